What follows belongs to an exercise in optimizing a design on an open flow for small area and a short achievable clock period; a production flow would make more cautious choices.
The RTL was checked by simulation tests, not by an equivalence proof against the original design.
Order is by start time. A run may have started before the one above it ended, and the first run may already hold edits.
Not every run is shown, and edits may drop behaviour that the tests do not exercise.

===== design/flow/run.sh =====
#!/bin/bash
# synth_recipe.tcl (not shown) runs the flow's synth.tcl, then flattens the netlist and writes it again
# the make line also repeats each setting of config.mk as NAME=value (left out here)
make -C /OpenROAD-flow-scripts/flow DESIGN_CONFIG=/design/flow/config.mk WORK_HOME=/design/flow/orfs CLKGATE_MAP_FILE= SYNTH_SCRIPT=/design/flow/synth_recipe.tcl finish

===== design/flow/config.mk =====
export PLATFORM = sky130hd
export DESIGN_NAME = demapper
export DESIGN_NICKNAME = demapper
export VERILOG_FILES = /design/flow/design.v
export SDC_FILE = /design/flow/constraint.sdc
export NUM_CORES = 4
export LEC_CHECK = 0
export CAP_MARGIN = 20
export CORE_MARGIN = 2
export CORE_UTILIZATION = 40
export SLEW_MARGIN = 20

===== design/flow/constraint.sdc =====
create_clock -name core_clock -period 85.0 [get_ports {clk}]
set_input_delay 17.0000 -clock core_clock [delete_from_list [all_inputs] [get_ports {clk}]]
set_output_delay 17.0000 -clock core_clock [all_outputs]
set_load 0.01 [all_outputs]

===== design/flow/design.v =====
module cordic (
  input [15:0] x_real, x_imag,
  input enable,
  output reg [15:0] angle,
  output reg ready
);
  reg [23:0] x_temp, y_temp, x_temp1, adjust_x, adjust_y;
  reg [19:0] angle1;
  reg xr_sign, xi_sign;
  integer i, d;
  function [19:0] look_up;
    input integer k;
    begin
      case (k)
        0: look_up = 20'b00001100100100010000;
        1: look_up = 20'b00000111011010110010;
        2: look_up = 20'b00000011111010110111;
        3: look_up = 20'b00000001111111010110;
        4: look_up = 20'b00000000111111111011;
        5: look_up = 20'b00000000011111111111;
        6: look_up = 20'b00000000010000000000;
        7: look_up = 20'b00000000001000000000;
        8: look_up = 20'b00000000000100000000;
        9: look_up = 20'b00000000000010000000;
        10: look_up = 20'b00000000000001000000;
        11: look_up = 20'b00000000000000100000;
        12: look_up = 20'b00000000000000010000;
        13: look_up = 20'b00000000000000001000;
        14: look_up = 20'b00000000000000000100;
        15: look_up = 20'b00000000000000000010;
        default: look_up = 20'b00000000000000000010;
      endcase
    end
  endfunction
  localparam [19:0] pi = 20'b00110010010000111111;
  always @(*) begin
    begin
      ready = 0;   
      angle = 16'd0;
      xr_sign = x_real[15];
      xi_sign = x_imag[15];
      x_temp = xr_sign ? {-x_real, 8'h00} : {x_real, 8'h00};
      y_temp = {x_imag, 8'h00};
      angle1 = 0;
      for (i = 0; i < 16; i = i + 1) begin
        case ({y_temp[23], x_temp[23]})
          2'b00: begin adjust_x = 0; adjust_y = 0; d = 1; end
          2'b01: begin adjust_x = ~(24'hFFFFFF >> i); adjust_y = 0; d = 1; end
          2'b10: begin adjust_x = 0; adjust_y = ~(24'hFFFFFF >> i); d = -1; end
          2'b11: begin adjust_x = ~(24'hFFFFFF >> i); adjust_y = ~(24'hFFFFFF >> i); d = -1; end
        endcase
        if (d > 0) begin
          x_temp1 = x_temp + ((y_temp >> i) | adjust_y);
          y_temp  = y_temp - ((x_temp >> i) | adjust_x);
          angle1  = angle1 + look_up(i);
        end else begin
          x_temp1 = x_temp - ((y_temp >> i) | adjust_y);
          y_temp  = y_temp + ((x_temp >> i) | adjust_x);
          angle1  = angle1 - look_up(i);
        end
        x_temp  = x_temp1;
      end
      case ({xr_sign, xi_sign})
        2'b00: angle1 = angle1;                   
        2'b01: angle1 = pi + pi + angle1;         
        2'b10,
        2'b11: angle1 = pi - angle1;              
      endcase
      angle1 = angle1 >> 4;                       
      angle = angle1[19:4];                       
      ready = 1;   
    end
  end
endmodule
module psk (
  input [5:0] n_points,
  input [15:0] x_real, x_imag,
  output reg [5:0] index
);
  localparam PI = 16'd804;   
  reg [15:0] reset_angle, dividend;
  wire [15:0] angle;
  wire cor_ready;
  cordic c1 (
    .angle(angle),
    .ready(cor_ready),
    .x_real(x_real),
    .x_imag(x_imag),
    .enable(1'b1)   
  );
  always @(*) begin
    reset_angle = (PI >> 2) - (
      (n_points == 6'd4)  ? 16'd201 :
      (n_points == 6'd8)  ? 16'd100 :
      (n_points == 6'd12) ? 16'd67  :
      (n_points == 6'd16) ? 16'd50  : 16'd0
    );
    begin   
      if (angle < reset_angle)
        dividend = angle - reset_angle + (PI << 1);   
      else
        dividend = angle - reset_angle;
      case (n_points)
        6'd4: begin
          if      (dividend < 16'd402)   index = 6'd0;
          else if (dividend < 16'd804)   index = 6'd1;
          else if (dividend < 16'd1206)  index = 6'd2;
          else                           index = 6'd3;
        end
        6'd8: begin
          if      (dividend < 16'd201)   index = 6'd0;
          else if (dividend < 16'd402)   index = 6'd1;
          else if (dividend < 16'd603)   index = 6'd2;
          else if (dividend < 16'd804)   index = 6'd3;
          else if (dividend < 16'd1005)  index = 6'd4;
          else if (dividend < 16'd1206)  index = 6'd5;
          else if (dividend < 16'd1407)  index = 6'd6;
          else                           index = 6'd7;
        end
        6'd12: begin
          if      (dividend < 16'd134)   index = 6'd0;
          else if (dividend < 16'd268)   index = 6'd1;
          else if (dividend < 16'd402)   index = 6'd2;
          else if (dividend < 16'd536)   index = 6'd3;
          else if (dividend < 16'd670)   index = 6'd4;
          else if (dividend < 16'd804)   index = 6'd5;
          else if (dividend < 16'd938)   index = 6'd6;
          else if (dividend < 16'd1072)  index = 6'd7;
          else if (dividend < 16'd1206)  index = 6'd8;
          else if (dividend < 16'd1340)  index = 6'd9;
          else if (dividend < 16'd1474)  index = 6'd10;
          else                           index = 6'd11;
        end
        6'd16: begin
          if      (dividend < 16'd100)   index = 6'd0;
          else if (dividend < 16'd201)   index = 6'd1;
          else if (dividend < 16'd301)   index = 6'd2;
          else if (dividend < 16'd402)   index = 6'd3;
          else if (dividend < 16'd502)   index = 6'd4;
          else if (dividend < 16'd603)   index = 6'd5;
          else if (dividend < 16'd703)   index = 6'd6;
          else if (dividend < 16'd804)   index = 6'd7;
          else if (dividend < 16'd904)   index = 6'd8;
          else if (dividend < 16'd1005)  index = 6'd9;
          else if (dividend < 16'd1105)  index = 6'd10;
          else if (dividend < 16'd1206)  index = 6'd11;
          else if (dividend < 16'd1306)  index = 6'd12;
          else if (dividend < 16'd1407)  index = 6'd13;
          else if (dividend < 16'd1507)  index = 6'd14;
          else                           index = 6'd15;
        end
        default: index = 6'd0;
      endcase
    end
  end
endmodule
`timescale 1ns / 1ps
module demapper #(
  parameter MAX_BITS = 5  
)(
  input clk,
  input rst,                    
  input enable,                 
  input [15:0] x_real,
  input [15:0] x_imag,
  input [3:0]  coding_rate,   
  output reg [MAX_BITS-1:0] bits,
  output reg valid_out          
);
  reg [15:0] abs_x, abs_y, max, min, magnitude;
  reg [5:0]  points;
  reg [1:0]  region;
  reg [5:0]  i;
  reg [MAX_BITS-1:0] bits_next;
  wire [5:0] psk_index;
  psk psk_inst (
    .n_points(points),
    .x_real(x_real),
    .x_imag(x_imag),
    .index(psk_index)
  );
  always @(*) begin
    abs_x = x_real[15] ? (~x_real + 1) : x_real;
    abs_y = x_imag[15] ? (~x_imag + 1) : x_imag;
    if (abs_x > abs_y) begin
      max = abs_x;
      min = abs_y;
    end else begin
      max = abs_y;
      min = abs_x;
    end
    magnitude = max + (min >> 2) + (min >> 3) + (min >> 4)
                    - (min >> 6) - (min >> 7);
    region = apsk_32_region(magnitude, coding_rate);
    case (MAX_BITS)
      3'd2: points = 6'd4;    
      3'd3: points = 6'd8;    
      3'd4: points = (magnitude < apsk_16_threshold(coding_rate)) ? 6'd4 : 6'd12;
      3'd5: begin             
        case (region)
          2'd0: points = 6'd4;
          2'd1: points = 6'd12;
          2'd2: points = 6'd16;
          default: points = 6'd0;
        endcase
      end
      default: points = 6'd0;
    endcase
  end
  always @(*) begin
    bits_next = 0;
    i = psk_index;
    case (MAX_BITS)
      3'd2: begin  
        if (i >= 4) i = 0;
        bits_next = gray_qpsk(i);
      end
      3'd3: begin  
        if (i >= 8) i = 0;
        bits_next = gray_8psk(i);
      end
      3'd4: begin  
        if (magnitude < apsk_16_threshold(coding_rate)) begin
          if (i >= 4) i = 0;
          bits_next = gray_16apsk(i);
        end else begin
          if (i >= 12) i = 0;
          bits_next = gray_16apsk(i + 4);
        end
      end
      3'd5: begin  
        case (region)
          2'd0: begin if (i >= 4)  i = 0; bits_next = gray_32apsk(i); end
          2'd1: begin if (i >= 12) i = 0; bits_next = gray_32apsk(i + 4); end
          2'd2: begin if (i >= 16) i = 0; bits_next = gray_32apsk(i + 16); end
          default: bits_next = 0;
        endcase
      end
      default: bits_next = 0;
    endcase
  end
  always @(posedge clk) begin
    if (rst)
      valid_out <= 1'b0;
    else
      valid_out <= enable;
    if (enable)
      bits <= bits_next;
  end
  function [15:0] apsk_16_threshold;
    input [3:0] rate;
    begin
      case (rate)
        4'd1: apsk_16_threshold = 16'd169;
        4'd2: apsk_16_threshold = 16'd173;
        4'd3: apsk_16_threshold = 16'd174;
        4'd4: apsk_16_threshold = 16'd175;
        4'd5: apsk_16_threshold = 16'd177;
        4'd6: apsk_16_threshold = 16'd178;
        default: apsk_16_threshold = 16'd173;
      endcase
    end
  endfunction
  function [1:0] apsk_32_region;
    input [15:0] mag;
    input [3:0]  rate;
    reg [15:0] t1, t2;
    begin
      case (rate)
        4'd2: begin t1 = 16'd54; t2 = 16'd173; end
        4'd3: begin t1 = 16'd57; t2 = 16'd175; end
        4'd4: begin t1 = 16'd59; t2 = 16'd176; end
        4'd5: begin t1 = 16'd62; t2 = 16'd178; end
        4'd6: begin t1 = 16'd63; t2 = 16'd179; end
        default: begin t1 = 16'd54; t2 = 16'd173; end
      endcase
      if (mag < t1)
        apsk_32_region = 2'd0;
      else if (mag < t2)
        apsk_32_region = 2'd1;
      else
        apsk_32_region = 2'd2;
    end
  endfunction
  function [1:0] gray_qpsk;
    input [5:0] k;
    begin
      case (k)
        6'd0: gray_qpsk = 2'b00;
        6'd1: gray_qpsk = 2'b01;
        6'd2: gray_qpsk = 2'b11;
        6'd3: gray_qpsk = 2'b10;
        default: gray_qpsk = 2'd0;
      endcase
    end
  endfunction
  function [2:0] gray_8psk;
    input [5:0] k;
    begin
      case (k)
        6'd0: gray_8psk = 3'b000;
        6'd1: gray_8psk = 3'b100;
        6'd2: gray_8psk = 3'b110;
        6'd3: gray_8psk = 3'b010;
        6'd4: gray_8psk = 3'b011;
        6'd5: gray_8psk = 3'b111;
        6'd6: gray_8psk = 3'b101;
        6'd7: gray_8psk = 3'b001;
        default: gray_8psk = 3'd0;
      endcase
    end
  endfunction
  function [3:0] gray_16apsk;
    input [5:0] k;
    begin
      case (k)
        6'd0: gray_16apsk = 4'b1100;
        6'd1: gray_16apsk = 4'b1110;
        6'd2: gray_16apsk = 4'b1111;
        6'd3: gray_16apsk = 4'b1101;
        6'd4: gray_16apsk = 4'b0000;
        6'd5: gray_16apsk = 4'b1000;
        6'd6: gray_16apsk = 4'b1010;
        6'd7: gray_16apsk = 4'b0010;
        6'd8: gray_16apsk = 4'b0110;
        6'd9: gray_16apsk = 4'b0111;
        6'd10: gray_16apsk = 4'b0011;
        6'd11: gray_16apsk = 4'b1011;
        6'd12: gray_16apsk = 4'b1001;
        6'd13: gray_16apsk = 4'b0001;
        6'd14: gray_16apsk = 4'b0101;
        6'd15: gray_16apsk = 4'b0100;
        default: gray_16apsk = 4'd0;
      endcase
    end
  endfunction
  function [4:0] gray_32apsk;
    input [5:0] k;
    begin
      case (k)
        6'd0: gray_32apsk = 5'b10001;
        6'd1: gray_32apsk = 5'b10101;
        6'd2: gray_32apsk = 5'b10111;
        6'd3: gray_32apsk = 5'b10011;
        6'd4: gray_32apsk = 5'b00000;
        6'd5: gray_32apsk = 5'b00001;
        6'd6: gray_32apsk = 5'b00101;
        6'd7: gray_32apsk = 5'b00100;
        6'd8: gray_32apsk = 5'b10100;
        6'd9: gray_32apsk = 5'b10110;
        6'd10: gray_32apsk = 5'b00110;
        6'd11: gray_32apsk = 5'b00111;
        6'd12: gray_32apsk = 5'b00011;
        6'd13: gray_32apsk = 5'b00010;
        6'd14: gray_32apsk = 5'b10010;
        6'd15: gray_32apsk = 5'b10000;
        6'd16: gray_32apsk = 5'b11001;
        6'd17: gray_32apsk = 5'b01001;
        6'd18: gray_32apsk = 5'b01101;
        6'd19: gray_32apsk = 5'b11101;
        6'd20: gray_32apsk = 5'b01100;
        6'd21: gray_32apsk = 5'b11100;
        6'd22: gray_32apsk = 5'b11110;
        6'd23: gray_32apsk = 5'b01110;
        6'd24: gray_32apsk = 5'b11111;
        6'd25: gray_32apsk = 5'b01111;
        6'd26: gray_32apsk = 5'b01011;
        6'd27: gray_32apsk = 5'b11011;
        6'd28: gray_32apsk = 5'b01010;
        6'd29: gray_32apsk = 5'b11010;
        6'd30: gray_32apsk = 5'b11000;
        6'd31: gray_32apsk = 5'b01000;
        default: gray_32apsk = 5'd0;
      endcase
    end
  endfunction
endmodule

==> results of run 1 <==
-- critical path, delay by kind of cell --
kind | cells | cell delay, ns
AO/OA/AOI/OAI | 204 | 32.59
XOR/XNOR | 31 | 5.56
adder cells (fa/ha/maj) | 20 | 5.44
buffers and inverters | 23 | 3.15
multiplexers | 4 | 0.96
AND/OR/NAND/NOR | 88 | 15.51
-- through the flow --
step	setup TNS (ns)	std cells	area [um2]	hold WS, ns	worst slack [ns]
after floorplan	0	6819	49300	17.07	0.00933
after global placement	-2.31	8629	53200	17.53	-0.589
after detailed placement	-6.34	8629	53200	17.54	-1.66
after CTS	0	8638	53500	17.31	0.0382
after global routing	-1.56	8689	54800	17.32	-0.428
final	0	8689	54800	17.31	4.79
-- synthesized netlist by cell type, types with 76 or more instances --
master	number
inv_1	587
nor2b_1	132
nand2_1	428
o21bai_1	217
ha_1	935
o21ai_0	438
a21oi_1	617
o21a_1	81
a21boi_0	76
nand2b_1	129
nor2_1	550
or3_1	95
xor2_1	360
fa_1	82
xnor2_1	733
clkbuf_1	97
a21o_1	311
nor3_1	152
-- routing by layer --
metal  wire length [um]  up-vias  part of all wire
met1              67100    22100              0.48
met5                  0        -                 0
met4               2020        0             0.014
met2              68300      700              0.48
li1                   -    24500                 -
met3               3460      111             0.025
-- state kept, by name, summed over array words and instances, names as in the netlist --
| register | cells |
|---|---|
| bits | 5 |
| valid_out | 1 |
-- cells by family (layout without fill, tap and decap cells) --
logic type / Yosys count / after routing / share of synthesized area
AOI/OAI and AO/OA: 2040 / 2040 / 0.264
and+or+nand+nor: 1828 / 1828 / 0.184
DFF: 6 / 6 / 0.00346
muxes: 99 / 99 / 0.0215
buffers and inverters: 718 / 961 / 0.0552
adders and majority gates: 1017 / 1017 / 0.272
xor gates and xnor gates: 1105 / 1107 / 0.200
other: 1 / 6 / 0.0000763
-- what timing repair did --
| action | CTS | global route |
|---|---|---|
| buffers inserted | 5 | 49 |
| hold buffers | 0 | 0 |
| pin swaps | 2 | 65 |
| gates cloned | 0 | 2 |
| endpoints found under the setup margin | 4 | 4 |
| resized for setup | 28 | 229 |
-- worst max path at each step --
stage / from / end / depth (start not counted)
after detailed placement: x_real[4] / bits[0] / 396
after floorplan: x_real[0] / bits[2] / 423
after global placement: x_real[4] / bits[4] / 393
after global routing: x_real[4] / bits[0] / 403
after CTS: x_real[4] / bits[1] / 396
final: x_real[4] / bits[1] / 370
-- final cells by class --
type / count / area (um2)
Clock buffer: 4 / 78.8
Fill cell: 12500 / 67100
Inverter: 600 / 2270
Multi-Input combinational cell: 6097 / 47400
Sequential cell: 6 / 170
Tap cell: 1625 / 2030
Timing Repair Buffer: 357 / 2830
==> impl_summary.log, run 1 <==
[metrics] Worst Max-Slew Pin Slew: 0.953 ns
[metrics] result of the run: complete, no violations
[metrics] final weighted congestion in routability-driven placement: 0.931
[metrics] final WL: 141000 um
[metrics] average instance area after synthesis: 7.21 um2
[metrics] starting utilization of the core area: 0.403
[metrics] f_max: 12.5 MHz
[metrics] crit start category: input pin
[metrics] deepest level of the CTS H-tree: 1
[metrics] signed area change from the synthesized netlist to the final layout: 11.5%
[metrics] Longest Clk Path Bufs: 2
[metrics] number of DRC violations after detailed routing: 0
[metrics] global-route wire length before repair: 232000 um
[metrics] worst endpoint required time: 85.09 ns
[metrics] total count of max-transition violations in the final report: 0
[metrics] # setup viols final: 0
[metrics] critical path's most frequent cell: a21o_1
[metrics] Tcrit/Tclk final: 0.944
[metrics] total congestion overflow: 0
[metrics] count of input and output buffers: 44
[metrics] Mapped Area: 49100 um2
[metrics] number of synthesized flops with an enable pin: 5
[metrics] leading cell types by total area after synthesis: ha_1, xnor2_1, xor2_1
[metrics] dominant cell type by area after synthesis: ha_1
[metrics] most frequent cells in the layout: ha_1, xnor2_1, inv_1
[metrics] global routing met3 resource utilization: 0.00452
[metrics] maximum number of pins on one net before global-route repair: 35
[metrics] number of clock buffers inserted by TritonCTS: 3
[metrics] count of final hold-check violations: 0
[metrics] global routing usage on met2: 0.394
[metrics] Post-synth ARST share: 0
[metrics] post-DR vias/cell: 5.46
[metrics] CTS Root Buffer Type: clkbuf_16
[metrics] post-DP HPWL: 122000 um
[metrics] total via count in the routed design: 47500
[metrics] crit path kind: in2reg
[metrics] worst relative slew slack: 0.360
[metrics] crit path max fanout: 26
[metrics] Clock Sinks: 6
[metrics] CTS clk-pin slew, worst paths: 0.04 ns
[metrics] critical path capture point type: flip-flop
[metrics] overall routing resource usage: 0.216
[metrics] share of layout cells above drive strength 1: 0.0899
[metrics] Post-Syn Instances: 6814
[metrics] number of search-and-repair iterations in the first detailed-routing pass: 5
[metrics] global-route met1 utilization: 0.290
[metrics] Worst Hold End: valid_out
[metrics] layout net count: 8121
[metrics] width of the die: 354 um
[metrics] number of antenna violations at the first check in global routing: 0
[metrics] startpoint of the worst hold path: rst
[metrics] DR WL/cell: 16.2 um
[metrics] antenna cell count: 0
[metrics] number of maximum-capacitance constraint violations: 0
[metrics] TritonCTS clock tree: yes
[metrics] height of the chip: 354 um
[metrics] fraction of post-synthesis cell area in the top cell type by area: 0.238
[metrics] number of global-route vias before repair: 46100
[metrics] Iteration-0 DRC Markers: 2433
[metrics] minimum clock period after layout: 80.21 ns
[metrics] post-synthesis register bit count: 6
[metrics] commonest non-fill, non-tap cell in the layout: ha_1
[metrics] Die ar.: 126000 um2
[metrics] number of different library cells in the post-synthesis netlist: 116
[metrics] dominant register cell in the synthesized netlist: edfxtp_1
[metrics] cell row count: 128
[metrics] maximum cell stage delay along the critical path: 0.59 ns
[metrics] standard cell core area: 122000 um2
[metrics] ANT nets after route: 0
[metrics] peak-usage layer in the global routing report: met2
[metrics] count of yosys warnings during synthesis: 3
[metrics] path class of the lowest-slack min-delay path: in2reg
[metrics] I/O pin total: 45
[metrics] cell count of the worst hold path: 2
[metrics] core utilization of the finished layout: 0.449
[metrics] critical path's slowest cell: or4_1
[metrics] critical path data arrival time: 80.30 ns
[metrics] sequential share of the synthesized area: 0.00346
Power of run 1 is left out: the tool's default activity adds up to more than one toggle a clock period on the data nets, which glitch-free logic cannot reach.
==> run 2, diff against run 1 <==
==> design/flow/design.v (replaced) <==
`timescale 1ns / 1ps
module cadd #(parameter W = 24) (
  input [W-1:0] a,
  input [W-1:0] b,
  input m,
  input ci,
  output [W-1:0] s,
  output co
);
  wire [W:0] c;
  wire [W-1:0] bb = b ^ {W{m}};
  assign c[0] = ci;
  genvar k;
  generate for (k = 0; k < W; k = k + 1) begin : g
    assign s[k] = a[k] ^ bb[k] ^ c[k];
    assign c[k+1] = (a[k] & bb[k]) | (c[k] & (a[k] ^ bb[k]));
  end endgenerate
  assign co = c[W];
endmodule
`timescale 1ns / 1ps
module demapper #(
  parameter MAX_BITS = 5
)(
  input clk,
  input rst,                    
  input enable,                 
  input [15:0] x_real,
  input [15:0] x_imag,
  input [3:0]  coding_rate,
  output reg [MAX_BITS-1:0] bits,
  output reg valid_out
);
  reg [15:0] xr_q, xi_q;
  reg [3:0] cr_q;
  always @(posedge clk) begin
    xr_q <= x_real;
    xi_q <= x_imag;
    cr_q <= coding_rate;
  end
  reg [9:0] vp;
  always @(posedge clk) begin
    if (rst) begin
      vp <= 10'd0;
      valid_out <= 1'b0;
    end else begin
      vp <= {vp[8:0], enable};
      valid_out <= vp[9];
    end
  end
  wire [15:0] ax, ay;
  cadd #(.W(16)) u_ax (.a(16'd0), .b(xr_q), .m(xr_q[15]), .ci(xr_q[15]), .s(ax), .co());
  cadd #(.W(16)) u_ay (.a(16'd0), .b(xi_q), .m(xi_q[15]), .ci(xi_q[15]), .s(ay), .co());
  wire big = (|ax[15:8]) | (|ay[15:8]);
  wire xgt = ax[7:0] > ay[7:0];
  wire [7:0] mx = xgt ? ax[7:0] : ay[7:0];
  wire [7:0] mn = xgt ? ay[7:0] : ax[7:0];
  wire [9:0] mag = mx + (mn >> 2) + (mn >> 3) + (mn >> 4) - (mn >> 6) - (mn >> 7);
  reg [9:0] t1, t2;
  always @(*) begin
    case (cr_q)
      4'd3: begin t1 = 10'd57; t2 = 10'd175; end
      4'd4: begin t1 = 10'd59; t2 = 10'd176; end
      4'd5: begin t1 = 10'd62; t2 = 10'd178; end
      4'd6: begin t1 = 10'd63; t2 = 10'd179; end
      default: begin t1 = 10'd54; t2 = 10'd173; end
    endcase
  end
  wire ri_0 = ~big & (mag < t1);           
  wire rm_0 = ~big & ~ri_0 & (mag < t2);   
  wire qx_0 = xr_q[15], qy_0 = xi_q[15];
  wire [23:0] x_0 = {ax, 8'd0};
  wire [23:0] y_0 = {xi_q, 8'd0};
  wire s_0 = y_0[23];
  wire [15:0] y1_0; wire y1_0_co;
  wire m0 = ~(s_0 ^ qx_0);
  cadd #(.W(16)) u_y1_0 (.a(y_0[23:8]), .b(xr_q[15:0]), .m(m0), .ci(m0), .s(y1_0), .co(y1_0_co));
  wire [15:0] x1_0; wire x1_0_co;
  cadd #(.W(16)) u_x1_0 (.a(x_0[23:8]), .b({y_0[23:8]}), .m(s_0), .ci(s_0), .s(x1_0), .co(x1_0_co));
  wire [23:0] y_1 = {y1_0, 8'd0};
  wire [23:0] x_1 = {x1_0, 8'd0};
  wire s_1 = y_1[23];
  wire [16:0] y2_0; wire y2_0_co;
  cadd #(.W(17)) u_y2_0 (.a(y_1[23:7]), .b({x_1[23], x_1[23:8]}), .m(~s_1), .ci(~s_1), .s(y2_0), .co(y2_0_co));
  wire [16:0] x2_0; wire x2_0_co;
  cadd #(.W(17)) u_x2_0 (.a(x_1[23:7]), .b({y_1[23], y_1[23:8]}), .m(s_1), .ci(s_1), .s(x2_0), .co(x2_0_co));
  reg [16:0] yl_c1;
  always @(posedge clk) yl_c1 <= y2_0[16:0];
  reg [16:0] xl_c1;
  always @(posedge clk) xl_c1 <= x2_0[16:0];
  reg [0:0] s_c1;
  always @(posedge clk) s_c1 <= s_1;
  reg qx_c1;
  always @(posedge clk) qx_c1 <= qx_0;
  reg qy_c1;
  always @(posedge clk) qy_c1 <= qy_0;
  reg ri_c1;
  always @(posedge clk) ri_c1 <= ri_0;
  reg rm_c1;
  always @(posedge clk) rm_c1 <= rm_0;
  reg [1:0] d_c1;
  always @(posedge clk) d_c1 <= {~s_1, ~s_0};
  wire [23:0] y_2 = {yl_c1, 7'd0};
  wire [23:0] x_2 = {xl_c1, 7'd0};
  wire s_2 = y_2[23];
  wire [18:0] y3_0; wire y3_0_co;
  cadd #(.W(19)) u_y3_0 (.a(y_2[23:5]), .b({{2{x_2[23]}}, x_2[23:7]}), .m(~s_2), .ci(~s_2), .s(y3_0), .co(y3_0_co));
  wire [18:0] x3_0; wire x3_0_co;
  cadd #(.W(19)) u_x3_0 (.a(x_2[23:5]), .b({{2{y_2[23]}}, y_2[23:7]}), .m(s_2), .ci(s_2), .s(x3_0), .co(x3_0_co));
  wire [23:0] y_3 = {y3_0, 5'd0};
  wire [23:0] x_3 = {x3_0, 5'd0};
  wire s_3 = y_3[23];
  wire [15:0] y4_0; wire y4_0_co;
  cadd #(.W(16)) u_y4_0 (.a(y_3[17:2]), .b({x_3[20:5]}), .m(~s_3), .ci(~s_3), .s(y4_0), .co(y4_0_co));
  wire [15:0] x4_0; wire x4_0_co;
  cadd #(.W(16)) u_x4_0 (.a(x_3[17:2]), .b({y_3[20:5]}), .m(s_3), .ci(s_3), .s(x4_0), .co(x4_0_co));
  reg [15:0] yl_c3;
  always @(posedge clk) yl_c3 <= y4_0[15:0];
  reg [15:0] xl_c3;
  always @(posedge clk) xl_c3 <= x4_0[15:0];
  reg [0:0] cy_c3;
  always @(posedge clk) cy_c3 <= y4_0_co;
  reg [0:0] cx_c3;
  always @(posedge clk) cx_c3 <= x4_0_co;
  reg [5:0] yh_c3;
  always @(posedge clk) yh_c3 <= y_3[23:18];
  reg [5:0] xh_c3;
  always @(posedge clk) xh_c3 <= x_3[23:18];
  wire [23:0] xi_c3 = {xh_c3, 18'd0};
  wire [23:0] yi_c3 = {yh_c3, 18'd0};
  reg [0:0] s_c3;
  always @(posedge clk) s_c3 <= s_3;
  reg qx_c3;
  always @(posedge clk) qx_c3 <= qx_c1;
  reg qy_c3;
  always @(posedge clk) qy_c3 <= qy_c1;
  reg ri_c3;
  always @(posedge clk) ri_c3 <= ri_c1;
  reg rm_c3;
  always @(posedge clk) rm_c3 <= rm_c1;
  reg [3:0] d_c3;
  always @(posedge clk) d_c3 <= {~s_3, ~s_2, ~s_c1[0], d_c1[0]};
  wire [5:0] y4_1; wire y4_1_co;
  cadd #(.W(6)) u_y4_1 (.a(yi_c3[23:18]), .b({{3{xi_c3[23]}}, xi_c3[23:21]}), .m(~s_c3[0]), .ci(cy_c3[0]), .s(y4_1), .co(y4_1_co));
  wire [5:0] x4_1; wire x4_1_co;
  cadd #(.W(6)) u_x4_1 (.a(xi_c3[23:18]), .b({{3{yi_c3[23]}}, yi_c3[23:21]}), .m(s_c3[0]), .ci(cx_c3[0]), .s(x4_1), .co(x4_1_co));
  wire [23:0] y_4 = {y4_1, yl_c3, 2'd0};
  wire [23:0] x_4 = {x4_1, xl_c3, 2'd0};
  wire s_4 = y_4[23];
  wire [23:0] y5_0; wire y5_0_co;
  cadd #(.W(24)) u_y5_0 (.a(y_4[23:0]), .b({{4{x_4[23]}}, x_4[23:4]}), .m(~s_4), .ci(~s_4), .s(y5_0), .co(y5_0_co));
  wire [23:0] x5_0; wire x5_0_co;
  cadd #(.W(24)) u_x5_0 (.a(x_4[23:0]), .b({{4{y_4[23]}}, y_4[23:4]}), .m(s_4), .ci(s_4), .s(x5_0), .co(x5_0_co));
  wire [23:0] y_5 = {y5_0};
  wire [23:0] x_5 = {x5_0};
  wire s_5 = y_5[23];
  wire [3:0] y6_0; wire y6_0_co;
  cadd #(.W(4)) u_y6_0 (.a(y_5[3:0]), .b({x_5[8:5]}), .m(~s_5), .ci(~s_5), .s(y6_0), .co(y6_0_co));
  wire [3:0] x6_0; wire x6_0_co;
  cadd #(.W(4)) u_x6_0 (.a(x_5[3:0]), .b({y_5[8:5]}), .m(s_5), .ci(s_5), .s(x6_0), .co(x6_0_co));
  reg [3:0] yl_c5;
  always @(posedge clk) yl_c5 <= y6_0[3:0];
  reg [3:0] xl_c5;
  always @(posedge clk) xl_c5 <= x6_0[3:0];
  reg [0:0] cy_c5;
  always @(posedge clk) cy_c5 <= y6_0_co;
  reg [0:0] cx_c5;
  always @(posedge clk) cx_c5 <= x6_0_co;
  reg [19:0] yh_c5;
  always @(posedge clk) yh_c5 <= y_5[23:4];
  reg [19:0] xh_c5;
  always @(posedge clk) xh_c5 <= x_5[23:4];
  wire [23:0] xi_c5 = {xh_c5, 4'd0};
  wire [23:0] yi_c5 = {yh_c5, 4'd0};
  reg [0:0] s_c5;
  always @(posedge clk) s_c5 <= s_5;
  reg qx_c5;
  always @(posedge clk) qx_c5 <= qx_c3;
  reg qy_c5;
  always @(posedge clk) qy_c5 <= qy_c3;
  reg ri_c5;
  always @(posedge clk) ri_c5 <= ri_c3;
  reg rm_c5;
  always @(posedge clk) rm_c5 <= rm_c3;
  reg [5:0] d_c5;
  always @(posedge clk) d_c5 <= {~s_5, ~s_4, ~s_c3[0], d_c3[2], d_c3[1], d_c3[0]};
  wire [19:0] y6_1; wire y6_1_co;
  cadd #(.W(20)) u_y6_1 (.a(yi_c5[23:4]), .b({{5{xi_c5[23]}}, xi_c5[23:9]}), .m(~s_c5[0]), .ci(cy_c5[0]), .s(y6_1), .co(y6_1_co));
  wire [19:0] x6_1; wire x6_1_co;
  cadd #(.W(20)) u_x6_1 (.a(xi_c5[23:4]), .b({{5{yi_c5[23]}}, yi_c5[23:9]}), .m(s_c5[0]), .ci(cx_c5[0]), .s(x6_1), .co(x6_1_co));
  wire [23:0] y_6 = {y6_1, yl_c5};
  wire [23:0] x_6 = {x6_1, xl_c5};
  wire s_6 = y_6[23];
  wire [17:0] y7_0; wire y7_0_co;
  cadd #(.W(18)) u_y7_0 (.a(y_6[17:0]), .b({x_6[23:6]}), .m(~s_6), .ci(~s_6), .s(y7_0), .co(y7_0_co));
  wire [17:0] x7_0; wire x7_0_co;
  cadd #(.W(18)) u_x7_0 (.a(x_6[17:0]), .b({y_6[23:6]}), .m(s_6), .ci(s_6), .s(x7_0), .co(x7_0_co));
  reg [17:0] yl_c6;
  always @(posedge clk) yl_c6 <= y7_0[17:0];
  reg [17:0] xl_c6;
  always @(posedge clk) xl_c6 <= x7_0[17:0];
  reg [0:0] cy_c6;
  always @(posedge clk) cy_c6 <= y7_0_co;
  reg [0:0] cx_c6;
  always @(posedge clk) cx_c6 <= x7_0_co;
  reg [5:0] yh_c6;
  always @(posedge clk) yh_c6 <= y_6[23:18];
  reg [5:0] xh_c6;
  always @(posedge clk) xh_c6 <= x_6[23:18];
  wire [23:0] xi_c6 = {xh_c6, 18'd0};
  wire [23:0] yi_c6 = {yh_c6, 18'd0};
  reg [0:0] s_c6;
  always @(posedge clk) s_c6 <= s_6;
  reg qx_c6;
  always @(posedge clk) qx_c6 <= qx_c5;
  reg qy_c6;
  always @(posedge clk) qy_c6 <= qy_c5;
  reg ri_c6;
  always @(posedge clk) ri_c6 <= ri_c5;
  reg rm_c6;
  always @(posedge clk) rm_c6 <= rm_c5;
  reg [6:0] d_c6;
  always @(posedge clk) d_c6 <= {~s_6, ~s_c5[0], d_c5[4], d_c5[3], d_c5[2], d_c5[1], d_c5[0]};
  wire [5:0] y7_1; wire y7_1_co;
  cadd #(.W(6)) u_y7_1 (.a(yi_c6[23:18]), .b({{6{xi_c6[23]}}}), .m(~s_c6[0]), .ci(cy_c6[0]), .s(y7_1), .co(y7_1_co));
  wire [5:0] x7_1; wire x7_1_co;
  cadd #(.W(6)) u_x7_1 (.a(xi_c6[23:18]), .b({{6{yi_c6[23]}}}), .m(s_c6[0]), .ci(cx_c6[0]), .s(x7_1), .co(x7_1_co));
  wire [23:0] y_7 = {y7_1, yl_c6};
  wire [23:0] x_7 = {x7_1, xl_c6};
  wire s_7 = y_7[23];
  wire [23:0] y8_0; wire y8_0_co;
  cadd #(.W(24)) u_y8_0 (.a(y_7[23:0]), .b({{7{x_7[23]}}, x_7[23:7]}), .m(~s_7), .ci(~s_7), .s(y8_0), .co(y8_0_co));
  wire [23:0] x8_0; wire x8_0_co;
  cadd #(.W(24)) u_x8_0 (.a(x_7[23:0]), .b({{7{y_7[23]}}, y_7[23:7]}), .m(s_7), .ci(s_7), .s(x8_0), .co(x8_0_co));
  wire [23:0] y_8 = {y8_0};
  wire [23:0] x_8 = {x8_0};
  wire s_8 = y_8[23];
  wire [3:0] y9_0; wire y9_0_co;
  cadd #(.W(4)) u_y9_0 (.a(y_8[3:0]), .b({x_8[11:8]}), .m(~s_8), .ci(~s_8), .s(y9_0), .co(y9_0_co));
  wire [3:0] x9_0; wire x9_0_co;
  cadd #(.W(4)) u_x9_0 (.a(x_8[3:0]), .b({y_8[11:8]}), .m(s_8), .ci(s_8), .s(x9_0), .co(x9_0_co));
  reg [3:0] yl_c8;
  always @(posedge clk) yl_c8 <= y9_0[3:0];
  reg [3:0] xl_c8;
  always @(posedge clk) xl_c8 <= x9_0[3:0];
  reg [0:0] cy_c8;
  always @(posedge clk) cy_c8 <= y9_0_co;
  reg [0:0] cx_c8;
  always @(posedge clk) cx_c8 <= x9_0_co;
  reg [19:0] yh_c8;
  always @(posedge clk) yh_c8 <= y_8[23:4];
  reg [19:0] xh_c8;
  always @(posedge clk) xh_c8 <= x_8[23:4];
  wire [23:0] xi_c8 = {xh_c8, 4'd0};
  wire [23:0] yi_c8 = {yh_c8, 4'd0};
  reg [0:0] s_c8;
  always @(posedge clk) s_c8 <= s_8;
  reg qx_c8;
  always @(posedge clk) qx_c8 <= qx_c6;
  reg qy_c8;
  always @(posedge clk) qy_c8 <= qy_c6;
  reg ri_c8;
  always @(posedge clk) ri_c8 <= ri_c6;
  reg rm_c8;
  always @(posedge clk) rm_c8 <= rm_c6;
  reg [8:0] d_c8;
  always @(posedge clk) d_c8 <= {~s_8, ~s_7, ~s_c6[0], d_c6[5], d_c6[4], d_c6[3], d_c6[2], d_c6[1], d_c6[0]};
  wire [19:0] y9_1; wire y9_1_co;
  cadd #(.W(20)) u_y9_1 (.a(yi_c8[23:4]), .b({{8{xi_c8[23]}}, xi_c8[23:12]}), .m(~s_c8[0]), .ci(cy_c8[0]), .s(y9_1), .co(y9_1_co));
  wire [19:0] x9_1; wire x9_1_co;
  cadd #(.W(20)) u_x9_1 (.a(xi_c8[23:4]), .b({{8{yi_c8[23]}}, yi_c8[23:12]}), .m(s_c8[0]), .ci(cx_c8[0]), .s(x9_1), .co(x9_1_co));
  wire [23:0] y_9 = {y9_1, yl_c8};
  wire [23:0] x_9 = {x9_1, xl_c8};
  wire s_9 = y_9[23];
  wire [17:0] y10_0; wire y10_0_co;
  cadd #(.W(18)) u_y10_0 (.a(y_9[17:0]), .b({{3{x_9[23]}}, x_9[23:9]}), .m(~s_9), .ci(~s_9), .s(y10_0), .co(y10_0_co));
  wire [17:0] x10_0; wire x10_0_co;
  cadd #(.W(18)) u_x10_0 (.a(x_9[17:0]), .b({{3{y_9[23]}}, y_9[23:9]}), .m(s_9), .ci(s_9), .s(x10_0), .co(x10_0_co));
  reg [17:0] yl_c9;
  always @(posedge clk) yl_c9 <= y10_0[17:0];
  reg [17:0] xl_c9;
  always @(posedge clk) xl_c9 <= x10_0[17:0];
  reg [0:0] cy_c9;
  always @(posedge clk) cy_c9 <= y10_0_co;
  reg [0:0] cx_c9;
  always @(posedge clk) cx_c9 <= x10_0_co;
  reg [5:0] yh_c9;
  always @(posedge clk) yh_c9 <= y_9[23:18];
  reg [5:0] xh_c9;
  always @(posedge clk) xh_c9 <= x_9[23:18];
  wire [23:0] xi_c9 = {xh_c9, 18'd0};
  wire [23:0] yi_c9 = {yh_c9, 18'd0};
  reg [0:0] s_c9;
  always @(posedge clk) s_c9 <= s_9;
  reg qx_c9;
  always @(posedge clk) qx_c9 <= qx_c8;
  reg qy_c9;
  always @(posedge clk) qy_c9 <= qy_c8;
  reg ri_c9;
  always @(posedge clk) ri_c9 <= ri_c8;
  reg rm_c9;
  always @(posedge clk) rm_c9 <= rm_c8;
  reg [9:0] d_c9;
  always @(posedge clk) d_c9 <= {~s_9, ~s_c8[0], d_c8[7], d_c8[6], d_c8[5], d_c8[4], d_c8[3], d_c8[2], d_c8[1], d_c8[0]};
  wire [5:0] y10_1; wire y10_1_co;
  cadd #(.W(6)) u_y10_1 (.a(yi_c9[23:18]), .b({{6{xi_c9[23]}}}), .m(~s_c9[0]), .ci(cy_c9[0]), .s(y10_1), .co(y10_1_co));
  wire [5:0] x10_1; wire x10_1_co;
  cadd #(.W(6)) u_x10_1 (.a(xi_c9[23:18]), .b({{6{yi_c9[23]}}}), .m(s_c9[0]), .ci(cx_c9[0]), .s(x10_1), .co(x10_1_co));
  wire [23:0] y_10 = {y10_1, yl_c9};
  wire [23:0] x_10 = {x10_1, xl_c9};
  wire s_10 = y_10[23];
  wire [23:0] y11_0; wire y11_0_co;
  cadd #(.W(24)) u_y11_0 (.a(y_10[23:0]), .b({{10{x_10[23]}}, x_10[23:10]}), .m(~s_10), .ci(~s_10), .s(y11_0), .co(y11_0_co));
  wire [23:0] x11_0; wire x11_0_co;
  cadd #(.W(24)) u_x11_0 (.a(x_10[23:0]), .b({{10{y_10[23]}}, y_10[23:10]}), .m(s_10), .ci(s_10), .s(x11_0), .co(x11_0_co));
  wire [23:0] y_11 = {y11_0};
  wire [23:0] x_11 = {x11_0};
  wire s_11 = y_11[23];
  wire [3:0] y12_0; wire y12_0_co;
  cadd #(.W(4)) u_y12_0 (.a(y_11[3:0]), .b({x_11[14:11]}), .m(~s_11), .ci(~s_11), .s(y12_0), .co(y12_0_co));
  wire [3:0] x12_0; wire x12_0_co;
  cadd #(.W(4)) u_x12_0 (.a(x_11[3:0]), .b({y_11[14:11]}), .m(s_11), .ci(s_11), .s(x12_0), .co(x12_0_co));
  reg [3:0] yl_c11;
  always @(posedge clk) yl_c11 <= y12_0[3:0];
  reg [3:0] xl_c11;
  always @(posedge clk) xl_c11 <= x12_0[3:0];
  reg [0:0] cy_c11;
  always @(posedge clk) cy_c11 <= y12_0_co;
  reg [0:0] cx_c11;
  always @(posedge clk) cx_c11 <= x12_0_co;
  reg [19:0] yh_c11;
  always @(posedge clk) yh_c11 <= y_11[23:4];
  reg [19:0] xh_c11;
  always @(posedge clk) xh_c11 <= x_11[23:4];
  wire [23:0] xi_c11 = {xh_c11, 4'd0};
  wire [23:0] yi_c11 = {yh_c11, 4'd0};
  reg [0:0] s_c11;
  always @(posedge clk) s_c11 <= s_11;
  reg qx_c11;
  always @(posedge clk) qx_c11 <= qx_c9;
  reg qy_c11;
  always @(posedge clk) qy_c11 <= qy_c9;
  reg ri_c11;
  always @(posedge clk) ri_c11 <= ri_c9;
  reg rm_c11;
  always @(posedge clk) rm_c11 <= rm_c9;
  reg [11:0] d_c11;
  always @(posedge clk) d_c11 <= {~s_11, ~s_10, ~s_c9[0], d_c9[8], d_c9[7], d_c9[6], d_c9[5], d_c9[4], d_c9[3], d_c9[2], d_c9[1], d_c9[0]};
  wire [19:0] y12_1; wire y12_1_co;
  cadd #(.W(20)) u_y12_1 (.a(yi_c11[23:4]), .b({{11{xi_c11[23]}}, xi_c11[23:15]}), .m(~s_c11[0]), .ci(cy_c11[0]), .s(y12_1), .co(y12_1_co));
  wire [19:0] x12_1; wire x12_1_co;
  cadd #(.W(20)) u_x12_1 (.a(xi_c11[23:4]), .b({{11{yi_c11[23]}}, yi_c11[23:15]}), .m(s_c11[0]), .ci(cx_c11[0]), .s(x12_1), .co(x12_1_co));
  wire [23:0] y_12 = {y12_1, yl_c11};
  wire [23:0] x_12 = {x12_1, xl_c11};
  wire s_12 = y_12[23];
  wire [17:0] y13_0; wire y13_0_co;
  cadd #(.W(18)) u_y13_0 (.a(y_12[17:0]), .b({{6{x_12[23]}}, x_12[23:12]}), .m(~s_12), .ci(~s_12), .s(y13_0), .co(y13_0_co));
  wire [17:0] x13_0; wire x13_0_co;
  cadd #(.W(18)) u_x13_0 (.a(x_12[17:0]), .b({{6{y_12[23]}}, y_12[23:12]}), .m(s_12), .ci(s_12), .s(x13_0), .co(x13_0_co));
  reg [17:0] yl_c12;
  always @(posedge clk) yl_c12 <= y13_0[17:0];
  reg [17:0] xl_c12;
  always @(posedge clk) xl_c12 <= x13_0[17:0];
  reg [0:0] cy_c12;
  always @(posedge clk) cy_c12 <= y13_0_co;
  reg [0:0] cx_c12;
  always @(posedge clk) cx_c12 <= x13_0_co;
  reg [5:0] yh_c12;
  always @(posedge clk) yh_c12 <= y_12[23:18];
  reg [5:0] xh_c12;
  always @(posedge clk) xh_c12 <= x_12[23:18];
  wire [23:0] xi_c12 = {xh_c12, 18'd0};
  wire [23:0] yi_c12 = {yh_c12, 18'd0};
  reg [0:0] s_c12;
  always @(posedge clk) s_c12 <= s_12;
  reg qx_c12;
  always @(posedge clk) qx_c12 <= qx_c11;
  reg qy_c12;
  always @(posedge clk) qy_c12 <= qy_c11;
  reg ri_c12;
  always @(posedge clk) ri_c12 <= ri_c11;
  reg rm_c12;
  always @(posedge clk) rm_c12 <= rm_c11;
  reg [12:0] d_c12;
  always @(posedge clk) d_c12 <= {~s_12, ~s_c11[0], d_c11[10], d_c11[9], d_c11[8], d_c11[7], d_c11[6], d_c11[5], d_c11[4], d_c11[3], d_c11[2], d_c11[1], d_c11[0]};
  wire [5:0] y13_1; wire y13_1_co;
  cadd #(.W(6)) u_y13_1 (.a(yi_c12[23:18]), .b({{6{xi_c12[23]}}}), .m(~s_c12[0]), .ci(cy_c12[0]), .s(y13_1), .co(y13_1_co));
  wire [5:0] x13_1; wire x13_1_co;
  cadd #(.W(6)) u_x13_1 (.a(xi_c12[23:18]), .b({{6{yi_c12[23]}}}), .m(s_c12[0]), .ci(cx_c12[0]), .s(x13_1), .co(x13_1_co));
  wire [23:0] y_13 = {y13_1, yl_c12};
  wire [23:0] x_13 = {x13_1, xl_c12};
  wire s_13 = y_13[23];
  wire [23:0] y14_0; wire y14_0_co;
  cadd #(.W(24)) u_y14_0 (.a(y_13[23:0]), .b({{13{x_13[23]}}, x_13[23:13]}), .m(~s_13), .ci(~s_13), .s(y14_0), .co(y14_0_co));
  wire [23:0] x14_0; wire x14_0_co;
  cadd #(.W(24)) u_x14_0 (.a(x_13[23:0]), .b({{13{y_13[23]}}, y_13[23:13]}), .m(s_13), .ci(s_13), .s(x14_0), .co(x14_0_co));
  wire [23:0] y_14 = {y14_0};
  wire [23:0] x_14 = {x14_0};
  wire s_14 = y_14[23];
  wire [3:0] y15_0; wire y15_0_co;
  cadd #(.W(4)) u_y15_0 (.a(y_14[3:0]), .b({x_14[17:14]}), .m(~s_14), .ci(~s_14), .s(y15_0), .co(y15_0_co));
  reg [0:0] cy_c14;
  always @(posedge clk) cy_c14 <= y15_0_co;
  reg [19:0] yh_c14;
  always @(posedge clk) yh_c14 <= y_14[23:4];
  reg [5:0] xh_c14;
  always @(posedge clk) xh_c14 <= x_14[23:18];
  wire [23:0] xi_c14 = {xh_c14, 18'd0};
  wire [23:0] yi_c14 = {yh_c14, 4'd0};
  reg [0:0] s_c14;
  always @(posedge clk) s_c14 <= s_14;
  reg qx_c14;
  always @(posedge clk) qx_c14 <= qx_c12;
  reg qy_c14;
  always @(posedge clk) qy_c14 <= qy_c12;
  reg ri_c14;
  always @(posedge clk) ri_c14 <= ri_c12;
  reg rm_c14;
  always @(posedge clk) rm_c14 <= rm_c12;
  reg [14:0] d_c14;
  always @(posedge clk) d_c14 <= {~s_14, ~s_13, ~s_c12[0], d_c12[11], d_c12[10], d_c12[9], d_c12[8], d_c12[7], d_c12[6], d_c12[5], d_c12[4], d_c12[3], d_c12[2], d_c12[1], d_c12[0]};
  wire [19:0] y15_1; wire y15_1_co;
  cadd #(.W(20)) u_y15_1 (.a(yi_c14[23:4]), .b({{14{xi_c14[23]}}, xi_c14[23:18]}), .m(~s_c14[0]), .ci(cy_c14[0]), .s(y15_1), .co(y15_1_co));
  wire [23:0] y_15 = {y15_1, 4'd0};
  wire s_15 = y_15[23];
  wire [15:0] dv = {~s_15, ~s_c14[0], d_c14[13], d_c14[12], d_c14[11], d_c14[10], d_c14[9], d_c14[8], d_c14[7], d_c14[6], d_c14[5], d_c14[4], d_c14[3], d_c14[2], d_c14[1], d_c14[0]};
  reg [19:0] rom;
  always @(*) begin
    case (dv[5:0])
      6'd0: rom = 20'hE41B9;
      6'd1: rom = 20'hFD3D9;
      6'd2: rom = 20'hF2F1D;
      6'd3: rom = 20'h0C13D;
      6'd4: rom = 20'hEBF27;
      6'd5: rom = 20'h05147;
      6'd6: rom = 20'hFAC8B;
      6'd7: rom = 20'h13EAB;
      6'd8: rom = 20'hE8165;
      6'd9: rom = 20'h01385;
      6'd10: rom = 20'hF6EC9;
      6'd11: rom = 20'h100E9;
      6'd12: rom = 20'hEFED3;
      6'd13: rom = 20'h090F3;
      6'd14: rom = 20'hFEC37;
      6'd15: rom = 20'h17E57;
      6'd16: rom = 20'hE61AF;
      6'd17: rom = 20'hFF3CF;
      6'd18: rom = 20'hF4F13;
      6'd19: rom = 20'h0E133;
      6'd20: rom = 20'hEDF1D;
      6'd21: rom = 20'h0713D;
      6'd22: rom = 20'hFCC81;
      6'd23: rom = 20'h15EA1;
      6'd24: rom = 20'hEA15B;
      6'd25: rom = 20'h0337B;
      6'd26: rom = 20'hF8EBF;
      6'd27: rom = 20'h120DF;
      6'd28: rom = 20'hF1EC9;
      6'd29: rom = 20'h0B0E9;
      6'd30: rom = 20'h00C2D;
      6'd31: rom = 20'h19E4D;
      6'd32: rom = 20'hE51B7;
      6'd33: rom = 20'hFE3D7;
      6'd34: rom = 20'hF3F1B;
      6'd35: rom = 20'h0D13B;
      6'd36: rom = 20'hECF25;
      6'd37: rom = 20'h06145;
      6'd38: rom = 20'hFBC89;
      6'd39: rom = 20'h14EA9;
      6'd40: rom = 20'hE9163;
      6'd41: rom = 20'h02383;
      6'd42: rom = 20'hF7EC7;
      6'd43: rom = 20'h110E7;
      6'd44: rom = 20'hF0ED1;
      6'd45: rom = 20'h0A0F1;
      6'd46: rom = 20'hFFC35;
      6'd47: rom = 20'h18E55;
      6'd48: rom = 20'hE71AD;
      6'd49: rom = 20'h003CD;
      6'd50: rom = 20'hF5F11;
      6'd51: rom = 20'h0F131;
      6'd52: rom = 20'hEEF1B;
      6'd53: rom = 20'h0813B;
      6'd54: rom = 20'hFDC7F;
      6'd55: rom = 20'h16E9F;
      6'd56: rom = 20'hEB159;
      6'd57: rom = 20'h04379;
      6'd58: rom = 20'hF9EBD;
      6'd59: rom = 20'h130DD;
      6'd60: rom = 20'hF2EC7;
      6'd61: rom = 20'h0C0E7;
      6'd62: rom = 20'h01C2B;
      6'd63: rom = 20'h1AE4B;
    endcase
  end
  wire [19:0] ang = rom + {8'd0, dv[6], dv[7], dv[8], dv[9], dv[10], dv[11], dv[12], dv[13], dv[14], dv[15], 2'b00};
  localparam [19:0] PI = 20'h3243F;
  reg [19:0] angq;
  always @(*) begin
    case ({qx_c14, qy_c14})
      2'b00: angq = ang;
      2'b01: angq = PI + PI + ang;
      default: angq = PI - ang;
    endcase
  end
  wire [11:0] a12 = angq[19:8];
  reg [4:0] lab;
  reg [11:0] dv2;
  always @(*) begin
    if (ri_c14) begin
      if      (a12 < 12'd402)  lab = 5'b10001;
      else if (a12 < 12'd804)  lab = 5'b10101;
      else if (a12 < 12'd1206) lab = 5'b10111;
      else                     lab = 5'b10011;
      dv2 = 12'd0;
    end else if (rm_c14) begin
      dv2 = (a12 < 12'd134) ? a12 + 12'd1474 : a12 - 12'd134;
      if      (dv2 < 12'd134)  lab = 5'b00000;
      else if (dv2 < 12'd268)  lab = 5'b00001;
      else if (dv2 < 12'd402)  lab = 5'b00101;
      else if (dv2 < 12'd536)  lab = 5'b00100;
      else if (dv2 < 12'd670)  lab = 5'b10100;
      else if (dv2 < 12'd804)  lab = 5'b10110;
      else if (dv2 < 12'd938)  lab = 5'b00110;
      else if (dv2 < 12'd1072) lab = 5'b00111;
      else if (dv2 < 12'd1206) lab = 5'b00011;
      else if (dv2 < 12'd1340) lab = 5'b00010;
      else if (dv2 < 12'd1474) lab = 5'b10010;
      else                     lab = 5'b10000;
    end else begin
      dv2 = (a12 < 12'd151) ? a12 + 12'd1457 : a12 - 12'd151;
      if      (dv2 < 12'd100)  lab = 5'b11001;
      else if (dv2 < 12'd201)  lab = 5'b01001;
      else if (dv2 < 12'd301)  lab = 5'b01101;
      else if (dv2 < 12'd402)  lab = 5'b11101;
      else if (dv2 < 12'd502)  lab = 5'b01100;
      else if (dv2 < 12'd603)  lab = 5'b11100;
      else if (dv2 < 12'd703)  lab = 5'b11110;
      else if (dv2 < 12'd804)  lab = 5'b01110;
      else if (dv2 < 12'd904)  lab = 5'b11111;
      else if (dv2 < 12'd1005) lab = 5'b01111;
      else if (dv2 < 12'd1105) lab = 5'b01011;
      else if (dv2 < 12'd1206) lab = 5'b11011;
      else if (dv2 < 12'd1306) lab = 5'b01010;
      else if (dv2 < 12'd1407) lab = 5'b11010;
      else if (dv2 < 12'd1507) lab = 5'b11000;
      else                     lab = 5'b01000;
    end
  end
  always @(posedge clk) bits <= lab;
endmodule
==> run 2 against run 1 <==
  * Still clean on timing, DRC and antenna
  * Core utilization is 0.21 points higher
  * Critical path depth is 369 lower
  * Critical path type is now reg2out
  * Final cell count is 50% lower
  * Die area is 28% lower
  * Flip-flop and latch count is 569 higher
==> impl_summary.log, run 2 <==
[metrics] layout filler cell count: 8061 (-35%)
[metrics] clock latency at the later pin of the worst-skew pair: 0.62 ns
[metrics] starting utilization of the core area: 0.404 (+0.00119)
[metrics] count of yosys warnings during synthesis: 1 (-2)
[metrics] I/O pin total: 45 (unchanged)
[metrics] number of buffers inserted for hold repair after clock tree synthesis: 0 (unchanged)
[metrics] number of DRC violations after detailed routing: 0 (unchanged)
[metrics] TritonCTS clock tree: yes
[metrics] dominant cell type by area after synthesis: dfxtp_1
[metrics] critical path cell sequence: clkdlybuf4s50_1
[metrics] Buffers & Inverters on Critical Path: 1 (-96%)
[metrics] most frequent cells in the layout: dfxtp_1, inv_1, fa_1
[metrics] Resized Gates After CTS: 0 (-100%)
[metrics] count of final hold-check violations: 0 (unchanged)
[metrics] count of input and output buffers: 44 (unchanged)
[metrics] commonest non-fill, non-tap cell in the layout: dfxtp_1
[metrics] critical path data arrival time: 1.43 ns (-78.87 ns)
[metrics] minimum clock period after layout: 18.43 ns (-61.78 ns)
[metrics] antenna cell count: 0 (unchanged)
[metrics] number of different library cells in the post-synthesis netlist: 103 (-11%)
[metrics] final WL: 61100 um (-57%)
[metrics] f_max: 54.3 MHz (+340%)
[metrics] path class of the lowest-slack min-delay path: reg2reg
[metrics] leading cell types by total area after synthesis: dfxtp_1, fa_1, xnor2_1
[metrics] dominant register cell in the synthesized netlist: dfxtp_1
[metrics] number of global-route vias before repair: 20900 (-55%)
[metrics] RSZ-0062 raised after global routing: no
[metrics] Iteration-0 DRC Markers: 830 (-66%)
[metrics] Clock Sinks: 575 (+569)
[metrics] crit path kind: reg2out
[metrics] Tcrit/Tclk final: 0.217 (-0.727)
[metrics] number of search-and-repair iterations in the first detailed-routing pass: 7 (+2)
[metrics] Die ar.: 90300 um2 (-28%)
[metrics] dominant cell by count in the synthesized netlist: dfxtp_1
[metrics] crit start category: flip-flop
[metrics] post-DR vias/cell: 4.52 (-17%)
[metrics] height of the chip: 301 um (-15%)
[metrics] overall routing resource usage: 0.143 (-0.0735)
[metrics] deepest level of the CTS H-tree: 3 (+2)
[metrics] cell area after layout: 39300 um2 (-28%)
[metrics] number of synthesized flops with an enable pin: 0 (-5)
[metrics] cell row count: 108 (-16%)
[metrics] result of the run: complete, no violations
[metrics] ANT nets after route: 0 (unchanged)
[metrics] total congestion overflow: 0 (unchanged)
[metrics] Longest Clk Path Bufs: 3 (+1)
[metrics] sequential share of the synthesized area: 0.327 (+0.324)
[metrics] Regs by FF count: xh_c11 (20), xh_c5 (20), xh_c8 (20)
[metrics] post-DP HPWL: 50300 um (-59%)
[metrics] worst relative slew slack: 0.276 (-0.0838)
[metrics] signed area change from the synthesized netlist to the final layout: 11.7%
[metrics] crit path max fanout: 1 (-96%)
[metrics] number of maximum-capacitance constraint violations: 0 (unchanged)
[metrics] maximum cell stage delay along the critical path: 0.52 ns (-0.07 ns)
[metrics] core utilization of the finished layout: 0.451 (+0.00211)
[metrics] CP delay by family, top: buffers and inverters
[metrics] Post-Syn Instances: 3074 (-55%)
[metrics] number of clock buffers inserted by TritonCTS: 67 (+64)
[metrics] synth cell count leaders: dfxtp_1, inv_1, fa_1
[metrics] maximum number of pins on one net before global-route repair: 41 (+17%)
[metrics] total count of max-transition violations in the final report: 0 (unchanged)
[metrics] CTS Root Buffer Type: clkbuf_16
[metrics] number of antenna violations at the first check in global routing: 1 (+1)
[metrics] width of the die: 301 um (-15%)
[metrics] Post-CTS Setup Repair Bufs: 0 (-5)
[metrics] final weighted congestion in routability-driven placement: 0.853 (-8.3%)
[metrics] clock skew: 0.0185 ns
[metrics] DR WL/cell: 14.1 um (-13%)
[metrics] CTS clk-pin slew, worst paths: 0.06 ns (+0.02 ns)
[metrics] share of layout cells above drive strength 1: 0.0643 (-0.0256)
[metrics] Setup TNS Final: 0 ns (unchanged)
[metrics] critical path's slowest cell: clkdlybuf4s50_1
[metrics] Post-synth ARST share: 0 (unchanged)
[metrics] Mapped Area: 35200 um2 (-28%)
[metrics] average instance area after synthesis: 11.4 um2 (+59%)
[metrics] standard cell core area: 87000 um2 (-29%)
[metrics] post-synthesis register bit count: 575 (+569)
[metrics] worst endpoint required time: 68.00 ns (-17.09 ns)
[metrics] critical path capture point type: output pin
[metrics] layout net count: 3863 (-52%)
[metrics] total via count in the routed design: 19600 (-59%)
[metrics] Area after DPL: 37000 um2 (-31%)
[metrics] fraction of post-synthesis cell area in the top cell type by area: 0.327 (+0.0891)
[metrics] global-route wire length before repair: 105000 um (-55%)
[metrics] Worst Max-Slew Pin Slew: 1.08 ns (+0.128 ns)
[metrics] # setup viols final: 0 (unchanged)
[run 2: cell types whose count changed in the layout (fill, tap and decap cells not counted), sizes merged, moves of 113 or more]
cell | before | now
o21ai | 450 | 59
o21bai | 217 | 7
a21oi | 619 | 60
nand2 | 428 | 77
fa | 82 | 480
buf | 313 | 25
nor2 | 551 | 63
xor2 | 364 | 215
dfxtp | 1 | 575
nor3 | 154 | 28
xnor2 | 739 | 323
nand2b | 129 | 16
a21o | 311 | 31
ha | 935 | 219
[run 2: final timing paths]
path	from	to	slack, ns	cells after the start
worst max register to register	s_c5	yl_c6[17]	69.83	49
worst min register to register	d_c8[2]	d_c9[2]	0.32	0
worst max-delay path	bits[0]	bits[0]	66.57	1
worst min-delay path	d_c8[2]	d_c9[2]	0.32	0
[run 2: cells by family (layout without fill, tap and decap cells)]
group | count (synthesis) | in the layout | synth area share
AND/OR/NAND/NOR | 305 | 305 | 0.0447
AO/OA/AOI/OAI | 323 | 323 | 0.0669
XOR/XNOR | 539 | 539 | 0.137
flip-flops | 575 | 575 | 0.327
buffers and inverters | 608 | 709 | 0.0658
multiplexers | 25 | 25 | 0.00733
adder cells (fa/ha/maj) | 699 | 699 | 0.351
[run 2: per-layer routing]
layer / track usage / up-vias / part of all wire
met3: 0.0242 / 94 / 0.033
met1: 0.184 / 9458 / 0.45
met5: 0 / - / 0
met2: 0.248 / 272 / 0.50
met4: 0.0353 / 0 / 0.022
li1: - / 9757 / -
[run 2: stage by stage]
step	hold slack (ns)	setup slack (ns)	std cells
after floorplan	0.310	67.56	3074
after global placement	0.310	66.95	4211
after detailed placement	0.312	66.95	4211
after CTS	0.319	66.51	4330
after global routing	0.326	66.50	4330
final	0.316	66.57	4330
[run 2: final cells by class]
cell class                      count  area (um2)  share of cell area
Multi-Input combinational cell   1891       21500               0.546
Sequential cell                   575       11500               0.293
Clock buffer                       92        1970              0.0502
Inverter                          521        1960              0.0498
Tap cell                         1155        1450              0.0368
Timing Repair Buffer               69         628              0.0160
Clock inverter                     27         314             0.00799
Power of run 2 is left out for the same reason.
==> run 3, diff against run 2 <==
==> design/flow/design.v (replaced) <==
`timescale 1ns / 1ps
module cadd #(parameter W = 24) (
  input [W-1:0] a,
  input [W-1:0] b,
  input m,
  input ci,
  output [W-1:0] s,
  output co
);
  wire [W:0] c;
  wire [W-1:0] bb = b ^ {W{m}};
  assign c[0] = ci;
  genvar k;
  generate for (k = 0; k < W; k = k + 1) begin : g
    assign s[k] = a[k] ^ bb[k] ^ c[k];
    assign c[k+1] = (a[k] & bb[k]) | (c[k] & (a[k] ^ bb[k]));
  end endgenerate
  assign co = c[W];
endmodule
`timescale 1ns / 1ps
module demapper #(
  parameter MAX_BITS = 5
)(
  input clk,
  input rst,                    
  input enable,                 
  input [15:0] x_real,
  input [15:0] x_imag,
  input [3:0]  coding_rate,
  output reg [MAX_BITS-1:0] bits,
  output reg valid_out
);
  reg [15:0] xr_q, xi_q;
  reg [3:0] cr_q;
  always @(posedge clk) begin
    xr_q <= x_real;
    xi_q <= x_imag;
    cr_q <= coding_rate;
  end
  reg [8:0] vp;
  always @(posedge clk) begin
    if (rst) begin
      vp <= 9'd0;
      valid_out <= 1'b0;
    end else begin
      vp <= {vp[7:0], enable};
      valid_out <= vp[8];
    end
  end
  wire [15:0] ax, ay;
  cadd #(.W(16)) u_ax (.a(16'd0), .b(xr_q), .m(xr_q[15]), .ci(xr_q[15]), .s(ax), .co());
  cadd #(.W(16)) u_ay (.a(16'd0), .b(xi_q), .m(xi_q[15]), .ci(xi_q[15]), .s(ay), .co());
  wire big = (|ax[15:8]) | (|ay[15:8]);
  wire xgt = ax[7:0] > ay[7:0];
  wire [7:0] mx = xgt ? ax[7:0] : ay[7:0];
  wire [7:0] mn = xgt ? ay[7:0] : ax[7:0];
  wire [9:0] mag = mx + (mn >> 2) + (mn >> 3) + (mn >> 4) - (mn >> 6) - (mn >> 7);
  reg [9:0] t1, t2;
  always @(*) begin
    case (cr_q)
      4'd3: begin t1 = 10'd57; t2 = 10'd175; end
      4'd4: begin t1 = 10'd59; t2 = 10'd176; end
      4'd5: begin t1 = 10'd62; t2 = 10'd178; end
      4'd6: begin t1 = 10'd63; t2 = 10'd179; end
      default: begin t1 = 10'd54; t2 = 10'd173; end
    endcase
  end
  wire ri_0 = ~big & (mag < t1);           
  wire rm_0 = ~big & ~ri_0 & (mag < t2);   
  wire qx_0 = xr_q[15];
  wire [23:0] x_0 = {ax, 8'd0};
  wire [23:0] y_0 = {xi_q, 8'd0};
  wire s_0 = y_0[23];
  wire [15:0] y1_0; wire y1_0_co;
  wire m0 = ~(s_0 ^ qx_0);
  cadd #(.W(16)) u_y1_0 (.a(y_0[23:8]), .b(xr_q[15:0]), .m(m0), .ci(m0), .s(y1_0), .co(y1_0_co));
  wire [15:0] x1_0; wire x1_0_co;
  cadd #(.W(16)) u_x1_0 (.a(x_0[23:8]), .b({y_0[23:8]}), .m(s_0), .ci(s_0), .s(x1_0), .co(x1_0_co));
  wire [23:0] y_1 = {y1_0, 8'd0};
  wire [23:0] x_1 = {x1_0, 8'd0};
  wire s_1 = y_1[23];
  wire [16:0] y2_0; wire y2_0_co;
  cadd #(.W(17)) u_y2_0 (.a(y_1[23:7]), .b({x_1[23], x_1[23:8]}), .m(~s_1), .ci(~s_1), .s(y2_0), .co(y2_0_co));
  wire [16:0] x2_0; wire x2_0_co;
  cadd #(.W(17)) u_x2_0 (.a(x_1[23:7]), .b({y_1[23], y_1[23:8]}), .m(s_1), .ci(s_1), .s(x2_0), .co(x2_0_co));
  reg [16:0] yl_c1;
  always @(posedge clk) yl_c1 <= y2_0[16:0];
  reg [16:0] xl_c1;
  always @(posedge clk) xl_c1 <= x2_0[16:0];
  reg [0:0] s_c1;
  always @(posedge clk) s_c1 <= s_1;
  reg qx_c1;
  always @(posedge clk) qx_c1 <= qx_0;
  reg ri_c1;
  always @(posedge clk) ri_c1 <= ri_0;
  reg rm_c1;
  always @(posedge clk) rm_c1 <= rm_0;
  reg [1:0] d_c1;
  always @(posedge clk) d_c1 <= {~s_1, ~s_0};
  wire [23:0] y_2 = {yl_c1, 7'd0};
  wire [23:0] x_2 = {xl_c1, 7'd0};
  wire s_2 = y_2[23];
  wire [18:0] y3_0; wire y3_0_co;
  cadd #(.W(19)) u_y3_0 (.a(y_2[23:5]), .b({{2{x_2[23]}}, x_2[23:7]}), .m(~s_2), .ci(~s_2), .s(y3_0), .co(y3_0_co));
  wire [18:0] x3_0; wire x3_0_co;
  cadd #(.W(19)) u_x3_0 (.a(x_2[23:5]), .b({{2{y_2[23]}}, y_2[23:7]}), .m(s_2), .ci(s_2), .s(x3_0), .co(x3_0_co));
  wire [23:0] y_3 = {y3_0, 5'd0};
  wire [23:0] x_3 = {x3_0, 5'd0};
  wire s_3 = y_3[23];
  wire [21:0] y4_0; wire y4_0_co;
  cadd #(.W(22)) u_y4_0 (.a(y_3[23:2]), .b({{3{x_3[23]}}, x_3[23:5]}), .m(~s_3), .ci(~s_3), .s(y4_0), .co(y4_0_co));
  wire [21:0] x4_0; wire x4_0_co;
  cadd #(.W(22)) u_x4_0 (.a(x_3[23:2]), .b({{3{y_3[23]}}, y_3[23:5]}), .m(s_3), .ci(s_3), .s(x4_0), .co(x4_0_co));
  reg [21:0] yl_c3;
  always @(posedge clk) yl_c3 <= y4_0[21:0];
  reg [21:0] xl_c3;
  always @(posedge clk) xl_c3 <= x4_0[21:0];
  reg [0:0] s_c3;
  always @(posedge clk) s_c3 <= s_3;
  reg qx_c3;
  always @(posedge clk) qx_c3 <= qx_c1;
  reg ri_c3;
  always @(posedge clk) ri_c3 <= ri_c1;
  reg rm_c3;
  always @(posedge clk) rm_c3 <= rm_c1;
  reg [3:0] d_c3;
  always @(posedge clk) d_c3 <= {~s_3, ~s_2, ~s_c1[0], d_c1[0]};
  wire [23:0] y_4 = {yl_c3, 2'd0};
  wire [23:0] x_4 = {xl_c3, 2'd0};
  wire s_4 = y_4[23];
  wire [23:0] y5_0; wire y5_0_co;
  cadd #(.W(24)) u_y5_0 (.a(y_4[23:0]), .b({{4{x_4[23]}}, x_4[23:4]}), .m(~s_4), .ci(~s_4), .s(y5_0), .co(y5_0_co));
  wire [23:0] x5_0; wire x5_0_co;
  cadd #(.W(24)) u_x5_0 (.a(x_4[23:0]), .b({{4{y_4[23]}}, y_4[23:4]}), .m(s_4), .ci(s_4), .s(x5_0), .co(x5_0_co));
  wire [23:0] y_5 = {y5_0};
  wire [23:0] x_5 = {x5_0};
  wire s_5 = y_5[23];
  wire [15:0] y6_0; wire y6_0_co;
  cadd #(.W(16)) u_y6_0 (.a(y_5[15:0]), .b({x_5[20:5]}), .m(~s_5), .ci(~s_5), .s(y6_0), .co(y6_0_co));
  wire [15:0] x6_0; wire x6_0_co;
  cadd #(.W(16)) u_x6_0 (.a(x_5[15:0]), .b({y_5[20:5]}), .m(s_5), .ci(s_5), .s(x6_0), .co(x6_0_co));
  reg [15:0] yl_c5;
  always @(posedge clk) yl_c5 <= y6_0[15:0];
  reg [15:0] xl_c5;
  always @(posedge clk) xl_c5 <= x6_0[15:0];
  reg [0:0] cy_c5;
  always @(posedge clk) cy_c5 <= y6_0_co;
  reg [0:0] cx_c5;
  always @(posedge clk) cx_c5 <= x6_0_co;
  reg [7:0] yh_c5;
  always @(posedge clk) yh_c5 <= y_5[23:16];
  reg [7:0] xh_c5;
  always @(posedge clk) xh_c5 <= x_5[23:16];
  wire [23:0] xi_c5 = {xh_c5, 16'd0};
  wire [23:0] yi_c5 = {yh_c5, 16'd0};
  reg [0:0] s_c5;
  always @(posedge clk) s_c5 <= s_5;
  reg qx_c5;
  always @(posedge clk) qx_c5 <= qx_c3;
  reg ri_c5;
  always @(posedge clk) ri_c5 <= ri_c3;
  reg rm_c5;
  always @(posedge clk) rm_c5 <= rm_c3;
  reg [5:0] d_c5;
  always @(posedge clk) d_c5 <= {~s_5, ~s_4, ~s_c3[0], d_c3[2], d_c3[1], d_c3[0]};
  wire [7:0] y6_1; wire y6_1_co;
  cadd #(.W(8)) u_y6_1 (.a(yi_c5[23:16]), .b({{5{xi_c5[23]}}, xi_c5[23:21]}), .m(~s_c5[0]), .ci(cy_c5[0]), .s(y6_1), .co(y6_1_co));
  wire [7:0] x6_1; wire x6_1_co;
  cadd #(.W(8)) u_x6_1 (.a(xi_c5[23:16]), .b({{5{yi_c5[23]}}, yi_c5[23:21]}), .m(s_c5[0]), .ci(cx_c5[0]), .s(x6_1), .co(x6_1_co));
  wire [23:0] y_6 = {y6_1, yl_c5};
  wire [23:0] x_6 = {x6_1, xl_c5};
  wire s_6 = y_6[23];
  wire [23:0] y7_0; wire y7_0_co;
  cadd #(.W(24)) u_y7_0 (.a(y_6[23:0]), .b({{6{x_6[23]}}, x_6[23:6]}), .m(~s_6), .ci(~s_6), .s(y7_0), .co(y7_0_co));
  wire [23:0] x7_0; wire x7_0_co;
  cadd #(.W(24)) u_x7_0 (.a(x_6[23:0]), .b({{6{y_6[23]}}, y_6[23:6]}), .m(s_6), .ci(s_6), .s(x7_0), .co(x7_0_co));
  wire [23:0] y_7 = {y7_0};
  wire [23:0] x_7 = {x7_0};
  wire s_7 = y_7[23];
  wire [5:0] y8_0; wire y8_0_co;
  cadd #(.W(6)) u_y8_0 (.a(y_7[5:0]), .b({x_7[12:7]}), .m(~s_7), .ci(~s_7), .s(y8_0), .co(y8_0_co));
  wire [5:0] x8_0; wire x8_0_co;
  cadd #(.W(6)) u_x8_0 (.a(x_7[5:0]), .b({y_7[12:7]}), .m(s_7), .ci(s_7), .s(x8_0), .co(x8_0_co));
  reg [5:0] yl_c7;
  always @(posedge clk) yl_c7 <= y8_0[5:0];
  reg [5:0] xl_c7;
  always @(posedge clk) xl_c7 <= x8_0[5:0];
  reg [0:0] cy_c7;
  always @(posedge clk) cy_c7 <= y8_0_co;
  reg [0:0] cx_c7;
  always @(posedge clk) cx_c7 <= x8_0_co;
  reg [17:0] yh_c7;
  always @(posedge clk) yh_c7 <= y_7[23:6];
  reg [17:0] xh_c7;
  always @(posedge clk) xh_c7 <= x_7[23:6];
  wire [23:0] xi_c7 = {xh_c7, 6'd0};
  wire [23:0] yi_c7 = {yh_c7, 6'd0};
  reg [0:0] s_c7;
  always @(posedge clk) s_c7 <= s_7;
  reg qx_c7;
  always @(posedge clk) qx_c7 <= qx_c5;
  reg ri_c7;
  always @(posedge clk) ri_c7 <= ri_c5;
  reg rm_c7;
  always @(posedge clk) rm_c7 <= rm_c5;
  reg [7:0] d_c7;
  always @(posedge clk) d_c7 <= {~s_7, ~s_6, ~s_c5[0], d_c5[4], d_c5[3], d_c5[2], d_c5[1], d_c5[0]};
  wire [17:0] y8_1; wire y8_1_co;
  cadd #(.W(18)) u_y8_1 (.a(yi_c7[23:6]), .b({{7{xi_c7[23]}}, xi_c7[23:13]}), .m(~s_c7[0]), .ci(cy_c7[0]), .s(y8_1), .co(y8_1_co));
  wire [17:0] x8_1; wire x8_1_co;
  cadd #(.W(18)) u_x8_1 (.a(xi_c7[23:6]), .b({{7{yi_c7[23]}}, yi_c7[23:13]}), .m(s_c7[0]), .ci(cx_c7[0]), .s(x8_1), .co(x8_1_co));
  wire [23:0] y_8 = {y8_1, yl_c7};
  wire [23:0] x_8 = {x8_1, xl_c7};
  wire s_8 = y_8[23];
  wire [23:0] y9_0; wire y9_0_co;
  cadd #(.W(24)) u_y9_0 (.a(y_8[23:0]), .b({{8{x_8[23]}}, x_8[23:8]}), .m(~s_8), .ci(~s_8), .s(y9_0), .co(y9_0_co));
  wire [23:0] x9_0; wire x9_0_co;
  cadd #(.W(24)) u_x9_0 (.a(x_8[23:0]), .b({{8{y_8[23]}}, y_8[23:8]}), .m(s_8), .ci(s_8), .s(x9_0), .co(x9_0_co));
  reg [23:0] yl_c8;
  always @(posedge clk) yl_c8 <= y9_0[23:0];
  reg [23:0] xl_c8;
  always @(posedge clk) xl_c8 <= x9_0[23:0];
  reg [0:0] s_c8;
  always @(posedge clk) s_c8 <= s_8;
  reg qx_c8;
  always @(posedge clk) qx_c8 <= qx_c7;
  reg ri_c8;
  always @(posedge clk) ri_c8 <= ri_c7;
  reg rm_c8;
  always @(posedge clk) rm_c8 <= rm_c7;
  reg [8:0] d_c8;
  always @(posedge clk) d_c8 <= {~s_8, ~s_c7[0], d_c7[6], d_c7[5], d_c7[4], d_c7[3], d_c7[2], d_c7[1], d_c7[0]};
  wire [23:0] y_9 = {yl_c8};
  wire [23:0] x_9 = {xl_c8};
  wire s_9 = y_9[23];
  wire [23:0] y10_0; wire y10_0_co;
  cadd #(.W(24)) u_y10_0 (.a(y_9[23:0]), .b({{9{x_9[23]}}, x_9[23:9]}), .m(~s_9), .ci(~s_9), .s(y10_0), .co(y10_0_co));
  wire [23:0] x10_0; wire x10_0_co;
  cadd #(.W(24)) u_x10_0 (.a(x_9[23:0]), .b({{9{y_9[23]}}, y_9[23:9]}), .m(s_9), .ci(s_9), .s(x10_0), .co(x10_0_co));
  wire [23:0] y_10 = {y10_0};
  wire [23:0] x_10 = {x10_0};
  wire s_10 = y_10[23];
  wire [15:0] y11_0; wire y11_0_co;
  cadd #(.W(16)) u_y11_0 (.a(y_10[15:0]), .b({{2{x_10[23]}}, x_10[23:10]}), .m(~s_10), .ci(~s_10), .s(y11_0), .co(y11_0_co));
  wire [15:0] x11_0; wire x11_0_co;
  cadd #(.W(16)) u_x11_0 (.a(x_10[15:0]), .b({{2{y_10[23]}}, y_10[23:10]}), .m(s_10), .ci(s_10), .s(x11_0), .co(x11_0_co));
  reg [15:0] yl_c10;
  always @(posedge clk) yl_c10 <= y11_0[15:0];
  reg [15:0] xl_c10;
  always @(posedge clk) xl_c10 <= x11_0[15:0];
  reg [0:0] cy_c10;
  always @(posedge clk) cy_c10 <= y11_0_co;
  reg [0:0] cx_c10;
  always @(posedge clk) cx_c10 <= x11_0_co;
  reg [7:0] yh_c10;
  always @(posedge clk) yh_c10 <= y_10[23:16];
  reg [7:0] xh_c10;
  always @(posedge clk) xh_c10 <= x_10[23:16];
  wire [23:0] xi_c10 = {xh_c10, 16'd0};
  wire [23:0] yi_c10 = {yh_c10, 16'd0};
  reg [0:0] s_c10;
  always @(posedge clk) s_c10 <= s_10;
  reg qx_c10;
  always @(posedge clk) qx_c10 <= qx_c8;
  reg ri_c10;
  always @(posedge clk) ri_c10 <= ri_c8;
  reg rm_c10;
  always @(posedge clk) rm_c10 <= rm_c8;
  reg [10:0] d_c10;
  always @(posedge clk) d_c10 <= {~s_10, ~s_9, ~s_c8[0], d_c8[7], d_c8[6], d_c8[5], d_c8[4], d_c8[3], d_c8[2], d_c8[1], d_c8[0]};
  wire [7:0] y11_1; wire y11_1_co;
  cadd #(.W(8)) u_y11_1 (.a(yi_c10[23:16]), .b({{8{xi_c10[23]}}}), .m(~s_c10[0]), .ci(cy_c10[0]), .s(y11_1), .co(y11_1_co));
  wire [7:0] x11_1; wire x11_1_co;
  cadd #(.W(8)) u_x11_1 (.a(xi_c10[23:16]), .b({{8{yi_c10[23]}}}), .m(s_c10[0]), .ci(cx_c10[0]), .s(x11_1), .co(x11_1_co));
  wire [23:0] y_11 = {y11_1, yl_c10};
  wire [23:0] x_11 = {x11_1, xl_c10};
  wire s_11 = y_11[23];
  wire [23:0] y12_0; wire y12_0_co;
  cadd #(.W(24)) u_y12_0 (.a(y_11[23:0]), .b({{11{x_11[23]}}, x_11[23:11]}), .m(~s_11), .ci(~s_11), .s(y12_0), .co(y12_0_co));
  wire [23:0] x12_0; wire x12_0_co;
  cadd #(.W(24)) u_x12_0 (.a(x_11[23:0]), .b({{11{y_11[23]}}, y_11[23:11]}), .m(s_11), .ci(s_11), .s(x12_0), .co(x12_0_co));
  wire [23:0] y_12 = {y12_0};
  wire [23:0] x_12 = {x12_0};
  wire s_12 = y_12[23];
  wire [5:0] y13_0; wire y13_0_co;
  cadd #(.W(6)) u_y13_0 (.a(y_12[5:0]), .b({x_12[17:12]}), .m(~s_12), .ci(~s_12), .s(y13_0), .co(y13_0_co));
  wire [5:0] x13_0; wire x13_0_co;
  cadd #(.W(6)) u_x13_0 (.a(x_12[5:0]), .b({y_12[17:12]}), .m(s_12), .ci(s_12), .s(x13_0), .co(x13_0_co));
  reg [5:0] yl_c12;
  always @(posedge clk) yl_c12 <= y13_0[5:0];
  reg [5:0] xl_c12;
  always @(posedge clk) xl_c12 <= x13_0[5:0];
  reg [0:0] cy_c12;
  always @(posedge clk) cy_c12 <= y13_0_co;
  reg [0:0] cx_c12;
  always @(posedge clk) cx_c12 <= x13_0_co;
  reg [17:0] yh_c12;
  always @(posedge clk) yh_c12 <= y_12[23:6];
  reg [17:0] xh_c12;
  always @(posedge clk) xh_c12 <= x_12[23:6];
  wire [23:0] xi_c12 = {xh_c12, 6'd0};
  wire [23:0] yi_c12 = {yh_c12, 6'd0};
  reg [0:0] s_c12;
  always @(posedge clk) s_c12 <= s_12;
  reg qx_c12;
  always @(posedge clk) qx_c12 <= qx_c10;
  reg ri_c12;
  always @(posedge clk) ri_c12 <= ri_c10;
  reg rm_c12;
  always @(posedge clk) rm_c12 <= rm_c10;
  reg [12:0] d_c12;
  always @(posedge clk) d_c12 <= {~s_12, ~s_11, ~s_c10[0], d_c10[9], d_c10[8], d_c10[7], d_c10[6], d_c10[5], d_c10[4], d_c10[3], d_c10[2], d_c10[1], d_c10[0]};
  wire [17:0] y13_1; wire y13_1_co;
  cadd #(.W(18)) u_y13_1 (.a(yi_c12[23:6]), .b({{12{xi_c12[23]}}, xi_c12[23:18]}), .m(~s_c12[0]), .ci(cy_c12[0]), .s(y13_1), .co(y13_1_co));
  wire [17:0] x13_1; wire x13_1_co;
  cadd #(.W(18)) u_x13_1 (.a(xi_c12[23:6]), .b({{12{yi_c12[23]}}, yi_c12[23:18]}), .m(s_c12[0]), .ci(cx_c12[0]), .s(x13_1), .co(x13_1_co));
  wire [23:0] y_13 = {y13_1, yl_c12};
  wire [23:0] x_13 = {x13_1, xl_c12};
  wire s_13 = y_13[23];
  wire [23:0] y14_0; wire y14_0_co;
  cadd #(.W(24)) u_y14_0 (.a(y_13[23:0]), .b({{13{x_13[23]}}, x_13[23:13]}), .m(~s_13), .ci(~s_13), .s(y14_0), .co(y14_0_co));
  wire [23:0] x14_0; wire x14_0_co;
  cadd #(.W(24)) u_x14_0 (.a(x_13[23:0]), .b({{13{y_13[23]}}, y_13[23:13]}), .m(s_13), .ci(s_13), .s(x14_0), .co(x14_0_co));
  reg [23:0] yl_c13;
  always @(posedge clk) yl_c13 <= y14_0[23:0];
  reg [9:0] xl_c13;
  always @(posedge clk) xl_c13 <= x14_0[23:14];
  reg [0:0] s_c13;
  always @(posedge clk) s_c13 <= s_13;
  reg qx_c13;
  always @(posedge clk) qx_c13 <= qx_c12;
  reg ri_c13;
  always @(posedge clk) ri_c13 <= ri_c12;
  reg rm_c13;
  always @(posedge clk) rm_c13 <= rm_c12;
  reg [13:0] d_c13;
  always @(posedge clk) d_c13 <= {~s_13, ~s_c12[0], d_c12[11], d_c12[10], d_c12[9], d_c12[8], d_c12[7], d_c12[6], d_c12[5], d_c12[4], d_c12[3], d_c12[2], d_c12[1], d_c12[0]};
  wire [23:0] y_14 = {yl_c13};
  wire [23:0] x_14 = {xl_c13, 14'd0};
  wire s_14 = y_14[23];
  wire [23:0] y15_0; wire y15_0_co;
  cadd #(.W(24)) u_y15_0 (.a(y_14[23:0]), .b({{14{x_14[23]}}, x_14[23:14]}), .m(~s_14), .ci(~s_14), .s(y15_0), .co(y15_0_co));
  wire [23:0] y_15 = {y15_0};
  wire s_15 = y_15[23];
  wire [15:0] dv = {~s_15, ~s_14, ~s_c13[0], d_c13[12], d_c13[11], d_c13[10], d_c13[9], d_c13[8], d_c13[7], d_c13[6], d_c13[5], d_c13[4], d_c13[3], d_c13[2], d_c13[1], d_c13[0]};
  reg [19:0] rom;
  always @(*) begin
    case (dv[5:0])
      6'd0: rom = 20'hE41B9;
      6'd1: rom = 20'hFD3D9;
      6'd2: rom = 20'hF2F1D;
      6'd3: rom = 20'h0C13D;
      6'd4: rom = 20'hEBF27;
      6'd5: rom = 20'h05147;
      6'd6: rom = 20'hFAC8B;
      6'd7: rom = 20'h13EAB;
      6'd8: rom = 20'hE8165;
      6'd9: rom = 20'h01385;
      6'd10: rom = 20'hF6EC9;
      6'd11: rom = 20'h100E9;
      6'd12: rom = 20'hEFED3;
      6'd13: rom = 20'h090F3;
      6'd14: rom = 20'hFEC37;
      6'd15: rom = 20'h17E57;
      6'd16: rom = 20'hE61AF;
      6'd17: rom = 20'hFF3CF;
      6'd18: rom = 20'hF4F13;
      6'd19: rom = 20'h0E133;
      6'd20: rom = 20'hEDF1D;
      6'd21: rom = 20'h0713D;
      6'd22: rom = 20'hFCC81;
      6'd23: rom = 20'h15EA1;
      6'd24: rom = 20'hEA15B;
      6'd25: rom = 20'h0337B;
      6'd26: rom = 20'hF8EBF;
      6'd27: rom = 20'h120DF;
      6'd28: rom = 20'hF1EC9;
      6'd29: rom = 20'h0B0E9;
      6'd30: rom = 20'h00C2D;
      6'd31: rom = 20'h19E4D;
      6'd32: rom = 20'hE51B7;
      6'd33: rom = 20'hFE3D7;
      6'd34: rom = 20'hF3F1B;
      6'd35: rom = 20'h0D13B;
      6'd36: rom = 20'hECF25;
      6'd37: rom = 20'h06145;
      6'd38: rom = 20'hFBC89;
      6'd39: rom = 20'h14EA9;
      6'd40: rom = 20'hE9163;
      6'd41: rom = 20'h02383;
      6'd42: rom = 20'hF7EC7;
      6'd43: rom = 20'h110E7;
      6'd44: rom = 20'hF0ED1;
      6'd45: rom = 20'h0A0F1;
      6'd46: rom = 20'hFFC35;
      6'd47: rom = 20'h18E55;
      6'd48: rom = 20'hE71AD;
      6'd49: rom = 20'h003CD;
      6'd50: rom = 20'hF5F11;
      6'd51: rom = 20'h0F131;
      6'd52: rom = 20'hEEF1B;
      6'd53: rom = 20'h0813B;
      6'd54: rom = 20'hFDC7F;
      6'd55: rom = 20'h16E9F;
      6'd56: rom = 20'hEB159;
      6'd57: rom = 20'h04379;
      6'd58: rom = 20'hF9EBD;
      6'd59: rom = 20'h130DD;
      6'd60: rom = 20'hF2EC7;
      6'd61: rom = 20'h0C0E7;
      6'd62: rom = 20'h01C2B;
      6'd63: rom = 20'h1AE4B;
    endcase
  end
  wire [19:0] ang = rom + {8'd0, dv[6], dv[7], dv[8], dv[9], dv[10], dv[11], dv[12], dv[13], dv[14], dv[15], 2'b00};
  localparam [19:0] PI = 20'h3243F;
  reg [19:0] angq;
  always @(*) begin
    case ({qx_c13, ~dv[0]})    
      2'b00: angq = ang;
      2'b01: angq = PI + PI + ang;
      default: angq = PI - ang;
    endcase
  end
  wire [11:0] a12 = angq[19:8];
  reg [4:0] lab;
  reg [11:0] dv2;
  always @(*) begin
    if (ri_c13) begin
      if      (a12 < 12'd402)  lab = 5'b10001;
      else if (a12 < 12'd804)  lab = 5'b10101;
      else if (a12 < 12'd1206) lab = 5'b10111;
      else                     lab = 5'b10011;
      dv2 = 12'd0;
    end else if (rm_c13) begin
      dv2 = (a12 < 12'd134) ? a12 + 12'd1474 : a12 - 12'd134;
      if      (dv2 < 12'd134)  lab = 5'b00000;
      else if (dv2 < 12'd268)  lab = 5'b00001;
      else if (dv2 < 12'd402)  lab = 5'b00101;
      else if (dv2 < 12'd536)  lab = 5'b00100;
      else if (dv2 < 12'd670)  lab = 5'b10100;
      else if (dv2 < 12'd804)  lab = 5'b10110;
      else if (dv2 < 12'd938)  lab = 5'b00110;
      else if (dv2 < 12'd1072) lab = 5'b00111;
      else if (dv2 < 12'd1206) lab = 5'b00011;
      else if (dv2 < 12'd1340) lab = 5'b00010;
      else if (dv2 < 12'd1474) lab = 5'b10010;
      else                     lab = 5'b10000;
    end else begin
      dv2 = (a12 < 12'd151) ? a12 + 12'd1457 : a12 - 12'd151;
      if      (dv2 < 12'd100)  lab = 5'b11001;
      else if (dv2 < 12'd201)  lab = 5'b01001;
      else if (dv2 < 12'd301)  lab = 5'b01101;
      else if (dv2 < 12'd402)  lab = 5'b11101;
      else if (dv2 < 12'd502)  lab = 5'b01100;
      else if (dv2 < 12'd603)  lab = 5'b11100;
      else if (dv2 < 12'd703)  lab = 5'b11110;
      else if (dv2 < 12'd804)  lab = 5'b01110;
      else if (dv2 < 12'd904)  lab = 5'b11111;
      else if (dv2 < 12'd1005) lab = 5'b01111;
      else if (dv2 < 12'd1105) lab = 5'b01011;
      else if (dv2 < 12'd1206) lab = 5'b11011;
      else if (dv2 < 12'd1306) lab = 5'b01010;
      else if (dv2 < 12'd1407) lab = 5'b11010;
      else if (dv2 < 12'd1507) lab = 5'b11000;
      else                     lab = 5'b01000;
    end
  end
  always @(posedge clk) bits <= lab;
endmodule
==> run 3 against run 2 <==
  * Via count decreased by 3.1%
  * Die area decreased by 5.0%
  * Still clean
  * Synthesized cell count decreased by 6.1%
  * First-iteration DRC count decreased by 0.24%
  * Sequential share of layout area decreased by 1.9 points
  * Register-to-register slack got worse by 1.3 ns
  * Area after synthesis decreased by 5.0%
==> impl_summary.log, run 3 <==
[metrics] startpoint of the worst hold path: ri_c5
[metrics] ANT nets after route: 0 (unchanged)
[metrics] final WL: 59700 um (-2.3%)
[metrics] core utilization of the finished layout: 0.451 (-0.000516)
[metrics] deepest level of the CTS H-tree: 2 (-1)
[metrics] number of buffers inserted for hold repair after clock tree synthesis: 0 (unchanged)
[metrics] number of maximum-capacitance constraint violations: 0 (unchanged)
[metrics] post-DP HPWL: 49100 um (-2.5%)
[metrics] RSZ-0062 raised after global routing: no
[metrics] total count of max-transition violations in the final report: 0 (unchanged)
[metrics] critical path capture point type: output pin
[metrics] crit start category: flip-flop
[metrics] global-route wire length before repair: 102000 um (-2.7%)
[metrics] Buffers & Inverters on Critical Path: 1 (unchanged)
[metrics] commonest non-fill, non-tap cell in the layout: dfxtp_1
[metrics] synth cell count leaders: dfxtp_1, fa_1, inv_1
[metrics] Synth Area in Simple Gates: 0.0512 (+0.00653)
[metrics] result of the run: complete, no violations
[metrics] Mapped Area: 33400 um2 (-5.0%)
[metrics] worst endpoint required time: 68.00 ns (about the same)
[metrics] number of antenna violations at the first check in global routing: 1 (unchanged)
[metrics] number of global-route vias before repair: 20200 (-3.4%)
[metrics] critical path's slowest cell: clkdlybuf4s50_1
[metrics] most frequent cells in the layout: dfxtp_1, fa_1, inv_1
[metrics] Post-synth ARST share: 0 (unchanged)
[metrics] cell count of the worst hold path: 0 (unchanged)
[metrics] Tcrit/Tclk final: 0.217 (+0.000488)
[metrics] mux contribution to synthesized area: 0.00704 (-0.000286)
[metrics] overall routing resource usage: 0.145 (+0.00186)
[metrics] Clock Sinks: 509 (-11%)
[metrics] Post-CTS Setup Repair Bufs: 0 (unchanged)
[metrics] dominant cell by count in the synthesized netlist: dfxtp_1
[metrics] minimum clock period after layout: 18.47 ns (+0.0415 ns)
[metrics] TritonCTS clock tree: yes
[metrics] fraction of post-synthesis cell area in the top cell type by area: 0.305 (-0.0222)
[metrics] total via count in the routed design: 19000 (-3.1%)
[metrics] number of clock buffers inserted by TritonCTS: 54 (-19%)
[metrics] Resized Gates After CTS: 0 (unchanged)
[metrics] maximum number of pins on one net before global-route repair: 42 (+2.4%)
[metrics] Critical R2R Launch: s_c12
[metrics] f_max: 54.1 MHz (-0.22%)
[metrics] antenna cell count: 0 (unchanged)
[metrics] Setup TNS Final: 0 ns (unchanged)
[metrics] total congestion overflow: 0 (unchanged)
[metrics] Regs by FF count: xl_c8 (24), yl_c13 (24), yl_c8 (24)
[metrics] Die ar.: 85800 um2 (-5.0%)
[metrics] sequential share of the synthesized area: 0.305 (-0.0222)
[metrics] post-synthesis register bit count: 509 (-11%)
[metrics] area share of xor/xnor cells in the synthesized design: 0.139 (+0.00231)
[metrics] # setup viols final: 0 (unchanged)
[metrics] count of input and output buffers: 44 (unchanged)
[metrics] minimum setup slack among reg-to-reg paths: 68.57 ns (-1.26 ns)
[metrics] number of different library cells in the post-synthesis netlist: 92 (-11%)
[metrics] maximum cell stage delay along the critical path: 0.54 ns (+0.02 ns)
[metrics] crit path max fanout: 1 (unchanged)
[metrics] height of the chip: 293 um (-2.5%)
[metrics] cell row count: 105 (-2.8%)
[metrics] number of synthesized flops with an enable pin: 0 (unchanged)
[metrics] final weighted congestion in routability-driven placement: 0.866 (+1.5%)
[metrics] CP delay by family, top: buffers and inverters
[metrics] share of layout cells above drive strength 1: 0.0598 (-0.00444)
[metrics] number of DRC violations after detailed routing: 0 (unchanged)
[metrics] critical path cell sequence: clkdlybuf4s50_1
[metrics] average instance area after synthesis: 11.6 um2 (+1.1%)
[metrics] Longest Clk Path Bufs: 3 (unchanged)
[metrics] Post-Syn Instances: 2887 (-6.1%)
[metrics] signed area change from the synthesized netlist to the final layout: 11.2%
[metrics] dominant cell type by area after synthesis: dfxtp_1
[metrics] Worst R2R End: yl_c13[23]
[metrics] clock latency at the later pin of the worst-skew pair: 0.63 ns (about the same)
[metrics] count of yosys warnings during synthesis: 1 (unchanged)
[metrics] layout net count: 3669 (-5.0%)
[metrics] width of the die: 293 um (-2.5%)
[metrics] starting utilization of the core area: 0.406 (+0.00133)
[metrics] Worst Max-Slew Pin Slew: 1.05 ns (-0.0288 ns)
[metrics] DR WL/cell: 14.7 um (+4.5%)
[metrics] number of search-and-repair iterations in the first detailed-routing pass: 5 (-2)
[metrics] dominant combinational cell family by area after synthesis: adder cells
[metrics] worst relative slew slack: 0.281 (+0.00423)
[metrics] cell count of the worst reg-to-reg path: 47 (-4.1%)
[metrics] post-DR vias/cell: 4.69 (+3.7%)
[metrics] adder and majority cell fraction of the synthesized area: 0.370 (+0.0186)
[metrics] dominant register cell in the synthesized netlist: dfxtp_1
[metrics] critical path data arrival time: 1.47 ns (+0.04 ns)
[metrics] leading cell types by total area after synthesis: dfxtp_1, fa_1, ha_1
[metrics] I/O pin total: 45 (unchanged)
[metrics] path class of the lowest-slack min-delay path: reg2reg
[metrics] CTS Root Buffer Type: clkbuf_16
[metrics] crit path kind: reg2out
[metrics] clock skew: 0.0571 ns (+0.0386 ns)
[metrics] count of final hold-check violations: 0 (unchanged)
[metrics] CTS clk-pin slew, worst paths: 0.07 ns (about the same)
[metrics] Compound-Gate Fraction of Synth Area: 0.0790 (+0.0120)
[metrics] standard cell core area: 82400 um2 (-5.3%)
[metrics] Worst Hold End: ri_c7
[metrics] Iteration-0 DRC Markers: 828 (-0.24%)
==> run 3: changes by cell type after synthesis, sizes merged, moves of 7 or more <==
cell / before / now
or3: 4 / 13
o211ai: 14 / 31
inv: 519 / 344
xor2: 215 / 231
clkbuf: 54 / 61
nor2: 63 / 81
xnor2: 323 / 292
dfxtp: 575 / 509
o21ai: 59 / 68
nand2: 77 / 69
a21oi: 60 / 80
buf: 33 / 26
==> run 3: layout make-up <==
| cell class | count | area (um2) |
|---|---|---|
| clock buffers | 80 | 1630 |
| clock inverters | 21 | 299 |
| fillers | 7636 | 45200 |
| inverters | 345 | 1290 |
| multi-input cells | 1946 | 21700 |
| flip-flops and latches | 509 | 10200 |
| well taps | 1070 | 1340 |
| repair buffers | 75 | 673 |
==> run 3: through the flow <==
step / hold WS (ns) / cells / instance area (um2) / worst slack [ns]
floorplan: 0.310 / 2887 / 33400 / 67.67
global placement: 0.310 / 3945 / 35200 / 67.14
detailed placement: 0.312 / 3945 / 35200 / 67.11
CTS: 0.322 / 4046 / 37100 / 66.47
global route: 0.329 / 4046 / 37100 / 66.46
finish: 0.321 / 4046 / 37100 / 66.53
==> run 3: cells by family after synthesis <==
| kind of cell | count (synthesis) |
|---|---|
| buf+inv | 432 |
| fa+ha+maj | 699 |
| compound gates | 364 |
| mux | 23 |
| simple gates | 336 |
| flops | 509 |
| xor+xnor | 524 |
==> run 3: worst max path at each step <==
stage                 start       to  slack, ns  cells past startpoint
detailed placement      rst    vp[5]      67.11                      2
global route        bits[3]  bits[3]      66.46                      1
CTS                 bits[0]  bits[0]      66.47                      1
finish              bits[0]  bits[0]      66.53                      1
global placement        rst    vp[0]      67.14                      2
floorplan           bits[0]  bits[0]      67.67                      0
==> run 3: metal layers <==
layer,GRT usage,wire [um],up-vias
met2,0.242,28900,272
met1,0.197,27300,9219
met3,0.0208,2210,81
met4,0.0373,1260,0
met5,0,0,-
li1,-,-,9401
Power of run 3 is left out for the same reason.
==> run 4, diff against run 3 <==
==> design/flow/flow/run.sh (new file) <==
#!/bin/bash
# The standard layout, with plain buffers (buf_2) on the ports instead of the
# delay buffers buffer_ports picks by default. Everything else is the standard flow's own flow.
set -euo pipefail
bash standard.sh "BUFFER_PORTS_ARGS=-buffer_cell sky130_fd_sc_hd__buf_2" finish > standard_flow.log 2>&1
==> design/flow/standard.sh (new file) <==
#!/bin/bash
# synth_recipe.tcl (not shown) runs the flow's synth.tcl, then flattens the netlist and writes it again
# the make line also repeats each setting of config.mk as NAME=value (left out here)
make -C /OpenROAD-flow-scripts/flow DESIGN_CONFIG=/design/flow/config.mk WORK_HOME=/design/flow/orfs CLKGATE_MAP_FILE= SYNTH_SCRIPT=/design/flow/synth_recipe.tcl "${@:-finish}"
removed: design/flow/run.sh
==> run 4 against run 3 <==
  * Core utilization down 0.14 points
  * Area after synthesis unchanged
  * Register-to-register slack worse by 0.08 ns
  * First-iteration DRC count down 2.8%
  * Non-clock buffer count down 1
==> impl_summary.log, run 4 <==
[metrics] height of the chip: 293 um (unchanged)
[metrics] CTS clk-pin slew, worst paths: 0.06 ns (about the same)
[metrics] dominant combinational cell family by area after synthesis: adder cells
[metrics] Worst R2R End: yl_c13[23]
[metrics] number of antenna violations at the first check in global routing: 0 (-1)
[metrics] overall routing resource usage: 0.146 (+0.00115)
[metrics] Critical R2R Launch: s_c12
[metrics] Post-CTS Setup Repair Bufs: 0 (unchanged)
[metrics] post-route insts no fill: 4046 (unchanged)
[metrics] number of synthesized flops with an enable pin: 0 (unchanged)
[metrics] average instance area after synthesis: 11.6 um2 (unchanged)
[metrics] share of layout cells above drive strength 1: 0.0733 (+0.0134)
[metrics] placed cell count: 3944 (-0.025%)
[metrics] cell row count: 105 (unchanged)
[metrics] number of DRC violations after detailed routing: 0 (unchanged)
[metrics] critical path's slowest cell: dfxtp_1
[metrics] deepest level of the CTS H-tree: 2 (unchanged)
[metrics] critical path cell sequence: buf_2
[metrics] number of global-route vias before repair: 20200 (+0.030%)
[metrics] Buffers & Inverters on Critical Path: 1 (unchanged)
[metrics] Setup TNS Final: 0 ns (unchanged)
[metrics] minimum clock period after layout: 18.05 ns (-0.427 ns)
[metrics] number of buffers inserted for hold repair after clock tree synthesis: 0 (unchanged)
[metrics] clock latency at the later pin of the worst-skew pair: 0.65 ns (+0.02 ns)
[metrics] Mapped Area: 33400 um2 (unchanged)
[metrics] total congestion overflow: 0 (unchanged)
[metrics] global-route wire length before repair: 102000 um (+0.38%)
[metrics] ANT nets after route: 0 (unchanged)
[metrics] maximum cell stage delay along the critical path: 0.31 ns (-0.23 ns)
[metrics] cell count of the worst hold path: 0 (unchanged)
[metrics] post-DR vias/cell: 4.68 (-0.26%)
[metrics] count of yosys warnings during synthesis: 1 (unchanged)
[metrics] clock skew: 0.0626 ns (+0.00556 ns)
[metrics] Post-Syn Instances: 2887 (unchanged)
[metrics] total count of max-transition violations in the final report: 0 (unchanged)
[metrics] post-DP HPWL: 48800 um (-0.49%)
[metrics] Die ar.: 85800 um2 (unchanged)
[metrics] area of the multi-input gates: 21700 um2 (about the same)
[metrics] commonest non-fill, non-tap cell in the layout: dfxtp_1
[metrics] sequential share of the synthesized area: 0.305 (unchanged)
[metrics] Compound-Gate Fraction of Synth Area: 0.0790 (unchanged)
[metrics] critical path data arrival time: 1.05 ns (-0.42 ns)
[metrics] cell count of the worst reg-to-reg path: 47 (unchanged)
[metrics] number of clock buffers inserted by TritonCTS: 57 (+5.6%)
[metrics] Longest Clk Path Bufs: 3 (unchanged)
[metrics] CTS Root Buffer Type: clkbuf_16
[metrics] CP delay by family, top: flip-flops
[metrics] Worst Hold End: d_c12[2]
[metrics] f_max: 55.4 MHz (+2.4%)
[metrics] TritonCTS clock tree: yes
[metrics] RSZ-0062 raised after global routing: no
[metrics] signed area change from the synthesized netlist to the final layout: 10.8%
[metrics] antenna cell count: 0 (unchanged)
[metrics] path class of the lowest-slack min-delay path: reg2reg
[metrics] area share of xor/xnor cells in the synthesized design: 0.139 (unchanged)
[metrics] Tcrit/Tclk final: 0.212 (-0.00502)
[metrics] dominant register cell in the synthesized netlist: dfxtp_1
[metrics] dominant cell by count in the synthesized netlist: dfxtp_1
[metrics] result of the run: complete, no violations
[metrics] layout net count: 3671 (+0.055%)
[metrics] number of different library cells in the post-synthesis netlist: 92 (unchanged)
[metrics] final weighted congestion in routability-driven placement: 0.865 (-0.15%)
[metrics] area used by sequential logic in the layout: 10200 um2 (unchanged)
[metrics] adder and majority cell fraction of the synthesized area: 0.370 (unchanged)
[metrics] synth cell count leaders: dfxtp_1, fa_1, inv_1
[metrics] most frequent cells in the layout: dfxtp_1, fa_1, inv_1
[metrics] maximum number of pins on one net before global-route repair: 42 (unchanged)
[metrics] standard cell core area: 82400 um2 (unchanged)
[metrics] number of search-and-repair iterations in the first detailed-routing pass: 5 (unchanged)
[metrics] core utilization of the finished layout: 0.449 (-0.00144)
[metrics] total via count in the routed design: 18900 (-0.26%)
[metrics] I/O pin total: 45 (unchanged)
[metrics] crit path kind: reg2out
[metrics] dominant cell type by area after synthesis: dfxtp_1
[metrics] leading cell types by total area after synthesis: dfxtp_1, fa_1, ha_1
[metrics] Worst Max-Slew Pin Slew: 1.06 ns (+0.00838 ns)
[metrics] count of input and output buffers: 44 (unchanged)
[metrics] layout filler cell count: 7666 (+0.39%)
[metrics] fraction of post-synthesis cell area in the top cell type by area: 0.305 (unchanged)
[metrics] startpoint of the worst hold path: d_c10[2]
[metrics] starting utilization of the core area: 0.406 (unchanged)
[metrics] Synth Area in Simple Gates: 0.0512 (unchanged)
[metrics] DR WL/cell: 14.7 um (about the same)
[metrics] crit start category: flip-flop
[metrics] worst endpoint required time: 68.00 ns (about the same)
[metrics] # setup viols final: 0 (unchanged)
[metrics] number of maximum-capacitance constraint violations: 0 (unchanged)
[metrics] Iteration-0 DRC Markers: 805 (-2.8%)
[metrics] worst relative slew slack: 0.282 (+0.00137)
[metrics] hold slack final: 0.319 ns (-0.00195 ns)
[metrics] critical path capture point type: output pin
[metrics] final WL: 59600 um (about the same)
[metrics] Resized Gates After CTS: 0 (unchanged)
[metrics] mux contribution to synthesized area: 0.00704 (unchanged)
[metrics] minimum setup slack among reg-to-reg paths: 68.49 ns (-0.08 ns)
[metrics] Regs by FF count: xl_c8 (24), yl_c13 (24), yl_c8 (24)
[metrics] Clock Sinks: 509 (unchanged)
[metrics] width of the die: 293 um (unchanged)
[metrics] post-synthesis register bit count: 509 (unchanged)
[metrics] count of final hold-check violations: 0 (unchanged)
[metrics] Post-synth ARST share: 0 (unchanged)
[metrics] crit path max fanout: 1 (unchanged)
## run 4: area by class of cell
cell class                      count  area share
Inverter                          345      0.0350
Clock inverter                     22      0.0109
Tap cell                         1070      0.0362
Sequential cell                   509       0.275
Multi-Input combinational cell   1946       0.587
Clock buffer                       80      0.0438
Timing Repair Buffer               74      0.0120
## run 4: how the worst max path moves through the flow
stage / from / to / slack, ns / cells after the start
after floorplan: bits[0] / bits[0] / 67.67 / 0
after global placement: valid_out / valid_out / 67.60 / 1
after detailed placement: bits[0] / bits[0] / 67.59 / 1
after CTS: bits[0] / bits[0] / 66.90 / 1
after global routing: bits[0] / bits[0] / 66.90 / 1
final: bits[0] / bits[0] / 66.95 / 1
## run 4: cells by family (layout without fill, tap and decap cells)
kind of cell	count (synthesis)	after routing
AND/OR/NAND/NOR	336	336
buffers and inverters	432	521
multiplexers	23	23
adder cells (fa/ha/maj)	699	699
flip-flops	509	509
XOR/XNOR	524	524
AO/OA/AOI/OAI	364	364
## run 4: through the flow
stage / setup slack [ns] / cell area [um2]
finish: 66.95 / 37000
global route: 66.90 / 37000
CTS: 66.90 / 37000
detailed placement: 67.59 / 35000
global placement: 67.60 / 35000
floorplan: 67.67 / 33400
## run 4: layer usage
metal	vias to the layer above	track usage	wire length (um)
met5	-	0	0
met4	0	0.0383	1200
met3	88	0.0281	2690
met2	284	0.243	28500
met1	9152	0.194	27200
li1	9400	-	-
Power of run 4 is left out for the same reason.
==> run 5, diff against run 4 <==
--- a/design/flow/config.mk
+++ b/design/flow/config.mk
@@ -9,3 +9,5 @@
 export CORE_MARGIN = 2
-export CORE_UTILIZATION = 40
+export CORE_UTILIZATION = 60
+export CTS_BUF_LIST = sky130_fd_sc_hd__clkbuf_4 sky130_fd_sc_hd__clkbuf_8
+export CTS_CLUSTER_SIZE = 20
 export SLEW_MARGIN = 20
==> run 5 against run 4 <==
  * First-iteration DRC count up 10%
  * Area after synthesis unchanged
  * Design area down 1.7%
  * Routed wire length up 4.7%
  * Register-to-register slack better by 0.07 ns
  * Largest cell class unchanged
  * Highest routed layer unchanged
==> impl_summary.log, run 5 <==
[metrics] RSZ-0062 raised after global routing: no
[metrics] leading cell types by total area after synthesis: dfxtp_1, fa_1, ha_1
[metrics] deepest level of the CTS H-tree: 3 (+1)
[metrics] dominant cell type by area after synthesis: dfxtp_1
[metrics] layout net count: 3693 (+0.60%)
[metrics] cell count of the worst reg-to-reg path: 47 (unchanged)
[metrics] minimum clock period after layout: 18.08 ns (+0.0318 ns)
[metrics] clock skew: 0.0698 ns (+0.00718 ns)
[metrics] wire length the detailed router placed on met1: 27600 um (+1.4%)
[metrics] synth cell count leaders: dfxtp_1, fa_1, inv_1
[metrics] width of the die: 240 um (-18%)
[metrics] CTS clk-pin slew, worst paths: 0.06 ns (about the same)
[metrics] Die ar.: 57600 um2 (-33%)
[metrics] worst endpoint required time: 68.00 ns (about the same)
[metrics] global-route wire length before repair: 106000 um (+2.9%)
[metrics] dominant register cell in the synthesized netlist: dfxtp_1
[metrics] post-synthesis register bit count: 509 (unchanged)
[metrics] Iteration-0 DRC Markers: 887 (+10%)
[metrics] ANT nets after route: 0 (unchanged)
[metrics] Worst R2R End: yl_c13[23]
[metrics] Post-CTS Setup Repair Bufs: 0 (unchanged)
[metrics] number of different library cells in the post-synthesis netlist: 92 (unchanged)
[metrics] Regs by FF count: xl_c8 (24), yl_c13 (24), yl_c8 (24)
[metrics] number of synthesized flops with an enable pin: 0 (unchanged)
[metrics] end point of the critical path: bits[1]
[metrics] Critical R2R Launch: s_c12
[metrics] total congestion overflow: 0 (unchanged)
[metrics] crit start category: flip-flop
[metrics] final weighted congestion in routability-driven placement: 0.882 (+2.0%)
[metrics] count of yosys warnings during synthesis: 1 (unchanged)
[metrics] Area after DPL: 34500 um2 (-1.2%)
[metrics] CTS Root Buffer Type: clkbuf_8
[metrics] overall routing resource usage: 0.230 (+0.0847)
[metrics] worst relative slew slack: 0.346 (+0.0644)
[metrics] clock latency at the later pin of the worst-skew pair: 0.69 ns (+0.04 ns)
[metrics] number of maximum-capacitance constraint violations: 0 (unchanged)
[metrics] Resized Gates After CTS: 0 (unchanged)
[metrics] Setup TNS Final: 0 ns (unchanged)
[metrics] I/O pin total: 45 (unchanged)
[metrics] signed area change from the synthesized netlist to the final layout: 8.99%
[metrics] critical path cell sequence: buf_2
[metrics] Clock Sinks: 509 (unchanged)
[metrics] DR top layer: met4
[metrics] total via count in the routed design: 19500 (+3.0%)
[metrics] setup slack after placement: 67.59 ns (-0.000300 ns)
[metrics] crit path kind: reg2out
[metrics] share of layout cells above drive strength 1: 0.0901 (+0.0168)
[metrics] CP delay by family, top: flip-flops
[metrics] # setup viols final: 0 (unchanged)
[metrics] number of buffers inserted for hold repair after clock tree synthesis: 0 (unchanged)
[metrics] starting utilization of the core area: 0.606 (+0.201)
[metrics] detailed-routed wire length on met3: 2540 um (-5.3%)
[metrics] critical path data arrival time: 1.08 ns (+0.03 ns)
[metrics] critical path's slowest cell: dfxtp_1
[metrics] f_max: 55.3 MHz (-0.18%)
[metrics] Buffers & Inverters on Critical Path: 1 (unchanged)
[metrics] maximum cell stage delay along the critical path: 0.31 ns (about the same)
[metrics] number of global-route vias before repair: 20900 (+3.5%)
[metrics] crit path max fanout: 1 (unchanged)
[metrics] maximum number of pins on one net before global-route repair: 42 (unchanged)
[metrics] TritonCTS clock tree: yes
[metrics] most frequent cells in the layout: dfxtp_1, fa_1, inv_1
[metrics] final WL: 62400 um (+4.7%)
[metrics] Post-synth ARST share: 0 (unchanged)
[metrics] dominant cell by count in the synthesized netlist: dfxtp_1
[metrics] fraction of post-synthesis cell area in the top cell type by area: 0.305 (unchanged)
[metrics] count of final hold-check violations: 0 (unchanged)
[metrics] average instance area after synthesis: 11.6 um2 (unchanged)
[metrics] result of the run: complete, no violations
[metrics] Tcrit/Tclk final: 0.213 (+0.000374)
[metrics] sequential share of the synthesized area: 0.305 (unchanged)
[metrics] number of clock buffers inserted by TritonCTS: 82 (+44%)
[metrics] DR WL met2: 31000 um (+8.7%)
[metrics] critical path capture point type: output pin
[metrics] Mapped Area: 33400 um2 (unchanged)
[metrics] Post-Syn Instances: 2887 (unchanged)
[metrics] number of antenna violations at the first check in global routing: 1 (+1)
[metrics] commonest non-fill, non-tap cell in the layout: dfxtp_1
[metrics] cell area after layout: 36400 um2 (-1.7%)
[metrics] minimum setup slack among reg-to-reg paths: 68.56 ns (+0.07 ns)
[metrics] worst setup margin: 66.92 ns (-0.0318 ns)
[metrics] Worst setup startpoint: bits[1]
[metrics] number of search-and-repair iterations in the first detailed-routing pass: 5 (unchanged)
[metrics] number of DRC violations after detailed routing: 0 (unchanged)
[metrics] Worst Max-Slew Pin Slew: 0.973 ns (-0.0868 ns)
[metrics] standard cell core area: 55100 um2 (-33%)
[metrics] cell row count: 86 (-18%)
[metrics] DR WL/cell: 16.6 um (+12%)
[metrics] number of cells on the critical path: 1 (unchanged)
[metrics] path class of the lowest-slack min-delay path: reg2reg
[metrics] post-DP HPWL: 51300 um (+5.0%)
[metrics] post-DR vias/cell: 5.17 (+11%)
[metrics] total count of max-transition violations in the final report: 0 (unchanged)
[metrics] Longest Clk Path Bufs: 3 (unchanged)
[metrics] count of input and output buffers: 44 (unchanged)
[metrics] height of the chip: 240 um (-18%)
[run 5: cell count changes in the layout (fill, tap and decap cells not counted), sizes merged]
| cell | change |
|---|---|
| inv | +5 |
| clkinvlp | -2 |
| bufinv | -1 |
| diode | +1 |
| clkinv | +8 |
| clkbuf | +37 |
| buf | -3 |
[run 5: layer usage]
metal  up-vias  global-route usage
li1       9451                   -
met2       361               0.392
met4         0              0.0646
met1      9587               0.307
met3        94              0.0356
met5         -                   0
[run 5: final cells by class]
type / count / area, um2
diodes: 1 / 2.50
clock buffers: 117 / 1470
clock inverters: 32 / 397
fillers: 4337 / 18700
inverters: 345 / 1290
multi-input cells: 1946 / 21700
flip-flops and latches: 509 / 10200
well taps: 748 / 936
repair buffers: 71 / 423
[run 5: worst min-delay path by stage]
stage	slack (ns)	depth (start not counted)	to	start
after floorplan	0.31	0	d_c10[0]	d_c8[0]
after global placement	0.31	0	d_c12[3]	d_c10[3]
after detailed placement	0.31	0	d_c10[2]	d_c8[2]
after CTS	0.30	0	d_c10[4]	d_c8[4]
after global routing	0.31	0	d_c10[4]	d_c8[4]
final	0.29	0	d_c10[4]	d_c8[4]
[run 5: stage by stage]
step	util	cells	hold slack (ns)
2_1_floorplan	-	2887	0.310
3_3_place_gp	0.627	3619	0.310
3_5_place_dp	0.627	3619	0.312
4_1_cts	0.661	3768	0.300
5_1_grt	0.661	3769	0.306
6_report	0.661	3769	0.291
[run 5: cells by family (layout without fill, tap and decap cells)]
family | after synthesis | after routing | share of synthesized area
DFF | 509 | 509 | 0.305
AOI/OAI and AO/OA | 364 | 364 | 0.0790
and+or+nand+nor | 336 | 336 | 0.0512
xor gates and xnor gates | 524 | 524 | 0.139
adders and majority gates | 699 | 699 | 0.370
muxes | 23 | 23 | 0.00704
buffers and inverters | 432 | 565 | 0.0488
other | 0 | 1 | 0
Power of run 5 is left out for the same reason.
==> run 6, diff against run 5 <==
--- a/design/flow/config.mk
+++ b/design/flow/config.mk
@@ -9,5 +9,6 @@
 export CORE_MARGIN = 2
-export CORE_UTILIZATION = 60
-export CTS_BUF_LIST = sky130_fd_sc_hd__clkbuf_4 sky130_fd_sc_hd__clkbuf_8
-export CTS_CLUSTER_SIZE = 20
+export CORE_UTILIZATION = 40
+export CTS_BUF_LIST = sky130_fd_sc_hd__clkbuf_16
+export CTS_CLUSTER_DIAMETER = 50
+export CTS_CLUSTER_SIZE = 22
 export SLEW_MARGIN = 20
==> run 6 against run 5 <==
  * Fmax grew 0.14%
  * Register-to-register slack lost 0.11 ns
  * Still clean on timing, DRC and antenna
  * Via count fell by 2.4%
  * Setup slack better by 0.026 ns
  * Global-route usage fell by 8.6 points
  * Design area grew 2.6%
==> impl_summary.log, run 6 <==
[metrics] result of the run: complete, no violations
[metrics] f_max: 55.4 MHz (+0.14%)
[metrics] clock latency at the later pin of the worst-skew pair: 0.65 ns (-0.04 ns)
[metrics] Post-Syn Instances: 2887 (unchanged)
[metrics] Tcrit/Tclk final: 0.212 (-0.000308)
[metrics] commonest non-fill, non-tap cell in the layout: dfxtp_1
[metrics] I/O pin total: 45 (unchanged)
[metrics] antenna cell count: 0 (-1)
[metrics] cell count of the worst reg-to-reg path: 47 (unchanged)
[metrics] leading cell types by total area after synthesis: dfxtp_1, fa_1, ha_1
[metrics] crit path kind: reg2out
[metrics] number of synthesized flops with an enable pin: 0 (unchanged)
[metrics] final weighted congestion in routability-driven placement: 0.865 (-1.9%)
[metrics] CTS Root Buffer Type: clkbuf_16
[metrics] critical path data arrival time: 1.05 ns (-0.03 ns)
[metrics] Resized Gates After CTS: 0 (unchanged)
[metrics] height of the chip: 293 um (+22%)
[metrics] number of clock buffers inserted by TritonCTS: 61 (-26%)
[metrics] worst relative slew slack: 0.265 (-0.0813)
[metrics] DR WL/cell: 14.6 um (-12%)
[metrics] Clock Sinks: 509 (unchanged)
[metrics] post-DP HPWL: 48800 um (-4.8%)
[metrics] number of buffers inserted for hold repair after clock tree synthesis: 0 (unchanged)
[metrics] dominant register cell in the synthesized netlist: dfxtp_1
[metrics] Post-CTS Setup Repair Bufs: 0 (unchanged)
[metrics] crit start category: flip-flop
[metrics] path class of the lowest-slack min-delay path: reg2reg
[metrics] critical path's slowest cell: dfxtp_1
[metrics] number of global-route vias before repair: 20200 (-3.4%)
[metrics] core utilization of the finished layout: 0.453 (-0.207)
[metrics] CP delay by family, top: flip-flops
[metrics] number of maximum-capacitance constraint violations: 0 (unchanged)
[metrics] final WL: 59200 um (-5.2%)
[metrics] Buffers & Inverters on Critical Path: 1 (unchanged)
[metrics] synth cell count leaders: dfxtp_1, fa_1, inv_1
[metrics] maximum cell stage delay along the critical path: 0.30 ns (about the same)
[metrics] deepest level of the CTS H-tree: 2 (-1)
[metrics] number of search-and-repair iterations in the first detailed-routing pass: 5 (unchanged)
[metrics] clock skew: 0.0604 ns (-0.00941 ns)
[metrics] Iteration-0 DRC Markers: 698 (-21%)
[metrics] placed cell count: 3944 (+9.0%)
[metrics] width of the die: 293 um (+22%)
[metrics] Mapped Area: 33400 um2 (unchanged)
[metrics] Die ar.: 85800 um2 (+49%)
[metrics] total congestion overflow: 0 (unchanged)
[metrics] Longest Clk Path Bufs: 3 (unchanged)
[metrics] most frequent cells in the layout: dfxtp_1, fa_1, inv_1
[metrics] share of layout cells above drive strength 1: 0.0806 (-0.00944)
[metrics] post-DR vias/cell: 4.69 (-9.4%)
[metrics] Post-synth ARST share: 0 (unchanged)
[metrics] Worst Max-Slew Pin Slew: 1.09 ns (+0.112 ns)
[metrics] count of input and output buffers: 44 (unchanged)
[metrics] layout filler cell count: 7634 (+76%)
[metrics] ANT nets after route: 0 (unchanged)
[metrics] post-route insts no fill: 4059 (+7.7%)
[metrics] critical path cell sequence: buf_2
[metrics] maximum number of pins on one net before global-route repair: 42 (unchanged)
[metrics] Regs by FF count: xl_c8 (24), yl_c13 (24), yl_c8 (24)
[metrics] count of yosys warnings during synthesis: 1 (unchanged)
[metrics] critical path capture point type: output pin
[metrics] worst endpoint required time: 68.00 ns (about the same)
[metrics] count of final hold-check violations: 0 (unchanged)
[metrics] RSZ-0062 raised after global routing: no
[metrics] number of antenna violations at the first check in global routing: 0 (-1)
[metrics] total count of max-transition violations in the final report: 0 (unchanged)
[metrics] total via count in the routed design: 19000 (-2.4%)
[metrics] post-synthesis register bit count: 509 (unchanged)
[metrics] number of cells on the critical path: 1 (unchanged)
[metrics] sequential share of the synthesized area: 0.305 (unchanged)
[metrics] dominant cell type by area after synthesis: dfxtp_1
[metrics] minimum clock period after layout: 18.05 ns (-0.0262 ns)
[metrics] dominant cell by count in the synthesized netlist: dfxtp_1
[metrics] CTS clk-pin slew, worst paths: 0.07 ns (about the same)
[metrics] standard cell core area: 82400 um2 (+50%)
[metrics] number of different library cells in the post-synthesis netlist: 92 (unchanged)
[metrics] signed area change from the synthesized netlist to the final layout: 11.8%
[metrics] layout net count: 3675 (-0.49%)
[metrics] crit path max fanout: 1 (unchanged)
[metrics] number of DRC violations after detailed routing: 0 (unchanged)
[metrics] average instance area after synthesis: 11.6 um2 (unchanged)
[metrics] overall routing resource usage: 0.145 (-0.0858)
[metrics] cell count of the worst hold path: 0 (unchanged)
[metrics] fraction of post-synthesis cell area in the top cell type by area: 0.305 (unchanged)
[metrics] TritonCTS clock tree: yes
[metrics] Setup TNS Final: 0 ns (unchanged)
[metrics] starting utilization of the core area: 0.406 (-0.201)
[metrics] global-route wire length before repair: 102000 um (-3.4%)
[metrics] # setup viols final: 0 (unchanged)
[metrics] cell row count: 105 (+22%)
==> run 6: cell counts after synthesis <==
No cell type changed its count.
==> run 6: layout make-up <==
class	instances	area (um2)	share of cell area
multi-input combinational	1946	21700	0.582
sequential	509	10200	0.273
clock buffer	61	1530	0.0409
tap	1070	1340	0.0358
inverter	345	1290	0.0347
clock inverter	54	830	0.0222
timing repair buffer	74	443	0.0119
==> run 6: path summary, 6_finish.rpt <==
check | startpoint | to | slack [ns]
worst max-delay path | valid_out | valid_out | 66.95
worst min-delay path | d_c8[6] | d_c10[6] | 0.29
worst max register to register | s_c12 | yl_c13[23] | 68.45
worst min register to register | d_c8[6] | d_c10[6] | 0.29
==> run 6: cell families (layout without fill, tap and decap cells) <==
family / after synthesis / count (layout) / share of synthesized area
buffers and inverters: 432 / 534 / 0.0488
XOR/XNOR: 524 / 524 / 0.139
AO/OA/AOI/OAI: 364 / 364 / 0.0790
multiplexers: 23 / 23 / 0.00704
adder cells (fa/ha/maj): 699 / 699 / 0.370
AND/OR/NAND/NOR: 336 / 336 / 0.0512
flip-flops: 509 / 509 / 0.305
==> run 6: per-stage QoR <==
stage                     setup WS [ns]  instance area [um2]  hold WS [ns]
after floorplan                   67.67                33400         0.310
after global placement            67.60                35000         0.310
after detailed placement          67.59                35000         0.312
after CTS                         66.90                37300         0.296
after global routing              66.89                37400         0.307
final                             66.95                37400         0.291
==> run 6: routing by layer <==
layer	global-route usage	share of wire	routed length, um	vias up
li1	-	-	-	9445
met1	0.194	0.46	27200	9201
met2	0.241	0.48	28200	285
met3	0.0270	0.043	2570	86
met4	0.0360	0.020	1190	0
met5	0	0	0	-
Power of run 6 is left out for the same reason.
==> run 7, diff against run 6 <==
--- a/design/flow/config.mk
+++ b/design/flow/config.mk
@@ -10,5 +10,5 @@
 export CORE_UTILIZATION = 40
-export CTS_BUF_LIST = sky130_fd_sc_hd__clkbuf_16
-export CTS_CLUSTER_DIAMETER = 50
-export CTS_CLUSTER_SIZE = 22
+export CTS_BUF_LIST = sky130_fd_sc_hd__clkbuf_8
+export CTS_CLUSTER_DIAMETER = 60
+export CTS_CLUSTER_SIZE = 18
 export SLEW_MARGIN = 20
==> run 7 against run 6 <==
  * Worst hold slack better by 0.022 ns
  * Critical path type unchanged
  * Synthesized cell count unchanged
  * Clock-buffer cell count down 12
  * Core utilization down 1.6 points
  * Highest routed layer unchanged
  * Final cell count down 0.94%
  * Flip-flop and latch count unchanged
  * First-iteration DRC count up 7.9%
  * Design area down 3.6%
  * Via count down 0.74%
  * Still clean on timing, DRC and antenna
==> impl_summary.log, run 7 <==
[metrics] cell count of the worst reg-to-reg path: 47 (unchanged)
[metrics] number of search-and-repair iterations in the first detailed-routing pass: 7 (+2)
[metrics] Buffers & Inverters on Critical Path: 1 (unchanged)
[metrics] Resized Gates After CTS: 0 (unchanged)
[metrics] final weighted congestion in routability-driven placement: 0.865 (unchanged)
[metrics] total congestion overflow: 0 (unchanged)
[metrics] total via count in the routed design: 18900 (-0.74%)
[metrics] number of global-route vias before repair: 20000 (-1.2%)
[metrics] signed area change from the synthesized netlist to the final layout: 7.76%
[metrics] f_max: 55.3 MHz (-0.24%)
[metrics] I/O pin total: 45 (unchanged)
[metrics] layout net count: 3660 (-0.41%)
[metrics] Setup TNS Final: 0 ns (unchanged)
[metrics] cell row count: 105 (unchanged)
[metrics] ANT nets after route: 0 (unchanged)
[metrics] dominant cell type by area after synthesis: dfxtp_1
[metrics] startpoint of the worst hold path: d_c7[0]
[metrics] hold slack final: 0.313 ns (+0.0215 ns)
[metrics] Iteration-0 DRC Markers: 753 (+7.9%)
[metrics] CTS Root Buffer Type: clkbuf_8
[metrics] DR WL met2: 27900 um (-1.2%)
[metrics] Clock Sinks: 509 (unchanged)
[metrics] # setup viols final: 0 (unchanged)
[metrics] worst relative slew slack: 0.293 (+0.0282)
[metrics] critical path data arrival time: 1.10 ns (+0.05 ns)
[metrics] count of yosys warnings during synthesis: 1 (unchanged)
[metrics] sequential share of the synthesized area: 0.305 (unchanged)
[metrics] post-DP HPWL: 48800 um (unchanged)
[metrics] deepest level of the CTS H-tree: 2 (unchanged)
[metrics] CTS clk-pin slew, worst paths: 0.10 ns (+0.03 ns)
[metrics] Mapped Area: 33400 um2 (unchanged)
[metrics] starting utilization of the core area: 0.406 (unchanged)
[metrics] detailed-routed wire length on met3: 2390 um (-7.1%)
[metrics] DR WL/cell: 14.6 um (about the same)
[metrics] clock skew: 0.0402 ns (-0.0202 ns)
[metrics] crit path kind: reg2out
[metrics] critical path's slowest cell: dfxtp_1
[metrics] path class of the lowest-slack min-delay path: reg2reg
[metrics] CP delay by family, top: flip-flops
[metrics] cell area after layout: 36000 um2 (-3.6%)
[metrics] RSZ-0062 raised after global routing: no
[metrics] maximum number of pins on one net before global-route repair: 42 (unchanged)
[metrics] wire length the detailed router placed on met1: 27300 um (+0.10%)
[metrics] Regs by FF count: xl_c8 (24), yl_c13 (24), yl_c8 (24)
[metrics] result of the run: complete, no violations
[metrics] post-synthesis register bit count: 509 (unchanged)
[metrics] number of different library cells in the post-synthesis netlist: 92 (unchanged)
[metrics] overall routing resource usage: 0.143 (-0.00117)
[metrics] width of the die: 293 um (unchanged)
[metrics] Area after DPL: 35000 um2 (unchanged)
[metrics] dominant cell by count in the synthesized netlist: dfxtp_1
[metrics] Longest Clk Path Bufs: 3 (unchanged)
[metrics] number of clock buffers inserted by TritonCTS: 46 (-25%)
[metrics] number of cells on the critical path: 1 (unchanged)
[metrics] commonest non-fill, non-tap cell in the layout: dfxtp_1
[metrics] Post-Syn Instances: 2887 (unchanged)
[metrics] number of DRC violations after detailed routing: 0 (unchanged)
[metrics] number of synthesized flops with an enable pin: 0 (unchanged)
[metrics] global-route wire length before repair: 101000 um (-0.89%)
[metrics] most frequent cells in the layout: dfxtp_1, fa_1, inv_1
[metrics] Post-synth ARST share: 0 (unchanged)
[metrics] Critical R2R Launch: s_c12
[metrics] Worst R2R End: yl_c13[23]
[metrics] critical path capture point type: output pin
[metrics] clock latency at the later pin of the worst-skew pair: 0.66 ns (about the same)
[metrics] count of input and output buffers: 44 (unchanged)
[metrics] number of maximum-capacitance constraint violations: 0 (unchanged)
[metrics] Post-CTS Setup Repair Bufs: 0 (unchanged)
[metrics] crit path max fanout: 1 (unchanged)
[metrics] height of the chip: 293 um (unchanged)
[metrics] Tcrit/Tclk final: 0.213 (+0.000507)
[metrics] Die ar.: 85800 um2 (unchanged)
[metrics] TritonCTS clock tree: yes
[metrics] minimum clock period after layout: 18.10 ns (+0.0431 ns)
[metrics] DR top layer: met4
[metrics] critical path cell sequence: buf_2
[metrics] post-DR vias/cell: 4.69 (+0.20%)
[metrics] crit start category: flip-flop
[metrics] total count of max-transition violations in the final report: 0 (unchanged)
[metrics] cell count of the worst hold path: 0 (unchanged)
[metrics] dominant register cell in the synthesized netlist: dfxtp_1
[metrics] number of buffers inserted for hold repair after clock tree synthesis: 0 (unchanged)
[metrics] share of layout cells above drive strength 1: 0.0688 (-0.0118)
[metrics] count of final hold-check violations: 0 (unchanged)
[metrics] minimum setup slack among reg-to-reg paths: 68.51 ns (+0.06 ns)
[metrics] final WL: 58700 um (-0.84%)
[metrics] leading cell types by total area after synthesis: dfxtp_1, fa_1, ha_1
[metrics] fraction of post-synthesis cell area in the top cell type by area: 0.305 (unchanged)
[metrics] worst endpoint required time: 68.00 ns (about the same)
[metrics] synth cell count leaders: dfxtp_1, fa_1, inv_1
[metrics] average instance area after synthesis: 11.6 um2 (unchanged)
[metrics] Worst Hold End: d_c8[0]
[metrics] standard cell core area: 82400 um2 (unchanged)
[metrics] maximum cell stage delay along the critical path: 0.33 ns (+0.03 ns)
[metrics] Worst Max-Slew Pin Slew: 1.04 ns (-0.0417 ns)
[metrics] number of antenna violations at the first check in global routing: 1 (+1)
run 7: cell families after synthesis:
logic type / after synthesis / share of synthesized area
compound gates: 364 / 0.0790
xor+xnor: 524 / 0.139
fa+ha+maj: 699 / 0.370
buf+inv: 432 / 0.0488
flops: 509 / 0.305
mux: 23 / 0.00704
simple gates: 336 / 0.0512
run 7: worst register-to-register path, delay by kind of cell (launching register included):
| kind | cells | cell delay [ns] |
|---|---|---|
| xor+xnor | 4 | 0.75 |
| fa+ha+maj | 39 | 14.34 |
| buf+inv | 4 | 0.50 |
| flops | 1 | 0.75 |
run 7: how the worst max path moves through the flow:
stage / startpoint / end / slack [ns]
after floorplan: bits[0] / bits[0] / 67.67
after global routing: bits[0] / bits[0] / 66.84
after detailed placement: bits[0] / bits[0] / 67.59
after CTS: bits[0] / bits[0] / 66.84
final: bits[0] / bits[0] / 66.90
after global placement: valid_out / valid_out / 67.60
run 7: stage by stage:
stage	setup slack [ns]	util	std cells
global route	66.84	0.437	4021
CTS	66.84	0.437	4020
finish	66.90	0.437	4021
floorplan	67.67	-	2887
detailed placement	67.59	0.425	3944
global placement	67.60	0.424	3943
run 7: area by class of cell:
| cell class | count | area, um2 |
|---|---|---|
| tap | 1070 | 1340 |
| clock buffer | 49 | 674 |
| multi-input combinational | 1946 | 21700 |
| inverter | 345 | 1290 |
| clock inverter | 27 | 327 |
| sequential | 509 | 10200 |
| fill | 7814 | 46400 |
| antenna | 1 | 2.50 |
| timing repair buffer | 74 | 443 |
run 7: per-layer routing:
metal / global-route usage / vias up
met2: 0.238 / 263
met5: 0 / -
met4: 0.0360 / 0
li1: - / 9367
met1: 0.194 / 9154
met3: 0.0250 / 92
Power of run 7 is left out for the same reason.
==> run 8, diff against run 7 <==
--- a/design/flow/design.v
+++ b/design/flow/design.v
@@ -85,25 +85,39 @@
   cadd #(.W(17)) u_x2_0 (.a(x_1[23:7]), .b({y_1[23], y_1[23:8]}), .m(s_1), .ci(s_1), .s(x2_0), .co(x2_0_co));
-  reg [16:0] yl_c1;
-  always @(posedge clk) yl_c1 <= y2_0[16:0];
-  reg [16:0] xl_c1;
-  always @(posedge clk) xl_c1 <= x2_0[16:0];
-  reg [0:0] s_c1;
-  always @(posedge clk) s_c1 <= s_1;
-  reg qx_c1;
-  always @(posedge clk) qx_c1 <= qx_0;
-  reg ri_c1;
-  always @(posedge clk) ri_c1 <= ri_0;
-  reg rm_c1;
-  always @(posedge clk) rm_c1 <= rm_0;
-  reg [1:0] d_c1;
-  always @(posedge clk) d_c1 <= {~s_1, ~s_0};
-  wire [23:0] y_2 = {yl_c1, 7'd0};
-  wire [23:0] x_2 = {xl_c1, 7'd0};
+  wire [23:0] y_2 = {y2_0, 7'd0};
+  wire [23:0] x_2 = {x2_0, 7'd0};
   wire s_2 = y_2[23];
-  wire [18:0] y3_0; wire y3_0_co;
-  cadd #(.W(19)) u_y3_0 (.a(y_2[23:5]), .b({{2{x_2[23]}}, x_2[23:7]}), .m(~s_2), .ci(~s_2), .s(y3_0), .co(y3_0_co));
-  wire [18:0] x3_0; wire x3_0_co;
-  cadd #(.W(19)) u_x3_0 (.a(x_2[23:5]), .b({{2{y_2[23]}}, y_2[23:7]}), .m(s_2), .ci(s_2), .s(x3_0), .co(x3_0_co));
-  wire [23:0] y_3 = {y3_0, 5'd0};
-  wire [23:0] x_3 = {x3_0, 5'd0};
+  wire [2:0] y3_0; wire y3_0_co;
+  cadd #(.W(3)) u_y3_0 (.a(y_2[7:5]), .b({x_2[9:7]}), .m(~s_2), .ci(~s_2), .s(y3_0), .co(y3_0_co));
+  wire [2:0] x3_0; wire x3_0_co;
+  cadd #(.W(3)) u_x3_0 (.a(x_2[7:5]), .b({y_2[9:7]}), .m(s_2), .ci(s_2), .s(x3_0), .co(x3_0_co));
+  reg [2:0] yl_c2;
+  always @(posedge clk) yl_c2 <= y3_0[2:0];
+  reg [2:0] xl_c2;
+  always @(posedge clk) xl_c2 <= x3_0[2:0];
+  reg [0:0] cy_c2;
+  always @(posedge clk) cy_c2 <= y3_0_co;
+  reg [0:0] cx_c2;
+  always @(posedge clk) cx_c2 <= x3_0_co;
+  reg [15:0] yh_c2;
+  always @(posedge clk) yh_c2 <= y_2[23:8];
+  reg [15:0] xh_c2;
+  always @(posedge clk) xh_c2 <= x_2[23:8];
+  wire [23:0] xi_c2 = {xh_c2, 8'd0};
+  wire [23:0] yi_c2 = {yh_c2, 8'd0};
+  reg [0:0] s_c2;
+  always @(posedge clk) s_c2 <= s_2;
+  reg qx_c2;
+  always @(posedge clk) qx_c2 <= qx_0;
+  reg ri_c2;
+  always @(posedge clk) ri_c2 <= ri_0;
+  reg rm_c2;
+  always @(posedge clk) rm_c2 <= rm_0;
+  reg [2:0] d_c2;
+  always @(posedge clk) d_c2 <= {~s_2, ~s_1, ~s_0};
+  wire [15:0] y3_1; wire y3_1_co;
+  cadd #(.W(16)) u_y3_1 (.a(yi_c2[23:8]), .b({{2{xi_c2[23]}}, xi_c2[23:10]}), .m(~s_c2[0]), .ci(cy_c2[0]), .s(y3_1), .co(y3_1_co));
+  wire [15:0] x3_1; wire x3_1_co;
+  cadd #(.W(16)) u_x3_1 (.a(xi_c2[23:8]), .b({{2{yi_c2[23]}}, yi_c2[23:10]}), .m(s_c2[0]), .ci(cx_c2[0]), .s(x3_1), .co(x3_1_co));
+  wire [23:0] y_3 = {y3_1, yl_c2, 5'd0};
+  wire [23:0] x_3 = {x3_1, xl_c2, 5'd0};
   wire s_3 = y_3[23];
@@ -120,9 +134,9 @@
   reg qx_c3;
-  always @(posedge clk) qx_c3 <= qx_c1;
+  always @(posedge clk) qx_c3 <= qx_c2;
   reg ri_c3;
-  always @(posedge clk) ri_c3 <= ri_c1;
+  always @(posedge clk) ri_c3 <= ri_c2;
   reg rm_c3;
-  always @(posedge clk) rm_c3 <= rm_c1;
+  always @(posedge clk) rm_c3 <= rm_c2;
   reg [3:0] d_c3;
-  always @(posedge clk) d_c3 <= {~s_3, ~s_2, ~s_c1[0], d_c1[0]};
+  always @(posedge clk) d_c3 <= {~s_3, ~s_c2[0], d_c2[1], d_c2[0]};
   wire [23:0] y_4 = {yl_c3, 2'd0};
@@ -137,10 +151,10 @@
   wire s_5 = y_5[23];
-  wire [15:0] y6_0; wire y6_0_co;
-  cadd #(.W(16)) u_y6_0 (.a(y_5[15:0]), .b({x_5[20:5]}), .m(~s_5), .ci(~s_5), .s(y6_0), .co(y6_0_co));
-  wire [15:0] x6_0; wire x6_0_co;
-  cadd #(.W(16)) u_x6_0 (.a(x_5[15:0]), .b({y_5[20:5]}), .m(s_5), .ci(s_5), .s(x6_0), .co(x6_0_co));
-  reg [15:0] yl_c5;
-  always @(posedge clk) yl_c5 <= y6_0[15:0];
-  reg [15:0] xl_c5;
-  always @(posedge clk) xl_c5 <= x6_0[15:0];
+  wire [14:0] y6_0; wire y6_0_co;
+  cadd #(.W(15)) u_y6_0 (.a(y_5[14:0]), .b({x_5[19:5]}), .m(~s_5), .ci(~s_5), .s(y6_0), .co(y6_0_co));
+  wire [14:0] x6_0; wire x6_0_co;
+  cadd #(.W(15)) u_x6_0 (.a(x_5[14:0]), .b({y_5[19:5]}), .m(s_5), .ci(s_5), .s(x6_0), .co(x6_0_co));
+  reg [14:0] yl_c5;
+  always @(posedge clk) yl_c5 <= y6_0[14:0];
+  reg [14:0] xl_c5;
+  always @(posedge clk) xl_c5 <= x6_0[14:0];
   reg [0:0] cy_c5;
@@ -149,8 +163,8 @@
   always @(posedge clk) cx_c5 <= x6_0_co;
-  reg [7:0] yh_c5;
-  always @(posedge clk) yh_c5 <= y_5[23:16];
-  reg [7:0] xh_c5;
-  always @(posedge clk) xh_c5 <= x_5[23:16];
-  wire [23:0] xi_c5 = {xh_c5, 16'd0};
-  wire [23:0] yi_c5 = {yh_c5, 16'd0};
+  reg [8:0] yh_c5;
+  always @(posedge clk) yh_c5 <= y_5[23:15];
+  reg [8:0] xh_c5;
+  always @(posedge clk) xh_c5 <= x_5[23:15];
+  wire [23:0] xi_c5 = {xh_c5, 15'd0};
+  wire [23:0] yi_c5 = {yh_c5, 15'd0};
   reg [0:0] s_c5;
@@ -165,6 +179,6 @@
   always @(posedge clk) d_c5 <= {~s_5, ~s_4, ~s_c3[0], d_c3[2], d_c3[1], d_c3[0]};
-  wire [7:0] y6_1; wire y6_1_co;
-  cadd #(.W(8)) u_y6_1 (.a(yi_c5[23:16]), .b({{5{xi_c5[23]}}, xi_c5[23:21]}), .m(~s_c5[0]), .ci(cy_c5[0]), .s(y6_1), .co(y6_1_co));
-  wire [7:0] x6_1; wire x6_1_co;
-  cadd #(.W(8)) u_x6_1 (.a(xi_c5[23:16]), .b({{5{yi_c5[23]}}, yi_c5[23:21]}), .m(s_c5[0]), .ci(cx_c5[0]), .s(x6_1), .co(x6_1_co));
+  wire [8:0] y6_1; wire y6_1_co;
+  cadd #(.W(9)) u_y6_1 (.a(yi_c5[23:15]), .b({{5{xi_c5[23]}}, xi_c5[23:20]}), .m(~s_c5[0]), .ci(cy_c5[0]), .s(y6_1), .co(y6_1_co));
+  wire [8:0] x6_1; wire x6_1_co;
+  cadd #(.W(9)) u_x6_1 (.a(xi_c5[23:15]), .b({{5{yi_c5[23]}}, yi_c5[23:20]}), .m(s_c5[0]), .ci(cx_c5[0]), .s(x6_1), .co(x6_1_co));
   wire [23:0] y_6 = {y6_1, yl_c5};
@@ -214,10 +228,20 @@
   wire s_8 = y_8[23];
-  wire [23:0] y9_0; wire y9_0_co;
-  cadd #(.W(24)) u_y9_0 (.a(y_8[23:0]), .b({{8{x_8[23]}}, x_8[23:8]}), .m(~s_8), .ci(~s_8), .s(y9_0), .co(y9_0_co));
-  wire [23:0] x9_0; wire x9_0_co;
-  cadd #(.W(24)) u_x9_0 (.a(x_8[23:0]), .b({{8{y_8[23]}}, y_8[23:8]}), .m(s_8), .ci(s_8), .s(x9_0), .co(x9_0_co));
-  reg [23:0] yl_c8;
-  always @(posedge clk) yl_c8 <= y9_0[23:0];
-  reg [23:0] xl_c8;
-  always @(posedge clk) xl_c8 <= x9_0[23:0];
+  wire [19:0] y9_0; wire y9_0_co;
+  cadd #(.W(20)) u_y9_0 (.a(y_8[19:0]), .b({{4{x_8[23]}}, x_8[23:8]}), .m(~s_8), .ci(~s_8), .s(y9_0), .co(y9_0_co));
+  wire [19:0] x9_0; wire x9_0_co;
+  cadd #(.W(20)) u_x9_0 (.a(x_8[19:0]), .b({{4{y_8[23]}}, y_8[23:8]}), .m(s_8), .ci(s_8), .s(x9_0), .co(x9_0_co));
+  reg [19:0] yl_c8;
+  always @(posedge clk) yl_c8 <= y9_0[19:0];
+  reg [19:0] xl_c8;
+  always @(posedge clk) xl_c8 <= x9_0[19:0];
+  reg [0:0] cy_c8;
+  always @(posedge clk) cy_c8 <= y9_0_co;
+  reg [0:0] cx_c8;
+  always @(posedge clk) cx_c8 <= x9_0_co;
+  reg [3:0] yh_c8;
+  always @(posedge clk) yh_c8 <= y_8[23:20];
+  reg [3:0] xh_c8;
+  always @(posedge clk) xh_c8 <= x_8[23:20];
+  wire [23:0] xi_c8 = {xh_c8, 20'd0};
+  wire [23:0] yi_c8 = {yh_c8, 20'd0};
   reg [0:0] s_c8;
@@ -232,4 +256,8 @@
   always @(posedge clk) d_c8 <= {~s_8, ~s_c7[0], d_c7[6], d_c7[5], d_c7[4], d_c7[3], d_c7[2], d_c7[1], d_c7[0]};
-  wire [23:0] y_9 = {yl_c8};
-  wire [23:0] x_9 = {xl_c8};
+  wire [3:0] y9_1; wire y9_1_co;
+  cadd #(.W(4)) u_y9_1 (.a(yi_c8[23:20]), .b({{4{xi_c8[23]}}}), .m(~s_c8[0]), .ci(cy_c8[0]), .s(y9_1), .co(y9_1_co));
+  wire [3:0] x9_1; wire x9_1_co;
+  cadd #(.W(4)) u_x9_1 (.a(xi_c8[23:20]), .b({{4{yi_c8[23]}}}), .m(s_c8[0]), .ci(cx_c8[0]), .s(x9_1), .co(x9_1_co));
+  wire [23:0] y_9 = {y9_1, yl_c8};
+  wire [23:0] x_9 = {x9_1, xl_c8};
   wire s_9 = y_9[23];
@@ -242,10 +270,10 @@
   wire s_10 = y_10[23];
-  wire [15:0] y11_0; wire y11_0_co;
-  cadd #(.W(16)) u_y11_0 (.a(y_10[15:0]), .b({{2{x_10[23]}}, x_10[23:10]}), .m(~s_10), .ci(~s_10), .s(y11_0), .co(y11_0_co));
-  wire [15:0] x11_0; wire x11_0_co;
-  cadd #(.W(16)) u_x11_0 (.a(x_10[15:0]), .b({{2{y_10[23]}}, y_10[23:10]}), .m(s_10), .ci(s_10), .s(x11_0), .co(x11_0_co));
-  reg [15:0] yl_c10;
-  always @(posedge clk) yl_c10 <= y11_0[15:0];
-  reg [15:0] xl_c10;
-  always @(posedge clk) xl_c10 <= x11_0[15:0];
+  wire [7:0] y11_0; wire y11_0_co;
+  cadd #(.W(8)) u_y11_0 (.a(y_10[7:0]), .b({x_10[17:10]}), .m(~s_10), .ci(~s_10), .s(y11_0), .co(y11_0_co));
+  wire [7:0] x11_0; wire x11_0_co;
+  cadd #(.W(8)) u_x11_0 (.a(x_10[7:0]), .b({y_10[17:10]}), .m(s_10), .ci(s_10), .s(x11_0), .co(x11_0_co));
+  reg [7:0] yl_c10;
+  always @(posedge clk) yl_c10 <= y11_0[7:0];
+  reg [7:0] xl_c10;
+  always @(posedge clk) xl_c10 <= x11_0[7:0];
   reg [0:0] cy_c10;
@@ -254,8 +282,8 @@
   always @(posedge clk) cx_c10 <= x11_0_co;
-  reg [7:0] yh_c10;
-  always @(posedge clk) yh_c10 <= y_10[23:16];
-  reg [7:0] xh_c10;
-  always @(posedge clk) xh_c10 <= x_10[23:16];
-  wire [23:0] xi_c10 = {xh_c10, 16'd0};
-  wire [23:0] yi_c10 = {yh_c10, 16'd0};
+  reg [15:0] yh_c10;
+  always @(posedge clk) yh_c10 <= y_10[23:8];
+  reg [15:0] xh_c10;
+  always @(posedge clk) xh_c10 <= x_10[23:8];
+  wire [23:0] xi_c10 = {xh_c10, 8'd0};
+  wire [23:0] yi_c10 = {yh_c10, 8'd0};
   reg [0:0] s_c10;
@@ -270,6 +298,6 @@
   always @(posedge clk) d_c10 <= {~s_10, ~s_9, ~s_c8[0], d_c8[7], d_c8[6], d_c8[5], d_c8[4], d_c8[3], d_c8[2], d_c8[1], d_c8[0]};
-  wire [7:0] y11_1; wire y11_1_co;
-  cadd #(.W(8)) u_y11_1 (.a(yi_c10[23:16]), .b({{8{xi_c10[23]}}}), .m(~s_c10[0]), .ci(cy_c10[0]), .s(y11_1), .co(y11_1_co));
-  wire [7:0] x11_1; wire x11_1_co;
-  cadd #(.W(8)) u_x11_1 (.a(xi_c10[23:16]), .b({{8{yi_c10[23]}}}), .m(s_c10[0]), .ci(cx_c10[0]), .s(x11_1), .co(x11_1_co));
+  wire [15:0] y11_1; wire y11_1_co;
+  cadd #(.W(16)) u_y11_1 (.a(yi_c10[23:8]), .b({{10{xi_c10[23]}}, xi_c10[23:18]}), .m(~s_c10[0]), .ci(cy_c10[0]), .s(y11_1), .co(y11_1_co));
+  wire [15:0] x11_1; wire x11_1_co;
+  cadd #(.W(16)) u_x11_1 (.a(xi_c10[23:8]), .b({{10{yi_c10[23]}}, yi_c10[23:18]}), .m(s_c10[0]), .ci(cx_c10[0]), .s(x11_1), .co(x11_1_co));
   wire [23:0] y_11 = {y11_1, yl_c10};
@@ -277,52 +305,60 @@
   wire s_11 = y_11[23];
-  wire [23:0] y12_0; wire y12_0_co;
-  cadd #(.W(24)) u_y12_0 (.a(y_11[23:0]), .b({{11{x_11[23]}}, x_11[23:11]}), .m(~s_11), .ci(~s_11), .s(y12_0), .co(y12_0_co));
-  wire [23:0] x12_0; wire x12_0_co;
-  cadd #(.W(24)) u_x12_0 (.a(x_11[23:0]), .b({{11{y_11[23]}}, y_11[23:11]}), .m(s_11), .ci(s_11), .s(x12_0), .co(x12_0_co));
-  wire [23:0] y_12 = {y12_0};
-  wire [23:0] x_12 = {x12_0};
+  wire [22:0] y12_0; wire y12_0_co;
+  cadd #(.W(23)) u_y12_0 (.a(y_11[22:0]), .b({{10{x_11[23]}}, x_11[23:11]}), .m(~s_11), .ci(~s_11), .s(y12_0), .co(y12_0_co));
+  wire [22:0] x12_0; wire x12_0_co;
+  cadd #(.W(23)) u_x12_0 (.a(x_11[22:0]), .b({{10{y_11[23]}}, y_11[23:11]}), .m(s_11), .ci(s_11), .s(x12_0), .co(x12_0_co));
+  reg [22:0] yl_c11;
+  always @(posedge clk) yl_c11 <= y12_0[22:0];
+  reg [22:0] xl_c11;
+  always @(posedge clk) xl_c11 <= x12_0[22:0];
+  reg [0:0] cy_c11;
+  always @(posedge clk) cy_c11 <= y12_0_co;
+  reg [0:0] cx_c11;
+  always @(posedge clk) cx_c11 <= x12_0_co;
+  reg [0:0] yh_c11;
+  always @(posedge clk) yh_c11 <= y_11[23:23];
+  reg [0:0] xh_c11;
+  always @(posedge clk) xh_c11 <= x_11[23:23];
+  wire [23:0] xi_c11 = {xh_c11, 23'd0};
+  wire [23:0] yi_c11 = {yh_c11, 23'd0};
+  reg [0:0] s_c11;
+  always @(posedge clk) s_c11 <= s_11;
+  reg qx_c11;
+  always @(posedge clk) qx_c11 <= qx_c10;
+  reg ri_c11;
+  always @(posedge clk) ri_c11 <= ri_c10;
+  reg rm_c11;
+  always @(posedge clk) rm_c11 <= rm_c10;
+  reg [11:0] d_c11;
+  always @(posedge clk) d_c11 <= {~s_11, ~s_c10[0], d_c10[9], d_c10[8], d_c10[7], d_c10[6], d_c10[5], d_c10[4], d_c10[3], d_c10[2], d_c10[1], d_c10[0]};
+  wire [0:0] y12_1; wire y12_1_co;
+  cadd #(.W(1)) u_y12_1 (.a(yi_c11[23:23]), .b({xi_c11[23]}), .m(~s_c11[0]), .ci(cy_c11[0]), .s(y12_1), .co(y12_1_co));
+  wire [0:0] x12_1; wire x12_1_co;
+  cadd #(.W(1)) u_x12_1 (.a(xi_c11[23:23]), .b({yi_c11[23]}), .m(s_c11[0]), .ci(cx_c11[0]), .s(x12_1), .co(x12_1_co));
+  wire [23:0] y_12 = {y12_1, yl_c11};
+  wire [23:0] x_12 = {x12_1, xl_c11};
   wire s_12 = y_12[23];
-  wire [5:0] y13_0; wire y13_0_co;
-  cadd #(.W(6)) u_y13_0 (.a(y_12[5:0]), .b({x_12[17:12]}), .m(~s_12), .ci(~s_12), .s(y13_0), .co(y13_0_co));
-  wire [5:0] x13_0; wire x13_0_co;
-  cadd #(.W(6)) u_x13_0 (.a(x_12[5:0]), .b({y_12[17:12]}), .m(s_12), .ci(s_12), .s(x13_0), .co(x13_0_co));
-  reg [5:0] yl_c12;
-  always @(posedge clk) yl_c12 <= y13_0[5:0];
-  reg [5:0] xl_c12;
-  always @(posedge clk) xl_c12 <= x13_0[5:0];
-  reg [0:0] cy_c12;
-  always @(posedge clk) cy_c12 <= y13_0_co;
-  reg [0:0] cx_c12;
-  always @(posedge clk) cx_c12 <= x13_0_co;
-  reg [17:0] yh_c12;
-  always @(posedge clk) yh_c12 <= y_12[23:6];
-  reg [17:0] xh_c12;
-  always @(posedge clk) xh_c12 <= x_12[23:6];
-  wire [23:0] xi_c12 = {xh_c12, 6'd0};
-  wire [23:0] yi_c12 = {yh_c12, 6'd0};
-  reg [0:0] s_c12;
-  always @(posedge clk) s_c12 <= s_12;
-  reg qx_c12;
-  always @(posedge clk) qx_c12 <= qx_c10;
-  reg ri_c12;
-  always @(posedge clk) ri_c12 <= ri_c10;
-  reg rm_c12;
-  always @(posedge clk) rm_c12 <= rm_c10;
-  reg [12:0] d_c12;
-  always @(posedge clk) d_c12 <= {~s_12, ~s_11, ~s_c10[0], d_c10[9], d_c10[8], d_c10[7], d_c10[6], d_c10[5], d_c10[4], d_c10[3], d_c10[2], d_c10[1], d_c10[0]};
-  wire [17:0] y13_1; wire y13_1_co;
-  cadd #(.W(18)) u_y13_1 (.a(yi_c12[23:6]), .b({{12{xi_c12[23]}}, xi_c12[23:18]}), .m(~s_c12[0]), .ci(cy_c12[0]), .s(y13_1), .co(y13_1_co));
-  wire [17:0] x13_1; wire x13_1_co;
-  cadd #(.W(18)) u_x13_1 (.a(xi_c12[23:6]), .b({{12{yi_c12[23]}}, yi_c12[23:18]}), .m(s_c12[0]), .ci(cx_c12[0]), .s(x13_1), .co(x13_1_co));
-  wire [23:0] y_13 = {y13_1, yl_c12};
-  wire [23:0] x_13 = {x13_1, xl_c12};
+  wire [23:0] y13_0; wire y13_0_co;
+  cadd #(.W(24)) u_y13_0 (.a(y_12[23:0]), .b({{12{x_12[23]}}, x_12[23:12]}), .m(~s_12), .ci(~s_12), .s(y13_0), .co(y13_0_co));
+  wire [23:0] x13_0; wire x13_0_co;
+  cadd #(.W(24)) u_x13_0 (.a(x_12[23:0]), .b({{12{y_12[23]}}, y_12[23:12]}), .m(s_12), .ci(s_12), .s(x13_0), .co(x13_0_co));
+  wire [23:0] y_13 = {y13_0};
+  wire [23:0] x_13 = {x13_0};
   wire s_13 = y_13[23];
-  wire [23:0] y14_0; wire y14_0_co;
-  cadd #(.W(24)) u_y14_0 (.a(y_13[23:0]), .b({{13{x_13[23]}}, x_13[23:13]}), .m(~s_13), .ci(~s_13), .s(y14_0), .co(y14_0_co));
-  wire [23:0] x14_0; wire x14_0_co;
-  cadd #(.W(24)) u_x14_0 (.a(x_13[23:0]), .b({{13{y_13[23]}}, y_13[23:13]}), .m(s_13), .ci(s_13), .s(x14_0), .co(x14_0_co));
-  reg [23:0] yl_c13;
-  always @(posedge clk) yl_c13 <= y14_0[23:0];
-  reg [9:0] xl_c13;
-  always @(posedge clk) xl_c13 <= x14_0[23:14];
+  wire [11:0] y14_0; wire y14_0_co;
+  cadd #(.W(12)) u_y14_0 (.a(y_13[11:0]), .b({x_13[23], x_13[23:13]}), .m(~s_13), .ci(~s_13), .s(y14_0), .co(y14_0_co));
+  wire [11:0] x14_0; wire x14_0_co;
+  cadd #(.W(12)) u_x14_0 (.a(x_13[11:0]), .b({y_13[23], y_13[23:13]}), .m(s_13), .ci(s_13), .s(x14_0), .co(x14_0_co));
+  reg [11:0] yl_c13;
+  always @(posedge clk) yl_c13 <= y14_0[11:0];
+  reg [0:0] cy_c13;
+  always @(posedge clk) cy_c13 <= y14_0_co;
+  reg [0:0] cx_c13;
+  always @(posedge clk) cx_c13 <= x14_0_co;
+  reg [11:0] yh_c13;
+  always @(posedge clk) yh_c13 <= y_13[23:12];
+  reg [11:0] xh_c13;
+  always @(posedge clk) xh_c13 <= x_13[23:12];
+  wire [23:0] xi_c13 = {xh_c13, 12'd0};
+  wire [23:0] yi_c13 = {yh_c13, 12'd0};
   reg [0:0] s_c13;
@@ -330,11 +366,15 @@
   reg qx_c13;
-  always @(posedge clk) qx_c13 <= qx_c12;
+  always @(posedge clk) qx_c13 <= qx_c11;
   reg ri_c13;
-  always @(posedge clk) ri_c13 <= ri_c12;
+  always @(posedge clk) ri_c13 <= ri_c11;
   reg rm_c13;
-  always @(posedge clk) rm_c13 <= rm_c12;
+  always @(posedge clk) rm_c13 <= rm_c11;
   reg [13:0] d_c13;
-  always @(posedge clk) d_c13 <= {~s_13, ~s_c12[0], d_c12[11], d_c12[10], d_c12[9], d_c12[8], d_c12[7], d_c12[6], d_c12[5], d_c12[4], d_c12[3], d_c12[2], d_c12[1], d_c12[0]};
-  wire [23:0] y_14 = {yl_c13};
-  wire [23:0] x_14 = {xl_c13, 14'd0};
+  always @(posedge clk) d_c13 <= {~s_13, ~s_12, ~s_c11[0], d_c11[10], d_c11[9], d_c11[8], d_c11[7], d_c11[6], d_c11[5], d_c11[4], d_c11[3], d_c11[2], d_c11[1], d_c11[0]};
+  wire [11:0] y14_1; wire y14_1_co;
+  cadd #(.W(12)) u_y14_1 (.a(yi_c13[23:12]), .b({{12{xi_c13[23]}}}), .m(~s_c13[0]), .ci(cy_c13[0]), .s(y14_1), .co(y14_1_co));
+  wire [11:0] x14_1; wire x14_1_co;
+  cadd #(.W(12)) u_x14_1 (.a(xi_c13[23:12]), .b({{12{yi_c13[23]}}}), .m(s_c13[0]), .ci(cx_c13[0]), .s(x14_1), .co(x14_1_co));
+  wire [23:0] y_14 = {y14_1, yl_c13};
+  wire [23:0] x_14 = {x14_1, 12'd0};
   wire s_14 = y_14[23];
@@ -414,54 +454,52 @@
   end
-  wire [19:0] ang = rom + {8'd0, dv[6], dv[7], dv[8], dv[9], dv[10], dv[11], dv[12], dv[13], dv[14], dv[15], 2'b00};
+  wire [17:0] ang_h;
+  cadd #(.W(18)) u_ang (.a(rom[19:2]), .b({8'd0, dv[6], dv[7], dv[8], dv[9], dv[10], dv[11], dv[12], dv[13], dv[14], dv[15]}),
+                        .m(1'b0), .ci(1'b0), .s(ang_h), .co());
+  wire [19:0] ang = {ang_h, rom[1:0]};
   localparam [19:0] PI = 20'h3243F;
-  reg [19:0] angq;
-  always @(*) begin
-    case ({qx_c13, ~dv[0]})    
-      2'b00: angq = ang;
-      2'b01: angq = PI + PI + ang;
-      default: angq = PI - ang;
-    endcase
-  end
+  wire qn = qx_c13;
+  wire [19:0] qk = qn ? PI : (dv[0] ? 20'd0 : PI + PI);
+  wire [19:0] angq;
+  cadd #(.W(20)) u_q (.a(qk), .b(ang), .m(qn), .ci(qn), .s(angq), .co());
   wire [11:0] a12 = angq[19:8];
   reg [4:0] lab;
-  reg [11:0] dv2;
   always @(*) begin
     if (ri_c13) begin
-      if      (a12 < 12'd402)  lab = 5'b10001;
-      else if (a12 < 12'd804)  lab = 5'b10101;
+      if (a12 < 12'd402) lab = 5'b10001;
+      else if (a12 < 12'd804) lab = 5'b10101;
       else if (a12 < 12'd1206) lab = 5'b10111;
-      else                     lab = 5'b10011;
-      dv2 = 12'd0;
+      else lab = 5'b10011;
     end else if (rm_c13) begin
-      dv2 = (a12 < 12'd134) ? a12 + 12'd1474 : a12 - 12'd134;
-      if      (dv2 < 12'd134)  lab = 5'b00000;
-      else if (dv2 < 12'd268)  lab = 5'b00001;
-      else if (dv2 < 12'd402)  lab = 5'b00101;
-      else if (dv2 < 12'd536)  lab = 5'b00100;
-      else if (dv2 < 12'd670)  lab = 5'b10100;
-      else if (dv2 < 12'd804)  lab = 5'b10110;
-      else if (dv2 < 12'd938)  lab = 5'b00110;
-      else if (dv2 < 12'd1072) lab = 5'b00111;
-      else if (dv2 < 12'd1206) lab = 5'b00011;
-      else if (dv2 < 12'd1340) lab = 5'b00010;
-      else if (dv2 < 12'd1474) lab = 5'b10010;
-      else                     lab = 5'b10000;
+      if (a12 < 12'd134) lab = 5'b10000;
+      else if (a12 < 12'd268) lab = 5'b00000;
+      else if (a12 < 12'd402) lab = 5'b00001;
+      else if (a12 < 12'd536) lab = 5'b00101;
+      else if (a12 < 12'd670) lab = 5'b00100;
+      else if (a12 < 12'd804) lab = 5'b10100;
+      else if (a12 < 12'd938) lab = 5'b10110;
+      else if (a12 < 12'd1072) lab = 5'b00110;
+      else if (a12 < 12'd1206) lab = 5'b00111;
+      else if (a12 < 12'd1340) lab = 5'b00011;
+      else if (a12 < 12'd1474) lab = 5'b00010;
+      else if (a12 < 12'd1608) lab = 5'b10010;
+      else lab = 5'b10000;
     end else begin
-      dv2 = (a12 < 12'd151) ? a12 + 12'd1457 : a12 - 12'd151;
-      if      (dv2 < 12'd100)  lab = 5'b11001;
-      else if (dv2 < 12'd201)  lab = 5'b01001;
-      else if (dv2 < 12'd301)  lab = 5'b01101;
-      else if (dv2 < 12'd402)  lab = 5'b11101;
-      else if (dv2 < 12'd502)  lab = 5'b01100;
-      else if (dv2 < 12'd603)  lab = 5'b11100;
-      else if (dv2 < 12'd703)  lab = 5'b11110;
-      else if (dv2 < 12'd804)  lab = 5'b01110;
-      else if (dv2 < 12'd904)  lab = 5'b11111;
-      else if (dv2 < 12'd1005) lab = 5'b01111;
-      else if (dv2 < 12'd1105) lab = 5'b01011;
-      else if (dv2 < 12'd1206) lab = 5'b11011;
-      else if (dv2 < 12'd1306) lab = 5'b01010;
-      else if (dv2 < 12'd1407) lab = 5'b11010;
-      else if (dv2 < 12'd1507) lab = 5'b11000;
-      else                     lab = 5'b01000;
+      if (a12 < 12'd50) lab = 5'b11000;
+      else if (a12 < 12'd151) lab = 5'b01000;
+      else if (a12 < 12'd251) lab = 5'b11001;
+      else if (a12 < 12'd352) lab = 5'b01001;
+      else if (a12 < 12'd452) lab = 5'b01101;
+      else if (a12 < 12'd553) lab = 5'b11101;
+      else if (a12 < 12'd653) lab = 5'b01100;
+      else if (a12 < 12'd754) lab = 5'b11100;
+      else if (a12 < 12'd854) lab = 5'b11110;
+      else if (a12 < 12'd955) lab = 5'b01110;
+      else if (a12 < 12'd1055) lab = 5'b11111;
+      else if (a12 < 12'd1156) lab = 5'b01111;
+      else if (a12 < 12'd1256) lab = 5'b01011;
+      else if (a12 < 12'd1357) lab = 5'b11011;
+      else if (a12 < 12'd1457) lab = 5'b01010;
+      else if (a12 < 12'd1558) lab = 5'b11010;
+      else if (a12 < 12'd1658) lab = 5'b11000;
+      else lab = 5'b01000;
     end
==> design/flow/flow/run.sh (replaced) <==
#!/bin/bash
set -uo pipefail
ARGS="BUFFER_PORTS_ARGS=-buffer_cell sky130_fd_sc_hd__buf_2"
R=orfs/results/${FLOW_PLATFORM:-sky130hd}/demapper/base
bash standard.sh "$ARGS" synth > standard_synth.log 2>&1 || exit 1
cp $R/1_2_yosys.v netlist_standard.v
if python3 flow/fapol.py netlist_standard.v netlist_fapol.v > fapol.log 2>&1; then
  # rename the instances of the new netlist so that only nets are paired by name
  sed -E 's/^(  sky130_fd_sc_hd__\w+ )(\\?)([^ ]+)( +\()/\1\2p\3\4/' netlist_fapol.v > netlist_fapol_check.v
  LIB=$FLOW_HOME/platforms/sky130hd/lib/sky130_fd_sc_hd__tt_025C_1v80.lib
  YOSYS=$(command -v yosys || echo $FLOW_HOME/../tools/install/yosys/bin/yosys)
  cat > equiv.ys <<EOT
read_liberty -ignore_miss_func $LIB
read_verilog netlist_standard.v
rename $FLOW_TOP gold
read_verilog netlist_fapol_check.v
rename $FLOW_TOP gate
flatten
opt_clean
equiv_make gold gate eq
hierarchy -top eq
equiv_simple -seq 1
equiv_induct
equiv_status -assert
EOT
  if timeout 900 $YOSYS -s equiv.ys > equiv.log 2>&1; then
    echo "fapol netlist proven equivalent; using it" >> fapol.log
    cp netlist_fapol.v $R/1_2_yosys.v
    touch $R/1_2_yosys.v
  else
    echo "fapol netlist not proven; keeping the standard netlist" >> fapol.log
  fi
fi
bash standard.sh "$ARGS" finish > standard_finish.log 2>&1 || exit 1
==> design/flow/flow/fapol.py (new file) <==
#!/usr/bin/env python3
"""Remove inverters around full adders in a gate-level netlist.

A full adder is self-dual: FA(~a, ~b, ~c) = (~cout, ~sum). Yosys's extract_fa often
builds adders whose inputs or outputs pass through inverters. This pass flips the
polarity of an adder whenever that removes more inverters than it adds, then removes
double inversions and inverters that drive nothing. Only combinational cells change;
flip-flops and ports are untouched.

usage: fapol.py IN.v OUT.v
"""
import re, sys, collections

INV = 'sky130_fd_sc_hd__inv_1'
FA_IN = ('A', 'B', 'CIN')
FA_OUT = ('COUT', 'SUM')
OUTPINS = {'X', 'Y', 'Q', 'Q_N', 'COUT', 'SUM', 'HI', 'LO'}

src = open(sys.argv[1]).read()
m = re.search(r'^module\s+(\w+)\s*\((.*?)\);', src, re.S | re.M)
head_end = None
# split the module into the declaration part and the instance part
inst_re = re.compile(r'^\s*(sky130_fd_sc_hd__\w+)\s+(\S+)\s*\((.*?)\);\s*$', re.S | re.M)
insts = []
first = None
for mm in inst_re.finditer(src):
    if first is None: first = mm.start()
    pins = {}
    for p, n in re.findall(r'\.(\w+)\(([^()]*)\)', mm.group(3)):
        pins[p] = n.strip()
    insts.append([mm.group(1), mm.group(2), pins])
last = list(inst_re.finditer(src))[-1].end()
pre = src[:first]
post = src[last:]
if re.search(r'^\s*assign\s', src[first:last], re.M):
    sys.exit('assign statements among the cells: not handled')

ports = set()
for d in re.findall(r'^\s*(?:input|output)\s+(?:\[[^\]]*\]\s*)?(.*?);', pre, re.M):
    for n in d.split(','):
        ports.add(n.strip())
def is_port(net):
    base = net.split('[')[0].strip()
    return base in ports or net in ports

alive = [True] * len(insts)
def build():
    drv = {}; loads = collections.defaultdict(list)
    for k, (t, nm, pins) in enumerate(insts):
        if not alive[k]: continue
        for p, n in pins.items():
            if p in OUTPINS: drv[n] = (k, p)
            else: loads[n].append((k, p))
    return drv, loads

newid = [0]
def newnet():
    newid[0] += 1
    return '_fapol_n%d_' % newid[0]
def newinv(a):
    newid[0] += 1
    y = '_fapol_n%d_' % newid[0]
    insts.append([INV, '_fapol_i%d_' % newid[0], {'A': a, 'Y': y}])
    alive.append(True)
    return y

def is_inv(k):
    return insts[k][0].startswith('sky130_fd_sc_hd__inv_') or insts[k][0].startswith('sky130_fd_sc_hd__clkinv_')

def flip_cost(k, drv, loads):
    t, nm, pins = insts[k]
    cost = 0
    seen = set()
    for p in FA_IN:
        n = pins[p]
        if n in seen: continue
        seen.add(n)
        d = drv.get(n)
        if d and is_inv(d[0]):
            # the inverter goes away if this adder is its only user
            if all(l[0] == k for l in loads[n]) and not is_port(n): cost -= 1
        else:
            if not any(is_inv(l[0]) for l in loads[n]): cost += 1
    for p in FA_OUT:
        o = pins[p]
        ls = loads.get(o, [])
        invl = [l for l in ls if is_inv(l[0])]
        other = [l for l in ls if not is_inv(l[0])]
        cost -= len(invl)
        if other or is_port(o): cost += 1
    return cost

def do_flip(k, drv, loads):
    t, nm, pins = insts[k]
    for p in FA_IN:
        n = pins[p]
        d = drv.get(n)
        if d and is_inv(d[0]):
            pins[p] = insts[d[0]][2]['A']
        else:
            il = [l for l in loads[n] if is_inv(l[0])]
            if il: pins[p] = insts[il[0][0]][2]['Y']
            else: pins[p] = newinv(n)
    for p in FA_OUT:
        o = pins[p]
        ls = loads.get(o, [])
        no = newnet()
        pins[p] = no
        for (j, q) in ls:
            if is_inv(j):
                # loads of that inverter now take the new output directly
                y = insts[j][2]['Y']
                alive[j] = False
                insts[j][2]['Y'] = y
                rename(y, no)
        others = [l for l in ls if not is_inv(l[0])]
        if others or is_port(o):
            # keep net o with its true value: o = ~no
            insts.append([INV, '_fapol_i%d_' % (newid[0] + 1), {'A': no, 'Y': o}])
            newid[0] += 1
            alive.append(True)

def rename(old, new):
    # every load of net old is moved to net new; old is not a port here
    if is_port(old):
        # keep the port net: drive it with a buffer-free inverter pair is wasteful;
        # instead rename the new net to the port (nets are names only)
        raise RuntimeError('port net rename')
    for k, (t, nm, pins) in enumerate(insts):
        if not alive[k]: continue
        for p, n in pins.items():
            if n == old and p not in OUTPINS: pins[p] = new

def cleanup():
    changed = True
    while changed:
        changed = False
        drv, loads = build()
        for k, (t, nm, pins) in enumerate(insts):
            if not alive[k] or not is_inv(k): continue
            y = pins['Y']
            if not loads.get(y) and not is_port(y):
                alive[k] = False; changed = True; continue
            d = drv.get(pins['A'])
            if d and is_inv(d[0]) and not is_port(y):
                # double inversion: loads of y take the first inverter's input
                a0 = insts[d[0]][2]['A']
                for (j, q) in loads[y]: insts[j][2][q] = a0
                alive[k] = False; changed = True
        if changed: continue

XOR = {'sky130_fd_sc_hd__xor2_1': ('sky130_fd_sc_hd__xnor2_1', 'X', 'Y'),
       'sky130_fd_sc_hd__xnor2_1': ('sky130_fd_sc_hd__xor2_1', 'Y', 'X')}
def swap_xor(j):
    t, nm, pins = insts[j]
    nt, op, np_ = XOR[t]
    pins[np_] = pins.pop(op)
    insts[j][0] = nt

def absorb():
    # fold inverters into xor2/xnor2 gates: xnor(a,b) = ~xor(a,b) = xor(~a,b)
    n = 0
    drv, loads = build()
    for k in range(len(insts)):
        if not alive[k] or not is_inv(k): continue
        a = insts[k][2]['A']; y = insts[k][2]['Y']
        if is_port(y) or is_port(a): continue
        d = drv.get(a)
        if d and insts[d[0]][0] in XOR and len(loads[a]) == 1:
            j = d[0]
            swap_xor(j)
            outp = 'X' if insts[j][0].endswith('xor2_1') else 'Y'
            insts[j][2][outp] = y
            alive[k] = False
            n += 1
            drv, loads = build()
            continue
        ls = loads.get(y, [])
        if ls and all(insts[j][0] in XOR for (j, q) in ls) and len(set(j for j, q in ls)) == len(ls):
            for (j, q) in ls:
                insts[j][2][q] = a
                swap_xor(j)
            alive[k] = False
            n += 1
            drv, loads = build()
    return n

before = sum(1 for k in range(len(insts)) if alive[k] and is_inv(k))
for rnd in range(6):
    nflip = 0
    drv, loads = build()
    fas = [k for k in range(len(insts)) if alive[k] and insts[k][0].startswith('sky130_fd_sc_hd__fa_')]
    for k in fas:
        c = flip_cost(k, drv, loads)
        if c < 0:
            try:
                do_flip(k, drv, loads)
            except RuntimeError:
                continue
            nflip += 1
            cleanup()
            drv, loads = build()
    na = absorb()
    cleanup()
    if nflip == 0 and na == 0: break
cleanup()
after = sum(1 for k in range(len(insts)) if alive[k] and is_inv(k))
sys.stderr.write('fapol: inverters %d -> %d\n' % (before, after))

# declare new nets
newnets = set()
for k, (t, nm, pins) in enumerate(insts):
    if not alive[k]: continue
    for n in pins.values():
        if n.startswith('_fapol_n'): newnets.add(n)
decl = ''.join('  wire %s;\n' % n for n in sorted(newnets))
body = []
for k, (t, nm, pins) in enumerate(insts):
    if not alive[k]: continue
    body.append('  %s %s (\n%s\n  );\n' % (t, nm, ',\n'.join('    .%s(%s)' % (p, n + ' ' if n.startswith('\\') else n) for p, n in pins.items())))
open(sys.argv[2], 'w').write(pre + decl + ''.join(body) + post)
==> run 8 against run 7 <==
  * Synthesized cell count fell by 21%
  * Routed wire length fell by 10%
  * Flip-flop and latch count rose by 9
  * Area after synthesis fell by 8.9%
  * Via count fell by 19%
  * Still clean on timing, DRC and antenna
  * Final cell count fell by 17%
  * Fmax rose by 0.12%
  * Critical path depth did not move
  * Clock-buffer cell count fell by 2
  * Worst hold slack improved by 0.015 ns
  * Critical path type unchanged
  * Global-route usage fell by 0.070 points
==> impl_summary.log, run 8 <==
[metrics] global-route met1 utilization: 0.186 (-0.00842)
[metrics] Area after DPL: 31900 um2 (-8.8%)
[metrics] RSZ-0062 raised after global routing: no
[metrics] Post-Syn Instances: 2294 (-21%)
[metrics] CTS Root Buffer Type: clkbuf_8
[metrics] critical path's slowest cell: dfxtp_1
[metrics] Mapped Area: 30400 um2 (-8.9%)
[metrics] Clock Sinks: 518 (+1.8%)
[metrics] total congestion overflow: 0 (unchanged)
[metrics] global routing usage on met2: 0.251 (+0.0121)
[metrics] CP delay by family, top: flip-flops
[metrics] Post-CTS Setup Repair Bufs: 0 (unchanged)
[metrics] count of yosys warnings during synthesis: 1 (unchanged)
[metrics] Tcrit/Tclk final: 0.213 (-0.000255)
[metrics] cell count of the worst hold path: 0 (unchanged)
[metrics] startpoint of the worst hold path: d_c8[5]
[metrics] crit start category: flip-flop
[metrics] post-DP HPWL: 44900 um (-8.0%)
[metrics] crit path kind: reg2out
[metrics] number of buffers inserted for hold repair after clock tree synthesis: 0 (unchanged)
[metrics] layout filler cell count: 6969 (-11%)
[metrics] average instance area after synthesis: 13.3 um2 (+15%)
[metrics] share of layout cells above drive strength 1: 0.0742 (+0.00542)
[metrics] critical path cell sequence: buf_2
[metrics] I/O pin total: 45 (unchanged)
[metrics] number of DRC violations after detailed routing: 0 (unchanged)
[metrics] Regs by FF count: xl_c11 (23), yl_c11 (23)
[metrics] clock skew: 0.0650 ns (+0.0247 ns)
[metrics] Buffers & Inverters on Critical Path: 1 (unchanged)
[metrics] starting utilization of the core area: 0.403 (-0.00303)
[metrics] f_max: 55.3 MHz (+0.12%)
[metrics] # setup viols final: 0 (unchanged)
[metrics] Worst Hold End: d_c10[5]
[metrics] clock latency at the later pin of the worst-skew pair: 0.67 ns (about the same)
[metrics] width of the die: 280 um (-4.5%)
[metrics] height of the chip: 280 um (-4.5%)
[metrics] Die ar.: 78300 um2 (-8.8%)
[metrics] maximum cell stage delay along the critical path: 0.32 ns (about the same)
[metrics] total via count in the routed design: 15300 (-19%)
[metrics] crit path max fanout: 1 (unchanged)
[metrics] Resized Gates After CTS: 0 (unchanged)
[metrics] Critical R2R Launch: s_c5
[metrics] overall routing resource usage: 0.143 (-0.000702)
[metrics] number of antenna violations at the first check in global routing: 0 (-1)
[metrics] worst relative slew slack: 0.315 (+0.0220)
[metrics] hold slack final: 0.327 ns (+0.0146 ns)
[metrics] antenna cell count: 0 (-1)
[metrics] minimum clock period after layout: 18.07 ns (-0.0217 ns)
[metrics] post-DR vias/cell: 4.56 (-2.9%)
[metrics] number of maximum-capacitance constraint violations: 0 (unchanged)
[metrics] cell row count: 101 (-3.8%)
[metrics] ANT nets after route: 0 (unchanged)
[metrics] most frequent cells in the layout: dfxtp_1, fa_1, xnor2_1
[metrics] global routing met3 resource utilization: 0.0222 (-0.00278)
[metrics] global-route wire length before repair: 89500 um (-11%)
[metrics] minimum setup slack among reg-to-reg paths: 67.94 ns (-0.57 ns)
[metrics] number of clock buffers inserted by TritonCTS: 43 (-6.5%)
[metrics] total count of max-transition violations in the final report: 0 (unchanged)
[metrics] worst endpoint required time: 68.00 ns (about the same)
[metrics] path class of the lowest-slack min-delay path: reg2reg
[metrics] maximum number of pins on one net before global-route repair: 42 (unchanged)
[metrics] number of global-route vias before repair: 17400 (-13%)
[metrics] count of final hold-check violations: 0 (unchanged)
[metrics] Iteration-0 DRC Markers: 731 (-2.9%)
[metrics] cell area after layout: 32900 um2 (-8.7%)
[metrics] Setup TNS Final: 0 ns (unchanged)
[metrics] number of search-and-repair iterations in the first detailed-routing pass: 5 (-2)
[metrics] Worst Max-Slew Pin Slew: 1.02 ns (-0.0238 ns)
[metrics] final WL: 52800 um (-10%)
[metrics] count of input and output buffers: 44 (unchanged)
[metrics] DR WL/cell: 15.8 um (+8.0%)
[metrics] deepest level of the CTS H-tree: 2 (unchanged)
[metrics] TritonCTS clock tree: yes
[metrics] result of the run: complete, no violations
[metrics] Longest Clk Path Bufs: 3 (unchanged)
[metrics] commonest non-fill, non-tap cell in the layout: dfxtp_1
[metrics] signed area change from the synthesized netlist to the final layout: 8.05%
[metrics] CTS clk-pin slew, worst paths: 0.10 ns (about the same)
[metrics] cell count of the worst reg-to-reg path: 42 (-11%)
[metrics] peak-usage layer in the global routing report: met2
[metrics] critical path capture point type: output pin
[metrics] layout net count: 3092 (-16%)
[metrics] standard cell core area: 75600 um2 (-8.3%)
[metrics] final weighted congestion in routability-driven placement: 0.823 (-4.8%)
[metrics] Worst R2R End: yl_c7[5]
[metrics] critical path data arrival time: 1.07 ns (-0.03 ns)
-- run 8: how the worst max path moves through the flow --
| stage | from | to | cells past startpoint |
|---|---|---|---|
| 3_5_place_dp | bits[4] | bits[4] | 1 |
| 4_1_cts | bits[4] | bits[4] | 1 |
| 2_1_floorplan | bits[0] | bits[0] | 0 |
| 5_1_grt | bits[4] | bits[4] | 1 |
| 6_report | bits[4] | bits[4] | 1 |
| 3_3_place_gp | bits[1] | bits[1] | 1 |
-- run 8: per-layer routing --
layer | vias up | routed length, um
met5 | - | 0
met4 | 0 | 1030
li1 | 7456 | -
met1 | 7592 | 23700
met2 | 145 | 26700
met3 | 78 | 1460
-- run 8: area by class of cell --
class | count | area (um2) | area share
multi-input cells | 1619 | 19500 | 0.595
flip-flops and latches | 518 | 10400 | 0.316
well taps | 978 | 1220 | 0.0372
clock buffers | 47 | 647 | 0.0197
repair buffers | 69 | 408 | 0.0124
inverters | 90 | 338 | 0.0103
clock inverters | 28 | 335 | 0.0102
-- run 8: through the flow --
stage               utilization  setup WS [ns]  cells
floorplan                     -          67.67   2294
global placement          0.422          67.60   3274
detailed placement        0.422          67.59   3274
CTS                       0.435          66.85   3349
global route              0.435          66.85   3349
finish                    0.435          66.93   3349
Power of run 8 is left out for the same reason.
==> run 9, diff against run 8 <==
==> design/flow/design.v (replaced) <==
`timescale 1ns / 1ps
module cadd #(parameter W = 24) (
  input [W-1:0] a,
  input [W-1:0] b,
  input m,
  input ci,
  output [W-1:0] s,
  output co
);
  wire [W:0] c;
  wire [W-1:0] bb = b ^ {W{m}};
  assign c[0] = ci;
  genvar k;
  generate for (k = 0; k < W; k = k + 1) begin : g
    assign s[k] = a[k] ^ bb[k] ^ c[k];
    assign c[k+1] = (a[k] & bb[k]) | (c[k] & (a[k] ^ bb[k]));
  end endgenerate
  assign co = c[W];
endmodule
`timescale 1ns / 1ps
module demapper #(
  parameter MAX_BITS = 5
)(
  input clk,
  input rst,                    
  input enable,                 
  input [15:0] x_real,
  input [15:0] x_imag,
  input [3:0]  coding_rate,
  output reg [MAX_BITS-1:0] bits,
  output reg valid_out
);
  reg [15:0] xr_q, xi_q;
  reg [3:0] cr_q;
  always @(posedge clk) begin
    xr_q <= x_real;
    xi_q <= x_imag;
    cr_q <= coding_rate;
  end
  reg [7:0] vp;
  always @(posedge clk) begin
    if (rst) begin
      vp <= 8'd0;
      valid_out <= 1'b0;
    end else begin
      vp <= {vp[6:0], enable};
      valid_out <= vp[7];
    end
  end
  wire [15:0] ax, ay;
  cadd #(.W(16)) u_ax (.a(16'd0), .b(xr_q), .m(xr_q[15]), .ci(xr_q[15]), .s(ax), .co());
  cadd #(.W(16)) u_ay (.a(16'd0), .b(xi_q), .m(xi_q[15]), .ci(xi_q[15]), .s(ay), .co());
  wire big = (|ax[15:8]) | (|ay[15:8]);
  wire xgt = ax[7:0] > ay[7:0];
  wire [7:0] mx = xgt ? ax[7:0] : ay[7:0];
  wire [7:0] mn = xgt ? ay[7:0] : ax[7:0];
  wire [9:0] mag = mx + (mn >> 2) + (mn >> 3) + (mn >> 4) - (mn >> 6) - (mn >> 7);
  reg [9:0] t1, t2;
  always @(*) begin
    case (cr_q)
      4'd3: begin t1 = 10'd57; t2 = 10'd175; end
      4'd4: begin t1 = 10'd59; t2 = 10'd176; end
      4'd5: begin t1 = 10'd62; t2 = 10'd178; end
      4'd6: begin t1 = 10'd63; t2 = 10'd179; end
      default: begin t1 = 10'd54; t2 = 10'd173; end
    endcase
  end
  wire ri_0 = ~big & (mag < t1);           
  wire rm_0 = ~big & ~ri_0 & (mag < t2);   
  wire qx_0 = xr_q[15];
  wire [23:0] x_0 = {ax, 8'd0};
  wire [23:0] y_0 = {xi_q, 8'd0};
  wire s_0 = y_0[23];
  wire [15:0] y1_0; wire y1_0_co;
  wire m0 = ~(s_0 ^ qx_0);
  cadd #(.W(16)) u_y1_0 (.a(y_0[23:8]), .b(xr_q[15:0]), .m(m0), .ci(m0), .s(y1_0), .co(y1_0_co));
  wire [15:0] x1_0; wire x1_0_co;
  cadd #(.W(16)) u_x1_0 (.a(x_0[23:8]), .b({y_0[23:8]}), .m(s_0), .ci(s_0), .s(x1_0), .co(x1_0_co));
  wire [23:0] y_1 = {y1_0, 8'd0};
  wire [23:0] x_1 = {x1_0, 8'd0};
  wire s_1 = y_1[23];
  wire [16:0] y2_0; wire y2_0_co;
  cadd #(.W(17)) u_y2_0 (.a(y_1[23:7]), .b({x_1[23], x_1[23:8]}), .m(~s_1), .ci(~s_1), .s(y2_0), .co(y2_0_co));
  wire [16:0] x2_0; wire x2_0_co;
  cadd #(.W(17)) u_x2_0 (.a(x_1[23:7]), .b({y_1[23], y_1[23:8]}), .m(s_1), .ci(s_1), .s(x2_0), .co(x2_0_co));
  wire [23:0] y_2 = {y2_0, 7'd0};
  wire [23:0] x_2 = {x2_0, 7'd0};
  wire s_2 = y_2[23];
  wire [13:0] y3_0; wire y3_0_co;
  cadd #(.W(14)) u_y3_0 (.a(y_2[18:5]), .b({x_2[20:7]}), .m(~s_2), .ci(~s_2), .s(y3_0), .co(y3_0_co));
  wire [13:0] x3_0; wire x3_0_co;
  cadd #(.W(14)) u_x3_0 (.a(x_2[18:5]), .b({y_2[20:7]}), .m(s_2), .ci(s_2), .s(x3_0), .co(x3_0_co));
  reg [13:0] yl_c2;
  always @(posedge clk) yl_c2 <= y3_0[13:0];
  reg [13:0] xl_c2;
  always @(posedge clk) xl_c2 <= x3_0[13:0];
  reg [0:0] cy_c2;
  always @(posedge clk) cy_c2 <= y3_0_co;
  reg [0:0] cx_c2;
  always @(posedge clk) cx_c2 <= x3_0_co;
  reg [4:0] yh_c2;
  always @(posedge clk) yh_c2 <= y_2[23:19];
  reg [4:0] xh_c2;
  always @(posedge clk) xh_c2 <= x_2[23:19];
  wire [23:0] xi_c2 = {xh_c2, 19'd0};
  wire [23:0] yi_c2 = {yh_c2, 19'd0};
  reg [0:0] s_c2;
  always @(posedge clk) s_c2 <= s_2;
  reg qx_c2;
  always @(posedge clk) qx_c2 <= qx_0;
  reg ri_c2;
  always @(posedge clk) ri_c2 <= ri_0;
  reg rm_c2;
  always @(posedge clk) rm_c2 <= rm_0;
  reg [2:0] d_c2;
  always @(posedge clk) d_c2 <= {~s_2, ~s_1, ~s_0};
  wire [4:0] y3_1; wire y3_1_co;
  cadd #(.W(5)) u_y3_1 (.a(yi_c2[23:19]), .b({{2{xi_c2[23]}}, xi_c2[23:21]}), .m(~s_c2[0]), .ci(cy_c2[0]), .s(y3_1), .co(y3_1_co));
  wire [4:0] x3_1; wire x3_1_co;
  cadd #(.W(5)) u_x3_1 (.a(xi_c2[23:19]), .b({{2{yi_c2[23]}}, yi_c2[23:21]}), .m(s_c2[0]), .ci(cx_c2[0]), .s(x3_1), .co(x3_1_co));
  wire [23:0] y_3 = {y3_1, yl_c2, 5'd0};
  wire [23:0] x_3 = {x3_1, xl_c2, 5'd0};
  wire s_3 = y_3[23];
  wire [21:0] y4_0; wire y4_0_co;
  cadd #(.W(22)) u_y4_0 (.a(y_3[23:2]), .b({{3{x_3[23]}}, x_3[23:5]}), .m(~s_3), .ci(~s_3), .s(y4_0), .co(y4_0_co));
  wire [21:0] x4_0; wire x4_0_co;
  cadd #(.W(22)) u_x4_0 (.a(x_3[23:2]), .b({{3{y_3[23]}}, y_3[23:5]}), .m(s_3), .ci(s_3), .s(x4_0), .co(x4_0_co));
  wire [23:0] y_4 = {y4_0, 2'd0};
  wire [23:0] x_4 = {x4_0, 2'd0};
  wire s_4 = y_4[23];
  wire [13:0] y5_0; wire y5_0_co;
  cadd #(.W(14)) u_y5_0 (.a(y_4[13:0]), .b({x_4[17:4]}), .m(~s_4), .ci(~s_4), .s(y5_0), .co(y5_0_co));
  wire [13:0] x5_0; wire x5_0_co;
  cadd #(.W(14)) u_x5_0 (.a(x_4[13:0]), .b({y_4[17:4]}), .m(s_4), .ci(s_4), .s(x5_0), .co(x5_0_co));
  reg [13:0] yl_c4;
  always @(posedge clk) yl_c4 <= y5_0[13:0];
  reg [13:0] xl_c4;
  always @(posedge clk) xl_c4 <= x5_0[13:0];
  reg [0:0] cy_c4;
  always @(posedge clk) cy_c4 <= y5_0_co;
  reg [0:0] cx_c4;
  always @(posedge clk) cx_c4 <= x5_0_co;
  reg [9:0] yh_c4;
  always @(posedge clk) yh_c4 <= y_4[23:14];
  reg [9:0] xh_c4;
  always @(posedge clk) xh_c4 <= x_4[23:14];
  wire [23:0] xi_c4 = {xh_c4, 14'd0};
  wire [23:0] yi_c4 = {yh_c4, 14'd0};
  reg [0:0] s_c4;
  always @(posedge clk) s_c4 <= s_4;
  reg qx_c4;
  always @(posedge clk) qx_c4 <= qx_c2;
  reg ri_c4;
  always @(posedge clk) ri_c4 <= ri_c2;
  reg rm_c4;
  always @(posedge clk) rm_c4 <= rm_c2;
  reg [4:0] d_c4;
  always @(posedge clk) d_c4 <= {~s_4, ~s_3, ~s_c2[0], d_c2[1], d_c2[0]};
  wire [9:0] y5_1; wire y5_1_co;
  cadd #(.W(10)) u_y5_1 (.a(yi_c4[23:14]), .b({{4{xi_c4[23]}}, xi_c4[23:18]}), .m(~s_c4[0]), .ci(cy_c4[0]), .s(y5_1), .co(y5_1_co));
  wire [9:0] x5_1; wire x5_1_co;
  cadd #(.W(10)) u_x5_1 (.a(xi_c4[23:14]), .b({{4{yi_c4[23]}}, yi_c4[23:18]}), .m(s_c4[0]), .ci(cx_c4[0]), .s(x5_1), .co(x5_1_co));
  wire [23:0] y_5 = {y5_1, yl_c4};
  wire [23:0] x_5 = {x5_1, xl_c4};
  wire s_5 = y_5[23];
  wire [23:0] y6_0; wire y6_0_co;
  cadd #(.W(24)) u_y6_0 (.a(y_5[23:0]), .b({{5{x_5[23]}}, x_5[23:5]}), .m(~s_5), .ci(~s_5), .s(y6_0), .co(y6_0_co));
  wire [23:0] x6_0; wire x6_0_co;
  cadd #(.W(24)) u_x6_0 (.a(x_5[23:0]), .b({{5{y_5[23]}}, y_5[23:5]}), .m(s_5), .ci(s_5), .s(x6_0), .co(x6_0_co));
  wire [23:0] y_6 = {y6_0};
  wire [23:0] x_6 = {x6_0};
  wire s_6 = y_6[23];
  wire [4:0] y7_0; wire y7_0_co;
  cadd #(.W(5)) u_y7_0 (.a(y_6[4:0]), .b({x_6[10:6]}), .m(~s_6), .ci(~s_6), .s(y7_0), .co(y7_0_co));
  wire [4:0] x7_0; wire x7_0_co;
  cadd #(.W(5)) u_x7_0 (.a(x_6[4:0]), .b({y_6[10:6]}), .m(s_6), .ci(s_6), .s(x7_0), .co(x7_0_co));
  reg [4:0] yl_c6;
  always @(posedge clk) yl_c6 <= y7_0[4:0];
  reg [4:0] xl_c6;
  always @(posedge clk) xl_c6 <= x7_0[4:0];
  reg [0:0] cy_c6;
  always @(posedge clk) cy_c6 <= y7_0_co;
  reg [0:0] cx_c6;
  always @(posedge clk) cx_c6 <= x7_0_co;
  reg [18:0] yh_c6;
  always @(posedge clk) yh_c6 <= y_6[23:5];
  reg [18:0] xh_c6;
  always @(posedge clk) xh_c6 <= x_6[23:5];
  wire [23:0] xi_c6 = {xh_c6, 5'd0};
  wire [23:0] yi_c6 = {yh_c6, 5'd0};
  reg [0:0] s_c6;
  always @(posedge clk) s_c6 <= s_6;
  reg qx_c6;
  always @(posedge clk) qx_c6 <= qx_c4;
  reg ri_c6;
  always @(posedge clk) ri_c6 <= ri_c4;
  reg rm_c6;
  always @(posedge clk) rm_c6 <= rm_c4;
  reg [6:0] d_c6;
  always @(posedge clk) d_c6 <= {~s_6, ~s_5, ~s_c4[0], d_c4[3], d_c4[2], d_c4[1], d_c4[0]};
  wire [18:0] y7_1; wire y7_1_co;
  cadd #(.W(19)) u_y7_1 (.a(yi_c6[23:5]), .b({{6{xi_c6[23]}}, xi_c6[23:11]}), .m(~s_c6[0]), .ci(cy_c6[0]), .s(y7_1), .co(y7_1_co));
  wire [18:0] x7_1; wire x7_1_co;
  cadd #(.W(19)) u_x7_1 (.a(xi_c6[23:5]), .b({{6{yi_c6[23]}}, yi_c6[23:11]}), .m(s_c6[0]), .ci(cx_c6[0]), .s(x7_1), .co(x7_1_co));
  wire [23:0] y_7 = {y7_1, yl_c6};
  wire [23:0] x_7 = {x7_1, xl_c6};
  wire s_7 = y_7[23];
  wire [23:0] y8_0; wire y8_0_co;
  cadd #(.W(24)) u_y8_0 (.a(y_7[23:0]), .b({{7{x_7[23]}}, x_7[23:7]}), .m(~s_7), .ci(~s_7), .s(y8_0), .co(y8_0_co));
  wire [23:0] x8_0; wire x8_0_co;
  cadd #(.W(24)) u_x8_0 (.a(x_7[23:0]), .b({{7{y_7[23]}}, y_7[23:7]}), .m(s_7), .ci(s_7), .s(x8_0), .co(x8_0_co));
  wire [23:0] y_8 = {y8_0};
  wire [23:0] x_8 = {x8_0};
  wire s_8 = y_8[23];
  wire [0:0] y9_0; wire y9_0_co;
  cadd #(.W(1)) u_y9_0 (.a(y_8[0:0]), .b({x_8[8:8]}), .m(~s_8), .ci(~s_8), .s(y9_0), .co(y9_0_co));
  wire [0:0] x9_0; wire x9_0_co;
  cadd #(.W(1)) u_x9_0 (.a(x_8[0:0]), .b({y_8[8:8]}), .m(s_8), .ci(s_8), .s(x9_0), .co(x9_0_co));
  reg [0:0] yl_c8;
  always @(posedge clk) yl_c8 <= y9_0[0:0];
  reg [0:0] xl_c8;
  always @(posedge clk) xl_c8 <= x9_0[0:0];
  reg [0:0] cy_c8;
  always @(posedge clk) cy_c8 <= y9_0_co;
  reg [0:0] cx_c8;
  always @(posedge clk) cx_c8 <= x9_0_co;
  reg [22:0] yh_c8;
  always @(posedge clk) yh_c8 <= y_8[23:1];
  reg [22:0] xh_c8;
  always @(posedge clk) xh_c8 <= x_8[23:1];
  wire [23:0] xi_c8 = {xh_c8, 1'd0};
  wire [23:0] yi_c8 = {yh_c8, 1'd0};
  reg [0:0] s_c8;
  always @(posedge clk) s_c8 <= s_8;
  reg qx_c8;
  always @(posedge clk) qx_c8 <= qx_c6;
  reg ri_c8;
  always @(posedge clk) ri_c8 <= ri_c6;
  reg rm_c8;
  always @(posedge clk) rm_c8 <= rm_c6;
  reg [8:0] d_c8;
  always @(posedge clk) d_c8 <= {~s_8, ~s_7, ~s_c6[0], d_c6[5], d_c6[4], d_c6[3], d_c6[2], d_c6[1], d_c6[0]};
  wire [22:0] y9_1; wire y9_1_co;
  cadd #(.W(23)) u_y9_1 (.a(yi_c8[23:1]), .b({{8{xi_c8[23]}}, xi_c8[23:9]}), .m(~s_c8[0]), .ci(cy_c8[0]), .s(y9_1), .co(y9_1_co));
  wire [22:0] x9_1; wire x9_1_co;
  cadd #(.W(23)) u_x9_1 (.a(xi_c8[23:1]), .b({{8{yi_c8[23]}}, yi_c8[23:9]}), .m(s_c8[0]), .ci(cx_c8[0]), .s(x9_1), .co(x9_1_co));
  wire [23:0] y_9 = {y9_1, yl_c8};
  wire [23:0] x_9 = {x9_1, xl_c8};
  wire s_9 = y_9[23];
  wire [19:0] y10_0; wire y10_0_co;
  cadd #(.W(20)) u_y10_0 (.a(y_9[19:0]), .b({{5{x_9[23]}}, x_9[23:9]}), .m(~s_9), .ci(~s_9), .s(y10_0), .co(y10_0_co));
  wire [19:0] x10_0; wire x10_0_co;
  cadd #(.W(20)) u_x10_0 (.a(x_9[19:0]), .b({{5{y_9[23]}}, y_9[23:9]}), .m(s_9), .ci(s_9), .s(x10_0), .co(x10_0_co));
  reg [19:0] yl_c9;
  always @(posedge clk) yl_c9 <= y10_0[19:0];
  reg [19:0] xl_c9;
  always @(posedge clk) xl_c9 <= x10_0[19:0];
  reg [0:0] cy_c9;
  always @(posedge clk) cy_c9 <= y10_0_co;
  reg [0:0] cx_c9;
  always @(posedge clk) cx_c9 <= x10_0_co;
  reg [3:0] yh_c9;
  always @(posedge clk) yh_c9 <= y_9[23:20];
  reg [3:0] xh_c9;
  always @(posedge clk) xh_c9 <= x_9[23:20];
  wire [23:0] xi_c9 = {xh_c9, 20'd0};
  wire [23:0] yi_c9 = {yh_c9, 20'd0};
  reg [0:0] s_c9;
  always @(posedge clk) s_c9 <= s_9;
  reg qx_c9;
  always @(posedge clk) qx_c9 <= qx_c8;
  reg ri_c9;
  always @(posedge clk) ri_c9 <= ri_c8;
  reg rm_c9;
  always @(posedge clk) rm_c9 <= rm_c8;
  reg [9:0] d_c9;
  always @(posedge clk) d_c9 <= {~s_9, ~s_c8[0], d_c8[7], d_c8[6], d_c8[5], d_c8[4], d_c8[3], d_c8[2], d_c8[1], d_c8[0]};
  wire [3:0] y10_1; wire y10_1_co;
  cadd #(.W(4)) u_y10_1 (.a(yi_c9[23:20]), .b({{4{xi_c9[23]}}}), .m(~s_c9[0]), .ci(cy_c9[0]), .s(y10_1), .co(y10_1_co));
  wire [3:0] x10_1; wire x10_1_co;
  cadd #(.W(4)) u_x10_1 (.a(xi_c9[23:20]), .b({{4{yi_c9[23]}}}), .m(s_c9[0]), .ci(cx_c9[0]), .s(x10_1), .co(x10_1_co));
  wire [23:0] y_10 = {y10_1, yl_c9};
  wire [23:0] x_10 = {x10_1, xl_c9};
  wire s_10 = y_10[23];
  wire [23:0] y11_0; wire y11_0_co;
  cadd #(.W(24)) u_y11_0 (.a(y_10[23:0]), .b({{10{x_10[23]}}, x_10[23:10]}), .m(~s_10), .ci(~s_10), .s(y11_0), .co(y11_0_co));
  wire [23:0] x11_0; wire x11_0_co;
  cadd #(.W(24)) u_x11_0 (.a(x_10[23:0]), .b({{10{y_10[23]}}, y_10[23:10]}), .m(s_10), .ci(s_10), .s(x11_0), .co(x11_0_co));
  wire [23:0] y_11 = {y11_0};
  wire [23:0] x_11 = {x11_0};
  wire s_11 = y_11[23];
  wire [9:0] y12_0; wire y12_0_co;
  cadd #(.W(10)) u_y12_0 (.a(y_11[9:0]), .b({x_11[20:11]}), .m(~s_11), .ci(~s_11), .s(y12_0), .co(y12_0_co));
  wire [9:0] x12_0; wire x12_0_co;
  cadd #(.W(10)) u_x12_0 (.a(x_11[9:0]), .b({y_11[20:11]}), .m(s_11), .ci(s_11), .s(x12_0), .co(x12_0_co));
  reg [9:0] yl_c11;
  always @(posedge clk) yl_c11 <= y12_0[9:0];
  reg [9:0] xl_c11;
  always @(posedge clk) xl_c11 <= x12_0[9:0];
  reg [0:0] cy_c11;
  always @(posedge clk) cy_c11 <= y12_0_co;
  reg [0:0] cx_c11;
  always @(posedge clk) cx_c11 <= x12_0_co;
  reg [13:0] yh_c11;
  always @(posedge clk) yh_c11 <= y_11[23:10];
  reg [13:0] xh_c11;
  always @(posedge clk) xh_c11 <= x_11[23:10];
  wire [23:0] xi_c11 = {xh_c11, 10'd0};
  wire [23:0] yi_c11 = {yh_c11, 10'd0};
  reg [0:0] s_c11;
  always @(posedge clk) s_c11 <= s_11;
  reg qx_c11;
  always @(posedge clk) qx_c11 <= qx_c9;
  reg ri_c11;
  always @(posedge clk) ri_c11 <= ri_c9;
  reg rm_c11;
  always @(posedge clk) rm_c11 <= rm_c9;
  reg [11:0] d_c11;
  always @(posedge clk) d_c11 <= {~s_11, ~s_10, ~s_c9[0], d_c9[8], d_c9[7], d_c9[6], d_c9[5], d_c9[4], d_c9[3], d_c9[2], d_c9[1], d_c9[0]};
  wire [13:0] y12_1; wire y12_1_co;
  cadd #(.W(14)) u_y12_1 (.a(yi_c11[23:10]), .b({{11{xi_c11[23]}}, xi_c11[23:21]}), .m(~s_c11[0]), .ci(cy_c11[0]), .s(y12_1), .co(y12_1_co));
  wire [13:0] x12_1; wire x12_1_co;
  cadd #(.W(14)) u_x12_1 (.a(xi_c11[23:10]), .b({{11{yi_c11[23]}}, yi_c11[23:21]}), .m(s_c11[0]), .ci(cx_c11[0]), .s(x12_1), .co(x12_1_co));
  wire [23:0] y_12 = {y12_1, yl_c11};
  wire [23:0] x_12 = {x12_1, xl_c11};
  wire s_12 = y_12[23];
  wire [23:0] y13_0; wire y13_0_co;
  cadd #(.W(24)) u_y13_0 (.a(y_12[23:0]), .b({{12{x_12[23]}}, x_12[23:12]}), .m(~s_12), .ci(~s_12), .s(y13_0), .co(y13_0_co));
  wire [23:0] x13_0; wire x13_0_co;
  cadd #(.W(24)) u_x13_0 (.a(x_12[23:0]), .b({{12{y_12[23]}}, y_12[23:12]}), .m(s_12), .ci(s_12), .s(x13_0), .co(x13_0_co));
  wire [23:0] y_13 = {y13_0};
  wire [23:0] x_13 = {x13_0};
  wire s_13 = y_13[23];
  wire [6:0] y14_0; wire y14_0_co;
  cadd #(.W(7)) u_y14_0 (.a(y_13[6:0]), .b({x_13[19:13]}), .m(~s_13), .ci(~s_13), .s(y14_0), .co(y14_0_co));
  wire [6:0] x14_0; wire x14_0_co;
  cadd #(.W(7)) u_x14_0 (.a(x_13[6:0]), .b({y_13[19:13]}), .m(s_13), .ci(s_13), .s(x14_0), .co(x14_0_co));
  reg [6:0] yl_c13;
  always @(posedge clk) yl_c13 <= y14_0[6:0];
  reg [0:0] cy_c13;
  always @(posedge clk) cy_c13 <= y14_0_co;
  reg [0:0] cx_c13;
  always @(posedge clk) cx_c13 <= x14_0_co;
  reg [16:0] yh_c13;
  always @(posedge clk) yh_c13 <= y_13[23:7];
  reg [16:0] xh_c13;
  always @(posedge clk) xh_c13 <= x_13[23:7];
  wire [23:0] xi_c13 = {xh_c13, 7'd0};
  wire [23:0] yi_c13 = {yh_c13, 7'd0};
  reg [0:0] s_c13;
  always @(posedge clk) s_c13 <= s_13;
  reg qx_c13;
  always @(posedge clk) qx_c13 <= qx_c11;
  reg ri_c13;
  always @(posedge clk) ri_c13 <= ri_c11;
  reg rm_c13;
  always @(posedge clk) rm_c13 <= rm_c11;
  reg [13:0] d_c13;
  always @(posedge clk) d_c13 <= {~s_13, ~s_12, ~s_c11[0], d_c11[10], d_c11[9], d_c11[8], d_c11[7], d_c11[6], d_c11[5], d_c11[4], d_c11[3], d_c11[2], d_c11[1], d_c11[0]};
  wire [16:0] y14_1; wire y14_1_co;
  cadd #(.W(17)) u_y14_1 (.a(yi_c13[23:7]), .b({{13{xi_c13[23]}}, xi_c13[23:20]}), .m(~s_c13[0]), .ci(cy_c13[0]), .s(y14_1), .co(y14_1_co));
  wire [16:0] x14_1; wire x14_1_co;
  cadd #(.W(17)) u_x14_1 (.a(xi_c13[23:7]), .b({{13{yi_c13[23]}}, yi_c13[23:20]}), .m(s_c13[0]), .ci(cx_c13[0]), .s(x14_1), .co(x14_1_co));
  wire [23:0] y_14 = {y14_1, yl_c13};
  wire [23:0] x_14 = {x14_1, 7'd0};
  wire s_14 = y_14[23];
  wire [23:0] y15_0; wire y15_0_co;
  cadd #(.W(24)) u_y15_0 (.a(y_14[23:0]), .b({{14{x_14[23]}}, x_14[23:14]}), .m(~s_14), .ci(~s_14), .s(y15_0), .co(y15_0_co));
  wire [23:0] y_15 = {y15_0};
  wire s_15 = y_15[23];
  wire [15:0] dv = {~s_15, ~s_14, ~s_c13[0], d_c13[12], d_c13[11], d_c13[10], d_c13[9], d_c13[8], d_c13[7], d_c13[6], d_c13[5], d_c13[4], d_c13[3], d_c13[2], d_c13[1], d_c13[0]};
  reg [19:0] rom;
  always @(*) begin
    case (dv[5:0])
      6'd0: rom = 20'hE41B9;
      6'd1: rom = 20'hFD3D9;
      6'd2: rom = 20'hF2F1D;
      6'd3: rom = 20'h0C13D;
      6'd4: rom = 20'hEBF27;
      6'd5: rom = 20'h05147;
      6'd6: rom = 20'hFAC8B;
      6'd7: rom = 20'h13EAB;
      6'd8: rom = 20'hE8165;
      6'd9: rom = 20'h01385;
      6'd10: rom = 20'hF6EC9;
      6'd11: rom = 20'h100E9;
      6'd12: rom = 20'hEFED3;
      6'd13: rom = 20'h090F3;
      6'd14: rom = 20'hFEC37;
      6'd15: rom = 20'h17E57;
      6'd16: rom = 20'hE61AF;
      6'd17: rom = 20'hFF3CF;
      6'd18: rom = 20'hF4F13;
      6'd19: rom = 20'h0E133;
      6'd20: rom = 20'hEDF1D;
      6'd21: rom = 20'h0713D;
      6'd22: rom = 20'hFCC81;
      6'd23: rom = 20'h15EA1;
      6'd24: rom = 20'hEA15B;
      6'd25: rom = 20'h0337B;
      6'd26: rom = 20'hF8EBF;
      6'd27: rom = 20'h120DF;
      6'd28: rom = 20'hF1EC9;
      6'd29: rom = 20'h0B0E9;
      6'd30: rom = 20'h00C2D;
      6'd31: rom = 20'h19E4D;
      6'd32: rom = 20'hE51B7;
      6'd33: rom = 20'hFE3D7;
      6'd34: rom = 20'hF3F1B;
      6'd35: rom = 20'h0D13B;
      6'd36: rom = 20'hECF25;
      6'd37: rom = 20'h06145;
      6'd38: rom = 20'hFBC89;
      6'd39: rom = 20'h14EA9;
      6'd40: rom = 20'hE9163;
      6'd41: rom = 20'h02383;
      6'd42: rom = 20'hF7EC7;
      6'd43: rom = 20'h110E7;
      6'd44: rom = 20'hF0ED1;
      6'd45: rom = 20'h0A0F1;
      6'd46: rom = 20'hFFC35;
      6'd47: rom = 20'h18E55;
      6'd48: rom = 20'hE71AD;
      6'd49: rom = 20'h003CD;
      6'd50: rom = 20'hF5F11;
      6'd51: rom = 20'h0F131;
      6'd52: rom = 20'hEEF1B;
      6'd53: rom = 20'h0813B;
      6'd54: rom = 20'hFDC7F;
      6'd55: rom = 20'h16E9F;
      6'd56: rom = 20'hEB159;
      6'd57: rom = 20'h04379;
      6'd58: rom = 20'hF9EBD;
      6'd59: rom = 20'h130DD;
      6'd60: rom = 20'hF2EC7;
      6'd61: rom = 20'h0C0E7;
      6'd62: rom = 20'h01C2B;
      6'd63: rom = 20'h1AE4B;
    endcase
  end
  wire [17:0] ang_h;
  cadd #(.W(18)) u_ang (.a(rom[19:2]), .b({8'd0, dv[6], dv[7], dv[8], dv[9], dv[10], dv[11], dv[12], dv[13], dv[14], dv[15]}),
                        .m(1'b0), .ci(1'b0), .s(ang_h), .co());
  wire [19:0] ang = {ang_h, rom[1:0]};
  localparam [19:0] PI = 20'h3243F;
  wire qn = qx_c13;
  wire [19:0] qk = qn ? PI : (dv[0] ? 20'd0 : PI + PI);
  wire [19:0] angq;
  cadd #(.W(20)) u_q (.a(qk), .b(ang), .m(qn), .ci(qn), .s(angq), .co());
  wire [11:0] a12 = angq[19:8];
  reg [4:0] lab;
  always @(*) begin
    if (ri_c13) begin
      if (a12 < 12'd402) lab = 5'b10001;
      else if (a12 < 12'd804) lab = 5'b10101;
      else if (a12 < 12'd1206) lab = 5'b10111;
      else lab = 5'b10011;
    end else if (rm_c13) begin
      if (a12 < 12'd134) lab = 5'b10000;
      else if (a12 < 12'd268) lab = 5'b00000;
      else if (a12 < 12'd402) lab = 5'b00001;
      else if (a12 < 12'd536) lab = 5'b00101;
      else if (a12 < 12'd670) lab = 5'b00100;
      else if (a12 < 12'd804) lab = 5'b10100;
      else if (a12 < 12'd938) lab = 5'b10110;
      else if (a12 < 12'd1072) lab = 5'b00110;
      else if (a12 < 12'd1206) lab = 5'b00111;
      else if (a12 < 12'd1340) lab = 5'b00011;
      else if (a12 < 12'd1474) lab = 5'b00010;
      else if (a12 < 12'd1608) lab = 5'b10010;
      else lab = 5'b10000;
    end else begin
      if (a12 < 12'd50) lab = 5'b11000;
      else if (a12 < 12'd151) lab = 5'b01000;
      else if (a12 < 12'd251) lab = 5'b11001;
      else if (a12 < 12'd352) lab = 5'b01001;
      else if (a12 < 12'd452) lab = 5'b01101;
      else if (a12 < 12'd553) lab = 5'b11101;
      else if (a12 < 12'd653) lab = 5'b01100;
      else if (a12 < 12'd754) lab = 5'b11100;
      else if (a12 < 12'd854) lab = 5'b11110;
      else if (a12 < 12'd955) lab = 5'b01110;
      else if (a12 < 12'd1055) lab = 5'b11111;
      else if (a12 < 12'd1156) lab = 5'b01111;
      else if (a12 < 12'd1256) lab = 5'b01011;
      else if (a12 < 12'd1357) lab = 5'b11011;
      else if (a12 < 12'd1457) lab = 5'b01010;
      else if (a12 < 12'd1558) lab = 5'b11010;
      else if (a12 < 12'd1658) lab = 5'b11000;
      else lab = 5'b01000;
    end
  end
  always @(posedge clk) bits <= lab;
endmodule
==> run 9 against run 8 <==
  * First-iteration DRC count shrank 6.2%
  * Final cell count grew 10%
  * Setup slack lost 0.12 ns
  * Critical path depth grew 52
  * Highest routed layer unchanged
  * Non-clock buffer count shrank 1
  * Core utilization grew 0.26 points
  * Still clean on timing, DRC and antenna
  * Worst hold slack lost 0.0067 ns
  * Sequential share of layout area shrank 3.4 points
  * Via count grew 6.5%
==> impl_summary.log, run 9 <==
[metrics] crit path max fanout: 30 (+29)
[metrics] Mapped Area: 30700 um2 (+0.77%)
[metrics] crit path kind: reg2reg
[metrics] post-DP HPWL: 47100 um (+4.9%)
[metrics] Iteration-0 DRC Markers: 686 (-6.2%)
[metrics] sequential share of the synthesized area: 0.306
[metrics] CTS clk-pin slew, worst paths: 0.11 ns (about the same)
[metrics] worst relative slew slack: 0.382 (+0.0668)
[metrics] count of final hold-check violations: 0 (unchanged)
[metrics] maximum cell stage delay along the critical path: 0.44 ns (+0.12 ns)
[metrics] number of maximum-capacitance constraint violations: 0 (unchanged)
[metrics] total via count in the routed design: 16300 (+6.5%)
[metrics] minimum setup slack among reg-to-reg paths: 66.80 ns (-1.14 ns)
[metrics] Post-synth ARST share: 0
[metrics] # setup viols final: 0 (unchanged)
[metrics] Post-Syn Instances: 2586 (+13%)
[metrics] Worst Hold End: d_c8[4]
[metrics] critical path's most frequent cell: fa_1
[metrics] count of input and output buffers: 44 (unchanged)
[metrics] Resized Gates After CTS: 0 (unchanged)
[metrics] number of DRC violations after detailed routing: 0 (unchanged)
[metrics] number of synthesized flops with an enable pin: 0
[metrics] number of antenna violations at the first check in global routing: 1 (+1)
[metrics] final weighted congestion in routability-driven placement: 0.868 (+5.5%)
[metrics] number of clock buffers inserted by TritonCTS: 42 (-2.3%)
[metrics] post-synthesis register bit count: 468
[metrics] total congestion overflow: 0 (unchanged)
[metrics] synth cell count leaders: fa_1, dfxtp_1, inv_1
[metrics] crit start category: flip-flop
[metrics] number of different library cells in the post-synthesis netlist: 63
[metrics] TritonCTS clock tree: yes
[metrics] antenna cell count: 0 (unchanged)
[metrics] path class of the lowest-slack min-delay path: reg2reg
[metrics] CP delay by family, top: adder cells
[metrics] critical path's slowest cell: fa_1
[metrics] worst endpoint required time: 85.58 ns (+17.58 ns)
[metrics] signed area change from the synthesized netlist to the final layout: 8.40%
[metrics] cell count of the worst hold path: 0 (unchanged)
[metrics] cell row count: 101 (unchanged)
[metrics] result of the run: complete, no violations
[metrics] area share of xor/xnor cells in the synthesized design: 0.148
[metrics] number of buffers inserted for hold repair after clock tree synthesis: 0 (unchanged)
[metrics] global-route wire length before repair: 92600 um (+3.5%)
[metrics] Buffers & Inverters on Critical Path: 9 (+8)
[metrics] Critical R2R Launch: s_c8
[metrics] register with the most flip-flops: xh_c8
[metrics] clock latency at the later pin of the worst-skew pair: 0.64 ns (-0.03 ns)
[metrics] fraction of post-synthesis cell area in the top cell type by area: 0.321
[metrics] ANT nets after route: 0 (unchanged)
[metrics] average instance area after synthesis: 11.9 um2 (-11%)
[metrics] I/O pin total: 45 (unchanged)
[metrics] post-DR vias/cell: 4.41 (-3.3%)
[metrics] final WL: 54500 um (+3.1%)
[metrics] Regs by FF count: xh_c8 (23), yh_c8 (22)
[metrics] most frequent cells in the layout: fa_1, dfxtp_1, inv_1
[metrics] CTS Root Buffer Type: clkbuf_8
[metrics] commonest non-fill, non-tap cell in the layout: fa_1
[metrics] height of the chip: 281 um (+0.38%)
[metrics] dominant register cell in the synthesized netlist: dfxtp_1
[metrics] critical path capture point type: flip-flop
[metrics] leading cell types by total area after synthesis: fa_1, dfxtp_1, ha_1
[metrics] count of yosys warnings during synthesis: 1 (unchanged)
[metrics] Compound-Gate Fraction of Synth Area: 0.0389
[metrics] Worst R2R End: yl_c9[19]
[metrics] Setup TNS Final: 0 ns (unchanged)
[metrics] number of search-and-repair iterations in the first detailed-routing pass: 5 (unchanged)
[metrics] Clock Sinks: 468 (-9.7%)
[metrics] standard cell core area: 75900 um2 (+0.50%)
[metrics] clock skew: 0.0413 ns (-0.0237 ns)
[metrics] DR WL/cell: 14.8 um (-6.4%)
[metrics] width of the die: 281 um (+0.38%)
[metrics] layout filler cell count: 7038 (+0.99%)
[metrics] mux contribution to synthesized area: 0.00620
[metrics] cell count of the worst reg-to-reg path: 53 (+26%)
[metrics] critical path data arrival time: 18.77 ns (+17.70 ns)
[metrics] dominant cell by count in the synthesized netlist: fa_1
[metrics] number of global-route vias before repair: 18400 (+5.9%)
[metrics] dominant cell type by area after synthesis: fa_1
[metrics] deepest level of the CTS H-tree: 2 (unchanged)
[metrics] minimum clock period after layout: 18.20 ns (+0.121 ns)
[metrics] Longest Clk Path Bufs: 3 (unchanged)
[metrics] Synth Area in Simple Gates: 0.0297
[metrics] total count of max-transition violations in the final report: 0 (unchanged)
[metrics] RSZ-0062 raised after global routing: no
[metrics] layout net count: 3381 (+9.3%)
[metrics] starting utilization of the core area: 0.404 (+0.00105)
[metrics] Post-CTS Setup Repair Bufs: 0 (unchanged)
[metrics] startpoint of the worst hold path: d_c6[4]
[metrics] dominant combinational cell family by area after synthesis: adder cells
[metrics] Tcrit/Tclk final: 0.214 (+0.00143)
[metrics] Worst Max-Slew Pin Slew: 0.924 ns (-0.0961 ns)
[metrics] maximum number of pins on one net before global-route repair: 40 (-4.8%)
[metrics] f_max: 55.0 MHz (-0.67%)
[metrics] Largest register FFs: 23
[metrics] share of layout cells above drive strength 1: 0.0628 (-0.0114)
[metrics] Die ar.: 78900 um2 (+0.76%)
[metrics] adder and majority cell fraction of the synthesized area: 0.411
[metrics] overall routing resource usage: 0.145 (+0.00275)
## run 9: per-stage QoR
stage | hold WS [ns] | std cells | worst slack (ns) | instance area [um2] | util
finish | 0.321 | 3688 | 66.80 | 33200 | 0.437
detailed placement | 0.312 | 3617 | 66.79 | 32200 | 0.424
global route | 0.325 | 3688 | 66.08 | 33200 | 0.437
global placement | 0.310 | 3617 | 67.05 | 32200 | 0.424
CTS | 0.322 | 3688 | 66.74 | 33200 | 0.437
floorplan | 0.310 | 2586 | 67.21 | 30700 | -
## run 9: layout make-up
type                       count  area, um2  share of cell area
clock buffer                  44        606              0.0182
clock inverter                27        390              0.0117
inverter                     428       1610              0.0484
multi-input combinational   1623      19600               0.589
sequential                   468       9370               0.282
tap                         1030       1290              0.0388
timing repair buffer          68        400              0.0121
## run 9: worst reg2reg max path: cells and delay by family (launching register included)
family	cells	cell delay (ns)
flops	1	0.33
xor+xnor	3	0.67
fa+ha+maj	41	15.88
buf+inv	9	1.28
## run 9: cells by family after synthesis
| group | Yosys count |
|---|---|
| adder cells (fa/ha/maj) | 711 |
| XOR/XNOR | 514 |
| buffers and inverters | 495 |
| flip-flops | 468 |
| AND/OR/NAND/NOR | 193 |
| AO/OA/AOI/OAI | 187 |
| multiplexers | 18 |
## run 9: worst max path at each step
stage	slack, ns	end	from	cells past startpoint
final	66.80	yl_c9[19]	s_c8	53
after global placement	67.05	yl_c9[19]	s_c8	53
after global routing	66.08	yl_c9[19]	s_c8	53
after detailed placement	66.79	yl_c9[19]	s_c8	54
after floorplan	67.21	yl_c2[13]	xi_q[15]	64
after CTS	66.74	yl_c9[19]	s_c8	53
## run 9: layer usage
layer  share of wire  GRT usage  routed length (um)  vias up
met2            0.50      0.256               27300      170
met3           0.027     0.0200                1490       85
met1            0.45      0.188               24400     8019
li1                -          -                   -     7988
met5               0          0                   0        -
met4           0.023     0.0391                1240        0
Power of run 9 is left out for the same reason.
==> run 10, diff against run 9 <==
==> design/flow/design.v: back to that of run 8 <==
--- a/design/flow/config.mk
+++ b/design/flow/config.mk
@@ -10,3 +10,3 @@
 export CORE_UTILIZATION = 40
-export CTS_BUF_LIST = sky130_fd_sc_hd__clkbuf_8
+export CTS_BUF_LIST = sky130_fd_sc_hd__clkbuf_16 sky130_fd_sc_hd__clkbuf_8
 export CTS_CLUSTER_DIAMETER = 60
==> run 10 against run 9 <==
  * Critical path type is now reg2out
  * Flip-flop and latch count increased by 50
  * Global-route usage is 0.20 points lower
  * Still clean
  * Largest cell class unchanged
  * Sequential share of layout area is 2.9 points higher
==> impl_summary.log, run 10 <==
[metrics] result of the run: complete, no violations
[metrics] layout net count: 3092 (-8.5%)
[metrics] count of input and output buffers: 44 (unchanged)
[metrics] # setup viols final: 0 (unchanged)
[metrics] number of search-and-repair iterations in the first detailed-routing pass: 4 (-1)
[metrics] detailed-routed wire length on met3: 1410 um (-5.6%)
[metrics] Post-Syn Instances: 2294 (-11%)
[metrics] CP delay by family, top: flip-flops
[metrics] cell row count: 101 (unchanged)
[metrics] number of maximum-capacitance constraint violations: 0 (unchanged)
[metrics] global-route wire length before repair: 90000 um (-2.9%)
[metrics] DR WL met2: 27100 um (-0.95%)
[metrics] number of antenna violations at the first check in global routing: 0 (-1)
[metrics] path class of the lowest-slack min-delay path: reg2reg
[metrics] maximum cell stage delay along the critical path: 0.31 ns (-0.13 ns)
[metrics] DR WL/cell: 15.9 um (+7.6%)
[metrics] worst relative slew slack: 0.320 (-0.0626)
[metrics] overall routing resource usage: 0.143 (-0.00198)
[metrics] number of global-route vias before repair: 17400 (-5.3%)
[metrics] clock skew: 0.0327 ns (-0.00854 ns)
[metrics] antenna cell count: 0 (unchanged)
[metrics] number of buffers inserted for hold repair after clock tree synthesis: 0 (unchanged)
[metrics] maximum number of pins on one net before global-route repair: 42 (+5.0%)
[metrics] CTS clk-pin slew, worst paths: 0.07 ns (-0.04 ns)
[metrics] total count of max-transition violations in the final report: 0 (unchanged)
[metrics] critical path data arrival time: 1.00 ns (-17.77 ns)
[metrics] RSZ-0062 raised after global routing: no
[metrics] wire length the detailed router placed on met1: 23800 um (-2.7%)
[metrics] height of the chip: 280 um (-0.38%)
[metrics] Setup TNS Final: 0 ns (unchanged)
[metrics] Resized Gates After CTS: 0 (unchanged)
[metrics] number of DRC violations after detailed routing: 0 (unchanged)
[metrics] most frequent cells in the layout: dfxtp_1, fa_1, xnor2_1
[metrics] total via count in the routed design: 15300 (-5.7%)
[metrics] number of clock buffers inserted by TritonCTS: 43 (+2.4%)
[metrics] final WL: 53200 um (-2.3%)
[metrics] commonest non-fill, non-tap cell in the layout: dfxtp_1
[metrics] crit path kind: reg2out
[metrics] signed area change from the synthesized netlist to the final layout: 9.70%
[metrics] I/O pin total: 45 (unchanged)
[metrics] crit start category: flip-flop
[metrics] average instance area after synthesis: 13.3 um2 (+12%)
[metrics] count of yosys warnings during synthesis: 1 (unchanged)
[metrics] critical path's slowest cell: dfxtp_1
[metrics] Post-CTS Setup Repair Bufs: 0 (unchanged)
[metrics] standard cell core area: 75600 um2 (-0.50%)
[metrics] Iteration-0 DRC Markers: 612 (-11%)
[metrics] Worst Max-Slew Pin Slew: 1.01 ns (+0.0897 ns)
[metrics] Tcrit/Tclk final: 0.212 (-0.00232)
[metrics] minimum clock period after layout: 18.00 ns (-0.197 ns)
[metrics] TritonCTS clock tree: yes
[metrics] total congestion overflow: 0 (unchanged)
[metrics] Clock Sinks: 518 (+11%)
[metrics] post-DP HPWL: 44900 um (-4.6%)
[metrics] critical path cell sequence: buf_2
[metrics] Buffers & Inverters on Critical Path: 1 (-8)
[metrics] Mapped Area: 30400 um2 (-0.76%)
[metrics] crit path max fanout: 1 (-97%)
[metrics] worst endpoint required time: 68.00 ns (-17.58 ns)
[metrics] width of the die: 280 um (-0.38%)
[metrics] clock latency at the later pin of the worst-skew pair: 0.59 ns (-0.05 ns)
[metrics] Die ar.: 78300 um2 (-0.75%)
[metrics] ANT nets after route: 0 (unchanged)
[metrics] deepest level of the CTS H-tree: 2 (unchanged)
[metrics] f_max: 55.6 MHz (+1.1%)
[metrics] post-DR vias/cell: 4.58 (+3.8%)
[metrics] count of final hold-check violations: 0 (unchanged)
[metrics] CTS Root Buffer Type: clkbuf_16
[metrics] Longest Clk Path Bufs: 3 (unchanged)
[metrics] critical path capture point type: output pin
[metrics] share of layout cells above drive strength 1: 0.0742 (+0.0114)
[metrics] Regs by FF count: xl_c11 (23), yl_c11 (23)
[metrics] DR top layer: met4
[metrics] starting utilization of the core area: 0.403 (-0.00105)
[metrics] final weighted congestion in routability-driven placement: 0.823 (-5.2%)
-- run 10: through the flow --
| step | cells | utilization | cell area (um2) | hold slack [ns] | setup slack (ns) |
|---|---|---|---|---|---|
| 4_1_cts | 3349 | 0.441 | 33400 | 0.325 | 66.95 |
| 6_report | 3349 | 0.442 | 33400 | 0.323 | 67.00 |
| 5_1_grt | 3349 | 0.442 | 33400 | 0.331 | 66.95 |
| 2_1_floorplan | 2294 | - | 30400 | 0.310 | 67.67 |
| 3_3_place_gp | 3274 | 0.422 | 31900 | 0.310 | 67.60 |
| 3_5_place_dp | 3274 | 0.422 | 31900 | 0.312 | 67.59 |
-- run 10: worst paths after layout --
kind / start / cells past startpoint / endpoint / slack [ns]
max reg2reg: s_c5 / 42 / yl_c7[5] / 67.89
min reg2reg: d_c8[5] / 0 / d_c10[5] / 0.32
min: d_c8[5] / 0 / d_c10[5] / 0.32
max: bits[4] / 1 / bits[4] / 67.00
-- run 10: cell type report --
cell class,count,area [um2]
timing repair buffer,69,408
tap,978,1220
clock inverter,28,344
sequential,518,10400
multi-input combinational,1619,19500
clock buffer,47,1140
inverter,90,338
fill,6899,42200
-- run 10: metal layers --
| layer | global-route usage | vias to the layer above |
|---|---|---|
| li1 | - | 7468 |
| met1 | 0.186 | 7646 |
| met4 | 0.0344 | 0 |
| met3 | 0.0190 | 74 |
| met2 | 0.254 | 142 |
| met5 | 0 | - |
Power of run 10 is left out for the same reason.
==> run 11, diff against run 10 <==
--- a/design/flow/config.mk
+++ b/design/flow/config.mk
@@ -10,5 +10,5 @@
 export CORE_UTILIZATION = 40
-export CTS_BUF_LIST = sky130_fd_sc_hd__clkbuf_16 sky130_fd_sc_hd__clkbuf_8
-export CTS_CLUSTER_DIAMETER = 60
-export CTS_CLUSTER_SIZE = 18
+export CTS_BUF_LIST = sky130_fd_sc_hd__clkbuf_16
+export CTS_CLUSTER_DIAMETER = 80
+export CTS_CLUSTER_SIZE = 30
 export SLEW_MARGIN = 20
==> run 11 against run 10 <==
  * Still clean
  * Die area stayed put
  * Routed wire length fell by 0.94%
  * Synthesized cell count stayed put
  * Area after synthesis unchanged
  * Fmax decreased by 0.24%
  * Critical path depth stayed put
==> impl_summary.log, run 11 <==
[metrics] cell row count: 101 (unchanged)
[metrics] count of final hold-check violations: 0 (unchanged)
[metrics] ANT nets after route: 0 (unchanged)
[metrics] Iteration-0 DRC Markers: 623 (+1.8%)
[metrics] critical path's slowest cell: dfxtp_1
[metrics] layout net count: 3078 (-0.45%)
[metrics] Resized Gates After CTS: 0 (unchanged)
[metrics] critical path cell sequence: buf_2
[metrics] number of maximum-capacitance constraint violations: 0 (unchanged)
[metrics] count of input and output buffers: 44 (unchanged)
[metrics] number of antenna violations at the first check in global routing: 0 (unchanged)
[metrics] Buffers & Inverters on Critical Path: 1 (unchanged)
[metrics] critical path capture point type: output pin
[metrics] post-route insts no fill: 3325 (-0.72%)
[metrics] Post-Syn Instances: 2294 (unchanged)
[metrics] maximum number of pins on one net before global-route repair: 42 (unchanged)
[metrics] global-route wire length before repair: 88900 um (-1.2%)
[metrics] maximum cell stage delay along the critical path: 0.31 ns (about the same)
[metrics] crit path max fanout: 1 (unchanged)
[metrics] number of search-and-repair iterations in the first detailed-routing pass: 5 (+1)
[metrics] CTS clk-pin slew, worst paths: 0.10 ns (+0.03 ns)
[metrics] most frequent cells in the layout: dfxtp_1, fa_1, xnor2_1
[metrics] overall routing resource usage: 0.141 (-0.00265)
[metrics] Tcrit/Tclk final: 0.212 (+0.000520)
[metrics] DR WL/cell: 15.9 um (-0.23%)
[metrics] worst endpoint required time: 68.00 ns (about the same)
[metrics] antenna cell count: 0 (unchanged)
[metrics] starting utilization of the core area: 0.403 (unchanged)
[metrics] Worst Max-Slew Pin Slew: 1.02 ns (+0.00655 ns)
[metrics] result of the run: complete, no violations
[metrics] Longest Clk Path Bufs: 3 (unchanged)
[metrics] signed area change from the synthesized netlist to the final layout: 8.29%
[metrics] number of buffers inserted for hold repair after clock tree synthesis: 0 (unchanged)
[metrics] minimum setup slack among reg-to-reg paths: 67.96 ns (+0.07 ns)
[metrics] f_max: 55.4 MHz (-0.24%)
[metrics] clock latency at the later pin of the worst-skew pair: 0.61 ns (+0.02 ns)
[metrics] peak-usage layer in the global routing report: met2
[metrics] I/O pin total: 45 (unchanged)
[metrics] clock skew: 0.0328 ns (+0.0000491 ns)
[metrics] global-route met1 utilization: 0.187 (+0.000846)
[metrics] number of global-route vias before repair: 17200 (-1.5%)
[metrics] Regs by FF count: xl_c11 (23), yl_c11 (23)
[metrics] total congestion overflow: 0 (unchanged)
[metrics] share of layout cells above drive strength 1: 0.0656 (-0.00861)
[metrics] Clock Sinks: 518 (unchanged)
[metrics] count of yosys warnings during synthesis: 1 (unchanged)
[metrics] crit path kind: reg2out
[metrics] post-DR vias/cell: 4.59 (+0.17%)
[metrics] average instance area after synthesis: 13.3 um2 (unchanged)
[metrics] global routing met3 resource utilization: 0.0148 (-0.00425)
[metrics] number of DRC violations after detailed routing: 0 (unchanged)
[metrics] TritonCTS clock tree: yes
[metrics] height of the chip: 280 um (unchanged)
[metrics] global routing usage on met2: 0.251 (-0.00242)
[metrics] total count of max-transition violations in the final report: 0 (unchanged)
[metrics] final WL: 52700 um (-0.94%)
[metrics] Die ar.: 78300 um2 (unchanged)
[metrics] commonest non-fill, non-tap cell in the layout: dfxtp_1
[metrics] Setup TNS Final: 0 ns (unchanged)
[metrics] path class of the lowest-slack min-delay path: reg2reg
[metrics] worst relative slew slack: 0.315 (-0.00440)
[metrics] critical path data arrival time: 1.04 ns (+0.04 ns)
[metrics] crit start category: flip-flop
[metrics] final weighted congestion in routability-driven placement: 0.823 (unchanged)
[metrics] CP delay by family, top: flip-flops
[metrics] # setup viols final: 0 (unchanged)
[metrics] number of clock buffers inserted by TritonCTS: 29 (-33%)
[metrics] deepest level of the CTS H-tree: 1 (-1)
[metrics] minimum clock period after layout: 18.04 ns (+0.0442 ns)
[metrics] width of the die: 280 um (unchanged)
[metrics] Post-CTS Setup Repair Bufs: 0 (unchanged)
[metrics] Mapped Area: 30400 um2 (unchanged)
[metrics] standard cell core area: 75600 um2 (unchanged)
[metrics] total via count in the routed design: 15200 (-0.55%)
[metrics] RSZ-0062 raised after global routing: no
[metrics] CTS Root Buffer Type: clkbuf_16
[metrics] post-DP HPWL: 44900 um (unchanged)
[metrics] placed cell count: 3274 (unchanged)
[run 11: layout make-up]
type	count	area, um2
multi-input cells	1619	19500
clock buffers	29	726
inverters	90	338
well taps	978	1220
flip-flops and latches	518	10400
clock inverters	22	330
repair buffers	69	408
fillers	6949	42600
[run 11: per-layer routing]
| layer | vias to the layer above | share of wire |
|---|---|---|
| li1 | 7424 | - |
| met1 | 7639 | 0.45 |
| met2 | 125 | 0.51 |
| met3 | 58 | 0.019 |
| met4 | 0 | 0.017 |
| met5 | - | 0 |
[run 11: final timing paths]
| check | startpoint | to | depth (start not counted) |
|---|---|---|---|
| worst min register to register | d_c3[0] | d_c5[0] | 0 |
| worst max register to register | s_c5 | yl_c7[5] | 42 |
| worst min-delay path | d_c3[0] | d_c5[0] | 0 |
| worst max-delay path | valid_out | valid_out | 1 |
[run 11: per-stage QoR]
stage | setup slack, ns | hold WS [ns] | util | cell area [um2]
after floorplan | 67.67 | 0.310 | - | 30400
after global placement | 67.60 | 0.310 | 0.422 | 31900
after detailed placement | 67.59 | 0.312 | 0.422 | 31900
after CTS | 66.91 | 0.310 | 0.436 | 32900
after global routing | 66.89 | 0.325 | 0.436 | 32900
final | 66.96 | 0.318 | 0.436 | 32900
Power of run 11 is left out for the same reason.
==> run 12, diff against run 11 <==
==> design/flow/design.v (replaced) <==
`timescale 1ns / 1ps
module cadd #(parameter W = 24) (
  input [W-1:0] a,
  input [W-1:0] b,
  input m,
  input ci,
  output [W-1:0] s,
  output co
);
  wire [W:0] c;
  wire [W-1:0] bb = b ^ {W{m}};
  assign c[0] = ci;
  genvar k;
  generate for (k = 0; k < W; k = k + 1) begin : g
    assign s[k] = a[k] ^ bb[k] ^ c[k];
    assign c[k+1] = (a[k] & bb[k]) | (c[k] & (a[k] ^ bb[k]));
  end endgenerate
  assign co = c[W];
endmodule
`timescale 1ns / 1ps
module demapper #(
  parameter MAX_BITS = 5
)(
  input clk,
  input rst,                    
  input enable,                 
  input [15:0] x_real,
  input [15:0] x_imag,
  input [3:0]  coding_rate,
  output reg [MAX_BITS-1:0] bits,
  output reg valid_out
);
  reg [15:0] xr_q, xi_q;
  reg [3:0] cr_q;
  always @(posedge clk) begin
    xr_q <= x_real;
    xi_q <= x_imag;
    cr_q <= coding_rate;
  end
  reg [7:0] vp;
  always @(posedge clk) begin
    if (rst) begin
      vp <= 8'd0;
      valid_out <= 1'b0;
    end else begin
      vp <= {vp[6:0], enable};
      valid_out <= vp[7];
    end
  end
  wire [15:0] ax, ay;
  cadd #(.W(16)) u_ax (.a(16'd0), .b(xr_q), .m(xr_q[15]), .ci(xr_q[15]), .s(ax), .co());
  cadd #(.W(16)) u_ay (.a(16'd0), .b(xi_q), .m(xi_q[15]), .ci(xi_q[15]), .s(ay), .co());
  wire big = (|ax[15:8]) | (|ay[15:8]);
  wire xgt = ax[7:0] > ay[7:0];
  wire [7:0] mx = xgt ? ax[7:0] : ay[7:0];
  wire [7:0] mn = xgt ? ay[7:0] : ax[7:0];
  wire [9:0] mag = mx + (mn >> 2) + (mn >> 3) + (mn >> 4) - (mn >> 6) - (mn >> 7);
  reg [9:0] t1, t2;
  always @(*) begin
    case (cr_q)
      4'd3: begin t1 = 10'd57; t2 = 10'd175; end
      4'd4: begin t1 = 10'd59; t2 = 10'd176; end
      4'd5: begin t1 = 10'd62; t2 = 10'd178; end
      4'd6: begin t1 = 10'd63; t2 = 10'd179; end
      default: begin t1 = 10'd54; t2 = 10'd173; end
    endcase
  end
  wire ri_0 = ~big & (mag < t1);           
  wire rm_0 = ~big & ~ri_0 & (mag < t2);   
  wire qx_0 = xr_q[15];
  wire [23:0] x_0 = {ax, 8'd0};
  wire [23:0] y_0 = {xi_q, 8'd0};
  wire s_0 = y_0[23];
  wire [15:0] y1_0; wire y1_0_co;
  wire m0 = ~(s_0 ^ qx_0);
  cadd #(.W(16)) u_y1_0 (.a(y_0[23:8]), .b(xr_q[15:0]), .m(m0), .ci(m0), .s(y1_0), .co(y1_0_co));
  wire [15:0] x1_0; wire x1_0_co;
  cadd #(.W(16)) u_x1_0 (.a(x_0[23:8]), .b({y_0[23:8]}), .m(s_0), .ci(s_0), .s(x1_0), .co(x1_0_co));
  wire [23:0] y_1 = {y1_0, 8'd0};
  wire [23:0] x_1 = {x1_0, 8'd0};
  wire s_1 = y_1[23];
  wire [16:0] y2_0; wire y2_0_co;
  cadd #(.W(17)) u_y2_0 (.a(y_1[23:7]), .b({x_1[23], x_1[23:8]}), .m(~s_1), .ci(~s_1), .s(y2_0), .co(y2_0_co));
  wire [16:0] x2_0; wire x2_0_co;
  cadd #(.W(17)) u_x2_0 (.a(x_1[23:7]), .b({y_1[23], y_1[23:8]}), .m(s_1), .ci(s_1), .s(x2_0), .co(x2_0_co));
  wire [23:0] y_2 = {y2_0, 7'd0};
  wire [23:0] x_2 = {x2_0, 7'd0};
  wire s_2 = y_2[23];
  wire [13:0] y3_0; wire y3_0_co;
  cadd #(.W(14)) u_y3_0 (.a(y_2[18:5]), .b({x_2[20:7]}), .m(~s_2), .ci(~s_2), .s(y3_0), .co(y3_0_co));
  wire [13:0] x3_0; wire x3_0_co;
  cadd #(.W(14)) u_x3_0 (.a(x_2[18:5]), .b({y_2[20:7]}), .m(s_2), .ci(s_2), .s(x3_0), .co(x3_0_co));
  reg [13:0] yl_c2;
  always @(posedge clk) yl_c2 <= y3_0[13:0];
  reg [13:0] xl_c2;
  always @(posedge clk) xl_c2 <= x3_0[13:0];
  reg [0:0] cy_c2;
  always @(posedge clk) cy_c2 <= y3_0_co;
  reg [0:0] cx_c2;
  always @(posedge clk) cx_c2 <= x3_0_co;
  reg [4:0] yh_c2;
  always @(posedge clk) yh_c2 <= y_2[23:19];
  reg [4:0] xh_c2;
  always @(posedge clk) xh_c2 <= x_2[23:19];
  wire [23:0] xi_c2 = {xh_c2, 19'd0};
  wire [23:0] yi_c2 = {yh_c2, 19'd0};
  reg [0:0] s_c2;
  always @(posedge clk) s_c2 <= s_2;
  reg qx_c2;
  always @(posedge clk) qx_c2 <= qx_0;
  reg ri_c2;
  always @(posedge clk) ri_c2 <= ri_0;
  reg rm_c2;
  always @(posedge clk) rm_c2 <= rm_0;
  reg [2:0] d_c2;
  always @(posedge clk) d_c2 <= {~s_2, ~s_1, ~s_0};
  wire [4:0] y3_1; wire y3_1_co;
  cadd #(.W(5)) u_y3_1 (.a(yi_c2[23:19]), .b({{2{xi_c2[23]}}, xi_c2[23:21]}), .m(~s_c2[0]), .ci(cy_c2[0]), .s(y3_1), .co(y3_1_co));
  wire [4:0] x3_1; wire x3_1_co;
  cadd #(.W(5)) u_x3_1 (.a(xi_c2[23:19]), .b({{2{yi_c2[23]}}, yi_c2[23:21]}), .m(s_c2[0]), .ci(cx_c2[0]), .s(x3_1), .co(x3_1_co));
  wire [23:0] y_3 = {y3_1, yl_c2, 5'd0};
  wire [23:0] x_3 = {x3_1, xl_c2, 5'd0};
  wire s_3 = y_3[23];
  wire [21:0] y4_0; wire y4_0_co;
  cadd #(.W(22)) u_y4_0 (.a(y_3[23:2]), .b({{3{x_3[23]}}, x_3[23:5]}), .m(~s_3), .ci(~s_3), .s(y4_0), .co(y4_0_co));
  wire [21:0] x4_0; wire x4_0_co;
  cadd #(.W(22)) u_x4_0 (.a(x_3[23:2]), .b({{3{y_3[23]}}, y_3[23:5]}), .m(s_3), .ci(s_3), .s(x4_0), .co(x4_0_co));
  wire [23:0] y_4 = {y4_0, 2'd0};
  wire [23:0] x_4 = {x4_0, 2'd0};
  wire s_4 = y_4[23];
  wire [12:0] y5_0; wire y5_0_co;
  cadd #(.W(13)) u_y5_0 (.a(y_4[12:0]), .b({x_4[16:4]}), .m(~s_4), .ci(~s_4), .s(y5_0), .co(y5_0_co));
  wire [12:0] x5_0; wire x5_0_co;
  cadd #(.W(13)) u_x5_0 (.a(x_4[12:0]), .b({y_4[16:4]}), .m(s_4), .ci(s_4), .s(x5_0), .co(x5_0_co));
  reg [12:0] yl_c4;
  always @(posedge clk) yl_c4 <= y5_0[12:0];
  reg [12:0] xl_c4;
  always @(posedge clk) xl_c4 <= x5_0[12:0];
  reg [0:0] cy_c4;
  always @(posedge clk) cy_c4 <= y5_0_co;
  reg [0:0] cx_c4;
  always @(posedge clk) cx_c4 <= x5_0_co;
  reg [10:0] yh_c4;
  always @(posedge clk) yh_c4 <= y_4[23:13];
  reg [10:0] xh_c4;
  always @(posedge clk) xh_c4 <= x_4[23:13];
  wire [23:0] xi_c4 = {xh_c4, 13'd0};
  wire [23:0] yi_c4 = {yh_c4, 13'd0};
  reg [0:0] s_c4;
  always @(posedge clk) s_c4 <= s_4;
  reg qx_c4;
  always @(posedge clk) qx_c4 <= qx_c2;
  reg ri_c4;
  always @(posedge clk) ri_c4 <= ri_c2;
  reg rm_c4;
  always @(posedge clk) rm_c4 <= rm_c2;
  reg [4:0] d_c4;
  always @(posedge clk) d_c4 <= {~s_4, ~s_3, ~s_c2[0], d_c2[1], d_c2[0]};
  wire [10:0] y5_1; wire y5_1_co;
  cadd #(.W(11)) u_y5_1 (.a(yi_c4[23:13]), .b({{4{xi_c4[23]}}, xi_c4[23:17]}), .m(~s_c4[0]), .ci(cy_c4[0]), .s(y5_1), .co(y5_1_co));
  wire [10:0] x5_1; wire x5_1_co;
  cadd #(.W(11)) u_x5_1 (.a(xi_c4[23:13]), .b({{4{yi_c4[23]}}, yi_c4[23:17]}), .m(s_c4[0]), .ci(cx_c4[0]), .s(x5_1), .co(x5_1_co));
  wire [23:0] y_5 = {y5_1, yl_c4};
  wire [23:0] x_5 = {x5_1, xl_c4};
  wire s_5 = y_5[23];
  wire [23:0] y6_0; wire y6_0_co;
  cadd #(.W(24)) u_y6_0 (.a(y_5[23:0]), .b({{5{x_5[23]}}, x_5[23:5]}), .m(~s_5), .ci(~s_5), .s(y6_0), .co(y6_0_co));
  wire [23:0] x6_0; wire x6_0_co;
  cadd #(.W(24)) u_x6_0 (.a(x_5[23:0]), .b({{5{y_5[23]}}, y_5[23:5]}), .m(s_5), .ci(s_5), .s(x6_0), .co(x6_0_co));
  wire [23:0] y_6 = {y6_0};
  wire [23:0] x_6 = {x6_0};
  wire s_6 = y_6[23];
  wire [5:0] y7_0; wire y7_0_co;
  cadd #(.W(6)) u_y7_0 (.a(y_6[5:0]), .b({x_6[11:6]}), .m(~s_6), .ci(~s_6), .s(y7_0), .co(y7_0_co));
  wire [5:0] x7_0; wire x7_0_co;
  cadd #(.W(6)) u_x7_0 (.a(x_6[5:0]), .b({y_6[11:6]}), .m(s_6), .ci(s_6), .s(x7_0), .co(x7_0_co));
  reg [5:0] yl_c6;
  always @(posedge clk) yl_c6 <= y7_0[5:0];
  reg [5:0] xl_c6;
  always @(posedge clk) xl_c6 <= x7_0[5:0];
  reg [0:0] cy_c6;
  always @(posedge clk) cy_c6 <= y7_0_co;
  reg [0:0] cx_c6;
  always @(posedge clk) cx_c6 <= x7_0_co;
  reg [17:0] yh_c6;
  always @(posedge clk) yh_c6 <= y_6[23:6];
  reg [17:0] xh_c6;
  always @(posedge clk) xh_c6 <= x_6[23:6];
  wire [23:0] xi_c6 = {xh_c6, 6'd0};
  wire [23:0] yi_c6 = {yh_c6, 6'd0};
  reg [0:0] s_c6;
  always @(posedge clk) s_c6 <= s_6;
  reg qx_c6;
  always @(posedge clk) qx_c6 <= qx_c4;
  reg ri_c6;
  always @(posedge clk) ri_c6 <= ri_c4;
  reg rm_c6;
  always @(posedge clk) rm_c6 <= rm_c4;
  reg [6:0] d_c6;
  always @(posedge clk) d_c6 <= {~s_6, ~s_5, ~s_c4[0], d_c4[3], d_c4[2], d_c4[1], d_c4[0]};
  wire [17:0] y7_1; wire y7_1_co;
  cadd #(.W(18)) u_y7_1 (.a(yi_c6[23:6]), .b({{6{xi_c6[23]}}, xi_c6[23:12]}), .m(~s_c6[0]), .ci(cy_c6[0]), .s(y7_1), .co(y7_1_co));
  wire [17:0] x7_1; wire x7_1_co;
  cadd #(.W(18)) u_x7_1 (.a(xi_c6[23:6]), .b({{6{yi_c6[23]}}, yi_c6[23:12]}), .m(s_c6[0]), .ci(cx_c6[0]), .s(x7_1), .co(x7_1_co));
  wire [23:0] y_7 = {y7_1, yl_c6};
  wire [23:0] x_7 = {x7_1, xl_c6};
  wire s_7 = y_7[23];
  wire [23:0] y8_0; wire y8_0_co;
  cadd #(.W(24)) u_y8_0 (.a(y_7[23:0]), .b({{7{x_7[23]}}, x_7[23:7]}), .m(~s_7), .ci(~s_7), .s(y8_0), .co(y8_0_co));
  wire [23:0] x8_0; wire x8_0_co;
  cadd #(.W(24)) u_x8_0 (.a(x_7[23:0]), .b({{7{y_7[23]}}, y_7[23:7]}), .m(s_7), .ci(s_7), .s(x8_0), .co(x8_0_co));
  reg [23:0] yl_c7;
  always @(posedge clk) yl_c7 <= y8_0[23:0];
  reg [23:0] xl_c7;
  always @(posedge clk) xl_c7 <= x8_0[23:0];
  reg [0:0] s_c7;
  always @(posedge clk) s_c7 <= s_7;
  reg qx_c7;
  always @(posedge clk) qx_c7 <= qx_c6;
  reg ri_c7;
  always @(posedge clk) ri_c7 <= ri_c6;
  reg rm_c7;
  always @(posedge clk) rm_c7 <= rm_c6;
  reg [7:0] d_c7;
  always @(posedge clk) d_c7 <= {~s_7, ~s_c6[0], d_c6[5], d_c6[4], d_c6[3], d_c6[2], d_c6[1], d_c6[0]};
  wire [23:0] y_8 = {yl_c7};
  wire [23:0] x_8 = {xl_c7};
  wire s_8 = y_8[23];
  wire [23:0] y9_0; wire y9_0_co;
  cadd #(.W(24)) u_y9_0 (.a(y_8[23:0]), .b({{8{x_8[23]}}, x_8[23:8]}), .m(~s_8), .ci(~s_8), .s(y9_0), .co(y9_0_co));
  wire [23:0] x9_0; wire x9_0_co;
  cadd #(.W(24)) u_x9_0 (.a(x_8[23:0]), .b({{8{y_8[23]}}, y_8[23:8]}), .m(s_8), .ci(s_8), .s(x9_0), .co(x9_0_co));
  wire [23:0] y_9 = {y9_0};
  wire [23:0] x_9 = {x9_0};
  wire s_9 = y_9[23];
  wire [14:0] y10_0; wire y10_0_co;
  cadd #(.W(15)) u_y10_0 (.a(y_9[14:0]), .b({x_9[23:9]}), .m(~s_9), .ci(~s_9), .s(y10_0), .co(y10_0_co));
  wire [14:0] x10_0; wire x10_0_co;
  cadd #(.W(15)) u_x10_0 (.a(x_9[14:0]), .b({y_9[23:9]}), .m(s_9), .ci(s_9), .s(x10_0), .co(x10_0_co));
  reg [14:0] yl_c9;
  always @(posedge clk) yl_c9 <= y10_0[14:0];
  reg [14:0] xl_c9;
  always @(posedge clk) xl_c9 <= x10_0[14:0];
  reg [0:0] cy_c9;
  always @(posedge clk) cy_c9 <= y10_0_co;
  reg [0:0] cx_c9;
  always @(posedge clk) cx_c9 <= x10_0_co;
  reg [8:0] yh_c9;
  always @(posedge clk) yh_c9 <= y_9[23:15];
  reg [8:0] xh_c9;
  always @(posedge clk) xh_c9 <= x_9[23:15];
  wire [23:0] xi_c9 = {xh_c9, 15'd0};
  wire [23:0] yi_c9 = {yh_c9, 15'd0};
  reg [0:0] s_c9;
  always @(posedge clk) s_c9 <= s_9;
  reg qx_c9;
  always @(posedge clk) qx_c9 <= qx_c7;
  reg ri_c9;
  always @(posedge clk) ri_c9 <= ri_c7;
  reg rm_c9;
  always @(posedge clk) rm_c9 <= rm_c7;
  reg [9:0] d_c9;
  always @(posedge clk) d_c9 <= {~s_9, ~s_8, ~s_c7[0], d_c7[6], d_c7[5], d_c7[4], d_c7[3], d_c7[2], d_c7[1], d_c7[0]};
  wire [8:0] y10_1; wire y10_1_co;
  cadd #(.W(9)) u_y10_1 (.a(yi_c9[23:15]), .b({{9{xi_c9[23]}}}), .m(~s_c9[0]), .ci(cy_c9[0]), .s(y10_1), .co(y10_1_co));
  wire [8:0] x10_1; wire x10_1_co;
  cadd #(.W(9)) u_x10_1 (.a(xi_c9[23:15]), .b({{9{yi_c9[23]}}}), .m(s_c9[0]), .ci(cx_c9[0]), .s(x10_1), .co(x10_1_co));
  wire [23:0] y_10 = {y10_1, yl_c9};
  wire [23:0] x_10 = {x10_1, xl_c9};
  wire s_10 = y_10[23];
  wire [23:0] y11_0; wire y11_0_co;
  cadd #(.W(24)) u_y11_0 (.a(y_10[23:0]), .b({{10{x_10[23]}}, x_10[23:10]}), .m(~s_10), .ci(~s_10), .s(y11_0), .co(y11_0_co));
  wire [23:0] x11_0; wire x11_0_co;
  cadd #(.W(24)) u_x11_0 (.a(x_10[23:0]), .b({{10{y_10[23]}}, y_10[23:10]}), .m(s_10), .ci(s_10), .s(x11_0), .co(x11_0_co));
  wire [23:0] y_11 = {y11_0};
  wire [23:0] x_11 = {x11_0};
  wire s_11 = y_11[23];
  wire [9:0] y12_0; wire y12_0_co;
  cadd #(.W(10)) u_y12_0 (.a(y_11[9:0]), .b({x_11[20:11]}), .m(~s_11), .ci(~s_11), .s(y12_0), .co(y12_0_co));
  wire [9:0] x12_0; wire x12_0_co;
  cadd #(.W(10)) u_x12_0 (.a(x_11[9:0]), .b({y_11[20:11]}), .m(s_11), .ci(s_11), .s(x12_0), .co(x12_0_co));
  reg [9:0] yl_c11;
  always @(posedge clk) yl_c11 <= y12_0[9:0];
  reg [9:0] xl_c11;
  always @(posedge clk) xl_c11 <= x12_0[9:0];
  reg [0:0] cy_c11;
  always @(posedge clk) cy_c11 <= y12_0_co;
  reg [0:0] cx_c11;
  always @(posedge clk) cx_c11 <= x12_0_co;
  reg [13:0] yh_c11;
  always @(posedge clk) yh_c11 <= y_11[23:10];
  reg [13:0] xh_c11;
  always @(posedge clk) xh_c11 <= x_11[23:10];
  wire [23:0] xi_c11 = {xh_c11, 10'd0};
  wire [23:0] yi_c11 = {yh_c11, 10'd0};
  reg [0:0] s_c11;
  always @(posedge clk) s_c11 <= s_11;
  reg qx_c11;
  always @(posedge clk) qx_c11 <= qx_c9;
  reg ri_c11;
  always @(posedge clk) ri_c11 <= ri_c9;
  reg rm_c11;
  always @(posedge clk) rm_c11 <= rm_c9;
  reg [11:0] d_c11;
  always @(posedge clk) d_c11 <= {~s_11, ~s_10, ~s_c9[0], d_c9[8], d_c9[7], d_c9[6], d_c9[5], d_c9[4], d_c9[3], d_c9[2], d_c9[1], d_c9[0]};
  wire [13:0] y12_1; wire y12_1_co;
  cadd #(.W(14)) u_y12_1 (.a(yi_c11[23:10]), .b({{11{xi_c11[23]}}, xi_c11[23:21]}), .m(~s_c11[0]), .ci(cy_c11[0]), .s(y12_1), .co(y12_1_co));
  wire [13:0] x12_1; wire x12_1_co;
  cadd #(.W(14)) u_x12_1 (.a(xi_c11[23:10]), .b({{11{yi_c11[23]}}, yi_c11[23:21]}), .m(s_c11[0]), .ci(cx_c11[0]), .s(x12_1), .co(x12_1_co));
  wire [23:0] y_12 = {y12_1, yl_c11};
  wire [23:0] x_12 = {x12_1, xl_c11};
  wire s_12 = y_12[23];
  wire [23:0] y13_0; wire y13_0_co;
  cadd #(.W(24)) u_y13_0 (.a(y_12[23:0]), .b({{12{x_12[23]}}, x_12[23:12]}), .m(~s_12), .ci(~s_12), .s(y13_0), .co(y13_0_co));
  wire [23:0] x13_0; wire x13_0_co;
  cadd #(.W(24)) u_x13_0 (.a(x_12[23:0]), .b({{12{y_12[23]}}, y_12[23:12]}), .m(s_12), .ci(s_12), .s(x13_0), .co(x13_0_co));
  wire [23:0] y_13 = {y13_0};
  wire [23:0] x_13 = {x13_0};
  wire s_13 = y_13[23];
  wire [6:0] y14_0; wire y14_0_co;
  cadd #(.W(7)) u_y14_0 (.a(y_13[6:0]), .b({x_13[19:13]}), .m(~s_13), .ci(~s_13), .s(y14_0), .co(y14_0_co));
  wire [6:0] x14_0; wire x14_0_co;
  cadd #(.W(7)) u_x14_0 (.a(x_13[6:0]), .b({y_13[19:13]}), .m(s_13), .ci(s_13), .s(x14_0), .co(x14_0_co));
  reg [6:0] yl_c13;
  always @(posedge clk) yl_c13 <= y14_0[6:0];
  reg [0:0] cy_c13;
  always @(posedge clk) cy_c13 <= y14_0_co;
  reg [0:0] cx_c13;
  always @(posedge clk) cx_c13 <= x14_0_co;
  reg [16:0] yh_c13;
  always @(posedge clk) yh_c13 <= y_13[23:7];
  reg [16:0] xh_c13;
  always @(posedge clk) xh_c13 <= x_13[23:7];
  wire [23:0] xi_c13 = {xh_c13, 7'd0};
  wire [23:0] yi_c13 = {yh_c13, 7'd0};
  reg [0:0] s_c13;
  always @(posedge clk) s_c13 <= s_13;
  reg qx_c13;
  always @(posedge clk) qx_c13 <= qx_c11;
  reg ri_c13;
  always @(posedge clk) ri_c13 <= ri_c11;
  reg rm_c13;
  always @(posedge clk) rm_c13 <= rm_c11;
  reg [13:0] d_c13;
  always @(posedge clk) d_c13 <= {~s_13, ~s_12, ~s_c11[0], d_c11[10], d_c11[9], d_c11[8], d_c11[7], d_c11[6], d_c11[5], d_c11[4], d_c11[3], d_c11[2], d_c11[1], d_c11[0]};
  wire [16:0] y14_1; wire y14_1_co;
  cadd #(.W(17)) u_y14_1 (.a(yi_c13[23:7]), .b({{13{xi_c13[23]}}, xi_c13[23:20]}), .m(~s_c13[0]), .ci(cy_c13[0]), .s(y14_1), .co(y14_1_co));
  wire [16:0] x14_1; wire x14_1_co;
  cadd #(.W(17)) u_x14_1 (.a(xi_c13[23:7]), .b({{13{yi_c13[23]}}, yi_c13[23:20]}), .m(s_c13[0]), .ci(cx_c13[0]), .s(x14_1), .co(x14_1_co));
  wire [23:0] y_14 = {y14_1, yl_c13};
  wire [23:0] x_14 = {x14_1, 7'd0};
  wire s_14 = y_14[23];
  wire [23:0] y15_0; wire y15_0_co;
  cadd #(.W(24)) u_y15_0 (.a(y_14[23:0]), .b({{14{x_14[23]}}, x_14[23:14]}), .m(~s_14), .ci(~s_14), .s(y15_0), .co(y15_0_co));
  wire [23:0] y_15 = {y15_0};
  wire s_15 = y_15[23];
  wire [15:0] dv = {~s_15, ~s_14, ~s_c13[0], d_c13[12], d_c13[11], d_c13[10], d_c13[9], d_c13[8], d_c13[7], d_c13[6], d_c13[5], d_c13[4], d_c13[3], d_c13[2], d_c13[1], d_c13[0]};
  reg [19:0] rom;
  always @(*) begin
    case (dv[5:0])
      6'd0: rom = 20'hE41B9;
      6'd1: rom = 20'hFD3D9;
      6'd2: rom = 20'hF2F1D;
      6'd3: rom = 20'h0C13D;
      6'd4: rom = 20'hEBF27;
      6'd5: rom = 20'h05147;
      6'd6: rom = 20'hFAC8B;
      6'd7: rom = 20'h13EAB;
      6'd8: rom = 20'hE8165;
      6'd9: rom = 20'h01385;
      6'd10: rom = 20'hF6EC9;
      6'd11: rom = 20'h100E9;
      6'd12: rom = 20'hEFED3;
      6'd13: rom = 20'h090F3;
      6'd14: rom = 20'hFEC37;
      6'd15: rom = 20'h17E57;
      6'd16: rom = 20'hE61AF;
      6'd17: rom = 20'hFF3CF;
      6'd18: rom = 20'hF4F13;
      6'd19: rom = 20'h0E133;
      6'd20: rom = 20'hEDF1D;
      6'd21: rom = 20'h0713D;
      6'd22: rom = 20'hFCC81;
      6'd23: rom = 20'h15EA1;
      6'd24: rom = 20'hEA15B;
      6'd25: rom = 20'h0337B;
      6'd26: rom = 20'hF8EBF;
      6'd27: rom = 20'h120DF;
      6'd28: rom = 20'hF1EC9;
      6'd29: rom = 20'h0B0E9;
      6'd30: rom = 20'h00C2D;
      6'd31: rom = 20'h19E4D;
      6'd32: rom = 20'hE51B7;
      6'd33: rom = 20'hFE3D7;
      6'd34: rom = 20'hF3F1B;
      6'd35: rom = 20'h0D13B;
      6'd36: rom = 20'hECF25;
      6'd37: rom = 20'h06145;
      6'd38: rom = 20'hFBC89;
      6'd39: rom = 20'h14EA9;
      6'd40: rom = 20'hE9163;
      6'd41: rom = 20'h02383;
      6'd42: rom = 20'hF7EC7;
      6'd43: rom = 20'h110E7;
      6'd44: rom = 20'hF0ED1;
      6'd45: rom = 20'h0A0F1;
      6'd46: rom = 20'hFFC35;
      6'd47: rom = 20'h18E55;
      6'd48: rom = 20'hE71AD;
      6'd49: rom = 20'h003CD;
      6'd50: rom = 20'hF5F11;
      6'd51: rom = 20'h0F131;
      6'd52: rom = 20'hEEF1B;
      6'd53: rom = 20'h0813B;
      6'd54: rom = 20'hFDC7F;
      6'd55: rom = 20'h16E9F;
      6'd56: rom = 20'hEB159;
      6'd57: rom = 20'h04379;
      6'd58: rom = 20'hF9EBD;
      6'd59: rom = 20'h130DD;
      6'd60: rom = 20'hF2EC7;
      6'd61: rom = 20'h0C0E7;
      6'd62: rom = 20'h01C2B;
      6'd63: rom = 20'h1AE4B;
    endcase
  end
  wire [17:0] ang_h;
  cadd #(.W(18)) u_ang (.a(rom[19:2]), .b({8'd0, dv[6], dv[7], dv[8], dv[9], dv[10], dv[11], dv[12], dv[13], dv[14], dv[15]}),
                        .m(1'b0), .ci(1'b0), .s(ang_h), .co());
  wire [19:0] ang = {ang_h, rom[1:0]};
  localparam [19:0] PI = 20'h3243F;
  wire qn = qx_c13;
  wire [19:0] qk = qn ? PI : (dv[0] ? 20'd0 : PI + PI);
  wire [19:0] angq;
  cadd #(.W(20)) u_q (.a(qk), .b(ang), .m(qn), .ci(qn), .s(angq), .co());
  wire [11:0] a12 = angq[19:8];
  reg [4:0] lab;
  always @(*) begin
    if (ri_c13) begin
      if (a12 < 12'd402) lab = 5'b10001;
      else if (a12 < 12'd804) lab = 5'b10101;
      else if (a12 < 12'd1206) lab = 5'b10111;
      else lab = 5'b10011;
    end else if (rm_c13) begin
      if (a12 < 12'd134) lab = 5'b10000;
      else if (a12 < 12'd268) lab = 5'b00000;
      else if (a12 < 12'd402) lab = 5'b00001;
      else if (a12 < 12'd536) lab = 5'b00101;
      else if (a12 < 12'd670) lab = 5'b00100;
      else if (a12 < 12'd804) lab = 5'b10100;
      else if (a12 < 12'd938) lab = 5'b10110;
      else if (a12 < 12'd1072) lab = 5'b00110;
      else if (a12 < 12'd1206) lab = 5'b00111;
      else if (a12 < 12'd1340) lab = 5'b00011;
      else if (a12 < 12'd1474) lab = 5'b00010;
      else if (a12 < 12'd1608) lab = 5'b10010;
      else lab = 5'b10000;
    end else begin
      if (a12 < 12'd50) lab = 5'b11000;
      else if (a12 < 12'd151) lab = 5'b01000;
      else if (a12 < 12'd251) lab = 5'b11001;
      else if (a12 < 12'd352) lab = 5'b01001;
      else if (a12 < 12'd452) lab = 5'b01101;
      else if (a12 < 12'd553) lab = 5'b11101;
      else if (a12 < 12'd653) lab = 5'b01100;
      else if (a12 < 12'd754) lab = 5'b11100;
      else if (a12 < 12'd854) lab = 5'b11110;
      else if (a12 < 12'd955) lab = 5'b01110;
      else if (a12 < 12'd1055) lab = 5'b11111;
      else if (a12 < 12'd1156) lab = 5'b01111;
      else if (a12 < 12'd1256) lab = 5'b01011;
      else if (a12 < 12'd1357) lab = 5'b11011;
      else if (a12 < 12'd1457) lab = 5'b01010;
      else if (a12 < 12'd1558) lab = 5'b11010;
      else if (a12 < 12'd1658) lab = 5'b11000;
      else lab = 5'b01000;
    end
  end
  always @(posedge clk) bits <= lab;
endmodule
--- a/design/flow/flow/fapol.py
+++ b/design/flow/flow/fapol.py
@@ -14,2 +14,3 @@
 INV = 'sky130_fd_sc_hd__inv_1'
+FMAX = 3   # never leave a full adder output or other driver with more loads than this
 FA_IN = ('A', 'B', 'CIN')
@@ -90,2 +91,10 @@
         if other or is_port(o): cost += 1
+        fo = sum(len(loads.get(insts[j][2]['Y'], [])) for (j, q) in invl) + (1 if (other or is_port(o)) else 0)
+        if fo > FMAX: return 99
+    for p in FA_IN:
+        n = pins[p]
+        d = drv.get(n)
+        if d and is_inv(d[0]):
+            a = insts[d[0]][2]['A']
+            if len(loads.get(a, [])) + 1 > FMAX and not all(l[0] == k for l in loads[n]): return 99
     return cost
@@ -178,3 +187,4 @@
         ls = loads.get(y, [])
-        if ls and all(insts[j][0] in XOR for (j, q) in ls) and len(set(j for j, q in ls)) == len(ls):
+        if ls and all(insts[j][0] in XOR for (j, q) in ls) and len(set(j for j, q in ls)) == len(ls) \
+           and len(loads.get(a, [])) - 1 + len(ls) <= FMAX:
             for (j, q) in ls:
--- a/design/flow/config.mk
+++ b/design/flow/config.mk
@@ -10,5 +10,5 @@
 export CORE_UTILIZATION = 40
-export CTS_BUF_LIST = sky130_fd_sc_hd__clkbuf_16
-export CTS_CLUSTER_DIAMETER = 80
-export CTS_CLUSTER_SIZE = 30
+export CTS_BUF_LIST = sky130_fd_sc_hd__clkbuf_8
+export CTS_CLUSTER_DIAMETER = 60
+export CTS_CLUSTER_SIZE = 18
 export SLEW_MARGIN = 20
==> run 12 against run 11 <==
  * Routed wire length increased by 2.2%
  * Clock-buffer cell count up 18
  * Still clean
  * First-iteration DRC count is 22% higher
  * Via count increased by 7.2%
  * Largest cell class unchanged
  * Setup slack got worse by 0.044 ns
  * Register-to-register slack worse by 0.70 ns
  * Sequential share of layout area decreased by 3.3 points
  * Global-route usage is 0.33 points higher
  * Non-clock buffer count down 3
  * Worst hold slack gained 0.011 ns
==> impl_summary.log, run 12 <==
[metrics] crit path max fanout: 1 (unchanged)
[metrics] Post-synth ARST share: 0
[metrics] cell count of the worst reg-to-reg path: 57 (+36%)
[metrics] critical path's slowest cell: dfxtp_1
[metrics] commonest non-fill, non-tap cell in the layout: fa_1
[metrics] clock latency at the later pin of the worst-skew pair: 0.68 ns (+0.07 ns)
[metrics] TritonCTS clock tree: yes
[metrics] synth cell count leaders: fa_1, dfxtp_1, inv_1
[metrics] worst setup margin: 66.91 ns (-0.0444 ns)
[metrics] result of the run: complete, no violations
[metrics] Die ar.: 78900 um2 (+0.85%)
[metrics] CTS clk-pin slew, worst paths: 0.10 ns (about the same)
[metrics] crit path kind: reg2out
[metrics] average instance area after synthesis: 11.9 um2 (-10%)
[metrics] dominant register cell in the synthesized netlist: dfxtp_1
[metrics] core utilization of the finished layout: 0.436 (about the same)
[metrics] number of different library cells in the post-synthesis netlist: 65
[metrics] count of input and output buffers: 44 (unchanged)
[metrics] path class of the lowest-slack min-delay path: reg2reg
[metrics] ANT nets after route: 0 (unchanged)
[metrics] cell count of the worst hold path: 0 (unchanged)
[metrics] number of clock buffers inserted by TritonCTS: 42 (+45%)
[metrics] final weighted congestion in routability-driven placement: 0.832 (+1.1%)
[metrics] RSZ-0062 raised after global routing: no
[metrics] layout filler cell count: 7080 (+1.9%)
[metrics] number of maximum-capacitance constraint violations: 0 (unchanged)
[metrics] count of yosys warnings during synthesis: 1 (unchanged)
[metrics] dominant cell type by area after synthesis: fa_1
[metrics] Post-Syn Instances: 2583 (+13%)
[metrics] overall routing resource usage: 0.144 (+0.00330)
[metrics] deepest level of the CTS H-tree: 2 (+1)
[metrics] dominant cell by count in the synthesized netlist: fa_1
[metrics] Setup TNS Final: 0 ns (unchanged)
[metrics] # setup viols final: 0 (unchanged)
[metrics] worst endpoint required time: 68.00 ns (about the same)
[metrics] antenna cell count: 0 (unchanged)
[metrics] worst relative slew slack: 0.225 (-0.0903)
[metrics] layout net count: 3371 (+9.5%)
[metrics] number of buffers inserted for hold repair after clock tree synthesis: 0 (unchanged)
[metrics] Mapped Area: 30700 um2 (+0.86%)
[metrics] starting utilization of the core area: 0.404 (+0.00142)
[metrics] Regs by FF count: xl_c7 (24), yl_c7 (24), xh_c6 (18)
[metrics] width of the die: 281 um (+0.42%)
[metrics] number of DRC violations after detailed routing: 0 (unchanged)
[metrics] minimum clock period after layout: 18.09 ns (+0.0444 ns)
[metrics] Buffers & Inverters on Critical Path: 1 (unchanged)
[metrics] Post-CTS Setup Repair Bufs: 0 (unchanged)
[metrics] CP delay by family, top: flip-flops
[metrics] total count of max-transition violations in the final report: 0 (unchanged)
[metrics] number of antenna violations at the first check in global routing: 0 (unchanged)
[metrics] global-route wire length before repair: 91800 um (+3.3%)
[metrics] leading cell types by total area after synthesis: fa_1, dfxtp_1, xnor2_1
[metrics] final WL: 53900 um (+2.2%)
[metrics] sequential share of the synthesized area: 0.304
[metrics] CTS Root Buffer Type: clkbuf_8
[metrics] fraction of post-synthesis cell area in the top cell type by area: 0.321
[metrics] critical path data arrival time: 1.09 ns (+0.05 ns)
[metrics] crit start category: flip-flop
[metrics] total congestion overflow: 0 (unchanged)
[metrics] I/O pin total: 45 (unchanged)
[metrics] Worst Max-Slew Pin Slew: 1.15 ns (+0.132 ns)
[metrics] post-DP HPWL: 46100 um (+2.5%)
[metrics] cell row count: 101 (unchanged)
[metrics] share of layout cells above drive strength 1: 0.0637 (-0.00187)
[metrics] setup slack after placement: 67.31 ns (-0.279 ns)
[metrics] Longest Clk Path Bufs: 3 (unchanged)
[metrics] f_max: 55.3 MHz (-0.25%)
[metrics] count of final hold-check violations: 0 (unchanged)
[metrics] maximum cell stage delay along the critical path: 0.32 ns (about the same)
[metrics] Iteration-0 DRC Markers: 759 (+22%)
[metrics] number of synthesized flops with an enable pin: 0
[metrics] most frequent cells in the layout: fa_1, dfxtp_1, inv_1
[metrics] Resized Gates After CTS: 0 (unchanged)
[metrics] height of the chip: 281 um (+0.42%)
[metrics] total via count in the routed design: 16300 (+7.2%)
[metrics] post-DR vias/cell: 4.44 (-3.1%)
[metrics] number of cells on the critical path: 1 (unchanged)
[metrics] Tcrit/Tclk final: 0.213 (+0.000522)
[metrics] DR WL/cell: 14.6 um (-7.6%)
[metrics] standard cell core area: 75900 um2 (+0.50%)
[metrics] critical path capture point type: output pin
[metrics] clock skew: 0.0689 ns (+0.0361 ns)
[metrics] signed area change from the synthesized netlist to the final layout: 7.95%
[metrics] critical path cell sequence: buf_2
[metrics] number of search-and-repair iterations in the first detailed-routing pass: 6 (+1)
[metrics] post-synthesis register bit count: 466
[metrics] number of global-route vias before repair: 18300 (+6.8%)
[metrics] Clock Sinks: 466 (-10%)
[metrics] maximum number of pins on one net before global-route repair: 39 (-7.1%)
run 12: stage by stage:
stage	instance area (um2)	hold slack [ns]	instances
floorplan	30700	0.310	2583
global placement	32200	0.310	3607
detailed placement	32200	0.312	3607
CTS	33100	0.331	3681
global route	33100	0.333	3681
finish	33100	0.329	3681
run 12: cell families (layout without fill, tap and decap cells):
| logic type | count (synthesis) | after routing | synth area share |
|---|---|---|---|
| fa+ha+maj | 711 | 711 | 0.410 |
| xor+xnor | 513 | 513 | 0.148 |
| buf+inv | 496 | 564 | 0.0620 |
| flops | 466 | 466 | 0.304 |
| compound gates | 194 | 194 | 0.0408 |
| simple gates | 186 | 186 | 0.0290 |
| mux | 17 | 17 | 0.00579 |
run 12: metal layers:
metal	wire, um	global-route usage	vias to the layer above
met5	0	0	-
met4	1190	0.0378	0
met3	1300	0.0185	88
met2	27900	0.257	198
met1	23500	0.184	8093
li1	-	-	7969
run 12: final cells by class:
class / instances / area (um2) / area share
flip-flops and latches: 466 / 9330 / 0.282
repair buffers: 66 / 385 / 0.0116
clock inverters: 27 / 297 / 0.00895
multi-input cells: 1621 / 19600 / 0.591
clock buffers: 47 / 647 / 0.0195
well taps: 1030 / 1290 / 0.0389
inverters: 424 / 1590 / 0.0481
run 12: worst paths after layout:
check	start	to	slack, ns
setup / recovery	bits[0]	bits[0]	66.91
hold / removal	rm_c11	rm_c13	0.33
setup reg to reg	s_c13	bits[4]	67.26
hold reg to reg	rm_c11	rm_c13	0.33
Power of run 12 is left out for the same reason.
==> run 13, diff against run 12 <==
==> design/flow/flow/run.sh (replaced) <==
#!/bin/bash
set -uo pipefail
ARGS="BUFFER_PORTS_ARGS=-buffer_cell sky130_fd_sc_hd__buf_2"
R=orfs/results/${FLOW_PLATFORM:-sky130hd}/demapper/base
bash standard.sh "$ARGS" synth > standard_synth.log 2>&1 || exit 1
cp $R/1_2_yosys.v netlist_standard.v
if python3 flow/fapol.py netlist_standard.v netlist_fapol.v > fapol.log 2>&1; then
  KEPLER=$(command -v kepler-formal || echo $FLOW_HOME/../tools/install/kepler-formal/bin/kepler-formal)
  LIB=$FLOW_HOME/platforms/sky130hd/lib/sky130_fd_sc_hd__tt_025C_1v80.lib
  mkdir -p kepler_run
  cat > kepler.yml <<EOT
format: verilog
input_paths:
  - $PWD/netlist_standard.v
  - $PWD/netlist_fapol.v
liberty_files:
  - $LIB
log_file: $PWD/kepler_detail.log
report_json: $PWD/kepler_report.json
verilog_design1_top: $FLOW_TOP
verilog_design2_top: $FLOW_TOP
EOT
  if (cd kepler_run && timeout 600 $KEPLER --config ../kepler.yml) > kepler.log 2>&1 \
     && grep -q "No difference was found." kepler.log \
     && grep -q "Verdict: EQUIVALENT" kepler.log; then
    echo "fapol netlist proven equivalent by kepler-formal; using it" >> fapol.log
    cp netlist_fapol.v $R/1_2_yosys.v
    touch $R/1_2_yosys.v
  else
    echo "fapol netlist not proven; keeping the standard netlist" >> fapol.log
  fi
fi
bash standard.sh "$ARGS" finish > standard_finish.log 2>&1 || exit 1
--- a/design/flow/flow/fapol.py
+++ b/design/flow/flow/fapol.py
@@ -14,3 +14,3 @@
 INV = 'sky130_fd_sc_hd__inv_1'
-FMAX = 3   # never leave a full adder output or other driver with more loads than this
+FMAX = 1000   # never leave a full adder output or other driver with more loads than this
 FA_IN = ('A', 'B', 'CIN')
@@ -47,2 +47,3 @@
 alive = [True] * len(insts)
+alias = {}   # net that disappeared -> (net, inverted)
 def build():
@@ -117,2 +118,3 @@
         pins[p] = no
+        alias[o] = (no, True)
         for (j, q) in ls:
@@ -124,2 +126,3 @@
                 rename(y, no)
+                alias[y] = (no, False)
         others = [l for l in ls if not is_inv(l[0])]
@@ -151,2 +154,3 @@
             if not loads.get(y) and not is_port(y):
+                alias[y] = (pins['A'], True)
                 alive[k] = False; changed = True; continue
@@ -157,2 +161,3 @@
                 for (j, q) in loads[y]: insts[j][2][q] = a0
+                alias[y] = (a0, False)
                 alive[k] = False; changed = True
@@ -182,2 +187,3 @@
             insts[j][2][outp] = y
+            alias[a] = (y, True)
             alive[k] = False
@@ -192,2 +198,3 @@
                 swap_xor(j)
+            alias[y] = (a, True)
             alive[k] = False
@@ -231 +238,22 @@
 open(sys.argv[2], 'w').write(pre + decl + ''.join(body) + post)
+if len(sys.argv) > 3:
+    # the same netlist plus observer cells that rebuild every net that disappeared, so
+    # that an equivalence check can pair every original net by name
+    present = set()
+    for k, (t, nm, pins) in enumerate(insts):
+        if alive[k]: present.update(pins.values())
+    obs = []; odecl = set()
+    for n in alias:
+        if n in present: continue
+        tgt, inv = alias[n]; seen = 0
+        while tgt not in present and tgt in alias and seen < 1000:
+            t2, i2 = alias[tgt]; tgt = t2; inv ^= i2; seen += 1
+        if tgt not in present: continue
+        w = n + ' ' if n.startswith('\\') else n
+        tg = tgt + ' ' if tgt.startswith('\\') else tgt
+        if inv: obs.append('  sky130_fd_sc_hd__inv_1 _fapol_o%d_ (\n    .A(%s),\n    .Y(%s)\n  );\n' % (len(obs), tg, w))
+        else: obs.append('  sky130_fd_sc_hd__buf_1 _fapol_o%d_ (\n    .A(%s),\n    .X(%s)\n  );\n' % (len(obs), tg, w))
+        if not n.startswith('\\') and '[' not in n: odecl.add(n)
+    odecl_s = ''.join('  wire %s;\n' % n for n in sorted(odecl) if ('wire %s;' % n) not in pre and ('wire %s ' % n) not in pre)
+    open(sys.argv[3], 'w').write(pre + decl + odecl_s + ''.join(body) + ''.join(obs) + post)
+    sys.stderr.write('fapol: %d observers\n' % len(obs))
==> run 13 against run 12 <==
  * Setup slack got worse by 1.2 ns
  * Register-to-register slack got worse by 1.5 ns
  * Clock skew fell by 0.042 ns
  * Routed wire length fell by 1.5%
  * Via count fell by 6.0%
  * Synthesized cell count fell by 11%
  * Non-clock buffer count rose by 1
  * Final cell count fell by 9.8%
  * Design area fell by 3.7%
  * Flip-flop and latch count did not move
  * Critical path type is now reg2reg
  * Fmax fell by 6.0%
==> impl_summary.log, run 13 <==
[metrics] global-route met1 utilization: 0.195 (+0.0111)
[metrics] TritonCTS clock tree: yes
[metrics] cell count of the worst hold path: 0 (unchanged)
[metrics] ANT nets after route: 0 (unchanged)
[metrics] I/O pin total: 45 (unchanged)
[metrics] CTS Root Buffer Type: clkbuf_8
[metrics] post-DR vias/cell: 4.62 (+4.1%)
[metrics] Post-Syn Instances: 2298 (-11%)
[metrics] hold slack final: 0.332 ns (+0.00329 ns)
[metrics] Mapped Area: 29600 um2 (-3.5%)
[metrics] maximum cell stage delay along the critical path: 0.57 ns (+0.25 ns)
[metrics] overall routing resource usage: 0.146 (+0.00143)
[metrics] critical path's most frequent cell: fa_1
[metrics] signed area change from the synthesized netlist to the final layout: 7.75%
[metrics] Resized Gates After CTS: 0 (unchanged)
[metrics] total congestion overflow: 0 (unchanged)
[metrics] width of the die: 276 um (-1.7%)
[metrics] Setup TNS Final: 0 ns (unchanged)
[metrics] number of global-route vias before repair: 17600 (-4.2%)
[metrics] height of the chip: 276 um (-1.7%)
[metrics] startpoint of the worst hold path: d_c9[3]
[metrics] peak-usage layer in the global routing report: met2
[metrics] deepest level of the CTS H-tree: 2 (unchanged)
[metrics] Longest Clk Path Bufs: 3 (unchanged)
[metrics] starting utilization of the core area: 0.405 (+0.00121)
[metrics] RSZ-0062 raised after global routing: no
[metrics] CTS clk-pin slew, worst paths: 0.10 ns (about the same)
[metrics] final weighted congestion in routability-driven placement: 0.820 (-1.4%)
[metrics] crit start category: flip-flop
[metrics] most frequent cells in the layout: fa_1, dfxtp_1, xnor2_1
[metrics] Worst Hold End: d_c11[3]
[metrics] Regs by FF count: xl_c7 (24), yl_c7 (24), xh_c6 (18)
[metrics] result of the run: complete, no violations
[metrics] Post-CTS Setup Repair Bufs: 0 (unchanged)
[metrics] count of final hold-check violations: 0 (unchanged)
[metrics] total count of max-transition violations in the final report: 0 (unchanged)
[metrics] Worst R2R End: yl_c13[6]
[metrics] Iteration-0 DRC Markers: 835 (+10%)
[metrics] number of buffers inserted for hold repair after clock tree synthesis: 0 (unchanged)
[metrics] path class of the lowest-slack min-delay path: reg2reg
[metrics] average instance area after synthesis: 12.9 um2 (+8.5%)
[metrics] minimum setup slack among reg-to-reg paths: 65.75 ns (-1.51 ns)
[metrics] share of layout cells above drive strength 1: 0.0698 (+0.00608)
[metrics] worst relative slew slack: 0.307 (+0.0820)
[metrics] critical path data arrival time: 19.78 ns (+18.69 ns)
[metrics] DR WL/cell: 16.0 um (+9.2%)
[metrics] Tcrit/Tclk final: 0.226 (+0.0137)
[metrics] number of search-and-repair iterations in the first detailed-routing pass: 5 (-1)
[metrics] count of yosys warnings during synthesis: 1 (unchanged)
[metrics] Worst Max-Slew Pin Slew: 1.04 ns (-0.113 ns)
[metrics] global-route wire length before repair: 90100 um (-1.9%)
[metrics] final WL: 53100 um (-1.5%)
[metrics] global routing usage on met2: 0.253 (-0.00458)
[metrics] post-DP HPWL: 45000 um (-2.4%)
[metrics] f_max: 51.9 MHz (-6.0%)
[metrics] critical path's slowest cell: dfxtp_1
[metrics] number of clock buffers inserted by TritonCTS: 40 (-4.8%)
[metrics] global routing met3 resource utilization: 0.0213 (+0.00276)
[metrics] crit path kind: reg2reg
[metrics] total via count in the routed design: 15400 (-6.0%)
[metrics] # setup viols final: 0 (unchanged)
[metrics] layout net count: 3085 (-8.5%)
[metrics] commonest non-fill, non-tap cell in the layout: fa_1
[metrics] layout filler cell count: 6669 (-5.8%)
[metrics] clock skew: 0.0272 ns (-0.0418 ns)
[metrics] standard cell core area: 73100 um2 (-3.8%)
[metrics] minimum clock period after layout: 19.25 ns (+1.16 ns)
[metrics] antenna cell count: 0 (unchanged)
[metrics] count of input and output buffers: 44 (unchanged)
[metrics] cell count of the worst reg-to-reg path: 48 (-16%)
[metrics] Die ar.: 76200 um2 (-3.4%)
[metrics] Clock Sinks: 466 (unchanged)
[metrics] cell row count: 99 (-2.0%)
[metrics] clock latency at the later pin of the worst-skew pair: 0.65 ns (-0.03 ns)
[metrics] maximum number of pins on one net before global-route repair: 39 (unchanged)
[metrics] number of antenna violations at the first check in global routing: 1 (+1)
[metrics] critical path capture point type: flip-flop
[metrics] number of DRC violations after detailed routing: 0 (unchanged)
[metrics] crit path max fanout: 23 (+22)
[metrics] number of maximum-capacitance constraint violations: 0 (unchanged)
[metrics] worst endpoint required time: 85.53 ns (+17.53 ns)
[metrics] Critical R2R Launch: s_c11
[run 13: how the worst max path moves through the flow]
stage / startpoint / to / slack (ns) / depth (start not counted)
after global routing: s_c11 / yl_c13[6] / 65.01 / 48
after floorplan: s_c11 / yl_c13[6] / 65.84 / 49
after global placement: s_c11 / yl_c13[6] / 66.01 / 48
after detailed placement: s_c11 / yl_c13[6] / 65.75 / 48
after CTS: s_c11 / yl_c13[6] / 65.73 / 48
final: s_c11 / yl_c13[6] / 65.75 / 48
[run 13: metal layers]
layer / vias up / wire length [um]
li1: 7400 / -
met1: 7715 / 24500
met2: 175 / 26200
met3: 69 / 1460
met4: 0 / 913
met5: - / 0
[run 13: stage by stage]
step	cell area, um2	cells	setup slack (ns)	utilization
final	31900	3322	65.75	0.437
after global routing	31900	3322	65.01	0.437
after CTS	31900	3321	65.73	0.436
after detailed placement	31000	3251	65.75	0.424
after global placement	31000	3251	66.01	0.424
after floorplan	29600	2298	65.84	-
[run 13: layout make-up]
cell class	count	area (um2)	share of cell area
tap	959	1200	0.0376
multi-input combinational	1621	19600	0.613
clock buffer	43	592	0.0186
inverter	139	522	0.0164
clock inverter	27	309	0.00969
timing repair buffer	67	390	0.0122
sequential	466	9330	0.292
[run 13: worst max-delay path, delay by kind of cell, from the launching register on]
kind,cells,cell delay [ns]
XOR/XNOR,4,0.67
flip-flops,1,0.57
adder cells (fa/ha/maj),41,17.18
buffers and inverters,2,0.56
AO/OA/AOI/OAI,1,0.17
Power of run 13 is left out for the same reason.
==> run 14, diff against run 13 <==
--- a/design/flow/flow/fapol.py
+++ b/design/flow/flow/fapol.py
@@ -14,3 +14,3 @@
 INV = 'sky130_fd_sc_hd__inv_1'
-FMAX = 1000   # never leave a full adder output or other driver with more loads than this
+FMAX = 3   # never leave a full adder output or other driver with more loads than this
 FA_IN = ('A', 'B', 'CIN')
==> run 14 against run 13 <==
  * Synthesized cell count rose by 2.1%
  * Final cell count rose by 1.6%
  * Area after synthesis rose by 0.61%
  * Via count rose by 0.67%
  * Worst hold slack lost 0.0047 ns
  * Highest routed layer unchanged
  * Clock-buffer cell count grew 1
==> impl_summary.log, run 14 <==
[metrics] result of the run: complete, no violations
[metrics] cell row count: 100 (+1.0%)
[metrics] CTS Root Buffer Type: clkbuf_8
[metrics] Worst Max-Slew Pin Slew: 1.16 ns (+0.126 ns)
[metrics] CP delay by family, top: adder cells
[metrics] TritonCTS clock tree: yes
[metrics] crit start category: flip-flop
[metrics] total congestion overflow: 0 (unchanged)
[metrics] height of the chip: 277 um (+0.30%)
[metrics] Post-Syn Instances: 2346 (+2.1%)
[metrics] layout net count: 3130 (+1.5%)
[metrics] number of clock buffers inserted by TritonCTS: 40 (unchanged)
[metrics] path class of the lowest-slack min-delay path: reg2reg
[metrics] average instance area after synthesis: 12.7 um2 (-1.4%)
[metrics] layout filler cell count: 6865 (+2.9%)
[metrics] overall routing resource usage: 0.145 (-0.000633)
[metrics] count of final hold-check violations: 0 (unchanged)
[metrics] post-DP HPWL: 45300 um (+0.74%)
[metrics] commonest non-fill, non-tap cell in the layout: fa_1
[metrics] number of buffers inserted for hold repair after clock tree synthesis: 0 (unchanged)
[metrics] Setup TNS Final: 0 ns (unchanged)
[metrics] Mapped Area: 29800 um2 (+0.61%)
[metrics] most frequent cells in the layout: fa_1, dfxtp_1, xnor2_1
[metrics] worst relative slew slack: 0.216 (-0.0907)
[metrics] number of maximum-capacitance constraint violations: 0 (unchanged)
[metrics] Die ar.: 76700 um2 (+0.60%)
[metrics] share of layout cells above drive strength 1: 0.0665 (-0.00330)
[metrics] clock latency at the later pin of the worst-skew pair: 0.64 ns (about the same)
[metrics] CTS clk-pin slew, worst paths: 0.10 ns (about the same)
[metrics] post-DR vias/cell: 4.58 (-0.88%)
[metrics] number of antenna violations at the first check in global routing: 0 (-1)
[metrics] deepest level of the CTS H-tree: 2 (unchanged)
[metrics] critical path's slowest cell: a2111oi_0
[metrics] total via count in the routed design: 15500 (+0.67%)
[metrics] Regs by FF count: xl_c7 (24), yl_c7 (24), xh_c6 (18)
[metrics] crit path kind: reg2reg
[metrics] Tcrit/Tclk final: 0.213 (-0.0132)
[metrics] worst endpoint required time: 85.48 ns (-0.05 ns)
[metrics] worst setup margin: 66.87 ns (+1.12 ns)
[metrics] global-route wire length before repair: 90400 um (+0.34%)
[metrics] Post-CTS Setup Repair Bufs: 0 (unchanged)
[metrics] DR WL/cell: 15.7 um (-1.9%)
[metrics] signed area change from the synthesized netlist to the final layout: 7.51%
[metrics] I/O pin total: 45 (unchanged)
[metrics] critical path capture point type: flip-flop
[metrics] critical path's most frequent cell: fa_1
[metrics] total count of max-transition violations in the final report: 0 (unchanged)
[metrics] Longest Clk Path Bufs: 3 (unchanged)
[metrics] number of DRC violations after detailed routing: 0 (unchanged)
[metrics] count of yosys warnings during synthesis: 1 (unchanged)
[metrics] antenna cell count: 0 (unchanged)
[metrics] Resized Gates After CTS: 0 (unchanged)
[metrics] crit path max fanout: 10 (-57%)
[metrics] maximum cell stage delay along the critical path: 0.81 ns (+0.24 ns)
[metrics] width of the die: 277 um (+0.30%)
[metrics] standard cell core area: 74100 um2 (+1.4%)
[metrics] Clock Sinks: 466 (unchanged)
[metrics] final weighted congestion in routability-driven placement: 0.831 (+1.2%)
[metrics] number of search-and-repair iterations in the first detailed-routing pass: 5 (unchanged)
[metrics] f_max: 55.2 MHz (+6.2%)
[metrics] RSZ-0062 raised after global routing: no
[metrics] setup slack after placement: 66.81 ns (+1.07 ns)
[metrics] starting utilization of the core area: 0.402 (-0.00297)
[metrics] maximum number of pins on one net before global-route repair: 39 (unchanged)
[metrics] number of global-route vias before repair: 17600 (+0.41%)
[metrics] count of input and output buffers: 44 (unchanged)
[metrics] ANT nets after route: 0 (unchanged)
[metrics] final WL: 52900 um (-0.37%)
[metrics] Iteration-0 DRC Markers: 615 (-26%)
[metrics] minimum clock period after layout: 18.13 ns (-1.12 ns)
[metrics] critical path data arrival time: 18.61 ns (-1.17 ns)
[metrics] # setup viols final: 0 (unchanged)
[metrics] Buffers & Inverters on Critical Path: 2 (unchanged)
[metrics] clock skew: 0.0272 ns (-0.00000640 ns)
==> run 14: per-stage QoR <==
stage / hold WS (ns) / std cells / area [um2] / util
3_3_place_gp: 0.310 / 3307 / 31100 / 0.421
3_5_place_dp: 0.312 / 3307 / 31100 / 0.421
6_report: 0.328 / 3374 / 32000 / 0.432
4_1_cts: 0.323 / 3374 / 32000 / 0.432
2_1_floorplan: 0.310 / 2346 / 29800 / -
5_1_grt: 0.338 / 3374 / 32000 / 0.432
==> run 14: layer usage <==
| layer | track usage | wire length [um] | vias up |
|---|---|---|---|
| met1 | 0.194 | 24200 | 7721 |
| met2 | 0.250 | 26200 | 188 |
| met5 | 0 | 0 | - |
| met4 | 0.0353 | 1110 | 0 |
| met3 | 0.0184 | 1440 | 71 |
| li1 | - | - | 7482 |
==> run 14: worst reg2reg max path, delay by kind of cell (launching register included) <==
kind	cells	cell delay [ns]
adders and majority gates	33	12.82
AOI/OAI and AO/OA	9	1.95
xor gates and xnor gates	5	1.49
DFF	1	0.58
and+or+nand+nor	4	0.49
muxes	2	0.47
buffers and inverters	2	0.20
==> run 14: worst paths after layout <==
path               to  startpoint  slack [ns]  depth (start not counted)
min          d_c11[5]     d_c9[5]        0.33                          0
min reg2reg  d_c11[5]     d_c9[5]        0.33                          0
max           bits[4]       s_c13       66.87                         55
max reg2reg   bits[4]       s_c13       66.87                         55
==> run 14: area by class of cell <==
cell class	instances	area (um2)	area share
Clock inverter	23	258	0.00805
Sequential cell	466	9330	0.291
Multi-Input combinational cell	1621	19500	0.610
Tap cell	969	1210	0.0379
Clock buffer	44	606	0.0189
Inverter	187	702	0.0219
Timing Repair Buffer	64	370	0.0116
Power of run 14 is left out for the same reason.
==> run 15, diff against run 14 <==
--- a/design/flow/design.v
+++ b/design/flow/design.v
@@ -130,10 +130,10 @@
   wire s_4 = y_4[23];
-  wire [12:0] y5_0; wire y5_0_co;
-  cadd #(.W(13)) u_y5_0 (.a(y_4[12:0]), .b({x_4[16:4]}), .m(~s_4), .ci(~s_4), .s(y5_0), .co(y5_0_co));
-  wire [12:0] x5_0; wire x5_0_co;
-  cadd #(.W(13)) u_x5_0 (.a(x_4[12:0]), .b({y_4[16:4]}), .m(s_4), .ci(s_4), .s(x5_0), .co(x5_0_co));
-  reg [12:0] yl_c4;
-  always @(posedge clk) yl_c4 <= y5_0[12:0];
-  reg [12:0] xl_c4;
-  always @(posedge clk) xl_c4 <= x5_0[12:0];
+  wire [14:0] y5_0; wire y5_0_co;
+  cadd #(.W(15)) u_y5_0 (.a(y_4[14:0]), .b({x_4[18:4]}), .m(~s_4), .ci(~s_4), .s(y5_0), .co(y5_0_co));
+  wire [14:0] x5_0; wire x5_0_co;
+  cadd #(.W(15)) u_x5_0 (.a(x_4[14:0]), .b({y_4[18:4]}), .m(s_4), .ci(s_4), .s(x5_0), .co(x5_0_co));
+  reg [14:0] yl_c4;
+  always @(posedge clk) yl_c4 <= y5_0[14:0];
+  reg [14:0] xl_c4;
+  always @(posedge clk) xl_c4 <= x5_0[14:0];
   reg [0:0] cy_c4;
@@ -142,8 +142,8 @@
   always @(posedge clk) cx_c4 <= x5_0_co;
-  reg [10:0] yh_c4;
-  always @(posedge clk) yh_c4 <= y_4[23:13];
-  reg [10:0] xh_c4;
-  always @(posedge clk) xh_c4 <= x_4[23:13];
-  wire [23:0] xi_c4 = {xh_c4, 13'd0};
-  wire [23:0] yi_c4 = {yh_c4, 13'd0};
+  reg [8:0] yh_c4;
+  always @(posedge clk) yh_c4 <= y_4[23:15];
+  reg [8:0] xh_c4;
+  always @(posedge clk) xh_c4 <= x_4[23:15];
+  wire [23:0] xi_c4 = {xh_c4, 15'd0};
+  wire [23:0] yi_c4 = {yh_c4, 15'd0};
   reg [0:0] s_c4;
@@ -158,6 +158,6 @@
   always @(posedge clk) d_c4 <= {~s_4, ~s_3, ~s_c2[0], d_c2[1], d_c2[0]};
-  wire [10:0] y5_1; wire y5_1_co;
-  cadd #(.W(11)) u_y5_1 (.a(yi_c4[23:13]), .b({{4{xi_c4[23]}}, xi_c4[23:17]}), .m(~s_c4[0]), .ci(cy_c4[0]), .s(y5_1), .co(y5_1_co));
-  wire [10:0] x5_1; wire x5_1_co;
-  cadd #(.W(11)) u_x5_1 (.a(xi_c4[23:13]), .b({{4{yi_c4[23]}}, yi_c4[23:17]}), .m(s_c4[0]), .ci(cx_c4[0]), .s(x5_1), .co(x5_1_co));
+  wire [8:0] y5_1; wire y5_1_co;
+  cadd #(.W(9)) u_y5_1 (.a(yi_c4[23:15]), .b({{4{xi_c4[23]}}, xi_c4[23:19]}), .m(~s_c4[0]), .ci(cy_c4[0]), .s(y5_1), .co(y5_1_co));
+  wire [8:0] x5_1; wire x5_1_co;
+  cadd #(.W(9)) u_x5_1 (.a(xi_c4[23:15]), .b({{4{yi_c4[23]}}, yi_c4[23:19]}), .m(s_c4[0]), .ci(cx_c4[0]), .s(x5_1), .co(x5_1_co));
   wire [23:0] y_5 = {y5_1, yl_c4};
@@ -319,8 +319,8 @@
   wire s_13 = y_13[23];
-  wire [6:0] y14_0; wire y14_0_co;
-  cadd #(.W(7)) u_y14_0 (.a(y_13[6:0]), .b({x_13[19:13]}), .m(~s_13), .ci(~s_13), .s(y14_0), .co(y14_0_co));
-  wire [6:0] x14_0; wire x14_0_co;
-  cadd #(.W(7)) u_x14_0 (.a(x_13[6:0]), .b({y_13[19:13]}), .m(s_13), .ci(s_13), .s(x14_0), .co(x14_0_co));
-  reg [6:0] yl_c13;
-  always @(posedge clk) yl_c13 <= y14_0[6:0];
+  wire [7:0] y14_0; wire y14_0_co;
+  cadd #(.W(8)) u_y14_0 (.a(y_13[7:0]), .b({x_13[20:13]}), .m(~s_13), .ci(~s_13), .s(y14_0), .co(y14_0_co));
+  wire [7:0] x14_0; wire x14_0_co;
+  cadd #(.W(8)) u_x14_0 (.a(x_13[7:0]), .b({y_13[20:13]}), .m(s_13), .ci(s_13), .s(x14_0), .co(x14_0_co));
+  reg [7:0] yl_c13;
+  always @(posedge clk) yl_c13 <= y14_0[7:0];
   reg [0:0] cy_c13;
@@ -329,8 +329,8 @@
   always @(posedge clk) cx_c13 <= x14_0_co;
-  reg [16:0] yh_c13;
-  always @(posedge clk) yh_c13 <= y_13[23:7];
-  reg [16:0] xh_c13;
-  always @(posedge clk) xh_c13 <= x_13[23:7];
-  wire [23:0] xi_c13 = {xh_c13, 7'd0};
-  wire [23:0] yi_c13 = {yh_c13, 7'd0};
+  reg [15:0] yh_c13;
+  always @(posedge clk) yh_c13 <= y_13[23:8];
+  reg [15:0] xh_c13;
+  always @(posedge clk) xh_c13 <= x_13[23:8];
+  wire [23:0] xi_c13 = {xh_c13, 8'd0};
+  wire [23:0] yi_c13 = {yh_c13, 8'd0};
   reg [0:0] s_c13;
@@ -345,8 +345,8 @@
   always @(posedge clk) d_c13 <= {~s_13, ~s_12, ~s_c11[0], d_c11[10], d_c11[9], d_c11[8], d_c11[7], d_c11[6], d_c11[5], d_c11[4], d_c11[3], d_c11[2], d_c11[1], d_c11[0]};
-  wire [16:0] y14_1; wire y14_1_co;
-  cadd #(.W(17)) u_y14_1 (.a(yi_c13[23:7]), .b({{13{xi_c13[23]}}, xi_c13[23:20]}), .m(~s_c13[0]), .ci(cy_c13[0]), .s(y14_1), .co(y14_1_co));
-  wire [16:0] x14_1; wire x14_1_co;
-  cadd #(.W(17)) u_x14_1 (.a(xi_c13[23:7]), .b({{13{yi_c13[23]}}, yi_c13[23:20]}), .m(s_c13[0]), .ci(cx_c13[0]), .s(x14_1), .co(x14_1_co));
+  wire [15:0] y14_1; wire y14_1_co;
+  cadd #(.W(16)) u_y14_1 (.a(yi_c13[23:8]), .b({{13{xi_c13[23]}}, xi_c13[23:21]}), .m(~s_c13[0]), .ci(cy_c13[0]), .s(y14_1), .co(y14_1_co));
+  wire [15:0] x14_1; wire x14_1_co;
+  cadd #(.W(16)) u_x14_1 (.a(xi_c13[23:8]), .b({{13{yi_c13[23]}}, yi_c13[23:21]}), .m(s_c13[0]), .ci(cx_c13[0]), .s(x14_1), .co(x14_1_co));
   wire [23:0] y_14 = {y14_1, yl_c13};
-  wire [23:0] x_14 = {x14_1, 7'd0};
+  wire [23:0] x_14 = {x14_1, 8'd0};
   wire s_14 = y_14[23];
==> run 15 against run 14 <==
  * Still clean
  * Clock-buffer cell count is 1 lower
  * Area after synthesis is 0.31% lower
  * Synthesized cell count is 0.47% lower
  * Final cell count is 0.56% lower
  * Non-clock buffer count is 2 higher
  * First-iteration DRC count is 7.2% higher
  * Via count is 1.2% lower
  * Setup slack better by 0.023 ns
  * Highest routed layer unchanged
==> impl_summary.log, run 15 <==
[metrics] result of the run: complete, no violations
[metrics] RSZ-0062 raised after global routing: no
[metrics] placed cell count: 3288 (-0.57%)
[metrics] f_max: 55.2 MHz (+0.13%)
[metrics] Worst Hold End: d_c11[8]
[metrics] DR WL/cell: 15.7 um (+0.40%)
[metrics] minimum setup slack among reg-to-reg paths: 67.09 ns (+0.22 ns)
[metrics] I/O pin total: 45 (unchanged)
[metrics] Post-CTS Setup Repair Bufs: 0 (unchanged)
[metrics] path class of the lowest-slack min-delay path: reg2reg
[metrics] number of maximum-capacitance constraint violations: 0 (unchanged)
[metrics] number of antenna violations at the first check in global routing: 0 (unchanged)
[metrics] final WL: 52800 um (-0.16%)
[metrics] count of input and output buffers: 44 (unchanged)
[metrics] CTS Root Buffer Type: clkbuf_8
[metrics] average instance area after synthesis: 12.7 um2 (+0.16%)
[metrics] critical path cell sequence: buf_2
[metrics] CTS clk-pin slew, worst paths: 0.11 ns (about the same)
[metrics] total count of max-transition violations in the final report: 0 (unchanged)
[metrics] post-route insts no fill: 3355 (-0.56%)
[metrics] core utilization of the finished layout: 0.437 (+0.00434)
[metrics] share of layout cells above drive strength 1: 0.0668 (+0.000250)
[metrics] number of buffers inserted for hold repair after clock tree synthesis: 0 (unchanged)
[metrics] minimum clock period after layout: 18.10 ns (-0.0235 ns)
[metrics] clock latency at the later pin of the worst-skew pair: 0.65 ns (about the same)
[metrics] Critical R2R Launch: s_c2
[metrics] layout net count: 3121 (-0.29%)
[metrics] number of DRC violations after detailed routing: 0 (unchanged)
[metrics] cell count of the worst hold path: 0 (unchanged)
[metrics] Resized Gates After CTS: 0 (unchanged)
[metrics] # setup viols final: 0 (unchanged)
[metrics] worst setup margin: 66.90 ns (+0.0235 ns)
[metrics] maximum cell stage delay along the critical path: 0.34 ns (-0.47 ns)
[metrics] total congestion overflow: 0 (unchanged)
[metrics] Post-Syn Instances: 2335 (-0.47%)
[metrics] most frequent cells in the layout: fa_1, dfxtp_1, xnor2_1
[metrics] deepest level of the CTS H-tree: 2 (unchanged)
[metrics] number of clock buffers inserted by TritonCTS: 40 (unchanged)
[metrics] ANT nets after route: 0 (unchanged)
[metrics] CP delay by family, top: flip-flops
[metrics] standard cell core area: 73200 um2 (-1.2%)
[metrics] commonest non-fill, non-tap cell in the layout: fa_1
[metrics] worst endpoint required time: 68.00 ns (-17.48 ns)
[metrics] number of search-and-repair iterations in the first detailed-routing pass: 5 (unchanged)
[metrics] Worst Max-Slew Pin Slew: 0.935 ns (-0.230 ns)
[metrics] clock skew: 0.0271 ns (-0.0000349 ns)
[metrics] maximum number of pins on one net before global-route repair: 39 (unchanged)
[metrics] cell row count: 99 (-1.0%)
[metrics] post-DR vias/cell: 4.55 (-0.63%)
[metrics] number of global-route vias before repair: 17600 (-0.27%)
[metrics] cell count of the worst reg-to-reg path: 47 (-15%)
[metrics] critical path capture point type: output pin
[metrics] Worst R2R End: yl_c4[14]
[metrics] critical path's slowest cell: dfxtp_1
[metrics] final weighted congestion in routability-driven placement: 0.844 (+1.6%)
[metrics] count of yosys warnings during synthesis: 1 (unchanged)
[metrics] Setup TNS Final: 0 ns (unchanged)
[metrics] antenna cell count: 0 (unchanged)
[metrics] height of the chip: 276 um (-0.15%)
[metrics] Longest Clk Path Bufs: 3 (unchanged)
[metrics] crit path kind: reg2out
[metrics] starting utilization of the core area: 0.406 (+0.00349)
[metrics] post-DP HPWL: 45100 um (-0.53%)
[metrics] Die ar.: 76400 um2 (-0.31%)
[metrics] total via count in the routed design: 15300 (-1.2%)
[metrics] setup slack after placement: 66.99 ns (+0.183 ns)
[metrics] Tcrit/Tclk final: 0.213 (-0.000276)
[metrics] Mapped Area: 29700 um2 (-0.31%)
[metrics] worst relative slew slack: 0.372 (+0.156)
[metrics] crit path max fanout: 1 (-9)
[metrics] critical path data arrival time: 1.10 ns (-17.51 ns)
[metrics] signed area change from the synthesized netlist to the final layout: 7.66%
[metrics] Clock Sinks: 465 (-0.21%)
[metrics] crit start category: flip-flop
[metrics] Regs by FF count: xl_c7 (24), yl_c7 (24), xh_c6 (18)
[metrics] count of final hold-check violations: 0 (unchanged)
[metrics] global-route wire length before repair: 91300 um (+0.94%)
[metrics] Iteration-0 DRC Markers: 659 (+7.2%)
[metrics] Buffers & Inverters on Critical Path: 1 (-1)
[metrics] startpoint of the worst hold path: d_c9[8]
[metrics] TritonCTS clock tree: yes
[metrics] overall routing resource usage: 0.147 (+0.00168)
[metrics] width of the die: 276 um (-0.15%)
run 15: cell count changes in the layout (fill, tap and decap cells not counted), moves of 4 or more:
cell	before	now
a21o_1	13	17
a21oi_1	53	49
a311oi_1	4	0
nand2b_1	10	14
o21ai_0	50	45
run 15: how the worst max path moves through the flow:
stage | slack, ns | endpoint | depth (start not counted) | from
2_1_floorplan | 67.35 | yl_c2[13] | 58 | xi_q[15]
3_3_place_gp | 67.46 | yl_c4[14] | 47 | s_c2
3_5_place_dp | 66.99 | yl_c4[14] | 47 | s_c2
4_1_cts | 66.83 | bits[4] | 1 | bits[4]
5_1_grt | 66.24 | yl_c4[14] | 47 | s_c2
6_report | 66.90 | bits[4] | 1 | bits[4]
run 15: metrics by stage:
stage	area, um2	hold slack, ns
2_1_floorplan	29700	0.310
3_5_place_dp	31100	0.312
3_3_place_gp	31100	0.310
4_1_cts	31900	0.334
5_1_grt	32000	0.337
6_report	32000	0.328
run 15: final cells by class:
type                    instances  area (um2)
multi-input cells            1610       19500
well taps                     959        1200
flip-flops and latches        465        9310
repair buffers                 66         385
clock buffers                  43         592
clock inverters                24         277
inverters                     188         706
fillers                      6698       41200
run 15: per-layer routing:
layer / vias to the layer above / GRT usage / routed length, um
met3: 60 / 0.0166 / 1370
met1: 7639 / 0.192 / 23500
met4: 0 / 0.0352 / 955
met5: - / 0 / 0
met2: 155 / 0.259 / 27000
li1: 7424 / - / -
Power of run 15 is left out for the same reason.
==> run 16, diff against run 15 <==
--- a/design/flow/config.mk
+++ b/design/flow/config.mk
@@ -9,3 +9,3 @@
 export CORE_MARGIN = 2
-export CORE_UTILIZATION = 40
+export CORE_UTILIZATION = 55
 export CTS_BUF_LIST = sky130_fd_sc_hd__clkbuf_8
==> run 16 against run 15 <==
  * Still clean on timing, DRC and antenna
  * Area after synthesis unchanged
  * Flip-flop and latch count unchanged
  * Critical path depth unchanged
  * Clock-buffer cell count up 3
  * Final cell count down 7.6%
  * Worst hold slack worse by 0.015 ns
  * Setup slack better by 0.012 ns
  * Register-to-register slack better by 0.14 ns
  * Die area down 27%
  * Non-clock buffer count unchanged
==> impl_summary.log, run 16 <==
[metrics] result of the run: complete, no violations
[metrics] startpoint of the worst hold path: d_c2[1]
[metrics] cell count of the worst hold path: 0 (unchanged)
[metrics] count of input and output buffers: 44 (unchanged)
[metrics] starting utilization of the core area: 0.554 (+0.148)
[metrics] CP delay by family, top: flip-flops
[metrics] Critical R2R Launch: s_c2
[metrics] overall routing resource usage: 0.204 (+0.0577)
[metrics] Resized Gates After CTS: 0 (unchanged)
[metrics] Post-CTS Setup Repair Bufs: 0 (unchanged)
[metrics] ANT nets after route: 0 (unchanged)
[metrics] Worst R2R End: yl_c4[14]
[metrics] Iteration-0 DRC Markers: 582 (-12%)
[metrics] clock skew: 0.0328 ns (+0.00565 ns)
[metrics] crit start category: flip-flop
[metrics] clock latency at the later pin of the worst-skew pair: 0.68 ns (+0.03 ns)
[metrics] maximum cell stage delay along the critical path: 0.32 ns (-0.02 ns)
[metrics] final weighted congestion in routability-driven placement: 0.863 (+2.2%)
[metrics] signed area change from the synthesized netlist to the final layout: 6.86%
[metrics] hold slack final: 0.313 ns (-0.0147 ns)
[metrics] TritonCTS clock tree: yes
[metrics] commonest non-fill, non-tap cell in the layout: fa_1
[metrics] number of buffers inserted for hold repair after clock tree synthesis: 0 (unchanged)
[metrics] crit path max fanout: 1 (unchanged)
[metrics] Post-Syn Instances: 2335 (unchanged)
[metrics] height of the chip: 236 um (-15%)
[metrics] average instance area after synthesis: 12.7 um2 (unchanged)
[metrics] critical path cell sequence: buf_2
[metrics] number of cells on the critical path: 1 (unchanged)
[metrics] standard cell core area: 53600 um2 (-27%)
[metrics] total via count in the routed design: 15400 (+0.82%)
[metrics] f_max: 55.3 MHz (about the same)
[metrics] I/O pin total: 45 (unchanged)
[metrics] maximum number of pins on one net before global-route repair: 39 (unchanged)
[metrics] critical path data arrival time: 1.09 ns (about the same)
[metrics] total count of max-transition violations in the final report: 0 (unchanged)
[metrics] count of final hold-check violations: 0 (unchanged)
[metrics] area of the multi-input gates: 19500 um2 (about the same)
[metrics] crit path kind: reg2out
[metrics] Clock Sinks: 465 (unchanged)
[metrics] worst endpoint required time: 68.00 ns (about the same)
[metrics] worst relative slew slack: 0.350 (-0.0225)
[metrics] area used by sequential logic in the layout: 9310 um2 (unchanged)
[metrics] layout net count: 3123 (+0.064%)
[metrics] RSZ-0062 raised after global routing: no
[metrics] most frequent cells in the layout: fa_1, dfxtp_1, xnor2_1
[metrics] share of layout cells above drive strength 1: 0.0699 (+0.00313)
[metrics] Die ar.: 55900 um2 (-27%)
[metrics] critical path's slowest cell: dfxtp_1
[metrics] Regs by FF count: xl_c7 (24), yl_c7 (24), xh_c6 (18)
[metrics] Worst Hold End: d_c4[1]
[metrics] number of global-route vias before repair: 17500 (-0.26%)
[metrics] Tcrit/Tclk final: 0.213 (about the same)
[metrics] cell count of the worst reg-to-reg path: 47 (unchanged)
[metrics] total congestion overflow: 0 (unchanged)
[metrics] global-route wire length before repair: 90600 um (-0.73%)
[metrics] number of antenna violations at the first check in global routing: 2 (+2)
[metrics] core utilization of the finished layout: 0.592 (+0.155)
[metrics] number of DRC violations after detailed routing: 0 (unchanged)
[metrics] Buffers & Inverters on Critical Path: 1 (unchanged)
[metrics] width of the die: 236 um (-15%)
[metrics] number of maximum-capacitance constraint violations: 0 (unchanged)
[metrics] deepest level of the CTS H-tree: 2 (unchanged)
[metrics] DR WL/cell: 17.3 um (+9.9%)
[metrics] post-DR vias/cell: 4.97 (+9.1%)
[metrics] # setup viols final: 0 (unchanged)
[metrics] number of clock buffers inserted by TritonCTS: 42 (+5.0%)
[metrics] minimum clock period after layout: 18.09 ns (-0.0119 ns)
[metrics] post-DP HPWL: 45300 um (+0.62%)
[metrics] path class of the lowest-slack min-delay path: reg2reg
[metrics] number of search-and-repair iterations in the first detailed-routing pass: 5 (unchanged)
[metrics] layout filler cell count: 4453 (-34%)
[metrics] Longest Clk Path Bufs: 3 (unchanged)
[metrics] final WL: 53700 um (+1.6%)
[metrics] Mapped Area: 29700 um2 (unchanged)
[metrics] minimum setup slack among reg-to-reg paths: 67.23 ns (+0.14 ns)
[metrics] cell row count: 85 (-14%)
[metrics] critical path capture point type: output pin
[metrics] Setup TNS Final: 0 ns (unchanged)
[metrics] count of yosys warnings during synthesis: 1 (unchanged)
[metrics] CTS Root Buffer Type: clkbuf_8
[metrics] Worst Max-Slew Pin Slew: 0.976 ns (+0.0405 ns)
[metrics] CTS clk-pin slew, worst paths: 0.11 ns (about the same)
## run 16: per-layer routing
layer  wire, um  global-route usage  up-vias  share of wire
met4        985              0.0439        0          0.018
met3       1390              0.0276       74          0.026
met1      24200               0.275     7743           0.45
met2      27100               0.355      142           0.51
li1           -                   -     7445              -
met5          0                   0        -              0
## run 16: how the worst max path moves through the flow
stage | start | endpoint | slack [ns]
after floorplan | xi_q[15] | yl_c2[13] | 67.35
after global placement | s_c13 | bits[1] | 67.30
after detailed placement | s_c13 | bits[1] | 67.08
after CTS | valid_out | valid_out | 66.83
after global routing | s_c13 | bits[1] | 66.42
final | valid_out | valid_out | 66.91
## run 16: stage by stage
step                instance area, um2  worst slack (ns)  cells
detailed placement               30800             67.08   3025
global route                     31700             66.42   3100
CTS                              31700             66.83   3099
finish                           31700             66.91   3101
global placement                 30800             67.30   3025
floorplan                        29700             67.35   2335
## run 16: area by class of cell
cell class,instances,area share
antenna,2,0.000158
clock buffer,46,0.0199
clock inverter,28,0.00997
inverter,188,0.0222
multi-input combinational,1610,0.615
sequential,465,0.293
tap,696,0.0274
timing repair buffer,66,0.0121
Power of run 16 is left out for the same reason.
==> run 17, diff against run 16 <==
--- a/design/flow/flow/run.sh
+++ b/design/flow/flow/run.sh
@@ -3,2 +3,3 @@
 ARGS="BUFFER_PORTS_ARGS=-buffer_cell sky130_fd_sc_hd__buf_2"
+CTS="CTS_ARGS=-sink_clustering_enable -repair_clock_nets -dont_use_dummy_load -sink_clustering_size 18 -sink_clustering_max_diameter 60 -buf_list sky130_fd_sc_hd__clkbuf_8"
 R=orfs/results/${FLOW_PLATFORM:-sky130hd}/demapper/base
@@ -32,2 +33,2 @@
 fi
-bash standard.sh "$ARGS" finish > standard_finish.log 2>&1 || exit 1
+bash standard.sh "$ARGS" "$CTS" finish > standard_finish.log 2>&1 || exit 1
--- a/design/flow/config.mk
+++ b/design/flow/config.mk
@@ -9,3 +9,3 @@
 export CORE_MARGIN = 2
-export CORE_UTILIZATION = 55
+export CORE_UTILIZATION = 40
 export CTS_BUF_LIST = sky130_fd_sc_hd__clkbuf_8
==> run 17 against run 16 <==
  * Design area fell by 0.26%
  * Core utilization shrank 16 points
  * Fmax is essentially flat
  * Still clean
  * Highest routed layer unchanged
==> impl_summary.log, run 17 <==
[metrics] standard cell core area: 73200 um2 (+37%)
[metrics] layout net count: 3121 (-0.064%)
[metrics] number of maximum-capacitance constraint violations: 0 (unchanged)
[metrics] TritonCTS clock tree: yes
[metrics] CTS Root Buffer Type: clkbuf_8
[metrics] global-route wire length before repair: 91000 um (+0.45%)
[metrics] critical path data arrival time: 1.08 ns (about the same)
[metrics] number of buffers inserted for hold repair after clock tree synthesis: 0 (unchanged)
[metrics] number of antenna violations at the first check in global routing: 0 (-2)
[metrics] area of the multi-input gates: 19500 um2 (about the same)
[metrics] ANT nets after route: 0 (unchanged)
[metrics] CTS clk-pin slew, worst paths: 0.10 ns (about the same)
[metrics] average instance area after synthesis: 12.7 um2 (unchanged)
[metrics] antenna cell count: 0 (-2)
[metrics] count of yosys warnings during synthesis: 1 (unchanged)
[metrics] # setup viols final: 0 (unchanged)
[metrics] crit start category: flip-flop
[metrics] DR WL/cell: 15.8 um (-8.5%)
[metrics] starting utilization of the core area: 0.406 (-0.148)
[metrics] minimum clock period after layout: 18.08 ns (-0.00680 ns)
[metrics] post-DP HPWL: 45100 um (-0.62%)
[metrics] I/O pin total: 45 (unchanged)
[metrics] placed cell count: 3288 (+8.7%)
[metrics] most frequent cells in the layout: fa_1, dfxtp_1, xnor2_1
[metrics] Buffers & Inverters on Critical Path: 1 (unchanged)
[metrics] overall routing resource usage: 0.146 (-0.0581)
[metrics] count of input and output buffers: 44 (unchanged)
[metrics] critical path's slowest cell: dfxtp_1
[metrics] Regs by FF count: xl_c7 (24), yl_c7 (24), xh_c6 (18)
[metrics] Resized Gates After CTS: 0 (unchanged)
[metrics] Iteration-0 DRC Markers: 633 (+8.8%)
[metrics] clock latency at the later pin of the worst-skew pair: 0.63 ns (-0.05 ns)
[metrics] Tcrit/Tclk final: 0.213 (about the same)
[metrics] crit path kind: reg2out
[metrics] maximum number of pins on one net before global-route repair: 39 (unchanged)
[metrics] CP delay by family, top: flip-flops
[metrics] RSZ-0062 raised after global routing: no
[metrics] total congestion overflow: 0 (unchanged)
[metrics] Worst Max-Slew Pin Slew: 0.948 ns (-0.0280 ns)
[metrics] height of the chip: 276 um (+17%)
[metrics] number of global-route vias before repair: 17500 (-0.040%)
[metrics] Mapped Area: 29700 um2 (unchanged)
[metrics] layout filler cell count: 6735 (+51%)
[metrics] Post-CTS Setup Repair Bufs: 0 (unchanged)
[metrics] total via count in the routed design: 15300 (-0.83%)
[metrics] clock skew: 0.0562 ns (+0.0234 ns)
[metrics] post-DR vias/cell: 4.59 (-7.6%)
[metrics] deepest level of the CTS H-tree: 2 (unchanged)
[metrics] maximum cell stage delay along the critical path: 0.32 ns (about the same)
[metrics] Setup TNS Final: 0 ns (unchanged)
[metrics] final weighted congestion in routability-driven placement: 0.844 (-2.2%)
[metrics] f_max: 55.3 MHz (about the same)
[metrics] number of search-and-repair iterations in the first detailed-routing pass: 5 (unchanged)
[metrics] critical path cell sequence: buf_2
[metrics] Post-Syn Instances: 2335 (unchanged)
[metrics] crit path max fanout: 1 (unchanged)
[metrics] critical path capture point type: output pin
[metrics] final WL: 52700 um (-1.8%)
[metrics] cell row count: 99 (+16%)
[metrics] worst endpoint required time: 68.00 ns (about the same)
[metrics] result of the run: complete, no violations
[metrics] total count of max-transition violations in the final report: 0 (unchanged)
[metrics] post-route insts no fill: 3328 (+7.3%)
[metrics] Longest Clk Path Bufs: 3 (unchanged)
[metrics] count of final hold-check violations: 0 (unchanged)
[metrics] signed area change from the synthesized netlist to the final layout: 6.59%
[metrics] number of clock buffers inserted by TritonCTS: 40 (-4.8%)
[metrics] commonest non-fill, non-tap cell in the layout: fa_1
[metrics] worst relative slew slack: 0.364 (+0.0141)
[metrics] Clock Sinks: 465 (unchanged)
[metrics] share of layout cells above drive strength 1: 0.0574 (-0.0125)
[metrics] Die ar.: 76400 um2 (+37%)
[metrics] area used by sequential logic in the layout: 9310 um2 (unchanged)
[metrics] number of DRC violations after detailed routing: 0 (unchanged)
[metrics] width of the die: 276 um (+17%)
[metrics] path class of the lowest-slack min-delay path: reg2reg
==> run 17: layout make-up <==
type | instances | area share
clock buffer | 40 | 0.0174
inverter | 188 | 0.0223
multi-input combinational | 1610 | 0.616
sequential | 465 | 0.294
tap | 959 | 0.0379
timing repair buffer | 66 | 0.0122
==> run 17: layer usage <==
layer / vias up / wire (um) / global-route usage
met5: - / 0 / 0
met4: 0 / 987 / 0.0346
met3: 68 / 1360 / 0.0169
met2: 180 / 26800 / 0.259
met1: 7631 / 23600 / 0.191
li1: 7397 / - / -
==> run 17: per-stage QoR <==
step	util	worst slack (ns)	instance area [um2]	hold WS [ns]
final	0.432	66.92	31700	0.291
after global routing	0.432	66.21	31700	0.298
after CTS	0.432	66.84	31600	0.284
after detailed placement	0.425	66.99	31100	0.312
after global placement	0.425	67.46	31100	0.310
after floorplan	-	67.35	29700	0.310
==> run 17: final timing paths <==
kind                  start   endpoint  slack, ns  cells after the start
setup reg to reg       s_c2  yl_c4[14]      67.05                     47
hold / removal    d_c11[10]  d_c13[10]       0.29                      0
hold reg to reg   d_c11[10]  d_c13[10]       0.29                      0
setup / recovery  valid_out  valid_out      66.92                      1
Power of run 17 is left out for the same reason.
==> run 18, diff against run 17 <==
--- a/design/flow/flow/run.sh
+++ b/design/flow/flow/run.sh
@@ -3,3 +3,3 @@
 ARGS="BUFFER_PORTS_ARGS=-buffer_cell sky130_fd_sc_hd__buf_2"
-CTS="CTS_ARGS=-sink_clustering_enable -repair_clock_nets -dont_use_dummy_load -sink_clustering_size 18 -sink_clustering_max_diameter 60 -buf_list sky130_fd_sc_hd__clkbuf_8"
+CTS="CTS_ARGS=-sink_clustering_enable -repair_clock_nets -dont_use_dummy_load -sink_clustering_size 20 -sink_clustering_max_diameter 90 -buf_list sky130_fd_sc_hd__clkbuf_8"
 R=orfs/results/${FLOW_PLATFORM:-sky130hd}/demapper/base
--- a/design/flow/config.mk
+++ b/design/flow/config.mk
@@ -11,4 +11,4 @@
 export CTS_BUF_LIST = sky130_fd_sc_hd__clkbuf_8
-export CTS_CLUSTER_DIAMETER = 60
-export CTS_CLUSTER_SIZE = 18
+export CTS_CLUSTER_DIAMETER = 90
+export CTS_CLUSTER_SIZE = 20
 export SLEW_MARGIN = 20
==> run 18 against run 17 <==
  * Largest cell class unchanged
  * Core utilization down 0.23 points
  * Highest routed layer unchanged
  * Synthesized cell count unchanged
  * Non-clock buffer count unchanged
  * Die area unchanged
  * Area after synthesis unchanged
  * Setup slack worse by 0.030 ns
  * Flip-flop and latch count unchanged
  * Critical path type unchanged
==> impl_summary.log, run 18 <==
[metrics] Resized Gates After CTS: 0 (unchanged)
[metrics] total congestion overflow: 0 (unchanged)
[metrics] crit path kind: reg2out
[metrics] width of the die: 276 um (unchanged)
[metrics] Mapped Area: 29700 um2 (unchanged)
[metrics] minimum setup slack among reg-to-reg paths: 67.09 ns (+0.04 ns)
[metrics] number of antenna violations at the first check in global routing: 0 (unchanged)
[metrics] critical path data arrival time: 1.11 ns (+0.03 ns)
[metrics] maximum cell stage delay along the critical path: 0.33 ns (about the same)
[metrics] overall routing resource usage: 0.144 (-0.00199)
[metrics] Setup TNS Final: 0 ns (unchanged)
[metrics] TritonCTS clock tree: yes
[metrics] CTS clk-pin slew, worst paths: 0.11 ns (about the same)
[metrics] DR WL/cell: 15.8 um (-0.15%)
[metrics] total via count in the routed design: 15300 (-0.092%)
[metrics] Regs by FF count: xl_c7 (24), yl_c7 (24), xh_c6 (18)
[metrics] count of input and output buffers: 44 (unchanged)
[metrics] number of DRC violations after detailed routing: 0 (unchanged)
[metrics] cell row count: 99 (unchanged)
[metrics] Tcrit/Tclk final: 0.213 (+0.000349)
[metrics] starting utilization of the core area: 0.406 (unchanged)
[metrics] ANT nets after route: 0 (unchanged)
[metrics] final WL: 52400 um (-0.51%)
[metrics] global-route wire length before repair: 90500 um (-0.58%)
[metrics] count of yosys warnings during synthesis: 1 (unchanged)
[metrics] clock latency at the later pin of the worst-skew pair: 0.67 ns (+0.04 ns)
[metrics] number of buffers inserted for hold repair after clock tree synthesis: 0 (unchanged)
[metrics] worst relative slew slack: 0.368 (+0.00426)
[metrics] critical path cell sequence: buf_2
[metrics] Die ar.: 76400 um2 (unchanged)
[metrics] Post-Syn Instances: 2335 (unchanged)
[metrics] height of the chip: 276 um (unchanged)
[metrics] CP delay by family, top: flip-flops
[metrics] Iteration-0 DRC Markers: 694 (+9.6%)
[metrics] most frequent cells in the layout: fa_1, dfxtp_1, xnor2_1
[metrics] average instance area after synthesis: 12.7 um2 (unchanged)
[metrics] deepest level of the CTS H-tree: 1 (-1)
[metrics] post-DP HPWL: 45100 um (unchanged)
[metrics] cell count of the worst reg-to-reg path: 47 (unchanged)
[metrics] Critical R2R Launch: s_c2
[metrics] signed area change from the synthesized netlist to the final layout: 6.03%
[metrics] number of maximum-capacitance constraint violations: 0 (unchanged)
[metrics] Post-CTS Setup Repair Bufs: 0 (unchanged)
[metrics] crit start category: flip-flop
[metrics] worst endpoint required time: 68.00 ns (about the same)
[metrics] result of the run: complete, no violations
[metrics] core utilization of the finished layout: 0.430 (-0.00226)
[metrics] Worst Hold End: d_c6[0]
[metrics] clock skew: 0.0522 ns (-0.00398 ns)
[metrics] standard cell core area: 73200 um2 (unchanged)
[metrics] Longest Clk Path Bufs: 3 (unchanged)
[metrics] minimum clock period after layout: 18.11 ns (+0.0297 ns)
[metrics] layout filler cell count: 6734 (-0.015%)
[metrics] cell count of the worst hold path: 0 (unchanged)
[metrics] critical path's slowest cell: dfxtp_1
[metrics] count of final hold-check violations: 0 (unchanged)
[metrics] Worst Max-Slew Pin Slew: 0.941 ns (-0.00634 ns)
[metrics] # setup viols final: 0 (unchanged)
[metrics] I/O pin total: 45 (unchanged)
[metrics] antenna cell count: 0 (unchanged)
[metrics] crit path max fanout: 1 (unchanged)
[metrics] RSZ-0062 raised after global routing: no
[metrics] final weighted congestion in routability-driven placement: 0.844 (unchanged)
[metrics] share of layout cells above drive strength 1: 0.0526 (-0.00480)
[metrics] startpoint of the worst hold path: d_c4[0]
[metrics] critical path capture point type: output pin
[metrics] number of global-route vias before repair: 17400 (-0.76%)
[metrics] Buffers & Inverters on Critical Path: 1 (unchanged)
[metrics] CTS Root Buffer Type: clkbuf_8
[metrics] path class of the lowest-slack min-delay path: reg2reg
[metrics] maximum number of pins on one net before global-route repair: 39 (unchanged)
[metrics] Clock Sinks: 465 (unchanged)
[metrics] layout net count: 3109 (-0.38%)
[metrics] total count of max-transition violations in the final report: 0 (unchanged)
[metrics] number of clock buffers inserted by TritonCTS: 28 (-30%)
[metrics] Worst R2R End: yl_c4[14]
[metrics] number of search-and-repair iterations in the first detailed-routing pass: 5 (unchanged)
[metrics] f_max: 55.2 MHz (-0.16%)
[metrics] post-DR vias/cell: 4.60 (+0.27%)
[metrics] commonest non-fill, non-tap cell in the layout: fa_1
[run 18: stage by stage]
stage	worst slack [ns]	hold slack [ns]	cells	cell area [um2]
6_report	66.89	0.283	3316	31500
5_1_grt	66.26	0.275	3316	31500
4_1_cts	66.81	0.282	3316	31500
3_5_place_dp	66.99	0.312	3288	31100
3_3_place_gp	67.46	0.310	3288	31100
2_1_floorplan	67.35	0.310	2335	29700
[run 18: worst max-delay path by stage]
stage / startpoint / endpoint / slack [ns] / cells after the start
detailed placement: s_c2 / yl_c4[14] / 66.99 / 47
global placement: s_c2 / yl_c4[14] / 67.46 / 47
floorplan: xi_q[15] / yl_c2[13] / 67.35 / 58
global route: s_c2 / yl_c4[14] / 66.26 / 47
CTS: bits[3] / bits[3] / 66.81 / 1
finish: valid_out / valid_out / 66.89 / 1
[run 18: cell type report]
| cell class | instances | area (um2) | share of cell area |
|---|---|---|---|
| inverter | 188 | 706 | 0.0224 |
| multi-input combinational | 1610 | 19500 | 0.619 |
| sequential | 465 | 9310 | 0.296 |
| tap | 959 | 1200 | 0.0381 |
| timing repair buffer | 66 | 385 | 0.0122 |
| clock buffer | 28 | 385 | 0.0122 |
[run 18: per-layer routing]
metal  part of all wire  GRT usage  vias to the layer above
li1                   -          -                     7372
met1               0.45      0.192                     7646
met2               0.51      0.258                      186
met3              0.021     0.0138                       58
met4              0.018     0.0241                        0
met5                  0          0                        -
Power of run 18 is left out for the same reason.
==> run 19, diff against run 18 <==
--- a/design/flow/design.v
+++ b/design/flow/design.v
@@ -88,10 +88,10 @@
   wire s_2 = y_2[23];
-  wire [13:0] y3_0; wire y3_0_co;
-  cadd #(.W(14)) u_y3_0 (.a(y_2[18:5]), .b({x_2[20:7]}), .m(~s_2), .ci(~s_2), .s(y3_0), .co(y3_0_co));
-  wire [13:0] x3_0; wire x3_0_co;
-  cadd #(.W(14)) u_x3_0 (.a(x_2[18:5]), .b({y_2[20:7]}), .m(s_2), .ci(s_2), .s(x3_0), .co(x3_0_co));
-  reg [13:0] yl_c2;
-  always @(posedge clk) yl_c2 <= y3_0[13:0];
-  reg [13:0] xl_c2;
-  always @(posedge clk) xl_c2 <= x3_0[13:0];
+  wire [12:0] y3_0; wire y3_0_co;
+  cadd #(.W(13)) u_y3_0 (.a(y_2[17:5]), .b({x_2[19:7]}), .m(~s_2), .ci(~s_2), .s(y3_0), .co(y3_0_co));
+  wire [12:0] x3_0; wire x3_0_co;
+  cadd #(.W(13)) u_x3_0 (.a(x_2[17:5]), .b({y_2[19:7]}), .m(s_2), .ci(s_2), .s(x3_0), .co(x3_0_co));
+  reg [12:0] yl_c2;
+  always @(posedge clk) yl_c2 <= y3_0[12:0];
+  reg [12:0] xl_c2;
+  always @(posedge clk) xl_c2 <= x3_0[12:0];
   reg [0:0] cy_c2;
@@ -100,8 +100,8 @@
   always @(posedge clk) cx_c2 <= x3_0_co;
-  reg [4:0] yh_c2;
-  always @(posedge clk) yh_c2 <= y_2[23:19];
-  reg [4:0] xh_c2;
-  always @(posedge clk) xh_c2 <= x_2[23:19];
-  wire [23:0] xi_c2 = {xh_c2, 19'd0};
-  wire [23:0] yi_c2 = {yh_c2, 19'd0};
+  reg [5:0] yh_c2;
+  always @(posedge clk) yh_c2 <= y_2[23:18];
+  reg [5:0] xh_c2;
+  always @(posedge clk) xh_c2 <= x_2[23:18];
+  wire [23:0] xi_c2 = {xh_c2, 18'd0};
+  wire [23:0] yi_c2 = {yh_c2, 18'd0};
   reg [0:0] s_c2;
@@ -116,6 +116,6 @@
   always @(posedge clk) d_c2 <= {~s_2, ~s_1, ~s_0};
-  wire [4:0] y3_1; wire y3_1_co;
-  cadd #(.W(5)) u_y3_1 (.a(yi_c2[23:19]), .b({{2{xi_c2[23]}}, xi_c2[23:21]}), .m(~s_c2[0]), .ci(cy_c2[0]), .s(y3_1), .co(y3_1_co));
-  wire [4:0] x3_1; wire x3_1_co;
-  cadd #(.W(5)) u_x3_1 (.a(xi_c2[23:19]), .b({{2{yi_c2[23]}}, yi_c2[23:21]}), .m(s_c2[0]), .ci(cx_c2[0]), .s(x3_1), .co(x3_1_co));
+  wire [5:0] y3_1; wire y3_1_co;
+  cadd #(.W(6)) u_y3_1 (.a(yi_c2[23:18]), .b({{2{xi_c2[23]}}, xi_c2[23:20]}), .m(~s_c2[0]), .ci(cy_c2[0]), .s(y3_1), .co(y3_1_co));
+  wire [5:0] x3_1; wire x3_1_co;
+  cadd #(.W(6)) u_x3_1 (.a(xi_c2[23:18]), .b({{2{yi_c2[23]}}, yi_c2[23:20]}), .m(s_c2[0]), .ci(cx_c2[0]), .s(x3_1), .co(x3_1_co));
   wire [23:0] y_3 = {y3_1, yl_c2, 5'd0};
@@ -130,10 +130,10 @@
   wire s_4 = y_4[23];
-  wire [14:0] y5_0; wire y5_0_co;
-  cadd #(.W(15)) u_y5_0 (.a(y_4[14:0]), .b({x_4[18:4]}), .m(~s_4), .ci(~s_4), .s(y5_0), .co(y5_0_co));
-  wire [14:0] x5_0; wire x5_0_co;
-  cadd #(.W(15)) u_x5_0 (.a(x_4[14:0]), .b({y_4[18:4]}), .m(s_4), .ci(s_4), .s(x5_0), .co(x5_0_co));
-  reg [14:0] yl_c4;
-  always @(posedge clk) yl_c4 <= y5_0[14:0];
-  reg [14:0] xl_c4;
-  always @(posedge clk) xl_c4 <= x5_0[14:0];
+  wire [13:0] y5_0; wire y5_0_co;
+  cadd #(.W(14)) u_y5_0 (.a(y_4[13:0]), .b({x_4[17:4]}), .m(~s_4), .ci(~s_4), .s(y5_0), .co(y5_0_co));
+  wire [13:0] x5_0; wire x5_0_co;
+  cadd #(.W(14)) u_x5_0 (.a(x_4[13:0]), .b({y_4[17:4]}), .m(s_4), .ci(s_4), .s(x5_0), .co(x5_0_co));
+  reg [13:0] yl_c4;
+  always @(posedge clk) yl_c4 <= y5_0[13:0];
+  reg [13:0] xl_c4;
+  always @(posedge clk) xl_c4 <= x5_0[13:0];
   reg [0:0] cy_c4;
@@ -142,8 +142,8 @@
   always @(posedge clk) cx_c4 <= x5_0_co;
-  reg [8:0] yh_c4;
-  always @(posedge clk) yh_c4 <= y_4[23:15];
-  reg [8:0] xh_c4;
-  always @(posedge clk) xh_c4 <= x_4[23:15];
-  wire [23:0] xi_c4 = {xh_c4, 15'd0};
-  wire [23:0] yi_c4 = {yh_c4, 15'd0};
+  reg [9:0] yh_c4;
+  always @(posedge clk) yh_c4 <= y_4[23:14];
+  reg [9:0] xh_c4;
+  always @(posedge clk) xh_c4 <= x_4[23:14];
+  wire [23:0] xi_c4 = {xh_c4, 14'd0};
+  wire [23:0] yi_c4 = {yh_c4, 14'd0};
   reg [0:0] s_c4;
@@ -158,6 +158,6 @@
   always @(posedge clk) d_c4 <= {~s_4, ~s_3, ~s_c2[0], d_c2[1], d_c2[0]};
-  wire [8:0] y5_1; wire y5_1_co;
-  cadd #(.W(9)) u_y5_1 (.a(yi_c4[23:15]), .b({{4{xi_c4[23]}}, xi_c4[23:19]}), .m(~s_c4[0]), .ci(cy_c4[0]), .s(y5_1), .co(y5_1_co));
-  wire [8:0] x5_1; wire x5_1_co;
-  cadd #(.W(9)) u_x5_1 (.a(xi_c4[23:15]), .b({{4{yi_c4[23]}}, yi_c4[23:19]}), .m(s_c4[0]), .ci(cx_c4[0]), .s(x5_1), .co(x5_1_co));
+  wire [9:0] y5_1; wire y5_1_co;
+  cadd #(.W(10)) u_y5_1 (.a(yi_c4[23:14]), .b({{4{xi_c4[23]}}, xi_c4[23:18]}), .m(~s_c4[0]), .ci(cy_c4[0]), .s(y5_1), .co(y5_1_co));
+  wire [9:0] x5_1; wire x5_1_co;
+  cadd #(.W(10)) u_x5_1 (.a(xi_c4[23:14]), .b({{4{yi_c4[23]}}, yi_c4[23:18]}), .m(s_c4[0]), .ci(cx_c4[0]), .s(x5_1), .co(x5_1_co));
   wire [23:0] y_5 = {y5_1, yl_c4};
@@ -207,10 +207,20 @@
   wire s_7 = y_7[23];
-  wire [23:0] y8_0; wire y8_0_co;
-  cadd #(.W(24)) u_y8_0 (.a(y_7[23:0]), .b({{7{x_7[23]}}, x_7[23:7]}), .m(~s_7), .ci(~s_7), .s(y8_0), .co(y8_0_co));
-  wire [23:0] x8_0; wire x8_0_co;
-  cadd #(.W(24)) u_x8_0 (.a(x_7[23:0]), .b({{7{y_7[23]}}, y_7[23:7]}), .m(s_7), .ci(s_7), .s(x8_0), .co(x8_0_co));
-  reg [23:0] yl_c7;
-  always @(posedge clk) yl_c7 <= y8_0[23:0];
-  reg [23:0] xl_c7;
-  always @(posedge clk) xl_c7 <= x8_0[23:0];
+  wire [21:0] y8_0; wire y8_0_co;
+  cadd #(.W(22)) u_y8_0 (.a(y_7[21:0]), .b({{5{x_7[23]}}, x_7[23:7]}), .m(~s_7), .ci(~s_7), .s(y8_0), .co(y8_0_co));
+  wire [21:0] x8_0; wire x8_0_co;
+  cadd #(.W(22)) u_x8_0 (.a(x_7[21:0]), .b({{5{y_7[23]}}, y_7[23:7]}), .m(s_7), .ci(s_7), .s(x8_0), .co(x8_0_co));
+  reg [21:0] yl_c7;
+  always @(posedge clk) yl_c7 <= y8_0[21:0];
+  reg [21:0] xl_c7;
+  always @(posedge clk) xl_c7 <= x8_0[21:0];
+  reg [0:0] cy_c7;
+  always @(posedge clk) cy_c7 <= y8_0_co;
+  reg [0:0] cx_c7;
+  always @(posedge clk) cx_c7 <= x8_0_co;
+  reg [1:0] yh_c7;
+  always @(posedge clk) yh_c7 <= y_7[23:22];
+  reg [1:0] xh_c7;
+  always @(posedge clk) xh_c7 <= x_7[23:22];
+  wire [23:0] xi_c7 = {xh_c7, 22'd0};
+  wire [23:0] yi_c7 = {yh_c7, 22'd0};
   reg [0:0] s_c7;
@@ -225,4 +235,8 @@
   always @(posedge clk) d_c7 <= {~s_7, ~s_c6[0], d_c6[5], d_c6[4], d_c6[3], d_c6[2], d_c6[1], d_c6[0]};
-  wire [23:0] y_8 = {yl_c7};
-  wire [23:0] x_8 = {xl_c7};
+  wire [1:0] y8_1; wire y8_1_co;
+  cadd #(.W(2)) u_y8_1 (.a(yi_c7[23:22]), .b({{2{xi_c7[23]}}}), .m(~s_c7[0]), .ci(cy_c7[0]), .s(y8_1), .co(y8_1_co));
+  wire [1:0] x8_1; wire x8_1_co;
+  cadd #(.W(2)) u_x8_1 (.a(xi_c7[23:22]), .b({{2{yi_c7[23]}}}), .m(s_c7[0]), .ci(cx_c7[0]), .s(x8_1), .co(x8_1_co));
+  wire [23:0] y_8 = {y8_1, yl_c7};
+  wire [23:0] x_8 = {x8_1, xl_c7};
   wire s_8 = y_8[23];
@@ -277,10 +291,10 @@
   wire s_11 = y_11[23];
-  wire [9:0] y12_0; wire y12_0_co;
-  cadd #(.W(10)) u_y12_0 (.a(y_11[9:0]), .b({x_11[20:11]}), .m(~s_11), .ci(~s_11), .s(y12_0), .co(y12_0_co));
-  wire [9:0] x12_0; wire x12_0_co;
-  cadd #(.W(10)) u_x12_0 (.a(x_11[9:0]), .b({y_11[20:11]}), .m(s_11), .ci(s_11), .s(x12_0), .co(x12_0_co));
-  reg [9:0] yl_c11;
-  always @(posedge clk) yl_c11 <= y12_0[9:0];
-  reg [9:0] xl_c11;
-  always @(posedge clk) xl_c11 <= x12_0[9:0];
+  wire [10:0] y12_0; wire y12_0_co;
+  cadd #(.W(11)) u_y12_0 (.a(y_11[10:0]), .b({x_11[21:11]}), .m(~s_11), .ci(~s_11), .s(y12_0), .co(y12_0_co));
+  wire [10:0] x12_0; wire x12_0_co;
+  cadd #(.W(11)) u_x12_0 (.a(x_11[10:0]), .b({y_11[21:11]}), .m(s_11), .ci(s_11), .s(x12_0), .co(x12_0_co));
+  reg [10:0] yl_c11;
+  always @(posedge clk) yl_c11 <= y12_0[10:0];
+  reg [10:0] xl_c11;
+  always @(posedge clk) xl_c11 <= x12_0[10:0];
   reg [0:0] cy_c11;
@@ -289,8 +303,8 @@
   always @(posedge clk) cx_c11 <= x12_0_co;
-  reg [13:0] yh_c11;
-  always @(posedge clk) yh_c11 <= y_11[23:10];
-  reg [13:0] xh_c11;
-  always @(posedge clk) xh_c11 <= x_11[23:10];
-  wire [23:0] xi_c11 = {xh_c11, 10'd0};
-  wire [23:0] yi_c11 = {yh_c11, 10'd0};
+  reg [12:0] yh_c11;
+  always @(posedge clk) yh_c11 <= y_11[23:11];
+  reg [12:0] xh_c11;
+  always @(posedge clk) xh_c11 <= x_11[23:11];
+  wire [23:0] xi_c11 = {xh_c11, 11'd0};
+  wire [23:0] yi_c11 = {yh_c11, 11'd0};
   reg [0:0] s_c11;
@@ -305,6 +319,6 @@
   always @(posedge clk) d_c11 <= {~s_11, ~s_10, ~s_c9[0], d_c9[8], d_c9[7], d_c9[6], d_c9[5], d_c9[4], d_c9[3], d_c9[2], d_c9[1], d_c9[0]};
-  wire [13:0] y12_1; wire y12_1_co;
-  cadd #(.W(14)) u_y12_1 (.a(yi_c11[23:10]), .b({{11{xi_c11[23]}}, xi_c11[23:21]}), .m(~s_c11[0]), .ci(cy_c11[0]), .s(y12_1), .co(y12_1_co));
-  wire [13:0] x12_1; wire x12_1_co;
-  cadd #(.W(14)) u_x12_1 (.a(xi_c11[23:10]), .b({{11{yi_c11[23]}}, yi_c11[23:21]}), .m(s_c11[0]), .ci(cx_c11[0]), .s(x12_1), .co(x12_1_co));
+  wire [12:0] y12_1; wire y12_1_co;
+  cadd #(.W(13)) u_y12_1 (.a(yi_c11[23:11]), .b({{11{xi_c11[23]}}, xi_c11[23:22]}), .m(~s_c11[0]), .ci(cy_c11[0]), .s(y12_1), .co(y12_1_co));
+  wire [12:0] x12_1; wire x12_1_co;
+  cadd #(.W(13)) u_x12_1 (.a(xi_c11[23:11]), .b({{11{yi_c11[23]}}, yi_c11[23:22]}), .m(s_c11[0]), .ci(cx_c11[0]), .s(x12_1), .co(x12_1_co));
   wire [23:0] y_12 = {y12_1, yl_c11};
@@ -319,8 +333,8 @@
   wire s_13 = y_13[23];
-  wire [7:0] y14_0; wire y14_0_co;
-  cadd #(.W(8)) u_y14_0 (.a(y_13[7:0]), .b({x_13[20:13]}), .m(~s_13), .ci(~s_13), .s(y14_0), .co(y14_0_co));
-  wire [7:0] x14_0; wire x14_0_co;
-  cadd #(.W(8)) u_x14_0 (.a(x_13[7:0]), .b({y_13[20:13]}), .m(s_13), .ci(s_13), .s(x14_0), .co(x14_0_co));
-  reg [7:0] yl_c13;
-  always @(posedge clk) yl_c13 <= y14_0[7:0];
+  wire [5:0] y14_0; wire y14_0_co;
+  cadd #(.W(6)) u_y14_0 (.a(y_13[5:0]), .b({x_13[18:13]}), .m(~s_13), .ci(~s_13), .s(y14_0), .co(y14_0_co));
+  wire [5:0] x14_0; wire x14_0_co;
+  cadd #(.W(6)) u_x14_0 (.a(x_13[5:0]), .b({y_13[18:13]}), .m(s_13), .ci(s_13), .s(x14_0), .co(x14_0_co));
+  reg [5:0] yl_c13;
+  always @(posedge clk) yl_c13 <= y14_0[5:0];
   reg [0:0] cy_c13;
@@ -329,8 +343,8 @@
   always @(posedge clk) cx_c13 <= x14_0_co;
-  reg [15:0] yh_c13;
-  always @(posedge clk) yh_c13 <= y_13[23:8];
-  reg [15:0] xh_c13;
-  always @(posedge clk) xh_c13 <= x_13[23:8];
-  wire [23:0] xi_c13 = {xh_c13, 8'd0};
-  wire [23:0] yi_c13 = {yh_c13, 8'd0};
+  reg [17:0] yh_c13;
+  always @(posedge clk) yh_c13 <= y_13[23:6];
+  reg [17:0] xh_c13;
+  always @(posedge clk) xh_c13 <= x_13[23:6];
+  wire [23:0] xi_c13 = {xh_c13, 6'd0};
+  wire [23:0] yi_c13 = {yh_c13, 6'd0};
   reg [0:0] s_c13;
@@ -345,8 +359,8 @@
   always @(posedge clk) d_c13 <= {~s_13, ~s_12, ~s_c11[0], d_c11[10], d_c11[9], d_c11[8], d_c11[7], d_c11[6], d_c11[5], d_c11[4], d_c11[3], d_c11[2], d_c11[1], d_c11[0]};
-  wire [15:0] y14_1; wire y14_1_co;
-  cadd #(.W(16)) u_y14_1 (.a(yi_c13[23:8]), .b({{13{xi_c13[23]}}, xi_c13[23:21]}), .m(~s_c13[0]), .ci(cy_c13[0]), .s(y14_1), .co(y14_1_co));
-  wire [15:0] x14_1; wire x14_1_co;
-  cadd #(.W(16)) u_x14_1 (.a(xi_c13[23:8]), .b({{13{yi_c13[23]}}, yi_c13[23:21]}), .m(s_c13[0]), .ci(cx_c13[0]), .s(x14_1), .co(x14_1_co));
+  wire [17:0] y14_1; wire y14_1_co;
+  cadd #(.W(18)) u_y14_1 (.a(yi_c13[23:6]), .b({{13{xi_c13[23]}}, xi_c13[23:19]}), .m(~s_c13[0]), .ci(cy_c13[0]), .s(y14_1), .co(y14_1_co));
+  wire [17:0] x14_1; wire x14_1_co;
+  cadd #(.W(18)) u_x14_1 (.a(xi_c13[23:6]), .b({{13{yi_c13[23]}}, yi_c13[23:19]}), .m(s_c13[0]), .ci(cx_c13[0]), .s(x14_1), .co(x14_1_co));
   wire [23:0] y_14 = {y14_1, yl_c13};
-  wire [23:0] x_14 = {x14_1, 8'd0};
+  wire [23:0] x_14 = {x14_1, 6'd0};
   wire s_14 = y_14[23];
@@ -357,71 +371,67 @@
   wire [15:0] dv = {~s_15, ~s_14, ~s_c13[0], d_c13[12], d_c13[11], d_c13[10], d_c13[9], d_c13[8], d_c13[7], d_c13[6], d_c13[5], d_c13[4], d_c13[3], d_c13[2], d_c13[1], d_c13[0]};
-  reg [19:0] rom;
-  always @(*) begin
-    case (dv[5:0])
-      6'd0: rom = 20'hE41B9;
-      6'd1: rom = 20'hFD3D9;
-      6'd2: rom = 20'hF2F1D;
-      6'd3: rom = 20'h0C13D;
-      6'd4: rom = 20'hEBF27;
-      6'd5: rom = 20'h05147;
-      6'd6: rom = 20'hFAC8B;
-      6'd7: rom = 20'h13EAB;
-      6'd8: rom = 20'hE8165;
-      6'd9: rom = 20'h01385;
-      6'd10: rom = 20'hF6EC9;
-      6'd11: rom = 20'h100E9;
-      6'd12: rom = 20'hEFED3;
-      6'd13: rom = 20'h090F3;
-      6'd14: rom = 20'hFEC37;
-      6'd15: rom = 20'h17E57;
-      6'd16: rom = 20'hE61AF;
-      6'd17: rom = 20'hFF3CF;
-      6'd18: rom = 20'hF4F13;
-      6'd19: rom = 20'h0E133;
-      6'd20: rom = 20'hEDF1D;
-      6'd21: rom = 20'h0713D;
-      6'd22: rom = 20'hFCC81;
-      6'd23: rom = 20'h15EA1;
-      6'd24: rom = 20'hEA15B;
-      6'd25: rom = 20'h0337B;
-      6'd26: rom = 20'hF8EBF;
-      6'd27: rom = 20'h120DF;
-      6'd28: rom = 20'hF1EC9;
-      6'd29: rom = 20'h0B0E9;
-      6'd30: rom = 20'h00C2D;
-      6'd31: rom = 20'h19E4D;
-      6'd32: rom = 20'hE51B7;
-      6'd33: rom = 20'hFE3D7;
-      6'd34: rom = 20'hF3F1B;
-      6'd35: rom = 20'h0D13B;
-      6'd36: rom = 20'hECF25;
-      6'd37: rom = 20'h06145;
-      6'd38: rom = 20'hFBC89;
-      6'd39: rom = 20'h14EA9;
-      6'd40: rom = 20'hE9163;
-      6'd41: rom = 20'h02383;
-      6'd42: rom = 20'hF7EC7;
-      6'd43: rom = 20'h110E7;
-      6'd44: rom = 20'hF0ED1;
-      6'd45: rom = 20'h0A0F1;
-      6'd46: rom = 20'hFFC35;
-      6'd47: rom = 20'h18E55;
-      6'd48: rom = 20'hE71AD;
-      6'd49: rom = 20'h003CD;
-      6'd50: rom = 20'hF5F11;
-      6'd51: rom = 20'h0F131;
-      6'd52: rom = 20'hEEF1B;
-      6'd53: rom = 20'h0813B;
-      6'd54: rom = 20'hFDC7F;
-      6'd55: rom = 20'h16E9F;
-      6'd56: rom = 20'hEB159;
-      6'd57: rom = 20'h04379;
-      6'd58: rom = 20'hF9EBD;
-      6'd59: rom = 20'h130DD;
-      6'd60: rom = 20'hF2EC7;
-      6'd61: rom = 20'h0C0E7;
-      6'd62: rom = 20'h01C2B;
-      6'd63: rom = 20'h1AE4B;
-    endcase
-  end
+  wire [19:0] rom =
+    (dv[5:0] == 6'd0) ? 20'hE41B9 :
+    (dv[5:0] == 6'd1) ? 20'hFD3D9 :
+    (dv[5:0] == 6'd2) ? 20'hF2F1D :
+    (dv[5:0] == 6'd3) ? 20'h0C13D :
+    (dv[5:0] == 6'd4) ? 20'hEBF27 :
+    (dv[5:0] == 6'd5) ? 20'h05147 :
+    (dv[5:0] == 6'd6) ? 20'hFAC8B :
+    (dv[5:0] == 6'd7) ? 20'h13EAB :
+    (dv[5:0] == 6'd8) ? 20'hE8165 :
+    (dv[5:0] == 6'd9) ? 20'h01385 :
+    (dv[5:0] == 6'd10) ? 20'hF6EC9 :
+    (dv[5:0] == 6'd11) ? 20'h100E9 :
+    (dv[5:0] == 6'd12) ? 20'hEFED3 :
+    (dv[5:0] == 6'd13) ? 20'h090F3 :
+    (dv[5:0] == 6'd14) ? 20'hFEC37 :
+    (dv[5:0] == 6'd15) ? 20'h17E57 :
+    (dv[5:0] == 6'd16) ? 20'hE61AF :
+    (dv[5:0] == 6'd17) ? 20'hFF3CF :
+    (dv[5:0] == 6'd18) ? 20'hF4F13 :
+    (dv[5:0] == 6'd19) ? 20'h0E133 :
+    (dv[5:0] == 6'd20) ? 20'hEDF1D :
+    (dv[5:0] == 6'd21) ? 20'h0713D :
+    (dv[5:0] == 6'd22) ? 20'hFCC81 :
+    (dv[5:0] == 6'd23) ? 20'h15EA1 :
+    (dv[5:0] == 6'd24) ? 20'hEA15B :
+    (dv[5:0] == 6'd25) ? 20'h0337B :
+    (dv[5:0] == 6'd26) ? 20'hF8EBF :
+    (dv[5:0] == 6'd27) ? 20'h120DF :
+    (dv[5:0] == 6'd28) ? 20'hF1EC9 :
+    (dv[5:0] == 6'd29) ? 20'h0B0E9 :
+    (dv[5:0] == 6'd30) ? 20'h00C2D :
+    (dv[5:0] == 6'd31) ? 20'h19E4D :
+    (dv[5:0] == 6'd32) ? 20'hE51B7 :
+    (dv[5:0] == 6'd33) ? 20'hFE3D7 :
+    (dv[5:0] == 6'd34) ? 20'hF3F1B :
+    (dv[5:0] == 6'd35) ? 20'h0D13B :
+    (dv[5:0] == 6'd36) ? 20'hECF25 :
+    (dv[5:0] == 6'd37) ? 20'h06145 :
+    (dv[5:0] == 6'd38) ? 20'hFBC89 :
+    (dv[5:0] == 6'd39) ? 20'h14EA9 :
+    (dv[5:0] == 6'd40) ? 20'hE9163 :
+    (dv[5:0] == 6'd41) ? 20'h02383 :
+    (dv[5:0] == 6'd42) ? 20'hF7EC7 :
+    (dv[5:0] == 6'd43) ? 20'h110E7 :
+    (dv[5:0] == 6'd44) ? 20'hF0ED1 :
+    (dv[5:0] == 6'd45) ? 20'h0A0F1 :
+    (dv[5:0] == 6'd46) ? 20'hFFC35 :
+    (dv[5:0] == 6'd47) ? 20'h18E55 :
+    (dv[5:0] == 6'd48) ? 20'hE71AD :
+    (dv[5:0] == 6'd49) ? 20'h003CD :
+    (dv[5:0] == 6'd50) ? 20'hF5F11 :
+    (dv[5:0] == 6'd51) ? 20'h0F131 :
+    (dv[5:0] == 6'd52) ? 20'hEEF1B :
+    (dv[5:0] == 6'd53) ? 20'h0813B :
+    (dv[5:0] == 6'd54) ? 20'hFDC7F :
+    (dv[5:0] == 6'd55) ? 20'h16E9F :
+    (dv[5:0] == 6'd56) ? 20'hEB159 :
+    (dv[5:0] == 6'd57) ? 20'h04379 :
+    (dv[5:0] == 6'd58) ? 20'hF9EBD :
+    (dv[5:0] == 6'd59) ? 20'h130DD :
+    (dv[5:0] == 6'd60) ? 20'hF2EC7 :
+    (dv[5:0] == 6'd61) ? 20'h0C0E7 :
+    (dv[5:0] == 6'd62) ? 20'h01C2B :
+    20'h1AE4B;
   wire [17:0] ang_h;
--- a/design/flow/flow/run.sh
+++ b/design/flow/flow/run.sh
@@ -3,3 +3,3 @@
 ARGS="BUFFER_PORTS_ARGS=-buffer_cell sky130_fd_sc_hd__buf_2"
-CTS="CTS_ARGS=-sink_clustering_enable -repair_clock_nets -dont_use_dummy_load -sink_clustering_size 20 -sink_clustering_max_diameter 90 -buf_list sky130_fd_sc_hd__clkbuf_8"
+CTS="CTS_ARGS=-sink_clustering_enable -repair_clock_nets -dont_use_dummy_load -sink_clustering_size 18 -sink_clustering_max_diameter 60 -buf_list sky130_fd_sc_hd__clkbuf_8"
 R=orfs/results/${FLOW_PLATFORM:-sky130hd}/demapper/base
--- a/design/flow/config.mk
+++ b/design/flow/config.mk
@@ -11,4 +11,4 @@
 export CTS_BUF_LIST = sky130_fd_sc_hd__clkbuf_8
-export CTS_CLUSTER_DIAMETER = 90
-export CTS_CLUSTER_SIZE = 20
+export CTS_CLUSTER_DIAMETER = 60
+export CTS_CLUSTER_SIZE = 18
 export SLEW_MARGIN = 20
==> run 19 against run 18 <==
  * Clock-buffer cell count grew 10
  * Still clean
  * Global-route usage grew 0.27 points
  * Critical path type is now reg2reg
  * Flip-flop and latch count shrank 8
==> impl_summary.log, run 19 <==
[metrics] total congestion overflow: 0 (unchanged)
[metrics] Post-Syn Instances: 2301 (-1.5%)
[metrics] critical path's most frequent cell: fa_1
[metrics] ANT nets after route: 0 (unchanged)
[metrics] Tcrit/Tclk final: 0.218 (+0.00518)
[metrics] overall routing resource usage: 0.147 (+0.00269)
[metrics] width of the die: 275 um (-0.67%)
[metrics] critical path capture point type: flip-flop
[metrics] cell count of the worst reg-to-reg path: 44 (-6.4%)
[metrics] crit path max fanout: 24 (+23)
[metrics] commonest non-fill, non-tap cell in the layout: fa_1
[metrics] share of layout cells above drive strength 1: 0.0583 (+0.00568)
[metrics] count of yosys warnings during synthesis: 1 (unchanged)
[metrics] # setup viols final: 0 (unchanged)
[metrics] signed area change from the synthesized netlist to the final layout: 6.55%
[metrics] layout filler cell count: 6723 (-0.16%)
[metrics] Worst R2R End: yl_c9[14]
[metrics] crit path kind: reg2reg
[metrics] Worst Max-Slew Pin Slew: 0.965 ns (+0.0235 ns)
[metrics] minimum setup slack among reg-to-reg paths: 66.44 ns (-0.65 ns)
[metrics] cell count of the worst hold path: 0 (unchanged)
[metrics] Critical R2R Launch: xh_c7[1]
[metrics] maximum number of pins on one net before global-route repair: 38 (-2.6%)
[metrics] crit start category: flip-flop
[metrics] number of search-and-repair iterations in the first detailed-routing pass: 5 (unchanged)
[metrics] number of antenna violations at the first check in global routing: 0 (unchanged)
[metrics] Mapped Area: 29300 um2 (-1.4%)
[metrics] most frequent cells in the layout: fa_1, dfxtp_1, xnor2_1
[metrics] startpoint of the worst hold path: qx_c2
[metrics] critical path data arrival time: 19.03 ns (+17.92 ns)
[metrics] worst endpoint required time: 85.47 ns (+17.47 ns)
[metrics] clock latency at the later pin of the worst-skew pair: 0.62 ns (-0.05 ns)
[metrics] result of the run: complete, no violations
[metrics] Clock Sinks: 457 (-1.7%)
[metrics] CTS Root Buffer Type: clkbuf_8
[metrics] worst relative slew slack: 0.357 (-0.0112)
[metrics] antenna cell count: 0 (unchanged)
[metrics] RSZ-0062 raised after global routing: no
[metrics] TritonCTS clock tree: yes
[metrics] Die ar.: 75400 um2 (-1.3%)
[metrics] number of buffers inserted for hold repair after clock tree synthesis: 0 (unchanged)
[metrics] post-DR vias/cell: 4.58 (-0.54%)
[metrics] Worst Hold End: qx_c4
[metrics] final WL: 52700 um (+0.56%)
[metrics] CTS clk-pin slew, worst paths: 0.10 ns (about the same)
[metrics] layout net count: 3071 (-1.2%)
[metrics] Setup TNS Final: 0 ns (unchanged)
[metrics] maximum cell stage delay along the critical path: 0.47 ns (+0.14 ns)
[metrics] clock skew: 0.0543 ns (+0.00210 ns)
[metrics] Resized Gates After CTS: 0 (unchanged)
[metrics] Regs by FF count: xl_c7 (22), yl_c7 (22)
[metrics] number of global-route vias before repair: 16900 (-2.8%)
[metrics] global-route wire length before repair: 88500 um (-2.2%)
[metrics] Iteration-0 DRC Markers: 571 (-18%)
[metrics] path class of the lowest-slack min-delay path: reg2reg
[metrics] critical path's slowest cell: fa_1
[metrics] starting utilization of the core area: 0.403 (-0.00278)
[metrics] average instance area after synthesis: 12.7 um2 (+0.10%)
[metrics] Post-CTS Setup Repair Bufs: 0 (unchanged)
[metrics] total via count in the routed design: 15100 (-1.3%)
[metrics] final weighted congestion in routability-driven placement: 0.858 (+1.7%)
[metrics] deepest level of the CTS H-tree: 2 (+1)
[metrics] f_max: 53.9 MHz (-2.4%)
[metrics] minimum clock period after layout: 18.56 ns (+0.440 ns)
[metrics] standard cell core area: 72700 um2 (-0.68%)
[metrics] number of clock buffers inserted by TritonCTS: 38 (+36%)
[metrics] count of input and output buffers: 44 (unchanged)
[metrics] count of final hold-check violations: 0 (unchanged)
[metrics] height of the chip: 275 um (-0.67%)
[metrics] number of maximum-capacitance constraint violations: 0 (unchanged)
[metrics] Longest Clk Path Bufs: 3 (unchanged)
[metrics] I/O pin total: 45 (unchanged)
[metrics] cell row count: 99 (unchanged)
[metrics] total count of max-transition violations in the final report: 0 (unchanged)
[metrics] number of DRC violations after detailed routing: 0 (unchanged)
[metrics] DR WL/cell: 16.0 um (+1.3%)
[metrics] post-DP HPWL: 45400 um (+0.75%)
[run 19: critical path: cells and delay by family (launching register included)]
kind | cells | cell delay [ns]
xor+xnor | 4 | 1.21
fa+ha+maj | 37 | 15.71
compound gates | 1 | 0.18
buf+inv | 2 | 0.85
flops | 1 | 0.44
[run 19: worst max path at each step]
stage	from	end	slack, ns	cells after the start
3_3_place_gp	s_c13	bits[4]	66.49	54
2_1_floorplan	s_c2	yl_c4[13]	67.23	49
5_1_grt	s_c13	bits[4]	65.42	56
6_report	xh_c7[1]	yl_c9[14]	66.44	44
4_1_cts	s_c13	bits[0]	66.16	53
3_5_place_dp	s_c13	bits[0]	66.26	53
[run 19: per-stage QoR]
step	util	instances	cell area [um2]	setup slack, ns	hold slack (ns)
5_1_grt	0.429	3292	31200	65.42	0.268
2_1_floorplan	-	2301	29300	67.23	0.310
3_5_place_dp	0.422	3254	30700	66.26	0.312
6_report	0.429	3292	31200	66.44	0.273
4_1_cts	0.429	3292	31200	66.16	0.272
3_3_place_gp	0.422	3254	30700	66.49	0.310
[run 19: final cells by class]
class,count,area [um2],area share
multi-input combinational,1592,19300,0.618
sequential,457,9150,0.293
tap,959,1200,0.0384
inverter,184,691,0.0221
clock buffer,38,523,0.0168
timing repair buffer,62,355,0.0114
[run 19: metal layers]
layer  global-route usage  vias up  part of all wire
met5                    0        -                 0
met2                0.251      133              0.49
met4               0.0322        0             0.018
met1                0.201     7599              0.47
met3               0.0171       52             0.022
li1                     -     7285                 -
Power of run 19 is left out for the same reason.
==> run 20, diff against run 19 <==
==> design/flow/design.v: back to that of run 15 <==
--- a/design/flow/flow/run.sh
+++ b/design/flow/flow/run.sh
@@ -3,3 +3,3 @@
 ARGS="BUFFER_PORTS_ARGS=-buffer_cell sky130_fd_sc_hd__buf_2"
-CTS="CTS_ARGS=-sink_clustering_enable -repair_clock_nets -dont_use_dummy_load -sink_clustering_size 18 -sink_clustering_max_diameter 60 -buf_list sky130_fd_sc_hd__clkbuf_8"
+CTS="CTS_ARGS=-sink_clustering_enable -repair_clock_nets -dont_use_dummy_load -sink_clustering_size 18 -sink_clustering_max_diameter 90 -buf_list sky130_fd_sc_hd__clkbuf_8"
 R=orfs/results/${FLOW_PLATFORM:-sky130hd}/demapper/base
--- a/design/flow/config.mk
+++ b/design/flow/config.mk
@@ -11,3 +11,3 @@
 export CTS_BUF_LIST = sky130_fd_sc_hd__clkbuf_8
-export CTS_CLUSTER_DIAMETER = 60
+export CTS_CLUSTER_DIAMETER = 90
 export CTS_CLUSTER_SIZE = 18
==> run 20 against run 19 <==
  * Still clean
  * Clock skew about the same
  * Area after synthesis increased by 1.4%
  * Synthesized cell count increased by 1.5%
  * First-iteration DRC count increased by 19%
  * Worst hold slack improved by 0.029 ns
  * Non-clock buffer count increased by 4
  * Via count increased by 0.78%
  * Register-to-register slack improved by 0.65 ns
  * Highest routed layer unchanged
==> impl_summary.log, run 20 <==
[metrics] number of buffers inserted for hold repair after clock tree synthesis: 0 (unchanged)
[metrics] cell count of the worst reg-to-reg path: 47 (+6.8%)
[metrics] crit path max fanout: 1 (-96%)
[metrics] worst relative slew slack: 0.374 (+0.0175)
[metrics] deepest level of the CTS H-tree: 1 (-1)
[metrics] f_max: 55.2 MHz (+2.4%)
[metrics] cell row count: 99 (unchanged)
[metrics] Resized Gates After CTS: 0 (unchanged)
[metrics] worst endpoint required time: 68.00 ns (-17.47 ns)
[metrics] number of DRC violations after detailed routing: 0 (unchanged)
[metrics] critical path's slowest cell: dfxtp_1
[metrics] share of layout cells above drive strength 1: 0.0538 (-0.00448)
[metrics] worst setup margin: 66.88 ns (+0.439 ns)
[metrics] minimum clock period after layout: 18.12 ns (-0.439 ns)
[metrics] Clock Sinks: 465 (+1.8%)
[metrics] layout filler cell count: 6738 (+0.22%)
[metrics] DR WL/cell: 15.8 um (-1.5%)
[metrics] RSZ-0062 raised after global routing: no
[metrics] critical path data arrival time: 1.12 ns (-17.91 ns)
[metrics] average instance area after synthesis: 12.7 um2 (-0.10%)
[metrics] ANT nets after route: 0 (unchanged)
[metrics] clock latency at the later pin of the worst-skew pair: 0.66 ns (+0.04 ns)
[metrics] antenna cell count: 0 (unchanged)
[metrics] TritonCTS clock tree: yes
[metrics] Die ar.: 76400 um2 (+1.4%)
[metrics] CTS clk-pin slew, worst paths: 0.10 ns (about the same)
[metrics] number of search-and-repair iterations in the first detailed-routing pass: 5 (unchanged)
[metrics] path class of the lowest-slack min-delay path: reg2reg
[metrics] Setup TNS Final: 0 ns (unchanged)
[metrics] critical path cell sequence: buf_2
[metrics] total congestion overflow: 0 (unchanged)
[metrics] number of global-route vias before repair: 17500 (+3.1%)
[metrics] result of the run: complete, no violations
[metrics] cell count of the worst hold path: 0 (unchanged)
[metrics] CP delay by family, top: flip-flops
[metrics] area used by sequential logic in the layout: 9310 um2 (+1.7%)
[metrics] Regs by FF count: xl_c7 (24), yl_c7 (24), xh_c6 (18)
[metrics] Post-Syn Instances: 2335 (+1.5%)
[metrics] Iteration-0 DRC Markers: 681 (+19%)
[metrics] area of the multi-input gates: 19500 um2 (+1.1%)
[metrics] CTS Root Buffer Type: clkbuf_8
[metrics] starting utilization of the core area: 0.406 (+0.00278)
[metrics] Mapped Area: 29700 um2 (+1.4%)
[metrics] Post-CTS Setup Repair Bufs: 0 (unchanged)
[metrics] maximum cell stage delay along the critical path: 0.33 ns (-0.14 ns)
[metrics] count of input and output buffers: 44 (unchanged)
[metrics] number of maximum-capacitance constraint violations: 0 (unchanged)
[metrics] clock skew: 0.0540 ns (-0.000318 ns)
[metrics] width of the die: 276 um (+0.68%)
[metrics] commonest non-fill, non-tap cell in the layout: fa_1
[metrics] post-DR vias/cell: 4.58 (about the same)
[metrics] signed area change from the synthesized netlist to the final layout: 6.17%
[metrics] overall routing resource usage: 0.144 (-0.00257)
[metrics] number of antenna violations at the first check in global routing: 0 (unchanged)
[metrics] total count of max-transition violations in the final report: 0 (unchanged)
[metrics] height of the chip: 276 um (+0.68%)
[metrics] most frequent cells in the layout: fa_1, dfxtp_1, xnor2_1
[metrics] crit start category: flip-flop
[metrics] core utilization of the finished layout: 0.431 (+0.00140)
[metrics] final weighted congestion in routability-driven placement: 0.844 (-1.6%)
[metrics] I/O pin total: 45 (unchanged)
[metrics] # setup viols final: 0 (unchanged)
[metrics] post-DP HPWL: 45100 um (-0.75%)
[metrics] global-route wire length before repair: 90700 um (+2.5%)
[metrics] critical path capture point type: output pin
[metrics] number of cells on the critical path: 1 (-98%)
[metrics] Buffers & Inverters on Critical Path: 1 (-1)
[metrics] Tcrit/Tclk final: 0.213 (-0.00516)
[metrics] final WL: 52300 um (-0.71%)
[metrics] count of yosys warnings during synthesis: 1 (unchanged)
[metrics] setup slack after placement: 66.99 ns (+0.732 ns)
[metrics] Longest Clk Path Bufs: 3 (unchanged)
[metrics] standard cell core area: 73200 um2 (+0.68%)
[metrics] count of final hold-check violations: 0 (unchanged)
[metrics] total via count in the routed design: 15200 (+0.78%)
[metrics] Worst Max-Slew Pin Slew: 0.932 ns (-0.0329 ns)
[metrics] maximum number of pins on one net before global-route repair: 39 (+2.6%)
[metrics] layout net count: 3112 (+1.3%)
[metrics] number of clock buffers inserted by TritonCTS: 31 (-18%)
[metrics] crit path kind: reg2out
## run 20: area by class of cell
type	instances	share of cell area
inverters	188	0.0224
repair buffers	66	0.0122
multi-input cells	1610	0.619
clock buffers	31	0.0135
flip-flops and latches	465	0.295
well taps	959	0.0381
## run 20: worst paths after layout
check	startpoint	slack, ns	endpoint
worst max-delay path	bits[4]	66.88	bits[4]
worst max register to register	s_c2	67.09	yl_c4[14]
worst min register to register	d_c7[1]	0.30	d_c9[1]
worst min-delay path	d_c7[1]	0.30	d_c9[1]
## run 20: metrics by stage
step	instances	hold slack, ns	instance area [um2]
6_report	3319	0.302	31500
5_1_grt	3319	0.313	31500
4_1_cts	3319	0.302	31500
3_5_place_dp	3288	0.312	31100
3_3_place_gp	3288	0.310	31100
2_1_floorplan	2335	0.310	29700
## run 20: routing by layer
layer,GRT usage,vias to the layer above,part of all wire
li1,-,7380,-
met1,0.193,7567,0.45
met2,0.258,183,0.51
met3,0.0133,56,0.020
met4,0.0245,0,0.018
met5,0,-,0
Power of run 20 is left out for the same reason.
==> run 21, diff against run 20 <==
--- a/design/flow/design.v
+++ b/design/flow/design.v
@@ -88,10 +88,10 @@
   wire s_2 = y_2[23];
-  wire [13:0] y3_0; wire y3_0_co;
-  cadd #(.W(14)) u_y3_0 (.a(y_2[18:5]), .b({x_2[20:7]}), .m(~s_2), .ci(~s_2), .s(y3_0), .co(y3_0_co));
-  wire [13:0] x3_0; wire x3_0_co;
-  cadd #(.W(14)) u_x3_0 (.a(x_2[18:5]), .b({y_2[20:7]}), .m(s_2), .ci(s_2), .s(x3_0), .co(x3_0_co));
-  reg [13:0] yl_c2;
-  always @(posedge clk) yl_c2 <= y3_0[13:0];
-  reg [13:0] xl_c2;
-  always @(posedge clk) xl_c2 <= x3_0[13:0];
+  wire [11:0] y3_0; wire y3_0_co;
+  cadd #(.W(12)) u_y3_0 (.a(y_2[16:5]), .b({x_2[18:7]}), .m(~s_2), .ci(~s_2), .s(y3_0), .co(y3_0_co));
+  wire [11:0] x3_0; wire x3_0_co;
+  cadd #(.W(12)) u_x3_0 (.a(x_2[16:5]), .b({y_2[18:7]}), .m(s_2), .ci(s_2), .s(x3_0), .co(x3_0_co));
+  reg [11:0] yl_c2;
+  always @(posedge clk) yl_c2 <= y3_0[11:0];
+  reg [11:0] xl_c2;
+  always @(posedge clk) xl_c2 <= x3_0[11:0];
   reg [0:0] cy_c2;
@@ -100,8 +100,8 @@
   always @(posedge clk) cx_c2 <= x3_0_co;
-  reg [4:0] yh_c2;
-  always @(posedge clk) yh_c2 <= y_2[23:19];
-  reg [4:0] xh_c2;
-  always @(posedge clk) xh_c2 <= x_2[23:19];
-  wire [23:0] xi_c2 = {xh_c2, 19'd0};
-  wire [23:0] yi_c2 = {yh_c2, 19'd0};
+  reg [6:0] yh_c2;
+  always @(posedge clk) yh_c2 <= y_2[23:17];
+  reg [6:0] xh_c2;
+  always @(posedge clk) xh_c2 <= x_2[23:17];
+  wire [23:0] xi_c2 = {xh_c2, 17'd0};
+  wire [23:0] yi_c2 = {yh_c2, 17'd0};
   reg [0:0] s_c2;
@@ -116,6 +116,6 @@
   always @(posedge clk) d_c2 <= {~s_2, ~s_1, ~s_0};
-  wire [4:0] y3_1; wire y3_1_co;
-  cadd #(.W(5)) u_y3_1 (.a(yi_c2[23:19]), .b({{2{xi_c2[23]}}, xi_c2[23:21]}), .m(~s_c2[0]), .ci(cy_c2[0]), .s(y3_1), .co(y3_1_co));
-  wire [4:0] x3_1; wire x3_1_co;
-  cadd #(.W(5)) u_x3_1 (.a(xi_c2[23:19]), .b({{2{yi_c2[23]}}, yi_c2[23:21]}), .m(s_c2[0]), .ci(cx_c2[0]), .s(x3_1), .co(x3_1_co));
+  wire [6:0] y3_1; wire y3_1_co;
+  cadd #(.W(7)) u_y3_1 (.a(yi_c2[23:17]), .b({{2{xi_c2[23]}}, xi_c2[23:19]}), .m(~s_c2[0]), .ci(cy_c2[0]), .s(y3_1), .co(y3_1_co));
+  wire [6:0] x3_1; wire x3_1_co;
+  cadd #(.W(7)) u_x3_1 (.a(xi_c2[23:17]), .b({{2{yi_c2[23]}}, yi_c2[23:19]}), .m(s_c2[0]), .ci(cx_c2[0]), .s(x3_1), .co(x3_1_co));
   wire [23:0] y_3 = {y3_1, yl_c2, 5'd0};
@@ -130,10 +130,10 @@
   wire s_4 = y_4[23];
-  wire [14:0] y5_0; wire y5_0_co;
-  cadd #(.W(15)) u_y5_0 (.a(y_4[14:0]), .b({x_4[18:4]}), .m(~s_4), .ci(~s_4), .s(y5_0), .co(y5_0_co));
-  wire [14:0] x5_0; wire x5_0_co;
-  cadd #(.W(15)) u_x5_0 (.a(x_4[14:0]), .b({y_4[18:4]}), .m(s_4), .ci(s_4), .s(x5_0), .co(x5_0_co));
-  reg [14:0] yl_c4;
-  always @(posedge clk) yl_c4 <= y5_0[14:0];
-  reg [14:0] xl_c4;
-  always @(posedge clk) xl_c4 <= x5_0[14:0];
+  wire [13:0] y5_0; wire y5_0_co;
+  cadd #(.W(14)) u_y5_0 (.a(y_4[13:0]), .b({x_4[17:4]}), .m(~s_4), .ci(~s_4), .s(y5_0), .co(y5_0_co));
+  wire [13:0] x5_0; wire x5_0_co;
+  cadd #(.W(14)) u_x5_0 (.a(x_4[13:0]), .b({y_4[17:4]}), .m(s_4), .ci(s_4), .s(x5_0), .co(x5_0_co));
+  reg [13:0] yl_c4;
+  always @(posedge clk) yl_c4 <= y5_0[13:0];
+  reg [13:0] xl_c4;
+  always @(posedge clk) xl_c4 <= x5_0[13:0];
   reg [0:0] cy_c4;
@@ -142,8 +142,8 @@
   always @(posedge clk) cx_c4 <= x5_0_co;
-  reg [8:0] yh_c4;
-  always @(posedge clk) yh_c4 <= y_4[23:15];
-  reg [8:0] xh_c4;
-  always @(posedge clk) xh_c4 <= x_4[23:15];
-  wire [23:0] xi_c4 = {xh_c4, 15'd0};
-  wire [23:0] yi_c4 = {yh_c4, 15'd0};
+  reg [9:0] yh_c4;
+  always @(posedge clk) yh_c4 <= y_4[23:14];
+  reg [9:0] xh_c4;
+  always @(posedge clk) xh_c4 <= x_4[23:14];
+  wire [23:0] xi_c4 = {xh_c4, 14'd0};
+  wire [23:0] yi_c4 = {yh_c4, 14'd0};
   reg [0:0] s_c4;
@@ -158,6 +158,6 @@
   always @(posedge clk) d_c4 <= {~s_4, ~s_3, ~s_c2[0], d_c2[1], d_c2[0]};
-  wire [8:0] y5_1; wire y5_1_co;
-  cadd #(.W(9)) u_y5_1 (.a(yi_c4[23:15]), .b({{4{xi_c4[23]}}, xi_c4[23:19]}), .m(~s_c4[0]), .ci(cy_c4[0]), .s(y5_1), .co(y5_1_co));
-  wire [8:0] x5_1; wire x5_1_co;
-  cadd #(.W(9)) u_x5_1 (.a(xi_c4[23:15]), .b({{4{yi_c4[23]}}, yi_c4[23:19]}), .m(s_c4[0]), .ci(cx_c4[0]), .s(x5_1), .co(x5_1_co));
+  wire [9:0] y5_1; wire y5_1_co;
+  cadd #(.W(10)) u_y5_1 (.a(yi_c4[23:14]), .b({{4{xi_c4[23]}}, xi_c4[23:18]}), .m(~s_c4[0]), .ci(cy_c4[0]), .s(y5_1), .co(y5_1_co));
+  wire [9:0] x5_1; wire x5_1_co;
+  cadd #(.W(10)) u_x5_1 (.a(xi_c4[23:14]), .b({{4{yi_c4[23]}}, yi_c4[23:18]}), .m(s_c4[0]), .ci(cx_c4[0]), .s(x5_1), .co(x5_1_co));
   wire [23:0] y_5 = {y5_1, yl_c4};
@@ -207,10 +207,20 @@
   wire s_7 = y_7[23];
-  wire [23:0] y8_0; wire y8_0_co;
-  cadd #(.W(24)) u_y8_0 (.a(y_7[23:0]), .b({{7{x_7[23]}}, x_7[23:7]}), .m(~s_7), .ci(~s_7), .s(y8_0), .co(y8_0_co));
-  wire [23:0] x8_0; wire x8_0_co;
-  cadd #(.W(24)) u_x8_0 (.a(x_7[23:0]), .b({{7{y_7[23]}}, y_7[23:7]}), .m(s_7), .ci(s_7), .s(x8_0), .co(x8_0_co));
-  reg [23:0] yl_c7;
-  always @(posedge clk) yl_c7 <= y8_0[23:0];
-  reg [23:0] xl_c7;
-  always @(posedge clk) xl_c7 <= x8_0[23:0];
+  wire [21:0] y8_0; wire y8_0_co;
+  cadd #(.W(22)) u_y8_0 (.a(y_7[21:0]), .b({{5{x_7[23]}}, x_7[23:7]}), .m(~s_7), .ci(~s_7), .s(y8_0), .co(y8_0_co));
+  wire [21:0] x8_0; wire x8_0_co;
+  cadd #(.W(22)) u_x8_0 (.a(x_7[21:0]), .b({{5{y_7[23]}}, y_7[23:7]}), .m(s_7), .ci(s_7), .s(x8_0), .co(x8_0_co));
+  reg [21:0] yl_c7;
+  always @(posedge clk) yl_c7 <= y8_0[21:0];
+  reg [21:0] xl_c7;
+  always @(posedge clk) xl_c7 <= x8_0[21:0];
+  reg [0:0] cy_c7;
+  always @(posedge clk) cy_c7 <= y8_0_co;
+  reg [0:0] cx_c7;
+  always @(posedge clk) cx_c7 <= x8_0_co;
+  reg [1:0] yh_c7;
+  always @(posedge clk) yh_c7 <= y_7[23:22];
+  reg [1:0] xh_c7;
+  always @(posedge clk) xh_c7 <= x_7[23:22];
+  wire [23:0] xi_c7 = {xh_c7, 22'd0};
+  wire [23:0] yi_c7 = {yh_c7, 22'd0};
   reg [0:0] s_c7;
@@ -225,4 +235,8 @@
   always @(posedge clk) d_c7 <= {~s_7, ~s_c6[0], d_c6[5], d_c6[4], d_c6[3], d_c6[2], d_c6[1], d_c6[0]};
-  wire [23:0] y_8 = {yl_c7};
-  wire [23:0] x_8 = {xl_c7};
+  wire [1:0] y8_1; wire y8_1_co;
+  cadd #(.W(2)) u_y8_1 (.a(yi_c7[23:22]), .b({{2{xi_c7[23]}}}), .m(~s_c7[0]), .ci(cy_c7[0]), .s(y8_1), .co(y8_1_co));
+  wire [1:0] x8_1; wire x8_1_co;
+  cadd #(.W(2)) u_x8_1 (.a(xi_c7[23:22]), .b({{2{yi_c7[23]}}}), .m(s_c7[0]), .ci(cx_c7[0]), .s(x8_1), .co(x8_1_co));
+  wire [23:0] y_8 = {y8_1, yl_c7};
+  wire [23:0] x_8 = {x8_1, xl_c7};
   wire s_8 = y_8[23];
@@ -319,8 +333,8 @@
   wire s_13 = y_13[23];
-  wire [7:0] y14_0; wire y14_0_co;
-  cadd #(.W(8)) u_y14_0 (.a(y_13[7:0]), .b({x_13[20:13]}), .m(~s_13), .ci(~s_13), .s(y14_0), .co(y14_0_co));
-  wire [7:0] x14_0; wire x14_0_co;
-  cadd #(.W(8)) u_x14_0 (.a(x_13[7:0]), .b({y_13[20:13]}), .m(s_13), .ci(s_13), .s(x14_0), .co(x14_0_co));
-  reg [7:0] yl_c13;
-  always @(posedge clk) yl_c13 <= y14_0[7:0];
+  wire [5:0] y14_0; wire y14_0_co;
+  cadd #(.W(6)) u_y14_0 (.a(y_13[5:0]), .b({x_13[18:13]}), .m(~s_13), .ci(~s_13), .s(y14_0), .co(y14_0_co));
+  wire [5:0] x14_0; wire x14_0_co;
+  cadd #(.W(6)) u_x14_0 (.a(x_13[5:0]), .b({y_13[18:13]}), .m(s_13), .ci(s_13), .s(x14_0), .co(x14_0_co));
+  reg [5:0] yl_c13;
+  always @(posedge clk) yl_c13 <= y14_0[5:0];
   reg [0:0] cy_c13;
@@ -329,8 +343,8 @@
   always @(posedge clk) cx_c13 <= x14_0_co;
-  reg [15:0] yh_c13;
-  always @(posedge clk) yh_c13 <= y_13[23:8];
-  reg [15:0] xh_c13;
-  always @(posedge clk) xh_c13 <= x_13[23:8];
-  wire [23:0] xi_c13 = {xh_c13, 8'd0};
-  wire [23:0] yi_c13 = {yh_c13, 8'd0};
+  reg [17:0] yh_c13;
+  always @(posedge clk) yh_c13 <= y_13[23:6];
+  reg [17:0] xh_c13;
+  always @(posedge clk) xh_c13 <= x_13[23:6];
+  wire [23:0] xi_c13 = {xh_c13, 6'd0};
+  wire [23:0] yi_c13 = {yh_c13, 6'd0};
   reg [0:0] s_c13;
@@ -343,10 +357,80 @@
   always @(posedge clk) rm_c13 <= rm_c11;
-  reg [13:0] d_c13;
-  always @(posedge clk) d_c13 <= {~s_13, ~s_12, ~s_c11[0], d_c11[10], d_c11[9], d_c11[8], d_c11[7], d_c11[6], d_c11[5], d_c11[4], d_c11[3], d_c11[2], d_c11[1], d_c11[0]};
-  wire [15:0] y14_1; wire y14_1_co;
-  cadd #(.W(16)) u_y14_1 (.a(yi_c13[23:8]), .b({{13{xi_c13[23]}}, xi_c13[23:21]}), .m(~s_c13[0]), .ci(cy_c13[0]), .s(y14_1), .co(y14_1_co));
-  wire [15:0] x14_1; wire x14_1_co;
-  cadd #(.W(16)) u_x14_1 (.a(xi_c13[23:8]), .b({{13{yi_c13[23]}}, yi_c13[23:21]}), .m(s_c13[0]), .ci(cx_c13[0]), .s(x14_1), .co(x14_1_co));
+  wire [5:0] romc_a = {d_c11[5], d_c11[4], d_c11[3], d_c11[2], d_c11[1], d_c11[0]};
+  wire [19:0] romc =
+    (romc_a == 6'd0) ? 20'hE41B9 :
+    (romc_a == 6'd1) ? 20'hFD3D9 :
+    (romc_a == 6'd2) ? 20'hF2F1D :
+    (romc_a == 6'd3) ? 20'h0C13D :
+    (romc_a == 6'd4) ? 20'hEBF27 :
+    (romc_a == 6'd5) ? 20'h05147 :
+    (romc_a == 6'd6) ? 20'hFAC8B :
+    (romc_a == 6'd7) ? 20'h13EAB :
+    (romc_a == 6'd8) ? 20'hE8165 :
+    (romc_a == 6'd9) ? 20'h01385 :
+    (romc_a == 6'd10) ? 20'hF6EC9 :
+    (romc_a == 6'd11) ? 20'h100E9 :
+    (romc_a == 6'd12) ? 20'hEFED3 :
+    (romc_a == 6'd13) ? 20'h090F3 :
+    (romc_a == 6'd14) ? 20'hFEC37 :
+    (romc_a == 6'd15) ? 20'h17E57 :
+    (romc_a == 6'd16) ? 20'hE61AF :
+    (romc_a == 6'd17) ? 20'hFF3CF :
+    (romc_a == 6'd18) ? 20'hF4F13 :
+    (romc_a == 6'd19) ? 20'h0E133 :
+    (romc_a == 6'd20) ? 20'hEDF1D :
+    (romc_a == 6'd21) ? 20'h0713D :
+    (romc_a == 6'd22) ? 20'hFCC81 :
+    (romc_a == 6'd23) ? 20'h15EA1 :
+    (romc_a == 6'd24) ? 20'hEA15B :
+    (romc_a == 6'd25) ? 20'h0337B :
+    (romc_a == 6'd26) ? 20'hF8EBF :
+    (romc_a == 6'd27) ? 20'h120DF :
+    (romc_a == 6'd28) ? 20'hF1EC9 :
+    (romc_a == 6'd29) ? 20'h0B0E9 :
+    (romc_a == 6'd30) ? 20'h00C2D :
+    (romc_a == 6'd31) ? 20'h19E4D :
+    (romc_a == 6'd32) ? 20'hE51B7 :
+    (romc_a == 6'd33) ? 20'hFE3D7 :
+    (romc_a == 6'd34) ? 20'hF3F1B :
+    (romc_a == 6'd35) ? 20'h0D13B :
+    (romc_a == 6'd36) ? 20'hECF25 :
+    (romc_a == 6'd37) ? 20'h06145 :
+    (romc_a == 6'd38) ? 20'hFBC89 :
+    (romc_a == 6'd39) ? 20'h14EA9 :
+    (romc_a == 6'd40) ? 20'hE9163 :
+    (romc_a == 6'd41) ? 20'h02383 :
+    (romc_a == 6'd42) ? 20'hF7EC7 :
+    (romc_a == 6'd43) ? 20'h110E7 :
+    (romc_a == 6'd44) ? 20'hF0ED1 :
+    (romc_a == 6'd45) ? 20'h0A0F1 :
+    (romc_a == 6'd46) ? 20'hFFC35 :
+    (romc_a == 6'd47) ? 20'h18E55 :
+    (romc_a == 6'd48) ? 20'hE71AD :
+    (romc_a == 6'd49) ? 20'h003CD :
+    (romc_a == 6'd50) ? 20'hF5F11 :
+    (romc_a == 6'd51) ? 20'h0F131 :
+    (romc_a == 6'd52) ? 20'hEEF1B :
+    (romc_a == 6'd53) ? 20'h0813B :
+    (romc_a == 6'd54) ? 20'hFDC7F :
+    (romc_a == 6'd55) ? 20'h16E9F :
+    (romc_a == 6'd56) ? 20'hEB159 :
+    (romc_a == 6'd57) ? 20'h04379 :
+    (romc_a == 6'd58) ? 20'hF9EBD :
+    (romc_a == 6'd59) ? 20'h130DD :
+    (romc_a == 6'd60) ? 20'hF2EC7 :
+    (romc_a == 6'd61) ? 20'h0C0E7 :
+    (romc_a == 6'd62) ? 20'h01C2B :
+    20'h1AE4B;
+  reg [18:0] rom_q;
+  always @(posedge clk) rom_q <= {romc[19], romc[18], romc[17], romc[16], romc[15], romc[14], romc[13], romc[12], romc[11], romc[10], romc[9], romc[8], romc[7], romc[6], romc[5], romc[4], romc[3], romc[2], romc[1]};
+  reg [0:0] d0_c13;
+  always @(posedge clk) d0_c13 <= d_c11[0];
+  reg [7:0] d_c13;
+  always @(posedge clk) d_c13 <= {~s_13, ~s_12, ~s_c11[0], d_c11[10], d_c11[9], d_c11[8], d_c11[7], d_c11[6]};
+  wire [17:0] y14_1; wire y14_1_co;
+  cadd #(.W(18)) u_y14_1 (.a(yi_c13[23:6]), .b({{13{xi_c13[23]}}, xi_c13[23:19]}), .m(~s_c13[0]), .ci(cy_c13[0]), .s(y14_1), .co(y14_1_co));
+  wire [17:0] x14_1; wire x14_1_co;
+  cadd #(.W(18)) u_x14_1 (.a(xi_c13[23:6]), .b({{13{yi_c13[23]}}, yi_c13[23:19]}), .m(s_c13[0]), .ci(cx_c13[0]), .s(x14_1), .co(x14_1_co));
   wire [23:0] y_14 = {y14_1, yl_c13};
-  wire [23:0] x_14 = {x14_1, 8'd0};
+  wire [23:0] x_14 = {x14_1, 6'd0};
   wire s_14 = y_14[23];
@@ -356,72 +440,4 @@
   wire s_15 = y_15[23];
-  wire [15:0] dv = {~s_15, ~s_14, ~s_c13[0], d_c13[12], d_c13[11], d_c13[10], d_c13[9], d_c13[8], d_c13[7], d_c13[6], d_c13[5], d_c13[4], d_c13[3], d_c13[2], d_c13[1], d_c13[0]};
-  reg [19:0] rom;
-  always @(*) begin
-    case (dv[5:0])
-      6'd0: rom = 20'hE41B9;
-      6'd1: rom = 20'hFD3D9;
-      6'd2: rom = 20'hF2F1D;
-      6'd3: rom = 20'h0C13D;
-      6'd4: rom = 20'hEBF27;
-      6'd5: rom = 20'h05147;
-      6'd6: rom = 20'hFAC8B;
-      6'd7: rom = 20'h13EAB;
-      6'd8: rom = 20'hE8165;
-      6'd9: rom = 20'h01385;
-      6'd10: rom = 20'hF6EC9;
-      6'd11: rom = 20'h100E9;
-      6'd12: rom = 20'hEFED3;
-      6'd13: rom = 20'h090F3;
-      6'd14: rom = 20'hFEC37;
-      6'd15: rom = 20'h17E57;
-      6'd16: rom = 20'hE61AF;
-      6'd17: rom = 20'hFF3CF;
-      6'd18: rom = 20'hF4F13;
-      6'd19: rom = 20'h0E133;
-      6'd20: rom = 20'hEDF1D;
-      6'd21: rom = 20'h0713D;
-      6'd22: rom = 20'hFCC81;
-      6'd23: rom = 20'h15EA1;
-      6'd24: rom = 20'hEA15B;
-      6'd25: rom = 20'h0337B;
-      6'd26: rom = 20'hF8EBF;
-      6'd27: rom = 20'h120DF;
-      6'd28: rom = 20'hF1EC9;
-      6'd29: rom = 20'h0B0E9;
-      6'd30: rom = 20'h00C2D;
-      6'd31: rom = 20'h19E4D;
-      6'd32: rom = 20'hE51B7;
-      6'd33: rom = 20'hFE3D7;
-      6'd34: rom = 20'hF3F1B;
-      6'd35: rom = 20'h0D13B;
-      6'd36: rom = 20'hECF25;
-      6'd37: rom = 20'h06145;
-      6'd38: rom = 20'hFBC89;
-      6'd39: rom = 20'h14EA9;
-      6'd40: rom = 20'hE9163;
-      6'd41: rom = 20'h02383;
-      6'd42: rom = 20'hF7EC7;
-      6'd43: rom = 20'h110E7;
-      6'd44: rom = 20'hF0ED1;
-      6'd45: rom = 20'h0A0F1;
-      6'd46: rom = 20'hFFC35;
-      6'd47: rom = 20'h18E55;
-      6'd48: rom = 20'hE71AD;
-      6'd49: rom = 20'h003CD;
-      6'd50: rom = 20'hF5F11;
-      6'd51: rom = 20'h0F131;
-      6'd52: rom = 20'hEEF1B;
-      6'd53: rom = 20'h0813B;
-      6'd54: rom = 20'hFDC7F;
-      6'd55: rom = 20'h16E9F;
-      6'd56: rom = 20'hEB159;
-      6'd57: rom = 20'h04379;
-      6'd58: rom = 20'hF9EBD;
-      6'd59: rom = 20'h130DD;
-      6'd60: rom = 20'hF2EC7;
-      6'd61: rom = 20'h0C0E7;
-      6'd62: rom = 20'h01C2B;
-      6'd63: rom = 20'h1AE4B;
-    endcase
-  end
+  wire [15:0] dv = {~s_15, ~s_14, ~s_c13[0], d_c13[6], d_c13[5], d_c13[4], d_c13[3], d_c13[2], d_c13[1], d_c13[0], 1'b0, 1'b0, 1'b0, 1'b0, 1'b0, d0_c13[0]};
+  wire [19:0] rom = {rom_q[18], rom_q[17], rom_q[16], rom_q[15], rom_q[14], rom_q[13], rom_q[12], rom_q[11], rom_q[10], rom_q[9], rom_q[8], rom_q[7], rom_q[6], rom_q[5], rom_q[4], rom_q[3], rom_q[2], rom_q[1], rom_q[0], 1'b1};
   wire [17:0] ang_h;
--- a/design/flow/flow/run.sh
+++ b/design/flow/flow/run.sh
@@ -3,3 +3,3 @@
 ARGS="BUFFER_PORTS_ARGS=-buffer_cell sky130_fd_sc_hd__buf_2"
-CTS="CTS_ARGS=-sink_clustering_enable -repair_clock_nets -dont_use_dummy_load -sink_clustering_size 18 -sink_clustering_max_diameter 90 -buf_list sky130_fd_sc_hd__clkbuf_8"
+CTS="CTS_ARGS=-sink_clustering_enable -repair_clock_nets -dont_use_dummy_load -sink_clustering_size 18 -sink_clustering_max_diameter 60 -buf_list sky130_fd_sc_hd__clkbuf_8"
 R=orfs/results/${FLOW_PLATFORM:-sky130hd}/demapper/base
--- a/design/flow/config.mk
+++ b/design/flow/config.mk
@@ -11,3 +11,3 @@
 export CTS_BUF_LIST = sky130_fd_sc_hd__clkbuf_8
-export CTS_CLUSTER_DIAMETER = 90
+export CTS_CLUSTER_DIAMETER = 60
 export CTS_CLUSTER_SIZE = 18
==> run 21 against run 20 <==
  * Flip-flop and latch count is 3 higher
  * Clock skew is 0.0040 ns higher
  * Area after synthesis is 0.53% lower
  * Critical path depth is 47 higher
==> impl_summary.log, run 21 <==
[metrics] crit path kind: reg2reg
[metrics] Worst Max-Slew Pin Slew: 1.06 ns (+0.126 ns)
[metrics] number of DRC violations after detailed routing: 0 (unchanged)
[metrics] commonest non-fill, non-tap cell in the layout: fa_1
[metrics] number of buffers inserted for hold repair after clock tree synthesis: 0 (unchanged)
[metrics] final WL: 54300 um (+3.7%)
[metrics] Die ar.: 76000 um2 (-0.52%)
[metrics] count of final hold-check violations: 0 (unchanged)
[metrics] Longest Clk Path Bufs: 3 (unchanged)
[metrics] CP delay by family, top: adder cells
[metrics] global-route wire length before repair: 89900 um (-0.81%)
[metrics] standard cell core area: 73100 um2 (-0.17%)
[metrics] Post-Syn Instances: 2319 (-0.69%)
[metrics] antenna cell count: 0 (unchanged)
[metrics] post-DP HPWL: 45800 um (+1.7%)
[metrics] Buffers & Inverters on Critical Path: 3 (+2)
[metrics] Iteration-0 DRC Markers: 592 (-13%)
[metrics] crit path max fanout: 23 (+22)
[metrics] number of search-and-repair iterations in the first detailed-routing pass: 5 (unchanged)
[metrics] CTS clk-pin slew, worst paths: 0.11 ns (about the same)
[metrics] TritonCTS clock tree: yes
[metrics] average instance area after synthesis: 12.7 um2 (+0.16%)
[metrics] cell row count: 99 (unchanged)
[metrics] clock latency at the later pin of the worst-skew pair: 0.63 ns (-0.03 ns)
[metrics] Resized Gates After CTS: 0 (unchanged)
[metrics] I/O pin total: 45 (unchanged)
[metrics] overall routing resource usage: 0.149 (+0.00480)
[metrics] number of clock buffers inserted by TritonCTS: 38 (+23%)
[metrics] worst relative slew slack: 0.294 (-0.0807)
[metrics] total count of max-transition violations in the final report: 0 (unchanged)
[metrics] Clock Sinks: 468 (+0.65%)
[metrics] starting utilization of the core area: 0.404 (-0.00147)
[metrics] Setup TNS Final: 0 ns (unchanged)
[metrics] maximum cell stage delay along the critical path: 0.70 ns (+0.37 ns)
[metrics] post-DR vias/cell: 4.61 (+0.81%)
[metrics] count of input and output buffers: 44 (unchanged)
[metrics] critical path capture point type: flip-flop
[metrics] ANT nets after route: 0 (unchanged)
[metrics] RSZ-0062 raised after global routing: no
[metrics] post-route insts no fill: 3309 (-0.30%)
[metrics] Regs by FF count: xl_c7 (22), yl_c7 (22)
[metrics] DR WL/cell: 16.4 um (+4.0%)
[metrics] placed cell count: 3271 (-0.52%)
[metrics] layout net count: 3088 (-0.77%)
[metrics] width of the die: 276 um (-0.26%)
[metrics] Mapped Area: 29500 um2 (-0.53%)
[metrics] number of antenna violations at the first check in global routing: 1 (+1)
[metrics] worst setup margin: 66.45 ns (-0.429 ns)
[metrics] critical path's most frequent cell: fa_1
[metrics] hold slack final: 0.260 ns (-0.0420 ns)
[metrics] minimum setup slack among reg-to-reg paths: 66.45 ns (-0.64 ns)
[metrics] critical path's slowest cell: xnor3_1
[metrics] height of the chip: 276 um (-0.26%)
[metrics] Tcrit/Tclk final: 0.218 (+0.00505)
[metrics] critical path data arrival time: 19.04 ns (+17.92 ns)
[metrics] total congestion overflow: 0 (unchanged)
[metrics] most frequent cells in the layout: fa_1, dfxtp_1, xnor2_1
[metrics] worst endpoint required time: 85.50 ns (+17.50 ns)
[metrics] minimum clock period after layout: 18.55 ns (+0.429 ns)
[metrics] clock skew: 0.0581 ns (+0.00402 ns)
[metrics] deepest level of the CTS H-tree: 2 (+1)
[metrics] final weighted congestion in routability-driven placement: 0.868 (+2.8%)
[metrics] number of global-route vias before repair: 17200 (-1.5%)
[metrics] total via count in the routed design: 15300 (+0.51%)
[metrics] result of the run: complete, no violations
[metrics] maximum number of pins on one net before global-route repair: 39 (unchanged)
[metrics] number of maximum-capacitance constraint violations: 0 (unchanged)
[metrics] path class of the lowest-slack min-delay path: reg2reg
[metrics] crit start category: flip-flop
[metrics] # setup viols final: 0 (unchanged)
[metrics] setup slack after placement: 66.44 ns (-0.552 ns)
[metrics] count of yosys warnings during synthesis: 1 (unchanged)
[metrics] Post-CTS Setup Repair Bufs: 0 (unchanged)
[metrics] signed area change from the synthesized netlist to the final layout: 6.49%
[metrics] f_max: 53.9 MHz (-2.3%)
[metrics] CTS Root Buffer Type: clkbuf_8
[metrics] share of layout cells above drive strength 1: 0.0553 (+0.00151)
## run 21: worst paths after layout
| kind | cells after the start | end | from |
|---|---|---|---|
| max | 48 | yl_c13[5] | s_c11 |
| min | 0 | d_c4[0] | d_c2[0] |
| min reg2reg | 0 | d_c4[0] | d_c2[0] |
| max reg2reg | 48 | yl_c13[5] | s_c11 |
## run 21: layout make-up
class | instances | area [um2]
flip-flops and latches | 468 | 9370
repair buffers | 63 | 363
fillers | 6809 | 41600
well taps | 959 | 1200
inverters | 182 | 683
clock buffers | 38 | 523
multi-input cells | 1599 | 19300
## run 21: layer usage
metal,up-vias,part of all wire,global-route usage
met2,165,0.50,0.260
met3,84,0.023,0.0166
met1,7654,0.45,0.196
li1,7360,-,-
met5,-,0,0
met4,0,0.025,0.0415
## run 21: through the flow
stage | util | area (um2)
2_1_floorplan | - | 29500
3_3_place_gp | 0.423 | 30900
3_5_place_dp | 0.423 | 30900
4_1_cts | 0.430 | 31500
5_1_grt | 0.430 | 31500
6_report | 0.430 | 31500
Power of run 21 is left out for the same reason.

## port drivers added, routing unchanged
The flow's constraints put no driver on any port. The routed layouts listed below were extracted and timed again, unchanged, in two steps. Step 1 sets driving cells, clkbuf_16 on the clock port and buf_2 on the other inputs (assumed; they add their load-dependent delay and slew). Step 2 also shifts input and output timing later by t, the mid clock arrival at the registers, as if the neighbouring blocks saw the same clock. a / b / c = no drivers / after step 1 / after step 2; a / b = the first two.
run | t (ns) | slack for setup (ns) | clock arrival spread, ns | worst data-port slew with drivers (ns) | pins driven straight from the clock port
run 1 | 0.258 | 4.790 / 4.795 / 4.537 | 0.002 / 0.003 | 0.05 | 1
run 2 | 0.676 | 66.567 / 66.502 / 66.930 | 0.024 / 0.024 | 0.04 | 1
run 3 | 0.665 | 66.526 / 66.463 / 67.128 | 0.058 / 0.058 | 0.04 | 1
run 4 | 0.679 | 66.952 / 66.891 / 67.571 | 0.063 / 0.063 | 0.03 | 1
run 5 | 0.718 | 66.920 / 66.861 / 67.579 | 0.070 / 0.070 | 0.04 | 1
run 6 | 0.678 | 66.946 / 66.885 / 67.564 | 0.067 / 0.067 | 0.03 | 1
run 7 | 0.696 | 66.903 / 66.844 / 67.540 | 0.041 / 0.041 | 0.03 | 1
run 8 | 0.691 | 66.925 / 66.868 / 67.559 | 0.065 / 0.066 | 0.03 | 1
run 9 | 0.680 | 66.804 / 66.804 / 66.804 | 0.042 / 0.041 | 0.03 | 1
run 10 | 0.631 | 67.001 / 66.941 / 67.572 | 0.033 / 0.034 | 0.04 | 1
run 11 | 0.661 | 66.957 / 66.897 / 67.558 | 0.044 / 0.043 | 0.04 | 1
run 12 | 0.702 | 66.913 / 66.856 / 67.259 | 0.069 / 0.069 | 0.04 | 1
run 13 | 0.682 | 65.750 / 65.750 / 65.750 | 0.034 / 0.034 | 0.05 | 1
run 14 | 0.676 | 66.873 / 66.835 / 66.873 | 0.036 / 0.037 | 0.04 | 1
run 15 | 0.686 | 66.896 / 66.842 / 67.088 | 0.027 / 0.028 | 0.03 | 1
run 16 | 0.705 | 66.908 / 66.858 / 67.235 | 0.046 / 0.045 | 0.04 | 1
run 17 | 0.663 | 66.915 / 66.860 / 67.053 | 0.068 / 0.068 | 0.03 | 1
run 18 | 0.692 | 66.885 / 66.830 / 67.090 | 0.063 / 0.063 | 0.04 | 1
run 19 | 0.641 | 66.445 / 66.445 / 66.445 | 0.059 / 0.060 | 0.04 | 1
run 20 | 0.697 | 66.883 / 66.827 / 67.092 | 0.061 / 0.060 | 0.03 | 1
run 21 | 0.653 | 66.454 / 66.454 / 66.454 | 0.064 / 0.064 | 0.04 | 1
After both steps setup and hold are still met in every run listed. For run 1, which loses most, drivers alone change the setup slack by +0.005 ns; drivers and shift together by -0.253 ns.
